This design comes from an exercise in tuning for small area and a short achievable clock period on the open sky130 flow, not from production work.
In this exercise RTL edits were held to simulation tests only and were not proved equivalent to the original.
Runs are listed by start time; runs that overlapped did not see each other's results, and the first one shown may already differ from the original design.
Some runs may be left out. An edit can pass the tests and still lose a function that they never use.

`flow/design.v`:
```
module Clamper #(
  parameter int DATA_WIDTH = 8,
  parameter int ACC_WIDTH  = (8*2 + $clog2(4))
) (
  input  logic signed [ ACC_WIDTH-1:0] in,
  output logic signed [DATA_WIDTH-1:0] out
);
  localparam MIN_VAL = -(1 << (DATA_WIDTH - 1));   
  localparam MAX_VAL = (1 << (DATA_WIDTH - 1)) - 1;   
  always_comb begin
    if (in > MAX_VAL) begin
      out = MAX_VAL;
    end else if (in < MIN_VAL) begin
      out = MIN_VAL;
    end else begin
      out = $signed(in[DATA_WIDTH-1:0]);
    end
  end
endmodule
module ReLU #(
  parameter int DATA_WIDTH = 8
) (
  input  logic signed [DATA_WIDTH-1:0] in,   
  output logic signed [DATA_WIDTH-1:0] out   
);
  always_comb begin
    if ($signed(in) < 0) begin
      out = '0;
    end else begin
      out = in;
    end
  end
endmodule
module PreActivation #(
  parameter int N = 4,   
  parameter DATA_WIDTH = 8,   
  parameter int ACC_WIDTH = (8*2 + $clog2(4))   
) (
  input  logic signed [N*DATA_WIDTH-1:0] x,    
  input  logic signed [N*DATA_WIDTH-1:0] w,    
  input  logic signed [  DATA_WIDTH-1:0] b,    
  output logic signed [   ACC_WIDTH-1:0] pre   
);
  logic signed [DATA_WIDTH-1:0] x_arr                     [N];
  logic signed [DATA_WIDTH-1:0] w_arr                     [N];
  logic signed [ ACC_WIDTH-1:0] dp;   
  genvar gi;
  generate
    for (gi = 0; gi < N; gi++) begin
      assign x_arr[gi] = x[gi*DATA_WIDTH+:DATA_WIDTH];
      assign w_arr[gi] = w[gi*DATA_WIDTH+:DATA_WIDTH];
    end
  endgenerate
  always_comb begin
    dp = '0;
    for (int i = 0; i < N; i++) begin
      dp += x_arr[i] * w_arr[i];
    end
    pre = dp + {{(ACC_WIDTH-DATA_WIDTH){b[DATA_WIDTH-1]}}, b};   
  end
endmodule
module Perceptron #(
  parameter int N = 4,   
  parameter int DATA_WIDTH = 8,   
  parameter int ACC_WIDTH = (8*2 + $clog2(4))   
) (
  input  logic                           clk,     
  input  logic                           rst_n,   
  input  logic signed [N*DATA_WIDTH-1:0] x,       
  input  logic signed [N*DATA_WIDTH-1:0] w,       
  input  logic signed [  DATA_WIDTH-1:0] b,       
  output logic signed [  DATA_WIDTH-1:0] y        
);
  logic signed [DATA_WIDTH-1:0] x_arr[N];
  logic signed [DATA_WIDTH-1:0] w_arr[N];
  genvar i;
  generate
    for (i = 0; i < N; i++) begin
      assign x_arr[i] = x[i*DATA_WIDTH+:DATA_WIDTH];
      assign w_arr[i] = w[i*DATA_WIDTH+:DATA_WIDTH];
    end
  endgenerate
  logic signed [ ACC_WIDTH-1:0] pre;   
  logic signed [DATA_WIDTH-1:0] pre_clamped;   
  logic signed [DATA_WIDTH-1:0] relu_out;   
  PreActivation #(
    .N         (N),
    .DATA_WIDTH(DATA_WIDTH),
    .ACC_WIDTH (ACC_WIDTH)
  ) pre_activation (
    .x  (x),
    .w  (w),
    .b  (b),
    .pre(pre)
  );
  Clamper #(
    .DATA_WIDTH(DATA_WIDTH),
    .ACC_WIDTH (ACC_WIDTH)
  ) clamp (
    .in (pre),
    .out(pre_clamped)
  );
  ReLU #(
    .DATA_WIDTH(DATA_WIDTH)
  ) act (
    .in (pre_clamped),
    .out(relu_out)
  );
  always_ff @(posedge clk or negedge rst_n) begin
    if (!rst_n) begin
      y <= '0;
    end else begin
      y <= relu_out;
    end
  end
endmodule
module Layer #(
  parameter int IN_N = 4,   
  parameter int OUT_N = 4,   
  parameter int DATA_WIDTH = 8,   
  parameter int ACC_WIDTH = (8*2 + $clog2(4))   
) (
  input  logic                                    clk,       
  input  logic                                    rst_n,     
  input  logic signed [      IN_N*DATA_WIDTH-1:0] in_vec,    
  input  logic signed [OUT_N*IN_N*DATA_WIDTH-1:0] weights,   
  input  logic signed [     OUT_N*DATA_WIDTH-1:0] biases,    
  output logic signed [     OUT_N*DATA_WIDTH-1:0] out_vec    
);
  genvar i;
  generate
    for (i = 0; i < OUT_N; i++) begin : gen_neurons
      Perceptron #(
        .N         (IN_N),
        .DATA_WIDTH(DATA_WIDTH),
        .ACC_WIDTH (ACC_WIDTH)
      ) u_neuron (
        .clk  (clk),
        .rst_n(rst_n),
        .x    (in_vec),
        .w    (weights[i*IN_N*DATA_WIDTH+:IN_N*DATA_WIDTH]),
        .b    (biases[i*DATA_WIDTH+:DATA_WIDTH]),
        .y    (out_vec[i*DATA_WIDTH+:DATA_WIDTH])
      );
    end
  endgenerate
endmodule
module KiwiNPU #(
  parameter integer NUM_LAYERS = 3,
  parameter [NUM_LAYERS*8-1:0] LAYER_SIZES = {8'd4, 8'd8, 8'd4},
  parameter integer DATA_WIDTH = 8
) (
  input wire clk,    
  input wire rst_n,  
  input wire signed [get_layer_size(0)*DATA_WIDTH - 1 : 0] in_vec,
  input wire signed [calc_weights_bits() - 1 : 0] weights_flat,
  input wire signed [calc_biases_bits() - 1 : 0] biases_flat,
  output wire signed [get_layer_size(NUM_LAYERS-1)*DATA_WIDTH - 1 : 0] out_vec
);
  function integer get_layer_size;
    input integer idx;
    integer offset;
    begin
      offset         = (NUM_LAYERS - 1 - idx) * 8;
      get_layer_size = {24'd0, LAYER_SIZES[offset+:8]};
    end
  endfunction
  function integer calc_weights_bits;
    integer sum;
    integer j;
    integer sz_j;
    integer sz_jm1;
    begin
      sum = 0;
      for (j = 1; j < NUM_LAYERS; j = j + 1) begin
        sz_j   = get_layer_size(j);
        sz_jm1 = get_layer_size(j - 1);
        sum    = sum + (sz_j * sz_jm1 * DATA_WIDTH);
      end
      calc_weights_bits = sum;
    end
  endfunction
  function integer calc_biases_bits;
    integer sum;
    integer j;
    integer sz_j;
    begin
      sum = 0;
      for (j = 1; j < NUM_LAYERS; j = j + 1) begin
        sz_j = get_layer_size(j);
        sum  = sum + (sz_j * DATA_WIDTH);
      end
      calc_biases_bits = sum;
    end
  endfunction
  function integer weight_offset;
    input integer idx;
    integer acc;
    integer k;
    integer s_k;
    integer s_km1;
    begin
      acc = 0;
      for (k = 1; k < idx; k = k + 1) begin
        s_k   = get_layer_size(k);
        s_km1 = get_layer_size(k - 1);
        acc   = acc + (s_k * s_km1 * DATA_WIDTH);
      end
      weight_offset = acc;
    end
  endfunction
  function integer bias_offset;
    input integer idx;
    integer acc;
    integer k;
    integer s_k;
    begin
      acc = 0;
      for (k = 1; k < idx; k = k + 1) begin
        s_k = get_layer_size(k);
        acc = acc + (s_k * DATA_WIDTH);
      end
      bias_offset = acc;
    end
  endfunction
  genvar j;
  generate
    for (j = 1; j < NUM_LAYERS; j = j + 1) begin : gen_layers
      localparam integer LSIZE_IN = get_layer_size(j - 1);
      localparam integer LSIZE_OUT = get_layer_size(j);
      localparam integer IN_WIDTH = LSIZE_IN * DATA_WIDTH;
      localparam integer OUT_WIDTH = LSIZE_OUT * DATA_WIDTH;
      localparam integer WEIGHT_SZ = LSIZE_IN * LSIZE_OUT * DATA_WIDTH;
      localparam integer BIAS_SZ = LSIZE_OUT * DATA_WIDTH;
      localparam integer OFFSET_WEIGHTS = weight_offset(j);
      localparam integer OFFSET_BIAS = bias_offset(j);
      wire signed [IN_WIDTH   - 1 : 0] layer_in;
      wire signed [OUT_WIDTH  - 1 : 0] layer_out;
      wire signed [ WEIGHT_SZ - 1 : 0] layer_weights;
      assign layer_weights = weights_flat[OFFSET_WEIGHTS+:WEIGHT_SZ];
      wire signed [BIAS_SZ   - 1 : 0] layer_biases;
      assign layer_biases = biases_flat[OFFSET_BIAS+:BIAS_SZ];
      if (j == 1) begin
        assign layer_in = in_vec;
      end else begin
        assign layer_in = gen_layers[j-1].layer_out;
      end
      Layer #(
        .IN_N      (LSIZE_IN),
        .OUT_N     (LSIZE_OUT),
        .DATA_WIDTH(DATA_WIDTH),
        .ACC_WIDTH (DATA_WIDTH * 2 + $clog2(LSIZE_IN))
      ) u_layer_inst (
        .clk    (clk),
        .rst_n  (rst_n),
        .in_vec (layer_in),
        .weights(layer_weights),
        .biases (layer_biases),
        .out_vec(layer_out)
      );
      if (j == NUM_LAYERS - 1) begin
        assign out_vec = layer_out;
      end
    end
  endgenerate
endmodule
```
`flow/run.sh`:
```
#!/bin/bash
# synth_recipe.tcl (not shown) runs the flow's synth.tcl, then flattens the netlist and writes it again
# the make line also repeats each setting of config.mk as NAME=value (left out here)
make -C /OpenROAD-flow-scripts/flow DESIGN_CONFIG=/design/flow/config.mk WORK_HOME=/design/flow/orfs CLKGATE_MAP_FILE= SYNTH_SCRIPT=/design/flow/synth_recipe.tcl finish
```
`flow/config.mk`:
```
export PLATFORM = sky130hd
export DESIGN_NAME = KiwiNPU
export DESIGN_NICKNAME = KiwiNPU
export VERILOG_FILES = /design/flow/design.v
export SDC_FILE = /design/flow/constraint.sdc
export NUM_CORES = 4
export LEC_CHECK = 0
export CAP_MARGIN = 20
export CORE_MARGIN = 2
export CORE_UTILIZATION = 40
export SLEW_MARGIN = 20
```
`flow/constraint.sdc`:
```
create_clock -name core_clock -period 12.0 [get_ports {clk}]
set_input_delay 2.4000 -clock core_clock [delete_from_list [all_inputs] [get_ports {clk}]]
set_output_delay 2.4000 -clock core_clock [all_outputs]
set_load 0.01 [all_outputs]
```
==> results of run 1 <==
==> metal layers <==
metal,wire (um),up-vias,GRT usage,share of wire
met5,600,-,0,0.0012
met4,23300,94,0.0927,0.046
met3,26700,628,0.0301,0.053
met2,246000,2753,0.396,0.49
met1,209000,65061,0.297,0.41
li1,-,61128,-,-
==> layout make-up <==
type	count	area, um2
Multi-Input combinational cell	14136	152000
Timing Repair Buffer	842	8030
Fill cell	43570	248000
Clock buffer	10	239
Inverter	5304	19900
Sequential cell	84	2110
Clock inverter	6	97.6
Tap cell	5757	7200
Antenna cell	104	260
==> kinds of logic (layout without fill, tap and decap cells) <==
family | Yosys count | count (layout) | share of synthesized area
adder cells (fa/ha/maj) | 6124 | 6124 | 0.590
other | 1 | 108 | 0.0000213
XOR/XNOR | 919 | 919 | 0.0460
multiplexers | 33 | 33 | 0.00194
AND/OR/NAND/NOR | 5372 | 5372 | 0.166
flip-flops | 84 | 84 | 0.0120
AO/OA/AOI/OAI | 1684 | 1684 | 0.0618
buffers and inverters | 5735 | 6162 | 0.123
==> timing repair <==
item	4_1_cts	5_1_grt
hold buffers	0	0
endpoints found under the setup margin	0	1
resized for setup	0	1
==> cell usage after synthesis, types with 25 or more instances <==
master    instances
nor2_1          370
nor3_1          223
a21o_1          172
a21boi_0         45
xor2_1          264
o21a_1           46
o41ai_1          35
inv_1          5304
o311a_1          28
ha_1           2524
o22ai_1          26
nand3_1         165
dfrtp_1          84
fa_1           3600
o21ai_0         292
clkbuf_1        419
and2_1         2343
nor4_1           38
o21bai_1        117
mux2i_1          25
a31oi_1          65
or3_1            71
nand2_1        1343
xnor2_1         652
nor2b_1         223
nand2b_1        363
o211ai_1         49
and3_1           56
or2_2            56
a211oi_1         53
a21oi_1         542
==> metrics by stage <==
step | hold slack (ns) | util
global route | 1.56 | 0.433
global placement | 1.44 | 0.432
CTS | 1.48 | 0.433
floorplan | 1.19 | -
finish | 1.46 | 0.434
detailed placement | 1.46 | 0.432
==> final timing paths <==
| path | from | to | slack [ns] | depth (start not counted) |
|---|---|---|---|---|
| worst min-delay path | register | register | 1.46 | 6 |
| max in group asynchronous | rst_n | async pin | 8.50 | 3 |
| worst max register to register | register | register | 2.19 | 34 |
| worst min register to register | register | register | 1.46 | 6 |
| min in group asynchronous | rst_n | async pin | 1.87 | 1 |
| worst max-delay path | weights_flat[442] | register | 0.79 | 34 |
==> critical path, delay by kind of cell <==
kind                       cells  cell delay [ns]
AOI/OAI and AO/OA             12             2.39
adders and majority gates     10             4.54
buffers and inverters          7             1.09
and+or+nand+nor                5             1.05
==> summary.txt, run 1 <==
Logic synthesis
  • Sequential share of the synthesized area: 0.0120
  • Post-synth EDFFs: 0
  • Share of the synthesized area in the top cell type: 0.410
  • Post-synthesis cell type with the largest combined area: fa_1
  • Cell count after synthesis: about 20000
  • Largest cells by area after synthesis: fa_1 (41%), ha_1 (18%), inv_1 (11%)
  • Main synth FF type: dfrtp_1
  • Synth warn: 15
  • Cell Area, Synth: between 150000 and 200000 um2
  • Netlist cell types: 87
  • Post-synth ARST share: 1.00
  • Post-synthesis register bit count: 84
  • Syn avg cell area: 8.81 um2

Critical path
  • Crit-path slowest cell: clkdlybuf4s50_1
  • Worst setup EP type: register
  • Worst EP required: 12.28 ns
  • Critical Path Source Type: input port
  • Kind of critical path: input port to register
  • CP most frequent cell: fa_1
  • CP max FO: 8
  • Largest stage delay, worst path: just over 0.6 ns
  • WP data arrival: 11.48 ns

Route
  • DR WL/cell: around 19 um
  • DR DRC count: 0
  • TritonRoute pass-1 iters: 6
  • Final ANT Viol Nets: 0
  • Vias: 129664
  • Detailed-route vias per instance: 4.94
  • 1st-iter DRT viols: about 6900
  • WL final: around 500 mm

Placed design
  • Placer Congestion: 0.908
  • Cell count after placement: about 26000
  • IO Port Bufs: about 670
  • Worst slack at placement: 0.289 ns
  • Post-DP HPWL: 451 mm
  • Post-Place Cell Area: 189000 um2

Clock network
  • TritonCTS buffer count: 9
  • Clock transition at path regs: 0.10 ns
  • Clk sink count: 84
  • Clock Latency Late Sink: 0.43 ns
  • Max clock buf depth: 2
  • CTS tree: built
  • Root Driver: clkbuf_16
  • Post-CTS Setup Repair Bufs: 0
  • CTS H-tree depth: 3

Timing
  • Min Tclk post-route: 11.21 ns
  • Worst-Margin Slew: ~1.0 ns
  • Final hold vios: 0
  • Setup Skew: roughly 0.027 ns
  • RSZ-0062 raised after global routing: false
  • Relative slew slack: 0.302
  • Final critical-path share of the clock period: 0.934
  • Highest clock rate: between 80 and 90 MHz
  • Worst Setup Slack, final: between 0.7 and 0.8 ns
  • Setup violators final: 0
  • Final max-slew violation count: 0
  • Setup TNS: 0 ns

Global routing
  • GRT Util Overall: 0.232
  • Vias in the first global route: about 130k
  • Global-route wire length before repair: 788 mm
  • Gr ovfl total: 0
  • Initial antenna violation count: slightly above 200
  • Largest net degree at the start of global routing: between 40 and 50

Floorplan
  • Row cnt: approximately 240
  • Die H: around 670 um
  • Full die area: 445000 um2
  • Ports: a little under 700
  • Horiz. Die Dim: approximately 670 um
  • Core footprint: between 400000 and 500000 um2
  • Initial Util: 0.401

Final layout
  • Commonest non-fill, non-tap cell in the layout: inv_1
  • Syn-to-layout area delta: 8.09%
  • Most flops, register: gen_layers.u_layer_inst.gen_neurons.u_neuron.y
  • Max reg flops: 84
  • Most frequent cells in the layout: inv_1 (5304), fa_1 (3600), ha_1 (2524)
  • Finished Layout Cells: roughly 26000
  • Biggest regs: gen_layers.u_layer_inst.gen_neurons.u_neuron.y: 84 flops
  • Fin area: 190000 um2
  • Share of layout cells above drive strength 1: 0.0155
  • Final #Nets: 27143

Flow run
  • Maxcap violations: 0

Status
  • Outcome: timing/DRC/antenna clean

Min path
  • HP Class: register to register
Power of run 1 is left out: the tool's default activity adds up to more than one toggle a clock period on the data nets, which glitch-free logic cannot reach.
==> run 2: too many edits to list; what changed since run 1 <==
flow/design.v: 266 -> 19651 lines; modules unchanged: 0
  KiwiNPU: edited, 119 -> 19651 lines, shown in part
  removed: Clamper, ReLU, PreActivation, Perceptron, Layer
==> module KiwiNPU, changes in run 2, first 80 of 19768 lines <==
@@ -1,119 +1,19651 @@
-module KiwiNPU #(
-  parameter integer NUM_LAYERS = 3,
-  parameter [NUM_LAYERS*8-1:0] LAYER_SIZES = {8'd4, 8'd8, 8'd4},
-  parameter integer DATA_WIDTH = 8
-) (
-  input wire clk,    
-  input wire rst_n,  
-  input wire signed [get_layer_size(0)*DATA_WIDTH - 1 : 0] in_vec,
-  input wire signed [calc_weights_bits() - 1 : 0] weights_flat,
-  input wire signed [calc_biases_bits() - 1 : 0] biases_flat,
-  output wire signed [get_layer_size(NUM_LAYERS-1)*DATA_WIDTH - 1 : 0] out_vec
+module KiwiNPU (
+  input  wire         clk,
+  input  wire         rst_n,
+  input  wire [31:0]  in_vec,
+  input  wire [511:0] weights_flat,
+  input  wire [95:0]  biases_flat,
+  output wire [31:0]  out_vec
 );
-  function integer get_layer_size;
-    input integer idx;
-    integer offset;
-    begin
-      offset         = (NUM_LAYERS - 1 - idx) * 8;
-      get_layer_size = {24'd0, LAYER_SIZES[offset+:8]};
+  reg hq1_0_0;
+  reg hq2_0_0;
+  reg hqn_0_0;
+  reg hq1_0_1;
+  reg hq2_0_1;
+  reg hqn_0_1;
+  reg hq1_0_2;
+  reg hq2_0_2;
+  reg hqn_0_2;
+  reg hq1_0_3;
+  reg hq2_0_3;
+  reg hq1_1_0;
+  reg hq2_1_0;
+  reg hqn_1_0;
+  reg hq1_1_1;
+  reg hq2_1_1;
+  reg hqn_1_1;
+  reg hq1_1_2;
+  reg hq2_1_2;
+  reg hqn_1_2;
+  reg hq1_1_3;
+  reg hq2_1_3;
+  reg hq1_2_0;
+  reg hq2_2_0;
+  reg hqn_2_0;
+  reg hq1_2_1;
+  reg hq2_2_1;
+  reg hqn_2_1;
+  reg hq1_2_2;
+  reg hq2_2_2;
+  reg hqn_2_2;
+  reg hq1_2_3;
+  reg hq2_2_3;
+  reg hq1_3_0;
+  reg hq2_3_0;
+  reg hqn_3_0;
+  reg hq1_3_1;
+  reg hq2_3_1;
+  reg hqn_3_1;
+  reg hq1_3_2;
+  reg hq2_3_2;
+  reg hqn_3_2;
+  reg hq1_3_3;
+  reg hq2_3_3;
+  reg hq1_4_0;
+  reg hq2_4_0;
+  reg hqn_4_0;
+  reg hq1_4_1;
+  reg hq2_4_1;
+  reg hqn_4_1;
+  reg hq1_4_2;
+  reg hq2_4_2;
+  reg hqn_4_2;
+  reg hq1_4_3;
removed: flow/run.sh
==> flow/flow/run.sh (new file) <==
#!/bin/bash
# The standard layout, with Yosys's generic ABC pass skipped before full-adder
# extraction (SYNTH_ARGS=-noabc), so the hand-built adder trees in the RTL map
# onto full-adder cells as written. ABC still maps the rest afterwards.
set -euo pipefail
bash standard.sh SYNTH_ARGS=-noabc finish > standard_flow.log 2>&1
==> flow/standard.sh (new file) <==
#!/bin/bash
# synth_recipe.tcl (not shown) runs the flow's synth.tcl, then flattens the netlist and writes it again
# the make line also repeats each setting of config.mk as NAME=value (left out here)
make -C /OpenROAD-flow-scripts/flow DESIGN_CONFIG=/design/flow/config.mk WORK_HOME=/design/flow/orfs CLKGATE_MAP_FILE= SYNTH_SCRIPT=/design/flow/synth_recipe.tcl "${@:-finish}"
==> run 2 against run 1 <==
Final cell count shrank 47%; worst setup slack gained 1.4 ns; wire length shrank 6.5%; final area shrank 37%; hold slack gained 0.041 ns; clock skew grew 0.0078 ns; via count shrank 35%; still clean; clock-buffer cell count grew 10; synthesized cell count shrank 48%; die area shrank 38%; sequential share of layout area grew 1.3 points; critical path depth shrank 15.
==> summary.txt, run 2 <==
Placed design
  • Post-DP HPWL: about 360 mm
  • IO Port Bufs: between 600 and 700
  • Cell count after placement: approximately 14000
  • Placer Congestion: about 1.1
  • Post-Place Cell Area: ~120000 um2
  • Worst slack at placement: between 1.5 and 2 ns

Floorplan
  • Full die area: ~280000 um2
  • Die H: roughly 530 um
  • Core footprint: 271000 um2
  • Ports: 674
  • Row cnt: 191
  • Horiz. Die Dim: 527 um
  • Initial Util: 0.403

Timing
  • Worst Setup Slack, final: around 2.2 ns
  • Final max-slew violation count: 0
  • Highest clock rate: 102 MHz
  • Min Tclk post-route: around 9.8 ns
  • Setup violators final: 0
  • Worst-Margin Slew: around 1.3 ns
  • RSZ-0062 raised after global routing: false
  • Final critical-path share of the clock period: 0.817
  • Setup Skew: 0.0352 ns
  • Final hold vios: 0
  • Setup TNS: 0 ns
  • Relative slew slack: 0.119

Critical path
  • CP most frequent cell: fa_1
  • Kind of critical path: input port to register
  • Delay-heaviest family, CP: adder cells
  • Worst setup EP type: register
  • WP data arrival: 10.14 ns
  • WP buf/inv: 2
  • Reg2Reg Depth: 19
  • CP max FO: 33
  • CP startpoint: in_vec[2]
  • Crit-path slowest cell: o2111ai_1
  • Worst EP required: around 12 ns
  • Worst setup path end: hq2_7_3
  • Worst path cell trace: buf_2 > buf_4 > and2_1 > fa_1 > fa_1 > fa_1 > fa_1 > fa_1 > fa_1 > ha_1 > o21ai_0 > nor2_1 > o21ai_0 > nand2b_1 > fa_1 > nor3_1 > nand3_1 > o2111ai_1 > o21ai_0
  • Critical Path Source Type: input port
  • Reg2Reg Launch Point: hq2_0_0
  • R2r setup slk: 3.36 ns
  • Largest stage delay, worst path: slightly below 0.8 ns
  • Critical path depth: 19
  • RR Endpoint: yq_0[5]

Final layout
  • Share of layout cells above drive strength 1: 0.0259
  • Final #Nets: roughly 15000
  • Commonest non-fill, non-tap cell in the layout: fa_1
  • Finished Layout Cells: between 10000 and 15000
  • Syn-to-layout area delta: 9.29%
  • Most frequent cells in the layout: fa_1 (2993), and2_1 (1761), inv_1 (1075)
  • Fin area: ~120000 um2

Logic synthesis
  • Post-synth ARST share: 1.00
  • Post-synthesis cell type with the largest combined area: fa_1
  • Post-synthesis register bit count: 116
  • Synth warn: 1
  • Most common cell in the netlist: fa_1
  • Share of the synthesized area in the top cell type: 0.548
  • Largest cells by area after synthesis: fa_1 (55%), and2_1 (10%), xnor2_1 (7.3%)
  • Cell count after synthesis: 10296
  • Synth top cells by count: fa_1 (2993), and2_1 (1761), inv_1 (1075), xnor2_1 (909), a22oi_1 (760)
  • Cell Area, Synth: between 100000 and 150000 um2
  • Netlist cell types: 54
  • Main synth FF type: dfrtp_1
  • Sequential share of the synthesized area: 0.0266
  • Syn avg cell area: 10.6 um2
  • Post-synth EDFFs: 0

Route
  • Final ANT Viol Nets: 0
  • 1st-iter DRT viols: 10342
  • Vias: between 80000 and 90000
  • WL final: between 400 and 500 mm
  • Detailed-route vias per instance: approximately 6.0
  • TritonRoute pass-1 iters: 8
  • DR WL/cell: 33.7 um
  • DR DRC count: 0

Clock network
  • Clock Latency Late Sink: 0.58 ns
  • Post-CTS Setup Repair Bufs: 0
  • CTS tree: built
  • Hold_buf cts: 0
  • TritonCTS buffer count: 17
  • Root Driver: clkbuf_16
  • # resized after CTS: 0
  • Max clock buf depth: 2
  • CTS H-tree depth: 4
  • Clk sink count: about 120
  • Clock transition at path regs: 0.07 ns

Global routing
  • Global-route wire length before repair: between 600 and 700 mm
  • GRT Util Overall: 0.343
  • Gr ovfl total: 0
  • Vias in the first global route: approximately 94000
  • Initial antenna violation count: ~110
  • Largest net degree at the start of global routing: 67

Status
  • Outcome: timing/DRC/antenna clean

Min path
  • HP Class: register to register

Flow run
  • Maxcap violations: 0
## run 2: cell count changes in the layout (fill, tap and decap cells not counted), moves of 582 or more
cell,change
inv_1,-4229
ha_1,-1991
nand2_1,-885
a22oi_1,+759
fa_1,-607
and2_1,-582
## run 2: final cells by class
type,instances,area (um2)
antenna,74,185
clock buffer,20,457
clock inverter,12,120
fill,25515,152000
inverter,1075,4040
multi-input combinational,8331,99300
sequential,116,2940
tap,3570,4470
timing repair buffer,833,7990
## run 2: through the flow
stage	hold WS [ns]	util
3_5_place_dp	1.48	0.438
6_report	1.50	0.440
3_3_place_gp	1.47	0.438
4_1_cts	1.50	0.440
2_1_floorplan	1.13	-
5_1_grt	1.62	0.440
## run 2: cells by family after synthesis
kind of cell / synth area share
adders and majority gates: 0.609
and+or+nand+nor: 0.127
buffers and inverters: 0.0654
AOI/OAI and AO/OA: 0.0857
xor gates and xnor gates: 0.0832
DFF: 0.0266
muxes: 0.00284
other: 0.0000343
## run 2: how the worst min path moves through the flow
stage	slack [ns]	to	cells after the start	from
5_1_grt	1.62	yq_3[0]	7	hqn_7_0
6_report	1.50	yq_0[0]	8	hq1_5_0
4_1_cts	1.50	yq_0[0]	8	hq1_5_0
3_5_place_dp	1.48	yq_0[0]	8	hq1_5_0
2_1_floorplan	1.13	yq_1[0]	6	hqn_1_0
3_3_place_gp	1.47	yq_0[0]	8	hq1_5_0
## run 2: worst reg2reg max path: stages, from the launching register on
cell,delay [ns]
dfrtp_1,1.22
buf_4,0.64
a22oi_1,0.18
xnor2_1,0.20
fa_1,0.62
fa_1,0.49
fa_1,0.55
fa_1,0.44
fa_1,0.41
fa_1,0.53
fa_1,0.42
ha_1,0.32
o21ai_0,0.10
nand2b_1,0.17
fa_1,0.41
a211oi_1,0.27
o21ai_0,0.20
a31oi_1,0.23
xor2_1,0.77
mux2i_1,0.32
## run 2: per-layer routing
| layer | up-vias | track usage | share of wire |
|---|---|---|---|
| met1 | 44180 | 0.440 | 0.37 |
| met2 | 6290 | 0.510 | 0.43 |
| met4 | 58 | 0.189 | 0.066 |
| met5 | - | 0 | 0.0011 |
| met3 | 1386 | 0.112 | 0.12 |
| li1 | 32242 | - | - |
Power of run 2 is left out for the same reason.
## Run 3: large edit since run 2, in outline
flow/design.v: 19651 -> 19679 lines; modules unchanged: 0
  KiwiNPU: edited, 19651 -> 19679 lines, shown in part
==> module KiwiNPU as of run 3, first 117 of 19679 lines <==
module KiwiNPU (
  input  wire         clk,
  input  wire         rst_n,
  input  wire [31:0]  in_vec,
  input  wire [511:0] weights_flat,
  input  wire [95:0]  biases_flat,
  output wire [31:0]  out_vec
);
  reg hq1_0_0;
  reg hq2_0_0;
  reg hqn_0_0;
  reg hq1_0_1;
  reg hq2_0_1;
  reg hqn_0_1;
  reg hq1_0_2;
  reg hq2_0_2;
  reg hqn_0_2;
  reg hq1_0_3;
  reg hq2_0_3;
  reg hq1_1_0;
  reg hq2_1_0;
  reg hqn_1_0;
  reg hq1_1_1;
  reg hq2_1_1;
  reg hqn_1_1;
  reg hq1_1_2;
  reg hq2_1_2;
  reg hqn_1_2;
  reg hq1_1_3;
  reg hq2_1_3;
  reg hq1_2_0;
  reg hq2_2_0;
  reg hqn_2_0;
  reg hq1_2_1;
  reg hq2_2_1;
  reg hqn_2_1;
  reg hq1_2_2;
  reg hq2_2_2;
  reg hqn_2_2;
  reg hq1_2_3;
  reg hq2_2_3;
  reg hq1_3_0;
  reg hq2_3_0;
  reg hqn_3_0;
  reg hq1_3_1;
  reg hq2_3_1;
  reg hqn_3_1;
  reg hq1_3_2;
  reg hq2_3_2;
  reg hqn_3_2;
  reg hq1_3_3;
  reg hq2_3_3;
  reg hq1_4_0;
  reg hq2_4_0;
  reg hqn_4_0;
  reg hq1_4_1;
  reg hq2_4_1;
  reg hqn_4_1;
  reg hq1_4_2;
  reg hq2_4_2;
  reg hqn_4_2;
  reg hq1_4_3;
  reg hq2_4_3;
  reg hq1_5_0;
  reg hq2_5_0;
  reg hqn_5_0;
  reg hq1_5_1;
  reg hq2_5_1;
  reg hqn_5_1;
  reg hq1_5_2;
  reg hq2_5_2;
  reg hqn_5_2;
  reg hq1_5_3;
  reg hq2_5_3;
  reg hq1_6_0;
  reg hq2_6_0;
  reg hqn_6_0;
  reg hq1_6_1;
  reg hq2_6_1;
  reg hqn_6_1;
  reg hq1_6_2;
  reg hq2_6_2;
  reg hqn_6_2;
  reg hq1_6_3;
  reg hq2_6_3;
  reg hq1_7_0;
  reg hq2_7_0;
  reg hqn_7_0;
  reg hq1_7_1;
  reg hq2_7_1;
  reg hqn_7_1;
  reg hq1_7_2;
  reg hq2_7_2;
  reg hqn_7_2;
  reg hq1_7_3;
  reg hq2_7_3;
  reg [6:0] yq_0;
  reg [6:0] yq_1;
  reg [6:0] yq_2;
  reg [6:0] yq_3;
  wire p0;
  wire p1;
  wire p2;
  wire p3;
  wire p4;
  wire p5;
  wire p6;
  wire p7;
  wire p8;
  wire p9;
  wire p10;
  wire p11;
  wire p12;
  wire p13;
  wire p14;
  wire p15;
  wire p16;
==> run 3 against run 2 <==
Still clean on timing, DRC and antenna; clock-buffer cell count down 2; critical path depth shrank 2; first-iteration DRC count down 4.8%; largest cell class unchanged.
==> summary.txt, run 3 <==
Status
  • Outcome: timing/DRC/antenna clean

Final layout
  • Commonest non-fill, non-tap cell in the layout: fa_1
  • Most frequent cells in the layout: fa_1 (2984), and2_1 (1651), xnor2_1 (882)
  • Final core occ: 0.440
  • Final #Nets: roughly 14000
  • Share of layout cells above drive strength 1: 0.0289
  • Syn-to-layout area delta: 9.32%
  • Fillers: around 25000
  • Finished Layout Cells: about 13000

Critical path
  • Worst path cell trace: buf_2 > buf_4 > and2_1 > fa_1 > fa_1 > fa_1 > fa_1 > fa_1 > fa_1 > fa_1 > inv_1 > ha_1 > xnor2_1 > nor4_1 > nand3_1 > o211ai_1 > o21a_1
  • CP most frequent cell: fa_1
  • WP data arrival: 10.15 ns
  • CP max FO: between 40 and 50
  • WP buf/inv: 3
  • Delay-heaviest family, CP: adder cells
  • Kind of critical path: input port to register
  • Worst EP required: between 10 and 15 ns
  • Largest stage delay, worst path: approximately 0.79 ns
  • Crit-path slowest cell: o211ai_1
  • Worst setup EP type: register
  • Critical Path Source Type: input port

Floorplan
  • Full die area: roughly 270000 um2
  • Initial Util: 0.403
  • Die H: 521 um
  • Ports: approximately 670
  • Row cnt: roughly 190
  • Horiz. Die Dim: between 500 and 600 um
  • Core footprint: roughly 270000 um2

Global routing
  • Gr ovfl total: 0
  • Vias in the first global route: between 90000 and 100k
  • GRT Util Overall: 0.336
  • Initial antenna violation count: between 100 and 150
  • Global-route wire length before repair: between 600 and 700 mm
  • Largest net degree at the start of global routing: 67

Route
  • DR WL/cell: roughly 34 um
  • DR DRC count: 0
  • Detailed-route vias per instance: a little over 6
  • Final ANT Viol Nets: 0
  • 1st-iter DRT viols: 9846
  • WL final: approximately 450 mm
  • TritonRoute pass-1 iters: 8
  • Vias: about 82000

Placed design
  • IO Port Bufs: about 670
  • Post-DP HPWL: roughly 350 mm
  • Cell count after placement: ~13000
  • Placer Congestion: a little over 1

Clock network
  • Clock Latency Late Sink: 0.53 ns
  • Root Driver: clkbuf_16
  • Max clock buf depth: 2
  • Post-CTS Setup Repair Bufs: 0
  • CTS tree: built
  • Clk sink count: ~120
  • # resized after CTS: 0
  • Clock transition at path regs: around 0.07 ns
  • TritonCTS buffer count: 17
  • Hold_buf cts: 0
  • CTS H-tree depth: 4

Logic synthesis
  • Cell Area, Synth: 107000 um2
  • Synth Area in Adders: 0.624
  • Main synth FF type: dfrtp_1
  • XOR/XNOR Fraction of Synth Area: 0.0849
  • Post-synthesis cell type with the largest combined area: fa_1
  • Area share of and/or/nand/nor cells after synthesis: 0.128
  • Post-synth ARST share: 1.00
  • Post-synthesis register bit count: about 120
  • Sequential share of the synthesized area: 0.0272
  • Post-synthesis compound-gate area fraction: 0.0897
  • Syn avg cell area: roughly 11 um2
  • Synth warn: 1
  • Post-synth EDFFs: 0
  • Largest family of logic cells by synthesized area: adder cells
  • Share of the synthesized area in the top cell type: 0.559
  • Most common cell in the netlist: fa_1
  • Netlist cell types: 60
  • Largest cells by area after synthesis: fa_1 (56%), and2_1 (9.7%), xnor2_1 (7.2%)
  • Synth top cells by count: fa_1 (2985), and2_1 (1651), xnor2_1 (882), a22oi_1 (676), nand2_1 (574)
  • Mux contribution to synthesized area: 0.00218
  • Cell count after synthesis: about 9700

Timing
  • Highest clock rate: 103 MHz
  • Worst-Margin Slew: between 1 and 1.5 ns
  • Setup violators final: 0
  • RSZ-0062 raised after global routing: false
  • Relative slew slack: 0.158
  • Min Tclk post-route: a little under 10 ns
  • Final critical-path share of the clock period: 0.809
  • Final hold vios: 0
  • Setup TNS: 0 ns
  • Final max-slew violation count: 0
  • Setup Skew: roughly 0.026 ns

Min path
  • HP Class: register to register

Flow run
  • Maxcap violations: 0
[run 3: cells by family (layout without fill, tap and decap cells)]
logic type / after synthesis / after routing
other: 1 / 101
buffers and inverters: 1182 / 1251
multiplexers: 23 / 23
AND/OR/NAND/NOR: 2453 / 2453
AO/OA/AOI/OAI: 1314 / 1314
flip-flops: 116 / 116
XOR/XNOR: 1035 / 1035
adder cells (fa/ha/maj): 3534 / 3534
[run 3: routing by layer]
layer / up-vias / global-route usage / part of all wire
met5: - / 0 / 0.00092
met4: 60 / 0.195 / 0.067
met3: 1293 / 0.0981 / 0.12
met2: 6077 / 0.511 / 0.45
met1: 43048 / 0.427 / 0.37
li1: 31032 / - / -
[run 3: cell type report]
cell class | instances | area [um2] | area share
multi-input cells | 8363 | 99300 | 0.850
repair buffers | 840 | 7910 | 0.0677
well taps | 3533 | 4420 | 0.0378
flip-flops and latches | 116 | 2930 | 0.0251
inverters | 379 | 1420 | 0.0122
clock buffers | 18 | 429 | 0.00367
diodes | 97 | 243 | 0.00208
clock inverters | 14 | 201 | 0.00172
[run 3: worst register-to-register path, stage by stage, from the launching register on]
cell,delay [ns]
dfrtp_2,0.34
buf_4,0.39
buf_4,0.51
fa_1,1.06
fa_1,0.59
ha_1,0.33
fa_1,0.46
fa_1,0.41
fa_1,0.57
fa_1,0.43
ha_1,0.24
or2_2,0.32
o221a_2,0.24
o21ai_0,0.14
nand2b_1,0.10
fa_1,0.38
a211oi_1,0.28
o21ai_0,0.16
a31oi_1,0.23
xor2_1,0.60
mux2i_1,0.21
[run 3: stage by stage]
| step | setup WS [ns] | hold slack [ns] | cell area (um2) |
|---|---|---|---|
| after floorplan | 3.88 | 1.13 | 107000 |
| after global placement | 1.97 | 1.48 | 116000 |
| after detailed placement | 1.98 | 1.49 | 116000 |
| after CTS | 2.57 | 1.51 | 117000 |
| after global routing | 2.26 | 1.56 | 117000 |
| final | 2.29 | 1.52 | 117000 |
[run 3: worst paths after layout]
path / startpoint / end / slack, ns / depth (start not counted)
setup / recovery: in_vec[21] / hqn_1_1 / 2.29 / 17
hold reg to reg: hqn_7_0 / yq_1[0] / 1.52 / 6
setup reg to reg: hqn_2_1 / yq_0[0] / 3.86 / 20
min in group asynchronous: rst_n / yq_0[3] / 1.81 / 1
hold / removal: hqn_7_0 / yq_1[0] / 1.52 / 6
max in group asynchronous: rst_n / hqn_1_2 / 8.71 / 2
Power of run 3 is left out for the same reason.
==> run 4, diff against run 3 <==
--- a/flow/config.mk
+++ b/flow/config.mk
@@ -10,2 +10,3 @@
 export CORE_UTILIZATION = 40
+export SETUP_SLACK_MARGIN = 3.0
 export SLEW_MARGIN = 20
==> run 4 against run 3 <==
Still clean on timing, DRC and antenna; worst setup slack gained 0.72 ns; non-clock buffer count grew 5; die area is the same; synthesized cell count is the same; sequential share of layout area is essentially flat; synthesized area is the same; sequential cell count is the same.
==> summary.txt, run 4 <==
Status
  • Outcome: timing/DRC/antenna clean

Timing
  • Setup Skew: ~0.026 ns
  • Relative slew slack: 0.158
  • Final max-slew violation count: 0
  • Highest clock rate: roughly 110 MHz
  • Final hold vios: 0
  • RSZ-0062 raised after global routing: false
  • Worst Setup Slack, final: around 3 ns
  • Worst-Margin Slew: 1.26 ns
  • Setup TNS: 0 ns
  • Final critical-path share of the clock period: 0.749
  • Setup violators final: 0
  • Min Tclk post-route: around 9 ns
  • Worst hold slack: between 1.5 and 2 ns

Final layout
  • Syn-to-layout area delta: 9.43%
  • Final core occ: 0.441
  • Most frequent cells in the layout: fa_1 (2984), and2_1 (1651), xnor2_1 (882)
  • Commonest non-fill, non-tap cell in the layout: fa_1
  • Fillers: between 20000 and 25000
  • Register Area: approximately 2900 um2
  • Final #Nets: roughly 14000
  • Multi-input gate area: 99300 um2
  • Share of layout cells above drive strength 1: 0.0301

Critical path
  • RR Endpoint: yq_3[4]
  • CP most frequent cell: fa_1
  • Largest stage delay, worst path: 0.66 ns
  • Critical Path Source Type: input port
  • Reg2Reg Depth: 20
  • WP data arrival: about 9.4 ns
  • Kind of critical path: input port to register
  • Reg2Reg Launch Point: hqn_2_1
  • CP max FO: 34
  • Worst setup EP type: register
  • Worst EP required: between 10 and 15 ns
  • CP startpoint: in_vec[12]
  • Crit-path slowest cell: buf_4
  • Worst setup path end: hqn_1_1
  • Worst path cell trace: buf_2 > buf_4 > and2_1 > fa_1 > fa_1 > fa_1 > fa_1 > fa_1 > fa_1 > fa_1 > inv_1 > ha_1 > xnor2_1 > nor4_1 > nand3_2 > o211ai_1 > buf_4 > o21a_1
  • R2r setup slk: between 4 and 5 ns

Clock network
  • CTS tree: built
  • Clock transition at path regs: approximately 0.07 ns
  • Clk sink count: between 100 and 150
  • TritonCTS buffer count: 17
  • Hold_buf cts: 0
  • CTS H-tree depth: 4
  • Clock Latency Late Sink: ~0.53 ns
  • Root Driver: clkbuf_16
  • Max clock buf depth: 2

Floorplan
  • Full die area: around 270000 um2
  • Row cnt: between 150 and 200
  • Initial Util: 0.403
  • Ports: just under 700
  • Die H: roughly 520 um
  • Horiz. Die Dim: between 500 and 600 um
  • Core footprint: approximately 270000 um2

Route
  • Top routing layer used: met5
  • Met3 WL post-DR: 54.1 mm
  • Vias: ~80000
  • 1st-iter DRT viols: approximately 10000
  • DR WL/cell: around 34 um
  • DR DRC count: 0
  • Wl on met1: between 150 and 200 mm
  • Final ANT Viol Nets: 0
  • Detailed-route vias per instance: 6.10
  • WL final: 452 mm
  • Met2 Wirelength: 202 mm
  • TritonRoute pass-1 iters: 10

Logic synthesis
  • Post-synth EDFFs: 0
  • Synth warn: 1
  • Cell Area, Synth: around 110000 um2
  • Sequential share of the synthesized area: 0.0272
  • Post-synth ARST share: 1.00
  • Cell count after synthesis: slightly below 10000
  • Most common cell in the netlist: fa_1
  • Share of the synthesized area in the top cell type: 0.559
  • Syn avg cell area: 11.1 um2
  • Post-synthesis cell type with the largest combined area: fa_1
  • Netlist cell types: 60
  • Largest cells by area after synthesis: fa_1 (56%), and2_1 (9.7%), xnor2_1 (7.2%)
  • Synth top cells by count: fa_1 (2985), and2_1 (1651), xnor2_1 (882), a22oi_1 (676), nand2_1 (574)
  • Main synth FF type: dfrtp_1
  • Post-synthesis register bit count: roughly 120

Global routing
  • Initial antenna violation count: 137
  • GRT Util Overall: 0.336
  • Vias in the first global route: slightly above 90000
  • Largest net degree at the start of global routing: 67
  • Gr ovfl total: 0
  • Global-route wire length before repair: 653 mm

Flow run
  • Maxcap violations: 0

Placed design
  • Placer Congestion: between 1 and 1.5
  • Worst slack at placement: 1.98 ns
  • IO Port Bufs: ~670
  • Post-DP HPWL: 354 mm

Min path
  • HP Class: register to register
==> run 4: cell count changes in the layout (fill, tap and decap cells not counted), moves of 4 or more <==
cell             before  now
nand3_2               0    4
buf_2                31   27
buf_6                 1    9
nand3_1              22   18
diode_2              97   82
dlymetal6s2s_1        0   10
clkdlybuf4s50_1     636  626
==> run 4: cell families after synthesis <==
group                    synth area share
adder cells (fa/ha/maj)             0.624
AND/OR/NAND/NOR                     0.128
AO/OA/AOI/OAI                      0.0897
buffers and inverters              0.0441
XOR/XNOR                           0.0849
flip-flops                         0.0272
multiplexers                      0.00218
other                           0.0000351
==> run 4: metal layers <==
| metal | vias up | GRT usage |
|---|---|---|
| li1 | 31025 | - |
| met1 | 43071 | 0.427 |
| met2 | 6013 | 0.511 |
| met3 | 1256 | 0.0978 |
| met4 | 72 | 0.195 |
| met5 | - | 0 |
==> run 4: worst min path at each step <==
stage / start / end / slack [ns] / depth (start not counted)
floorplan: hqn_1_0 / yq_1[0] / 1.13 / 6
finish: hqn_7_0 / yq_1[0] / 1.52 / 6
detailed placement: hqn_7_0 / yq_1[0] / 1.49 / 6
global placement: hq1_2_0 / yq_0[0] / 1.48 / 8
global route: hqn_7_0 / yq_1[0] / 1.56 / 6
CTS: hqn_7_0 / yq_1[0] / 1.51 / 6
==> run 4: per-stage QoR <==
stage | cell area, um2 | std cells
2_1_floorplan | 107000 | 9661
3_3_place_gp | 116000 | 13230
6_report | 117000 | 13350
3_5_place_dp | 116000 | 13230
5_1_grt | 117000 | 13303
4_1_cts | 117000 | 13265
==> run 4: final cells by class <==
class / instances / area share
clock buffers: 18 / 0.00367
flip-flops and latches: 116 / 0.0251
multi-input cells: 8363 / 0.849
clock inverters: 14 / 0.00172
well taps: 3533 / 0.0378
repair buffers: 845 / 0.0685
inverters: 379 / 0.0122
diodes: 82 / 0.00175
==> run 4: critical path: cells and delay by family <==
kind                       cells  cell delay (ns)
AOI/OAI and AO/OA              2             0.37
xor gates and xnor gates       1             0.14
buffers and inverters          4             1.44
adders and majority gates      8             3.64
and+or+nand+nor                3             1.34
==> run 4: what timing repair did <==
action / CTS / global route
resized for setup: 6 / 24
hold endpoints to repair: 0 / 0
buffers inserted: 3 / 3
endpoints found under the setup margin: 15 / 59
pin swaps: 3 / 2
Power of run 4 is left out for the same reason.
==> run 5: too many edits to list; what changed since run 4 <==
flow/design.v: 19679 -> 14934 lines; modules unchanged: 0
  KiwiNPU: edited, 19679 -> 14919 lines, shown in part
  benc: new, 15 lines
==> module KiwiNPU, changes in run 5, first 125 of 32444 lines <==
@@ -244,114 +244,114 @@
   wire p143;
-  wire p144;
-  wire p145;
-  wire p146;
-  wire p147;
-  wire p148;
-  wire p149;
-  wire p150;
-  wire p151;
-  wire p152;
-  wire p153;
-  wire p154;
-  wire p155;
-  wire p156;
-  wire p157;
-  wire p158;
-  wire p159;
-  wire p160;
-  wire p161;
-  wire p162;
-  wire p163;
-  wire p164;
-  wire p165;
-  wire p166;
-  wire p167;
-  wire p168;
-  wire p169;
-  wire p170;
-  wire p171;
-  wire p172;
-  wire p173;
-  wire p174;
-  wire p175;
-  wire p176;
-  wire p177;
-  wire p178;
-  wire p179;
-  wire p180;
-  wire p181;
-  wire p182;
-  wire p183;
-  wire p184;
-  wire p185;
-  wire p186;
-  wire p187;
-  wire p188;
-  wire p189;
-  wire p190;
-  wire p191;
-  wire p192;
-  wire p193;
-  wire p194;
-  wire p195;
-  wire p196;
-  wire p197;
-  wire p198;
-  wire p199;
-  wire p200;
-  wire p201;
-  wire p202;
-  wire p203;
-  wire p204;
-  wire p205;
-  wire p206;
-  wire p207;
-  wire p208;
-  wire p209;
-  wire p210;
-  wire p211;
-  wire p212;
-  wire p213;
-  wire p214;
-  wire p215;
-  wire p216;
-  wire p217;
-  wire p218;
-  wire p219;
-  wire p220;
-  wire p221;
-  wire p222;
-  wire p223;
-  wire p224;
-  wire p225;
-  wire p226;
-  wire p227;
-  wire p228;
-  wire p229;
-  wire p230;
-  wire p231;
-  wire p232;
-  wire p233;
-  wire p234;
-  wire p235;
-  wire p236;
-  wire p237;
-  wire p238;
-  wire p239;
-  wire p240;
-  wire p241;
-  wire p242;
-  wire p243;
-  wire p244;
-  wire p245;
-  wire p246;
-  wire p247;
-  wire p248;
-  wire p249;
-  wire p250;
-  wire p251;
-  wire p252;
-  wire p253;
-  wire p254;
-  wire p255;
+  wire a0_s144;
+  wire a0_c145;
+  wire a0_s146;
+  wire a0_c147;
+  wire a0_s148;
+  wire a0_c149;
+  wire a0_s150;
+  wire a0_c151;
+  wire a0_s152;
+  wire a0_c153;
+  wire a0_s154;
==> module benc as of run 5 <==
module benc (
  input  wire [7:0] x,
  output wire [3:0] one,
  output wire [3:0] two
);
  assign one[0] = x[0];
  assign two[0] = x[1] & ~x[0];
  genvar j;
  generate
    for (j = 1; j < 4; j = j + 1) begin : g
      assign one[j] = x[2*j] ^ x[2*j-1];
      assign two[j] = (x[2*j+1] & ~x[2*j] & ~x[2*j-1]) | (~x[2*j+1] & x[2*j] & x[2*j-1]);
    end
  endgenerate
endmodule
==> flow/flow/run.sh (replaced) <==
#!/bin/bash
# The standard layout (standard.sh), with two synthesis changes:
#  - SYNTH_ARGS=-noabc: skip Yosys's generic ABC pass before full-adder
#    extraction, so the adder trees written in the RTL map onto full-adder
#    cells as written (ABC still maps everything else afterwards);
set -euo pipefail
bash standard.sh SYNTH_ARGS=-noabc SYNTH_HIERARCHICAL=1 finish > standard_flow.log 2>&1
--- a/flow/config.mk
+++ b/flow/config.mk
@@ -10,3 +10,2 @@
 export CORE_UTILIZATION = 40
-export SETUP_SLACK_MARGIN = 3.0
 export SLEW_MARGIN = 20
==> run 5 against run 4 <==
First-iteration DRC count increased by 27%; clock skew increased by 0.0094 ns; clock-buffer cell count decreased by 1.
==> summary.txt, run 5 <==
Status
  • Outcome: timing/DRC/antenna clean

Route
  • Final ANT Viol Nets: 0
  • WL final: about 480 mm
  • DR DRC count: 0
  • 1st-iter DRT viols: about 13000
  • Detailed-route vias per instance: 6.65
  • DR WL/cell: 37.6 um
  • TritonRoute pass-1 iters: 7
  • Vias: ~85000

Critical path
  • Worst path cell trace: clkdlybuf4s50_1 > nand2b_1 > o22ai_4 > or2_2 > nand2_1 > xor2_1 > fa_1 > fa_1 > fa_1 > fa_1 > fa_1 > inv_1 > ha_1 > xnor2_1 > nor4_1 > nand3_1 > nor3b_1
  • Largest stage delay, worst path: between 0.9 and 1 ns
  • Crit-path slowest cell: o22ai_4
  • WP buf/inv: 2
  • Critical Path Source Type: input port
  • CP startpoint: in_vec[26]
  • Reg2Reg Launch Point: hqn_4_0
  • R2r setup slk: approximately 4 ns
  • Delay-heaviest family, CP: adder cells
  • Kind of critical path: input port to register
  • Worst setup EP type: register
  • WP data arrival: 9.79 ns
  • CP most frequent cell: fa_1
  • CP max FO: 18
  • Worst EP required: roughly 12 ns

Timing
  • Setup TNS: 0 ns
  • Final critical-path share of the clock period: 0.782
  • Setup violators final: 0
  • Worst hold slack: ~1.6 ns
  • Setup Skew: 0.0358 ns
  • Highest clock rate: approximately 110 MHz
  • Relative slew slack: 0.155
  • Final hold vios: 0
  • Min Tclk post-route: 9.38 ns
  • Worst Setup Slack, final: about 2.6 ns
  • Final max-slew violation count: 0
  • RSZ-0062 raised after global routing: false
  • Worst-Margin Slew: around 1.3 ns

Clock network
  • CTS tree: built
  • Clock Latency Late Sink: roughly 0.55 ns
  • Max clock buf depth: 2
  • CTS H-tree depth: 4
  • Root Driver: clkbuf_16
  • # resized after CTS: 0
  • Post-CTS Setup Repair Bufs: 0
  • Hold_buf cts: 0
  • Clock transition at path regs: approximately 0.090 ns
  • Clk sink count: between 100 and 150
  • TritonCTS buffer count: 17

Final layout
  • Fillers: between 20000 and 25000
  • Syn-to-layout area delta: 8.75%
  • Share of layout cells above drive strength 1: 0.0341
  • Commonest non-fill, non-tap cell in the layout: fa_1
  • Fin area: approximately 110000 um2
  • Final #Nets: about 13000
  • Most frequent cells in the layout: fa_1 (2216), xnor2_1 (1859), a22oi_1 (1573)

Logic synthesis
  • Netlist cell types: 60
  • Post-synth ARST share: 1.00
  • Largest cells by area after synthesis: fa_1 (44%), xnor2_1 (16%), a22oi_1 (12%)
  • Syn avg cell area: just over 10 um2
  • Post-synthesis cell type with the largest combined area: fa_1
  • Synth top cells by count: fa_1 (2217), xnor2_1 (1859), a22oi_1 (1573), clkbuf_1 (573), ha_1 (566)
  • Synth warn: 7
  • Main synth FF type: dfrtp_1
  • Sequential share of the synthesized area: 0.0290
  • Most common cell in the netlist: fa_1
  • Cell count after synthesis: between 9000 and 10000
  • Post-synthesis register bit count: 116
  • Share of the synthesized area in the top cell type: 0.444
  • Post-synth EDFFs: 0
  • Cell Area, Synth: about 100000 um2

Floorplan
  • Full die area: about 250000 um2
  • Die H: 504 um
  • Ports: ~670
  • Core footprint: approximately 250000 um2
  • Initial Util: 0.402
  • Row cnt: 183
  • Horiz. Die Dim: 504 um

Global routing
  • Gr ovfl total: 0
  • Initial antenna violation count: 104
  • Vias in the first global route: 90430
  • Largest net degree at the start of global routing: 66
  • Global-route wire length before repair: 675 mm
  • GRT Util Overall: 0.370

Placed design
  • IO Port Bufs: 669
  • Placer Congestion: 1.00
  • Worst slack at placement: about 2.3 ns
  • Post-Place Cell Area: around 110000 um2
  • Post-DP HPWL: approximately 350 mm

Min path
  • Hold Startpoint: hqn_6_0
  • HP Class: register to register

Flow run
  • Maxcap violations: 0
## run 5: worst paths after layout
kind / endpoint / cells past startpoint
max: hq2_2_0 / 17
min: yq_3[0] / 6
max reg2reg: yq_2[2] / 16
min reg2reg: yq_3[0] / 6
max in group asynchronous: hqn_2_1 / 2
min in group asynchronous: yq_0[4] / 1
## run 5: area by class of cell
cell class	count	area, um2	area share
multi-input combinational	7918	91000	0.837
tap	3330	4170	0.0383
antenna	46	115	0.00106
clock buffer	17	425	0.00391
inverter	447	1680	0.0154
clock inverter	15	160	0.00147
sequential	116	2940	0.0270
timing repair buffer	854	8280	0.0761
## run 5: routing by layer
layer	up-vias	wire length, um	GRT usage
li1	31647	-	-
met1	43238	170000	0.456
met2	7857	201000	0.534
met3	1866	75100	0.171
met4	101	32300	0.204
met5	-	767	0.00469
## run 5: cells by family (layout without fill, tap and decap cells)
| group | Yosys count | in the layout | synth area share |
|---|---|---|---|
| adders and majority gates | 2783 | 2783 | 0.515 |
| AOI/OAI and AO/OA | 2244 | 2244 | 0.165 |
| xor gates and xnor gates | 2200 | 2200 | 0.193 |
| buffers and inverters | 1612 | 1333 | 0.0653 |
| and+or+nand+nor | 658 | 658 | 0.0305 |
| DFF | 116 | 116 | 0.0290 |
| muxes | 29 | 29 | 0.00290 |
| other | 1 | 50 | 0.0000375 |
## run 5: worst reg2reg max path, delay by kind of cell, from the launching register on
kind | cells | cell delay (ns)
xor gates and xnor gates | 2 | 0.47
and+or+nand+nor | 3 | 1.27
adders and majority gates | 8 | 3.95
muxes | 1 | 0.30
DFF | 1 | 1.15
buffers and inverters | 2 | 0.72
## run 5: modules after synthesis, one instance, submodules excluded
module | flops+latches | cells inside | times used
benc | 0 | 14 | 4
KiwiNPU | 116 | 9587 | 1
## run 5: stage by stage
stage | utilization | instances
floorplan | - | 9646
global placement | 0.434 | 12664
detailed placement | 0.435 | 12665
CTS | 0.437 | 12697
global route | 0.437 | 12716
finish | 0.437 | 12743
Power of run 5 is left out for the same reason.
--- run 6: outline of the changes from run 5 ---
flow/design.v: 14934 -> 14710 lines; modules unchanged: 1
  KiwiNPU: edited, 14919 -> 14695 lines, shown in part
==> module KiwiNPU, changes in run 6, first 102 of 2836 lines <==
@@ -8,90 +8,10 @@
 );
-  reg hq1_0_0;
-  reg hq2_0_0;
-  reg hqn_0_0;
-  reg hq1_0_1;
-  reg hq2_0_1;
-  reg hqn_0_1;
-  reg hq1_0_2;
-  reg hq2_0_2;
-  reg hqn_0_2;
-  reg hq1_0_3;
-  reg hq2_0_3;
-  reg hq1_1_0;
-  reg hq2_1_0;
-  reg hqn_1_0;
-  reg hq1_1_1;
-  reg hq2_1_1;
-  reg hqn_1_1;
-  reg hq1_1_2;
-  reg hq2_1_2;
-  reg hqn_1_2;
-  reg hq1_1_3;
-  reg hq2_1_3;
-  reg hq1_2_0;
-  reg hq2_2_0;
-  reg hqn_2_0;
-  reg hq1_2_1;
-  reg hq2_2_1;
-  reg hqn_2_1;
-  reg hq1_2_2;
-  reg hq2_2_2;
-  reg hqn_2_2;
-  reg hq1_2_3;
-  reg hq2_2_3;
-  reg hq1_3_0;
-  reg hq2_3_0;
-  reg hqn_3_0;
-  reg hq1_3_1;
-  reg hq2_3_1;
-  reg hqn_3_1;
-  reg hq1_3_2;
-  reg hq2_3_2;
-  reg hqn_3_2;
-  reg hq1_3_3;
-  reg hq2_3_3;
-  reg hq1_4_0;
-  reg hq2_4_0;
-  reg hqn_4_0;
-  reg hq1_4_1;
-  reg hq2_4_1;
-  reg hqn_4_1;
-  reg hq1_4_2;
-  reg hq2_4_2;
-  reg hqn_4_2;
-  reg hq1_4_3;
-  reg hq2_4_3;
-  reg hq1_5_0;
-  reg hq2_5_0;
-  reg hqn_5_0;
-  reg hq1_5_1;
-  reg hq2_5_1;
-  reg hqn_5_1;
-  reg hq1_5_2;
-  reg hq2_5_2;
-  reg hqn_5_2;
-  reg hq1_5_3;
-  reg hq2_5_3;
-  reg hq1_6_0;
-  reg hq2_6_0;
-  reg hqn_6_0;
-  reg hq1_6_1;
-  reg hq2_6_1;
-  reg hqn_6_1;
-  reg hq1_6_2;
-  reg hq2_6_2;
-  reg hqn_6_2;
-  reg hq1_6_3;
-  reg hq2_6_3;
-  reg hq1_7_0;
-  reg hq2_7_0;
-  reg hqn_7_0;
-  reg hq1_7_1;
-  reg hq2_7_1;
-  reg hqn_7_1;
-  reg hq1_7_2;
-  reg hq2_7_2;
-  reg hqn_7_2;
-  reg hq1_7_3;
-  reg hq2_7_3;
+  reg [6:0] hq_0;
+  reg [6:0] hq_1;
+  reg [6:0] hq_2;
+  reg [6:0] hq_3;
+  reg [6:0] hq_4;
+  reg [6:0] hq_5;
+  reg [6:0] hq_6;
+  reg [6:0] hq_7;
   reg [6:0] yq_0;
@@ -10948,296 +10868,296 @@
   assign a7_c3615 = a7_s3582 | a7_c3581;
-  assign q3616 = (hq1_0_0 & weights_flat[256]) ^ hqn_0_0;
==> run 6 against run 5 <==
First-iteration DRC count rose by 2.1%; clock skew shrank 0.0016 ns; die area is 0.37% lower; final cell count increased by 0.26%; hold slack got worse by 0.22 ns; register-to-register slack lost 0.83 ns; maximum frequency down 1.7%; wire length decreased by 2.2%; clock-buffer cell count down 8; final area about the same; sequential cell count fell by 32; critical endpoint is now hq_0[3]; highest routed layer unchanged.
==> summary.txt, run 6 <==
Timing
  • Worst-Margin Slew: roughly 1.3 ns
  • Setup TNS: 0 ns
  • Min Tclk post-route: 9.55 ns
  • Highest clock rate: roughly 100 MHz
  • Final critical-path share of the clock period: 0.796
  • RSZ-0062 raised after global routing: false
  • Worst hold slack: 1.39 ns
  • Final hold vios: 0
  • Final max-slew violation count: 0
  • Setup Skew: roughly 0.034 ns
  • Relative slew slack: 0.134
  • Setup violators final: 0

Logic synthesis
  • Synth warn: 7
  • Most common cell in the netlist: fa_1
  • Post-synthesis compound-gate area fraction: 0.165
  • Post-synth EDFFs: 0
  • Largest cells by area after synthesis: fa_1 (45%), xnor2_1 (16%), a22oi_1 (12%)
  • Post-synthesis cell type with the largest combined area: fa_1
  • Netlist cell types: 62
  • Syn avg cell area: a little over 10 um2
  • Synth top cells by count: fa_1 (2217), xnor2_1 (1820), a22oi_1 (1572), ha_1 (558), clkbuf_1 (520)
  • Synth Area in Adders: 0.516
  • Post-synthesis register bit count: 84
  • Mux contribution to synthesized area: 0.00131
  • Share of the synthesized area in the top cell type: 0.445
  • Area share of and/or/nand/nor cells after synthesis: 0.0349
  • Main synth FF type: dfrtp_1
  • XOR/XNOR Fraction of Synth Area: 0.195
  • Cell Area, Synth: ~100000 um2
  • Cell count after synthesis: approximately 9700
  • Sequential share of the synthesized area: 0.0211
  • Post-synth ARST share: 1.00
  • Largest family of logic cells by synthesized area: adder cells

Clock network
  • Max clock buf depth: 2
  • Clk sink count: between 80 and 90
  • CTS tree: built
  • # resized after CTS: 0
  • TritonCTS buffer count: 9
  • Hold_buf cts: 0
  • Root Driver: clkbuf_16
  • CTS H-tree depth: 3
  • Post-CTS Setup Repair Bufs: 0
  • Clock Latency Late Sink: between 0.4 and 0.5 ns
  • Clock transition at path regs: ~0.11 ns

Critical path
  • WP data arrival: just under 10 ns
  • Delay-heaviest family, CP: adder cells
  • WP buf/inv: 2
  • Worst setup EP type: register
  • Crit-path slowest cell: o22ai_4
  • Worst EP required: roughly 12 ns
  • Kind of critical path: input port to register
  • Worst path cell trace: buf_6 > nand2_1 > o22ai_4 > buf_4 > a22oi_1 > xnor2_1 > fa_1 > fa_1 > fa_1 > fa_1 > fa_1 > ha_1 > a21o_1 > fa_1 > a211oi_1 > o21ai_0 > a32oi_1 > a21oi_1 > a21o_1
  • CP most frequent cell: fa_1
  • CP max FO: 51
  • Critical Path Source Type: input port
  • Largest stage delay, worst path: 0.87 ns

Status
  • Outcome: timing/DRC/antenna clean

Route
  • Detailed-route vias per instance: about 6.5
  • DR WL/cell: about 37 um
  • Wl on met1: roughly 170 mm
  • WL final: around 470 mm
  • Vias: about 84000
  • Met3 WL post-DR: roughly 71 mm
  • 1st-iter DRT viols: ~13000
  • Top routing layer used: met5
  • Met2 Wirelength: roughly 200 mm
  • Final ANT Viol Nets: 0
  • DR DRC count: 0
  • TritonRoute pass-1 iters: 8

Placed design
  • Post-Place Cell Area: 108000 um2
  • IO Port Bufs: 669
  • Placer Congestion: about 1
  • Post-DP HPWL: between 300 and 400 mm

Final layout
  • Fin area: between 100000 and 150000 um2
  • Share of layout cells above drive strength 1: 0.0409
  • Syn-to-layout area delta: 9.06%
  • Most frequent cells in the layout: fa_1 (2217), xnor2_1 (1820), a22oi_1 (1572)
  • Commonest non-fill, non-tap cell in the layout: fa_1
  • Final #Nets: roughly 13000

Global routing
  • Largest net degree at the start of global routing: 66
  • Vias in the first global route: ~89000
  • GRT Util Overall: 0.366
  • Global-route wire length before repair: approximately 660 mm
  • Initial antenna violation count: 108
  • Gr ovfl total: 0

Floorplan
  • Ports: between 600 and 700
  • Row cnt: between 150 and 200
  • Horiz. Die Dim: between 500 and 600 um
  • Die H: a little over 500 um
  • Full die area: ~250000 um2
  • Core footprint: between 200000 and 250000 um2
  • Initial Util: 0.401

Flow run
  • Maxcap violations: 0

Min path
  • HP Class: register to register
-- run 6: Yosys stat by module (local to each module, per instance) --
module / cells / cell area, um2 / copies in the design
benc: 14 / 91.3 / 12
KiwiNPU: 9488 / 98500 / 1
-- run 6: kinds of logic after synthesis --
family,count (synthesis)
fa+ha+maj,2775
other cells,1
buf+inv,1605
xor+xnor,2212
flops,84
simple gates,725
mux,13
compound gates,2241
-- run 6: worst paths after layout --
kind	depth (start not counted)	from	endpoint	slack, ns
min in group asynchronous	1	rst_n	yq_0[6]	2.06
max in group asynchronous	2	rst_n	hq_6[3]	8.56
worst max-delay path	19	in_vec[3]	hq_0[3]	2.45
worst max register to register	21	hq_1[1]	yq_0[1]	3.26
worst min register to register	8	hq_7[0]	yq_3[0]	1.39
worst min-delay path	8	hq_7[0]	yq_3[0]	1.39
-- run 6: worst min-delay path, delay by kind of cell, from the launching register on --
| kind | cells | cell delay (ns) |
|---|---|---|
| adder cells (fa/ha/maj) | 3 | 0.39 |
| XOR/XNOR | 1 | 0.12 |
| AND/OR/NAND/NOR | 3 | 0.23 |
| buffers and inverters | 1 | 0.21 |
| flip-flops | 1 | 0.38 |
-- run 6: cell type report --
type	count	area [um2]
Fill cell	23562	140000
Clock buffer	9	225
Timing Repair Buffer	863	8320
Inverter	439	1650
Multi-Input combinational cell	7986	91900
Sequential cell	84	2150
Clock inverter	7	106
Antenna cell	58	145
Tap cell	3330	4170
-- run 6: layer usage --
metal  vias up  GRT usage
met5         -          0
met1     42666      0.462
met3      1589      0.144
li1      31686          -
met2      7488      0.536
met4        76      0.197
-- run 6: through the flow --
step / util / instances / setup WS (ns)
global route: 0.437 / 12743 / 2.36
detailed placement: 0.436 / 12702 / 2.18
finish: 0.438 / 12776 / 2.45
floorplan: - / 9675 / 3.99
global placement: 0.436 / 12700 / 2.29
CTS: 0.437 / 12718 / 2.69
Power of run 6 is left out for the same reason.
==> run 7, diff against run 6 <==
--- a/flow/config.mk
+++ b/flow/config.mk
@@ -10,2 +10,3 @@
 export CORE_UTILIZATION = 40
+export SETUP_SLACK_MARGIN = 5.0
 export SLEW_MARGIN = 20
==> run 7 against run 6 <==
Via count up 5.9%; critical path depth unchanged; utilization is 4.7 points higher; synthesized cell count unchanged; non-clock buffer count increased by 465; synthesized area is the same; wire length grew 9.9%; die area stayed put; hold slack improved by 0.16 ns; still clean; worst setup slack better by 1.6 ns; largest cell class unchanged; maximum frequency increased by 21%.
==> summary.txt, run 7 <==
Clock network
  • CTS H-tree depth: 3
  • Max clock buf depth: 2
  • TritonCTS buffer count: 9
  • CTS tree: built
  • Clk sink count: 84
  • Clock transition at path regs: 0.11 ns
  • Clock Latency Late Sink: 0.50 ns
  • Root Driver: clkbuf_16

Route
  • Final ANT Viol Nets: 0
  • DR DRC count: 0
  • Detailed-route vias per instance: ~6.7
  • TritonRoute pass-1 iters: 10
  • Vias: slightly below 90000
  • DR WL/cell: 38.9 um
  • WL final: between 500 and 600 mm
  • 1st-iter DRT viols: between 10000 and 15000

Logic synthesis
  • XOR/XNOR Fraction of Synth Area: 0.195
  • Sequential share of the synthesized area: 0.0211
  • Netlist cell types: 62
  • Synth top cells by count: fa_1 (2217), xnor2_1 (1820), a22oi_1 (1572), ha_1 (558), clkbuf_1 (520)
  • Synth Area in Adders: 0.516
  • Cell Area, Synth: 99600 um2
  • Area share of and/or/nand/nor cells after synthesis: 0.0349
  • Post-synthesis compound-gate area fraction: 0.165
  • Share of the synthesized area in the top cell type: 0.445
  • Cell count after synthesis: between 9000 and 10000
  • Largest cells by area after synthesis: fa_1 (45%), xnor2_1 (16%), a22oi_1 (12%)
  • Main synth FF type: dfrtp_1
  • Mux contribution to synthesized area: 0.00131
  • Most common cell in the netlist: fa_1
  • Post-synth EDFFs: 0
  • Syn avg cell area: 10.3 um2
  • Post-synthesis register bit count: between 80 and 90
  • Post-synth ARST share: 1.00
  • Largest family of logic cells by synthesized area: adder cells
  • Post-synthesis cell type with the largest combined area: fa_1
  • Synth warn: 7

Critical path
  • Worst setup EP type: register
  • Kind of critical path: input port to register
  • Reg2Reg Launch Point: hq_3[1]
  • WP data arrival: approximately 8.3 ns
  • R2r setup slk: 4.16 ns
  • Worst EP required: between 10 and 15 ns
  • Reg2Reg Depth: 22
  • RR Endpoint: yq_3[5]
  • CP max FO: 4
  • Critical Path Source Type: input port
  • CP startpoint: biases_flat[84]

Final layout
  • Commonest non-fill, non-tap cell in the layout: fa_1
  • Fillers: about 22000
  • Final #Nets: 13271
  • Share of layout cells above drive strength 1: 0.211
  • Most frequent cells in the layout: fa_1 (1898), xnor2_1 (1715), a22oi_1 (1306)
  • Syn-to-layout area delta: 20.8%

Global routing
  • Initial antenna violation count: roughly 110
  • Largest net degree at the start of global routing: 44
  • GRT Util Overall: 0.394
  • Vias in the first global route: 91819
  • Global-route wire length before repair: about 700 mm
  • Gr ovfl total: 0

Min path
  • HP Class: register to register
  • Hold Path Depth: 8
  • Hold Startpoint: hq_6[0]
  • End of the worst hold path: yq_2[0]

Timing
  • Final max-slew violation count: 0
  • Setup violators final: 0
  • Final critical-path share of the clock period: 0.659
  • Worst-Margin Slew: around 1.2 ns
  • Relative slew slack: 0.208
  • RSZ-0062 raised after global routing: true
  • Worst hold slack: 1.54 ns
  • Final hold vios: 0
  • Setup TNS: 0 ns
  • Setup Skew: 0.0297 ns
  • Highest clock rate: about 130 MHz
  • Min Tclk post-route: about 7.9 ns

Floorplan
  • Ports: 674
  • Core footprint: ~250000 um2
  • Initial Util: 0.401
  • Full die area: 253000 um2
  • Die H: roughly 500 um
  • Horiz. Die Dim: approximately 500 um
  • Row cnt: approximately 180

Status
  • Outcome: timing/DRC/antenna clean

Flow run
  • Maxcap violations: 0

Placed design
  • IO Port Bufs: between 600 and 700
  • Post-DP HPWL: 358 mm
  • Placer Congestion: ~1.1
[run 7: cells by family (layout without fill, tap and decap cells)]
logic type / count (synthesis) / count (layout)
flip-flops: 84 / 84
AO/OA/AOI/OAI: 2241 / 2244
adder cells (fa/ha/maj): 2775 / 2775
XOR/XNOR: 2212 / 2212
buffers and inverters: 1605 / 1783
multiplexers: 13 / 13
other: 1 / 101
AND/OR/NAND/NOR: 725 / 728
[run 7: how the worst max path moves through the flow]
stage          slack (ns)  endpoint
2_1_floorplan        4.17   yq_2[3]
3_3_place_gp         2.35   hq_0[2]
3_5_place_dp         2.32   hq_0[2]
4_1_cts              4.14   yq_2[5]
5_1_grt              4.01   yq_3[5]
6_report             4.09   yq_2[5]
[run 7: through the flow]
stage / instances / instance area (um2) / utilization / setup slack (ns)
6_report: 13270 / 120000 / 0.485 / 4.09
5_1_grt: 13230 / 120000 / 0.485 / 4.01
4_1_cts: 13088 / 117000 / 0.472 / 4.14
3_5_place_dp: 12700 / 109000 / 0.440 / 2.32
3_3_place_gp: 12700 / 109000 / 0.440 / 2.35
2_1_floorplan: 9675 / 102000 / - / 4.17
[run 7: metal layers]
layer | GRT usage | vias to the layer above | part of all wire
met5 | 0.00400 | - | 0.0016
met4 | 0.269 | 52 | 0.084
met3 | 0.180 | 2104 | 0.16
met2 | 0.568 | 8578 | 0.42
met1 | 0.468 | 44980 | 0.33
li1 | - | 32752 | -
[run 7: cell type report]
| cell class | count | area [um2] | area share |
|---|---|---|---|
| Tap cell | 3330 | 4170 | 0.0346 |
| Clock inverter | 5 | 60.1 | 0.000499 |
| Antenna cell | 81 | 203 | 0.00168 |
| Sequential cell | 84 | 2150 | 0.0179 |
| Inverter | 439 | 1650 | 0.0137 |
| Timing Repair Buffer | 1328 | 15000 | 0.125 |
| Clock buffer | 11 | 243 | 0.00202 |
| Multi-Input combinational cell | 7992 | 96900 | 0.805 |
[run 7: worst max-delay path, cell delays in order]
cell,delay (ns)
buf_8,0.11
fa_2,0.36
fa_1,0.52
fa_1,0.63
fa_1,0.46
fa_1,0.53
fa_2,0.36
fa_1,0.47
fa_1,0.56
ha_4,0.22
o21ai_2,0.05
nand2b_1,0.13
fa_2,0.39
a21oi_4,0.23
o21bai_4,0.11
or4_4,0.41
nand4_1,0.11
buf_6,0.15
o31ai_2,0.07
[run 7: modules after synthesis, one instance, submodules excluded]
module   area, um2  cells
KiwiNPU      98500   9488
benc          91.3     14
[run 7: repair_timing]
item / 4_1_cts / 5_1_grt
hold buffers: 0 / 0
setup endpoints to repair: 84 / 84
buffers inserted: 306 / 90
pin swaps: 415 / 393
cloned: 66 / 11
gates resized for setup: 1978 / 657
Power of run 7 is left out for the same reason.
## Run 8: large edit since run 7, in outline
flow/design.v: 14710 -> 14734 lines; modules unchanged: 1
  KiwiNPU: edited, 14695 -> 14719 lines, shown in part
==> module KiwiNPU, changes in run 8, first 22 of 2371 lines <==
@@ -7252,146 +7252,146 @@
   wire b3_c7231;
-  assign p0 = (xe1_0[0] & weights_flat[0]) ^ in_vec[1];
-  assign p1 = ((xe1_0[0] & weights_flat[1]) | (xe2_0[0] & weights_flat[0])) ^ in_vec[1];
-  assign p2 = ((xe1_0[0] & weights_flat[2]) | (xe2_0[0] & weights_flat[1])) ^ in_vec[1];
-  assign p3 = ((xe1_0[0] & weights_flat[3]) | (xe2_0[0] & weights_flat[2])) ^ in_vec[1];
-  assign p4 = ((xe1_0[0] & weights_flat[4]) | (xe2_0[0] & weights_flat[3])) ^ in_vec[1];
-  assign p5 = ((xe1_0[0] & weights_flat[5]) | (xe2_0[0] & weights_flat[4])) ^ in_vec[1];
-  assign p6 = ((xe1_0[0] & weights_flat[6]) | (xe2_0[0] & weights_flat[5])) ^ in_vec[1];
-  assign p7 = ((xe1_0[0] & weights_flat[7]) | (xe2_0[0] & weights_flat[6])) ^ in_vec[1];
-  assign p8 = ((xe1_0[0] | xe2_0[0]) & weights_flat[7]) ~^ in_vec[1];
-  assign p9 = (xe1_0[1] & weights_flat[0]) ^ in_vec[3];
-  assign p10 = ((xe1_0[1] & weights_flat[1]) | (xe2_0[1] & weights_flat[0])) ^ in_vec[3];
-  assign p11 = ((xe1_0[1] & weights_flat[2]) | (xe2_0[1] & weights_flat[1])) ^ in_vec[3];
-  assign p12 = ((xe1_0[1] & weights_flat[3]) | (xe2_0[1] & weights_flat[2])) ^ in_vec[3];
-  assign p13 = ((xe1_0[1] & weights_flat[4]) | (xe2_0[1] & weights_flat[3])) ^ in_vec[3];
-  assign p14 = ((xe1_0[1] & weights_flat[5]) | (xe2_0[1] & weights_flat[4])) ^ in_vec[3];
-  assign p15 = ((xe1_0[1] & weights_flat[6]) | (xe2_0[1] & weights_flat[5])) ^ in_vec[3];
-  assign p16 = ((xe1_0[1] & weights_flat[7]) | (xe2_0[1] & weights_flat[6])) ^ in_vec[3];
-  assign p17 = ((xe1_0[1] | xe2_0[1]) & weights_flat[7]) ~^ in_vec[3];
-  assign p18 = (xe1_0[2] & weights_flat[0]) ^ in_vec[5];
-  assign p19 = ((xe1_0[2] & weights_flat[1]) | (xe2_0[2] & weights_flat[0])) ^ in_vec[5];
==> run 8 against run 7 <==
Final cell count rose by 2.0%; synthesized area increased by 0.43%; wire length decreased by 3.8%; register-to-register slack improved by 0.13 ns; global-route usage fell by 1.2 points; via count is 0.74% lower; hold slack better by 0.066 ns; die area is 0.43% higher; sequential cell count is the same; synthesized cell count grew 0.68%; still clean on timing, DRC and antenna; critical path type unchanged; non-clock buffer count is 143 higher; final area rose by 1.8%.
==> summary.txt, run 8 <==
Timing
  • RSZ-0062 raised after global routing: true
  • Setup violators final: 0
  • Worst-Margin Slew: approximately 1.1 ns
  • Highest clock rate: roughly 130 MHz
  • Min Tclk post-route: between 7 and 8 ns
  • Final critical-path share of the clock period: 0.646
  • Final hold vios: 0
  • Setup Skew: ~0.031 ns
  • Relative slew slack: 0.239
  • Final max-slew violation count: 0
  • Setup TNS: 0 ns

Placed design
  • IO Port Bufs: 669
  • Placer Congestion: 1.01
  • Post-DP HPWL: between 300 and 400 mm
  • Post-Place Cell Area: 110000 um2

Floorplan
  • Full die area: approximately 250000 um2
  • Die H: between 500 and 600 um
  • Row cnt: 183
  • Ports: about 670
  • Core footprint: between 200000 and 250000 um2
  • Horiz. Die Dim: between 500 and 600 um
  • Initial Util: 0.402

Clock network
  • Clock transition at path regs: 0.09 ns
  • CTS H-tree depth: 3
  • Clk sink count: 84
  • CTS tree: built
  • Clock Latency Late Sink: 0.51 ns
  • Root Driver: clkbuf_16
  • TritonCTS buffer count: 9
  • Max clock buf depth: 2

Global routing
  • Vias in the first global route: approximately 93000
  • GRT Util Overall: 0.382
  • Gr ovfl total: 0
  • Largest net degree at the start of global routing: 61
  • Initial antenna violation count: 126
  • Global-route wire length before repair: 695 mm

Critical path
  • CP most frequent cell: fa_1
  • CP max FO: 7
  • WP data arrival: 8.13 ns
  • R2r setup slk: approximately 4.3 ns
  • CP startpoint: biases_flat[74]
  • Critical path depth: 20
  • RR Endpoint: yq_1[2]
  • Reg2Reg Depth: 20
  • Worst EP required: 12.37 ns
  • Delay-heaviest family, CP: adder cells
  • Kind of critical path: input port to register
  • Crit-path slowest cell: fa_1
  • Largest stage delay, worst path: around 0.53 ns
  • WP buf/inv: 2
  • Worst setup EP type: register
  • Worst path cell trace: clkdlybuf4s50_1 > fa_2 > fa_1 > fa_1 > fa_1 > fa_1 > fa_1 > ha_1 > nand2_1 > o211ai_1 > a21oi_2 > o21bai_1 > a21o_4 > fa_2 > a211oi_2 > o21ai_2 > a21oi_4 > xnor2_4 > buf_12 > mux2i_1
  • Reg2Reg Launch Point: hq_4[1]
  • Critical Path Source Type: input port

Final layout
  • Share of layout cells above drive strength 1: 0.220
  • Most frequent cells in the layout: fa_1 (1892), xnor2_1 (1718), a22oi_1 (1312)
  • Fillers: 22504
  • Fin area: 123000 um2
  • Commonest non-fill, non-tap cell in the layout: fa_1
  • Final #Nets: around 14000
  • Syn-to-layout area delta: 22.5%

Status
  • Outcome: timing/DRC/antenna clean

Logic synthesis
  • Post-synthesis cell type with the largest combined area: fa_1
  • Cell count after synthesis: around 9700
  • Syn avg cell area: approximately 10 um2
  • Netlist cell types: between 50 and 60
  • Cell Area, Synth: ~100000 um2
  • Synth top cells by count: fa_1 (2217), xnor2_1 (1820), a22oi_1 (1572), clkbuf_1 (703), ha_1 (558)
  • Sequential share of the synthesized area: 0.0210
  • Most common cell in the netlist: fa_1
  • Post-synth ARST share: 1.00
  • Main synth FF type: dfrtp_1
  • Post-synth EDFFs: 0
  • Synth warn: 7
  • Share of the synthesized area in the top cell type: 0.444
  • Largest cells by area after synthesis: fa_1 (44%), xnor2_1 (16%), a22oi_1 (12%)
  • Post-synthesis register bit count: 84

Route
  • Detailed-route vias per instance: 6.49
  • WL final: 496 mm
  • DR WL/cell: ~37 um
  • Vias: between 80000 and 90000
  • Final ANT Viol Nets: 0
  • TritonRoute pass-1 iters: 7
  • DR DRC count: 0
  • 1st-iter DRT viols: 12716

Min path
  • Hold Path Depth: 6
  • Hold Startpoint: hq_4[1]
  • HP Class: register to register
  • End of the worst hold path: yq_0[0]

Flow run
  • Maxcap violations: 0
## run 8: cell count changes after synthesis, moves of 24 or more
cell	previous run	this run
buf_2	184	20
o21ai_1	0	63
clkbuf_2	325	201
o21ai_0	199	259
nand2b_1	48	83
nand2_1	438	334
buf_1	121	157
o22ai_1	24	48
clkbuf_1	520	703
xor2_1	388	432
## run 8: routing by layer
layer / track usage / part of all wire
met1: 0.457 / 0.34
met2: 0.563 / 0.43
met3: 0.139 / 0.13
met4: 0.285 / 0.090
met5: 0.000375 / 0.00097
## run 8: how the worst max path moves through the flow
stage          slack (ns)  endpoint
2_1_floorplan        4.16   yq_0[0]
3_3_place_gp         2.30   hq_3[2]
3_5_place_dp         2.11   hq_3[2]
4_1_cts              4.22   yq_1[2]
5_1_grt              4.11   yq_1[4]
6_report             4.25   yq_1[2]
## run 8: cell families after synthesis
logic type,Yosys count,synth area share
multiplexers,23,0.00230
adder cells (fa/ha/maj),2775,0.513
AO/OA/AOI/OAI,2390,0.172
AND/OR/NAND/NOR,640,0.0316
XOR/XNOR,2253,0.197
buffers and inverters,1556,0.0625
other,1,0.0000375
flip-flops,84,0.0210
## run 8: timing repair
action                      CTS  global route
gates cloned                 59             1
pin swaps                   472           328
resized for setup          2191           606
setup buffers               462            63
setup endpoints to repair    84            84
hold buffers                  0             0
## run 8: through the flow
stage          setup slack (ns)  cells  hold WS [ns]  utilization
2_1_floorplan              4.16   9741          1.24            -
3_3_place_gp               2.30  12842          1.50        0.444
3_5_place_dp               2.11  12842          1.55        0.444
4_1_cts                    4.22  13379          1.60        0.483
5_1_grt                    4.11  13489          1.65        0.493
6_report                   4.25  13533          1.61        0.493
## run 8: worst min-delay path, delay by kind of cell, from the launching register on
kind / cells / cell delay [ns]
XOR/XNOR: 1 / 0.23
adder cells (fa/ha/maj): 3 / 0.45
buffers and inverters: 1 / 0.04
flip-flops: 1 / 0.70
multiplexers: 1 / 0.11
## run 8: Yosys stat by module, one instance, submodules excluded
module / area [um2] / flops+latches / copies in the design / cells
KiwiNPU: 97900 / 84 / 1 / 9386
benc: 91.3 / 0 / 24 / 14
## run 8: area by class of cell
cell class	count	area (um2)	share of cell area
Antenna cell	90	225	0.00184
Clock buffer	10	239	0.00195
Clock inverter	6	77.6	0.000633
Inverter	439	1650	0.0134
Multi-Input combinational cell	8103	98200	0.801
Sequential cell	84	2160	0.0176
Tap cell	3330	4170	0.0340
Timing Repair Buffer	1471	15900	0.130
Power of run 8 is left out for the same reason.
==> run 9, diff against run 8 <==
--- a/flow/config.mk
+++ b/flow/config.mk
@@ -10,3 +10,3 @@
 export CORE_UTILIZATION = 40
-export SETUP_SLACK_MARGIN = 5.0
+export SETUP_SLACK_MARGIN = 3.0
 export SLEW_MARGIN = 20
==> run 9 against run 8 <==
Sequential share of layout area increased by 0.19 points; utilization decreased by 5.0 points; clock skew decreased by 0.0020 ns; maximum frequency decreased by 13%; global-route usage decreased by 2.9 points; worst setup slack got worse by 1.2 ns; critical path depth decreased by 2; die area unchanged; sequential cell count unchanged; first-iteration DRC count decreased by 6.9%; hold slack improved by 0.034 ns; largest cell class unchanged.
==> summary.txt, run 9 <==
Critical path
  • Critical Path Source Type: input port
  • CP most frequent cell: fa_1
  • Kind of critical path: input port to register
  • WP data arrival: around 9.3 ns
  • Reg2Reg Launch Point: hq_6[3]
  • RR Endpoint: yq_2[0]
  • Worst setup EP type: register
  • WP buf/inv: 2
  • Worst EP required: about 12 ns
  • R2r setup slk: ~3.6 ns
  • Delay-heaviest family, CP: adder cells
  • CP max FO: 8
  • Worst path cell trace: clkdlybuf4s50_1 > a22oi_1 > xnor2_1 > fa_1 > fa_1 > fa_1 > fa_1 > fa_1 > fa_1 > ha_1 > a21o_1 > fa_1 > a211oi_1 > o21ai_0 > a21oi_1 > xnor2_1 > buf_4 > mux2i_1
  • Largest stage delay, worst path: 1.01 ns
  • Reg2Reg Depth: 21
  • Crit-path slowest cell: clkdlybuf4s50_1

Min path
  • Hold Startpoint: hq_7[1]
  • End of the worst hold path: yq_3[0]
  • HP Class: register to register
  • Hold Path Depth: 7

Final layout
  • Most frequent cells in the layout: fa_1 (2216), xnor2_1 (1820), a22oi_1 (1572)
  • Fillers: 23747
  • Register Area: 2150 um2
  • Finished Layout Cells: about 13000
  • Multi-input gate area: roughly 90000 um2
  • Syn-to-layout area delta: 10.0%
  • Share of layout cells above drive strength 1: 0.0456
  • Final #Nets: 12996
  • Commonest non-fill, non-tap cell in the layout: fa_1

Route
  • Final ANT Viol Nets: 0
  • DR WL/cell: 35.0 um
  • Vias: a little over 80000
  • WL final: roughly 450 mm
  • Detailed-route vias per instance: roughly 6.4
  • 1st-iter DRT viols: approximately 12000
  • DR DRC count: 0
  • TritonRoute pass-1 iters: 7

Global routing
  • Initial antenna violation count: approximately 130
  • Gr ovfl total: 0
  • Global-route wire length before repair: between 600 and 700 mm
  • Vias in the first global route: 88319
  • Largest net degree at the start of global routing: 61
  • GRT Util Overall: 0.353

Timing
  • Final critical-path share of the clock period: 0.744
  • Final max-slew violation count: 0
  • Setup violators final: 0
  • Final hold vios: 0
  • Worst-Margin Slew: 1.25 ns
  • Setup Skew: slightly below 0.03 ns
  • Setup TNS: 0 ns
  • Highest clock rate: about 110 MHz
  • RSZ-0062 raised after global routing: false
  • Min Tclk post-route: between 8 and 9 ns
  • Relative slew slack: 0.166

Logic synthesis
  • Largest cells by area after synthesis: fa_1 (44%), xnor2_1 (16%), a22oi_1 (12%)
  • Post-synth ARST share: 1.00
  • Synth top cells by count: fa_1 (2217), xnor2_1 (1820), a22oi_1 (1572), clkbuf_1 (703), ha_1 (558)
  • Sequential share of the synthesized area: 0.0210
  • Cell Area, Synth: 100000 um2
  • Synth warn: 7
  • Cell count after synthesis: ~9700
  • Post-synthesis register bit count: between 80 and 90
  • Netlist cell types: 57
  • Most common cell in the netlist: fa_1
  • Syn avg cell area: roughly 10 um2
  • Post-synth EDFFs: 0
  • Post-synthesis cell type with the largest combined area: fa_1
  • Share of the synthesized area in the top cell type: 0.444
  • Main synth FF type: dfrtp_1

Clock network
  • Root Driver: clkbuf_16
  • Hold_buf cts: 0
  • Clock transition at path regs: 0.12 ns
  • Clock Latency Late Sink: around 0.5 ns
  • CTS tree: built
  • Clk sink count: between 80 and 90
  • CTS H-tree depth: 3
  • TritonCTS buffer count: 9
  • Max clock buf depth: 2

Flow run
  • Maxcap violations: 0

Floorplan
  • Core footprint: between 200000 and 250000 um2
  • Initial Util: 0.402
  • Row cnt: 183
  • Horiz. Die Dim: just over 500 um
  • Ports: 674
  • Die H: 504 um
  • Full die area: 254000 um2

Placed design
  • Placer Congestion: ~1.0
  • IO Port Bufs: 669
  • Post-DP HPWL: between 300 and 400 mm
  • Cell count after placement: ~13000

Status
  • Outcome: timing/DRC/antenna clean
==> run 9: cell counts after synthesis <==
Identical to the previous run, type by type.
==> run 9: worst reg2reg max path, stage by stage, from the launching register on <==
cell	delay, ns
dfrtp_2	0.44
buf_4	0.45
buf_4	0.68
nand2_1	0.21
o22ai_4	0.15
buf_4	0.66
a22oi_1	0.21
xnor2_1	0.21
fa_1	0.49
fa_1	0.44
fa_1	0.43
fa_1	0.43
fa_1	0.46
fa_1	0.49
fa_1	0.56
inv_1	0.06
ha_1	0.32
a21oi_1	0.08
o21ai_0	0.57
mux2i_1	0.24
nor4_4	0.64
nor2_1	0.12
==> run 9: area by class of cell <==
cell class,count,area share
Multi-Input combinational cell,8101,0.842
Sequential cell,84,0.0195
Inverter,439,0.0150
Clock inverter,5,0.000545
Clock buffer,11,0.00220
Tap cell,3330,0.0378
Antenna cell,75,0.00170
Timing Repair Buffer,944,0.0809
==> run 9: what timing repair did <==
| action | 4_1_cts | 5_1_grt |
|---|---|---|
| gates resized for setup | 26 | 64 |
| setup endpoints to repair | 58 | 74 |
| pin swaps | 2 | 1 |
| buffers inserted | 2 | 2 |
==> run 9: cell families (layout without fill, tap and decap cells) <==
logic type,count (synthesis),after routing,synth area share
buf+inv,1556,1399,0.0625
compound gates,2390,2390,0.172
simple gates,640,640,0.0316
xor+xnor,2253,2253,0.197
fa+ha+maj,2775,2775,0.513
other cells,1,95,0.0000375
flops,84,84,0.0210
mux,23,23,0.00230
==> run 9: Yosys stat by module, one instance, submodules excluded <==
module   times used  flops+latches  area [um2]  cells
KiwiNPU           1             84       97900   9386
benc             24              0        91.3     14
==> run 9: per-layer routing <==
layer | share of wire | global-route usage | wire length (um) | up-vias
met5 | 0.0017 | 0.00225 | 793 | -
met2 | 0.44 | 0.536 | 201000 | 6554
li1 | - | - | - | 32376
met3 | 0.13 | 0.120 | 59600 | 1474
met4 | 0.076 | 0.231 | 34600 | 112
met1 | 0.35 | 0.427 | 158000 | 42436
==> run 9: how the worst max path moves through the flow <==
stage | cells after the start | to | from
floorplan | 18 | yq_1[0] | weights_flat[325]
global placement | 21 | hq_3[0] | in_vec[3]
detailed placement | 21 | hq_3[0] | in_vec[3]
CTS | 21 | hq_3[0] | in_vec[3]
global route | 20 | yq_3[5] | weights_flat[453]
finish | 18 | yq_1[5] | weights_flat[373]
==> run 9: per-stage QoR <==
step / worst slack, ns / hold WS (ns) / util / area (um2)
after CTS: 2.98 / 1.60 / 0.441 / 110000
after global placement: 1.92 / 1.56 / 0.439 / 109000
after detailed placement: 1.84 / 1.55 / 0.439 / 109000
after global routing: 2.95 / 1.64 / 0.442 / 110000
final: 3.08 / 1.64 / 0.443 / 110000
after floorplan: 3.92 / 1.22 / - / 100000
Power of run 9 is left out for the same reason.
--- run 10: outline of the changes from run 9 ---
flow/design.v: 14734 -> 14671 lines; modules unchanged: 1
  KiwiNPU: edited, 14719 -> 14656 lines, shown in part
==> module KiwiNPU, changes in run 10, first 109 of 15291 lines <==
@@ -468,6 +468,6 @@
   wire a0_c447;
-  wire a0_s448;
-  wire a0_c449;
-  wire a0_s450;
-  wire a0_c451;
+  wire p448;
+  wire p449;
+  wire p450;
+  wire p451;
   wire p452;
@@ -612,6 +612,6 @@
   wire p591;
-  wire p592;
-  wire p593;
-  wire p594;
-  wire p595;
+  wire a1_s592;
+  wire a1_c593;
+  wire a1_s594;
+  wire a1_c595;
   wire a1_s596;
@@ -916,10 +916,10 @@
   wire a1_c895;
-  wire a1_s896;
-  wire a1_c897;
-  wire a1_s898;
-  wire a1_c899;
-  wire a1_s900;
-  wire a1_c901;
-  wire a1_s902;
-  wire a1_c903;
+  wire p896;
+  wire p897;
+  wire p898;
+  wire p899;
+  wire p900;
+  wire p901;
+  wire p902;
+  wire p903;
   wire p904;
@@ -1060,10 +1060,10 @@
   wire p1039;
-  wire p1040;
-  wire p1041;
-  wire p1042;
-  wire p1043;
-  wire p1044;
-  wire p1045;
-  wire p1046;
-  wire p1047;
+  wire a2_s1040;
+  wire a2_c1041;
+  wire a2_s1042;
+  wire a2_c1043;
+  wire a2_s1044;
+  wire a2_c1045;
+  wire a2_s1046;
+  wire a2_c1047;
   wire a2_s1048;
@@ -1364,14 +1364,14 @@
   wire a2_c1343;
-  wire a2_s1344;
-  wire a2_c1345;
-  wire a2_s1346;
-  wire a2_c1347;
-  wire a2_s1348;
-  wire a2_c1349;
-  wire a2_s1350;
-  wire a2_c1351;
-  wire a2_s1352;
-  wire a2_c1353;
-  wire a2_s1354;
-  wire a2_c1355;
+  wire p1344;
+  wire p1345;
+  wire p1346;
+  wire p1347;
+  wire p1348;
+  wire p1349;
+  wire p1350;
+  wire p1351;
+  wire p1352;
+  wire p1353;
+  wire p1354;
+  wire p1355;
   wire p1356;
@@ -1508,14 +1508,14 @@
   wire p1487;
-  wire p1488;
-  wire p1489;
-  wire p1490;
-  wire p1491;
-  wire p1492;
-  wire p1493;
-  wire p1494;
-  wire p1495;
-  wire p1496;
-  wire p1497;
-  wire p1498;
-  wire p1499;
+  wire a3_s1488;
+  wire a3_c1489;
+  wire a3_s1490;
+  wire a3_c1491;
+  wire a3_s1492;
+  wire a3_c1493;
+  wire a3_s1494;
+  wire a3_c1495;
--- a/flow/config.mk
+++ b/flow/config.mk
@@ -10,3 +10,3 @@
 export CORE_UTILIZATION = 40
-export SETUP_SLACK_MARGIN = 3.0
+export SETUP_SLACK_MARGIN = 5.0
 export SLEW_MARGIN = 20
==> run 10 against run 9 <==
Still clean on timing, DRC and antenna; hold slack got worse by 0.25 ns; synthesized cell count decreased by 0.11%; wire length increased by 11%; clock-buffer cell count increased by 1; first-iteration DRC count increased by 11%; sequential share of layout area decreased by 0.19 points; clock skew increased by 0.024 ns; critical path type unchanged; critical endpoint is now yq_1[2]; largest cell class unchanged.
==> summary.txt, run 10 <==
Final layout
  • Final #Nets: 13569
  • Fin area: about 120000 um2
  • Commonest non-fill, non-tap cell in the layout: fa_1
  • Fillers: 22413
  • Multi-input gate area: just under 100000 um2
  • Register Area: about 2200 um2
  • Share of layout cells above drive strength 1: 0.220
  • Syn-to-layout area delta: 23.0%
  • Most frequent cells in the layout: fa_1 (1926), xnor2_1 (1694), a22oi_1 (1327)
  • Final core occ: 0.495

Timing
  • Highest clock rate: ~130 MHz
  • Worst Setup Slack, final: just over 4 ns
  • Setup TNS: 0 ns
  • Final critical-path share of the clock period: 0.662
  • Setup Skew: between 0.05 and 0.06 ns
  • RSZ-0062 raised after global routing: true
  • Final max-slew violation count: 0
  • Setup violators final: 0
  • Relative slew slack: 0.246
  • Min Tclk post-route: 7.94 ns
  • Worst-Margin Slew: 1.13 ns
  • Final hold vios: 0

Critical path
  • Worst EP required: ~12 ns
  • Reg2Reg Launch Point: hq_7[5]
  • Worst setup EP type: register
  • CP startpoint: weights_flat[369]
  • RR Endpoint: yq_1[2]
  • CP max FO: 8
  • R2r setup slk: slightly above 4 ns
  • Reg2Reg Depth: 18
  • WP data arrival: 8.27 ns
  • Kind of critical path: input port to register
  • Critical Path Source Type: input port
  • Worst setup path end: yq_1[2]

Floorplan
  • Horiz. Die Dim: between 500 and 600 um
  • Ports: a little under 700
  • Initial Util: 0.402
  • Die H: between 500 and 600 um
  • Full die area: approximately 250000 um2
  • Row cnt: about 180
  • Core footprint: 249000 um2

Clock network
  • Clk sink count: 84
  • Root Driver: clkbuf_16
  • Max clock buf depth: 2
  • CTS tree: built
  • CTS H-tree depth: 3
  • Clock Latency Late Sink: roughly 0.5 ns
  • Clock transition at path regs: roughly 0.11 ns
  • TritonCTS buffer count: 9

Logic synthesis
  • Sequential share of the synthesized area: 0.0210
  • Netlist cell types: 59
  • Synth Area in Adders: 0.512
  • XOR/XNOR Fraction of Synth Area: 0.197
  • Synth warn: 7
  • Largest cells by area after synthesis: fa_1 (44%), xnor2_1 (16%), a22oi_1 (12%)
  • Area share of and/or/nand/nor cells after synthesis: 0.0318
  • Most common cell in the netlist: fa_1
  • Cell count after synthesis: between 9000 and 10000
  • Post-synth ARST share: 1.00
  • Main synth FF type: dfrtp_1
  • Cell Area, Synth: about 100000 um2
  • Post-synthesis register bit count: 84
  • Syn avg cell area: 10.3 um2
  • Largest family of logic cells by synthesized area: adder cells
  • Post-synthesis compound-gate area fraction: 0.173
  • Share of the synthesized area in the top cell type: 0.443
  • Post-synth EDFFs: 0
  • Post-synthesis cell type with the largest combined area: fa_1
  • Synth top cells by count: fa_1 (2210), xnor2_1 (1809), a22oi_1 (1572), clkbuf_1 (579), ha_1 (552)
  • Mux contribution to synthesized area: 0.00230

Min path
  • HP Class: register to register
  • Hold Startpoint: hq_7[0]

Placed design
  • IO Port Bufs: between 600 and 700
  • Worst slack at placement: approximately 2.2 ns
  • Post-Place Cell Area: 110000 um2
  • Post-DP HPWL: about 360 mm
  • Placer Congestion: 1.04

Global routing
  • Vias in the first global route: around 93000
  • Gr ovfl total: 0
  • Initial antenna violation count: 91
  • Largest net degree at the start of global routing: 54
  • Global-route wire length before repair: between 700 and 800 mm
  • GRT Util Overall: 0.384

Route
  • Detailed-route vias per instance: 6.53
  • 1st-iter DRT viols: ~13000
  • DR WL/cell: 37.0 um
  • TritonRoute pass-1 iters: 9
  • Final ANT Viol Nets: 0
  • DR DRC count: 0
  • WL final: roughly 500 mm
  • Vias: roughly 89000

Flow run
  • Maxcap violations: 0

Status
  • Outcome: timing/DRC/antenna clean
-- run 10: per-stage QoR --
| stage | hold slack (ns) | std cells |
|---|---|---|
| 4_1_cts | 1.39 | 13371 |
| 2_1_floorplan | 1.26 | 9730 |
| 3_3_place_gp | 1.39 | 12838 |
| 5_1_grt | 1.45 | 13520 |
| 6_report | 1.39 | 13548 |
| 3_5_place_dp | 1.43 | 12838 |
-- run 10: worst min path at each step --
stage	cells after the start	slack, ns	end
floorplan	6	1.26	yq_1[0]
global placement	8	1.39	yq_3[0]
detailed placement	8	1.43	yq_3[0]
CTS	8	1.39	yq_3[0]
global route	8	1.45	yq_3[0]
finish	8	1.39	yq_3[0]
-- run 10: worst max-delay path: stages --
cell and delay (ns):
clkdlybuf4s15_2 0.37, a22oi_1 0.16, xnor2_1 0.21, fa_1 0.47
fa_1 0.54, fa_2 0.68, fa_1 0.47, fa_1 0.42
fa_1 0.49, fa_1 0.55, inv_1 0.06, ha_1 0.34
xor2_2 0.24, nand4_1 0.18, nor3_4 0.22, nand3_4 0.20
mux2i_4 0.26
-- run 10: layer usage --
layer | part of all wire | vias up | global-route usage
met3 | 0.14 | 1832 | 0.144
met1 | 0.35 | 45184 | 0.476
met4 | 0.078 | 42 | 0.229
li1 | - | 33584 | -
met5 | 0.00063 | - | 0.00282
met2 | 0.43 | 7860 | 0.568
-- run 10: cell families after synthesis --
| family | count (synthesis) |
|---|---|
| AO/OA/AOI/OAI | 2401 |
| XOR/XNOR | 2248 |
| adder cells (fa/ha/maj) | 2762 |
| buffers and inverters | 1552 |
| flip-flops | 84 |
| multiplexers | 23 |
| other | 1 |
| AND/OR/NAND/NOR | 640 |
-- run 10: area by class of cell --
type                    count  area share
clock buffers              12     0.00209
repair buffers           1535       0.136
diodes                     48    0.000977
flip-flops and latches     84      0.0176
well taps                3330      0.0339
multi-input cells        8097       0.796
inverters                 438      0.0134
clock inverters             4    0.000275
-- run 10: timing repair --
item	CTS	global route
hold buffers	0	0
setup endpoints to repair	84	84
gates resized for setup	2235	485
pin swaps	414	324
cloned	57	9
setup buffers	460	120
-- run 10: modules after synthesis, one instance, submodules excluded --
module	copies in the design	cell area, um2	cells inside	flops+latches
benc	24	91.3	14	0
KiwiNPU	1	97800	9375	84
Power of run 10 is left out for the same reason.
==> run 11, diff against run 10 <==
--- a/flow/design.v
+++ b/flow/design.v
@@ -14471,12 +14471,59 @@
   wire [17:0] f1_0_b = {1'b0, a0_c447, a0_c445, a0_c443, a0_c441, a0_s440, a0_s438, a0_s436, a0_s434, a0_s432, a0_s430, a0_s428, a0_s426, a0_s424, a0_s422, a0_s420, a0_s418, a0_s416};
-  wire [7:0] f1_0_lo = f1_0_a[6:0] + f1_0_b[6:0];
-  wire [6:0] f1_0_l = f1_0_lo[6:0];
-  wire f1_0_c7 = f1_0_lo[7];
-  wire [10:0] f1_0_x = f1_0_a[17:7] ^ f1_0_b[17:7];
-  wire [10:0] f1_0_g = f1_0_a[17:7] & f1_0_b[17:7];
-  wire [10:0] f1_0_o = f1_0_x | f1_0_g;
+  wire [17:0] f1_0_pg = f1_0_a & f1_0_b;
+  wire [17:0] f1_0_pp = f1_0_a ^ f1_0_b;
+  wire f1_0_lG0_1 = f1_0_pg[1] | (f1_0_pp[1] & f1_0_pg[0]);
+  wire f1_0_lP0_1 = f1_0_pp[1] & f1_0_pp[0];
+  wire f1_0_lG0_3 = f1_0_pg[3] | (f1_0_pp[3] & f1_0_pg[2]);
+  wire f1_0_lP0_3 = f1_0_pp[3] & f1_0_pp[2];
+  wire f1_0_lG0_5 = f1_0_pg[5] | (f1_0_pp[5] & f1_0_pg[4]);
+  wire f1_0_lP0_5 = f1_0_pp[5] & f1_0_pp[4];
+  wire f1_0_lG1_2 = f1_0_pg[2] | (f1_0_pp[2] & f1_0_lG0_1);
+  wire f1_0_lP1_2 = f1_0_pp[2] & f1_0_lP0_1;
+  wire f1_0_lG1_3 = f1_0_lG0_3 | (f1_0_lP0_3 & f1_0_lG0_1);
+  wire f1_0_lP1_3 = f1_0_lP0_3 & f1_0_lP0_1;
+  wire f1_0_lG1_6 = f1_0_pg[6] | (f1_0_pp[6] & f1_0_lG0_5);
+  wire f1_0_lP1_6 = f1_0_pp[6] & f1_0_lP0_5;
+  wire f1_0_lG2_4 = f1_0_pg[4] | (f1_0_pp[4] & f1_0_lG1_3);
+  wire f1_0_lP2_4 = f1_0_pp[4] & f1_0_lP1_3;
+  wire f1_0_lG2_5 = f1_0_lG0_5 | (f1_0_lP0_5 & f1_0_lG1_3);
+  wire f1_0_lP2_5 = f1_0_lP0_5 & f1_0_lP1_3;
+  wire f1_0_lG2_6 = f1_0_lG1_6 | (f1_0_lP1_6 & f1_0_lG1_3);
+  wire f1_0_lP2_6 = f1_0_lP1_6 & f1_0_lP1_3;
+  wire [6:0] f1_0_l = {f1_0_pp[6] ^ f1_0_lG2_5, f1_0_pp[5] ^ f1_0_lG2_4, f1_0_pp[4] ^ f1_0_lG1_3, f1_0_pp[3] ^ f1_0_lG1_2, f1_0_pp[2] ^ f1_0_lG0_1, f1_0_pp[1] ^ f1_0_pg[0], f1_0_pp[0]};
+  wire f1_0_c7 = f1_0_lG2_6;
+  wire f1_0_hG0_8 = f1_0_pg[8] | (f1_0_pp[8] & f1_0_pg[7]);
+  wire f1_0_hP0_8 = f1_0_pp[8] & f1_0_pp[7];
+  wire f1_0_hG0_10 = f1_0_pg[10] | (f1_0_pp[10] & f1_0_pg[9]);
+  wire f1_0_hP0_10 = f1_0_pp[10] & f1_0_pp[9];
+  wire f1_0_hG0_12 = f1_0_pg[12] | (f1_0_pp[12] & f1_0_pg[11]);
+  wire f1_0_hP0_12 = f1_0_pp[12] & f1_0_pp[11];
+  wire f1_0_hG0_14 = f1_0_pg[14] | (f1_0_pp[14] & f1_0_pg[13]);
+  wire f1_0_hP0_14 = f1_0_pp[14] & f1_0_pp[13];
+  wire f1_0_hG0_16 = f1_0_pg[16] | (f1_0_pp[16] & f1_0_pg[15]);
+  wire f1_0_hP0_16 = f1_0_pp[16] & f1_0_pp[15];
+  wire f1_0_hG1_9 = f1_0_pg[9] | (f1_0_pp[9] & f1_0_hG0_8);
+  wire f1_0_hP1_9 = f1_0_pp[9] & f1_0_hP0_8;
+  wire f1_0_hG1_10 = f1_0_hG0_10 | (f1_0_hP0_10 & f1_0_hG0_8);
+  wire f1_0_hP1_10 = f1_0_hP0_10 & f1_0_hP0_8;
+  wire f1_0_hG1_13 = f1_0_pg[13] | (f1_0_pp[13] & f1_0_hG0_12);
+  wire f1_0_hP1_13 = f1_0_pp[13] & f1_0_hP0_12;
+  wire f1_0_hG1_14 = f1_0_hG0_14 | (f1_0_hP0_14 & f1_0_hG0_12);
+  wire f1_0_hP1_14 = f1_0_hP0_14 & f1_0_hP0_12;
+  wire f1_0_hG2_11 = f1_0_pg[11] | (f1_0_pp[11] & f1_0_hG1_10);
+  wire f1_0_hP2_11 = f1_0_pp[11] & f1_0_hP1_10;
+  wire f1_0_hG2_12 = f1_0_hG0_12 | (f1_0_hP0_12 & f1_0_hG1_10);
+  wire f1_0_hP2_12 = f1_0_hP0_12 & f1_0_hP1_10;
+  wire f1_0_hG2_13 = f1_0_hG1_13 | (f1_0_hP1_13 & f1_0_hG1_10);
+  wire f1_0_hP2_13 = f1_0_hP1_13 & f1_0_hP1_10;
+  wire f1_0_hG2_14 = f1_0_hG1_14 | (f1_0_hP1_14 & f1_0_hG1_10);
+  wire f1_0_hP2_14 = f1_0_hP1_14 & f1_0_hP1_10;
+  wire f1_0_hG3_15 = f1_0_pg[15] | (f1_0_pp[15] & f1_0_hG2_14);
+  wire f1_0_hP3_15 = f1_0_pp[15] & f1_0_hP2_14;
+  wire f1_0_hG3_16 = f1_0_hG0_16 | (f1_0_hP0_16 & f1_0_hG2_14);
+  wire f1_0_hP3_16 = f1_0_hP0_16 & f1_0_hP2_14;
+  wire f1_0_sg = f1_0_pp[17] ^ (f1_0_hG3_16 | (f1_0_hP3_16 & f1_0_c7));
+  wire [10:0] f1_0_x = f1_0_pp[17:7];
+  wire [10:0] f1_0_o = f1_0_pp[17:7] | f1_0_pg[17:7];
   wire f1_0_e = &(~(f1_0_x[10:1] ^ f1_0_o[9:0]));
   wire f1_0_z = f1_0_e & ~(f1_0_x[0] ^ f1_0_c7);
-  wire [10:0] f1_0_h = f1_0_a[17:7] + f1_0_b[17:7] + f1_0_c7;
-  wire f1_0_sg = f1_0_h[10];
   wire [6:0] h_0 = f1_0_z ? f1_0_l : {7{~f1_0_sg}};
@@ -14484,12 +14531,59 @@
   wire [17:0] f1_1_b = {1'b0, a1_c895, a1_c893, a1_c891, a1_c889, a1_s888, a1_s886, a1_s884, a1_s882, a1_s880, a1_s878, a1_s876, a1_s874, a1_s872, a1_s870, a1_s868, a1_s866, a1_s864};
-  wire [7:0] f1_1_lo = f1_1_a[6:0] + f1_1_b[6:0];
-  wire [6:0] f1_1_l = f1_1_lo[6:0];
-  wire f1_1_c7 = f1_1_lo[7];
-  wire [10:0] f1_1_x = f1_1_a[17:7] ^ f1_1_b[17:7];
-  wire [10:0] f1_1_g = f1_1_a[17:7] & f1_1_b[17:7];
-  wire [10:0] f1_1_o = f1_1_x | f1_1_g;
+  wire [17:0] f1_1_pg = f1_1_a & f1_1_b;
+  wire [17:0] f1_1_pp = f1_1_a ^ f1_1_b;
+  wire f1_1_lG0_1 = f1_1_pg[1] | (f1_1_pp[1] & f1_1_pg[0]);
+  wire f1_1_lP0_1 = f1_1_pp[1] & f1_1_pp[0];
+  wire f1_1_lG0_3 = f1_1_pg[3] | (f1_1_pp[3] & f1_1_pg[2]);
+  wire f1_1_lP0_3 = f1_1_pp[3] & f1_1_pp[2];
+  wire f1_1_lG0_5 = f1_1_pg[5] | (f1_1_pp[5] & f1_1_pg[4]);
+  wire f1_1_lP0_5 = f1_1_pp[5] & f1_1_pp[4];
+  wire f1_1_lG1_2 = f1_1_pg[2] | (f1_1_pp[2] & f1_1_lG0_1);
+  wire f1_1_lP1_2 = f1_1_pp[2] & f1_1_lP0_1;
+  wire f1_1_lG1_3 = f1_1_lG0_3 | (f1_1_lP0_3 & f1_1_lG0_1);
+  wire f1_1_lP1_3 = f1_1_lP0_3 & f1_1_lP0_1;
+  wire f1_1_lG1_6 = f1_1_pg[6] | (f1_1_pp[6] & f1_1_lG0_5);
+  wire f1_1_lP1_6 = f1_1_pp[6] & f1_1_lP0_5;
+  wire f1_1_lG2_4 = f1_1_pg[4] | (f1_1_pp[4] & f1_1_lG1_3);
+  wire f1_1_lP2_4 = f1_1_pp[4] & f1_1_lP1_3;
+  wire f1_1_lG2_5 = f1_1_lG0_5 | (f1_1_lP0_5 & f1_1_lG1_3);
+  wire f1_1_lP2_5 = f1_1_lP0_5 & f1_1_lP1_3;
+  wire f1_1_lG2_6 = f1_1_lG1_6 | (f1_1_lP1_6 & f1_1_lG1_3);
+  wire f1_1_lP2_6 = f1_1_lP1_6 & f1_1_lP1_3;
+  wire [6:0] f1_1_l = {f1_1_pp[6] ^ f1_1_lG2_5, f1_1_pp[5] ^ f1_1_lG2_4, f1_1_pp[4] ^ f1_1_lG1_3, f1_1_pp[3] ^ f1_1_lG1_2, f1_1_pp[2] ^ f1_1_lG0_1, f1_1_pp[1] ^ f1_1_pg[0], f1_1_pp[0]};
+  wire f1_1_c7 = f1_1_lG2_6;
+  wire f1_1_hG0_8 = f1_1_pg[8] | (f1_1_pp[8] & f1_1_pg[7]);
+  wire f1_1_hP0_8 = f1_1_pp[8] & f1_1_pp[7];
+  wire f1_1_hG0_10 = f1_1_pg[10] | (f1_1_pp[10] & f1_1_pg[9]);
+  wire f1_1_hP0_10 = f1_1_pp[10] & f1_1_pp[9];
+  wire f1_1_hG0_12 = f1_1_pg[12] | (f1_1_pp[12] & f1_1_pg[11]);
+  wire f1_1_hP0_12 = f1_1_pp[12] & f1_1_pp[11];
+  wire f1_1_hG0_14 = f1_1_pg[14] | (f1_1_pp[14] & f1_1_pg[13]);
+  wire f1_1_hP0_14 = f1_1_pp[14] & f1_1_pp[13];
+  wire f1_1_hG0_16 = f1_1_pg[16] | (f1_1_pp[16] & f1_1_pg[15]);
+  wire f1_1_hP0_16 = f1_1_pp[16] & f1_1_pp[15];
+  wire f1_1_hG1_9 = f1_1_pg[9] | (f1_1_pp[9] & f1_1_hG0_8);
+  wire f1_1_hP1_9 = f1_1_pp[9] & f1_1_hP0_8;
+  wire f1_1_hG1_10 = f1_1_hG0_10 | (f1_1_hP0_10 & f1_1_hG0_8);
+  wire f1_1_hP1_10 = f1_1_hP0_10 & f1_1_hP0_8;
+  wire f1_1_hG1_13 = f1_1_pg[13] | (f1_1_pp[13] & f1_1_hG0_12);
+  wire f1_1_hP1_13 = f1_1_pp[13] & f1_1_hP0_12;
+  wire f1_1_hG1_14 = f1_1_hG0_14 | (f1_1_hP0_14 & f1_1_hG0_12);
+  wire f1_1_hP1_14 = f1_1_hP0_14 & f1_1_hP0_12;
+  wire f1_1_hG2_11 = f1_1_pg[11] | (f1_1_pp[11] & f1_1_hG1_10);
+  wire f1_1_hP2_11 = f1_1_pp[11] & f1_1_hP1_10;
+  wire f1_1_hG2_12 = f1_1_hG0_12 | (f1_1_hP0_12 & f1_1_hG1_10);
+  wire f1_1_hP2_12 = f1_1_hP0_12 & f1_1_hP1_10;
+  wire f1_1_hG2_13 = f1_1_hG1_13 | (f1_1_hP1_13 & f1_1_hG1_10);
+  wire f1_1_hP2_13 = f1_1_hP1_13 & f1_1_hP1_10;
+  wire f1_1_hG2_14 = f1_1_hG1_14 | (f1_1_hP1_14 & f1_1_hG1_10);
+  wire f1_1_hP2_14 = f1_1_hP1_14 & f1_1_hP1_10;
+  wire f1_1_hG3_15 = f1_1_pg[15] | (f1_1_pp[15] & f1_1_hG2_14);
+  wire f1_1_hP3_15 = f1_1_pp[15] & f1_1_hP2_14;
+  wire f1_1_hG3_16 = f1_1_hG0_16 | (f1_1_hP0_16 & f1_1_hG2_14);
+  wire f1_1_hP3_16 = f1_1_hP0_16 & f1_1_hP2_14;
+  wire f1_1_sg = f1_1_pp[17] ^ (f1_1_hG3_16 | (f1_1_hP3_16 & f1_1_c7));
+  wire [10:0] f1_1_x = f1_1_pp[17:7];
+  wire [10:0] f1_1_o = f1_1_pp[17:7] | f1_1_pg[17:7];
   wire f1_1_e = &(~(f1_1_x[10:1] ^ f1_1_o[9:0]));
   wire f1_1_z = f1_1_e & ~(f1_1_x[0] ^ f1_1_c7);
-  wire [10:0] f1_1_h = f1_1_a[17:7] + f1_1_b[17:7] + f1_1_c7;
-  wire f1_1_sg = f1_1_h[10];
   wire [6:0] h_1 = f1_1_z ? f1_1_l : {7{~f1_1_sg}};
@@ -14497,12 +14591,59 @@
   wire [17:0] f1_2_b = {1'b0, a2_c1343, a2_c1341, a2_c1339, a2_c1337, a2_s1336, a2_s1334, a2_s1332, a2_s1330, a2_s1328, a2_s1326, a2_s1324, a2_s1322, a2_s1320, a2_s1318, a2_s1316, a2_s1314, a2_s1312};
-  wire [7:0] f1_2_lo = f1_2_a[6:0] + f1_2_b[6:0];
-  wire [6:0] f1_2_l = f1_2_lo[6:0];
-  wire f1_2_c7 = f1_2_lo[7];
-  wire [10:0] f1_2_x = f1_2_a[17:7] ^ f1_2_b[17:7];
-  wire [10:0] f1_2_g = f1_2_a[17:7] & f1_2_b[17:7];
-  wire [10:0] f1_2_o = f1_2_x | f1_2_g;
+  wire [17:0] f1_2_pg = f1_2_a & f1_2_b;
+  wire [17:0] f1_2_pp = f1_2_a ^ f1_2_b;
+  wire f1_2_lG0_1 = f1_2_pg[1] | (f1_2_pp[1] & f1_2_pg[0]);
+  wire f1_2_lP0_1 = f1_2_pp[1] & f1_2_pp[0];
+  wire f1_2_lG0_3 = f1_2_pg[3] | (f1_2_pp[3] & f1_2_pg[2]);
+  wire f1_2_lP0_3 = f1_2_pp[3] & f1_2_pp[2];
+  wire f1_2_lG0_5 = f1_2_pg[5] | (f1_2_pp[5] & f1_2_pg[4]);
+  wire f1_2_lP0_5 = f1_2_pp[5] & f1_2_pp[4];
+  wire f1_2_lG1_2 = f1_2_pg[2] | (f1_2_pp[2] & f1_2_lG0_1);
+  wire f1_2_lP1_2 = f1_2_pp[2] & f1_2_lP0_1;
+  wire f1_2_lG1_3 = f1_2_lG0_3 | (f1_2_lP0_3 & f1_2_lG0_1);
+  wire f1_2_lP1_3 = f1_2_lP0_3 & f1_2_lP0_1;
+  wire f1_2_lG1_6 = f1_2_pg[6] | (f1_2_pp[6] & f1_2_lG0_5);
+  wire f1_2_lP1_6 = f1_2_pp[6] & f1_2_lP0_5;
+  wire f1_2_lG2_4 = f1_2_pg[4] | (f1_2_pp[4] & f1_2_lG1_3);
+  wire f1_2_lP2_4 = f1_2_pp[4] & f1_2_lP1_3;
+  wire f1_2_lG2_5 = f1_2_lG0_5 | (f1_2_lP0_5 & f1_2_lG1_3);
+  wire f1_2_lP2_5 = f1_2_lP0_5 & f1_2_lP1_3;
+  wire f1_2_lG2_6 = f1_2_lG1_6 | (f1_2_lP1_6 & f1_2_lG1_3);
+  wire f1_2_lP2_6 = f1_2_lP1_6 & f1_2_lP1_3;
+  wire [6:0] f1_2_l = {f1_2_pp[6] ^ f1_2_lG2_5, f1_2_pp[5] ^ f1_2_lG2_4, f1_2_pp[4] ^ f1_2_lG1_3, f1_2_pp[3] ^ f1_2_lG1_2, f1_2_pp[2] ^ f1_2_lG0_1, f1_2_pp[1] ^ f1_2_pg[0], f1_2_pp[0]};
+  wire f1_2_c7 = f1_2_lG2_6;
+  wire f1_2_hG0_8 = f1_2_pg[8] | (f1_2_pp[8] & f1_2_pg[7]);
+  wire f1_2_hP0_8 = f1_2_pp[8] & f1_2_pp[7];
+  wire f1_2_hG0_10 = f1_2_pg[10] | (f1_2_pp[10] & f1_2_pg[9]);
+  wire f1_2_hP0_10 = f1_2_pp[10] & f1_2_pp[9];
+  wire f1_2_hG0_12 = f1_2_pg[12] | (f1_2_pp[12] & f1_2_pg[11]);
+  wire f1_2_hP0_12 = f1_2_pp[12] & f1_2_pp[11];
+  wire f1_2_hG0_14 = f1_2_pg[14] | (f1_2_pp[14] & f1_2_pg[13]);
+  wire f1_2_hP0_14 = f1_2_pp[14] & f1_2_pp[13];
+  wire f1_2_hG0_16 = f1_2_pg[16] | (f1_2_pp[16] & f1_2_pg[15]);
+  wire f1_2_hP0_16 = f1_2_pp[16] & f1_2_pp[15];
+  wire f1_2_hG1_9 = f1_2_pg[9] | (f1_2_pp[9] & f1_2_hG0_8);
+  wire f1_2_hP1_9 = f1_2_pp[9] & f1_2_hP0_8;
+  wire f1_2_hG1_10 = f1_2_hG0_10 | (f1_2_hP0_10 & f1_2_hG0_8);
+  wire f1_2_hP1_10 = f1_2_hP0_10 & f1_2_hP0_8;
+  wire f1_2_hG1_13 = f1_2_pg[13] | (f1_2_pp[13] & f1_2_hG0_12);
+  wire f1_2_hP1_13 = f1_2_pp[13] & f1_2_hP0_12;
+  wire f1_2_hG1_14 = f1_2_hG0_14 | (f1_2_hP0_14 & f1_2_hG0_12);
+  wire f1_2_hP1_14 = f1_2_hP0_14 & f1_2_hP0_12;
+  wire f1_2_hG2_11 = f1_2_pg[11] | (f1_2_pp[11] & f1_2_hG1_10);
+  wire f1_2_hP2_11 = f1_2_pp[11] & f1_2_hP1_10;
+  wire f1_2_hG2_12 = f1_2_hG0_12 | (f1_2_hP0_12 & f1_2_hG1_10);
+  wire f1_2_hP2_12 = f1_2_hP0_12 & f1_2_hP1_10;
+  wire f1_2_hG2_13 = f1_2_hG1_13 | (f1_2_hP1_13 & f1_2_hG1_10);
+  wire f1_2_hP2_13 = f1_2_hP1_13 & f1_2_hP1_10;
+  wire f1_2_hG2_14 = f1_2_hG1_14 | (f1_2_hP1_14 & f1_2_hG1_10);
+  wire f1_2_hP2_14 = f1_2_hP1_14 & f1_2_hP1_10;
+  wire f1_2_hG3_15 = f1_2_pg[15] | (f1_2_pp[15] & f1_2_hG2_14);
+  wire f1_2_hP3_15 = f1_2_pp[15] & f1_2_hP2_14;
+  wire f1_2_hG3_16 = f1_2_hG0_16 | (f1_2_hP0_16 & f1_2_hG2_14);
+  wire f1_2_hP3_16 = f1_2_hP0_16 & f1_2_hP2_14;
+  wire f1_2_sg = f1_2_pp[17] ^ (f1_2_hG3_16 | (f1_2_hP3_16 & f1_2_c7));
+  wire [10:0] f1_2_x = f1_2_pp[17:7];
+  wire [10:0] f1_2_o = f1_2_pp[17:7] | f1_2_pg[17:7];
   wire f1_2_e = &(~(f1_2_x[10:1] ^ f1_2_o[9:0]));
   wire f1_2_z = f1_2_e & ~(f1_2_x[0] ^ f1_2_c7);
-  wire [10:0] f1_2_h = f1_2_a[17:7] + f1_2_b[17:7] + f1_2_c7;
-  wire f1_2_sg = f1_2_h[10];
   wire [6:0] h_2 = f1_2_z ? f1_2_l : {7{~f1_2_sg}};
@@ -14510,12 +14651,59 @@
   wire [17:0] f1_3_b = {1'b0, a3_c1791, a3_c1789, a3_c1787, a3_c1785, a3_s1784, a3_s1782, a3_s1780, a3_s1778, a3_s1776, a3_s1774, a3_s1772, a3_s1770, a3_s1768, a3_s1766, a3_s1764, a3_s1762, a3_s1760};
-  wire [7:0] f1_3_lo = f1_3_a[6:0] + f1_3_b[6:0];
-  wire [6:0] f1_3_l = f1_3_lo[6:0];
-  wire f1_3_c7 = f1_3_lo[7];
-  wire [10:0] f1_3_x = f1_3_a[17:7] ^ f1_3_b[17:7];
-  wire [10:0] f1_3_g = f1_3_a[17:7] & f1_3_b[17:7];
-  wire [10:0] f1_3_o = f1_3_x | f1_3_g;
+  wire [17:0] f1_3_pg = f1_3_a & f1_3_b;
+  wire [17:0] f1_3_pp = f1_3_a ^ f1_3_b;
+  wire f1_3_lG0_1 = f1_3_pg[1] | (f1_3_pp[1] & f1_3_pg[0]);
+  wire f1_3_lP0_1 = f1_3_pp[1] & f1_3_pp[0];
+  wire f1_3_lG0_3 = f1_3_pg[3] | (f1_3_pp[3] & f1_3_pg[2]);
+  wire f1_3_lP0_3 = f1_3_pp[3] & f1_3_pp[2];
+  wire f1_3_lG0_5 = f1_3_pg[5] | (f1_3_pp[5] & f1_3_pg[4]);
+  wire f1_3_lP0_5 = f1_3_pp[5] & f1_3_pp[4];
+  wire f1_3_lG1_2 = f1_3_pg[2] | (f1_3_pp[2] & f1_3_lG0_1);
+  wire f1_3_lP1_2 = f1_3_pp[2] & f1_3_lP0_1;
+  wire f1_3_lG1_3 = f1_3_lG0_3 | (f1_3_lP0_3 & f1_3_lG0_1);
+  wire f1_3_lP1_3 = f1_3_lP0_3 & f1_3_lP0_1;
+  wire f1_3_lG1_6 = f1_3_pg[6] | (f1_3_pp[6] & f1_3_lG0_5);
+  wire f1_3_lP1_6 = f1_3_pp[6] & f1_3_lP0_5;
+  wire f1_3_lG2_4 = f1_3_pg[4] | (f1_3_pp[4] & f1_3_lG1_3);
+  wire f1_3_lP2_4 = f1_3_pp[4] & f1_3_lP1_3;
+  wire f1_3_lG2_5 = f1_3_lG0_5 | (f1_3_lP0_5 & f1_3_lG1_3);
+  wire f1_3_lP2_5 = f1_3_lP0_5 & f1_3_lP1_3;
+  wire f1_3_lG2_6 = f1_3_lG1_6 | (f1_3_lP1_6 & f1_3_lG1_3);
+  wire f1_3_lP2_6 = f1_3_lP1_6 & f1_3_lP1_3;
+  wire [6:0] f1_3_l = {f1_3_pp[6] ^ f1_3_lG2_5, f1_3_pp[5] ^ f1_3_lG2_4, f1_3_pp[4] ^ f1_3_lG1_3, f1_3_pp[3] ^ f1_3_lG1_2, f1_3_pp[2] ^ f1_3_lG0_1, f1_3_pp[1] ^ f1_3_pg[0], f1_3_pp[0]};
+  wire f1_3_c7 = f1_3_lG2_6;
+  wire f1_3_hG0_8 = f1_3_pg[8] | (f1_3_pp[8] & f1_3_pg[7]);
+  wire f1_3_hP0_8 = f1_3_pp[8] & f1_3_pp[7];
+  wire f1_3_hG0_10 = f1_3_pg[10] | (f1_3_pp[10] & f1_3_pg[9]);
+  wire f1_3_hP0_10 = f1_3_pp[10] & f1_3_pp[9];
+  wire f1_3_hG0_12 = f1_3_pg[12] | (f1_3_pp[12] & f1_3_pg[11]);
+  wire f1_3_hP0_12 = f1_3_pp[12] & f1_3_pp[11];
+  wire f1_3_hG0_14 = f1_3_pg[14] | (f1_3_pp[14] & f1_3_pg[13]);
+  wire f1_3_hP0_14 = f1_3_pp[14] & f1_3_pp[13];
+  wire f1_3_hG0_16 = f1_3_pg[16] | (f1_3_pp[16] & f1_3_pg[15]);
+  wire f1_3_hP0_16 = f1_3_pp[16] & f1_3_pp[15];
+  wire f1_3_hG1_9 = f1_3_pg[9] | (f1_3_pp[9] & f1_3_hG0_8);
+  wire f1_3_hP1_9 = f1_3_pp[9] & f1_3_hP0_8;
+  wire f1_3_hG1_10 = f1_3_hG0_10 | (f1_3_hP0_10 & f1_3_hG0_8);
+  wire f1_3_hP1_10 = f1_3_hP0_10 & f1_3_hP0_8;
+  wire f1_3_hG1_13 = f1_3_pg[13] | (f1_3_pp[13] & f1_3_hG0_12);
+  wire f1_3_hP1_13 = f1_3_pp[13] & f1_3_hP0_12;
+  wire f1_3_hG1_14 = f1_3_hG0_14 | (f1_3_hP0_14 & f1_3_hG0_12);
+  wire f1_3_hP1_14 = f1_3_hP0_14 & f1_3_hP0_12;
+  wire f1_3_hG2_11 = f1_3_pg[11] | (f1_3_pp[11] & f1_3_hG1_10);
+  wire f1_3_hP2_11 = f1_3_pp[11] & f1_3_hP1_10;
+  wire f1_3_hG2_12 = f1_3_hG0_12 | (f1_3_hP0_12 & f1_3_hG1_10);
+  wire f1_3_hP2_12 = f1_3_hP0_12 & f1_3_hP1_10;
+  wire f1_3_hG2_13 = f1_3_hG1_13 | (f1_3_hP1_13 & f1_3_hG1_10);
+  wire f1_3_hP2_13 = f1_3_hP1_13 & f1_3_hP1_10;
+  wire f1_3_hG2_14 = f1_3_hG1_14 | (f1_3_hP1_14 & f1_3_hG1_10);
+  wire f1_3_hP2_14 = f1_3_hP1_14 & f1_3_hP1_10;
+  wire f1_3_hG3_15 = f1_3_pg[15] | (f1_3_pp[15] & f1_3_hG2_14);
+  wire f1_3_hP3_15 = f1_3_pp[15] & f1_3_hP2_14;
+  wire f1_3_hG3_16 = f1_3_hG0_16 | (f1_3_hP0_16 & f1_3_hG2_14);
+  wire f1_3_hP3_16 = f1_3_hP0_16 & f1_3_hP2_14;
+  wire f1_3_sg = f1_3_pp[17] ^ (f1_3_hG3_16 | (f1_3_hP3_16 & f1_3_c7));
+  wire [10:0] f1_3_x = f1_3_pp[17:7];
+  wire [10:0] f1_3_o = f1_3_pp[17:7] | f1_3_pg[17:7];
   wire f1_3_e = &(~(f1_3_x[10:1] ^ f1_3_o[9:0]));
   wire f1_3_z = f1_3_e & ~(f1_3_x[0] ^ f1_3_c7);
-  wire [10:0] f1_3_h = f1_3_a[17:7] + f1_3_b[17:7] + f1_3_c7;
-  wire f1_3_sg = f1_3_h[10];
   wire [6:0] h_3 = f1_3_z ? f1_3_l : {7{~f1_3_sg}};
@@ -14523,12 +14711,59 @@
   wire [17:0] f1_4_b = {1'b0, a4_c2239, a4_c2237, a4_c2235, a4_c2233, a4_s2232, a4_s2230, a4_s2228, a4_s2226, a4_s2224, a4_s2222, a4_s2220, a4_s2218, a4_s2216, a4_s2214, a4_s2212, a4_s2210, a4_s2208};
-  wire [7:0] f1_4_lo = f1_4_a[6:0] + f1_4_b[6:0];
-  wire [6:0] f1_4_l = f1_4_lo[6:0];
-  wire f1_4_c7 = f1_4_lo[7];
-  wire [10:0] f1_4_x = f1_4_a[17:7] ^ f1_4_b[17:7];
-  wire [10:0] f1_4_g = f1_4_a[17:7] & f1_4_b[17:7];
-  wire [10:0] f1_4_o = f1_4_x | f1_4_g;
+  wire [17:0] f1_4_pg = f1_4_a & f1_4_b;
+  wire [17:0] f1_4_pp = f1_4_a ^ f1_4_b;
+  wire f1_4_lG0_1 = f1_4_pg[1] | (f1_4_pp[1] & f1_4_pg[0]);
+  wire f1_4_lP0_1 = f1_4_pp[1] & f1_4_pp[0];
+  wire f1_4_lG0_3 = f1_4_pg[3] | (f1_4_pp[3] & f1_4_pg[2]);
+  wire f1_4_lP0_3 = f1_4_pp[3] & f1_4_pp[2];
+  wire f1_4_lG0_5 = f1_4_pg[5] | (f1_4_pp[5] & f1_4_pg[4]);
+  wire f1_4_lP0_5 = f1_4_pp[5] & f1_4_pp[4];
+  wire f1_4_lG1_2 = f1_4_pg[2] | (f1_4_pp[2] & f1_4_lG0_1);
+  wire f1_4_lP1_2 = f1_4_pp[2] & f1_4_lP0_1;
+  wire f1_4_lG1_3 = f1_4_lG0_3 | (f1_4_lP0_3 & f1_4_lG0_1);
+  wire f1_4_lP1_3 = f1_4_lP0_3 & f1_4_lP0_1;
+  wire f1_4_lG1_6 = f1_4_pg[6] | (f1_4_pp[6] & f1_4_lG0_5);
+  wire f1_4_lP1_6 = f1_4_pp[6] & f1_4_lP0_5;
+  wire f1_4_lG2_4 = f1_4_pg[4] | (f1_4_pp[4] & f1_4_lG1_3);
+  wire f1_4_lP2_4 = f1_4_pp[4] & f1_4_lP1_3;
+  wire f1_4_lG2_5 = f1_4_lG0_5 | (f1_4_lP0_5 & f1_4_lG1_3);
+  wire f1_4_lP2_5 = f1_4_lP0_5 & f1_4_lP1_3;
+  wire f1_4_lG2_6 = f1_4_lG1_6 | (f1_4_lP1_6 & f1_4_lG1_3);
+  wire f1_4_lP2_6 = f1_4_lP1_6 & f1_4_lP1_3;
+  wire [6:0] f1_4_l = {f1_4_pp[6] ^ f1_4_lG2_5, f1_4_pp[5] ^ f1_4_lG2_4, f1_4_pp[4] ^ f1_4_lG1_3, f1_4_pp[3] ^ f1_4_lG1_2, f1_4_pp[2] ^ f1_4_lG0_1, f1_4_pp[1] ^ f1_4_pg[0], f1_4_pp[0]};
+  wire f1_4_c7 = f1_4_lG2_6;
+  wire f1_4_hG0_8 = f1_4_pg[8] | (f1_4_pp[8] & f1_4_pg[7]);
+  wire f1_4_hP0_8 = f1_4_pp[8] & f1_4_pp[7];
+  wire f1_4_hG0_10 = f1_4_pg[10] | (f1_4_pp[10] & f1_4_pg[9]);
+  wire f1_4_hP0_10 = f1_4_pp[10] & f1_4_pp[9];
+  wire f1_4_hG0_12 = f1_4_pg[12] | (f1_4_pp[12] & f1_4_pg[11]);
+  wire f1_4_hP0_12 = f1_4_pp[12] & f1_4_pp[11];
+  wire f1_4_hG0_14 = f1_4_pg[14] | (f1_4_pp[14] & f1_4_pg[13]);
+  wire f1_4_hP0_14 = f1_4_pp[14] & f1_4_pp[13];
+  wire f1_4_hG0_16 = f1_4_pg[16] | (f1_4_pp[16] & f1_4_pg[15]);
+  wire f1_4_hP0_16 = f1_4_pp[16] & f1_4_pp[15];
+  wire f1_4_hG1_9 = f1_4_pg[9] | (f1_4_pp[9] & f1_4_hG0_8);
+  wire f1_4_hP1_9 = f1_4_pp[9] & f1_4_hP0_8;
+  wire f1_4_hG1_10 = f1_4_hG0_10 | (f1_4_hP0_10 & f1_4_hG0_8);
+  wire f1_4_hP1_10 = f1_4_hP0_10 & f1_4_hP0_8;
+  wire f1_4_hG1_13 = f1_4_pg[13] | (f1_4_pp[13] & f1_4_hG0_12);
+  wire f1_4_hP1_13 = f1_4_pp[13] & f1_4_hP0_12;
+  wire f1_4_hG1_14 = f1_4_hG0_14 | (f1_4_hP0_14 & f1_4_hG0_12);
+  wire f1_4_hP1_14 = f1_4_hP0_14 & f1_4_hP0_12;
+  wire f1_4_hG2_11 = f1_4_pg[11] | (f1_4_pp[11] & f1_4_hG1_10);
+  wire f1_4_hP2_11 = f1_4_pp[11] & f1_4_hP1_10;
+  wire f1_4_hG2_12 = f1_4_hG0_12 | (f1_4_hP0_12 & f1_4_hG1_10);
+  wire f1_4_hP2_12 = f1_4_hP0_12 & f1_4_hP1_10;
+  wire f1_4_hG2_13 = f1_4_hG1_13 | (f1_4_hP1_13 & f1_4_hG1_10);
+  wire f1_4_hP2_13 = f1_4_hP1_13 & f1_4_hP1_10;
+  wire f1_4_hG2_14 = f1_4_hG1_14 | (f1_4_hP1_14 & f1_4_hG1_10);
+  wire f1_4_hP2_14 = f1_4_hP1_14 & f1_4_hP1_10;
+  wire f1_4_hG3_15 = f1_4_pg[15] | (f1_4_pp[15] & f1_4_hG2_14);
+  wire f1_4_hP3_15 = f1_4_pp[15] & f1_4_hP2_14;
+  wire f1_4_hG3_16 = f1_4_hG0_16 | (f1_4_hP0_16 & f1_4_hG2_14);
+  wire f1_4_hP3_16 = f1_4_hP0_16 & f1_4_hP2_14;
+  wire f1_4_sg = f1_4_pp[17] ^ (f1_4_hG3_16 | (f1_4_hP3_16 & f1_4_c7));
+  wire [10:0] f1_4_x = f1_4_pp[17:7];
+  wire [10:0] f1_4_o = f1_4_pp[17:7] | f1_4_pg[17:7];
   wire f1_4_e = &(~(f1_4_x[10:1] ^ f1_4_o[9:0]));
   wire f1_4_z = f1_4_e & ~(f1_4_x[0] ^ f1_4_c7);
-  wire [10:0] f1_4_h = f1_4_a[17:7] + f1_4_b[17:7] + f1_4_c7;
-  wire f1_4_sg = f1_4_h[10];
   wire [6:0] h_4 = f1_4_z ? f1_4_l : {7{~f1_4_sg}};
@@ -14536,12 +14771,59 @@
   wire [17:0] f1_5_b = {1'b0, a5_c2687, a5_c2685, a5_c2683, a5_c2681, a5_s2680, a5_s2678, a5_s2676, a5_s2674, a5_s2672, a5_s2670, a5_s2668, a5_s2666, a5_s2664, a5_s2662, a5_s2660, a5_s2658, a5_s2656};
-  wire [7:0] f1_5_lo = f1_5_a[6:0] + f1_5_b[6:0];
-  wire [6:0] f1_5_l = f1_5_lo[6:0];
-  wire f1_5_c7 = f1_5_lo[7];
-  wire [10:0] f1_5_x = f1_5_a[17:7] ^ f1_5_b[17:7];
-  wire [10:0] f1_5_g = f1_5_a[17:7] & f1_5_b[17:7];
-  wire [10:0] f1_5_o = f1_5_x | f1_5_g;
+  wire [17:0] f1_5_pg = f1_5_a & f1_5_b;
+  wire [17:0] f1_5_pp = f1_5_a ^ f1_5_b;
+  wire f1_5_lG0_1 = f1_5_pg[1] | (f1_5_pp[1] & f1_5_pg[0]);
+  wire f1_5_lP0_1 = f1_5_pp[1] & f1_5_pp[0];
+  wire f1_5_lG0_3 = f1_5_pg[3] | (f1_5_pp[3] & f1_5_pg[2]);
+  wire f1_5_lP0_3 = f1_5_pp[3] & f1_5_pp[2];
+  wire f1_5_lG0_5 = f1_5_pg[5] | (f1_5_pp[5] & f1_5_pg[4]);
+  wire f1_5_lP0_5 = f1_5_pp[5] & f1_5_pp[4];
+  wire f1_5_lG1_2 = f1_5_pg[2] | (f1_5_pp[2] & f1_5_lG0_1);
+  wire f1_5_lP1_2 = f1_5_pp[2] & f1_5_lP0_1;
+  wire f1_5_lG1_3 = f1_5_lG0_3 | (f1_5_lP0_3 & f1_5_lG0_1);
+  wire f1_5_lP1_3 = f1_5_lP0_3 & f1_5_lP0_1;
+  wire f1_5_lG1_6 = f1_5_pg[6] | (f1_5_pp[6] & f1_5_lG0_5);
+  wire f1_5_lP1_6 = f1_5_pp[6] & f1_5_lP0_5;
+  wire f1_5_lG2_4 = f1_5_pg[4] | (f1_5_pp[4] & f1_5_lG1_3);
+  wire f1_5_lP2_4 = f1_5_pp[4] & f1_5_lP1_3;
+  wire f1_5_lG2_5 = f1_5_lG0_5 | (f1_5_lP0_5 & f1_5_lG1_3);
+  wire f1_5_lP2_5 = f1_5_lP0_5 & f1_5_lP1_3;
+  wire f1_5_lG2_6 = f1_5_lG1_6 | (f1_5_lP1_6 & f1_5_lG1_3);
+  wire f1_5_lP2_6 = f1_5_lP1_6 & f1_5_lP1_3;
+  wire [6:0] f1_5_l = {f1_5_pp[6] ^ f1_5_lG2_5, f1_5_pp[5] ^ f1_5_lG2_4, f1_5_pp[4] ^ f1_5_lG1_3, f1_5_pp[3] ^ f1_5_lG1_2, f1_5_pp[2] ^ f1_5_lG0_1, f1_5_pp[1] ^ f1_5_pg[0], f1_5_pp[0]};
+  wire f1_5_c7 = f1_5_lG2_6;
+  wire f1_5_hG0_8 = f1_5_pg[8] | (f1_5_pp[8] & f1_5_pg[7]);
+  wire f1_5_hP0_8 = f1_5_pp[8] & f1_5_pp[7];
+  wire f1_5_hG0_10 = f1_5_pg[10] | (f1_5_pp[10] & f1_5_pg[9]);
+  wire f1_5_hP0_10 = f1_5_pp[10] & f1_5_pp[9];
+  wire f1_5_hG0_12 = f1_5_pg[12] | (f1_5_pp[12] & f1_5_pg[11]);
+  wire f1_5_hP0_12 = f1_5_pp[12] & f1_5_pp[11];
+  wire f1_5_hG0_14 = f1_5_pg[14] | (f1_5_pp[14] & f1_5_pg[13]);
+  wire f1_5_hP0_14 = f1_5_pp[14] & f1_5_pp[13];
+  wire f1_5_hG0_16 = f1_5_pg[16] | (f1_5_pp[16] & f1_5_pg[15]);
+  wire f1_5_hP0_16 = f1_5_pp[16] & f1_5_pp[15];
+  wire f1_5_hG1_9 = f1_5_pg[9] | (f1_5_pp[9] & f1_5_hG0_8);
+  wire f1_5_hP1_9 = f1_5_pp[9] & f1_5_hP0_8;
+  wire f1_5_hG1_10 = f1_5_hG0_10 | (f1_5_hP0_10 & f1_5_hG0_8);
+  wire f1_5_hP1_10 = f1_5_hP0_10 & f1_5_hP0_8;
+  wire f1_5_hG1_13 = f1_5_pg[13] | (f1_5_pp[13] & f1_5_hG0_12);
+  wire f1_5_hP1_13 = f1_5_pp[13] & f1_5_hP0_12;
+  wire f1_5_hG1_14 = f1_5_hG0_14 | (f1_5_hP0_14 & f1_5_hG0_12);
+  wire f1_5_hP1_14 = f1_5_hP0_14 & f1_5_hP0_12;
+  wire f1_5_hG2_11 = f1_5_pg[11] | (f1_5_pp[11] & f1_5_hG1_10);
+  wire f1_5_hP2_11 = f1_5_pp[11] & f1_5_hP1_10;
+  wire f1_5_hG2_12 = f1_5_hG0_12 | (f1_5_hP0_12 & f1_5_hG1_10);
+  wire f1_5_hP2_12 = f1_5_hP0_12 & f1_5_hP1_10;
+  wire f1_5_hG2_13 = f1_5_hG1_13 | (f1_5_hP1_13 & f1_5_hG1_10);
+  wire f1_5_hP2_13 = f1_5_hP1_13 & f1_5_hP1_10;
+  wire f1_5_hG2_14 = f1_5_hG1_14 | (f1_5_hP1_14 & f1_5_hG1_10);
+  wire f1_5_hP2_14 = f1_5_hP1_14 & f1_5_hP1_10;
+  wire f1_5_hG3_15 = f1_5_pg[15] | (f1_5_pp[15] & f1_5_hG2_14);
+  wire f1_5_hP3_15 = f1_5_pp[15] & f1_5_hP2_14;
+  wire f1_5_hG3_16 = f1_5_hG0_16 | (f1_5_hP0_16 & f1_5_hG2_14);
+  wire f1_5_hP3_16 = f1_5_hP0_16 & f1_5_hP2_14;
+  wire f1_5_sg = f1_5_pp[17] ^ (f1_5_hG3_16 | (f1_5_hP3_16 & f1_5_c7));
+  wire [10:0] f1_5_x = f1_5_pp[17:7];
+  wire [10:0] f1_5_o = f1_5_pp[17:7] | f1_5_pg[17:7];
   wire f1_5_e = &(~(f1_5_x[10:1] ^ f1_5_o[9:0]));
   wire f1_5_z = f1_5_e & ~(f1_5_x[0] ^ f1_5_c7);
-  wire [10:0] f1_5_h = f1_5_a[17:7] + f1_5_b[17:7] + f1_5_c7;
-  wire f1_5_sg = f1_5_h[10];
   wire [6:0] h_5 = f1_5_z ? f1_5_l : {7{~f1_5_sg}};
@@ -14549,12 +14831,59 @@
   wire [17:0] f1_6_b = {1'b0, a6_c3135, a6_c3133, a6_c3131, a6_c3129, a6_s3128, a6_s3126, a6_s3124, a6_s3122, a6_s3120, a6_s3118, a6_s3116, a6_s3114, a6_s3112, a6_s3110, a6_s3108, a6_s3106, a6_s3104};
-  wire [7:0] f1_6_lo = f1_6_a[6:0] + f1_6_b[6:0];
-  wire [6:0] f1_6_l = f1_6_lo[6:0];
-  wire f1_6_c7 = f1_6_lo[7];
-  wire [10:0] f1_6_x = f1_6_a[17:7] ^ f1_6_b[17:7];
-  wire [10:0] f1_6_g = f1_6_a[17:7] & f1_6_b[17:7];
-  wire [10:0] f1_6_o = f1_6_x | f1_6_g;
+  wire [17:0] f1_6_pg = f1_6_a & f1_6_b;
+  wire [17:0] f1_6_pp = f1_6_a ^ f1_6_b;
+  wire f1_6_lG0_1 = f1_6_pg[1] | (f1_6_pp[1] & f1_6_pg[0]);
+  wire f1_6_lP0_1 = f1_6_pp[1] & f1_6_pp[0];
+  wire f1_6_lG0_3 = f1_6_pg[3] | (f1_6_pp[3] & f1_6_pg[2]);
+  wire f1_6_lP0_3 = f1_6_pp[3] & f1_6_pp[2];
+  wire f1_6_lG0_5 = f1_6_pg[5] | (f1_6_pp[5] & f1_6_pg[4]);
+  wire f1_6_lP0_5 = f1_6_pp[5] & f1_6_pp[4];
+  wire f1_6_lG1_2 = f1_6_pg[2] | (f1_6_pp[2] & f1_6_lG0_1);
+  wire f1_6_lP1_2 = f1_6_pp[2] & f1_6_lP0_1;
+  wire f1_6_lG1_3 = f1_6_lG0_3 | (f1_6_lP0_3 & f1_6_lG0_1);
+  wire f1_6_lP1_3 = f1_6_lP0_3 & f1_6_lP0_1;
+  wire f1_6_lG1_6 = f1_6_pg[6] | (f1_6_pp[6] & f1_6_lG0_5);
+  wire f1_6_lP1_6 = f1_6_pp[6] & f1_6_lP0_5;
+  wire f1_6_lG2_4 = f1_6_pg[4] | (f1_6_pp[4] & f1_6_lG1_3);
+  wire f1_6_lP2_4 = f1_6_pp[4] & f1_6_lP1_3;
+  wire f1_6_lG2_5 = f1_6_lG0_5 | (f1_6_lP0_5 & f1_6_lG1_3);
+  wire f1_6_lP2_5 = f1_6_lP0_5 & f1_6_lP1_3;
+  wire f1_6_lG2_6 = f1_6_lG1_6 | (f1_6_lP1_6 & f1_6_lG1_3);
+  wire f1_6_lP2_6 = f1_6_lP1_6 & f1_6_lP1_3;
+  wire [6:0] f1_6_l = {f1_6_pp[6] ^ f1_6_lG2_5, f1_6_pp[5] ^ f1_6_lG2_4, f1_6_pp[4] ^ f1_6_lG1_3, f1_6_pp[3] ^ f1_6_lG1_2, f1_6_pp[2] ^ f1_6_lG0_1, f1_6_pp[1] ^ f1_6_pg[0], f1_6_pp[0]};
+  wire f1_6_c7 = f1_6_lG2_6;
+  wire f1_6_hG0_8 = f1_6_pg[8] | (f1_6_pp[8] & f1_6_pg[7]);
+  wire f1_6_hP0_8 = f1_6_pp[8] & f1_6_pp[7];
+  wire f1_6_hG0_10 = f1_6_pg[10] | (f1_6_pp[10] & f1_6_pg[9]);
+  wire f1_6_hP0_10 = f1_6_pp[10] & f1_6_pp[9];
+  wire f1_6_hG0_12 = f1_6_pg[12] | (f1_6_pp[12] & f1_6_pg[11]);
+  wire f1_6_hP0_12 = f1_6_pp[12] & f1_6_pp[11];
+  wire f1_6_hG0_14 = f1_6_pg[14] | (f1_6_pp[14] & f1_6_pg[13]);
+  wire f1_6_hP0_14 = f1_6_pp[14] & f1_6_pp[13];
+  wire f1_6_hG0_16 = f1_6_pg[16] | (f1_6_pp[16] & f1_6_pg[15]);
+  wire f1_6_hP0_16 = f1_6_pp[16] & f1_6_pp[15];
+  wire f1_6_hG1_9 = f1_6_pg[9] | (f1_6_pp[9] & f1_6_hG0_8);
+  wire f1_6_hP1_9 = f1_6_pp[9] & f1_6_hP0_8;
+  wire f1_6_hG1_10 = f1_6_hG0_10 | (f1_6_hP0_10 & f1_6_hG0_8);
+  wire f1_6_hP1_10 = f1_6_hP0_10 & f1_6_hP0_8;
+  wire f1_6_hG1_13 = f1_6_pg[13] | (f1_6_pp[13] & f1_6_hG0_12);
+  wire f1_6_hP1_13 = f1_6_pp[13] & f1_6_hP0_12;
+  wire f1_6_hG1_14 = f1_6_hG0_14 | (f1_6_hP0_14 & f1_6_hG0_12);
+  wire f1_6_hP1_14 = f1_6_hP0_14 & f1_6_hP0_12;
+  wire f1_6_hG2_11 = f1_6_pg[11] | (f1_6_pp[11] & f1_6_hG1_10);
+  wire f1_6_hP2_11 = f1_6_pp[11] & f1_6_hP1_10;
+  wire f1_6_hG2_12 = f1_6_hG0_12 | (f1_6_hP0_12 & f1_6_hG1_10);
+  wire f1_6_hP2_12 = f1_6_hP0_12 & f1_6_hP1_10;
+  wire f1_6_hG2_13 = f1_6_hG1_13 | (f1_6_hP1_13 & f1_6_hG1_10);
+  wire f1_6_hP2_13 = f1_6_hP1_13 & f1_6_hP1_10;
+  wire f1_6_hG2_14 = f1_6_hG1_14 | (f1_6_hP1_14 & f1_6_hG1_10);
+  wire f1_6_hP2_14 = f1_6_hP1_14 & f1_6_hP1_10;
+  wire f1_6_hG3_15 = f1_6_pg[15] | (f1_6_pp[15] & f1_6_hG2_14);
+  wire f1_6_hP3_15 = f1_6_pp[15] & f1_6_hP2_14;
+  wire f1_6_hG3_16 = f1_6_hG0_16 | (f1_6_hP0_16 & f1_6_hG2_14);
+  wire f1_6_hP3_16 = f1_6_hP0_16 & f1_6_hP2_14;
+  wire f1_6_sg = f1_6_pp[17] ^ (f1_6_hG3_16 | (f1_6_hP3_16 & f1_6_c7));
+  wire [10:0] f1_6_x = f1_6_pp[17:7];
+  wire [10:0] f1_6_o = f1_6_pp[17:7] | f1_6_pg[17:7];
   wire f1_6_e = &(~(f1_6_x[10:1] ^ f1_6_o[9:0]));
   wire f1_6_z = f1_6_e & ~(f1_6_x[0] ^ f1_6_c7);
-  wire [10:0] f1_6_h = f1_6_a[17:7] + f1_6_b[17:7] + f1_6_c7;
-  wire f1_6_sg = f1_6_h[10];
   wire [6:0] h_6 = f1_6_z ? f1_6_l : {7{~f1_6_sg}};
@@ -14562,12 +14891,59 @@
   wire [17:0] f1_7_b = {1'b0, a7_c3583, a7_c3581, a7_c3579, a7_c3577, a7_s3576, a7_s3574, a7_s3572, a7_s3570, a7_s3568, a7_s3566, a7_s3564, a7_s3562, a7_s3560, a7_s3558, a7_s3556, a7_s3554, a7_s3552};
-  wire [7:0] f1_7_lo = f1_7_a[6:0] + f1_7_b[6:0];
-  wire [6:0] f1_7_l = f1_7_lo[6:0];
-  wire f1_7_c7 = f1_7_lo[7];
-  wire [10:0] f1_7_x = f1_7_a[17:7] ^ f1_7_b[17:7];
-  wire [10:0] f1_7_g = f1_7_a[17:7] & f1_7_b[17:7];
-  wire [10:0] f1_7_o = f1_7_x | f1_7_g;
+  wire [17:0] f1_7_pg = f1_7_a & f1_7_b;
+  wire [17:0] f1_7_pp = f1_7_a ^ f1_7_b;
+  wire f1_7_lG0_1 = f1_7_pg[1] | (f1_7_pp[1] & f1_7_pg[0]);
+  wire f1_7_lP0_1 = f1_7_pp[1] & f1_7_pp[0];
+  wire f1_7_lG0_3 = f1_7_pg[3] | (f1_7_pp[3] & f1_7_pg[2]);
+  wire f1_7_lP0_3 = f1_7_pp[3] & f1_7_pp[2];
+  wire f1_7_lG0_5 = f1_7_pg[5] | (f1_7_pp[5] & f1_7_pg[4]);
+  wire f1_7_lP0_5 = f1_7_pp[5] & f1_7_pp[4];
+  wire f1_7_lG1_2 = f1_7_pg[2] | (f1_7_pp[2] & f1_7_lG0_1);
+  wire f1_7_lP1_2 = f1_7_pp[2] & f1_7_lP0_1;
+  wire f1_7_lG1_3 = f1_7_lG0_3 | (f1_7_lP0_3 & f1_7_lG0_1);
+  wire f1_7_lP1_3 = f1_7_lP0_3 & f1_7_lP0_1;
+  wire f1_7_lG1_6 = f1_7_pg[6] | (f1_7_pp[6] & f1_7_lG0_5);
+  wire f1_7_lP1_6 = f1_7_pp[6] & f1_7_lP0_5;
+  wire f1_7_lG2_4 = f1_7_pg[4] | (f1_7_pp[4] & f1_7_lG1_3);
+  wire f1_7_lP2_4 = f1_7_pp[4] & f1_7_lP1_3;
+  wire f1_7_lG2_5 = f1_7_lG0_5 | (f1_7_lP0_5 & f1_7_lG1_3);
+  wire f1_7_lP2_5 = f1_7_lP0_5 & f1_7_lP1_3;
+  wire f1_7_lG2_6 = f1_7_lG1_6 | (f1_7_lP1_6 & f1_7_lG1_3);
+  wire f1_7_lP2_6 = f1_7_lP1_6 & f1_7_lP1_3;
+  wire [6:0] f1_7_l = {f1_7_pp[6] ^ f1_7_lG2_5, f1_7_pp[5] ^ f1_7_lG2_4, f1_7_pp[4] ^ f1_7_lG1_3, f1_7_pp[3] ^ f1_7_lG1_2, f1_7_pp[2] ^ f1_7_lG0_1, f1_7_pp[1] ^ f1_7_pg[0], f1_7_pp[0]};
+  wire f1_7_c7 = f1_7_lG2_6;
+  wire f1_7_hG0_8 = f1_7_pg[8] | (f1_7_pp[8] & f1_7_pg[7]);
+  wire f1_7_hP0_8 = f1_7_pp[8] & f1_7_pp[7];
+  wire f1_7_hG0_10 = f1_7_pg[10] | (f1_7_pp[10] & f1_7_pg[9]);
+  wire f1_7_hP0_10 = f1_7_pp[10] & f1_7_pp[9];
+  wire f1_7_hG0_12 = f1_7_pg[12] | (f1_7_pp[12] & f1_7_pg[11]);
+  wire f1_7_hP0_12 = f1_7_pp[12] & f1_7_pp[11];
+  wire f1_7_hG0_14 = f1_7_pg[14] | (f1_7_pp[14] & f1_7_pg[13]);
+  wire f1_7_hP0_14 = f1_7_pp[14] & f1_7_pp[13];
+  wire f1_7_hG0_16 = f1_7_pg[16] | (f1_7_pp[16] & f1_7_pg[15]);
+  wire f1_7_hP0_16 = f1_7_pp[16] & f1_7_pp[15];
+  wire f1_7_hG1_9 = f1_7_pg[9] | (f1_7_pp[9] & f1_7_hG0_8);
+  wire f1_7_hP1_9 = f1_7_pp[9] & f1_7_hP0_8;
+  wire f1_7_hG1_10 = f1_7_hG0_10 | (f1_7_hP0_10 & f1_7_hG0_8);
+  wire f1_7_hP1_10 = f1_7_hP0_10 & f1_7_hP0_8;
+  wire f1_7_hG1_13 = f1_7_pg[13] | (f1_7_pp[13] & f1_7_hG0_12);
+  wire f1_7_hP1_13 = f1_7_pp[13] & f1_7_hP0_12;
+  wire f1_7_hG1_14 = f1_7_hG0_14 | (f1_7_hP0_14 & f1_7_hG0_12);
+  wire f1_7_hP1_14 = f1_7_hP0_14 & f1_7_hP0_12;
+  wire f1_7_hG2_11 = f1_7_pg[11] | (f1_7_pp[11] & f1_7_hG1_10);
+  wire f1_7_hP2_11 = f1_7_pp[11] & f1_7_hP1_10;
+  wire f1_7_hG2_12 = f1_7_hG0_12 | (f1_7_hP0_12 & f1_7_hG1_10);
+  wire f1_7_hP2_12 = f1_7_hP0_12 & f1_7_hP1_10;
+  wire f1_7_hG2_13 = f1_7_hG1_13 | (f1_7_hP1_13 & f1_7_hG1_10);
+  wire f1_7_hP2_13 = f1_7_hP1_13 & f1_7_hP1_10;
+  wire f1_7_hG2_14 = f1_7_hG1_14 | (f1_7_hP1_14 & f1_7_hG1_10);
+  wire f1_7_hP2_14 = f1_7_hP1_14 & f1_7_hP1_10;
+  wire f1_7_hG3_15 = f1_7_pg[15] | (f1_7_pp[15] & f1_7_hG2_14);
+  wire f1_7_hP3_15 = f1_7_pp[15] & f1_7_hP2_14;
+  wire f1_7_hG3_16 = f1_7_hG0_16 | (f1_7_hP0_16 & f1_7_hG2_14);
+  wire f1_7_hP3_16 = f1_7_hP0_16 & f1_7_hP2_14;
+  wire f1_7_sg = f1_7_pp[17] ^ (f1_7_hG3_16 | (f1_7_hP3_16 & f1_7_c7));
+  wire [10:0] f1_7_x = f1_7_pp[17:7];
+  wire [10:0] f1_7_o = f1_7_pp[17:7] | f1_7_pg[17:7];
   wire f1_7_e = &(~(f1_7_x[10:1] ^ f1_7_o[9:0]));
   wire f1_7_z = f1_7_e & ~(f1_7_x[0] ^ f1_7_c7);
-  wire [10:0] f1_7_h = f1_7_a[17:7] + f1_7_b[17:7] + f1_7_c7;
-  wire f1_7_sg = f1_7_h[10];
   wire [6:0] h_7 = f1_7_z ? f1_7_l : {7{~f1_7_sg}};
@@ -14575,12 +14951,59 @@
   wire [17:0] f2_0_b = {b0_c4487, b0_c4485, b0_s4484, b0_c4481, b0_c4479, b0_s4478, b0_s4476, b0_s4474, b0_s4472, b0_s4470, b0_s4468, b0_s4466, b0_s4464, b0_s4462, b0_s4460, b0_s4458, b0_s4456, b0_s4454};
-  wire [7:0] f2_0_lo = f2_0_a[6:0] + f2_0_b[6:0];
-  wire [6:0] f2_0_l = f2_0_lo[6:0];
-  wire f2_0_c7 = f2_0_lo[7];
-  wire [10:0] f2_0_x = f2_0_a[17:7] ^ f2_0_b[17:7];
-  wire [10:0] f2_0_g = f2_0_a[17:7] & f2_0_b[17:7];
-  wire [10:0] f2_0_o = f2_0_x | f2_0_g;
+  wire [17:0] f2_0_pg = f2_0_a & f2_0_b;
+  wire [17:0] f2_0_pp = f2_0_a ^ f2_0_b;
+  wire f2_0_lG0_1 = f2_0_pg[1] | (f2_0_pp[1] & f2_0_pg[0]);
+  wire f2_0_lP0_1 = f2_0_pp[1] & f2_0_pp[0];
+  wire f2_0_lG0_3 = f2_0_pg[3] | (f2_0_pp[3] & f2_0_pg[2]);
+  wire f2_0_lP0_3 = f2_0_pp[3] & f2_0_pp[2];
+  wire f2_0_lG0_5 = f2_0_pg[5] | (f2_0_pp[5] & f2_0_pg[4]);
+  wire f2_0_lP0_5 = f2_0_pp[5] & f2_0_pp[4];
+  wire f2_0_lG1_2 = f2_0_pg[2] | (f2_0_pp[2] & f2_0_lG0_1);
+  wire f2_0_lP1_2 = f2_0_pp[2] & f2_0_lP0_1;
+  wire f2_0_lG1_3 = f2_0_lG0_3 | (f2_0_lP0_3 & f2_0_lG0_1);
+  wire f2_0_lP1_3 = f2_0_lP0_3 & f2_0_lP0_1;
+  wire f2_0_lG1_6 = f2_0_pg[6] | (f2_0_pp[6] & f2_0_lG0_5);
+  wire f2_0_lP1_6 = f2_0_pp[6] & f2_0_lP0_5;
+  wire f2_0_lG2_4 = f2_0_pg[4] | (f2_0_pp[4] & f2_0_lG1_3);
+  wire f2_0_lP2_4 = f2_0_pp[4] & f2_0_lP1_3;
+  wire f2_0_lG2_5 = f2_0_lG0_5 | (f2_0_lP0_5 & f2_0_lG1_3);
+  wire f2_0_lP2_5 = f2_0_lP0_5 & f2_0_lP1_3;
+  wire f2_0_lG2_6 = f2_0_lG1_6 | (f2_0_lP1_6 & f2_0_lG1_3);
+  wire f2_0_lP2_6 = f2_0_lP1_6 & f2_0_lP1_3;
+  wire [6:0] f2_0_l = {f2_0_pp[6] ^ f2_0_lG2_5, f2_0_pp[5] ^ f2_0_lG2_4, f2_0_pp[4] ^ f2_0_lG1_3, f2_0_pp[3] ^ f2_0_lG1_2, f2_0_pp[2] ^ f2_0_lG0_1, f2_0_pp[1] ^ f2_0_pg[0], f2_0_pp[0]};
+  wire f2_0_c7 = f2_0_lG2_6;
+  wire f2_0_hG0_8 = f2_0_pg[8] | (f2_0_pp[8] & f2_0_pg[7]);
+  wire f2_0_hP0_8 = f2_0_pp[8] & f2_0_pp[7];
+  wire f2_0_hG0_10 = f2_0_pg[10] | (f2_0_pp[10] & f2_0_pg[9]);
+  wire f2_0_hP0_10 = f2_0_pp[10] & f2_0_pp[9];
+  wire f2_0_hG0_12 = f2_0_pg[12] | (f2_0_pp[12] & f2_0_pg[11]);
+  wire f2_0_hP0_12 = f2_0_pp[12] & f2_0_pp[11];
+  wire f2_0_hG0_14 = f2_0_pg[14] | (f2_0_pp[14] & f2_0_pg[13]);
+  wire f2_0_hP0_14 = f2_0_pp[14] & f2_0_pp[13];
+  wire f2_0_hG0_16 = f2_0_pg[16] | (f2_0_pp[16] & f2_0_pg[15]);
+  wire f2_0_hP0_16 = f2_0_pp[16] & f2_0_pp[15];
+  wire f2_0_hG1_9 = f2_0_pg[9] | (f2_0_pp[9] & f2_0_hG0_8);
+  wire f2_0_hP1_9 = f2_0_pp[9] & f2_0_hP0_8;
+  wire f2_0_hG1_10 = f2_0_hG0_10 | (f2_0_hP0_10 & f2_0_hG0_8);
+  wire f2_0_hP1_10 = f2_0_hP0_10 & f2_0_hP0_8;
+  wire f2_0_hG1_13 = f2_0_pg[13] | (f2_0_pp[13] & f2_0_hG0_12);
+  wire f2_0_hP1_13 = f2_0_pp[13] & f2_0_hP0_12;
+  wire f2_0_hG1_14 = f2_0_hG0_14 | (f2_0_hP0_14 & f2_0_hG0_12);
+  wire f2_0_hP1_14 = f2_0_hP0_14 & f2_0_hP0_12;
+  wire f2_0_hG2_11 = f2_0_pg[11] | (f2_0_pp[11] & f2_0_hG1_10);
+  wire f2_0_hP2_11 = f2_0_pp[11] & f2_0_hP1_10;
+  wire f2_0_hG2_12 = f2_0_hG0_12 | (f2_0_hP0_12 & f2_0_hG1_10);
+  wire f2_0_hP2_12 = f2_0_hP0_12 & f2_0_hP1_10;
+  wire f2_0_hG2_13 = f2_0_hG1_13 | (f2_0_hP1_13 & f2_0_hG1_10);
+  wire f2_0_hP2_13 = f2_0_hP1_13 & f2_0_hP1_10;
+  wire f2_0_hG2_14 = f2_0_hG1_14 | (f2_0_hP1_14 & f2_0_hG1_10);
+  wire f2_0_hP2_14 = f2_0_hP1_14 & f2_0_hP1_10;
+  wire f2_0_hG3_15 = f2_0_pg[15] | (f2_0_pp[15] & f2_0_hG2_14);
+  wire f2_0_hP3_15 = f2_0_pp[15] & f2_0_hP2_14;
+  wire f2_0_hG3_16 = f2_0_hG0_16 | (f2_0_hP0_16 & f2_0_hG2_14);
+  wire f2_0_hP3_16 = f2_0_hP0_16 & f2_0_hP2_14;
+  wire f2_0_sg = f2_0_pp[17] ^ (f2_0_hG3_16 | (f2_0_hP3_16 & f2_0_c7));
+  wire [10:0] f2_0_x = f2_0_pp[17:7];
+  wire [10:0] f2_0_o = f2_0_pp[17:7] | f2_0_pg[17:7];
   wire f2_0_e = &(~(f2_0_x[10:1] ^ f2_0_o[9:0]));
   wire f2_0_z = f2_0_e & ~(f2_0_x[0] ^ f2_0_c7);
-  wire [10:0] f2_0_h = f2_0_a[17:7] + f2_0_b[17:7] + f2_0_c7;
-  wire f2_0_sg = f2_0_h[10];
   wire [6:0] y_0 = f2_0_z ? f2_0_l : {7{~f2_0_sg}};
@@ -14588,12 +15011,59 @@
   wire [17:0] f2_1_b = {b1_c5391, b1_c5389, b1_s5388, b1_c5385, b1_c5383, b1_s5382, b1_s5380, b1_s5378, b1_s5376, b1_s5374, b1_s5372, b1_s5370, b1_s5368, b1_s5366, b1_s5364, b1_s5362, b1_s5360, b1_s5358};
-  wire [7:0] f2_1_lo = f2_1_a[6:0] + f2_1_b[6:0];
-  wire [6:0] f2_1_l = f2_1_lo[6:0];
-  wire f2_1_c7 = f2_1_lo[7];
-  wire [10:0] f2_1_x = f2_1_a[17:7] ^ f2_1_b[17:7];
-  wire [10:0] f2_1_g = f2_1_a[17:7] & f2_1_b[17:7];
-  wire [10:0] f2_1_o = f2_1_x | f2_1_g;
+  wire [17:0] f2_1_pg = f2_1_a & f2_1_b;
+  wire [17:0] f2_1_pp = f2_1_a ^ f2_1_b;
+  wire f2_1_lG0_1 = f2_1_pg[1] | (f2_1_pp[1] & f2_1_pg[0]);
+  wire f2_1_lP0_1 = f2_1_pp[1] & f2_1_pp[0];
+  wire f2_1_lG0_3 = f2_1_pg[3] | (f2_1_pp[3] & f2_1_pg[2]);
+  wire f2_1_lP0_3 = f2_1_pp[3] & f2_1_pp[2];
+  wire f2_1_lG0_5 = f2_1_pg[5] | (f2_1_pp[5] & f2_1_pg[4]);
+  wire f2_1_lP0_5 = f2_1_pp[5] & f2_1_pp[4];
+  wire f2_1_lG1_2 = f2_1_pg[2] | (f2_1_pp[2] & f2_1_lG0_1);
+  wire f2_1_lP1_2 = f2_1_pp[2] & f2_1_lP0_1;
+  wire f2_1_lG1_3 = f2_1_lG0_3 | (f2_1_lP0_3 & f2_1_lG0_1);
+  wire f2_1_lP1_3 = f2_1_lP0_3 & f2_1_lP0_1;
+  wire f2_1_lG1_6 = f2_1_pg[6] | (f2_1_pp[6] & f2_1_lG0_5);
+  wire f2_1_lP1_6 = f2_1_pp[6] & f2_1_lP0_5;
+  wire f2_1_lG2_4 = f2_1_pg[4] | (f2_1_pp[4] & f2_1_lG1_3);
+  wire f2_1_lP2_4 = f2_1_pp[4] & f2_1_lP1_3;
+  wire f2_1_lG2_5 = f2_1_lG0_5 | (f2_1_lP0_5 & f2_1_lG1_3);
+  wire f2_1_lP2_5 = f2_1_lP0_5 & f2_1_lP1_3;
+  wire f2_1_lG2_6 = f2_1_lG1_6 | (f2_1_lP1_6 & f2_1_lG1_3);
+  wire f2_1_lP2_6 = f2_1_lP1_6 & f2_1_lP1_3;
+  wire [6:0] f2_1_l = {f2_1_pp[6] ^ f2_1_lG2_5, f2_1_pp[5] ^ f2_1_lG2_4, f2_1_pp[4] ^ f2_1_lG1_3, f2_1_pp[3] ^ f2_1_lG1_2, f2_1_pp[2] ^ f2_1_lG0_1, f2_1_pp[1] ^ f2_1_pg[0], f2_1_pp[0]};
+  wire f2_1_c7 = f2_1_lG2_6;
+  wire f2_1_hG0_8 = f2_1_pg[8] | (f2_1_pp[8] & f2_1_pg[7]);
+  wire f2_1_hP0_8 = f2_1_pp[8] & f2_1_pp[7];
+  wire f2_1_hG0_10 = f2_1_pg[10] | (f2_1_pp[10] & f2_1_pg[9]);
+  wire f2_1_hP0_10 = f2_1_pp[10] & f2_1_pp[9];
+  wire f2_1_hG0_12 = f2_1_pg[12] | (f2_1_pp[12] & f2_1_pg[11]);
+  wire f2_1_hP0_12 = f2_1_pp[12] & f2_1_pp[11];
+  wire f2_1_hG0_14 = f2_1_pg[14] | (f2_1_pp[14] & f2_1_pg[13]);
+  wire f2_1_hP0_14 = f2_1_pp[14] & f2_1_pp[13];
+  wire f2_1_hG0_16 = f2_1_pg[16] | (f2_1_pp[16] & f2_1_pg[15]);
+  wire f2_1_hP0_16 = f2_1_pp[16] & f2_1_pp[15];
+  wire f2_1_hG1_9 = f2_1_pg[9] | (f2_1_pp[9] & f2_1_hG0_8);
+  wire f2_1_hP1_9 = f2_1_pp[9] & f2_1_hP0_8;
+  wire f2_1_hG1_10 = f2_1_hG0_10 | (f2_1_hP0_10 & f2_1_hG0_8);
+  wire f2_1_hP1_10 = f2_1_hP0_10 & f2_1_hP0_8;
+  wire f2_1_hG1_13 = f2_1_pg[13] | (f2_1_pp[13] & f2_1_hG0_12);
+  wire f2_1_hP1_13 = f2_1_pp[13] & f2_1_hP0_12;
+  wire f2_1_hG1_14 = f2_1_hG0_14 | (f2_1_hP0_14 & f2_1_hG0_12);
+  wire f2_1_hP1_14 = f2_1_hP0_14 & f2_1_hP0_12;
+  wire f2_1_hG2_11 = f2_1_pg[11] | (f2_1_pp[11] & f2_1_hG1_10);
+  wire f2_1_hP2_11 = f2_1_pp[11] & f2_1_hP1_10;
+  wire f2_1_hG2_12 = f2_1_hG0_12 | (f2_1_hP0_12 & f2_1_hG1_10);
+  wire f2_1_hP2_12 = f2_1_hP0_12 & f2_1_hP1_10;
+  wire f2_1_hG2_13 = f2_1_hG1_13 | (f2_1_hP1_13 & f2_1_hG1_10);
+  wire f2_1_hP2_13 = f2_1_hP1_13 & f2_1_hP1_10;
+  wire f2_1_hG2_14 = f2_1_hG1_14 | (f2_1_hP1_14 & f2_1_hG1_10);
+  wire f2_1_hP2_14 = f2_1_hP1_14 & f2_1_hP1_10;
+  wire f2_1_hG3_15 = f2_1_pg[15] | (f2_1_pp[15] & f2_1_hG2_14);
+  wire f2_1_hP3_15 = f2_1_pp[15] & f2_1_hP2_14;
+  wire f2_1_hG3_16 = f2_1_hG0_16 | (f2_1_hP0_16 & f2_1_hG2_14);
+  wire f2_1_hP3_16 = f2_1_hP0_16 & f2_1_hP2_14;
+  wire f2_1_sg = f2_1_pp[17] ^ (f2_1_hG3_16 | (f2_1_hP3_16 & f2_1_c7));
+  wire [10:0] f2_1_x = f2_1_pp[17:7];
+  wire [10:0] f2_1_o = f2_1_pp[17:7] | f2_1_pg[17:7];
   wire f2_1_e = &(~(f2_1_x[10:1] ^ f2_1_o[9:0]));
   wire f2_1_z = f2_1_e & ~(f2_1_x[0] ^ f2_1_c7);
-  wire [10:0] f2_1_h = f2_1_a[17:7] + f2_1_b[17:7] + f2_1_c7;
-  wire f2_1_sg = f2_1_h[10];
   wire [6:0] y_1 = f2_1_z ? f2_1_l : {7{~f2_1_sg}};
@@ -14601,12 +15071,59 @@
   wire [17:0] f2_2_b = {b2_c6295, b2_c6293, b2_s6292, b2_c6289, b2_c6287, b2_s6286, b2_s6284, b2_s6282, b2_s6280, b2_s6278, b2_s6276, b2_s6274, b2_s6272, b2_s6270, b2_s6268, b2_s6266, b2_s6264, b2_s6262};
-  wire [7:0] f2_2_lo = f2_2_a[6:0] + f2_2_b[6:0];
-  wire [6:0] f2_2_l = f2_2_lo[6:0];
-  wire f2_2_c7 = f2_2_lo[7];
-  wire [10:0] f2_2_x = f2_2_a[17:7] ^ f2_2_b[17:7];
-  wire [10:0] f2_2_g = f2_2_a[17:7] & f2_2_b[17:7];
-  wire [10:0] f2_2_o = f2_2_x | f2_2_g;
+  wire [17:0] f2_2_pg = f2_2_a & f2_2_b;
+  wire [17:0] f2_2_pp = f2_2_a ^ f2_2_b;
+  wire f2_2_lG0_1 = f2_2_pg[1] | (f2_2_pp[1] & f2_2_pg[0]);
+  wire f2_2_lP0_1 = f2_2_pp[1] & f2_2_pp[0];
+  wire f2_2_lG0_3 = f2_2_pg[3] | (f2_2_pp[3] & f2_2_pg[2]);
+  wire f2_2_lP0_3 = f2_2_pp[3] & f2_2_pp[2];
+  wire f2_2_lG0_5 = f2_2_pg[5] | (f2_2_pp[5] & f2_2_pg[4]);
+  wire f2_2_lP0_5 = f2_2_pp[5] & f2_2_pp[4];
+  wire f2_2_lG1_2 = f2_2_pg[2] | (f2_2_pp[2] & f2_2_lG0_1);
+  wire f2_2_lP1_2 = f2_2_pp[2] & f2_2_lP0_1;
+  wire f2_2_lG1_3 = f2_2_lG0_3 | (f2_2_lP0_3 & f2_2_lG0_1);
+  wire f2_2_lP1_3 = f2_2_lP0_3 & f2_2_lP0_1;
+  wire f2_2_lG1_6 = f2_2_pg[6] | (f2_2_pp[6] & f2_2_lG0_5);
+  wire f2_2_lP1_6 = f2_2_pp[6] & f2_2_lP0_5;
+  wire f2_2_lG2_4 = f2_2_pg[4] | (f2_2_pp[4] & f2_2_lG1_3);
+  wire f2_2_lP2_4 = f2_2_pp[4] & f2_2_lP1_3;
+  wire f2_2_lG2_5 = f2_2_lG0_5 | (f2_2_lP0_5 & f2_2_lG1_3);
+  wire f2_2_lP2_5 = f2_2_lP0_5 & f2_2_lP1_3;
+  wire f2_2_lG2_6 = f2_2_lG1_6 | (f2_2_lP1_6 & f2_2_lG1_3);
+  wire f2_2_lP2_6 = f2_2_lP1_6 & f2_2_lP1_3;
+  wire [6:0] f2_2_l = {f2_2_pp[6] ^ f2_2_lG2_5, f2_2_pp[5] ^ f2_2_lG2_4, f2_2_pp[4] ^ f2_2_lG1_3, f2_2_pp[3] ^ f2_2_lG1_2, f2_2_pp[2] ^ f2_2_lG0_1, f2_2_pp[1] ^ f2_2_pg[0], f2_2_pp[0]};
+  wire f2_2_c7 = f2_2_lG2_6;
+  wire f2_2_hG0_8 = f2_2_pg[8] | (f2_2_pp[8] & f2_2_pg[7]);
+  wire f2_2_hP0_8 = f2_2_pp[8] & f2_2_pp[7];
+  wire f2_2_hG0_10 = f2_2_pg[10] | (f2_2_pp[10] & f2_2_pg[9]);
+  wire f2_2_hP0_10 = f2_2_pp[10] & f2_2_pp[9];
+  wire f2_2_hG0_12 = f2_2_pg[12] | (f2_2_pp[12] & f2_2_pg[11]);
+  wire f2_2_hP0_12 = f2_2_pp[12] & f2_2_pp[11];
+  wire f2_2_hG0_14 = f2_2_pg[14] | (f2_2_pp[14] & f2_2_pg[13]);
+  wire f2_2_hP0_14 = f2_2_pp[14] & f2_2_pp[13];
+  wire f2_2_hG0_16 = f2_2_pg[16] | (f2_2_pp[16] & f2_2_pg[15]);
+  wire f2_2_hP0_16 = f2_2_pp[16] & f2_2_pp[15];
+  wire f2_2_hG1_9 = f2_2_pg[9] | (f2_2_pp[9] & f2_2_hG0_8);
+  wire f2_2_hP1_9 = f2_2_pp[9] & f2_2_hP0_8;
+  wire f2_2_hG1_10 = f2_2_hG0_10 | (f2_2_hP0_10 & f2_2_hG0_8);
+  wire f2_2_hP1_10 = f2_2_hP0_10 & f2_2_hP0_8;
+  wire f2_2_hG1_13 = f2_2_pg[13] | (f2_2_pp[13] & f2_2_hG0_12);
+  wire f2_2_hP1_13 = f2_2_pp[13] & f2_2_hP0_12;
+  wire f2_2_hG1_14 = f2_2_hG0_14 | (f2_2_hP0_14 & f2_2_hG0_12);
+  wire f2_2_hP1_14 = f2_2_hP0_14 & f2_2_hP0_12;
+  wire f2_2_hG2_11 = f2_2_pg[11] | (f2_2_pp[11] & f2_2_hG1_10);
+  wire f2_2_hP2_11 = f2_2_pp[11] & f2_2_hP1_10;
+  wire f2_2_hG2_12 = f2_2_hG0_12 | (f2_2_hP0_12 & f2_2_hG1_10);
+  wire f2_2_hP2_12 = f2_2_hP0_12 & f2_2_hP1_10;
+  wire f2_2_hG2_13 = f2_2_hG1_13 | (f2_2_hP1_13 & f2_2_hG1_10);
+  wire f2_2_hP2_13 = f2_2_hP1_13 & f2_2_hP1_10;
+  wire f2_2_hG2_14 = f2_2_hG1_14 | (f2_2_hP1_14 & f2_2_hG1_10);
+  wire f2_2_hP2_14 = f2_2_hP1_14 & f2_2_hP1_10;
+  wire f2_2_hG3_15 = f2_2_pg[15] | (f2_2_pp[15] & f2_2_hG2_14);
+  wire f2_2_hP3_15 = f2_2_pp[15] & f2_2_hP2_14;
+  wire f2_2_hG3_16 = f2_2_hG0_16 | (f2_2_hP0_16 & f2_2_hG2_14);
+  wire f2_2_hP3_16 = f2_2_hP0_16 & f2_2_hP2_14;
+  wire f2_2_sg = f2_2_pp[17] ^ (f2_2_hG3_16 | (f2_2_hP3_16 & f2_2_c7));
+  wire [10:0] f2_2_x = f2_2_pp[17:7];
+  wire [10:0] f2_2_o = f2_2_pp[17:7] | f2_2_pg[17:7];
   wire f2_2_e = &(~(f2_2_x[10:1] ^ f2_2_o[9:0]));
   wire f2_2_z = f2_2_e & ~(f2_2_x[0] ^ f2_2_c7);
-  wire [10:0] f2_2_h = f2_2_a[17:7] + f2_2_b[17:7] + f2_2_c7;
-  wire f2_2_sg = f2_2_h[10];
   wire [6:0] y_2 = f2_2_z ? f2_2_l : {7{~f2_2_sg}};
@@ -14614,12 +15131,59 @@
   wire [17:0] f2_3_b = {b3_c7199, b3_c7197, b3_s7196, b3_c7193, b3_c7191, b3_s7190, b3_s7188, b3_s7186, b3_s7184, b3_s7182, b3_s7180, b3_s7178, b3_s7176, b3_s7174, b3_s7172, b3_s7170, b3_s7168, b3_s7166};
-  wire [7:0] f2_3_lo = f2_3_a[6:0] + f2_3_b[6:0];
-  wire [6:0] f2_3_l = f2_3_lo[6:0];
-  wire f2_3_c7 = f2_3_lo[7];
-  wire [10:0] f2_3_x = f2_3_a[17:7] ^ f2_3_b[17:7];
-  wire [10:0] f2_3_g = f2_3_a[17:7] & f2_3_b[17:7];
-  wire [10:0] f2_3_o = f2_3_x | f2_3_g;
+  wire [17:0] f2_3_pg = f2_3_a & f2_3_b;
+  wire [17:0] f2_3_pp = f2_3_a ^ f2_3_b;
+  wire f2_3_lG0_1 = f2_3_pg[1] | (f2_3_pp[1] & f2_3_pg[0]);
+  wire f2_3_lP0_1 = f2_3_pp[1] & f2_3_pp[0];
+  wire f2_3_lG0_3 = f2_3_pg[3] | (f2_3_pp[3] & f2_3_pg[2]);
+  wire f2_3_lP0_3 = f2_3_pp[3] & f2_3_pp[2];
+  wire f2_3_lG0_5 = f2_3_pg[5] | (f2_3_pp[5] & f2_3_pg[4]);
+  wire f2_3_lP0_5 = f2_3_pp[5] & f2_3_pp[4];
+  wire f2_3_lG1_2 = f2_3_pg[2] | (f2_3_pp[2] & f2_3_lG0_1);
+  wire f2_3_lP1_2 = f2_3_pp[2] & f2_3_lP0_1;
+  wire f2_3_lG1_3 = f2_3_lG0_3 | (f2_3_lP0_3 & f2_3_lG0_1);
+  wire f2_3_lP1_3 = f2_3_lP0_3 & f2_3_lP0_1;
+  wire f2_3_lG1_6 = f2_3_pg[6] | (f2_3_pp[6] & f2_3_lG0_5);
+  wire f2_3_lP1_6 = f2_3_pp[6] & f2_3_lP0_5;
+  wire f2_3_lG2_4 = f2_3_pg[4] | (f2_3_pp[4] & f2_3_lG1_3);
+  wire f2_3_lP2_4 = f2_3_pp[4] & f2_3_lP1_3;
+  wire f2_3_lG2_5 = f2_3_lG0_5 | (f2_3_lP0_5 & f2_3_lG1_3);
+  wire f2_3_lP2_5 = f2_3_lP0_5 & f2_3_lP1_3;
+  wire f2_3_lG2_6 = f2_3_lG1_6 | (f2_3_lP1_6 & f2_3_lG1_3);
+  wire f2_3_lP2_6 = f2_3_lP1_6 & f2_3_lP1_3;
+  wire [6:0] f2_3_l = {f2_3_pp[6] ^ f2_3_lG2_5, f2_3_pp[5] ^ f2_3_lG2_4, f2_3_pp[4] ^ f2_3_lG1_3, f2_3_pp[3] ^ f2_3_lG1_2, f2_3_pp[2] ^ f2_3_lG0_1, f2_3_pp[1] ^ f2_3_pg[0], f2_3_pp[0]};
+  wire f2_3_c7 = f2_3_lG2_6;
+  wire f2_3_hG0_8 = f2_3_pg[8] | (f2_3_pp[8] & f2_3_pg[7]);
+  wire f2_3_hP0_8 = f2_3_pp[8] & f2_3_pp[7];
+  wire f2_3_hG0_10 = f2_3_pg[10] | (f2_3_pp[10] & f2_3_pg[9]);
+  wire f2_3_hP0_10 = f2_3_pp[10] & f2_3_pp[9];
+  wire f2_3_hG0_12 = f2_3_pg[12] | (f2_3_pp[12] & f2_3_pg[11]);
+  wire f2_3_hP0_12 = f2_3_pp[12] & f2_3_pp[11];
+  wire f2_3_hG0_14 = f2_3_pg[14] | (f2_3_pp[14] & f2_3_pg[13]);
+  wire f2_3_hP0_14 = f2_3_pp[14] & f2_3_pp[13];
+  wire f2_3_hG0_16 = f2_3_pg[16] | (f2_3_pp[16] & f2_3_pg[15]);
+  wire f2_3_hP0_16 = f2_3_pp[16] & f2_3_pp[15];
+  wire f2_3_hG1_9 = f2_3_pg[9] | (f2_3_pp[9] & f2_3_hG0_8);
+  wire f2_3_hP1_9 = f2_3_pp[9] & f2_3_hP0_8;
+  wire f2_3_hG1_10 = f2_3_hG0_10 | (f2_3_hP0_10 & f2_3_hG0_8);
+  wire f2_3_hP1_10 = f2_3_hP0_10 & f2_3_hP0_8;
+  wire f2_3_hG1_13 = f2_3_pg[13] | (f2_3_pp[13] & f2_3_hG0_12);
+  wire f2_3_hP1_13 = f2_3_pp[13] & f2_3_hP0_12;
+  wire f2_3_hG1_14 = f2_3_hG0_14 | (f2_3_hP0_14 & f2_3_hG0_12);
+  wire f2_3_hP1_14 = f2_3_hP0_14 & f2_3_hP0_12;
+  wire f2_3_hG2_11 = f2_3_pg[11] | (f2_3_pp[11] & f2_3_hG1_10);
+  wire f2_3_hP2_11 = f2_3_pp[11] & f2_3_hP1_10;
+  wire f2_3_hG2_12 = f2_3_hG0_12 | (f2_3_hP0_12 & f2_3_hG1_10);
+  wire f2_3_hP2_12 = f2_3_hP0_12 & f2_3_hP1_10;
+  wire f2_3_hG2_13 = f2_3_hG1_13 | (f2_3_hP1_13 & f2_3_hG1_10);
+  wire f2_3_hP2_13 = f2_3_hP1_13 & f2_3_hP1_10;
+  wire f2_3_hG2_14 = f2_3_hG1_14 | (f2_3_hP1_14 & f2_3_hG1_10);
+  wire f2_3_hP2_14 = f2_3_hP1_14 & f2_3_hP1_10;
+  wire f2_3_hG3_15 = f2_3_pg[15] | (f2_3_pp[15] & f2_3_hG2_14);
+  wire f2_3_hP3_15 = f2_3_pp[15] & f2_3_hP2_14;
+  wire f2_3_hG3_16 = f2_3_hG0_16 | (f2_3_hP0_16 & f2_3_hG2_14);
+  wire f2_3_hP3_16 = f2_3_hP0_16 & f2_3_hP2_14;
+  wire f2_3_sg = f2_3_pp[17] ^ (f2_3_hG3_16 | (f2_3_hP3_16 & f2_3_c7));
+  wire [10:0] f2_3_x = f2_3_pp[17:7];
+  wire [10:0] f2_3_o = f2_3_pp[17:7] | f2_3_pg[17:7];
   wire f2_3_e = &(~(f2_3_x[10:1] ^ f2_3_o[9:0]));
   wire f2_3_z = f2_3_e & ~(f2_3_x[0] ^ f2_3_c7);
-  wire [10:0] f2_3_h = f2_3_a[17:7] + f2_3_b[17:7] + f2_3_c7;
-  wire f2_3_sg = f2_3_h[10];
   wire [6:0] y_3 = f2_3_z ? f2_3_l : {7{~f2_3_sg}};
==> run 11 against run 10 <==
Hold slack better by 0.14 ns; clock skew is 0.020 ns lower; synthesized cell count is 1.1% lower; wire length is 2.9% lower; final area is 2.0% lower; worst setup slack better by 0.26 ns; synthesized area is 0.20% lower.
==> summary.txt, run 11 <==
Status
  • Outcome: timing/DRC/antenna clean

Logic synthesis
  • Cell Area, Synth: approximately 100000 um2
  • Main synth FF type: dfrtp_1
  • Post-synthesis cell type with the largest combined area: fa_1
  • Share of the synthesized area in the top cell type: 0.446
  • Synth top cells by count: fa_1 (2222), xnor2_1 (1796), a22oi_1 (1572), clkbuf_1 (597), ha_1 (552)
  • Netlist cell types: 56
  • Syn avg cell area: a little over 10 um2
  • Largest cells by area after synthesis: fa_1 (45%), xnor2_1 (16%), a22oi_1 (12%)
  • Cell count after synthesis: a little under 10000
  • Sequential share of the synthesized area: 0.0211
  • Post-synth EDFFs: 0
  • Synth warn: 7
  • Post-synth ARST share: 1.00
  • Post-synthesis register bit count: between 80 and 90
  • Most common cell in the netlist: fa_1

Critical path
  • WP data arrival: 8.11 ns
  • Reg2Reg Launch Point: hq_7[5]
  • Worst EP required: 12.43 ns
  • R2r setup slk: about 4.4 ns
  • CP max FO: 8
  • Critical Path Source Type: input port
  • Worst setup EP type: register
  • Kind of critical path: input port to register
  • RR Endpoint: yq_2[6]
  • Reg2Reg Depth: 19

Final layout
  • Finished Layout Cells: around 13000
  • Commonest non-fill, non-tap cell in the layout: fa_1
  • Share of layout cells above drive strength 1: 0.211
  • Syn-to-layout area delta: 20.8%
  • Final #Nets: between 10000 and 15000
  • Final core occ: 0.485
  • Most frequent cells in the layout: fa_1 (1839), xnor2_1 (1712), a22oi_1 (1336)

Timing
  • Final max-slew violation count: 0
  • Setup violators final: 0
  • Min Tclk post-route: 7.68 ns
  • Final critical-path share of the clock period: 0.640
  • RSZ-0062 raised after global routing: true
  • Highest clock rate: ~130 MHz
  • Final hold vios: 0
  • Setup Skew: 0.0340 ns
  • Worst-Margin Slew: approximately 1.1 ns
  • Setup TNS: 0 ns
  • Relative slew slack: 0.276

Floorplan
  • Ports: between 600 and 700
  • Initial Util: 0.402
  • Row cnt: ~180
  • Die H: between 500 and 600 um
  • Full die area: 253000 um2
  • Horiz. Die Dim: 503 um
  • Core footprint: around 250000 um2

Min path
  • HP Class: register to register
  • End of the worst hold path: yq_1[0]
  • Hold Path Depth: 6
  • Hold Startpoint: hq_6[1]

Global routing
  • Initial antenna violation count: 86
  • Largest net degree at the start of global routing: 44
  • Gr ovfl total: 0
  • Vias in the first global route: between 90000 and 100k
  • Global-route wire length before repair: 680 mm
  • GRT Util Overall: 0.378

Clock network
  • Hold_buf cts: 0
  • Clock Latency Late Sink: 0.48 ns
  • Root Driver: clkbuf_16
  • Clock transition at path regs: roughly 0.11 ns
  • Max clock buf depth: 2
  • Clk sink count: 84
  • TritonCTS buffer count: 9
  • CTS tree: built
  • CTS H-tree depth: 3

Placed design
  • Placer Congestion: ~1.0
  • Post-DP HPWL: 345 mm
  • Cell count after placement: roughly 13000
  • IO Port Bufs: roughly 670

Route
  • WL final: between 400 and 500 mm
  • DR WL/cell: 36.7 um
  • Vias: around 87000
  • TritonRoute pass-1 iters: 10
  • DR DRC count: 0
  • Final ANT Viol Nets: 0
  • 1st-iter DRT viols: 12991
  • Detailed-route vias per instance: ~6.5

Flow run
  • Maxcap violations: 0
run 11: cell types whose count changed in the layout (fill, tap and decap cells not counted), moves of 35 or more:
cell      delta
fa_2        +99
buf_12      -35
nand2_1     -38
fa_1        -87
buf_4       -75
buf_2       -67
clkbuf_4    +49
run 11: how the worst max path moves through the flow:
stage,startpoint,endpoint,slack (ns)
2_1_floorplan,weights_flat[387],yq_2[3],4.23
3_3_place_gp,in_vec[12],hq_5[3],2.19
3_5_place_dp,in_vec[12],hq_5[0],2.20
4_1_cts,weights_flat[390],yq_2[3],4.37
5_1_grt,weights_flat[396],yq_2[3],4.19
6_report,weights_flat[388],yq_2[6],4.32
run 11: modules after synthesis (local to each module, per instance):
| module | area, um2 | copies in the design | flops+latches |
|---|---|---|---|
| benc | 91.3 | 24 | 0 |
| KiwiNPU | 97600 | 1 | 84 |
run 11: routing by layer:
layer | track usage | vias up | share of wire
met3 | 0.143 | 1562 | 0.15
met2 | 0.543 | 7784 | 0.42
met4 | 0.242 | 50 | 0.075
met5 | 0.00133 | - | 0.00063
met1 | 0.476 | 44435 | 0.36
li1 | - | 32969 | -
run 11: worst max-delay path, stage by stage:
cell and delay [ns]:
buf_8 0.14, a22oi_1 0.22, xnor2_1 0.12, fa_2 0.46, fa_2 0.44, fa_2 0.41
fa_2 0.55, fa_2 0.44, fa_2 0.36, fa_2 0.38, fa_1 0.54, inv_2 0.06
ha_4 0.27, nand4_1 0.08, nor2_2 0.19, or4b_4 0.49, a31o_1 0.26, nand3_4 0.14
o21a_1 0.15
run 11: final cells by class:
type / count / area, um2
Fill cell: 22503 / 128000
Multi-Input combinational cell: 8007 / 97300
Timing Repair Buffer: 1372 / 14900
Tap cell: 3330 / 4170
Sequential cell: 84 / 2170
Inverter: 417 / 1570
Clock buffer: 11 / 233
Antenna cell: 56 / 140
Clock inverter: 5 / 86.3
run 11: cell families after synthesis:
| kind of cell | share of synthesized area |
|---|---|
| simple gates | 0.0291 |
| mux | 0.00211 |
| fa+ha+maj | 0.515 |
| flops | 0.0211 |
| other cells | 0.0000376 |
| buf+inv | 0.0627 |
| compound gates | 0.173 |
| xor+xnor | 0.197 |
run 11: repair_timing:
item | 4_1_cts | 5_1_grt
pin swaps | 307 | 333
setup buffers | 343 | 78
gates resized for setup | 2168 | 639
endpoints found under the setup margin | 84 | 84
gates cloned | 54 | 2
run 11: stage by stage:
step / hold slack [ns] / setup slack (ns) / instance area (um2)
global route: 1.61 / 4.19 / 120000
CTS: 1.53 / 4.37 / 118000
finish: 1.53 / 4.32 / 121000
global placement: 1.51 / 2.19 / 110000
detailed placement: 1.50 / 2.20 / 110000
floorplan: 1.22 / 4.23 / 102000
Power of run 11 is left out for the same reason.
==> run 12, diff against run 11 <==
--- a/flow/design.v
+++ b/flow/design.v
@@ -14523,3 +14523,3 @@
   wire f1_0_hP3_16 = f1_0_hP0_16 & f1_0_hP2_14;
-  wire f1_0_sg = f1_0_pp[17] ^ (f1_0_hG3_16 | (f1_0_hP3_16 & f1_0_c7));
+  wire f1_0_sg = f1_0_pp[17] ^ f1_0_hG3_16;
   wire [10:0] f1_0_x = f1_0_pp[17:7];
@@ -14583,3 +14583,3 @@
   wire f1_1_hP3_16 = f1_1_hP0_16 & f1_1_hP2_14;
-  wire f1_1_sg = f1_1_pp[17] ^ (f1_1_hG3_16 | (f1_1_hP3_16 & f1_1_c7));
+  wire f1_1_sg = f1_1_pp[17] ^ f1_1_hG3_16;
   wire [10:0] f1_1_x = f1_1_pp[17:7];
@@ -14643,3 +14643,3 @@
   wire f1_2_hP3_16 = f1_2_hP0_16 & f1_2_hP2_14;
-  wire f1_2_sg = f1_2_pp[17] ^ (f1_2_hG3_16 | (f1_2_hP3_16 & f1_2_c7));
+  wire f1_2_sg = f1_2_pp[17] ^ f1_2_hG3_16;
   wire [10:0] f1_2_x = f1_2_pp[17:7];
@@ -14703,3 +14703,3 @@
   wire f1_3_hP3_16 = f1_3_hP0_16 & f1_3_hP2_14;
-  wire f1_3_sg = f1_3_pp[17] ^ (f1_3_hG3_16 | (f1_3_hP3_16 & f1_3_c7));
+  wire f1_3_sg = f1_3_pp[17] ^ f1_3_hG3_16;
   wire [10:0] f1_3_x = f1_3_pp[17:7];
@@ -14763,3 +14763,3 @@
   wire f1_4_hP3_16 = f1_4_hP0_16 & f1_4_hP2_14;
-  wire f1_4_sg = f1_4_pp[17] ^ (f1_4_hG3_16 | (f1_4_hP3_16 & f1_4_c7));
+  wire f1_4_sg = f1_4_pp[17] ^ f1_4_hG3_16;
   wire [10:0] f1_4_x = f1_4_pp[17:7];
@@ -14823,3 +14823,3 @@
   wire f1_5_hP3_16 = f1_5_hP0_16 & f1_5_hP2_14;
-  wire f1_5_sg = f1_5_pp[17] ^ (f1_5_hG3_16 | (f1_5_hP3_16 & f1_5_c7));
+  wire f1_5_sg = f1_5_pp[17] ^ f1_5_hG3_16;
   wire [10:0] f1_5_x = f1_5_pp[17:7];
@@ -14883,3 +14883,3 @@
   wire f1_6_hP3_16 = f1_6_hP0_16 & f1_6_hP2_14;
-  wire f1_6_sg = f1_6_pp[17] ^ (f1_6_hG3_16 | (f1_6_hP3_16 & f1_6_c7));
+  wire f1_6_sg = f1_6_pp[17] ^ f1_6_hG3_16;
   wire [10:0] f1_6_x = f1_6_pp[17:7];
@@ -14943,3 +14943,3 @@
   wire f1_7_hP3_16 = f1_7_hP0_16 & f1_7_hP2_14;
-  wire f1_7_sg = f1_7_pp[17] ^ (f1_7_hG3_16 | (f1_7_hP3_16 & f1_7_c7));
+  wire f1_7_sg = f1_7_pp[17] ^ f1_7_hG3_16;
   wire [10:0] f1_7_x = f1_7_pp[17:7];
@@ -15003,3 +15003,3 @@
   wire f2_0_hP3_16 = f2_0_hP0_16 & f2_0_hP2_14;
-  wire f2_0_sg = f2_0_pp[17] ^ (f2_0_hG3_16 | (f2_0_hP3_16 & f2_0_c7));
+  wire f2_0_sg = f2_0_pp[17] ^ f2_0_hG3_16;
   wire [10:0] f2_0_x = f2_0_pp[17:7];
@@ -15063,3 +15063,3 @@
   wire f2_1_hP3_16 = f2_1_hP0_16 & f2_1_hP2_14;
-  wire f2_1_sg = f2_1_pp[17] ^ (f2_1_hG3_16 | (f2_1_hP3_16 & f2_1_c7));
+  wire f2_1_sg = f2_1_pp[17] ^ f2_1_hG3_16;
   wire [10:0] f2_1_x = f2_1_pp[17:7];
@@ -15123,3 +15123,3 @@
   wire f2_2_hP3_16 = f2_2_hP0_16 & f2_2_hP2_14;
-  wire f2_2_sg = f2_2_pp[17] ^ (f2_2_hG3_16 | (f2_2_hP3_16 & f2_2_c7));
+  wire f2_2_sg = f2_2_pp[17] ^ f2_2_hG3_16;
   wire [10:0] f2_2_x = f2_2_pp[17:7];
@@ -15183,3 +15183,3 @@
   wire f2_3_hP3_16 = f2_3_hP0_16 & f2_3_hP2_14;
-  wire f2_3_sg = f2_3_pp[17] ^ (f2_3_hG3_16 | (f2_3_hP3_16 & f2_3_c7));
+  wire f2_3_sg = f2_3_pp[17] ^ f2_3_hG3_16;
   wire [10:0] f2_3_x = f2_3_pp[17:7];
==> run 12 against run 11 <==
Final cell count increased by 0.66%; wire length increased by 1.1%; global-route usage about the same; first-iteration DRC count decreased by 9.6%; register-to-register slack got worse by 0.17 ns; worst setup slack got worse by 0.22 ns; hold slack improved by 0.11 ns; utilization increased by 0.30 points; largest cell class unchanged; highest routed layer unchanged.
==> summary.txt, run 12 <==
Route
  • 1st-iter DRT viols: between 10000 and 15000
  • DR DRC count: 0
  • TritonRoute pass-1 iters: 9
  • Final ANT Viol Nets: 0
  • WL final: between 400 and 500 mm
  • Detailed-route vias per instance: roughly 6.5
  • DR WL/cell: about 37 um
  • Vias: 86510

Floorplan
  • Row cnt: around 180
  • Core footprint: between 200000 and 250000 um2
  • Die H: 504 um
  • Initial Util: 0.402
  • Full die area: approximately 250000 um2
  • Ports: 674
  • Horiz. Die Dim: 504 um

Min path
  • HP Class: register to register
  • Hold Path Depth: 8

Final layout
  • Share of layout cells above drive strength 1: 0.219
  • Most frequent cells in the layout: fa_1 (1842), xnor2_1 (1727), a22oi_1 (1284)
  • Commonest non-fill, non-tap cell in the layout: fa_1
  • Fin area: about 120000 um2
  • Final #Nets: approximately 13000
  • Fillers: about 23000
  • Finished Layout Cells: between 10000 and 15000
  • Syn-to-layout area delta: 21.4%

Timing
  • Min Tclk post-route: roughly 7.9 ns
  • Highest clock rate: around 130 MHz
  • RSZ-0062 raised after global routing: true
  • Relative slew slack: 0.137
  • Final max-slew violation count: 0
  • Final hold vios: 0
  • Worst Setup Slack, final: roughly 4.1 ns
  • Final critical-path share of the clock period: 0.659
  • Setup violators final: 0
  • Setup TNS: 0 ns
  • Setup Skew: ~0.021 ns
  • Worst-Margin Slew: ~1.3 ns

Logic synthesis
  • Syn avg cell area: just over 10 um2
  • Share of the synthesized area in the top cell type: 0.445
  • Post-synthesis cell type with the largest combined area: fa_1
  • Post-synthesis register bit count: between 80 and 90
  • Synth warn: 7
  • Synth top cells by count: fa_1 (2222), xnor2_1 (1836), a22oi_1 (1576), clkbuf_1 (600), ha_1 (552)
  • Post-synth ARST share: 1.00
  • Netlist cell types: 58
  • Largest cells by area after synthesis: fa_1 (44%), xnor2_1 (16%), a22oi_1 (12%)
  • Post-synth EDFFs: 0
  • Main synth FF type: dfrtp_1
  • Cell Area, Synth: 100000 um2
  • Cell count after synthesis: between 9000 and 10000
  • Most common cell in the netlist: fa_1
  • Sequential share of the synthesized area: 0.0210

Critical path
  • WP data arrival: between 8 and 9 ns
  • CP most frequent cell: fa_1
  • Reg2Reg Depth: 19
  • Worst path cell trace: buf_12 > buf_12 > buf_4 > xor2_4 > buf_6 > a22oi_2 > xnor2_2 > fa_1 > fa_1 > fa_1 > fa_2 > fa_1 > fa_1 > inv_2 > ha_4 > and3b_2 > nor4_4 > nand4_1 > a311o_2 > buf_12 > mux2i_1
  • Largest stage delay, worst path: just over 0.6 ns
  • Delay-heaviest family, CP: adder cells
  • Critical Path Source Type: input port
  • Critical path depth: 21
  • WP buf/inv: 6
  • Worst setup EP type: register
  • Worst EP required: about 12 ns
  • CP max FO: 10
  • Crit-path slowest cell: fa_1
  • Kind of critical path: input port to register

Placed design
  • Cell count after placement: between 10000 and 15000
  • Worst slack at placement: 1.96 ns
  • Post-Place Cell Area: around 110000 um2
  • IO Port Bufs: around 670
  • Post-DP HPWL: between 300 and 400 mm
  • Placer Congestion: between 1 and 1.5

Global routing
  • GRT Util Overall: 0.378
  • Largest net degree at the start of global routing: 43
  • Gr ovfl total: 0
  • Initial antenna violation count: 129
  • Vias in the first global route: 91449
  • Global-route wire length before repair: 686 mm

Clock network
  • Max clock buf depth: 2
  • Root Driver: clkbuf_16
  • Clock Latency Late Sink: roughly 0.49 ns
  • CTS H-tree depth: 3
  • CTS tree: built
  • TritonCTS buffer count: 9
  • Clock transition at path regs: about 0.09 ns
  • Clk sink count: 84

Status
  • Outcome: timing/DRC/antenna clean

Flow run
  • Maxcap violations: 0
## run 12: layout make-up
class,instances,area (um2),area share
multi-input cells,8014,98100,0.808
clock inverters,6,75.1,0.000618
flip-flops and latches,84,2170,0.0179
inverters,460,1730,0.0142
diodes,87,218,0.00179
clock buffers,10,239,0.00197
well taps,3330,4170,0.0343
repair buffers,1378,14700,0.121
## run 12: cell families after synthesis
family / synth area share
AO/OA/AOI/OAI: 0.167
AND/OR/NAND/NOR: 0.0283
other: 0.0000375
adder cells (fa/ha/maj): 0.514
flip-flops: 0.0210
buffers and inverters: 0.0648
multiplexers: 0.00841
XOR/XNOR: 0.196
## run 12: per-stage QoR
| stage | util | hold slack (ns) |
|---|---|---|
| floorplan | - | 1.26 |
| CTS | 0.475 | 1.61 |
| global placement | 0.445 | 1.58 |
| detailed placement | 0.445 | 1.58 |
| global route | 0.488 | 1.66 |
| finish | 0.488 | 1.64 |
## run 12: per-module statistics from Yosys (local to each module, per instance)
module / copies in the design / cells inside / cell area, um2
benc: 24 / 14 / 91.3
KiwiNPU: 1 / 9325 / 97800
## run 12: what timing repair did
action | in CTS | in global routing
setup endpoints to repair | 84 | 84
hold buffers | 0 | 0
setup buffers | 311 | 89
gates resized for setup | 2300 | 570
endpoints found under the hold margin | 0 | 0
gates cloned | 39 | 7
pin swaps | 406 | 367
## run 12: final timing paths
path                           end  slack (ns)      start
max in group asynchronous  hq_2[3]        9.16      rst_n
min reg2reg                yq_1[0]        1.64    hq_6[0]
max reg2reg                yq_1[5]        4.18    hq_2[3]
min                        yq_1[0]        1.64    hq_6[0]
max                        hq_2[0]        4.09  in_vec[4]
min in group asynchronous  yq_1[0]        1.75      rst_n
## run 12: layer usage
metal | track usage | share of wire | wire [um] | vias to the layer above
met5 | 0 | 0.00093 | 457 | -
met4 | 0.286 | 0.096 | 47200 | 74
met3 | 0.124 | 0.13 | 63400 | 1974
met2 | 0.577 | 0.44 | 217000 | 7178
met1 | 0.441 | 0.33 | 164000 | 44163
li1 | - | - | - | 33121
## run 12: tightest hold or removal path, cell delays in order (launching register included)
cell	delay, ns
dfrtp_1	0.37
buf_4	0.34
nand2_1	0.17
xnor2_1	0.13
ha_1	0.14
ha_1	0.13
ha_1	0.13
inv_1	0.04
mux2i_1	0.11
Power of run 12 is left out for the same reason.
==> run 13, diff against run 12 <==
==> flow/design.v: back to that of run 11 <==
--- a/flow/config.mk
+++ b/flow/config.mk
@@ -9,3 +9,4 @@
 export CORE_MARGIN = 2
-export CORE_UTILIZATION = 40
+export CORE_UTILIZATION = 60
+export PLACE_DENSITY = 0.72
 export SETUP_SLACK_MARGIN = 5.0
==> run 13 against run 12 <==
Sequential cell count unchanged; sequential share of layout area about the same; die area decreased by 33%; critical path depth decreased by 1; critical endpoint is now yq_2[2]; final cell count fell by 8.1%; hold slack got worse by 0.11 ns.
==> summary.txt, run 13 <==
Logic synthesis
  • Sequential share of the synthesized area: 0.0211
  • Synth top cells by count: fa_1 (2222), xnor2_1 (1796), a22oi_1 (1572), clkbuf_1 (597), ha_1 (552)
  • Cell count after synthesis: 9604
  • Synth warn: 7
  • Post-synthesis register bit count: 84
  • Main synth FF type: dfrtp_1
  • Post-synthesis cell type with the largest combined area: fa_1
  • Post-synth EDFFs: 0
  • Cell Area, Synth: 99800 um2
  • Most common cell in the netlist: fa_1
  • Share of the synthesized area in the top cell type: 0.446
  • Netlist cell types: 56
  • Post-synth ARST share: 1.00
  • Largest cells by area after synthesis: fa_1 (45%), xnor2_1 (16%), a22oi_1 (12%)
  • Syn avg cell area: 10.4 um2

Critical path
  • Delay-heaviest family, CP: adder cells
  • Worst EP required: between 10 and 15 ns
  • CP max FO: 17
  • Worst path cell trace: nor2b_4 > buf_4 > a22oi_2 > xnor2_2 > fa_2 > fa_1 > fa_2 > fa_2 > fa_2 > fa_2 > fa_2 > fa_1 > inv_2 > ha_4 > nand4_1 > nor2_4 > or4b_4 > a31o_2 > nand3_4 > o21a_1
  • R2r setup slk: about 4.2 ns
  • Critical Path Source Type: register
  • Worst setup EP type: register
  • Critical path depth: 20
  • RR Endpoint: yq_2[2]
  • Kind of critical path: register to register
  • Reg2Reg Depth: 20
  • WP buf/inv: 2
  • Crit-path slowest cell: nor2b_4
  • Largest stage delay, worst path: around 0.91 ns
  • CP most frequent cell: fa_2
  • WP data arrival: about 8.3 ns
  • Reg2Reg Launch Point: hq_2[1]

Min path
  • Hold Startpoint: hq_1[0]
  • Hold Path Depth: 6
  • End of the worst hold path: yq_3[0]
  • HP Class: register to register

Floorplan
  • Core footprint: ~160000 um2
  • Row cnt: around 150
  • Full die area: 170000 um2
  • Initial Util: 0.605
  • Die H: between 400 and 500 um
  • Horiz. Die Dim: 412 um
  • Ports: around 670

Route
  • DR WL/cell: 38.9 um
  • DR DRC count: 0
  • WL final: about 480 mm
  • 1st-iter DRT viols: around 16000
  • Vias: around 91000
  • Detailed-route vias per instance: 7.43
  • TritonRoute pass-1 iters: 12
  • Final ANT Viol Nets: 0

Timing
  • Relative slew slack: 0.159
  • Setup violators final: 0
  • Min Tclk post-route: a little under 8 ns
  • Setup Skew: between 0.02 and 0.03 ns
  • Worst-Margin Slew: approximately 1.3 ns
  • Final hold vios: 0
  • Final critical-path share of the clock period: 0.652
  • Final max-slew violation count: 0
  • RSZ-0062 raised after global routing: true
  • Setup TNS: 0 ns
  • Highest clock rate: 128 MHz

Global routing
  • Vias in the first global route: around 95000
  • GRT Util Overall: 0.549
  • Largest net degree at the start of global routing: 50
  • Initial antenna violation count: 80
  • Global-route wire length before repair: roughly 660 mm
  • Gr ovfl total: 0

Clock network
  • Hold_buf cts: 0
  • Clock Latency Late Sink: roughly 0.50 ns
  • TritonCTS buffer count: 9
  • Max clock buf depth: 2
  • Root Driver: clkbuf_16
  • Clock transition at path regs: 0.10 ns
  • CTS tree: built
  • Clk sink count: between 80 and 90
  • CTS H-tree depth: 3

Final layout
  • Fin area: approximately 120000 um2
  • Final #Nets: roughly 13000
  • Final core occ: 0.732
  • Commonest non-fill, non-tap cell in the layout: fa_1
  • Share of layout cells above drive strength 1: 0.229
  • Syn-to-layout area delta: 21.1%
  • Most frequent cells in the layout: fa_1 (1839), xnor2_1 (1698), a22oi_1 (1303)
  • Fillers: 11651

Placed design
  • Placer Congestion: approximately 1.1
  • IO Port Bufs: roughly 670
  • Post-Place Cell Area: ~110000 um2
  • Post-DP HPWL: ~330 mm

Status
  • Outcome: timing/DRC/antenna clean

Flow run
  • Maxcap violations: 0
## run 13: final cells by class
class | count | area, um2 | area share
repair buffers | 1503 | 16000 | 0.133
flip-flops and latches | 84 | 2160 | 0.0179
clock buffers | 11 | 233 | 0.00193
inverters | 417 | 1570 | 0.0130
clock inverters | 5 | 86.3 | 0.000714
multi-input cells | 8007 | 97900 | 0.810
diodes | 67 | 168 | 0.00139
well taps | 2189 | 2740 | 0.0227
## run 13: cell families (layout without fill, tap and decap cells)
kind of cell    after synthesis  after routing  share of synthesized area
compound gates             2365           2365                      0.173
simple gates                580            580                     0.0291
other cells                   1             87                  0.0000376
xor+xnor                   2247           2247                      0.197
mux                          21             21                    0.00211
flops                        84             84                     0.0211
fa+ha+maj                  2774           2774                      0.515
buf+inv                    1532           1936                     0.0627
## run 13: timing repair
action / in CTS / in global routing
cloned: 53 / 8
hold endpoints to repair: 0 / 0
pin swaps: 354 / 403
resized for setup: 2007 / 797
endpoints found under the setup margin: 84 / 84
buffers inserted: 401 / 130
## run 13: worst max-delay path by stage
stage | start | to | slack [ns]
finish | hq_2[1] | yq_2[2] | 4.18
CTS | weights_flat[387] | yq_2[1] | 4.26
detailed placement | in_vec[10] | hq_6[1] | 2.48
global route | weights_flat[320] | yq_1[5] | 4.12
floorplan | weights_flat[387] | yq_2[3] | 4.23
global placement | in_vec[10] | hq_6[5] | 2.56
## run 13: metal layers
metal,global-route usage,routed length (um)
met1,0.642,149000
met3,0.246,81500
met2,0.765,192000
met5,0.00989,555
met4,0.465,54300
## run 13: through the flow
stage	cells	worst slack, ns	hold slack (ns)
after floorplan	9623	4.23	1.22
after detailed placement	11608	2.48	1.49
after CTS	12078	4.26	1.52
after global routing	12265	4.12	1.56
final	12283	4.18	1.53
after global placement	11607	2.56	1.45
## run 13: modules after synthesis (local to each module, per instance)
| module | times used | flip-flops and latches | area, um2 | cells inside |
|---|---|---|---|---|
| KiwiNPU | 1 | 84 | 97600 | 9268 |
| benc | 24 | 0 | 91.3 | 14 |
## run 13: worst min-delay path, delay by kind of cell (launching register included)
family                   cells  cell delay [ns]
AO/OA/AOI/OAI                1             0.12
flip-flops                   1             0.59
AND/OR/NAND/NOR              1             0.15
adder cells (fa/ha/maj)      3             0.46
XOR/XNOR                     1             0.15
Power of run 13 is left out for the same reason.
==> run 14: too many edits to list; what changed since run 13 <==
flow/design.v: 15235 -> 15271 lines; modules unchanged: 1
  KiwiNPU: edited, 15220 -> 15256 lines, shown in part
==> module KiwiNPU, changes in run 14, first 52 of 2267 lines <==
@@ -8,14 +8,26 @@
 );
-  reg [6:0] hq_0;
-  reg [6:0] hq_1;
-  reg [6:0] hq_2;
-  reg [6:0] hq_3;
-  reg [6:0] hq_4;
-  reg [6:0] hq_5;
-  reg [6:0] hq_6;
-  reg [6:0] hq_7;
-  reg [6:0] yq_0;
-  reg [6:0] yq_1;
-  reg [6:0] yq_2;
-  reg [6:0] yq_3;
+  reg [17:0] r1_0a;
+  reg [16:0] r1_0b;
+  reg [17:0] r1_1a;
+  reg [16:0] r1_1b;
+  reg [17:0] r1_2a;
+  reg [16:0] r1_2b;
+  reg [17:0] r1_3a;
+  reg [16:0] r1_3b;
+  reg [17:0] r1_4a;
+  reg [16:0] r1_4b;
+  reg [17:0] r1_5a;
+  reg [16:0] r1_5b;
+  reg [17:0] r1_6a;
+  reg [16:0] r1_6b;
+  reg [17:0] r1_7a;
+  reg [16:0] r1_7b;
+  reg [17:0] r2_0a;
+  reg [17:0] r2_0b;
+  reg [17:0] r2_1a;
+  reg [17:0] r2_1b;
+  reg [17:0] r2_2a;
+  reg [17:0] r2_2b;
+  reg [17:0] r2_3a;
+  reg [17:0] r2_3b;
   wire p0;
@@ -10804,29 +10816,29 @@
   assign a7_c3583 = a7_s3550 | a7_c3549;
-  assign q3584 = (he1_0[0] & weights_flat[256]) ^ hq_0[1];
-  assign q3585 = ((he1_0[0] & weights_flat[257]) | (he2_0[0] & weights_flat[256])) ^ hq_0[1];
-  assign q3586 = ((he1_0[0] & weights_flat[258]) | (he2_0[0] & weights_flat[257])) ^ hq_0[1];
-  assign q3587 = ((he1_0[0] & weights_flat[259]) | (he2_0[0] & weights_flat[258])) ^ hq_0[1];
-  assign q3588 = ((he1_0[0] & weights_flat[260]) | (he2_0[0] & weights_flat[259])) ^ hq_0[1];
-  assign q3589 = ((he1_0[0] & weights_flat[261]) | (he2_0[0] & weights_flat[260])) ^ hq_0[1];
-  assign q3590 = ((he1_0[0] & weights_flat[262]) | (he2_0[0] & weights_flat[261])) ^ hq_0[1];
-  assign q3591 = ((he1_0[0] & weights_flat[263]) | (he2_0[0] & weights_flat[262])) ^ hq_0[1];
-  assign q3592 = ((he1_0[0] | he2_0[0]) & weights_flat[263]) ~^ hq_0[1];
-  assign q3593 = (he1_0[1] & weights_flat[256]) ^ hq_0[3];
-  assign q3594 = ((he1_0[1] & weights_flat[257]) | (he2_0[1] & weights_flat[256])) ^ hq_0[3];
--- a/flow/config.mk
+++ b/flow/config.mk
@@ -9,4 +9,3 @@
 export CORE_MARGIN = 2
-export CORE_UTILIZATION = 60
-export PLACE_DENSITY = 0.72
+export CORE_UTILIZATION = 40
 export SETUP_SLACK_MARGIN = 5.0
==> run 14 against run 13 <==
Utilization is 26 points lower; highest routed layer unchanged; synthesized cell count is 4.4% higher; critical path type unchanged; critical endpoint is now r2_1b[10]; critical path depth is 5 higher; worst setup slack better by 0.38 ns; global-route usage is 18 points lower.
==> summary.txt, run 14 <==
Critical path
  • Worst setup EP type: register
  • Crit-path slowest cell: fa_2
  • Worst EP required: 12.65 ns
  • Critical Path Source Type: register
  • CP most frequent cell: fa_2
  • Kind of critical path: register to register
  • WP data arrival: ~8.1 ns
  • Largest stage delay, worst path: 0.62 ns
  • CP max FO: 8

Logic synthesis
  • Post-synthesis register bit count: approximately 420
  • Post-synth EDFFs: 0
  • Cell count after synthesis: roughly 10000
  • Most common cell in the netlist: fa_1
  • Sequential share of the synthesized area: 0.0960
  • Main synth FF type: dfrtp_1
  • Largest cells by area after synthesis: fa_1 (41%), xnor2_1 (14%), a22oi_1 (11%)
  • Synth top cells by count: fa_1 (2222), xnor2_1 (1756), a22oi_1 (1572), clkbuf_1 (563), ha_1 (552)
  • Post-synthesis cell type with the largest combined area: fa_1
  • Cell Area, Synth: 109000 um2
  • Post-synth ARST share: 1.00
  • Netlist cell types: 61
  • Synth warn: 7
  • Share of the synthesized area in the top cell type: 0.409
  • Syn avg cell area: about 11 um2

Global routing
  • Initial antenna violation count: about 120
  • Gr ovfl total: 0
  • Global-route wire length before repair: 718 mm
  • Vias in the first global route: ~95000
  • Largest net degree at the start of global routing: around 150
  • GRT Util Overall: 0.366

Floorplan
  • Core footprint: between 200000 and 300000 um2
  • Ports: 674
  • Row cnt: between 150 and 200
  • Die H: around 530 um
  • Initial Util: 0.402
  • Full die area: around 280000 um2
  • Horiz. Die Dim: ~530 um

Clock network
  • Clock Latency Late Sink: 0.81 ns
  • TritonCTS buffer count: between 50 and 60
  • CTS tree: built
  • Max clock buf depth: 3
  • Clock transition at path regs: roughly 0.060 ns
  • Root Driver: clkbuf_16
  • Clk sink count: about 420
  • CTS H-tree depth: 2

Final layout
  • Final #Nets: 13680
  • Fin area: ~130000 um2
  • Commonest non-fill, non-tap cell in the layout: fa_1
  • Most frequent cells in the layout: fa_1 (1815), xnor2_1 (1713), a22oi_1 (1508)
  • Syn-to-layout area delta: 18.3%
  • Fillers: 24511
  • Multi-input gate area: 95200 um2
  • Share of layout cells above drive strength 1: 0.142
  • Register Area: 10400 um2
  • Finished Layout Cells: around 14000

Route
  • Final ANT Viol Nets: 0
  • WL final: roughly 520 mm
  • DR WL/cell: 37.4 um
  • Vias: between 90000 and 100k
  • Detailed-route vias per instance: between 6 and 7
  • TritonRoute pass-1 iters: 14
  • DR DRC count: 0
  • 1st-iter DRT viols: ~15000

Timing
  • Highest clock rate: 134 MHz
  • Final max-slew violation count: 0
  • RSZ-0062 raised after global routing: true
  • Setup violators final: 0
  • Relative slew slack: 0.143
  • Final hold vios: 0
  • Final critical-path share of the clock period: 0.620
  • Setup TNS: 0 ns
  • Setup Skew: between 0.1 and 0.15 ns
  • Min Tclk post-route: 7.44 ns
  • Worst-Margin Slew: about 1.3 ns

Placed design
  • Placer Congestion: 0.999
  • Cell count after placement: 13427
  • Post-Place Cell Area: ~120000 um2
  • IO Port Bufs: between 600 and 700
  • Post-DP HPWL: 360 mm

Status
  • Outcome: timing/DRC/antenna clean

Flow run
  • Maxcap violations: 0

Min path
  • HP Class: register to register
[run 14: logic make-up (layout without fill, tap and decap cells)]
family,count (synthesis),count (layout),synth area share
compound gates,2389,2393,0.159
xor+xnor,2263,2263,0.182
fa+ha+maj,2774,2774,0.473
buf+inv,1566,1826,0.0615
flops,417,417,0.0960
mux,5,5,0.000461
other cells,2,107,0.0000691
simple gates,614,614,0.0277
[run 14: through the flow]
step / worst slack, ns / hold slack [ns] / util
2_1_floorplan: 5.00 / 1.33 / -
3_3_place_gp: 3.37 / 1.59 / 0.436
3_5_place_dp: 3.26 / 1.57 / 0.436
4_1_cts: 4.58 / 1.59 / 0.467
5_1_grt: 4.39 / 1.56 / 0.475
6_report: 4.56 / 1.49 / 0.475
[run 14: timing repair]
| action | in CTS | in global routing |
|---|---|---|
| cloned | 53 | 14 |
| pin swaps | 244 | 276 |
| endpoints found under the setup margin | 178 | 158 |
| buffers inserted | 214 | 66 |
| hold buffers | 0 | 0 |
| gates resized for setup | 720 | 286 |
[run 14: layout make-up]
class	instances	share of cell area
multi-input cells	8070	0.741
repair buffers	1270	0.112
flip-flops and latches	417	0.0812
well taps	3570	0.0348
inverters	447	0.0131
clock buffers	66	0.0119
clock inverters	43	0.00431
diodes	86	0.00167
[run 14: path summary, 6_finish.rpt]
| check | slack (ns) | cells past startpoint | start | endpoint |
|---|---|---|---|---|
| worst max-delay path | 4.56 | 25 | r1_5a[0] | r2_1b[10] |
| worst min-delay path | 1.49 | 8 | r1_7b[0] | r2_2a[0] |
| worst max register to register | 4.56 | 25 | r1_5a[0] | r2_1b[10] |
| worst min register to register | 1.49 | 8 | r1_7b[0] | r2_2a[0] |
| max in group asynchronous | 8.21 | 3 | rst_n | r1_7b[3] |
| min in group asynchronous | 1.59 | 1 | rst_n | r2_1a[2] |
[run 14: routing by layer]
metal,share of wire,global-route usage,vias up
li1,-,-,34171
met2,0.42,0.538,8269
met4,0.090,0.251,75
met1,0.33,0.429,46688
met3,0.15,0.160,2222
met5,0.0021,0.0109,-
[run 14: critical path, delay by kind of cell (launching register included)]
kind                       cells  cell delay, ns
and+or+nand+nor                1            0.13
xor gates and xnor gates       3            0.54
adders and majority gates      9            3.96
DFF                            1            0.37
buffers and inverters          6            0.92
AOI/OAI and AO/OA              6            1.33
[run 14: Yosys stat by module, one instance, submodules excluded]
| module | area (um2) | flip-flops and latches |
|---|---|---|
| KiwiNPU | 106000 | 417 |
| benc | 91.3 | 0 |
Power of run 14 is left out for the same reason.
==> run 15, diff against run 14 <==
--- a/flow/design.v
+++ b/flow/design.v
@@ -24,10 +24,18 @@
   reg [16:0] r1_7b;
-  reg [17:0] r2_0a;
-  reg [17:0] r2_0b;
-  reg [17:0] r2_1a;
-  reg [17:0] r2_1b;
-  reg [17:0] r2_2a;
-  reg [17:0] r2_2b;
-  reg [17:0] r2_3a;
-  reg [17:0] r2_3b;
+  reg [16:0] r2_0a;
+  reg [16:0] r2_0b;
+  reg [16:0] r2_0c;
+  reg [15:0] r2_0d;
+  reg [16:0] r2_1a;
+  reg [16:0] r2_1b;
+  reg [16:0] r2_1c;
+  reg [15:0] r2_1d;
+  reg [16:0] r2_2a;
+  reg [16:0] r2_2b;
+  reg [16:0] r2_2c;
+  reg [15:0] r2_2d;
+  reg [16:0] r2_3a;
+  reg [16:0] r2_3b;
+  reg [16:0] r2_3c;
+  reg [15:0] r2_3d;
   wire p0;
@@ -4452,70 +4460,70 @@
   wire b0_c4419;
-  wire b0_s4420;
-  wire b0_c4421;
-  wire b0_s4422;
-  wire b0_c4423;
-  wire b0_s4424;
-  wire b0_c4425;
-  wire b0_s4426;
-  wire b0_c4427;
-  wire b0_s4428;
-  wire b0_c4429;
-  wire b0_s4430;
-  wire b0_c4431;
-  wire b0_s4432;
-  wire b0_c4433;
-  wire b0_s4434;
-  wire b0_c4435;
-  wire b0_s4436;
-  wire b0_c4437;
-  wire b0_s4438;
-  wire b0_c4439;
-  wire b0_s4440;
-  wire b0_c4441;
-  wire b0_s4442;
-  wire b0_c4443;
-  wire b0_s4444;
-  wire b0_c4445;
-  wire b0_s4446;
-  wire b0_c4447;
-  wire b0_s4448;
-  wire b0_c4449;
-  wire b0_s4450;
-  wire b0_c4451;
-  wire b0_s4452;
-  wire b0_c4453;
-  wire b0_s4454;
-  wire b0_c4455;
-  wire b0_s4456;
-  wire b0_c4457;
-  wire b0_s4458;
-  wire b0_c4459;
-  wire b0_s4460;
-  wire b0_c4461;
-  wire b0_s4462;
-  wire b0_c4463;
-  wire b0_s4464;
-  wire b0_c4465;
-  wire b0_s4466;
-  wire b0_c4467;
-  wire b0_s4468;
-  wire b0_c4469;
-  wire b0_s4470;
-  wire b0_c4471;
-  wire b0_s4472;
-  wire b0_c4473;
-  wire b0_s4474;
-  wire b0_c4475;
-  wire b0_s4476;
-  wire b0_c4477;
-  wire b0_s4478;
-  wire b0_c4479;
-  wire b0_s4480;
-  wire b0_c4481;
-  wire b0_s4482;
-  wire b0_c4483;
-  wire b0_s4484;
-  wire b0_c4485;
-  wire b0_s4486;
-  wire b0_c4487;
+  wire d0_s4420;
+  wire d0_c4421;
+  wire d0_s4422;
+  wire d0_c4423;
+  wire d0_s4424;
+  wire d0_c4425;
+  wire d0_s4426;
+  wire d0_c4427;
+  wire d0_s4428;
+  wire d0_c4429;
+  wire d0_s4430;
+  wire d0_c4431;
+  wire d0_s4432;
+  wire d0_c4433;
+  wire d0_s4434;
+  wire d0_c4435;
+  wire d0_s4436;
+  wire d0_c4437;
+  wire d0_s4438;
+  wire d0_c4439;
+  wire d0_s4440;
+  wire d0_c4441;
+  wire d0_s4442;
+  wire d0_c4443;
+  wire d0_s4444;
+  wire d0_c4445;
+  wire d0_s4446;
+  wire d0_c4447;
+  wire d0_s4448;
+  wire d0_c4449;
+  wire d0_s4450;
+  wire d0_c4451;
+  wire d0_s4452;
+  wire d0_c4453;
+  wire d0_s4454;
+  wire d0_c4455;
+  wire d0_s4456;
+  wire d0_c4457;
+  wire d0_s4458;
+  wire d0_c4459;
+  wire d0_s4460;
+  wire d0_c4461;
+  wire d0_s4462;
+  wire d0_c4463;
+  wire d0_s4464;
+  wire d0_c4465;
+  wire d0_s4466;
+  wire d0_c4467;
+  wire d0_s4468;
+  wire d0_c4469;
+  wire d0_s4470;
+  wire d0_c4471;
+  wire d0_s4472;
+  wire d0_c4473;
+  wire d0_s4474;
+  wire d0_c4475;
+  wire d0_s4476;
+  wire d0_c4477;
+  wire d0_s4478;
+  wire d0_c4479;
+  wire d0_s4480;
+  wire d0_c4481;
+  wire d0_s4482;
+  wire d0_c4483;
+  wire d0_s4484;
+  wire d0_c4485;
+  wire d0_s4486;
+  wire d0_c4487;
   wire q4488;
@@ -5356,70 +5364,70 @@
   wire b1_c5323;
-  wire b1_s5324;
-  wire b1_c5325;
-  wire b1_s5326;
-  wire b1_c5327;
-  wire b1_s5328;
-  wire b1_c5329;
-  wire b1_s5330;
-  wire b1_c5331;
-  wire b1_s5332;
-  wire b1_c5333;
-  wire b1_s5334;
-  wire b1_c5335;
-  wire b1_s5336;
-  wire b1_c5337;
-  wire b1_s5338;
-  wire b1_c5339;
-  wire b1_s5340;
-  wire b1_c5341;
-  wire b1_s5342;
-  wire b1_c5343;
-  wire b1_s5344;
-  wire b1_c5345;
-  wire b1_s5346;
-  wire b1_c5347;
-  wire b1_s5348;
-  wire b1_c5349;
-  wire b1_s5350;
-  wire b1_c5351;
-  wire b1_s5352;
-  wire b1_c5353;
-  wire b1_s5354;
-  wire b1_c5355;
-  wire b1_s5356;
-  wire b1_c5357;
-  wire b1_s5358;
-  wire b1_c5359;
-  wire b1_s5360;
-  wire b1_c5361;
-  wire b1_s5362;
-  wire b1_c5363;
-  wire b1_s5364;
-  wire b1_c5365;
-  wire b1_s5366;
-  wire b1_c5367;
-  wire b1_s5368;
-  wire b1_c5369;
-  wire b1_s5370;
-  wire b1_c5371;
-  wire b1_s5372;
-  wire b1_c5373;
-  wire b1_s5374;
-  wire b1_c5375;
-  wire b1_s5376;
-  wire b1_c5377;
-  wire b1_s5378;
-  wire b1_c5379;
-  wire b1_s5380;
-  wire b1_c5381;
-  wire b1_s5382;
-  wire b1_c5383;
-  wire b1_s5384;
-  wire b1_c5385;
-  wire b1_s5386;
-  wire b1_c5387;
-  wire b1_s5388;
-  wire b1_c5389;
-  wire b1_s5390;
-  wire b1_c5391;
+  wire d1_s5324;
+  wire d1_c5325;
+  wire d1_s5326;
+  wire d1_c5327;
+  wire d1_s5328;
+  wire d1_c5329;
+  wire d1_s5330;
+  wire d1_c5331;
+  wire d1_s5332;
+  wire d1_c5333;
+  wire d1_s5334;
+  wire d1_c5335;
+  wire d1_s5336;
+  wire d1_c5337;
+  wire d1_s5338;
+  wire d1_c5339;
+  wire d1_s5340;
+  wire d1_c5341;
+  wire d1_s5342;
+  wire d1_c5343;
+  wire d1_s5344;
+  wire d1_c5345;
+  wire d1_s5346;
+  wire d1_c5347;
+  wire d1_s5348;
+  wire d1_c5349;
+  wire d1_s5350;
+  wire d1_c5351;
+  wire d1_s5352;
+  wire d1_c5353;
+  wire d1_s5354;
+  wire d1_c5355;
+  wire d1_s5356;
+  wire d1_c5357;
+  wire d1_s5358;
+  wire d1_c5359;
+  wire d1_s5360;
+  wire d1_c5361;
+  wire d1_s5362;
+  wire d1_c5363;
+  wire d1_s5364;
+  wire d1_c5365;
+  wire d1_s5366;
+  wire d1_c5367;
+  wire d1_s5368;
+  wire d1_c5369;
+  wire d1_s5370;
+  wire d1_c5371;
+  wire d1_s5372;
+  wire d1_c5373;
+  wire d1_s5374;
+  wire d1_c5375;
+  wire d1_s5376;
+  wire d1_c5377;
+  wire d1_s5378;
+  wire d1_c5379;
+  wire d1_s5380;
+  wire d1_c5381;
+  wire d1_s5382;
+  wire d1_c5383;
+  wire d1_s5384;
+  wire d1_c5385;
+  wire d1_s5386;
+  wire d1_c5387;
+  wire d1_s5388;
+  wire d1_c5389;
+  wire d1_s5390;
+  wire d1_c5391;
   wire q5392;
@@ -6260,70 +6268,70 @@
   wire b2_c6227;
-  wire b2_s6228;
-  wire b2_c6229;
-  wire b2_s6230;
-  wire b2_c6231;
-  wire b2_s6232;
-  wire b2_c6233;
-  wire b2_s6234;
-  wire b2_c6235;
-  wire b2_s6236;
-  wire b2_c6237;
-  wire b2_s6238;
-  wire b2_c6239;
-  wire b2_s6240;
-  wire b2_c6241;
-  wire b2_s6242;
-  wire b2_c6243;
-  wire b2_s6244;
-  wire b2_c6245;
-  wire b2_s6246;
-  wire b2_c6247;
-  wire b2_s6248;
-  wire b2_c6249;
-  wire b2_s6250;
-  wire b2_c6251;
-  wire b2_s6252;
-  wire b2_c6253;
-  wire b2_s6254;
-  wire b2_c6255;
-  wire b2_s6256;
-  wire b2_c6257;
-  wire b2_s6258;
-  wire b2_c6259;
-  wire b2_s6260;
-  wire b2_c6261;
-  wire b2_s6262;
-  wire b2_c6263;
-  wire b2_s6264;
-  wire b2_c6265;
-  wire b2_s6266;
-  wire b2_c6267;
-  wire b2_s6268;
-  wire b2_c6269;
-  wire b2_s6270;
-  wire b2_c6271;
-  wire b2_s6272;
-  wire b2_c6273;
-  wire b2_s6274;
-  wire b2_c6275;
-  wire b2_s6276;
-  wire b2_c6277;
-  wire b2_s6278;
-  wire b2_c6279;
-  wire b2_s6280;
-  wire b2_c6281;
-  wire b2_s6282;
-  wire b2_c6283;
-  wire b2_s6284;
-  wire b2_c6285;
-  wire b2_s6286;
-  wire b2_c6287;
-  wire b2_s6288;
-  wire b2_c6289;
-  wire b2_s6290;
-  wire b2_c6291;
-  wire b2_s6292;
-  wire b2_c6293;
-  wire b2_s6294;
-  wire b2_c6295;
+  wire d2_s6228;
+  wire d2_c6229;
+  wire d2_s6230;
+  wire d2_c6231;
+  wire d2_s6232;
+  wire d2_c6233;
+  wire d2_s6234;
+  wire d2_c6235;
+  wire d2_s6236;
+  wire d2_c6237;
+  wire d2_s6238;
+  wire d2_c6239;
+  wire d2_s6240;
+  wire d2_c6241;
+  wire d2_s6242;
+  wire d2_c6243;
+  wire d2_s6244;
+  wire d2_c6245;
+  wire d2_s6246;
+  wire d2_c6247;
+  wire d2_s6248;
+  wire d2_c6249;
+  wire d2_s6250;
+  wire d2_c6251;
+  wire d2_s6252;
+  wire d2_c6253;
+  wire d2_s6254;
+  wire d2_c6255;
+  wire d2_s6256;
+  wire d2_c6257;
+  wire d2_s6258;
+  wire d2_c6259;
+  wire d2_s6260;
+  wire d2_c6261;
+  wire d2_s6262;
+  wire d2_c6263;
+  wire d2_s6264;
+  wire d2_c6265;
+  wire d2_s6266;
+  wire d2_c6267;
+  wire d2_s6268;
+  wire d2_c6269;
+  wire d2_s6270;
+  wire d2_c6271;
+  wire d2_s6272;
+  wire d2_c6273;
+  wire d2_s6274;
+  wire d2_c6275;
+  wire d2_s6276;
+  wire d2_c6277;
+  wire d2_s6278;
+  wire d2_c6279;
+  wire d2_s6280;
+  wire d2_c6281;
+  wire d2_s6282;
+  wire d2_c6283;
+  wire d2_s6284;
+  wire d2_c6285;
+  wire d2_s6286;
+  wire d2_c6287;
+  wire d2_s6288;
+  wire d2_c6289;
+  wire d2_s6290;
+  wire d2_c6291;
+  wire d2_s6292;
+  wire d2_c6293;
+  wire d2_s6294;
+  wire d2_c6295;
   wire q6296;
@@ -7164,70 +7172,70 @@
   wire b3_c7131;
-  wire b3_s7132;
-  wire b3_c7133;
-  wire b3_s7134;
-  wire b3_c7135;
-  wire b3_s7136;
-  wire b3_c7137;
-  wire b3_s7138;
-  wire b3_c7139;
-  wire b3_s7140;
-  wire b3_c7141;
-  wire b3_s7142;
-  wire b3_c7143;
-  wire b3_s7144;
-  wire b3_c7145;
-  wire b3_s7146;
-  wire b3_c7147;
-  wire b3_s7148;
-  wire b3_c7149;
-  wire b3_s7150;
-  wire b3_c7151;
-  wire b3_s7152;
-  wire b3_c7153;
-  wire b3_s7154;
-  wire b3_c7155;
-  wire b3_s7156;
-  wire b3_c7157;
-  wire b3_s7158;
-  wire b3_c7159;
-  wire b3_s7160;
-  wire b3_c7161;
-  wire b3_s7162;
-  wire b3_c7163;
-  wire b3_s7164;
-  wire b3_c7165;
-  wire b3_s7166;
-  wire b3_c7167;
-  wire b3_s7168;
-  wire b3_c7169;
-  wire b3_s7170;
-  wire b3_c7171;
-  wire b3_s7172;
-  wire b3_c7173;
-  wire b3_s7174;
-  wire b3_c7175;
-  wire b3_s7176;
-  wire b3_c7177;
-  wire b3_s7178;
-  wire b3_c7179;
-  wire b3_s7180;
-  wire b3_c7181;
-  wire b3_s7182;
-  wire b3_c7183;
-  wire b3_s7184;
-  wire b3_c7185;
-  wire b3_s7186;
-  wire b3_c7187;
-  wire b3_s7188;
-  wire b3_c7189;
-  wire b3_s7190;
-  wire b3_c7191;
-  wire b3_s7192;
-  wire b3_c7193;
-  wire b3_s7194;
-  wire b3_c7195;
-  wire b3_s7196;
-  wire b3_c7197;
-  wire b3_s7198;
-  wire b3_c7199;
+  wire d3_s7132;
+  wire d3_c7133;
+  wire d3_s7134;
+  wire d3_c7135;
+  wire d3_s7136;
+  wire d3_c7137;
+  wire d3_s7138;
+  wire d3_c7139;
+  wire d3_s7140;
+  wire d3_c7141;
+  wire d3_s7142;
+  wire d3_c7143;
+  wire d3_s7144;
+  wire d3_c7145;
+  wire d3_s7146;
+  wire d3_c7147;
+  wire d3_s7148;
+  wire d3_c7149;
+  wire d3_s7150;
+  wire d3_c7151;
+  wire d3_s7152;
+  wire d3_c7153;
+  wire d3_s7154;
+  wire d3_c7155;
+  wire d3_s7156;
+  wire d3_c7157;
+  wire d3_s7158;
+  wire d3_c7159;
+  wire d3_s7160;
+  wire d3_c7161;
+  wire d3_s7162;
+  wire d3_c7163;
+  wire d3_s7164;
+  wire d3_c7165;
+  wire d3_s7166;
+  wire d3_c7167;
+  wire d3_s7168;
+  wire d3_c7169;
+  wire d3_s7170;
+  wire d3_c7171;
+  wire d3_s7172;
+  wire d3_c7173;
+  wire d3_s7174;
+  wire d3_c7175;
+  wire d3_s7176;
+  wire d3_c7177;
+  wire d3_s7178;
+  wire d3_c7179;
+  wire d3_s7180;
+  wire d3_c7181;
+  wire d3_s7182;
+  wire d3_c7183;
+  wire d3_s7184;
+  wire d3_c7185;
+  wire d3_s7186;
+  wire d3_c7187;
+  wire d3_s7188;
+  wire d3_c7189;
+  wire d3_s7190;
+  wire d3_c7191;
+  wire d3_s7192;
+  wire d3_c7193;
+  wire d3_s7194;
+  wire d3_c7195;
+  wire d3_s7196;
+  wire d3_c7197;
+  wire d3_s7198;
+  wire d3_c7199;
   assign p0 = (xe1_0_0[0] & weights_flat[0]) ^ in_vec[1];
@@ -11652,70 +11660,70 @@
   assign b0_c4419 = (b0_c4353 & b0_c4355) | (b0_c4357 & (b0_c4353 | b0_c4355));
-  assign b0_s4420 = b0_s4272 ^ b0_s4270;
-  assign b0_c4421 = b0_s4272 & b0_s4270;
-  assign b0_s4422 = b0_c4359 ^ b0_s4278 ^ b0_s4362;
-  assign b0_c4423 = (b0_c4359 & b0_s4278) | (b0_s4362 & (b0_c4359 | b0_s4278));
-  assign b0_s4424 = b0_c4363 ^ b0_c4361 ^ b0_s4364;
-  assign b0_c4425 = (b0_c4363 & b0_c4361) | (b0_s4364 & (b0_c4363 | b0_c4361));
-  assign b0_s4426 = b0_c4365 ^ b0_c4367 ^ b0_s4368;
-  assign b0_c4427 = (b0_c4365 & b0_c4367) | (b0_s4368 & (b0_c4365 | b0_c4367));
-  assign b0_s4428 = b0_c4369 ^ b0_s4372 ^ b0_c4371;
-  assign b0_c4429 = (b0_c4369 & b0_s4372) | (b0_c4371 & (b0_c4369 | b0_s4372));
-  assign b0_s4430 = b0_c4373 ^ b0_s4376 ^ b0_c4375;
-  assign b0_c4431 = (b0_c4373 & b0_s4376) | (b0_c4375 & (b0_c4373 | b0_s4376));
-  assign b0_s4432 = b0_c4377 ^ b0_s4380 ^ b0_c4379;
-  assign b0_c4433 = (b0_c4377 & b0_s4380) | (b0_c4379 & (b0_c4377 | b0_s4380));
-  assign b0_s4434 = b0_c4381 ^ b0_s4384 ^ b0_c4383;
-  assign b0_c4435 = (b0_c4381 & b0_s4384) | (b0_c4383 & (b0_c4381 | b0_s4384));
-  assign b0_s4436 = b0_c4385 ^ b0_s4388 ^ b0_c4387;
-  assign b0_c4437 = (b0_c4385 & b0_s4388) | (b0_c4387 & (b0_c4385 | b0_s4388));
-  assign b0_s4438 = b0_c4389 ^ b0_s4392 ^ b0_c4391;
-  assign b0_c4439 = (b0_c4389 & b0_s4392) | (b0_c4391 & (b0_c4389 | b0_s4392));
-  assign b0_s4440 = b0_c4393 ^ b0_s4396 ^ b0_c4395;
-  assign b0_c4441 = (b0_c4393 & b0_s4396) | (b0_c4395 & (b0_c4393 | b0_s4396));
-  assign b0_s4442 = b0_c4397 ^ b0_s4400 ^ b0_c4399;
-  assign b0_c4443 = (b0_c4397 & b0_s4400) | (b0_c4399 & (b0_c4397 | b0_s4400));
-  assign b0_s4444 = b0_s4404 ^ b0_c4401 ^ b0_s4406;
-  assign b0_c4445 = (b0_s4404 & b0_c4401) | (b0_s4406 & (b0_s4404 | b0_c4401));
-  assign b0_s4446 = b0_s4408 ^ b0_c4405 ^ b0_s4410;
-  assign b0_c4447 = (b0_s4408 & b0_c4405) | (b0_s4410 & (b0_s4408 | b0_c4405));
-  assign b0_s4448 = b0_s4412 ^ b0_c4409 ^ b0_c4411;
-  assign b0_c4449 = (b0_s4412 & b0_c4409) | (b0_c4411 & (b0_s4412 | b0_c4409));
-  assign b0_s4450 = b0_s4416 ^ b0_c4413 ^ b0_s4418;
-  assign b0_c4451 = (b0_s4416 & b0_c4413) | (b0_s4418 & (b0_s4416 | b0_c4413));
-  assign b0_s4452 = b0_c4417 ^ b0_c4419;
-  assign b0_c4453 = b0_c4417 & b0_c4419;
-  assign b0_s4454 = b0_s4164 ^ b0_s4358;
-  assign b0_c4455 = b0_s4164 & b0_s4358;
-  assign b0_s4456 = b0_c4421 ^ b0_s4360 ^ b0_s4422;
-  assign b0_c4457 = (b0_c4421 & b0_s4360) | (b0_s4422 & (b0_c4421 | b0_s4360));
-  assign b0_s4458 = b0_c4423 ^ b0_s4366 ^ b0_s4424;
-  assign b0_c4459 = (b0_c4423 & b0_s4366) | (b0_s4424 & (b0_c4423 | b0_s4366));
-  assign b0_s4460 = b0_c4425 ^ b0_s4370 ^ b0_s4426;
-  assign b0_c4461 = (b0_c4425 & b0_s4370) | (b0_s4426 & (b0_c4425 | b0_s4370));
-  assign b0_s4462 = b0_c4427 ^ b0_s4428 ^ b0_s4374;
-  assign b0_c4463 = (b0_c4427 & b0_s4428) | (b0_s4374 & (b0_c4427 | b0_s4428));
-  assign b0_s4464 = b0_c4429 ^ b0_s4378 ^ b0_s4430;
-  assign b0_c4465 = (b0_c4429 & b0_s4378) | (b0_s4430 & (b0_c4429 | b0_s4378));
-  assign b0_s4466 = b0_s4382 ^ b0_c4431 ^ b0_s4432;
-  assign b0_c4467 = (b0_s4382 & b0_c4431) | (b0_s4432 & (b0_s4382 | b0_c4431));
-  assign b0_s4468 = b0_s4386 ^ b0_c4433 ^ b0_s4434;
-  assign b0_c4469 = (b0_s4386 & b0_c4433) | (b0_s4434 & (b0_s4386 | b0_c4433));
-  assign b0_s4470 = b0_s4390 ^ b0_c4435 ^ b0_s4436;
-  assign b0_c4471 = (b0_s4390 & b0_c4435) | (b0_s4436 & (b0_s4390 | b0_c4435));
-  assign b0_s4472 = b0_c4437 ^ b0_s4394 ^ b0_s4438;
-  assign b0_c4473 = (b0_c4437 & b0_s4394) | (b0_s4438 & (b0_c4437 | b0_s4394));
-  assign b0_s4474 = b0_s4398 ^ b0_c4439 ^ b0_s4440;
-  assign b0_c4475 = (b0_s4398 & b0_c4439) | (b0_s4440 & (b0_s4398 | b0_c4439));
-  assign b0_s4476 = b0_s4402 ^ b0_c4441 ^ b0_s4442;
-  assign b0_c4477 = (b0_s4402 & b0_c4441) | (b0_s4442 & (b0_s4402 | b0_c4441));
-  assign b0_s4478 = b0_c4403 ^ b0_s4444 ^ b0_c4443;
-  assign b0_c4479 = (b0_c4403 & b0_s4444) | (b0_c4443 & (b0_c4403 | b0_s4444));
-  assign b0_s4480 = b0_c4407 ^ b0_s4446 ^ b0_c4445;
-  assign b0_c4481 = (b0_c4407 & b0_s4446) | (b0_c4445 & (b0_c4407 | b0_s4446));
-  assign b0_s4482 = b0_s4414 ^ b0_c4447 ^ b0_s4448;
-  assign b0_c4483 = (b0_s4414 & b0_c4447) | (b0_s4448 & (b0_s4414 | b0_c4447));
-  assign b0_s4484 = b0_c4415 ^ b0_s4450 ^ b0_c4449;
-  assign b0_c4485 = (b0_c4415 & b0_s4450) | (b0_c4449 & (b0_c4415 | b0_s4450));
-  assign b0_s4486 = b0_s4452 ~^ b0_c4451;
-  assign b0_c4487 = b0_s4452 | b0_c4451;
+  assign d0_s4420 = r2_0a[0] ^ r2_0b[0];
+  assign d0_c4421 = r2_0a[0] & r2_0b[0];
+  assign d0_s4422 = r2_0a[1] ^ r2_0b[1] ^ r2_0c[1];
+  assign d0_c4423 = (r2_0a[1] & r2_0b[1]) | (r2_0c[1] & (r2_0a[1] | r2_0b[1]));
+  assign d0_s4424 = r2_0a[2] ^ r2_0b[2] ^ r2_0c[2];
+  assign d0_c4425 = (r2_0a[2] & r2_0b[2]) | (r2_0c[2] & (r2_0a[2] | r2_0b[2]));
+  assign d0_s4426 = r2_0a[3] ^ r2_0b[3] ^ r2_0c[3];
+  assign d0_c4427 = (r2_0a[3] & r2_0b[3]) | (r2_0c[3] & (r2_0a[3] | r2_0b[3]));
+  assign d0_s4428 = r2_0a[4] ^ r2_0b[4] ^ r2_0c[4];
+  assign d0_c4429 = (r2_0a[4] & r2_0b[4]) | (r2_0c[4] & (r2_0a[4] | r2_0b[4]));
+  assign d0_s4430 = r2_0a[5] ^ r2_0b[5] ^ r2_0c[5];
+  assign d0_c4431 = (r2_0a[5] & r2_0b[5]) | (r2_0c[5] & (r2_0a[5] | r2_0b[5]));
+  assign d0_s4432 = r2_0a[6] ^ r2_0b[6] ^ r2_0c[6];
+  assign d0_c4433 = (r2_0a[6] & r2_0b[6]) | (r2_0c[6] & (r2_0a[6] | r2_0b[6]));
+  assign d0_s4434 = r2_0a[7] ^ r2_0b[7] ^ r2_0c[7];
+  assign d0_c4435 = (r2_0a[7] & r2_0b[7]) | (r2_0c[7] & (r2_0a[7] | r2_0b[7]));
+  assign d0_s4436 = r2_0a[8] ^ r2_0b[8] ^ r2_0c[8];
+  assign d0_c4437 = (r2_0a[8] & r2_0b[8]) | (r2_0c[8] & (r2_0a[8] | r2_0b[8]));
+  assign d0_s4438 = r2_0a[9] ^ r2_0b[9] ^ r2_0c[9];
+  assign d0_c4439 = (r2_0a[9] & r2_0b[9]) | (r2_0c[9] & (r2_0a[9] | r2_0b[9]));
+  assign d0_s4440 = r2_0a[10] ^ r2_0b[10] ^ r2_0c[10];
+  assign d0_c4441 = (r2_0a[10] & r2_0b[10]) | (r2_0c[10] & (r2_0a[10] | r2_0b[10]));
+  assign d0_s4442 = r2_0a[11] ^ r2_0b[11] ^ r2_0c[11];
+  assign d0_c4443 = (r2_0a[11] & r2_0b[11]) | (r2_0c[11] & (r2_0a[11] | r2_0b[11]));
+  assign d0_s4444 = r2_0a[12] ^ r2_0b[12] ^ r2_0c[12];
+  assign d0_c4445 = (r2_0a[12] & r2_0b[12]) | (r2_0c[12] & (r2_0a[12] | r2_0b[12]));
+  assign d0_s4446 = r2_0a[13] ^ r2_0b[13] ^ r2_0c[13];
+  assign d0_c4447 = (r2_0a[13] & r2_0b[13]) | (r2_0c[13] & (r2_0a[13] | r2_0b[13]));
+  assign d0_s4448 = r2_0a[14] ^ r2_0b[14] ^ r2_0c[14];
+  assign d0_c4449 = (r2_0a[14] & r2_0b[14]) | (r2_0c[14] & (r2_0a[14] | r2_0b[14]));
+  assign d0_s4450 = r2_0a[15] ^ r2_0b[15] ^ r2_0c[15];
+  assign d0_c4451 = (r2_0a[15] & r2_0b[15]) | (r2_0c[15] & (r2_0a[15] | r2_0b[15]));
+  assign d0_s4452 = r2_0a[16] ^ r2_0b[16];
+  assign d0_c4453 = r2_0a[16] & r2_0b[16];
+  assign d0_s4454 = r2_0c[0] ^ r2_0d[0];
+  assign d0_c4455 = r2_0c[0] & r2_0d[0];
+  assign d0_s4456 = r2_0d[1] ^ d0_c4421 ^ d0_s4422;
+  assign d0_c4457 = (r2_0d[1] & d0_c4421) | (d0_s4422 & (r2_0d[1] | d0_c4421));
+  assign d0_s4458 = r2_0d[2] ^ d0_c4423 ^ d0_s4424;
+  assign d0_c4459 = (r2_0d[2] & d0_c4423) | (d0_s4424 & (r2_0d[2] | d0_c4423));
+  assign d0_s4460 = r2_0d[3] ^ d0_c4425 ^ d0_s4426;
+  assign d0_c4461 = (r2_0d[3] & d0_c4425) | (d0_s4426 & (r2_0d[3] | d0_c4425));
+  assign d0_s4462 = r2_0d[4] ^ d0_c4427 ^ d0_s4428;
+  assign d0_c4463 = (r2_0d[4] & d0_c4427) | (d0_s4428 & (r2_0d[4] | d0_c4427));
+  assign d0_s4464 = r2_0d[5] ^ d0_c4429 ^ d0_s4430;
+  assign d0_c4465 = (r2_0d[5] & d0_c4429) | (d0_s4430 & (r2_0d[5] | d0_c4429));
+  assign d0_s4466 = r2_0d[6] ^ d0_c4431 ^ d0_s4432;
+  assign d0_c4467 = (r2_0d[6] & d0_c4431) | (d0_s4432 & (r2_0d[6] | d0_c4431));
+  assign d0_s4468 = r2_0d[7] ^ d0_c4433 ^ d0_s4434;
+  assign d0_c4469 = (r2_0d[7] & d0_c4433) | (d0_s4434 & (r2_0d[7] | d0_c4433));
+  assign d0_s4470 = r2_0d[8] ^ d0_c4435 ^ d0_s4436;
+  assign d0_c4471 = (r2_0d[8] & d0_c4435) | (d0_s4436 & (r2_0d[8] | d0_c4435));
+  assign d0_s4472 = r2_0d[9] ^ d0_c4437 ^ d0_s4438;
+  assign d0_c4473 = (r2_0d[9] & d0_c4437) | (d0_s4438 & (r2_0d[9] | d0_c4437));
+  assign d0_s4474 = r2_0d[10] ^ d0_c4439 ^ d0_s4440;
+  assign d0_c4475 = (r2_0d[10] & d0_c4439) | (d0_s4440 & (r2_0d[10] | d0_c4439));
+  assign d0_s4476 = r2_0d[11] ^ d0_c4441 ^ d0_s4442;
+  assign d0_c4477 = (r2_0d[11] & d0_c4441) | (d0_s4442 & (r2_0d[11] | d0_c4441));
+  assign d0_s4478 = r2_0d[12] ^ d0_c4443 ^ d0_s4444;
+  assign d0_c4479 = (r2_0d[12] & d0_c4443) | (d0_s4444 & (r2_0d[12] | d0_c4443));
+  assign d0_s4480 = r2_0d[13] ^ d0_c4445 ^ d0_s4446;
+  assign d0_c4481 = (r2_0d[13] & d0_c4445) | (d0_s4446 & (r2_0d[13] | d0_c4445));
+  assign d0_s4482 = r2_0d[14] ^ d0_c4447 ^ d0_s4448;
+  assign d0_c4483 = (r2_0d[14] & d0_c4447) | (d0_s4448 & (r2_0d[14] | d0_c4447));
+  assign d0_s4484 = r2_0d[15] ^ d0_c4449 ^ d0_s4450;
+  assign d0_c4485 = (r2_0d[15] & d0_c4449) | (d0_s4450 & (r2_0d[15] | d0_c4449));
+  assign d0_s4486 = r2_0c[16] ^ d0_s4452 ^ d0_c4451;
+  assign d0_c4487 = (r2_0c[16] & d0_s4452) | (d0_c4451 & (r2_0c[16] | d0_s4452));
   assign q4488 = (he1_0[0] & weights_flat[320]) ^ h_0[1];
@@ -12556,70 +12564,70 @@
   assign b1_c5323 = (b1_c5257 & b1_c5259) | (b1_c5261 & (b1_c5257 | b1_c5259));
-  assign b1_s5324 = b1_s5176 ^ b1_s5174;
-  assign b1_c5325 = b1_s5176 & b1_s5174;
-  assign b1_s5326 = b1_c5263 ^ b1_s5182 ^ b1_s5266;
-  assign b1_c5327 = (b1_c5263 & b1_s5182) | (b1_s5266 & (b1_c5263 | b1_s5182));
-  assign b1_s5328 = b1_c5267 ^ b1_c5265 ^ b1_s5268;
-  assign b1_c5329 = (b1_c5267 & b1_c5265) | (b1_s5268 & (b1_c5267 | b1_c5265));
-  assign b1_s5330 = b1_c5269 ^ b1_c5271 ^ b1_s5272;
-  assign b1_c5331 = (b1_c5269 & b1_c5271) | (b1_s5272 & (b1_c5269 | b1_c5271));
-  assign b1_s5332 = b1_c5273 ^ b1_s5276 ^ b1_c5275;
-  assign b1_c5333 = (b1_c5273 & b1_s5276) | (b1_c5275 & (b1_c5273 | b1_s5276));
-  assign b1_s5334 = b1_c5277 ^ b1_s5280 ^ b1_c5279;
-  assign b1_c5335 = (b1_c5277 & b1_s5280) | (b1_c5279 & (b1_c5277 | b1_s5280));
-  assign b1_s5336 = b1_c5281 ^ b1_s5284 ^ b1_c5283;
-  assign b1_c5337 = (b1_c5281 & b1_s5284) | (b1_c5283 & (b1_c5281 | b1_s5284));
-  assign b1_s5338 = b1_c5285 ^ b1_s5288 ^ b1_c5287;
-  assign b1_c5339 = (b1_c5285 & b1_s5288) | (b1_c5287 & (b1_c5285 | b1_s5288));
-  assign b1_s5340 = b1_c5289 ^ b1_s5292 ^ b1_c5291;
-  assign b1_c5341 = (b1_c5289 & b1_s5292) | (b1_c5291 & (b1_c5289 | b1_s5292));
-  assign b1_s5342 = b1_c5293 ^ b1_s5296 ^ b1_c5295;
-  assign b1_c5343 = (b1_c5293 & b1_s5296) | (b1_c5295 & (b1_c5293 | b1_s5296));
-  assign b1_s5344 = b1_c5297 ^ b1_s5300 ^ b1_c5299;
-  assign b1_c5345 = (b1_c5297 & b1_s5300) | (b1_c5299 & (b1_c5297 | b1_s5300));
-  assign b1_s5346 = b1_c5301 ^ b1_s5304 ^ b1_c5303;
-  assign b1_c5347 = (b1_c5301 & b1_s5304) | (b1_c5303 & (b1_c5301 | b1_s5304));
-  assign b1_s5348 = b1_s5308 ^ b1_c5305 ^ b1_s5310;
-  assign b1_c5349 = (b1_s5308 & b1_c5305) | (b1_s5310 & (b1_s5308 | b1_c5305));
-  assign b1_s5350 = b1_s5312 ^ b1_c5309 ^ b1_s5314;
-  assign b1_c5351 = (b1_s5312 & b1_c5309) | (b1_s5314 & (b1_s5312 | b1_c5309));
-  assign b1_s5352 = b1_s5316 ^ b1_c5313 ^ b1_c5315;
-  assign b1_c5353 = (b1_s5316 & b1_c5313) | (b1_c5315 & (b1_s5316 | b1_c5313));
-  assign b1_s5354 = b1_s5320 ^ b1_c5317 ^ b1_s5322;
-  assign b1_c5355 = (b1_s5320 & b1_c5317) | (b1_s5322 & (b1_s5320 | b1_c5317));
-  assign b1_s5356 = b1_c5321 ^ b1_c5323;
-  assign b1_c5357 = b1_c5321 & b1_c5323;
-  assign b1_s5358 = b1_s5068 ^ b1_s5262;
-  assign b1_c5359 = b1_s5068 & b1_s5262;
-  assign b1_s5360 = b1_c5325 ^ b1_s5264 ^ b1_s5326;
-  assign b1_c5361 = (b1_c5325 & b1_s5264) | (b1_s5326 & (b1_c5325 | b1_s5264));
-  assign b1_s5362 = b1_c5327 ^ b1_s5270 ^ b1_s5328;
-  assign b1_c5363 = (b1_c5327 & b1_s5270) | (b1_s5328 & (b1_c5327 | b1_s5270));
-  assign b1_s5364 = b1_c5329 ^ b1_s5274 ^ b1_s5330;
-  assign b1_c5365 = (b1_c5329 & b1_s5274) | (b1_s5330 & (b1_c5329 | b1_s5274));
-  assign b1_s5366 = b1_c5331 ^ b1_s5332 ^ b1_s5278;
-  assign b1_c5367 = (b1_c5331 & b1_s5332) | (b1_s5278 & (b1_c5331 | b1_s5332));
-  assign b1_s5368 = b1_c5333 ^ b1_s5282 ^ b1_s5334;
-  assign b1_c5369 = (b1_c5333 & b1_s5282) | (b1_s5334 & (b1_c5333 | b1_s5282));
-  assign b1_s5370 = b1_s5286 ^ b1_c5335 ^ b1_s5336;
-  assign b1_c5371 = (b1_s5286 & b1_c5335) | (b1_s5336 & (b1_s5286 | b1_c5335));
-  assign b1_s5372 = b1_s5290 ^ b1_c5337 ^ b1_s5338;
-  assign b1_c5373 = (b1_s5290 & b1_c5337) | (b1_s5338 & (b1_s5290 | b1_c5337));
-  assign b1_s5374 = b1_s5294 ^ b1_c5339 ^ b1_s5340;
-  assign b1_c5375 = (b1_s5294 & b1_c5339) | (b1_s5340 & (b1_s5294 | b1_c5339));
-  assign b1_s5376 = b1_c5341 ^ b1_s5298 ^ b1_s5342;
-  assign b1_c5377 = (b1_c5341 & b1_s5298) | (b1_s5342 & (b1_c5341 | b1_s5298));
-  assign b1_s5378 = b1_s5302 ^ b1_c5343 ^ b1_s5344;
-  assign b1_c5379 = (b1_s5302 & b1_c5343) | (b1_s5344 & (b1_s5302 | b1_c5343));
-  assign b1_s5380 = b1_s5306 ^ b1_c5345 ^ b1_s5346;
-  assign b1_c5381 = (b1_s5306 & b1_c5345) | (b1_s5346 & (b1_s5306 | b1_c5345));
-  assign b1_s5382 = b1_c5307 ^ b1_s5348 ^ b1_c5347;
-  assign b1_c5383 = (b1_c5307 & b1_s5348) | (b1_c5347 & (b1_c5307 | b1_s5348));
-  assign b1_s5384 = b1_c5311 ^ b1_s5350 ^ b1_c5349;
-  assign b1_c5385 = (b1_c5311 & b1_s5350) | (b1_c5349 & (b1_c5311 | b1_s5350));
-  assign b1_s5386 = b1_s5318 ^ b1_c5351 ^ b1_s5352;
-  assign b1_c5387 = (b1_s5318 & b1_c5351) | (b1_s5352 & (b1_s5318 | b1_c5351));
-  assign b1_s5388 = b1_c5319 ^ b1_s5354 ^ b1_c5353;
-  assign b1_c5389 = (b1_c5319 & b1_s5354) | (b1_c5353 & (b1_c5319 | b1_s5354));
-  assign b1_s5390 = b1_s5356 ~^ b1_c5355;
-  assign b1_c5391 = b1_s5356 | b1_c5355;
+  assign d1_s5324 = r2_1a[0] ^ r2_1b[0];
+  assign d1_c5325 = r2_1a[0] & r2_1b[0];
+  assign d1_s5326 = r2_1a[1] ^ r2_1b[1] ^ r2_1c[1];
+  assign d1_c5327 = (r2_1a[1] & r2_1b[1]) | (r2_1c[1] & (r2_1a[1] | r2_1b[1]));
+  assign d1_s5328 = r2_1a[2] ^ r2_1b[2] ^ r2_1c[2];
+  assign d1_c5329 = (r2_1a[2] & r2_1b[2]) | (r2_1c[2] & (r2_1a[2] | r2_1b[2]));
+  assign d1_s5330 = r2_1a[3] ^ r2_1b[3] ^ r2_1c[3];
+  assign d1_c5331 = (r2_1a[3] & r2_1b[3]) | (r2_1c[3] & (r2_1a[3] | r2_1b[3]));
+  assign d1_s5332 = r2_1a[4] ^ r2_1b[4] ^ r2_1c[4];
+  assign d1_c5333 = (r2_1a[4] & r2_1b[4]) | (r2_1c[4] & (r2_1a[4] | r2_1b[4]));
+  assign d1_s5334 = r2_1a[5] ^ r2_1b[5] ^ r2_1c[5];
+  assign d1_c5335 = (r2_1a[5] & r2_1b[5]) | (r2_1c[5] & (r2_1a[5] | r2_1b[5]));
+  assign d1_s5336 = r2_1a[6] ^ r2_1b[6] ^ r2_1c[6];
+  assign d1_c5337 = (r2_1a[6] & r2_1b[6]) | (r2_1c[6] & (r2_1a[6] | r2_1b[6]));
+  assign d1_s5338 = r2_1a[7] ^ r2_1b[7] ^ r2_1c[7];
+  assign d1_c5339 = (r2_1a[7] & r2_1b[7]) | (r2_1c[7] & (r2_1a[7] | r2_1b[7]));
+  assign d1_s5340 = r2_1a[8] ^ r2_1b[8] ^ r2_1c[8];
+  assign d1_c5341 = (r2_1a[8] & r2_1b[8]) | (r2_1c[8] & (r2_1a[8] | r2_1b[8]));
+  assign d1_s5342 = r2_1a[9] ^ r2_1b[9] ^ r2_1c[9];
+  assign d1_c5343 = (r2_1a[9] & r2_1b[9]) | (r2_1c[9] & (r2_1a[9] | r2_1b[9]));
+  assign d1_s5344 = r2_1a[10] ^ r2_1b[10] ^ r2_1c[10];
+  assign d1_c5345 = (r2_1a[10] & r2_1b[10]) | (r2_1c[10] & (r2_1a[10] | r2_1b[10]));
+  assign d1_s5346 = r2_1a[11] ^ r2_1b[11] ^ r2_1c[11];
+  assign d1_c5347 = (r2_1a[11] & r2_1b[11]) | (r2_1c[11] & (r2_1a[11] | r2_1b[11]));
+  assign d1_s5348 = r2_1a[12] ^ r2_1b[12] ^ r2_1c[12];
+  assign d1_c5349 = (r2_1a[12] & r2_1b[12]) | (r2_1c[12] & (r2_1a[12] | r2_1b[12]));
+  assign d1_s5350 = r2_1a[13] ^ r2_1b[13] ^ r2_1c[13];
+  assign d1_c5351 = (r2_1a[13] & r2_1b[13]) | (r2_1c[13] & (r2_1a[13] | r2_1b[13]));
+  assign d1_s5352 = r2_1a[14] ^ r2_1b[14] ^ r2_1c[14];
+  assign d1_c5353 = (r2_1a[14] & r2_1b[14]) | (r2_1c[14] & (r2_1a[14] | r2_1b[14]));
+  assign d1_s5354 = r2_1a[15] ^ r2_1b[15] ^ r2_1c[15];
+  assign d1_c5355 = (r2_1a[15] & r2_1b[15]) | (r2_1c[15] & (r2_1a[15] | r2_1b[15]));
+  assign d1_s5356 = r2_1a[16] ^ r2_1b[16];
+  assign d1_c5357 = r2_1a[16] & r2_1b[16];
+  assign d1_s5358 = r2_1c[0] ^ r2_1d[0];
+  assign d1_c5359 = r2_1c[0] & r2_1d[0];
+  assign d1_s5360 = r2_1d[1] ^ d1_c5325 ^ d1_s5326;
+  assign d1_c5361 = (r2_1d[1] & d1_c5325) | (d1_s5326 & (r2_1d[1] | d1_c5325));
+  assign d1_s5362 = r2_1d[2] ^ d1_c5327 ^ d1_s5328;
+  assign d1_c5363 = (r2_1d[2] & d1_c5327) | (d1_s5328 & (r2_1d[2] | d1_c5327));
+  assign d1_s5364 = r2_1d[3] ^ d1_c5329 ^ d1_s5330;
+  assign d1_c5365 = (r2_1d[3] & d1_c5329) | (d1_s5330 & (r2_1d[3] | d1_c5329));
+  assign d1_s5366 = r2_1d[4] ^ d1_c5331 ^ d1_s5332;
+  assign d1_c5367 = (r2_1d[4] & d1_c5331) | (d1_s5332 & (r2_1d[4] | d1_c5331));
+  assign d1_s5368 = r2_1d[5] ^ d1_c5333 ^ d1_s5334;
+  assign d1_c5369 = (r2_1d[5] & d1_c5333) | (d1_s5334 & (r2_1d[5] | d1_c5333));
+  assign d1_s5370 = r2_1d[6] ^ d1_c5335 ^ d1_s5336;
+  assign d1_c5371 = (r2_1d[6] & d1_c5335) | (d1_s5336 & (r2_1d[6] | d1_c5335));
+  assign d1_s5372 = r2_1d[7] ^ d1_c5337 ^ d1_s5338;
+  assign d1_c5373 = (r2_1d[7] & d1_c5337) | (d1_s5338 & (r2_1d[7] | d1_c5337));
+  assign d1_s5374 = r2_1d[8] ^ d1_c5339 ^ d1_s5340;
+  assign d1_c5375 = (r2_1d[8] & d1_c5339) | (d1_s5340 & (r2_1d[8] | d1_c5339));
+  assign d1_s5376 = r2_1d[9] ^ d1_c5341 ^ d1_s5342;
+  assign d1_c5377 = (r2_1d[9] & d1_c5341) | (d1_s5342 & (r2_1d[9] | d1_c5341));
+  assign d1_s5378 = r2_1d[10] ^ d1_c5343 ^ d1_s5344;
+  assign d1_c5379 = (r2_1d[10] & d1_c5343) | (d1_s5344 & (r2_1d[10] | d1_c5343));
+  assign d1_s5380 = r2_1d[11] ^ d1_c5345 ^ d1_s5346;
+  assign d1_c5381 = (r2_1d[11] & d1_c5345) | (d1_s5346 & (r2_1d[11] | d1_c5345));
+  assign d1_s5382 = r2_1d[12] ^ d1_c5347 ^ d1_s5348;
+  assign d1_c5383 = (r2_1d[12] & d1_c5347) | (d1_s5348 & (r2_1d[12] | d1_c5347));
+  assign d1_s5384 = r2_1d[13] ^ d1_c5349 ^ d1_s5350;
+  assign d1_c5385 = (r2_1d[13] & d1_c5349) | (d1_s5350 & (r2_1d[13] | d1_c5349));
+  assign d1_s5386 = r2_1d[14] ^ d1_c5351 ^ d1_s5352;
+  assign d1_c5387 = (r2_1d[14] & d1_c5351) | (d1_s5352 & (r2_1d[14] | d1_c5351));
+  assign d1_s5388 = r2_1d[15] ^ d1_c5353 ^ d1_s5354;
+  assign d1_c5389 = (r2_1d[15] & d1_c5353) | (d1_s5354 & (r2_1d[15] | d1_c5353));
+  assign d1_s5390 = r2_1c[16] ^ d1_s5356 ^ d1_c5355;
+  assign d1_c5391 = (r2_1c[16] & d1_s5356) | (d1_c5355 & (r2_1c[16] | d1_s5356));
   assign q5392 = (he1_0[0] & weights_flat[384]) ^ h_0[1];
@@ -13460,70 +13468,70 @@
   assign b2_c6227 = (b2_c6161 & b2_c6163) | (b2_c6165 & (b2_c6161 | b2_c6163));
-  assign b2_s6228 = b2_s6080 ^ b2_s6078;
-  assign b2_c6229 = b2_s6080 & b2_s6078;
-  assign b2_s6230 = b2_c6167 ^ b2_s6086 ^ b2_s6170;
-  assign b2_c6231 = (b2_c6167 & b2_s6086) | (b2_s6170 & (b2_c6167 | b2_s6086));
-  assign b2_s6232 = b2_c6171 ^ b2_c6169 ^ b2_s6172;
-  assign b2_c6233 = (b2_c6171 & b2_c6169) | (b2_s6172 & (b2_c6171 | b2_c6169));
-  assign b2_s6234 = b2_c6173 ^ b2_c6175 ^ b2_s6176;
-  assign b2_c6235 = (b2_c6173 & b2_c6175) | (b2_s6176 & (b2_c6173 | b2_c6175));
-  assign b2_s6236 = b2_c6177 ^ b2_s6180 ^ b2_c6179;
-  assign b2_c6237 = (b2_c6177 & b2_s6180) | (b2_c6179 & (b2_c6177 | b2_s6180));
-  assign b2_s6238 = b2_c6181 ^ b2_s6184 ^ b2_c6183;
-  assign b2_c6239 = (b2_c6181 & b2_s6184) | (b2_c6183 & (b2_c6181 | b2_s6184));
-  assign b2_s6240 = b2_c6185 ^ b2_s6188 ^ b2_c6187;
-  assign b2_c6241 = (b2_c6185 & b2_s6188) | (b2_c6187 & (b2_c6185 | b2_s6188));
-  assign b2_s6242 = b2_c6189 ^ b2_s6192 ^ b2_c6191;
-  assign b2_c6243 = (b2_c6189 & b2_s6192) | (b2_c6191 & (b2_c6189 | b2_s6192));
-  assign b2_s6244 = b2_c6193 ^ b2_s6196 ^ b2_c6195;
-  assign b2_c6245 = (b2_c6193 & b2_s6196) | (b2_c6195 & (b2_c6193 | b2_s6196));
-  assign b2_s6246 = b2_c6197 ^ b2_s6200 ^ b2_c6199;
-  assign b2_c6247 = (b2_c6197 & b2_s6200) | (b2_c6199 & (b2_c6197 | b2_s6200));
-  assign b2_s6248 = b2_c6201 ^ b2_s6204 ^ b2_c6203;
-  assign b2_c6249 = (b2_c6201 & b2_s6204) | (b2_c6203 & (b2_c6201 | b2_s6204));
-  assign b2_s6250 = b2_c6205 ^ b2_s6208 ^ b2_c6207;
-  assign b2_c6251 = (b2_c6205 & b2_s6208) | (b2_c6207 & (b2_c6205 | b2_s6208));
-  assign b2_s6252 = b2_s6212 ^ b2_c6209 ^ b2_s6214;
-  assign b2_c6253 = (b2_s6212 & b2_c6209) | (b2_s6214 & (b2_s6212 | b2_c6209));
-  assign b2_s6254 = b2_s6216 ^ b2_c6213 ^ b2_s6218;
-  assign b2_c6255 = (b2_s6216 & b2_c6213) | (b2_s6218 & (b2_s6216 | b2_c6213));
-  assign b2_s6256 = b2_s6220 ^ b2_c6217 ^ b2_c6219;
-  assign b2_c6257 = (b2_s6220 & b2_c6217) | (b2_c6219 & (b2_s6220 | b2_c6217));
-  assign b2_s6258 = b2_s6224 ^ b2_c6221 ^ b2_s6226;
-  assign b2_c6259 = (b2_s6224 & b2_c6221) | (b2_s6226 & (b2_s6224 | b2_c6221));
-  assign b2_s6260 = b2_c6225 ^ b2_c6227;
-  assign b2_c6261 = b2_c6225 & b2_c6227;
-  assign b2_s6262 = b2_s5972 ^ b2_s6166;
-  assign b2_c6263 = b2_s5972 & b2_s6166;
-  assign b2_s6264 = b2_c6229 ^ b2_s6168 ^ b2_s6230;
-  assign b2_c6265 = (b2_c6229 & b2_s6168) | (b2_s6230 & (b2_c6229 | b2_s6168));
-  assign b2_s6266 = b2_c6231 ^ b2_s6174 ^ b2_s6232;
-  assign b2_c6267 = (b2_c6231 & b2_s6174) | (b2_s6232 & (b2_c6231 | b2_s6174));
-  assign b2_s6268 = b2_c6233 ^ b2_s6178 ^ b2_s6234;
-  assign b2_c6269 = (b2_c6233 & b2_s6178) | (b2_s6234 & (b2_c6233 | b2_s6178));
-  assign b2_s6270 = b2_c6235 ^ b2_s6236 ^ b2_s6182;
-  assign b2_c6271 = (b2_c6235 & b2_s6236) | (b2_s6182 & (b2_c6235 | b2_s6236));
-  assign b2_s6272 = b2_c6237 ^ b2_s6186 ^ b2_s6238;
-  assign b2_c6273 = (b2_c6237 & b2_s6186) | (b2_s6238 & (b2_c6237 | b2_s6186));
-  assign b2_s6274 = b2_s6190 ^ b2_c6239 ^ b2_s6240;
-  assign b2_c6275 = (b2_s6190 & b2_c6239) | (b2_s6240 & (b2_s6190 | b2_c6239));
-  assign b2_s6276 = b2_s6194 ^ b2_c6241 ^ b2_s6242;
-  assign b2_c6277 = (b2_s6194 & b2_c6241) | (b2_s6242 & (b2_s6194 | b2_c6241));
-  assign b2_s6278 = b2_s6198 ^ b2_c6243 ^ b2_s6244;
-  assign b2_c6279 = (b2_s6198 & b2_c6243) | (b2_s6244 & (b2_s6198 | b2_c6243));
-  assign b2_s6280 = b2_c6245 ^ b2_s6202 ^ b2_s6246;
-  assign b2_c6281 = (b2_c6245 & b2_s6202) | (b2_s6246 & (b2_c6245 | b2_s6202));
-  assign b2_s6282 = b2_s6206 ^ b2_c6247 ^ b2_s6248;
-  assign b2_c6283 = (b2_s6206 & b2_c6247) | (b2_s6248 & (b2_s6206 | b2_c6247));
-  assign b2_s6284 = b2_s6210 ^ b2_c6249 ^ b2_s6250;
-  assign b2_c6285 = (b2_s6210 & b2_c6249) | (b2_s6250 & (b2_s6210 | b2_c6249));
-  assign b2_s6286 = b2_c6211 ^ b2_s6252 ^ b2_c6251;
-  assign b2_c6287 = (b2_c6211 & b2_s6252) | (b2_c6251 & (b2_c6211 | b2_s6252));
-  assign b2_s6288 = b2_c6215 ^ b2_s6254 ^ b2_c6253;
-  assign b2_c6289 = (b2_c6215 & b2_s6254) | (b2_c6253 & (b2_c6215 | b2_s6254));
-  assign b2_s6290 = b2_s6222 ^ b2_c6255 ^ b2_s6256;
-  assign b2_c6291 = (b2_s6222 & b2_c6255) | (b2_s6256 & (b2_s6222 | b2_c6255));
-  assign b2_s6292 = b2_c6223 ^ b2_s6258 ^ b2_c6257;
-  assign b2_c6293 = (b2_c6223 & b2_s6258) | (b2_c6257 & (b2_c6223 | b2_s6258));
-  assign b2_s6294 = b2_s6260 ~^ b2_c6259;
-  assign b2_c6295 = b2_s6260 | b2_c6259;
+  assign d2_s6228 = r2_2a[0] ^ r2_2b[0];
+  assign d2_c6229 = r2_2a[0] & r2_2b[0];
+  assign d2_s6230 = r2_2a[1] ^ r2_2b[1] ^ r2_2c[1];
+  assign d2_c6231 = (r2_2a[1] & r2_2b[1]) | (r2_2c[1] & (r2_2a[1] | r2_2b[1]));
+  assign d2_s6232 = r2_2a[2] ^ r2_2b[2] ^ r2_2c[2];
+  assign d2_c6233 = (r2_2a[2] & r2_2b[2]) | (r2_2c[2] & (r2_2a[2] | r2_2b[2]));
+  assign d2_s6234 = r2_2a[3] ^ r2_2b[3] ^ r2_2c[3];
+  assign d2_c6235 = (r2_2a[3] & r2_2b[3]) | (r2_2c[3] & (r2_2a[3] | r2_2b[3]));
+  assign d2_s6236 = r2_2a[4] ^ r2_2b[4] ^ r2_2c[4];
+  assign d2_c6237 = (r2_2a[4] & r2_2b[4]) | (r2_2c[4] & (r2_2a[4] | r2_2b[4]));
+  assign d2_s6238 = r2_2a[5] ^ r2_2b[5] ^ r2_2c[5];
+  assign d2_c6239 = (r2_2a[5] & r2_2b[5]) | (r2_2c[5] & (r2_2a[5] | r2_2b[5]));
+  assign d2_s6240 = r2_2a[6] ^ r2_2b[6] ^ r2_2c[6];
+  assign d2_c6241 = (r2_2a[6] & r2_2b[6]) | (r2_2c[6] & (r2_2a[6] | r2_2b[6]));
+  assign d2_s6242 = r2_2a[7] ^ r2_2b[7] ^ r2_2c[7];
+  assign d2_c6243 = (r2_2a[7] & r2_2b[7]) | (r2_2c[7] & (r2_2a[7] | r2_2b[7]));
+  assign d2_s6244 = r2_2a[8] ^ r2_2b[8] ^ r2_2c[8];
+  assign d2_c6245 = (r2_2a[8] & r2_2b[8]) | (r2_2c[8] & (r2_2a[8] | r2_2b[8]));
+  assign d2_s6246 = r2_2a[9] ^ r2_2b[9] ^ r2_2c[9];
+  assign d2_c6247 = (r2_2a[9] & r2_2b[9]) | (r2_2c[9] & (r2_2a[9] | r2_2b[9]));
+  assign d2_s6248 = r2_2a[10] ^ r2_2b[10] ^ r2_2c[10];
+  assign d2_c6249 = (r2_2a[10] & r2_2b[10]) | (r2_2c[10] & (r2_2a[10] | r2_2b[10]));
+  assign d2_s6250 = r2_2a[11] ^ r2_2b[11] ^ r2_2c[11];
+  assign d2_c6251 = (r2_2a[11] & r2_2b[11]) | (r2_2c[11] & (r2_2a[11] | r2_2b[11]));
+  assign d2_s6252 = r2_2a[12] ^ r2_2b[12] ^ r2_2c[12];
+  assign d2_c6253 = (r2_2a[12] & r2_2b[12]) | (r2_2c[12] & (r2_2a[12] | r2_2b[12]));
+  assign d2_s6254 = r2_2a[13] ^ r2_2b[13] ^ r2_2c[13];
+  assign d2_c6255 = (r2_2a[13] & r2_2b[13]) | (r2_2c[13] & (r2_2a[13] | r2_2b[13]));
+  assign d2_s6256 = r2_2a[14] ^ r2_2b[14] ^ r2_2c[14];
+  assign d2_c6257 = (r2_2a[14] & r2_2b[14]) | (r2_2c[14] & (r2_2a[14] | r2_2b[14]));
+  assign d2_s6258 = r2_2a[15] ^ r2_2b[15] ^ r2_2c[15];
+  assign d2_c6259 = (r2_2a[15] & r2_2b[15]) | (r2_2c[15] & (r2_2a[15] | r2_2b[15]));
+  assign d2_s6260 = r2_2a[16] ^ r2_2b[16];
+  assign d2_c6261 = r2_2a[16] & r2_2b[16];
+  assign d2_s6262 = r2_2c[0] ^ r2_2d[0];
+  assign d2_c6263 = r2_2c[0] & r2_2d[0];
+  assign d2_s6264 = r2_2d[1] ^ d2_c6229 ^ d2_s6230;
+  assign d2_c6265 = (r2_2d[1] & d2_c6229) | (d2_s6230 & (r2_2d[1] | d2_c6229));
+  assign d2_s6266 = r2_2d[2] ^ d2_c6231 ^ d2_s6232;
+  assign d2_c6267 = (r2_2d[2] & d2_c6231) | (d2_s6232 & (r2_2d[2] | d2_c6231));
+  assign d2_s6268 = r2_2d[3] ^ d2_c6233 ^ d2_s6234;
+  assign d2_c6269 = (r2_2d[3] & d2_c6233) | (d2_s6234 & (r2_2d[3] | d2_c6233));
+  assign d2_s6270 = r2_2d[4] ^ d2_c6235 ^ d2_s6236;
+  assign d2_c6271 = (r2_2d[4] & d2_c6235) | (d2_s6236 & (r2_2d[4] | d2_c6235));
+  assign d2_s6272 = r2_2d[5] ^ d2_c6237 ^ d2_s6238;
+  assign d2_c6273 = (r2_2d[5] & d2_c6237) | (d2_s6238 & (r2_2d[5] | d2_c6237));
+  assign d2_s6274 = r2_2d[6] ^ d2_c6239 ^ d2_s6240;
+  assign d2_c6275 = (r2_2d[6] & d2_c6239) | (d2_s6240 & (r2_2d[6] | d2_c6239));
+  assign d2_s6276 = r2_2d[7] ^ d2_c6241 ^ d2_s6242;
+  assign d2_c6277 = (r2_2d[7] & d2_c6241) | (d2_s6242 & (r2_2d[7] | d2_c6241));
+  assign d2_s6278 = r2_2d[8] ^ d2_c6243 ^ d2_s6244;
+  assign d2_c6279 = (r2_2d[8] & d2_c6243) | (d2_s6244 & (r2_2d[8] | d2_c6243));
+  assign d2_s6280 = r2_2d[9] ^ d2_c6245 ^ d2_s6246;
+  assign d2_c6281 = (r2_2d[9] & d2_c6245) | (d2_s6246 & (r2_2d[9] | d2_c6245));
+  assign d2_s6282 = r2_2d[10] ^ d2_c6247 ^ d2_s6248;
+  assign d2_c6283 = (r2_2d[10] & d2_c6247) | (d2_s6248 & (r2_2d[10] | d2_c6247));
+  assign d2_s6284 = r2_2d[11] ^ d2_c6249 ^ d2_s6250;
+  assign d2_c6285 = (r2_2d[11] & d2_c6249) | (d2_s6250 & (r2_2d[11] | d2_c6249));
+  assign d2_s6286 = r2_2d[12] ^ d2_c6251 ^ d2_s6252;
+  assign d2_c6287 = (r2_2d[12] & d2_c6251) | (d2_s6252 & (r2_2d[12] | d2_c6251));
+  assign d2_s6288 = r2_2d[13] ^ d2_c6253 ^ d2_s6254;
+  assign d2_c6289 = (r2_2d[13] & d2_c6253) | (d2_s6254 & (r2_2d[13] | d2_c6253));
+  assign d2_s6290 = r2_2d[14] ^ d2_c6255 ^ d2_s6256;
+  assign d2_c6291 = (r2_2d[14] & d2_c6255) | (d2_s6256 & (r2_2d[14] | d2_c6255));
+  assign d2_s6292 = r2_2d[15] ^ d2_c6257 ^ d2_s6258;
+  assign d2_c6293 = (r2_2d[15] & d2_c6257) | (d2_s6258 & (r2_2d[15] | d2_c6257));
+  assign d2_s6294 = r2_2c[16] ^ d2_s6260 ^ d2_c6259;
+  assign d2_c6295 = (r2_2c[16] & d2_s6260) | (d2_c6259 & (r2_2c[16] | d2_s6260));
   assign q6296 = (he1_0[0] & weights_flat[448]) ^ h_0[1];
@@ -14364,70 +14372,70 @@
   assign b3_c7131 = (b3_c7065 & b3_c7067) | (b3_c7069 & (b3_c7065 | b3_c7067));
-  assign b3_s7132 = b3_s6984 ^ b3_s6982;
-  assign b3_c7133 = b3_s6984 & b3_s6982;
-  assign b3_s7134 = b3_c7071 ^ b3_s6990 ^ b3_s7074;
-  assign b3_c7135 = (b3_c7071 & b3_s6990) | (b3_s7074 & (b3_c7071 | b3_s6990));
-  assign b3_s7136 = b3_c7075 ^ b3_c7073 ^ b3_s7076;
-  assign b3_c7137 = (b3_c7075 & b3_c7073) | (b3_s7076 & (b3_c7075 | b3_c7073));
-  assign b3_s7138 = b3_c7077 ^ b3_c7079 ^ b3_s7080;
-  assign b3_c7139 = (b3_c7077 & b3_c7079) | (b3_s7080 & (b3_c7077 | b3_c7079));
-  assign b3_s7140 = b3_c7081 ^ b3_s7084 ^ b3_c7083;
-  assign b3_c7141 = (b3_c7081 & b3_s7084) | (b3_c7083 & (b3_c7081 | b3_s7084));
-  assign b3_s7142 = b3_c7085 ^ b3_s7088 ^ b3_c7087;
-  assign b3_c7143 = (b3_c7085 & b3_s7088) | (b3_c7087 & (b3_c7085 | b3_s7088));
-  assign b3_s7144 = b3_c7089 ^ b3_s7092 ^ b3_c7091;
-  assign b3_c7145 = (b3_c7089 & b3_s7092) | (b3_c7091 & (b3_c7089 | b3_s7092));
-  assign b3_s7146 = b3_c7093 ^ b3_s7096 ^ b3_c7095;
-  assign b3_c7147 = (b3_c7093 & b3_s7096) | (b3_c7095 & (b3_c7093 | b3_s7096));
-  assign b3_s7148 = b3_c7097 ^ b3_s7100 ^ b3_c7099;
-  assign b3_c7149 = (b3_c7097 & b3_s7100) | (b3_c7099 & (b3_c7097 | b3_s7100));
-  assign b3_s7150 = b3_c7101 ^ b3_s7104 ^ b3_c7103;
-  assign b3_c7151 = (b3_c7101 & b3_s7104) | (b3_c7103 & (b3_c7101 | b3_s7104));
-  assign b3_s7152 = b3_c7105 ^ b3_s7108 ^ b3_c7107;
-  assign b3_c7153 = (b3_c7105 & b3_s7108) | (b3_c7107 & (b3_c7105 | b3_s7108));
-  assign b3_s7154 = b3_c7109 ^ b3_s7112 ^ b3_c7111;
-  assign b3_c7155 = (b3_c7109 & b3_s7112) | (b3_c7111 & (b3_c7109 | b3_s7112));
-  assign b3_s7156 = b3_s7116 ^ b3_c7113 ^ b3_s7118;
-  assign b3_c7157 = (b3_s7116 & b3_c7113) | (b3_s7118 & (b3_s7116 | b3_c7113));
-  assign b3_s7158 = b3_s7120 ^ b3_c7117 ^ b3_s7122;
-  assign b3_c7159 = (b3_s7120 & b3_c7117) | (b3_s7122 & (b3_s7120 | b3_c7117));
-  assign b3_s7160 = b3_s7124 ^ b3_c7121 ^ b3_c7123;
-  assign b3_c7161 = (b3_s7124 & b3_c7121) | (b3_c7123 & (b3_s7124 | b3_c7121));
-  assign b3_s7162 = b3_s7128 ^ b3_c7125 ^ b3_s7130;
-  assign b3_c7163 = (b3_s7128 & b3_c7125) | (b3_s7130 & (b3_s7128 | b3_c7125));
-  assign b3_s7164 = b3_c7129 ^ b3_c7131;
-  assign b3_c7165 = b3_c7129 & b3_c7131;
-  assign b3_s7166 = b3_s6876 ^ b3_s7070;
-  assign b3_c7167 = b3_s6876 & b3_s7070;
-  assign b3_s7168 = b3_c7133 ^ b3_s7072 ^ b3_s7134;
-  assign b3_c7169 = (b3_c7133 & b3_s7072) | (b3_s7134 & (b3_c7133 | b3_s7072));
-  assign b3_s7170 = b3_c7135 ^ b3_s7078 ^ b3_s7136;
-  assign b3_c7171 = (b3_c7135 & b3_s7078) | (b3_s7136 & (b3_c7135 | b3_s7078));
-  assign b3_s7172 = b3_c7137 ^ b3_s7082 ^ b3_s7138;
-  assign b3_c7173 = (b3_c7137 & b3_s7082) | (b3_s7138 & (b3_c7137 | b3_s7082));
-  assign b3_s7174 = b3_c7139 ^ b3_s7140 ^ b3_s7086;
-  assign b3_c7175 = (b3_c7139 & b3_s7140) | (b3_s7086 & (b3_c7139 | b3_s7140));
-  assign b3_s7176 = b3_c7141 ^ b3_s7090 ^ b3_s7142;
-  assign b3_c7177 = (b3_c7141 & b3_s7090) | (b3_s7142 & (b3_c7141 | b3_s7090));
-  assign b3_s7178 = b3_s7094 ^ b3_c7143 ^ b3_s7144;
-  assign b3_c7179 = (b3_s7094 & b3_c7143) | (b3_s7144 & (b3_s7094 | b3_c7143));
-  assign b3_s7180 = b3_s7098 ^ b3_c7145 ^ b3_s7146;
-  assign b3_c7181 = (b3_s7098 & b3_c7145) | (b3_s7146 & (b3_s7098 | b3_c7145));
-  assign b3_s7182 = b3_s7102 ^ b3_c7147 ^ b3_s7148;
-  assign b3_c7183 = (b3_s7102 & b3_c7147) | (b3_s7148 & (b3_s7102 | b3_c7147));
-  assign b3_s7184 = b3_c7149 ^ b3_s7106 ^ b3_s7150;
-  assign b3_c7185 = (b3_c7149 & b3_s7106) | (b3_s7150 & (b3_c7149 | b3_s7106));
-  assign b3_s7186 = b3_s7110 ^ b3_c7151 ^ b3_s7152;
-  assign b3_c7187 = (b3_s7110 & b3_c7151) | (b3_s7152 & (b3_s7110 | b3_c7151));
-  assign b3_s7188 = b3_s7114 ^ b3_c7153 ^ b3_s7154;
-  assign b3_c7189 = (b3_s7114 & b3_c7153) | (b3_s7154 & (b3_s7114 | b3_c7153));
-  assign b3_s7190 = b3_c7115 ^ b3_s7156 ^ b3_c7155;
-  assign b3_c7191 = (b3_c7115 & b3_s7156) | (b3_c7155 & (b3_c7115 | b3_s7156));
-  assign b3_s7192 = b3_c7119 ^ b3_s7158 ^ b3_c7157;
-  assign b3_c7193 = (b3_c7119 & b3_s7158) | (b3_c7157 & (b3_c7119 | b3_s7158));
-  assign b3_s7194 = b3_s7126 ^ b3_c7159 ^ b3_s7160;
-  assign b3_c7195 = (b3_s7126 & b3_c7159) | (b3_s7160 & (b3_s7126 | b3_c7159));
-  assign b3_s7196 = b3_c7127 ^ b3_s7162 ^ b3_c7161;
-  assign b3_c7197 = (b3_c7127 & b3_s7162) | (b3_c7161 & (b3_c7127 | b3_s7162));
-  assign b3_s7198 = b3_s7164 ~^ b3_c7163;
-  assign b3_c7199 = b3_s7164 | b3_c7163;
+  assign d3_s7132 = r2_3a[0] ^ r2_3b[0];
+  assign d3_c7133 = r2_3a[0] & r2_3b[0];
+  assign d3_s7134 = r2_3a[1] ^ r2_3b[1] ^ r2_3c[1];
+  assign d3_c7135 = (r2_3a[1] & r2_3b[1]) | (r2_3c[1] & (r2_3a[1] | r2_3b[1]));
+  assign d3_s7136 = r2_3a[2] ^ r2_3b[2] ^ r2_3c[2];
+  assign d3_c7137 = (r2_3a[2] & r2_3b[2]) | (r2_3c[2] & (r2_3a[2] | r2_3b[2]));
+  assign d3_s7138 = r2_3a[3] ^ r2_3b[3] ^ r2_3c[3];
+  assign d3_c7139 = (r2_3a[3] & r2_3b[3]) | (r2_3c[3] & (r2_3a[3] | r2_3b[3]));
+  assign d3_s7140 = r2_3a[4] ^ r2_3b[4] ^ r2_3c[4];
+  assign d3_c7141 = (r2_3a[4] & r2_3b[4]) | (r2_3c[4] & (r2_3a[4] | r2_3b[4]));
+  assign d3_s7142 = r2_3a[5] ^ r2_3b[5] ^ r2_3c[5];
+  assign d3_c7143 = (r2_3a[5] & r2_3b[5]) | (r2_3c[5] & (r2_3a[5] | r2_3b[5]));
+  assign d3_s7144 = r2_3a[6] ^ r2_3b[6] ^ r2_3c[6];
+  assign d3_c7145 = (r2_3a[6] & r2_3b[6]) | (r2_3c[6] & (r2_3a[6] | r2_3b[6]));
+  assign d3_s7146 = r2_3a[7] ^ r2_3b[7] ^ r2_3c[7];
+  assign d3_c7147 = (r2_3a[7] & r2_3b[7]) | (r2_3c[7] & (r2_3a[7] | r2_3b[7]));
+  assign d3_s7148 = r2_3a[8] ^ r2_3b[8] ^ r2_3c[8];
+  assign d3_c7149 = (r2_3a[8] & r2_3b[8]) | (r2_3c[8] & (r2_3a[8] | r2_3b[8]));
+  assign d3_s7150 = r2_3a[9] ^ r2_3b[9] ^ r2_3c[9];
+  assign d3_c7151 = (r2_3a[9] & r2_3b[9]) | (r2_3c[9] & (r2_3a[9] | r2_3b[9]));
+  assign d3_s7152 = r2_3a[10] ^ r2_3b[10] ^ r2_3c[10];
+  assign d3_c7153 = (r2_3a[10] & r2_3b[10]) | (r2_3c[10] & (r2_3a[10] | r2_3b[10]));
+  assign d3_s7154 = r2_3a[11] ^ r2_3b[11] ^ r2_3c[11];
+  assign d3_c7155 = (r2_3a[11] & r2_3b[11]) | (r2_3c[11] & (r2_3a[11] | r2_3b[11]));
+  assign d3_s7156 = r2_3a[12] ^ r2_3b[12] ^ r2_3c[12];
+  assign d3_c7157 = (r2_3a[12] & r2_3b[12]) | (r2_3c[12] & (r2_3a[12] | r2_3b[12]));
+  assign d3_s7158 = r2_3a[13] ^ r2_3b[13] ^ r2_3c[13];
+  assign d3_c7159 = (r2_3a[13] & r2_3b[13]) | (r2_3c[13] & (r2_3a[13] | r2_3b[13]));
+  assign d3_s7160 = r2_3a[14] ^ r2_3b[14] ^ r2_3c[14];
+  assign d3_c7161 = (r2_3a[14] & r2_3b[14]) | (r2_3c[14] & (r2_3a[14] | r2_3b[14]));
+  assign d3_s7162 = r2_3a[15] ^ r2_3b[15] ^ r2_3c[15];
+  assign d3_c7163 = (r2_3a[15] & r2_3b[15]) | (r2_3c[15] & (r2_3a[15] | r2_3b[15]));
+  assign d3_s7164 = r2_3a[16] ^ r2_3b[16];
+  assign d3_c7165 = r2_3a[16] & r2_3b[16];
+  assign d3_s7166 = r2_3c[0] ^ r2_3d[0];
+  assign d3_c7167 = r2_3c[0] & r2_3d[0];
+  assign d3_s7168 = r2_3d[1] ^ d3_c7133 ^ d3_s7134;
+  assign d3_c7169 = (r2_3d[1] & d3_c7133) | (d3_s7134 & (r2_3d[1] | d3_c7133));
+  assign d3_s7170 = r2_3d[2] ^ d3_c7135 ^ d3_s7136;
+  assign d3_c7171 = (r2_3d[2] & d3_c7135) | (d3_s7136 & (r2_3d[2] | d3_c7135));
+  assign d3_s7172 = r2_3d[3] ^ d3_c7137 ^ d3_s7138;
+  assign d3_c7173 = (r2_3d[3] & d3_c7137) | (d3_s7138 & (r2_3d[3] | d3_c7137));
+  assign d3_s7174 = r2_3d[4] ^ d3_c7139 ^ d3_s7140;
+  assign d3_c7175 = (r2_3d[4] & d3_c7139) | (d3_s7140 & (r2_3d[4] | d3_c7139));
+  assign d3_s7176 = r2_3d[5] ^ d3_c7141 ^ d3_s7142;
+  assign d3_c7177 = (r2_3d[5] & d3_c7141) | (d3_s7142 & (r2_3d[5] | d3_c7141));
+  assign d3_s7178 = r2_3d[6] ^ d3_c7143 ^ d3_s7144;
+  assign d3_c7179 = (r2_3d[6] & d3_c7143) | (d3_s7144 & (r2_3d[6] | d3_c7143));
+  assign d3_s7180 = r2_3d[7] ^ d3_c7145 ^ d3_s7146;
+  assign d3_c7181 = (r2_3d[7] & d3_c7145) | (d3_s7146 & (r2_3d[7] | d3_c7145));
+  assign d3_s7182 = r2_3d[8] ^ d3_c7147 ^ d3_s7148;
+  assign d3_c7183 = (r2_3d[8] & d3_c7147) | (d3_s7148 & (r2_3d[8] | d3_c7147));
+  assign d3_s7184 = r2_3d[9] ^ d3_c7149 ^ d3_s7150;
+  assign d3_c7185 = (r2_3d[9] & d3_c7149) | (d3_s7150 & (r2_3d[9] | d3_c7149));
+  assign d3_s7186 = r2_3d[10] ^ d3_c7151 ^ d3_s7152;
+  assign d3_c7187 = (r2_3d[10] & d3_c7151) | (d3_s7152 & (r2_3d[10] | d3_c7151));
+  assign d3_s7188 = r2_3d[11] ^ d3_c7153 ^ d3_s7154;
+  assign d3_c7189 = (r2_3d[11] & d3_c7153) | (d3_s7154 & (r2_3d[11] | d3_c7153));
+  assign d3_s7190 = r2_3d[12] ^ d3_c7155 ^ d3_s7156;
+  assign d3_c7191 = (r2_3d[12] & d3_c7155) | (d3_s7156 & (r2_3d[12] | d3_c7155));
+  assign d3_s7192 = r2_3d[13] ^ d3_c7157 ^ d3_s7158;
+  assign d3_c7193 = (r2_3d[13] & d3_c7157) | (d3_s7158 & (r2_3d[13] | d3_c7157));
+  assign d3_s7194 = r2_3d[14] ^ d3_c7159 ^ d3_s7160;
+  assign d3_c7195 = (r2_3d[14] & d3_c7159) | (d3_s7160 & (r2_3d[14] | d3_c7159));
+  assign d3_s7196 = r2_3d[15] ^ d3_c7161 ^ d3_s7162;
+  assign d3_c7197 = (r2_3d[15] & d3_c7161) | (d3_s7162 & (r2_3d[15] | d3_c7161));
+  assign d3_s7198 = r2_3c[16] ^ d3_s7164 ^ d3_c7163;
+  assign d3_c7199 = (r2_3c[16] & d3_s7164) | (d3_c7163 & (r2_3c[16] | d3_s7164));
   wire [3:0] xe1_0_0, xe2_0_0;
@@ -14961,4 +14969,4 @@
   wire [6:0] h_7 = f1_7_z ? f1_7_l : {7{~f1_7_sg}};
-  wire [17:0] f2_0_a = {r2_0a[17], r2_0a[16], r2_0a[15], r2_0a[14], r2_0a[13], r2_0a[12], r2_0a[11], r2_0a[10], r2_0a[9], r2_0a[8], r2_0a[7], r2_0a[6], r2_0a[5], r2_0a[4], r2_0a[3], r2_0a[2], r2_0a[1], r2_0a[0]};
-  wire [17:0] f2_0_b = {r2_0b[17], r2_0b[16], r2_0b[15], r2_0b[14], r2_0b[13], r2_0b[12], r2_0b[11], r2_0b[10], r2_0b[9], r2_0b[8], r2_0b[7], r2_0b[6], r2_0b[5], r2_0b[4], r2_0b[3], r2_0b[2], r2_0b[1], r2_0b[0]};
+  wire [17:0] f2_0_a = {d0_c4453, d0_c4485, d0_c4483, d0_c4481, d0_c4479, d0_c4477, d0_c4475, d0_c4473, d0_c4471, d0_c4469, d0_c4467, d0_c4465, d0_c4463, d0_c4461, d0_c4459, d0_c4457, d0_c4455, d0_s4454};
+  wire [17:0] f2_0_b = {d0_c4487, d0_s4486, d0_s4484, d0_s4482, d0_s4480, d0_s4478, d0_s4476, d0_s4474, d0_s4472, d0_s4470, d0_s4468, d0_s4466, d0_s4464, d0_s4462, d0_s4460, d0_s4458, d0_s4456, d0_s4420};
   wire [17:0] f2_0_pg = f2_0_a & f2_0_b;
@@ -15021,4 +15029,4 @@
   wire [6:0] y_0 = f2_0_z ? f2_0_l : {7{~f2_0_sg}};
-  wire [17:0] f2_1_a = {r2_1a[17], r2_1a[16], r2_1a[15], r2_1a[14], r2_1a[13], r2_1a[12], r2_1a[11], r2_1a[10], r2_1a[9], r2_1a[8], r2_1a[7], r2_1a[6], r2_1a[5], r2_1a[4], r2_1a[3], r2_1a[2], r2_1a[1], r2_1a[0]};
-  wire [17:0] f2_1_b = {r2_1b[17], r2_1b[16], r2_1b[15], r2_1b[14], r2_1b[13], r2_1b[12], r2_1b[11], r2_1b[10], r2_1b[9], r2_1b[8], r2_1b[7], r2_1b[6], r2_1b[5], r2_1b[4], r2_1b[3], r2_1b[2], r2_1b[1], r2_1b[0]};
+  wire [17:0] f2_1_a = {d1_c5357, d1_c5389, d1_c5387, d1_c5385, d1_c5383, d1_c5381, d1_c5379, d1_c5377, d1_c5375, d1_c5373, d1_c5371, d1_c5369, d1_c5367, d1_c5365, d1_c5363, d1_c5361, d1_c5359, d1_s5358};
+  wire [17:0] f2_1_b = {d1_c5391, d1_s5390, d1_s5388, d1_s5386, d1_s5384, d1_s5382, d1_s5380, d1_s5378, d1_s5376, d1_s5374, d1_s5372, d1_s5370, d1_s5368, d1_s5366, d1_s5364, d1_s5362, d1_s5360, d1_s5324};
   wire [17:0] f2_1_pg = f2_1_a & f2_1_b;
@@ -15081,4 +15089,4 @@
   wire [6:0] y_1 = f2_1_z ? f2_1_l : {7{~f2_1_sg}};
-  wire [17:0] f2_2_a = {r2_2a[17], r2_2a[16], r2_2a[15], r2_2a[14], r2_2a[13], r2_2a[12], r2_2a[11], r2_2a[10], r2_2a[9], r2_2a[8], r2_2a[7], r2_2a[6], r2_2a[5], r2_2a[4], r2_2a[3], r2_2a[2], r2_2a[1], r2_2a[0]};
-  wire [17:0] f2_2_b = {r2_2b[17], r2_2b[16], r2_2b[15], r2_2b[14], r2_2b[13], r2_2b[12], r2_2b[11], r2_2b[10], r2_2b[9], r2_2b[8], r2_2b[7], r2_2b[6], r2_2b[5], r2_2b[4], r2_2b[3], r2_2b[2], r2_2b[1], r2_2b[0]};
+  wire [17:0] f2_2_a = {d2_c6261, d2_c6293, d2_c6291, d2_c6289, d2_c6287, d2_c6285, d2_c6283, d2_c6281, d2_c6279, d2_c6277, d2_c6275, d2_c6273, d2_c6271, d2_c6269, d2_c6267, d2_c6265, d2_c6263, d2_s6262};
+  wire [17:0] f2_2_b = {d2_c6295, d2_s6294, d2_s6292, d2_s6290, d2_s6288, d2_s6286, d2_s6284, d2_s6282, d2_s6280, d2_s6278, d2_s6276, d2_s6274, d2_s6272, d2_s6270, d2_s6268, d2_s6266, d2_s6264, d2_s6228};
   wire [17:0] f2_2_pg = f2_2_a & f2_2_b;
@@ -15141,4 +15149,4 @@
   wire [6:0] y_2 = f2_2_z ? f2_2_l : {7{~f2_2_sg}};
-  wire [17:0] f2_3_a = {r2_3a[17], r2_3a[16], r2_3a[15], r2_3a[14], r2_3a[13], r2_3a[12], r2_3a[11], r2_3a[10], r2_3a[9], r2_3a[8], r2_3a[7], r2_3a[6], r2_3a[5], r2_3a[4], r2_3a[3], r2_3a[2], r2_3a[1], r2_3a[0]};
-  wire [17:0] f2_3_b = {r2_3b[17], r2_3b[16], r2_3b[15], r2_3b[14], r2_3b[13], r2_3b[12], r2_3b[11], r2_3b[10], r2_3b[9], r2_3b[8], r2_3b[7], r2_3b[6], r2_3b[5], r2_3b[4], r2_3b[3], r2_3b[2], r2_3b[1], r2_3b[0]};
+  wire [17:0] f2_3_a = {d3_c7165, d3_c7197, d3_c7195, d3_c7193, d3_c7191, d3_c7189, d3_c7187, d3_c7185, d3_c7183, d3_c7181, d3_c7179, d3_c7177, d3_c7175, d3_c7173, d3_c7171, d3_c7169, d3_c7167, d3_s7166};
+  wire [17:0] f2_3_b = {d3_c7199, d3_s7198, d3_s7196, d3_s7194, d3_s7192, d3_s7190, d3_s7188, d3_s7186, d3_s7184, d3_s7182, d3_s7180, d3_s7178, d3_s7176, d3_s7174, d3_s7172, d3_s7170, d3_s7168, d3_s7132};
   wire [17:0] f2_3_pg = f2_3_a & f2_3_b;
@@ -15219,10 +15227,18 @@
       r1_7b <= 17'd0;
-      r2_0a <= 18'd0;
-      r2_0b <= 18'd0;
-      r2_1a <= 18'd0;
-      r2_1b <= 18'd0;
-      r2_2a <= 18'd0;
-      r2_2b <= 18'd0;
-      r2_3a <= 18'd0;
-      r2_3b <= 18'd0;
+      r2_0a <= 17'd0;
+      r2_0b <= 17'd0;
+      r2_0c <= 17'd0;
+      r2_0d <= 16'd0;
+      r2_1a <= 17'd0;
+      r2_1b <= 17'd0;
+      r2_1c <= 17'd0;
+      r2_1d <= 16'd0;
+      r2_2a <= 17'd0;
+      r2_2b <= 17'd0;
+      r2_2c <= 17'd0;
+      r2_2d <= 16'd0;
+      r2_3a <= 17'd0;
+      r2_3b <= 17'd0;
+      r2_3c <= 17'd0;
+      r2_3d <= 16'd0;
     end else begin
@@ -15244,10 +15260,18 @@
       r1_7b <= {a7_c3583, a7_c3581, a7_c3579, a7_c3577, a7_s3576, a7_s3574, a7_s3572, a7_s3570, a7_s3568, a7_s3566, a7_s3564, a7_s3562, a7_s3560, a7_s3558, a7_s3556, a7_s3554, a7_s3552};
-      r2_0a <= {b0_c4453, b0_s4486, b0_c4483, b0_s4482, b0_s4480, b0_c4477, b0_c4475, b0_c4473, b0_c4471, b0_c4469, b0_c4467, b0_c4465, b0_c4463, b0_c4461, b0_c4459, b0_c4457, b0_c4455, b0_s4420};
-      r2_0b <= {b0_c4487, b0_c4485, b0_s4484, b0_c4481, b0_c4479, b0_s4478, b0_s4476, b0_s4474, b0_s4472, b0_s4470, b0_s4468, b0_s4466, b0_s4464, b0_s4462, b0_s4460, b0_s4458, b0_s4456, b0_s4454};
-      r2_1a <= {b1_c5357, b1_s5390, b1_c5387, b1_s5386, b1_s5384, b1_c5381, b1_c5379, b1_c5377, b1_c5375, b1_c5373, b1_c5371, b1_c5369, b1_c5367, b1_c5365, b1_c5363, b1_c5361, b1_c5359, b1_s5324};
-      r2_1b <= {b1_c5391, b1_c5389, b1_s5388, b1_c5385, b1_c5383, b1_s5382, b1_s5380, b1_s5378, b1_s5376, b1_s5374, b1_s5372, b1_s5370, b1_s5368, b1_s5366, b1_s5364, b1_s5362, b1_s5360, b1_s5358};
-      r2_2a <= {b2_c6261, b2_s6294, b2_c6291, b2_s6290, b2_s6288, b2_c6285, b2_c6283, b2_c6281, b2_c6279, b2_c6277, b2_c6275, b2_c6273, b2_c6271, b2_c6269, b2_c6267, b2_c6265, b2_c6263, b2_s6228};
-      r2_2b <= {b2_c6295, b2_c6293, b2_s6292, b2_c6289, b2_c6287, b2_s6286, b2_s6284, b2_s6282, b2_s6280, b2_s6278, b2_s6276, b2_s6274, b2_s6272, b2_s6270, b2_s6268, b2_s6266, b2_s6264, b2_s6262};
-      r2_3a <= {b3_c7165, b3_s7198, b3_c7195, b3_s7194, b3_s7192, b3_c7189, b3_c7187, b3_c7185, b3_c7183, b3_c7181, b3_c7179, b3_c7177, b3_c7175, b3_c7173, b3_c7171, b3_c7169, b3_c7167, b3_s7132};
-      r2_3b <= {b3_c7199, b3_c7197, b3_s7196, b3_c7193, b3_c7191, b3_s7190, b3_s7188, b3_s7186, b3_s7184, b3_s7182, b3_s7180, b3_s7178, b3_s7176, b3_s7174, b3_s7172, b3_s7170, b3_s7168, b3_s7166};
+      r2_0a <= {1'b1, b0_s4416, b0_s4412, b0_s4408, b0_s4404, b0_c4397, b0_c4393, b0_c4389, b0_c4385, b0_c4381, b0_c4377, b0_c4373, b0_c4369, b0_c4365, b0_c4363, b0_c4359, b0_s4272};
+      r2_0b <= {b0_c4417, b0_c4413, b0_c4409, b0_c4405, b0_c4401, b0_s4400, b0_s4396, b0_s4392, b0_s4388, b0_s4384, b0_s4380, b0_s4376, b0_s4372, b0_c4367, b0_c4361, b0_s4278, b0_s4270};
+      r2_0c <= {b0_c4419, b0_s4418, b0_c4411, b0_s4410, b0_s4406, b0_c4399, b0_c4395, b0_c4391, b0_c4387, b0_c4383, b0_c4379, b0_c4375, b0_c4371, b0_s4368, b0_s4364, b0_s4362, b0_s4164};
+      r2_0d <= {b0_c4415, b0_s4414, b0_c4407, b0_c4403, b0_s4402, b0_s4398, b0_s4394, b0_s4390, b0_s4386, b0_s4382, b0_s4378, b0_s4374, b0_s4370, b0_s4366, b0_s4360, b0_s4358};
+      r2_1a <= {1'b1, b1_s5320, b1_s5316, b1_s5312, b1_s5308, b1_c5301, b1_c5297, b1_c5293, b1_c5289, b1_c5285, b1_c5281, b1_c5277, b1_c5273, b1_c5269, b1_c5267, b1_c5263, b1_s5176};
+      r2_1b <= {b1_c5321, b1_c5317, b1_c5313, b1_c5309, b1_c5305, b1_s5304, b1_s5300, b1_s5296, b1_s5292, b1_s5288, b1_s5284, b1_s5280, b1_s5276, b1_c5271, b1_c5265, b1_s5182, b1_s5174};
+      r2_1c <= {b1_c5323, b1_s5322, b1_c5315, b1_s5314, b1_s5310, b1_c5303, b1_c5299, b1_c5295, b1_c5291, b1_c5287, b1_c5283, b1_c5279, b1_c5275, b1_s5272, b1_s5268, b1_s5266, b1_s5068};
+      r2_1d <= {b1_c5319, b1_s5318, b1_c5311, b1_c5307, b1_s5306, b1_s5302, b1_s5298, b1_s5294, b1_s5290, b1_s5286, b1_s5282, b1_s5278, b1_s5274, b1_s5270, b1_s5264, b1_s5262};
+      r2_2a <= {1'b1, b2_s6224, b2_s6220, b2_s6216, b2_s6212, b2_c6205, b2_c6201, b2_c6197, b2_c6193, b2_c6189, b2_c6185, b2_c6181, b2_c6177, b2_c6173, b2_c6171, b2_c6167, b2_s6080};
+      r2_2b <= {b2_c6225, b2_c6221, b2_c6217, b2_c6213, b2_c6209, b2_s6208, b2_s6204, b2_s6200, b2_s6196, b2_s6192, b2_s6188, b2_s6184, b2_s6180, b2_c6175, b2_c6169, b2_s6086, b2_s6078};
+      r2_2c <= {b2_c6227, b2_s6226, b2_c6219, b2_s6218, b2_s6214, b2_c6207, b2_c6203, b2_c6199, b2_c6195, b2_c6191, b2_c6187, b2_c6183, b2_c6179, b2_s6176, b2_s6172, b2_s6170, b2_s5972};
+      r2_2d <= {b2_c6223, b2_s6222, b2_c6215, b2_c6211, b2_s6210, b2_s6206, b2_s6202, b2_s6198, b2_s6194, b2_s6190, b2_s6186, b2_s6182, b2_s6178, b2_s6174, b2_s6168, b2_s6166};
+      r2_3a <= {1'b1, b3_s7128, b3_s7124, b3_s7120, b3_s7116, b3_c7109, b3_c7105, b3_c7101, b3_c7097, b3_c7093, b3_c7089, b3_c7085, b3_c7081, b3_c7077, b3_c7075, b3_c7071, b3_s6984};
+      r2_3b <= {b3_c7129, b3_c7125, b3_c7121, b3_c7117, b3_c7113, b3_s7112, b3_s7108, b3_s7104, b3_s7100, b3_s7096, b3_s7092, b3_s7088, b3_s7084, b3_c7079, b3_c7073, b3_s6990, b3_s6982};
+      r2_3c <= {b3_c7131, b3_s7130, b3_c7123, b3_s7122, b3_s7118, b3_c7111, b3_c7107, b3_c7103, b3_c7099, b3_c7095, b3_c7091, b3_c7087, b3_c7083, b3_s7080, b3_s7076, b3_s7074, b3_s6876};
+      r2_3d <= {b3_c7127, b3_s7126, b3_c7119, b3_c7115, b3_s7114, b3_s7110, b3_s7106, b3_s7102, b3_s7098, b3_s7094, b3_s7090, b3_s7086, b3_s7082, b3_s7078, b3_s7072, b3_s7070};
     end
==> run 15 against run 14 <==
Still clean on timing, DRC and antenna; register-to-register slack improved by 0.61 ns; sequential cell count up 120; non-clock buffer count decreased by 250; worst setup slack improved by 0.45 ns; clock-buffer cell count is 31 higher; critical path depth decreased by 12; critical path type is now input port to register; critical endpoint is now r1_4b[10].
==> summary.txt, run 15 <==
Critical path
  • RR Endpoint: r2_0d[8]
  • Worst setup path end: r1_4b[10]
  • Kind of critical path: input port to register
  • CP most frequent cell: fa_1
  • Worst setup EP type: register
  • CP max FO: 12
  • Worst EP required: 12.61 ns
  • Worst path cell trace: clkdlybuf4s50_1 > buf_4 > nand2_1 > o22ai_1 > buf_4 > a22oi_1 > xnor2_1 > fa_1 > fa_1 > fa_1 > fa_1 > fa_1 > fa_1
  • Reg2Reg Launch Point: r1_4a[0]
  • Critical Path Source Type: input port
  • CP startpoint: in_vec[26]
  • Crit-path slowest cell: o22ai_1
  • WP data arrival: 7.60 ns
  • Largest stage delay, worst path: 0.89 ns
  • R2r setup slk: about 5.2 ns
  • Reg2Reg Depth: 21

Logic synthesis
  • Sequential share of the synthesized area: 0.120
  • Post-synthesis cell type with the largest combined area: fa_1
  • Syn avg cell area: ~11 um2
  • Post-synth EDFFs: 0
  • Cell Area, Synth: 112000 um2
  • Netlist cell types: 70
  • Synth top cells by count: fa_1 (2226), xnor2_1 (1774), a22oi_1 (1573), clkbuf_1 (583), ha_1 (548)
  • Synth warn: 7
  • Main synth FF type: dfrtp_1
  • Share of the synthesized area in the top cell type: 0.398
  • Most common cell in the netlist: fa_1
  • Post-synthesis register bit count: about 540
  • Cell count after synthesis: around 10000
  • Post-synth ARST share: 1.00
  • Largest cells by area after synthesis: fa_1 (40%), xnor2_1 (14%), dfrtp_1 (12%)

Global routing
  • Largest net degree at the start of global routing: 146
  • GRT Util Overall: 0.340
  • Initial antenna violation count: roughly 130
  • Gr ovfl total: 0
  • Vias in the first global route: 93215
  • Global-route wire length before repair: around 700 mm

Route
  • WL final: just under 500 mm
  • DR DRC count: 0
  • TritonRoute pass-1 iters: 8
  • Vias: 88607
  • Final ANT Viol Nets: 0
  • DR WL/cell: approximately 35 um
  • 1st-iter DRT viols: approximately 13000
  • Detailed-route vias per instance: ~6.3

Floorplan
  • Core footprint: about 280000 um2
  • Die H: ~530 um
  • Horiz. Die Dim: about 530 um
  • Full die area: 284000 um2
  • Row cnt: 194
  • Ports: slightly below 700
  • Initial Util: 0.402

Placed design
  • Post-DP HPWL: 373 mm
  • Placer Congestion: approximately 1
  • Worst slack at placement: a little over 4 ns
  • IO Port Bufs: 669

Clock network
  • Max clock buf depth: 3
  • CTS tree: built
  • Clock transition at path regs: 0.06 ns
  • Root Driver: clkbuf_16
  • CTS H-tree depth: 3
  • Hold_buf cts: 0
  • TritonCTS buffer count: 75
  • Clock Latency Late Sink: ~0.76 ns
  • Clk sink count: between 500 and 600

Final layout
  • Max reg flops: 18
  • Share of layout cells above drive strength 1: 0.0711
  • Final #Nets: around 14000
  • Syn-to-layout area delta: 12.7%
  • Most flops, register: r1_0a
  • Fillers: 25674
  • Most frequent cells in the layout: fa_1 (2218), xnor2_1 (1769), a22oi_1 (1573)
  • Commonest non-fill, non-tap cell in the layout: fa_1

Timing
  • Final max-slew violation count: 0
  • Highest clock rate: around 140 MHz
  • Final critical-path share of the clock period: 0.582
  • Setup violators final: 0
  • Worst Setup Slack, final: around 5.0 ns
  • Worst hold slack: ~1.5 ns
  • Setup TNS: 0 ns
  • Min Tclk post-route: roughly 7.0 ns
  • Worst-Margin Slew: ~1.2 ns
  • Setup Skew: between 0.05 and 0.06 ns
  • Final hold vios: 0
  • Relative slew slack: 0.204
  • RSZ-0062 raised after global routing: true

Status
  • Outcome: timing/DRC/antenna clean

Min path
  • HP Class: register to register

Flow run
  • Maxcap violations: 0
-- run 15: cell types whose count changed in the layout (fill, tap and decap cells not counted), moves of 31 or more --
cell     before   now
buf_16       38     0
fa_2        407     8
buf_4       352   280
xnor2_1    1713  1769
xnor2_2      43    12
dfrtp_1     417   535
nor2_1       30    63
a22oi_1    1508  1573
fa_1       1815  2218
buf_12      102    20
a22oi_2      64     0
-- run 15: how the worst min path moves through the flow --
stage / from / to / cells past startpoint / slack [ns]
after global placement: r1_2b[0] / r2_0c[0] / 6 / 1.32
after floorplan: r1_7b[1] / r2_2a[0] / 6 / 1.15
after CTS: r1_6b[1] / r2_0a[0] / 4 / 1.51
after detailed placement: r1_2b[0] / r2_0c[0] / 6 / 1.34
final: r1_4b[0] / r2_1b[0] / 7 / 1.50
after global routing: r1_4b[0] / r2_1b[0] / 7 / 1.55
-- run 15: per-module statistics from Yosys (local to each module, per instance) --
module	cell area [um2]	cells	times used
KiwiNPU	110000	9836	1
benc	91.3	14	24
-- run 15: worst max-delay path, delay by kind of cell --
family                     cells  cell delay [ns]
adders and majority gates      6             2.79
buffers and inverters          3             1.12
and+or+nand+nor                1             0.09
xor gates and xnor gates       1             0.18
AOI/OAI and AO/OA              2             1.01
-- run 15: final cells by class --
type                            instances  area [um2]  share of cell area
Sequential cell                       537       13400               0.106
Tap cell                             3724        4660              0.0369
Antenna cell                           87         218             0.00172
Timing Repair Buffer                 1020        9880              0.0783
Clock buffer                           97        2130              0.0169
Multi-Input combinational cell       8113       93600               0.742
Clock inverter                         42         672             0.00532
Inverter                              424        1600              0.0127
-- run 15: what timing repair did --
action / in CTS / in global routing
setup buffers: 50 / 26
gates resized for setup: 151 / 134
setup endpoints to repair: 236 / 212
pin swaps: 27 / 29
gates cloned: 3 / 3
-- run 15: metrics by stage --
stage                     std cells  utilization  cell area [um2]
final                         14044        0.453           126000
after global routing          14012        0.452           126000
after CTS                     13928        0.449           125000
after detailed placement      13736        0.435           121000
after global placement        13736        0.435           121000
after floorplan               10191            -           112000
-- run 15: cells by family (layout without fill, tap and decap cells) --
kind of cell	Yosys count	in the layout	share of synthesized area
AO/OA/AOI/OAI	2359	2362	0.152
XOR/XNOR	2261	2261	0.177
adder cells (fa/ha/maj)	2774	2774	0.459
buffers and inverters	1544	1583	0.0598
flip-flops	537	537	0.120
multiplexers	25	25	0.00239
other	2	108	0.0000670
AND/OR/NAND/NOR	670	670	0.0292
-- run 15: layer usage --
metal / track usage / vias up / part of all wire
li1: - / 34166 / -
met1: 0.442 / 45615 / 0.37
met2: 0.487 / 7371 / 0.42
met3: 0.117 / 1395 / 0.14
met4: 0.206 / 60 / 0.069
met5: 0 / - / 0.0017
Power of run 15 is left out for the same reason.
--- run 16: outline of the changes from run 15 ---
flow/design.v: 15295 -> 15319 lines; modules unchanged: 1
  KiwiNPU: edited, 15280 -> 15304 lines, shown in part
==> module KiwiNPU, changes in run 16, first 94 of 1699 lines <==
@@ -25,17 +25,25 @@
   reg [16:0] r2_0a;
-  reg [16:0] r2_0b;
-  reg [16:0] r2_0c;
+  reg [15:0] r2_0b;
+  reg [15:0] r2_0c;
   reg [15:0] r2_0d;
+  reg [15:0] r2_0e;
+  reg [15:0] r2_0f;
   reg [16:0] r2_1a;
-  reg [16:0] r2_1b;
-  reg [16:0] r2_1c;
+  reg [15:0] r2_1b;
+  reg [15:0] r2_1c;
   reg [15:0] r2_1d;
+  reg [15:0] r2_1e;
+  reg [15:0] r2_1f;
   reg [16:0] r2_2a;
-  reg [16:0] r2_2b;
-  reg [16:0] r2_2c;
+  reg [15:0] r2_2b;
+  reg [15:0] r2_2c;
   reg [15:0] r2_2d;
+  reg [15:0] r2_2e;
+  reg [15:0] r2_2f;
   reg [16:0] r2_3a;
-  reg [16:0] r2_3b;
-  reg [16:0] r2_3c;
+  reg [15:0] r2_3b;
+  reg [15:0] r2_3c;
   reg [15:0] r2_3d;
+  reg [15:0] r2_3e;
+  reg [15:0] r2_3f;
   wire p0;
@@ -4398,64 +4406,64 @@
   wire b0_c4357;
-  wire b0_s4358;
-  wire b0_c4359;
-  wire b0_s4360;
-  wire b0_c4361;
-  wire b0_s4362;
-  wire b0_c4363;
-  wire b0_s4364;
-  wire b0_c4365;
-  wire b0_s4366;
-  wire b0_c4367;
-  wire b0_s4368;
-  wire b0_c4369;
-  wire b0_s4370;
-  wire b0_c4371;
-  wire b0_s4372;
-  wire b0_c4373;
-  wire b0_s4374;
-  wire b0_c4375;
-  wire b0_s4376;
-  wire b0_c4377;
-  wire b0_s4378;
-  wire b0_c4379;
-  wire b0_s4380;
-  wire b0_c4381;
-  wire b0_s4382;
-  wire b0_c4383;
-  wire b0_s4384;
-  wire b0_c4385;
-  wire b0_s4386;
-  wire b0_c4387;
-  wire b0_s4388;
-  wire b0_c4389;
-  wire b0_s4390;
-  wire b0_c4391;
-  wire b0_s4392;
-  wire b0_c4393;
-  wire b0_s4394;
-  wire b0_c4395;
-  wire b0_s4396;
-  wire b0_c4397;
-  wire b0_s4398;
-  wire b0_c4399;
-  wire b0_s4400;
-  wire b0_c4401;
-  wire b0_s4402;
-  wire b0_c4403;
-  wire b0_s4404;
-  wire b0_c4405;
-  wire b0_s4406;
-  wire b0_c4407;
-  wire b0_s4408;
-  wire b0_c4409;
-  wire b0_s4410;
-  wire b0_c4411;
-  wire b0_s4412;
-  wire b0_c4413;
-  wire b0_s4414;
-  wire b0_c4415;
==> run 16 against run 15 <==
Maximum frequency shrank 2.9%; utilization is essentially flat; via count grew 1.5%; final area grew 2.2%; first-iteration DRC count shrank 2.8%; final cell count grew 0.92%; critical path depth grew 1; clock-buffer cell count grew 9; clock skew shrank 0.013 ns; critical path type is now register to primary output.
==> summary.txt, run 16 <==
Logic synthesis
  • Most common cell in the netlist: fa_1
  • Post-synth EDFFs: 0
  • Cell Area, Synth: about 110000 um2
  • Post-synthesis cell type with the largest combined area: fa_1
  • Cell count after synthesis: roughly 10000
  • Largest family of logic cells by synthesized area: adder cells
  • Main synth FF type: dfrtp_1
  • Post-synth ARST share: 1.00
  • Mux contribution to synthesized area: 0.000872
  • Netlist cell types: just over 60
  • Largest cells by area after synthesis: fa_1 (39%), dfrtp_1 (14%), xnor2_1 (14%)
  • Synth top cells by count: fa_1 (2226), xnor2_1 (1795), a22oi_1 (1572), dfrtp_1 (651), clkbuf_1 (560)
  • Syn avg cell area: 11.2 um2
  • Share of the synthesized area in the top cell type: 0.388
  • Post-synthesis compound-gate area fraction: 0.152
  • Area share of and/or/nand/nor cells after synthesis: 0.0263
  • XOR/XNOR Fraction of Synth Area: 0.172
  • Post-synthesis register bit count: roughly 650
  • Synth warn: 7
  • Synth Area in Adders: 0.448
  • Sequential share of the synthesized area: 0.142

Status
  • Outcome: timing/DRC/antenna clean

Min path
  • HP Class: register to register
  • Hold Path Depth: 6
  • End of the worst hold path: r2_3d[0]
  • Hold Startpoint: r1_7b[1]

Critical path
  • Critical Path Source Type: register
  • Worst path cell trace: fa_1 > fa_1 > fa_1 > buf_4 > ha_1 > a21o_1 > a221oi_4 > o221ai_4 > o221ai_2 > a21oi_2 > buf_4 > buf_4 > a21o_1 > buf_2
  • Crit-path slowest cell: fa_1
  • Delay-heaviest family, CP: adder cells
  • Reg2Reg Launch Point: r1_0a[17]
  • RR Endpoint: r2_1f[8]
  • Largest stage delay, worst path: around 0.58 ns
  • Kind of critical path: register to primary output
  • R2r setup slk: between 5 and 6 ns
  • Worst EP required: between 9 and 10 ns
  • Reg2Reg Depth: 17
  • Worst setup EP type: primary output
  • WP buf/inv: 4
  • WP data arrival: between 4 and 5 ns
  • CP max FO: 3

Clock network
  • CTS tree: built
  • Clk sink count: ~650
  • Clock transition at path regs: roughly 0.060 ns
  • Clock Latency Late Sink: a little under 0.8 ns
  • Max clock buf depth: 3
  • Root Driver: clkbuf_16
  • Hold_buf cts: 0
  • CTS H-tree depth: 3
  • TritonCTS buffer count: between 80 and 90

Final layout
  • Most flops, register: r1_0a
  • Multi-input gate area: roughly 94000 um2
  • Final #Nets: around 14000
  • Most frequent cells in the layout: fa_1 (2207), xnor2_1 (1789), a22oi_1 (1572)
  • Syn-to-layout area delta: 12.4%
  • Max reg flops: 18
  • Share of layout cells above drive strength 1: 0.0748
  • Register Area: around 16000 um2
  • Commonest non-fill, non-tap cell in the layout: fa_1
  • Fillers: around 26000

Placed design
  • Post-DP HPWL: just under 400 mm
  • Placer Congestion: roughly 0.99
  • IO Port Bufs: around 670

Route
  • DR DRC count: 0
  • WL final: between 500 and 600 mm
  • Vias: 89976
  • TritonRoute pass-1 iters: 9
  • Detailed-route vias per instance: roughly 6.3
  • DR WL/cell: 36.1 um
  • 1st-iter DRT viols: between 10000 and 15000
  • Final ANT Viol Nets: 0

Floorplan
  • Ports: just under 700
  • Die H: between 500 and 600 um
  • Full die area: ~290000 um2
  • Horiz. Die Dim: around 540 um
  • Row cnt: 196
  • Core footprint: 285000 um2
  • Initial Util: 0.402

Timing
  • Setup Skew: approximately 0.040 ns
  • Min Tclk post-route: about 7.2 ns
  • RSZ-0062 raised after global routing: true
  • Final hold vios: 0
  • Setup violators final: 0
  • Worst-Margin Slew: 1.25 ns
  • Setup TNS: 0 ns
  • Relative slew slack: 0.165
  • Final critical-path share of the clock period: 0.600
  • Final max-slew violation count: 0
  • Highest clock rate: roughly 140 MHz

Global routing
  • GRT Util Overall: 0.349
  • Gr ovfl total: 0
  • Largest net degree at the start of global routing: roughly 150
  • Global-route wire length before repair: ~720 mm
  • Initial antenna violation count: about 160
  • Vias in the first global route: ~95000

Flow run
  • Maxcap violations: 0
-- run 16: cell types whose count changed in the layout (fill, tap and decap cells not counted), moves of 23 or more --
cell	previous run	this run
xor2_1	442	418
a211oi_1	12	38
nand2_1	320	292
buf_2	0	23
dfrtp_1	535	646
-- run 16: through the flow --
step / setup WS [ns] / utilization / area (um2) / cells / hold WS (ns)
final: 4.80 / 0.452 / 129000 / 14173 / 1.35
after floorplan: 5.53 / - / 115000 / 10297 / 1.21
after global placement: 3.99 / 0.437 / 125000 / 13871 / 1.34
after CTS: 4.81 / 0.450 / 128000 / 14065 / 1.37
after global routing: 4.70 / 0.452 / 129000 / 14132 / 1.44
after detailed placement: 3.97 / 0.437 / 125000 / 13875 / 1.37
-- run 16: worst reg2reg max path, stage by stage, from the launching register on --
cell,delay (ns)
dfrtp_2,0.46
buf_6,0.34
buf_4,0.36
xnor2_1,0.11
nor4_1,0.29
nand4_1,0.27
a21o_1,0.43
a31oi_4,0.24
buf_4,0.42
buf_6,0.50
nand3b_1,0.22
o21ai_4,0.22
buf_4,0.52
a22o_1,0.36
fa_1,0.47
fa_1,0.53
fa_1,0.60
fa_1,0.44
-- run 16: per-layer routing --
layer / GRT usage / wire length, um
met4: 0.216 / 36700
met2: 0.508 / 220000
met1: 0.438 / 187000
met3: 0.128 / 66700
met5: 0.00263 / 1090
-- run 16: per-module statistics from Yosys (local to each module, per instance) --
| module | cell area (um2) | times used |
|---|---|---|
| benc | 91.3 | 24 |
| KiwiNPU | 113000 | 1 |
-- run 16: repair_timing --
item	in CTS	in global routing
pin swaps	48	36
buffers inserted	28	19
resized for setup	224	67
endpoints found under the setup margin	155	189
-- run 16: cell type report --
class / instances / share of cell area
timing repair buffer: 989 / 0.0712
antenna: 89 / 0.00173
tap: 3762 / 0.0365
clock inverter: 56 / 0.00423
multi-input combinational: 8094 / 0.729
clock buffer: 106 / 0.0186
sequential: 651 / 0.126
inverter: 426 / 0.0125
-- run 16: worst max-delay path by stage --
stage | from | endpoint | slack [ns] | depth (start not counted)
final | r2_1b[9] | out_vec[10] | 4.80 | 14
after global routing | r2_1b[9] | out_vec[9] | 4.70 | 14
after CTS | r2_1b[0] | out_vec[10] | 4.81 | 14
after detailed placement | in_vec[20] | r1_0b[10] | 3.97 | 10
after global placement | in_vec[4] | r1_4b[9] | 3.99 | 11
after floorplan | in_vec[6] | r1_5b[9] | 5.53 | 11
-- run 16: cells by family (layout without fill, tap and decap cells) --
logic type | after synthesis | count (layout)
xor gates and xnor gates | 2255 | 2255
adders and majority gates | 2774 | 2774
and+or+nand+nor | 616 | 616
other | 2 | 110
DFF | 651 | 651
AOI/OAI and AO/OA | 2418 | 2418
buffers and inverters | 1552 | 1577
muxes | 10 | 10
Power of run 16 is left out for the same reason.
==> run 17, diff against run 16 <==
==> flow/design.v: back to that of run 15 <==
==> flow/flow/run.sh (replaced) <==
#!/bin/bash
# The standard layout (standard.sh), with these changes:
#  - SYNTH_ARGS=-noabc: skip Yosys's generic ABC pass before full-adder
#    extraction, so the adder trees written in the RTL map onto full-adder
#    cells as written (ABC still maps everything else afterwards);
set -euo pipefail
bash standard.sh SYNTH_ARGS=-noabc SYNTH_HIERARCHICAL=1 SETUP_SLACK_MARGIN=6.5 finish > standard_flow.log 2>&1
--- a/flow/config.mk
+++ b/flow/config.mk
@@ -10,3 +10,2 @@
 export CORE_UTILIZATION = 40
-export SETUP_SLACK_MARGIN = 5.0
 export SLEW_MARGIN = 20
==> run 17 against run 16 <==
Utilization up 8.1 points; first-iteration DRC count up 21%; register-to-register slack better by 0.38 ns; sequential share of layout area down 3.6 points; via count up 9.0%; largest cell class unchanged; global-route usage up 5.0 points; still clean on timing, DRC and antenna; highest routed layer unchanged; critical path type unchanged.
==> summary.txt, run 17 <==
Clock network
  • Clk sink count: 537
  • Max clock buf depth: 3
  • Hold_buf cts: 0
  • Root Driver: clkbuf_16
  • Clock Latency Late Sink: between 0.7 and 0.8 ns
  • CTS H-tree depth: 3
  • Clock transition at path regs: 0.06 ns
  • TritonCTS buffer count: between 70 and 80
  • CTS tree: built

Logic synthesis
  • Sequential share of the synthesized area: 0.120
  • Share of the synthesized area in the top cell type: 0.398
  • Post-synthesis register bit count: roughly 540
  • Cell Area, Synth: ~110000 um2
  • Post-synth ARST share: 1.00
  • Synth warn: 7
  • Syn avg cell area: between 10 and 15 um2
  • Post-synthesis cell type with the largest combined area: fa_1
  • Most common cell in the netlist: fa_1
  • Largest cells by area after synthesis: fa_1 (40%), xnor2_1 (14%), dfrtp_1 (12%)
  • Synth top cells by count: fa_1 (2226), xnor2_1 (1774), a22oi_1 (1573), clkbuf_1 (583), ha_1 (548)
  • Post-synth EDFFs: 0
  • Main synth FF type: dfrtp_1
  • Cell count after synthesis: between 10000 and 15000
  • Netlist cell types: 70

Critical path
  • Worst EP required: between 9 and 10 ns
  • Crit-path slowest cell: fa_1
  • Worst setup EP type: primary output
  • CP most frequent cell: buf_6
  • WP buf/inv: 4
  • Delay-heaviest family, CP: adder cells
  • Worst path cell trace: fa_1 > fa_1 > fa_2 > a211oi_4 > nor2_4 > o41ai_4 > buf_6 > nor4_4 > a2111oi_4 > xnor2_1 > buf_4 > buf_6 > mux2_4 > buf_6
  • WP data arrival: around 4.4 ns
  • CP max FO: 5
  • Critical Path Source Type: register
  • Largest stage delay, worst path: 0.55 ns
  • Kind of critical path: register to primary output

Timing
  • Relative slew slack: 0.310
  • Worst-Margin Slew: 1.04 ns
  • RSZ-0062 raised after global routing: true
  • Final critical-path share of the clock period: 0.566
  • Highest clock rate: around 150 MHz
  • Worst Setup Slack, final: 5.21 ns
  • Min Tclk post-route: around 6.8 ns
  • Final max-slew violation count: 0
  • Setup Skew: ~0.07 ns
  • Final hold vios: 0
  • Setup TNS: 0 ns
  • Setup violators final: 0

Final layout
  • Commonest non-fill, non-tap cell in the layout: xnor2_1
  • Share of layout cells above drive strength 1: 0.308
  • Final #Nets: 14509
  • Max reg flops: 18
  • Most flops, register: r1_0a
  • Most frequent cells in the layout: xnor2_1 (1620), a22oi_1 (1251), fa_1 (1218)
  • Syn-to-layout area delta: 32.6%
  • Fin area: 149000 um2

Route
  • Final ANT Viol Nets: 0
  • DR WL/cell: ~39 um
  • 1st-iter DRT viols: between 15000 and 20000
  • DR DRC count: 0
  • TritonRoute pass-1 iters: 13
  • Detailed-route vias per instance: between 6 and 7
  • WL final: between 500 and 600 mm
  • Vias: just under 100k

Floorplan
  • Horiz. Die Dim: roughly 530 um
  • Die H: 533 um
  • Initial Util: 0.402
  • Row cnt: between 150 and 200
  • Core footprint: 279000 um2
  • Full die area: about 280000 um2
  • Ports: approximately 670

Global routing
  • Vias in the first global route: 100444
  • Initial antenna violation count: around 130
  • Gr ovfl total: 0
  • GRT Util Overall: 0.399
  • Global-route wire length before repair: ~790 mm
  • Largest net degree at the start of global routing: between 100 and 150

Placed design
  • Worst slack at placement: between 3 and 4 ns
  • IO Port Bufs: approximately 670
  • Post-Place Cell Area: about 120000 um2
  • Placer Congestion: ~1.0
  • Post-DP HPWL: 376 mm

Min path
  • HP Class: register to register

Status
  • Outcome: timing/DRC/antenna clean

Flow run
  • Maxcap violations: 0
-- run 17: path summary, 6_finish.rpt --
path	start	to	slack [ns]	cells after the start
setup / recovery	r2_1c[1]	out_vec[11]	5.21	14
hold / removal	r1_7a[0]	r2_2a[0]	1.44	7
setup reg to reg	r1_2a[10]	r2_2d[9]	5.51	24
hold reg to reg	r1_7a[0]	r2_2a[0]	1.44	7
min in group asynchronous	rst_n	r2_0c[0]	1.64	1
max in group asynchronous	rst_n	r1_7a[14]	8.16	3
-- run 17: Yosys stat by module, one instance, submodules excluded --
module | cells | copies in the design | area [um2]
benc | 14 | 24 | 91.3
KiwiNPU | 9836 | 1 | 110000
-- run 17: cells by family (layout without fill, tap and decap cells) --
logic type,Yosys count,count (layout),synth area share
AOI/OAI and AO/OA,2359,2359,0.152
xor gates and xnor gates,2261,2261,0.177
adders and majority gates,2774,2774,0.459
buffers and inverters,1544,2502,0.0598
DFF,537,537,0.120
muxes,25,25,0.00239
other,2,124,0.0000670
and+or+nand+nor,670,670,0.0292
-- run 17: worst min-delay path, cell delays in order (launching register included) --
cell and delay, ns:
dfrtp_1 0.33, ha_2 0.26, inv_1 0.09, a21oi_4 0.07, buf_12 0.17, nand2_1 0.13, xnor2_1 0.12, ha_1 0.14
-- run 17: layer usage --
metal / vias to the layer above / GRT usage / share of wire
met3: 2367 / 0.194 / 0.17
met5: - / 0.00400 / 0.0012
li1: 36122 / - / -
met2: 9528 / 0.547 / 0.40
met4: 43 / 0.267 / 0.089
met1: 49994 / 0.492 / 0.34
-- run 17: what timing repair did --
item                       in CTS  in global routing
setup endpoints to repair     498                404
setup buffers                 702                216
cloned                        109                 26
gates resized for setup      1754                559
pin swaps                     862                626
-- run 17: final cells by class --
cell class                 count  area [um2]
fill                       23472      130000
multi-input combinational   8110      102000
timing repair buffer        1945       24500
sequential                   537       13500
tap                         3724        4660
clock buffer                  94        2020
inverter                     424        1630
clock inverter                39         518
antenna                      103         258
-- run 17: metrics by stage --
stage | util | hold slack (ns) | cells
6_report | 0.533 | 1.44 | 14976
4_1_cts | 0.514 | 1.45 | 14630
3_5_place_dp | 0.447 | 1.37 | 13686
3_3_place_gp | 0.447 | 1.35 | 13685
2_1_floorplan | - | 1.19 | 10191
5_1_grt | 0.532 | 1.51 | 14919
Power of run 17 is left out for the same reason.
## Run 18: large edit since run 17, in outline
flow/design.v: 15295 -> 15343 lines; modules unchanged: 1
  KiwiNPU: edited, 15280 -> 15328 lines, shown in part
==> module KiwiNPU, changes in run 18, first 90 of 2929 lines <==
@@ -9,33 +9,49 @@
   reg [17:0] r1_0a;
-  reg [16:0] r1_0b;
+  reg [15:0] r1_0b;
+  reg [15:0] r1_0c;
   reg [17:0] r1_1a;
-  reg [16:0] r1_1b;
+  reg [15:0] r1_1b;
+  reg [15:0] r1_1c;
   reg [17:0] r1_2a;
-  reg [16:0] r1_2b;
+  reg [15:0] r1_2b;
+  reg [15:0] r1_2c;
   reg [17:0] r1_3a;
-  reg [16:0] r1_3b;
+  reg [15:0] r1_3b;
+  reg [15:0] r1_3c;
   reg [17:0] r1_4a;
-  reg [16:0] r1_4b;
+  reg [15:0] r1_4b;
+  reg [15:0] r1_4c;
   reg [17:0] r1_5a;
-  reg [16:0] r1_5b;
+  reg [15:0] r1_5b;
+  reg [15:0] r1_5c;
   reg [17:0] r1_6a;
-  reg [16:0] r1_6b;
+  reg [15:0] r1_6b;
+  reg [15:0] r1_6c;
   reg [17:0] r1_7a;
-  reg [16:0] r1_7b;
+  reg [15:0] r1_7b;
+  reg [15:0] r1_7c;
   reg [16:0] r2_0a;
-  reg [16:0] r2_0b;
-  reg [16:0] r2_0c;
+  reg [15:0] r2_0b;
+  reg [15:0] r2_0c;
   reg [15:0] r2_0d;
+  reg [15:0] r2_0e;
+  reg [15:0] r2_0f;
   reg [16:0] r2_1a;
-  reg [16:0] r2_1b;
-  reg [16:0] r2_1c;
+  reg [15:0] r2_1b;
+  reg [15:0] r2_1c;
   reg [15:0] r2_1d;
+  reg [15:0] r2_1e;
+  reg [15:0] r2_1f;
   reg [16:0] r2_2a;
-  reg [16:0] r2_2b;
-  reg [16:0] r2_2c;
+  reg [15:0] r2_2b;
+  reg [15:0] r2_2c;
   reg [15:0] r2_2d;
+  reg [15:0] r2_2e;
+  reg [15:0] r2_2f;
   reg [16:0] r2_3a;
-  reg [16:0] r2_3b;
-  reg [16:0] r2_3c;
+  reg [15:0] r2_3b;
+  reg [15:0] r2_3c;
   reg [15:0] r2_3d;
+  reg [15:0] r2_3e;
+  reg [15:0] r2_3f;
   wire p0;
@@ -456,34 +472,34 @@
   wire a0_c415;
-  wire a0_s416;
-  wire a0_c417;
-  wire a0_s418;
-  wire a0_c419;
-  wire a0_s420;
-  wire a0_c421;
-  wire a0_s422;
-  wire a0_c423;
-  wire a0_s424;
-  wire a0_c425;
-  wire a0_s426;
-  wire a0_c427;
-  wire a0_s428;
-  wire a0_c429;
-  wire a0_s430;
-  wire a0_c431;
-  wire a0_s432;
-  wire a0_c433;
-  wire a0_s434;
-  wire a0_c435;
-  wire a0_s436;
-  wire a0_c437;
==> flow/flow/run.sh (replaced) <==
#!/bin/bash
# The standard layout (standard.sh), with two synthesis changes:
#  - SYNTH_ARGS=-noabc: skip Yosys's generic ABC pass before full-adder
#    extraction, so the adder trees written in the RTL map onto full-adder
#    cells as written (ABC still maps everything else afterwards);
set -euo pipefail
bash standard.sh SYNTH_ARGS=-noabc SYNTH_HIERARCHICAL=1 finish > standard_flow.log 2>&1
--- a/flow/config.mk
+++ b/flow/config.mk
@@ -10,2 +10,3 @@
 export CORE_UTILIZATION = 40
+export SETUP_SLACK_MARGIN = 5.0
 export SLEW_MARGIN = 20
==> run 18 against run 17 <==
Wire length down 14%; sequential share of layout area up 5.3 points; clock skew down 0.0024 ns; die area up 4.8%; critical endpoint is now out_vec[20]; highest routed layer unchanged.
==> summary.txt, run 18 <==
Route
  • Detailed-route vias per instance: 6.29
  • Vias: 90648
  • DR DRC count: 0
  • DR WL/cell: ~35 um
  • Final ANT Viol Nets: 0
  • TritonRoute pass-1 iters: 10
  • WL final: slightly above 500 mm
  • 1st-iter DRT viols: between 10000 and 15000

Timing
  • Final hold vios: 0
  • Worst hold slack: 1.41 ns
  • Final max-slew violation count: 0
  • Highest clock rate: 139 MHz
  • Setup violators final: 0
  • RSZ-0062 raised after global routing: true
  • Final critical-path share of the clock period: 0.599
  • Relative slew slack: 0.147
  • Setup TNS: 0 ns
  • Worst-Margin Slew: about 1.3 ns
  • Min Tclk post-route: a little over 7 ns
  • Setup Skew: ~0.067 ns

Logic synthesis
  • Cell count after synthesis: between 10000 and 15000
  • Sequential share of the synthesized area: 0.163
  • Largest cells by area after synthesis: fa_1 (38%), dfrtp_1 (16%), xnor2_1 (13%)
  • Netlist cell types: 65
  • Main synth FF type: dfrtp_1
  • Synth warn: 7
  • Post-synthesis register bit count: ~760
  • Cell Area, Synth: about 120000 um2
  • Post-synth EDFFs: 0
  • Most common cell in the netlist: fa_1
  • Post-synth ARST share: 1.00
  • Post-synthesis cell type with the largest combined area: fa_1
  • Share of the synthesized area in the top cell type: 0.381
  • Syn avg cell area: around 11 um2
  • Synth top cells by count: fa_1 (2234), xnor2_1 (1758), a22oi_1 (1572), dfrtp_1 (763), clkbuf_1 (557)

Status
  • Outcome: timing/DRC/antenna clean

Clock network
  • Max clock buf depth: 3
  • Clock Latency Late Sink: approximately 0.76 ns
  • Clock transition at path regs: about 0.060 ns
  • TritonCTS buffer count: between 90 and 100
  • CTS H-tree depth: 3
  • Root Driver: clkbuf_16
  • Clk sink count: between 700 and 800
  • CTS tree: built

Critical path
  • Worst EP required: between 9 and 10 ns
  • CP max FO: 7
  • Worst setup EP type: primary output
  • R2r setup slk: 5.09 ns
  • Reg2Reg Launch Point: r1_7a[15]
  • WP data arrival: 4.79 ns
  • CP startpoint: r2_2b[0]
  • Critical Path Source Type: register
  • Kind of critical path: register to primary output
  • RR Endpoint: r2_2f[8]
  • Reg2Reg Depth: 19

Placed design
  • Post-DP HPWL: 383 mm
  • Placer Congestion: roughly 1
  • IO Port Bufs: roughly 670

Floorplan
  • Horiz. Die Dim: between 500 and 600 um
  • Row cnt: slightly below 200
  • Die H: roughly 550 um
  • Full die area: between 200000 and 300000 um2
  • Core footprint: slightly below 300000 um2
  • Initial Util: 0.403
  • Ports: slightly below 700

Global routing
  • Largest net degree at the start of global routing: 150
  • Gr ovfl total: 0
  • Initial antenna violation count: ~140
  • Global-route wire length before repair: 721 mm
  • GRT Util Overall: 0.338
  • Vias in the first global route: between 90000 and 100k

Final layout
  • Max reg flops: 17
  • Multi-input gate area: between 90000 and 100000 um2
  • Commonest non-fill, non-tap cell in the layout: fa_1
  • Register Area: 19100 um2
  • Syn-to-layout area delta: 13.0%
  • Most frequent cells in the layout: fa_1 (2209), xnor2_1 (1755), a22oi_1 (1572)
  • Most flops, register: r1_7a
  • Final #Nets: 13782
  • Share of layout cells above drive strength 1: 0.0779
  • Fillers: 26612

Min path
  • HP Class: register to register
  • End of the worst hold path: r2_3a[2]
  • Hold Path Depth: 6
  • Hold Startpoint: r1_4c[0]

Flow run
  • Maxcap violations: 0
==> run 18: cell types whose count changed in the layout (fill, tap and decap cells not counted), sizes merged, moves of 24 or more <==
cell	previous run	this run
buf	1242	381
dlymetal6s2s	36	0
clkdlybuf4s50	500	619
dlygate4sd2	70	0
xnor2	1782	1758
diode	103	64
inv	429	395
nor2	74	46
bufbuf	70	0
dfrtp	537	763
==> run 18: worst max-delay path, cell delays in order (launching register included) <==
cell and delay [ns]:
dfrtp_1 0.48, fa_2 0.56, fa_1 0.56, fa_1 0.45, fa_2 0.38, a21o_1 0.17
a21o_1 0.17, a221o_2 0.41, xnor2_4 0.16, a32o_2 0.32, o21ai_2 0.21, buf_2 0.16
==> run 18: per-layer routing <==
layer | part of all wire | track usage | routed length (um) | vias to the layer above
li1 | - | - | - | 34840
met1 | 0.36 | 0.418 | 183000 | 46797
met5 | 0.0016 | 0 | 822 | -
met4 | 0.072 | 0.192 | 36700 | 124
met2 | 0.43 | 0.498 | 217000 | 7175
met3 | 0.14 | 0.137 | 72100 | 1712
==> run 18: logic make-up after synthesis <==
logic type	after synthesis	synth area share
flops	763	0.163
simple gates	642	0.0269
other cells	2	0.0000640
fa+ha+maj	2774	0.438
compound gates	2410	0.149
buf+inv	1514	0.0547
xor+xnor	2252	0.168
mux	9	0.000767
==> run 18: per-module statistics from Yosys, one instance, submodules excluded <==
| module | copies in the design | flip-flops and latches | cell area, um2 |
|---|---|---|---|
| KiwiNPU | 1 | 763 | 115000 |
| benc | 24 | 0 | 91.3 |
==> run 18: worst max path at each step <==
stage / cells past startpoint / slack [ns] / endpoint
after CTS: 13 / 4.74 / out_vec[2]
after detailed placement: 18 / 4.19 / r2_3f[9]
after global routing: 12 / 4.72 / out_vec[20]
after floorplan: 20 / 5.66 / r2_2f[9]
after global placement: 10 / 4.22 / out_vec[24]
final: 11 / 4.81 / out_vec[20]
==> run 18: cell type report <==
type	count	area share
antenna	64	0.00121
clock buffer	121	0.0202
clock inverter	52	0.00522
inverter	390	0.0111
multi-input combinational	8110	0.709
sequential	763	0.144
tap	3900	0.0368
timing repair buffer	1007	0.0730
==> run 18: timing repair <==
item / in CTS / in global routing
endpoints found under the setup margin: 219 / 175
pin swaps: 69 / 51
gates resized for setup: 281 / 123
hold buffers: 0 / 0
buffers inserted: 46 / 17
cloned: 2 / 2
==> run 18: stage by stage <==
stage | cell area, um2 | setup slack [ns] | cells | util
6_report | 133000 | 4.81 | 14407 | 0.455
3_3_place_gp | 127000 | 4.22 | 14099 | 0.437
3_5_place_dp | 127000 | 4.19 | 14103 | 0.437
4_1_cts | 132000 | 4.74 | 14324 | 0.452
5_1_grt | 133000 | 4.72 | 14360 | 0.455
2_1_floorplan | 117000 | 5.66 | 10385 | -
Power of run 18 is left out for the same reason.
## Run 19: large edit since run 18, in outline
flow/design.v: 15343 -> 14894 lines; modules unchanged: 1
  KiwiNPU: edited, 15328 -> 14800 lines, shown in part
  hfin: new, 79 lines
==> module KiwiNPU, changes in run 19, first 90 of 5894 lines <==
@@ -9,49 +9,33 @@
   reg [17:0] r1_0a;
-  reg [15:0] r1_0b;
-  reg [15:0] r1_0c;
+  reg [16:0] r1_0b;
   reg [17:0] r1_1a;
-  reg [15:0] r1_1b;
-  reg [15:0] r1_1c;
+  reg [16:0] r1_1b;
   reg [17:0] r1_2a;
-  reg [15:0] r1_2b;
-  reg [15:0] r1_2c;
+  reg [16:0] r1_2b;
   reg [17:0] r1_3a;
-  reg [15:0] r1_3b;
-  reg [15:0] r1_3c;
+  reg [16:0] r1_3b;
   reg [17:0] r1_4a;
-  reg [15:0] r1_4b;
-  reg [15:0] r1_4c;
+  reg [16:0] r1_4b;
   reg [17:0] r1_5a;
-  reg [15:0] r1_5b;
-  reg [15:0] r1_5c;
+  reg [16:0] r1_5b;
   reg [17:0] r1_6a;
-  reg [15:0] r1_6b;
-  reg [15:0] r1_6c;
+  reg [16:0] r1_6b;
   reg [17:0] r1_7a;
-  reg [15:0] r1_7b;
-  reg [15:0] r1_7c;
+  reg [16:0] r1_7b;
   reg [16:0] r2_0a;
-  reg [15:0] r2_0b;
-  reg [15:0] r2_0c;
+  reg [16:0] r2_0b;
+  reg [16:0] r2_0c;
   reg [15:0] r2_0d;
-  reg [15:0] r2_0e;
-  reg [15:0] r2_0f;
   reg [16:0] r2_1a;
-  reg [15:0] r2_1b;
-  reg [15:0] r2_1c;
+  reg [16:0] r2_1b;
+  reg [16:0] r2_1c;
   reg [15:0] r2_1d;
-  reg [15:0] r2_1e;
-  reg [15:0] r2_1f;
   reg [16:0] r2_2a;
-  reg [15:0] r2_2b;
-  reg [15:0] r2_2c;
+  reg [16:0] r2_2b;
+  reg [16:0] r2_2c;
   reg [15:0] r2_2d;
-  reg [15:0] r2_2e;
-  reg [15:0] r2_2f;
   reg [16:0] r2_3a;
-  reg [15:0] r2_3b;
-  reg [15:0] r2_3c;
+  reg [16:0] r2_3b;
+  reg [16:0] r2_3c;
   reg [15:0] r2_3d;
-  reg [15:0] r2_3e;
-  reg [15:0] r2_3f;
   wire p0;
@@ -472,34 +456,34 @@
   wire a0_c415;
-  wire c0_s416;
-  wire c0_c417;
-  wire c0_s418;
-  wire c0_c419;
-  wire c0_s420;
-  wire c0_c421;
-  wire c0_s422;
-  wire c0_c423;
-  wire c0_s424;
-  wire c0_c425;
-  wire c0_s426;
-  wire c0_c427;
-  wire c0_s428;
-  wire c0_c429;
-  wire c0_s430;
-  wire c0_c431;
-  wire c0_s432;
-  wire c0_c433;
-  wire c0_s434;
-  wire c0_c435;
-  wire c0_s436;
-  wire c0_c437;
==> module hfin as of run 19 <==
module hfin (
  input  wire [17:0] a,
  input  wire [17:0] b,
  output wire [3:0] one,
  output wire [3:0] two,
  output wire [3:0] neg
);
  wire [17:0] f_a = a;
  wire [17:0] f_b = b;
  wire [17:0] f_pg = f_a & f_b;
  wire [17:0] f_pp = f_a ^ f_b;
  wire f_lG0_1 = f_pg[1] | (f_pp[1] & f_pg[0]);
  wire f_lP0_1 = f_pp[1] & f_pp[0];
  wire f_lG0_3 = f_pg[3] | (f_pp[3] & f_pg[2]);
  wire f_lP0_3 = f_pp[3] & f_pp[2];
  wire f_lG0_5 = f_pg[5] | (f_pp[5] & f_pg[4]);
  wire f_lP0_5 = f_pp[5] & f_pp[4];
  wire f_lG1_2 = f_pg[2] | (f_pp[2] & f_lG0_1);
  wire f_lP1_2 = f_pp[2] & f_lP0_1;
  wire f_lG1_3 = f_lG0_3 | (f_lP0_3 & f_lG0_1);
  wire f_lP1_3 = f_lP0_3 & f_lP0_1;
  wire f_lG1_6 = f_pg[6] | (f_pp[6] & f_lG0_5);
  wire f_lP1_6 = f_pp[6] & f_lP0_5;
  wire f_lG2_4 = f_pg[4] | (f_pp[4] & f_lG1_3);
  wire f_lP2_4 = f_pp[4] & f_lP1_3;
  wire f_lG2_5 = f_lG0_5 | (f_lP0_5 & f_lG1_3);
  wire f_lP2_5 = f_lP0_5 & f_lP1_3;
  wire f_lG2_6 = f_lG1_6 | (f_lP1_6 & f_lG1_3);
  wire f_lP2_6 = f_lP1_6 & f_lP1_3;
  wire [6:0] f_l = {f_pp[6] ^ f_lG2_5, f_pp[5] ^ f_lG2_4, f_pp[4] ^ f_lG1_3, f_pp[3] ^ f_lG1_2, f_pp[2] ^ f_lG0_1, f_pp[1] ^ f_pg[0], f_pp[0]};
  wire f_c7 = f_lG2_6;
  wire f_hG0_8 = f_pg[8] | (f_pp[8] & f_pg[7]);
  wire f_hP0_8 = f_pp[8] & f_pp[7];
  wire f_hG0_10 = f_pg[10] | (f_pp[10] & f_pg[9]);
  wire f_hP0_10 = f_pp[10] & f_pp[9];
  wire f_hG0_12 = f_pg[12] | (f_pp[12] & f_pg[11]);
  wire f_hP0_12 = f_pp[12] & f_pp[11];
  wire f_hG0_14 = f_pg[14] | (f_pp[14] & f_pg[13]);
  wire f_hP0_14 = f_pp[14] & f_pp[13];
  wire f_hG0_16 = f_pg[16] | (f_pp[16] & f_pg[15]);
  wire f_hP0_16 = f_pp[16] & f_pp[15];
  wire f_hG1_9 = f_pg[9] | (f_pp[9] & f_hG0_8);
  wire f_hP1_9 = f_pp[9] & f_hP0_8;
  wire f_hG1_10 = f_hG0_10 | (f_hP0_10 & f_hG0_8);
  wire f_hP1_10 = f_hP0_10 & f_hP0_8;
  wire f_hG1_13 = f_pg[13] | (f_pp[13] & f_hG0_12);
  wire f_hP1_13 = f_pp[13] & f_hP0_12;
  wire f_hG1_14 = f_hG0_14 | (f_hP0_14 & f_hG0_12);
  wire f_hP1_14 = f_hP0_14 & f_hP0_12;
  wire f_hG2_11 = f_pg[11] | (f_pp[11] & f_hG1_10);
  wire f_hP2_11 = f_pp[11] & f_hP1_10;
  wire f_hG2_12 = f_hG0_12 | (f_hP0_12 & f_hG1_10);
  wire f_hP2_12 = f_hP0_12 & f_hP1_10;
  wire f_hG2_13 = f_hG1_13 | (f_hP1_13 & f_hG1_10);
  wire f_hP2_13 = f_hP1_13 & f_hP1_10;
  wire f_hG2_14 = f_hG1_14 | (f_hP1_14 & f_hG1_10);
  wire f_hP2_14 = f_hP1_14 & f_hP1_10;
  wire f_hG3_15 = f_pg[15] | (f_pp[15] & f_hG2_14);
  wire f_hP3_15 = f_pp[15] & f_hP2_14;
  wire f_hG3_16 = f_hG0_16 | (f_hP0_16 & f_hG2_14);
  wire f_hP3_16 = f_hP0_16 & f_hP2_14;
  wire f_sg = f_pp[17] ^ (f_hG3_16 | (f_hP3_16 & f_c7));
  wire [10:0] f_x = f_pp[17:7];
  wire [10:0] f_o = f_pp[17:7] | f_pg[17:7];
  wire f_e = &(~(f_x[10:1] ^ f_o[9:0]));
  wire f_z = f_e & ~(f_x[0] ^ f_c7);
  wire [7:0] x = {1'b0, f_z ? f_l : {7{~f_sg}}};
  assign one[0] = x[0];
  assign two[0] = x[1] & ~x[0];
  assign neg[0] = x[1];
  genvar j;
  generate
    for (j = 1; j < 4; j = j + 1) begin : g
      assign one[j] = x[2*j] ^ x[2*j-1];
      assign two[j] = (x[2*j+1] & ~x[2*j] & ~x[2*j-1]) | (~x[2*j+1] & x[2*j] & x[2*j-1]);
      assign neg[j] = x[2*j+1] & ~(x[2*j] & x[2*j-1]);
    end
  endgenerate
endmodule
==> run 19 against run 18 <==
Die area is 3.9% lower; final area is 5.4% lower; largest cell class unchanged; worst setup slack better by 0.20 ns; sequential share of layout area is 3.7 points lower.
==> summary.txt, run 19 <==
Status
  • Outcome: timing/DRC/antenna clean

Clock network
  • CTS H-tree depth: 3
  • CTS tree: built
  • Clock transition at path regs: approximately 0.060 ns
  • Clock Latency Late Sink: 0.77 ns
  • Clk sink count: 537
  • Hold_buf cts: 0
  • TritonCTS buffer count: 75
  • Max clock buf depth: 3
  • Root Driver: clkbuf_16

Critical path
  • Worst setup EP type: primary output
  • Reg2Reg Launch Point: r1_0a[17]
  • RR Endpoint: r2_3d[4]
  • R2r setup slk: between 5 and 6 ns
  • Critical Path Source Type: register
  • Reg2Reg Depth: 15
  • Kind of critical path: register to primary output
  • CP max FO: 6
  • WP data arrival: 4.59 ns
  • Worst EP required: about 9.6 ns

Timing
  • Min Tclk post-route: 6.99 ns
  • Relative slew slack: 0.227
  • Setup TNS: 0 ns
  • Highest clock rate: roughly 140 MHz
  • Setup Skew: about 0.084 ns
  • Final hold vios: 0
  • Final critical-path share of the clock period: 0.583
  • RSZ-0062 raised after global routing: true
  • Setup violators final: 0
  • Final max-slew violation count: 0
  • Worst-Margin Slew: approximately 1.2 ns

Global routing
  • Largest net degree at the start of global routing: ~140
  • Initial antenna violation count: 129
  • GRT Util Overall: 0.347
  • Gr ovfl total: 0
  • Vias in the first global route: roughly 95000
  • Global-route wire length before repair: 709 mm

Logic synthesis
  • Cell Area, Synth: 113000 um2
  • Cell count after synthesis: around 10000
  • Synth warn: 7
  • Syn avg cell area: 11.0 um2

Flow run
  • Maxcap violations: 0

Final layout
  • Most frequent cells in the layout: fa_1 (2218), xnor2_1 (1780), a22oi_1 (1576)
  • Share of layout cells above drive strength 1: 0.0618
  • Register Area: about 13000 um2
  • Max reg flops: 18
  • Commonest non-fill, non-tap cell in the layout: fa_1
  • Final #Nets: around 14000
  • Multi-input gate area: roughly 94000 um2
  • Most flops, register: r1_0a
  • Syn-to-layout area delta: 11.3%
  • Fillers: 26132

Floorplan
  • Row cnt: just under 200
  • Full die area: between 200000 and 300000 um2
  • Die H: about 540 um
  • Ports: 674
  • Initial Util: 0.403
  • Core footprint: about 280000 um2
  • Horiz. Die Dim: between 500 and 600 um

Route
  • 1st-iter DRT viols: between 10000 and 15000
  • Final ANT Viol Nets: 0
  • DR WL/cell: roughly 36 um
  • WL final: 504 mm
  • TritonRoute pass-1 iters: 8
  • DR DRC count: 0
  • Vias: between 80000 and 90000
  • Detailed-route vias per instance: around 6.4

Min path
  • End of the worst hold path: r2_1b[0]
  • HP Class: register to register
  • Hold Path Depth: 4
  • Hold Startpoint: r1_3a[1]

Placed design
  • IO Port Bufs: approximately 670
  • Placer Congestion: ~1
  • Post-DP HPWL: 375 mm
-- run 19: timing repair --
item | CTS | global route
gates cloned | 1 | 1
buffers inserted | 34 | 13
gates resized for setup | 131 | 81
endpoints found under the setup margin | 246 | 203
pin swaps | 25 | 14
-- run 19: layer usage --
metal / vias to the layer above / share of wire / wire length [um] / global-route usage
li1: 34459 / - / - / -
met1: 46148 / 0.37 / 185000 / 0.438
met2: 7274 / 0.43 / 214000 / 0.508
met3: 1664 / 0.14 / 70900 / 0.132
met4: 90 / 0.066 / 33000 / 0.196
met5: - / 0.0013 / 658 / 0.000333
-- run 19: layout make-up --
class | instances | area share
antenna | 61 | 0.00122
tap | 3724 | 0.0371
sequential | 537 | 0.107
timing repair buffer | 971 | 0.0745
multi-input combinational | 8207 | 0.748
clock inverter | 27 | 0.00263
clock buffer | 99 | 0.0171
inverter | 416 | 0.0124
-- run 19: how the worst max path moves through the flow --
stage                     startpoint          end  slack (ns)  cells past startpoint
after floorplan             r1_0a[0]    r2_0d[10]        5.45                     19
after global placement     in_vec[4]     r1_3b[9]        4.09                     12
after detailed placement  in_vec[12]    r1_1b[10]        4.06                     11
after CTS                   r2_1a[1]  out_vec[10]        4.91                     11
after global routing        r2_0a[1]   out_vec[1]        4.88                     10
final                       r2_0a[1]   out_vec[1]        5.01                     10
-- run 19: worst max-delay path, cell delays in order (launching register included) --
cell             delay [ns]
dfrtp_1                0.38
fa_1                   0.56
fa_1                   0.44
fa_2                   0.41
a211oi_4               0.33
nor3_4                 0.11
or3_4                  0.36
a2111oi_4              0.42
buf_6                  0.20
a21o_1                 0.12
clkdlybuf4s50_1        0.53
-- run 19: per-stage QoR --
stage               instance area, um2  setup slack, ns   util  cells  hold WS, ns
finish                          126000             5.01  0.449  14042         1.40
global route                    125000             4.88  0.448  14018         1.42
CTS                             125000             4.91  0.446  13967         1.38
detailed placement              122000             4.06  0.435  13806         1.51
global placement                122000             4.09  0.435  13806         1.50
floorplan                       113000             5.45      -  10288         1.14
Power of run 19 is left out for the same reason.

[port drivers added, routing unchanged]
Ports are ideal in the flow. The routed layouts listed here were re-timed in OpenROAD. Step 1: set_driving_cell puts a clkbuf_16 on clk and a buf_2 on each other input, an assumption about the parent block. Step 2 adds t to the input delays and takes it off the output delays; t is the mean of the earliest and latest rising clock arrival at the registers after step 1. Input paths then give back, and output paths get back, about the clock's delay inside the block. Three values: no drivers, after step 1, after step 2; two values: the first two.
run	t, ns	slack for setup (ns)	worst register clock-pin slew, ns
run 1	0.516	0.793 / 0.800 / 0.285	0.10 / 0.10
run 2	0.651	2.201 / 2.263 / 1.613	0.09 / 0.09
run 3	0.593	2.294 / 2.343 / 1.750	0.08 / 0.08
run 4	0.593	3.010 / 3.057 / 2.463	0.08 / 0.08
run 5	0.625	2.618 / 2.685 / 2.060	0.10 / 0.10
run 6	0.567	2.454 / 2.485 / 1.918	0.11 / 0.11
run 7	0.585	4.089 / 4.042 / 3.457	0.11 / 0.11
run 8	0.596	4.246 / 4.076 / 3.480	0.12 / 0.12
run 9	0.570	3.076 / 3.117 / 2.547	0.12 / 0.12
run 10	0.561	4.059 / 3.999 / 3.438	0.12 / 0.12
run 11	0.562	4.315 / 4.155 / 3.593	0.11 / 0.11
run 12	0.574	4.092 / 3.969 / 3.395	0.10 / 0.10
run 13	0.561	4.176 / 4.053 / 3.491	0.10 / 0.10
run 14	0.861	4.556 / 4.556 / 4.235	0.10 / 0.10
run 15	0.837	5.011 / 4.934 / 4.252	0.08 / 0.08
run 16	0.869	4.802 / 4.696 / 4.244	0.08 / 0.08
run 17	0.838	5.207 / 5.098 / 4.985	0.07 / 0.07
run 18	0.841	4.809 / 4.703 / 4.443	0.07 / 0.07
run 19	0.828	5.007 / 4.905 / 4.288	0.09 / 0.09
After both steps every run listed still meets setup and hold. For run 8, which loses most, drivers alone change the setup slack by -0.170 ns; drivers and shift together by -0.766 ns.
